Context: an optimization exercise on an open-source flow, tuned for small area and a short achievable clock period. The choices shown serve that exercise and are no tape-out recipe. Where RTL was checked, it was by simulation tests only, not by an equivalence proof against the original. The runs stand in the order in which they began. Some may have run side by side, so a run need not build on the results above it, and the first need not be the original design. Not every run is shown, and edits may drop behaviour that the tests do not exercise. The RTL of runs 2 to 10, 15, 19, 22, 23, 28, 29, 31, 34 and 35 was laid out without a check of its function. No activity file was given, so power comes from the tool's default toggle rates.

`flow/config.mk`:
```
export PLATFORM = sky130hd
export DESIGN_NAME = DSP48A1_simplified
export DESIGN_NICKNAME = DSP48A1_simplified
export VERILOG_FILES = /design/flow/design.v
export SDC_FILE = /design/flow/constraint.sdc
export NUM_CORES = 4
export LEC_CHECK = 0
export CAP_MARGIN = 20
export CORE_MARGIN = 2
export CORE_UTILIZATION = 40
export SLEW_MARGIN = 20
```
`flow/constraint.sdc`:
```
create_clock -name core_clock -period 6.5 [get_ports {clk}]
set_input_delay 1.3000 -clock core_clock [delete_from_list [all_inputs] [get_ports {clk}]]
set_output_delay 1.3000 -clock core_clock [all_outputs]
set_load 0.01 [all_outputs]
```
`flow/design.v`:
```
module DSP48A1_simplified (P, A, B, D, C, clk, rst_n);
    parameter OPERATION = "ADD";
    input [17:0] A, B, D;
    input [47:0] C;
    input clk, rst_n;
    output reg [47:0] P;
    reg [17:0] A_reg, B_reg, D_reg;
    reg [47:0] C_reg;
    reg [18:0] DB;
    reg [47:0] DBA;
    always @(posedge clk) begin
        A_reg <= A; B_reg <= B; D_reg <= D; C_reg <= C;
    end
    always @(posedge clk) begin
        if(!rst_n)begin
            DB <= 0;
            DBA <= 0;
            P <= 0;
        end
        else begin
            if(OPERATION == "ADD")begin
                DB <= D_reg + B_reg;
                DBA <= DB * A_reg;
                P <= DBA + C_reg;
            end
            else begin
                DB <= D_reg - B_reg;
                DBA <= DB * A_reg;
                P <= DBA - C_reg;
            end
        end
    end
endmodule
```
`flow/run.sh`:
```
#!/bin/bash
# synth_recipe.tcl (not shown) runs the flow's synth.tcl, then flattens the netlist and writes it again
# the make line also repeats each setting of config.mk as NAME=value (left out here)
make -C /OpenROAD-flow-scripts/flow DESIGN_CONFIG=/design/flow/config.mk WORK_HOME=/design/flow/orfs CLKGATE_MAP_FILE= SYNTH_SCRIPT=/design/flow/synth_recipe.tcl finish
```
==> results of run 1 <==
cells in the final DEF, fill, tap and decap left out, types with 13 or more instances in the layout:
| cell | count |
|---|---|
| o21ai_0 | 48 |
| clkdlybuf4s50_1 | 151 |
| nand2_1 | 255 |
| xor2_1 | 35 |
| inv_1 | 321 |
| clkbuf_16 | 25 |
| nand3_1 | 17 |
| dfxtp_2 | 13 |
| fa_1 | 274 |
| nor2_1 | 110 |
| a21o_1 | 28 |
| ha_1 | 166 |
| and2_1 | 158 |
| nand4_1 | 14 |
| a21oi_1 | 87 |
| dfxtp_1 | 193 |
| buf_4 | 70 |
| xnor2_1 | 39 |
power groups by stage:
stage               sequential, mW  clock (mW)  combinational [mW]
floorplan                     1.69           0                5.90
global placement              1.73           0                8.47
detailed placement            1.73           0                8.55
CTS                           1.71        1.41                8.61
global route                  1.73        1.47                9.68
finish                        1.70        1.37                8.58
routing by layer:
layer  wire (microns)  vias up  part of all wire (%)
met5                0        -                     0
met4             1950        0                   4.1
met3             2020       76                   4.3
met2            23300      327                    49
met1            19800     6969                    42
li1                 -     6610                     -
final cells by class:
cell class	count	area, sq um	area share (%)
clock buffer	32	682	3.13
multi-input combinational	1397	12800	58.9
timing repair buffer	222	2060	9.43
sequential	206	4140	19.0
inverter	322	1210	5.54
clock inverter	10	125	0.574
tap	600	751	3.44
per-stage QoR:
stage	util (%)	cell area (sq um)
2_1_floorplan	-	18500
3_3_place_gp	46.1	21000
3_5_place_dp	46.1	21000
4_1_cts	47.8	21800
5_1_grt	47.9	21800
6_report	47.9	21800
worst paths after layout:
path | start | end | slack (ns) | cells past startpoint
setup / recovery | DB[14] | DBA[33] | 0.27 | 21
hold / removal | C_reg[47] | P[47] | 0.48 | 2
setup reg to reg | DB[14] | DBA[33] | 0.27 | 21
hold reg to reg | C_reg[47] | P[47] | 0.48 | 2
timing repair:
action / 4_1_cts / 5_1_grt
resized for setup: 0 / 13
setup endpoints to repair: 0 / 9
hold endpoints to repair: 0 / 0
hold buffers: 0 / 0
cell families (layout without fill, tap and decap cells):
kind of cell | count (synthesis) | in the layout
AOI/OAI and AO/OA | 259 | 259
muxes | 2 | 2
DFF | 206 | 206
buffers and inverters | 405 | 586
and+or+nand+nor | 622 | 622
xor gates and xnor gates | 74 | 74
adders and majority gates | 440 | 440
critical path: stages (launching register included):
cell	delay (ns)
dfxtp_1	0.63
buf_4	0.29
nand2_1	0.10
fa_1	0.51
inv_1	0.05
fa_1	0.48
fa_1	0.61
fa_1	0.45
fa_1	0.49
inv_1	0.05
fa_1	0.49
inv_1	0.05
ha_1	0.37
a211o_1	0.33
o31a_1	0.27
nand4_1	0.09
a21oi_1	0.06
o41ai_1	0.30
buf_4	0.18
a31oi_1	0.10
xnor2_1	0.17
nor2_1	0.06
==> flow_metrics.env, run 1 <==
export IMPL_status="timing/DRC/antenna clean"
export IMPL_cts_buffers=24
export IMPL_drc_errors=0
export IMPL_synth_xor_area_share_pct=3.50
export IMPL_fp_dieW_microns=219
export IMPL_startpoint_type="register"
export IMPL_hpwl_mm=38.6
export IMPL_nets=2717
export IMPL_grt_busiest_layer="met2"
export IMPL_post_cts_buffers=0
export IMPL_max_cap_viol_count=0
export IMPL_drive_gt1_share_pct=6.17
export IMPL_slew_headroom_pct=38.8
export IMPL_grt_usage_pct=20.2
export IMPL_synthArstFlopShare_pct=0
export IMPL_pin_count=152
export IMPL_placedCellCount=2747
export IMPL_yosysSeqAreaShare_pct=22.3
export IMPL_synth_fa_ha_area_share_pct=40.9
export IMPL_clkPwrFrac_pct=11.7
export IMPL_synth_top_family_by_area="adder cells"
export IMPL_sequentialPowerShare_pct=14.6
export IMPL_synth_avg_cell_area_sq_um=9.22
export IMPL_n_antenna_cell=0
export IMPL_p_total_mw=11.7
export IMPL_antenna_found_initial=0
export IMPL_final_cell_count_no_fill=2789
export IMPL_worst_pin_slew_ns=0.918
export IMPL_core_sq_um=45600
export IMPL_grt_util_met3_pct=2.69
export IMPL_ant_nets=0
export IMPL_synth_mux_area_share_pct=0.108
export IMPL_use_met2_pct=35.3
export IMPL_viasPerCell=5.01
export IMPL_cts_num_sinks=206
export IMPL_die_height_microns=219
export IMPL_crit_type="register to register"
export IMPL_synth_compound_area_share_pct=8.89
export IMPL_synth_area_top_cells="fa_1, dfxtp_1, ha_1, inv_1, and2_1"
export IMPL_syn_inst=2008
export IMPL_setup_viol=0
export IMPL_fin_skew_ns=0.0404
export IMPL_comb_power_share_pct=73.7
export IMPL_grt_max_degree=50
export IMPL_yosysMostFrequentCell="inv_1"
export IMPL_syn_area_sq_um=18500
export IMPL_period_needed_ns=6.23
export IMPL_grt_pass1_vias=14700
export IMPL_powerDensity_nw_per_um2=534
export IMPL_finalCritPeriodShare_pct=95.9
export IMPL_numPortBuffers=151
export IMPL_clk_pin_slew_ns=0.06
export IMPL_ys_seq_elements=206
export IMPL_p_switching_mw=5.44
export IMPL_hold_violations=0
export IMPL_synth_distinct_cells=64
export IMPL_cp_required_ns=6.94
export IMPL_fmax_ghz=0.160
export IMPL_clockBufferDepth=3
export IMPL_hold_ws_ns=0.481
export IMPL_tns_ns=0
export IMPL_cp_max_fo=10
export IMPL_hp_class="register to register"
export IMPL_grt_setup_unrepaired="false"
export IMPL_grt_pass1_wl_mm=75.9
export IMPL_cp_arrival_ns=6.67
export IMPL_finalWorstSetupSlack_ns=0.265
export IMPL_vias=14000
export IMPL_fp_row_count=78
export IMPL_fillers=4257
export IMPL_place_worst_setup_slack_ns=0.126
export IMPL_synth_largest_area_cell="fa_1"
export IMPL_grt_ovfl_total=0
export IMPL_initial_core_util_pct=40.6
export IMPL_dr_pass1_iters=6
export IMPL_dieArea_sq_um=48000
export IMPL_cts_tree="built"
export IMPL_synth_edf_count=0
export IMPL_drtIter0Drc=730
export IMPL_synth_warnings=1
export IMPL_yosys_top_cells_count="inv_1, fa_1, nand2_1, dfxtp_1, ha_1"
export IMPL_p_int_mw=6.21
export IMPL_p_leak_nw=10.4
export IMPL_clock_latency_ns=0.55
export IMPL_cts_root_buffer="clkbuf_16"
export IMPL_totalWireLength_mm=47.1
export IMPL_yosys_area_share_simple_pct=16.1
export IMPL_areaGrowthSynthToFinish_pct=17.8
export IMPL_ir_drop_uv=751
export IMPL_synth_top_flop_cell="dfxtp_1"
export IMPL_wl_per_cell_microns=16.9
export IMPL_end_kind="register"
export IMPL_use_met1_pct=25.3
export IMPL_netSwitchingFraction_pct=46.7
export IMPL_h_tree_depth=1
export IMPL_synth_top_cell_area_share_pct=29.6
export IMPL_slew_viol_final=0
export IMPL_gp_congestion=0.869
==> run 2: changes to the inputs <==
==> flow/design.v (replaced) <==
module DSP48A1_simplified (P, A, B, D, C, clk, rst_n);
  parameter OPERATION = "ADD";
  input [17:0] A, B, D;
  input [47:0] C;
  input clk, rst_n;
  output reg [47:0] P;
  reg [18:0] S;       
  reg [18:0] DB;      
  reg [17:0] A_r;
  reg [47:0] C_r;
  reg R0_0;
  reg R0_1;
  reg R1_1;
  reg R0_2;
  reg R1_2;
  reg R0_3;
  reg R1_3;
  reg R0_4;
  reg R1_4;
  reg R0_5;
  reg R1_5;
  reg R0_6;
  reg R1_6;
  reg R0_7;
  reg R1_7;
  reg R0_8;
  reg R1_8;
  reg R0_9;
  reg R1_9;
  reg R0_10;
  reg R1_10;
  reg R0_11;
  reg R1_11;
  reg R0_12;
  reg R1_12;
  reg R0_13;
  reg R1_13;
  reg R0_14;
  reg R1_14;
  reg R0_15;
  reg R1_15;
  reg R0_16;
  reg R1_16;
  reg R0_17;
  reg R1_17;
  reg R0_18;
  reg R1_18;
  reg R0_19;
  reg R1_19;
  reg R0_20;
  reg R1_20;
  reg R0_21;
  reg R1_21;
  reg R0_22;
  reg R1_22;
  reg R0_23;
  reg R1_23;
  reg R0_24;
  reg R1_24;
  reg R0_25;
  reg R1_25;
  reg R0_26;
  reg R1_26;
  reg R0_27;
  reg R1_27;
  reg R0_28;
  reg R1_28;
  reg R0_29;
  reg R1_29;
  reg R0_30;
  reg R1_30;
  reg R0_31;
  reg R1_31;
  reg R0_32;
  reg R1_32;
  reg R0_33;
  reg R1_33;
  reg R0_34;
  reg R1_34;
  reg R0_35;
  reg R1_35;
  always @(posedge clk) begin
    S <= D + B;
    A_r <= A;
    C_r <= C;
    DB <= rst_n ? S : 19'd0;
  end
  wire pp_0_0 = A_r[0] & DB[0];
  wire pp_0_1 = A_r[0] & DB[1];
  wire pp_0_2 = A_r[0] & DB[2];
  wire pp_0_3 = A_r[0] & DB[3];
  wire pp_0_4 = A_r[0] & DB[4];
  wire pp_0_5 = A_r[0] & DB[5];
  wire pp_0_6 = A_r[0] & DB[6];
  wire pp_0_7 = A_r[0] & DB[7];
  wire pp_0_8 = A_r[0] & DB[8];
  wire pp_0_9 = A_r[0] & DB[9];
  wire pp_0_10 = A_r[0] & DB[10];
  wire pp_0_11 = A_r[0] & DB[11];
  wire pp_0_12 = A_r[0] & DB[12];
  wire pp_0_13 = A_r[0] & DB[13];
  wire pp_0_14 = A_r[0] & DB[14];
  wire pp_0_15 = A_r[0] & DB[15];
  wire pp_0_16 = A_r[0] & DB[16];
  wire pp_0_17 = A_r[0] & DB[17];
  wire pp_0_18 = A_r[0] & DB[18];
  wire pp_1_0 = A_r[1] & DB[0];
  wire pp_1_1 = A_r[1] & DB[1];
  wire pp_1_2 = A_r[1] & DB[2];
  wire pp_1_3 = A_r[1] & DB[3];
  wire pp_1_4 = A_r[1] & DB[4];
  wire pp_1_5 = A_r[1] & DB[5];
  wire pp_1_6 = A_r[1] & DB[6];
  wire pp_1_7 = A_r[1] & DB[7];
  wire pp_1_8 = A_r[1] & DB[8];
  wire pp_1_9 = A_r[1] & DB[9];
  wire pp_1_10 = A_r[1] & DB[10];
  wire pp_1_11 = A_r[1] & DB[11];
  wire pp_1_12 = A_r[1] & DB[12];
  wire pp_1_13 = A_r[1] & DB[13];
  wire pp_1_14 = A_r[1] & DB[14];
  wire pp_1_15 = A_r[1] & DB[15];
  wire pp_1_16 = A_r[1] & DB[16];
  wire pp_1_17 = A_r[1] & DB[17];
  wire pp_1_18 = A_r[1] & DB[18];
  wire pp_2_0 = A_r[2] & DB[0];
  wire pp_2_1 = A_r[2] & DB[1];
  wire pp_2_2 = A_r[2] & DB[2];
  wire pp_2_3 = A_r[2] & DB[3];
  wire pp_2_4 = A_r[2] & DB[4];
  wire pp_2_5 = A_r[2] & DB[5];
  wire pp_2_6 = A_r[2] & DB[6];
  wire pp_2_7 = A_r[2] & DB[7];
  wire pp_2_8 = A_r[2] & DB[8];
  wire pp_2_9 = A_r[2] & DB[9];
  wire pp_2_10 = A_r[2] & DB[10];
  wire pp_2_11 = A_r[2] & DB[11];
  wire pp_2_12 = A_r[2] & DB[12];
  wire pp_2_13 = A_r[2] & DB[13];
  wire pp_2_14 = A_r[2] & DB[14];
  wire pp_2_15 = A_r[2] & DB[15];
  wire pp_2_16 = A_r[2] & DB[16];
  wire pp_2_17 = A_r[2] & DB[17];
  wire pp_2_18 = A_r[2] & DB[18];
  wire pp_3_0 = A_r[3] & DB[0];
  wire pp_3_1 = A_r[3] & DB[1];
  wire pp_3_2 = A_r[3] & DB[2];
  wire pp_3_3 = A_r[3] & DB[3];
  wire pp_3_4 = A_r[3] & DB[4];
  wire pp_3_5 = A_r[3] & DB[5];
  wire pp_3_6 = A_r[3] & DB[6];
  wire pp_3_7 = A_r[3] & DB[7];
  wire pp_3_8 = A_r[3] & DB[8];
  wire pp_3_9 = A_r[3] & DB[9];
  wire pp_3_10 = A_r[3] & DB[10];
  wire pp_3_11 = A_r[3] & DB[11];
  wire pp_3_12 = A_r[3] & DB[12];
  wire pp_3_13 = A_r[3] & DB[13];
  wire pp_3_14 = A_r[3] & DB[14];
  wire pp_3_15 = A_r[3] & DB[15];
  wire pp_3_16 = A_r[3] & DB[16];
  wire pp_3_17 = A_r[3] & DB[17];
  wire pp_3_18 = A_r[3] & DB[18];
  wire pp_4_0 = A_r[4] & DB[0];
  wire pp_4_1 = A_r[4] & DB[1];
  wire pp_4_2 = A_r[4] & DB[2];
  wire pp_4_3 = A_r[4] & DB[3];
  wire pp_4_4 = A_r[4] & DB[4];
  wire pp_4_5 = A_r[4] & DB[5];
  wire pp_4_6 = A_r[4] & DB[6];
  wire pp_4_7 = A_r[4] & DB[7];
  wire pp_4_8 = A_r[4] & DB[8];
  wire pp_4_9 = A_r[4] & DB[9];
  wire pp_4_10 = A_r[4] & DB[10];
  wire pp_4_11 = A_r[4] & DB[11];
  wire pp_4_12 = A_r[4] & DB[12];
  wire pp_4_13 = A_r[4] & DB[13];
  wire pp_4_14 = A_r[4] & DB[14];
  wire pp_4_15 = A_r[4] & DB[15];
  wire pp_4_16 = A_r[4] & DB[16];
  wire pp_4_17 = A_r[4] & DB[17];
  wire pp_4_18 = A_r[4] & DB[18];
  wire pp_5_0 = A_r[5] & DB[0];
  wire pp_5_1 = A_r[5] & DB[1];
  wire pp_5_2 = A_r[5] & DB[2];
  wire pp_5_3 = A_r[5] & DB[3];
  wire pp_5_4 = A_r[5] & DB[4];
  wire pp_5_5 = A_r[5] & DB[5];
  wire pp_5_6 = A_r[5] & DB[6];
  wire pp_5_7 = A_r[5] & DB[7];
  wire pp_5_8 = A_r[5] & DB[8];
  wire pp_5_9 = A_r[5] & DB[9];
  wire pp_5_10 = A_r[5] & DB[10];
  wire pp_5_11 = A_r[5] & DB[11];
  wire pp_5_12 = A_r[5] & DB[12];
  wire pp_5_13 = A_r[5] & DB[13];
  wire pp_5_14 = A_r[5] & DB[14];
  wire pp_5_15 = A_r[5] & DB[15];
  wire pp_5_16 = A_r[5] & DB[16];
  wire pp_5_17 = A_r[5] & DB[17];
  wire pp_5_18 = A_r[5] & DB[18];
  wire pp_6_0 = A_r[6] & DB[0];
  wire pp_6_1 = A_r[6] & DB[1];
  wire pp_6_2 = A_r[6] & DB[2];
  wire pp_6_3 = A_r[6] & DB[3];
  wire pp_6_4 = A_r[6] & DB[4];
  wire pp_6_5 = A_r[6] & DB[5];
  wire pp_6_6 = A_r[6] & DB[6];
  wire pp_6_7 = A_r[6] & DB[7];
  wire pp_6_8 = A_r[6] & DB[8];
  wire pp_6_9 = A_r[6] & DB[9];
  wire pp_6_10 = A_r[6] & DB[10];
  wire pp_6_11 = A_r[6] & DB[11];
  wire pp_6_12 = A_r[6] & DB[12];
  wire pp_6_13 = A_r[6] & DB[13];
  wire pp_6_14 = A_r[6] & DB[14];
  wire pp_6_15 = A_r[6] & DB[15];
  wire pp_6_16 = A_r[6] & DB[16];
  wire pp_6_17 = A_r[6] & DB[17];
  wire pp_6_18 = A_r[6] & DB[18];
  wire pp_7_0 = A_r[7] & DB[0];
  wire pp_7_1 = A_r[7] & DB[1];
  wire pp_7_2 = A_r[7] & DB[2];
  wire pp_7_3 = A_r[7] & DB[3];
  wire pp_7_4 = A_r[7] & DB[4];
  wire pp_7_5 = A_r[7] & DB[5];
  wire pp_7_6 = A_r[7] & DB[6];
  wire pp_7_7 = A_r[7] & DB[7];
  wire pp_7_8 = A_r[7] & DB[8];
  wire pp_7_9 = A_r[7] & DB[9];
  wire pp_7_10 = A_r[7] & DB[10];
  wire pp_7_11 = A_r[7] & DB[11];
  wire pp_7_12 = A_r[7] & DB[12];
  wire pp_7_13 = A_r[7] & DB[13];
  wire pp_7_14 = A_r[7] & DB[14];
  wire pp_7_15 = A_r[7] & DB[15];
  wire pp_7_16 = A_r[7] & DB[16];
  wire pp_7_17 = A_r[7] & DB[17];
  wire pp_7_18 = A_r[7] & DB[18];
  wire pp_8_0 = A_r[8] & DB[0];
  wire pp_8_1 = A_r[8] & DB[1];
  wire pp_8_2 = A_r[8] & DB[2];
  wire pp_8_3 = A_r[8] & DB[3];
  wire pp_8_4 = A_r[8] & DB[4];
  wire pp_8_5 = A_r[8] & DB[5];
  wire pp_8_6 = A_r[8] & DB[6];
  wire pp_8_7 = A_r[8] & DB[7];
  wire pp_8_8 = A_r[8] & DB[8];
  wire pp_8_9 = A_r[8] & DB[9];
  wire pp_8_10 = A_r[8] & DB[10];
  wire pp_8_11 = A_r[8] & DB[11];
  wire pp_8_12 = A_r[8] & DB[12];
  wire pp_8_13 = A_r[8] & DB[13];
  wire pp_8_14 = A_r[8] & DB[14];
  wire pp_8_15 = A_r[8] & DB[15];
  wire pp_8_16 = A_r[8] & DB[16];
  wire pp_8_17 = A_r[8] & DB[17];
  wire pp_8_18 = A_r[8] & DB[18];
  wire pp_9_0 = A_r[9] & DB[0];
  wire pp_9_1 = A_r[9] & DB[1];
  wire pp_9_2 = A_r[9] & DB[2];
  wire pp_9_3 = A_r[9] & DB[3];
  wire pp_9_4 = A_r[9] & DB[4];
  wire pp_9_5 = A_r[9] & DB[5];
  wire pp_9_6 = A_r[9] & DB[6];
  wire pp_9_7 = A_r[9] & DB[7];
  wire pp_9_8 = A_r[9] & DB[8];
  wire pp_9_9 = A_r[9] & DB[9];
  wire pp_9_10 = A_r[9] & DB[10];
  wire pp_9_11 = A_r[9] & DB[11];
  wire pp_9_12 = A_r[9] & DB[12];
  wire pp_9_13 = A_r[9] & DB[13];
  wire pp_9_14 = A_r[9] & DB[14];
  wire pp_9_15 = A_r[9] & DB[15];
  wire pp_9_16 = A_r[9] & DB[16];
  wire pp_9_17 = A_r[9] & DB[17];
  wire pp_9_18 = A_r[9] & DB[18];
  wire pp_10_0 = A_r[10] & DB[0];
  wire pp_10_1 = A_r[10] & DB[1];
  wire pp_10_2 = A_r[10] & DB[2];
  wire pp_10_3 = A_r[10] & DB[3];
  wire pp_10_4 = A_r[10] & DB[4];
  wire pp_10_5 = A_r[10] & DB[5];
  wire pp_10_6 = A_r[10] & DB[6];
  wire pp_10_7 = A_r[10] & DB[7];
  wire pp_10_8 = A_r[10] & DB[8];
  wire pp_10_9 = A_r[10] & DB[9];
  wire pp_10_10 = A_r[10] & DB[10];
  wire pp_10_11 = A_r[10] & DB[11];
  wire pp_10_12 = A_r[10] & DB[12];
  wire pp_10_13 = A_r[10] & DB[13];
  wire pp_10_14 = A_r[10] & DB[14];
  wire pp_10_15 = A_r[10] & DB[15];
  wire pp_10_16 = A_r[10] & DB[16];
  wire pp_10_17 = A_r[10] & DB[17];
  wire pp_10_18 = A_r[10] & DB[18];
  wire pp_11_0 = A_r[11] & DB[0];
  wire pp_11_1 = A_r[11] & DB[1];
  wire pp_11_2 = A_r[11] & DB[2];
  wire pp_11_3 = A_r[11] & DB[3];
  wire pp_11_4 = A_r[11] & DB[4];
  wire pp_11_5 = A_r[11] & DB[5];
  wire pp_11_6 = A_r[11] & DB[6];
  wire pp_11_7 = A_r[11] & DB[7];
  wire pp_11_8 = A_r[11] & DB[8];
  wire pp_11_9 = A_r[11] & DB[9];
  wire pp_11_10 = A_r[11] & DB[10];
  wire pp_11_11 = A_r[11] & DB[11];
  wire pp_11_12 = A_r[11] & DB[12];
  wire pp_11_13 = A_r[11] & DB[13];
  wire pp_11_14 = A_r[11] & DB[14];
  wire pp_11_15 = A_r[11] & DB[15];
  wire pp_11_16 = A_r[11] & DB[16];
  wire pp_11_17 = A_r[11] & DB[17];
  wire pp_11_18 = A_r[11] & DB[18];
  wire pp_12_0 = A_r[12] & DB[0];
  wire pp_12_1 = A_r[12] & DB[1];
  wire pp_12_2 = A_r[12] & DB[2];
  wire pp_12_3 = A_r[12] & DB[3];
  wire pp_12_4 = A_r[12] & DB[4];
  wire pp_12_5 = A_r[12] & DB[5];
  wire pp_12_6 = A_r[12] & DB[6];
  wire pp_12_7 = A_r[12] & DB[7];
  wire pp_12_8 = A_r[12] & DB[8];
  wire pp_12_9 = A_r[12] & DB[9];
  wire pp_12_10 = A_r[12] & DB[10];
  wire pp_12_11 = A_r[12] & DB[11];
  wire pp_12_12 = A_r[12] & DB[12];
  wire pp_12_13 = A_r[12] & DB[13];
  wire pp_12_14 = A_r[12] & DB[14];
  wire pp_12_15 = A_r[12] & DB[15];
  wire pp_12_16 = A_r[12] & DB[16];
  wire pp_12_17 = A_r[12] & DB[17];
  wire pp_12_18 = A_r[12] & DB[18];
  wire pp_13_0 = A_r[13] & DB[0];
  wire pp_13_1 = A_r[13] & DB[1];
  wire pp_13_2 = A_r[13] & DB[2];
  wire pp_13_3 = A_r[13] & DB[3];
  wire pp_13_4 = A_r[13] & DB[4];
  wire pp_13_5 = A_r[13] & DB[5];
  wire pp_13_6 = A_r[13] & DB[6];
  wire pp_13_7 = A_r[13] & DB[7];
  wire pp_13_8 = A_r[13] & DB[8];
  wire pp_13_9 = A_r[13] & DB[9];
  wire pp_13_10 = A_r[13] & DB[10];
  wire pp_13_11 = A_r[13] & DB[11];
  wire pp_13_12 = A_r[13] & DB[12];
  wire pp_13_13 = A_r[13] & DB[13];
  wire pp_13_14 = A_r[13] & DB[14];
  wire pp_13_15 = A_r[13] & DB[15];
  wire pp_13_16 = A_r[13] & DB[16];
  wire pp_13_17 = A_r[13] & DB[17];
  wire pp_13_18 = A_r[13] & DB[18];
  wire pp_14_0 = A_r[14] & DB[0];
  wire pp_14_1 = A_r[14] & DB[1];
  wire pp_14_2 = A_r[14] & DB[2];
  wire pp_14_3 = A_r[14] & DB[3];
  wire pp_14_4 = A_r[14] & DB[4];
  wire pp_14_5 = A_r[14] & DB[5];
  wire pp_14_6 = A_r[14] & DB[6];
  wire pp_14_7 = A_r[14] & DB[7];
  wire pp_14_8 = A_r[14] & DB[8];
  wire pp_14_9 = A_r[14] & DB[9];
  wire pp_14_10 = A_r[14] & DB[10];
  wire pp_14_11 = A_r[14] & DB[11];
  wire pp_14_12 = A_r[14] & DB[12];
  wire pp_14_13 = A_r[14] & DB[13];
  wire pp_14_14 = A_r[14] & DB[14];
  wire pp_14_15 = A_r[14] & DB[15];
  wire pp_14_16 = A_r[14] & DB[16];
  wire pp_14_17 = A_r[14] & DB[17];
  wire pp_14_18 = A_r[14] & DB[18];
  wire pp_15_0 = A_r[15] & DB[0];
  wire pp_15_1 = A_r[15] & DB[1];
  wire pp_15_2 = A_r[15] & DB[2];
  wire pp_15_3 = A_r[15] & DB[3];
  wire pp_15_4 = A_r[15] & DB[4];
  wire pp_15_5 = A_r[15] & DB[5];
  wire pp_15_6 = A_r[15] & DB[6];
  wire pp_15_7 = A_r[15] & DB[7];
  wire pp_15_8 = A_r[15] & DB[8];
  wire pp_15_9 = A_r[15] & DB[9];
  wire pp_15_10 = A_r[15] & DB[10];
  wire pp_15_11 = A_r[15] & DB[11];
  wire pp_15_12 = A_r[15] & DB[12];
  wire pp_15_13 = A_r[15] & DB[13];
  wire pp_15_14 = A_r[15] & DB[14];
  wire pp_15_15 = A_r[15] & DB[15];
  wire pp_15_16 = A_r[15] & DB[16];
  wire pp_15_17 = A_r[15] & DB[17];
  wire pp_15_18 = A_r[15] & DB[18];
  wire pp_16_0 = A_r[16] & DB[0];
  wire pp_16_1 = A_r[16] & DB[1];
  wire pp_16_2 = A_r[16] & DB[2];
  wire pp_16_3 = A_r[16] & DB[3];
  wire pp_16_4 = A_r[16] & DB[4];
  wire pp_16_5 = A_r[16] & DB[5];
  wire pp_16_6 = A_r[16] & DB[6];
  wire pp_16_7 = A_r[16] & DB[7];
  wire pp_16_8 = A_r[16] & DB[8];
  wire pp_16_9 = A_r[16] & DB[9];
  wire pp_16_10 = A_r[16] & DB[10];
  wire pp_16_11 = A_r[16] & DB[11];
  wire pp_16_12 = A_r[16] & DB[12];
  wire pp_16_13 = A_r[16] & DB[13];
  wire pp_16_14 = A_r[16] & DB[14];
  wire pp_16_15 = A_r[16] & DB[15];
  wire pp_16_16 = A_r[16] & DB[16];
  wire pp_16_17 = A_r[16] & DB[17];
  wire pp_16_18 = A_r[16] & DB[18];
  wire pp_17_0 = A_r[17] & DB[0];
  wire pp_17_1 = A_r[17] & DB[1];
  wire pp_17_2 = A_r[17] & DB[2];
  wire pp_17_3 = A_r[17] & DB[3];
  wire pp_17_4 = A_r[17] & DB[4];
  wire pp_17_5 = A_r[17] & DB[5];
  wire pp_17_6 = A_r[17] & DB[6];
  wire pp_17_7 = A_r[17] & DB[7];
  wire pp_17_8 = A_r[17] & DB[8];
  wire pp_17_9 = A_r[17] & DB[9];
  wire pp_17_10 = A_r[17] & DB[10];
  wire pp_17_11 = A_r[17] & DB[11];
  wire pp_17_12 = A_r[17] & DB[12];
  wire pp_17_13 = A_r[17] & DB[13];
  wire pp_17_14 = A_r[17] & DB[14];
  wire pp_17_15 = A_r[17] & DB[15];
  wire pp_17_16 = A_r[17] & DB[16];
  wire pp_17_17 = A_r[17] & DB[17];
  wire pp_17_18 = A_r[17] & DB[18];
  wire mc10;
  wire mc100;
  wire mc102;
  wire mc104;
  wire mc106;
  wire mc108;
  wire mc110;
  wire mc112;
  wire mc114;
  wire mc116;
  wire mc118;
  wire mc12;
  wire mc120;
  wire mc122;
  wire mc124;
  wire mc126;
  wire mc128;
  wire mc130;
  wire mc132;
  wire mc134;
  wire mc136;
  wire mc138;
  wire mc14;
  wire mc140;
  wire mc142;
  wire mc144;
  wire mc146;
  wire mc148;
  wire mc150;
  wire mc152;
  wire mc154;
  wire mc156;
  wire mc158;
  wire mc16;
  wire mc160;
  wire mc162;
  wire mc164;
  wire mc166;
  wire mc168;
  wire mc170;
  wire mc172;
  wire mc174;
  wire mc176;
  wire mc178;
  wire mc18;
  wire mc180;
  wire mc182;
  wire mc184;
  wire mc186;
  wire mc188;
  wire mc190;
  wire mc192;
  wire mc194;
  wire mc196;
  wire mc198;
  wire mc2;
  wire mc20;
  wire mc200;
  wire mc202;
  wire mc204;
  wire mc206;
  wire mc208;
  wire mc210;
  wire mc212;
  wire mc214;
  wire mc216;
  wire mc218;
  wire mc22;
  wire mc220;
  wire mc222;
  wire mc224;
  wire mc226;
  wire mc228;
  wire mc230;
  wire mc232;
  wire mc234;
  wire mc236;
  wire mc238;
  wire mc24;
  wire mc240;
  wire mc242;
  wire mc244;
  wire mc246;
  wire mc248;
  wire mc250;
  wire mc252;
  wire mc254;
  wire mc256;
  wire mc258;
  wire mc26;
  wire mc260;
  wire mc262;
  wire mc264;
  wire mc266;
  wire mc268;
  wire mc270;
  wire mc272;
  wire mc274;
  wire mc276;
  wire mc278;
  wire mc28;
  wire mc280;
  wire mc282;
  wire mc284;
  wire mc286;
  wire mc288;
  wire mc290;
  wire mc292;
  wire mc294;
  wire mc296;
  wire mc298;
  wire mc30;
  wire mc300;
  wire mc302;
  wire mc304;
  wire mc306;
  wire mc308;
  wire mc310;
  wire mc312;
  wire mc314;
  wire mc316;
  wire mc318;
  wire mc32;
  wire mc320;
  wire mc322;
  wire mc324;
  wire mc326;
  wire mc328;
  wire mc330;
  wire mc332;
  wire mc334;
  wire mc336;
  wire mc338;
  wire mc34;
  wire mc340;
  wire mc342;
  wire mc344;
  wire mc346;
  wire mc348;
  wire mc350;
  wire mc352;
  wire mc354;
  wire mc356;
  wire mc358;
  wire mc36;
  wire mc360;
  wire mc362;
  wire mc364;
  wire mc366;
  wire mc368;
  wire mc370;
  wire mc372;
  wire mc374;
  wire mc376;
  wire mc378;
  wire mc38;
  wire mc380;
  wire mc382;
  wire mc384;
  wire mc386;
  wire mc388;
  wire mc390;
  wire mc392;
  wire mc394;
  wire mc396;
  wire mc398;
  wire mc4;
  wire mc40;
  wire mc400;
  wire mc402;
  wire mc404;
  wire mc406;
  wire mc408;
  wire mc410;
  wire mc412;
  wire mc414;
  wire mc416;
  wire mc418;
  wire mc42;
  wire mc420;
  wire mc422;
  wire mc424;
  wire mc426;
  wire mc428;
  wire mc430;
  wire mc432;
  wire mc434;
  wire mc436;
  wire mc438;
  wire mc44;
  wire mc440;
  wire mc442;
  wire mc444;
  wire mc446;
  wire mc448;
  wire mc450;
  wire mc452;
  wire mc454;
  wire mc456;
  wire mc458;
  wire mc46;
  wire mc460;
  wire mc462;
  wire mc464;
  wire mc466;
  wire mc468;
  wire mc470;
  wire mc472;
  wire mc474;
  wire mc476;
  wire mc478;
  wire mc48;
  wire mc480;
  wire mc482;
  wire mc484;
  wire mc486;
  wire mc488;
  wire mc490;
  wire mc492;
  wire mc494;
  wire mc496;
  wire mc498;
  wire mc50;
  wire mc500;
  wire mc502;
  wire mc504;
  wire mc506;
  wire mc508;
  wire mc510;
  wire mc512;
  wire mc514;
  wire mc516;
  wire mc518;
  wire mc52;
  wire mc520;
  wire mc522;
  wire mc524;
  wire mc526;
  wire mc528;
  wire mc530;
  wire mc532;
  wire mc534;
  wire mc536;
  wire mc538;
  wire mc54;
  wire mc540;
  wire mc542;
  wire mc544;
  wire mc546;
  wire mc548;
  wire mc550;
  wire mc552;
  wire mc554;
  wire mc556;
  wire mc558;
  wire mc56;
  wire mc560;
  wire mc562;
  wire mc564;
  wire mc566;
  wire mc568;
  wire mc570;
  wire mc572;
  wire mc574;
  wire mc576;
  wire mc58;
  wire mc6;
  wire mc60;
  wire mc62;
  wire mc64;
  wire mc66;
  wire mc68;
  wire mc70;
  wire mc72;
  wire mc74;
  wire mc76;
  wire mc78;
  wire mc8;
  wire mc80;
  wire mc82;
  wire mc84;
  wire mc86;
  wire mc88;
  wire mc90;
  wire mc92;
  wire mc94;
  wire mc96;
  wire mc98;
  wire ms1;
  wire ms101;
  wire ms103;
  wire ms105;
  wire ms107;
  wire ms109;
  wire ms11;
  wire ms111;
  wire ms113;
  wire ms115;
  wire ms117;
  wire ms119;
  wire ms121;
  wire ms123;
  wire ms125;
  wire ms127;
  wire ms129;
  wire ms13;
  wire ms131;
  wire ms133;
  wire ms135;
  wire ms137;
  wire ms139;
  wire ms141;
  wire ms143;
  wire ms145;
  wire ms147;
  wire ms149;
  wire ms15;
  wire ms151;
  wire ms153;
  wire ms155;
  wire ms157;
  wire ms159;
  wire ms161;
  wire ms163;
  wire ms165;
  wire ms167;
  wire ms169;
  wire ms17;
  wire ms171;
  wire ms173;
  wire ms175;
  wire ms177;
  wire ms179;
  wire ms181;
  wire ms183;
  wire ms185;
  wire ms187;
  wire ms189;
  wire ms19;
  wire ms191;
  wire ms193;
  wire ms195;
  wire ms197;
  wire ms199;
  wire ms201;
  wire ms203;
  wire ms205;
  wire ms207;
  wire ms209;
  wire ms21;
  wire ms211;
  wire ms213;
  wire ms215;
  wire ms217;
  wire ms219;
  wire ms221;
  wire ms223;
  wire ms225;
  wire ms227;
  wire ms229;
  wire ms23;
  wire ms231;
  wire ms233;
  wire ms235;
  wire ms237;
  wire ms239;
  wire ms241;
  wire ms243;
  wire ms245;
  wire ms247;
  wire ms249;
  wire ms25;
  wire ms251;
  wire ms253;
  wire ms255;
  wire ms257;
  wire ms259;
  wire ms261;
  wire ms263;
  wire ms265;
  wire ms267;
  wire ms269;
  wire ms27;
  wire ms271;
  wire ms273;
  wire ms275;
  wire ms277;
  wire ms279;
  wire ms281;
  wire ms283;
  wire ms285;
  wire ms287;
  wire ms289;
  wire ms29;
  wire ms291;
  wire ms293;
  wire ms295;
  wire ms297;
  wire ms299;
  wire ms3;
  wire ms301;
  wire ms303;
  wire ms305;
  wire ms307;
  wire ms309;
  wire ms31;
  wire ms311;
  wire ms313;
  wire ms315;
  wire ms317;
  wire ms319;
  wire ms321;
  wire ms323;
  wire ms325;
  wire ms327;
  wire ms329;
  wire ms33;
  wire ms331;
  wire ms333;
  wire ms335;
  wire ms337;
  wire ms339;
  wire ms341;
  wire ms343;
  wire ms345;
  wire ms347;
  wire ms349;
  wire ms35;
  wire ms351;
  wire ms353;
  wire ms355;
  wire ms357;
  wire ms359;
  wire ms361;
  wire ms363;
  wire ms365;
  wire ms367;
  wire ms369;
  wire ms37;
  wire ms371;
  wire ms373;
  wire ms375;
  wire ms377;
  wire ms379;
  wire ms381;
  wire ms383;
  wire ms385;
  wire ms387;
  wire ms389;
  wire ms39;
  wire ms391;
  wire ms393;
  wire ms395;
  wire ms397;
  wire ms399;
  wire ms401;
  wire ms403;
  wire ms405;
  wire ms407;
  wire ms409;
  wire ms41;
  wire ms411;
  wire ms413;
  wire ms415;
  wire ms417;
  wire ms419;
  wire ms421;
  wire ms423;
  wire ms425;
  wire ms427;
  wire ms429;
  wire ms43;
  wire ms431;
  wire ms433;
  wire ms435;
  wire ms437;
  wire ms439;
  wire ms441;
  wire ms443;
  wire ms445;
  wire ms447;
  wire ms449;
  wire ms45;
  wire ms451;
  wire ms453;
  wire ms455;
  wire ms457;
  wire ms459;
  wire ms461;
  wire ms463;
  wire ms465;
  wire ms467;
  wire ms469;
  wire ms47;
  wire ms471;
  wire ms473;
  wire ms475;
  wire ms477;
  wire ms479;
  wire ms481;
  wire ms483;
  wire ms485;
  wire ms487;
  wire ms489;
  wire ms49;
  wire ms491;
  wire ms493;
  wire ms495;
  wire ms497;
  wire ms499;
  wire ms5;
  wire ms501;
  wire ms503;
  wire ms505;
  wire ms507;
  wire ms509;
  wire ms51;
  wire ms511;
  wire ms513;
  wire ms515;
  wire ms517;
  wire ms519;
  wire ms521;
  wire ms523;
  wire ms525;
  wire ms527;
  wire ms529;
  wire ms53;
  wire ms531;
  wire ms533;
  wire ms535;
  wire ms537;
  wire ms539;
  wire ms541;
  wire ms543;
  wire ms545;
  wire ms547;
  wire ms549;
  wire ms55;
  wire ms551;
  wire ms553;
  wire ms555;
  wire ms557;
  wire ms559;
  wire ms561;
  wire ms563;
  wire ms565;
  wire ms567;
  wire ms569;
  wire ms57;
  wire ms571;
  wire ms573;
  wire ms575;
  wire ms59;
  wire ms61;
  wire ms63;
  wire ms65;
  wire ms67;
  wire ms69;
  wire ms7;
  wire ms71;
  wire ms73;
  wire ms75;
  wire ms77;
  wire ms79;
  wire ms81;
  wire ms83;
  wire ms85;
  wire ms87;
  wire ms89;
  wire ms9;
  wire ms91;
  wire ms93;
  wire ms95;
  wire ms97;
  wire ms99;
  assign ms1 = pp_0_13 ^ pp_1_12;
  assign mc2 = pp_0_13 & pp_1_12;
  assign ms3 = pp_0_14 ^ pp_1_13 ^ pp_2_12;
  assign mc4 = (pp_0_14 & pp_1_13) | (pp_0_14 & pp_2_12) | (pp_1_13 & pp_2_12);
  assign ms5 = pp_3_11 ^ pp_4_10;
  assign mc6 = pp_3_11 & pp_4_10;
  assign ms7 = pp_0_15 ^ pp_1_14 ^ pp_2_13;
  assign mc8 = (pp_0_15 & pp_1_14) | (pp_0_15 & pp_2_13) | (pp_1_14 & pp_2_13);
  assign ms9 = pp_3_12 ^ pp_4_11 ^ pp_5_10;
  assign mc10 = (pp_3_12 & pp_4_11) | (pp_3_12 & pp_5_10) | (pp_4_11 & pp_5_10);
  assign ms11 = pp_6_9 ^ pp_7_8;
  assign mc12 = pp_6_9 & pp_7_8;
  assign ms13 = pp_0_16 ^ pp_1_15 ^ pp_2_14;
  assign mc14 = (pp_0_16 & pp_1_15) | (pp_0_16 & pp_2_14) | (pp_1_15 & pp_2_14);
  assign ms15 = pp_3_13 ^ pp_4_12 ^ pp_5_11;
  assign mc16 = (pp_3_13 & pp_4_12) | (pp_3_13 & pp_5_11) | (pp_4_12 & pp_5_11);
  assign ms17 = pp_6_10 ^ pp_7_9 ^ pp_8_8;
  assign mc18 = (pp_6_10 & pp_7_9) | (pp_6_10 & pp_8_8) | (pp_7_9 & pp_8_8);
  assign ms19 = pp_9_7 ^ pp_10_6;
  assign mc20 = pp_9_7 & pp_10_6;
  assign ms21 = pp_0_17 ^ pp_1_16 ^ pp_2_15;
  assign mc22 = (pp_0_17 & pp_1_16) | (pp_0_17 & pp_2_15) | (pp_1_16 & pp_2_15);
  assign ms23 = pp_3_14 ^ pp_4_13 ^ pp_5_12;
  assign mc24 = (pp_3_14 & pp_4_13) | (pp_3_14 & pp_5_12) | (pp_4_13 & pp_5_12);
  assign ms25 = pp_6_11 ^ pp_7_10 ^ pp_8_9;
  assign mc26 = (pp_6_11 & pp_7_10) | (pp_6_11 & pp_8_9) | (pp_7_10 & pp_8_9);
  assign ms27 = pp_9_8 ^ pp_10_7 ^ pp_11_6;
  assign mc28 = (pp_9_8 & pp_10_7) | (pp_9_8 & pp_11_6) | (pp_10_7 & pp_11_6);
  assign ms29 = pp_12_5 ^ pp_13_4;
  assign mc30 = pp_12_5 & pp_13_4;
  assign ms31 = pp_0_18 ^ pp_1_17 ^ pp_2_16;
  assign mc32 = (pp_0_18 & pp_1_17) | (pp_0_18 & pp_2_16) | (pp_1_17 & pp_2_16);
  assign ms33 = pp_3_15 ^ pp_4_14 ^ pp_5_13;
  assign mc34 = (pp_3_15 & pp_4_14) | (pp_3_15 & pp_5_13) | (pp_4_14 & pp_5_13);
  assign ms35 = pp_6_12 ^ pp_7_11 ^ pp_8_10;
  assign mc36 = (pp_6_12 & pp_7_11) | (pp_6_12 & pp_8_10) | (pp_7_11 & pp_8_10);
  assign ms37 = pp_9_9 ^ pp_10_8 ^ pp_11_7;
  assign mc38 = (pp_9_9 & pp_10_8) | (pp_9_9 & pp_11_7) | (pp_10_8 & pp_11_7);
  assign ms39 = pp_12_6 ^ pp_13_5 ^ pp_14_4;
  assign mc40 = (pp_12_6 & pp_13_5) | (pp_12_6 & pp_14_4) | (pp_13_5 & pp_14_4);
  assign ms41 = pp_1_18 ^ pp_2_17 ^ pp_3_16;
  assign mc42 = (pp_1_18 & pp_2_17) | (pp_1_18 & pp_3_16) | (pp_2_17 & pp_3_16);
  assign ms43 = pp_4_15 ^ pp_5_14 ^ pp_6_13;
  assign mc44 = (pp_4_15 & pp_5_14) | (pp_4_15 & pp_6_13) | (pp_5_14 & pp_6_13);
  assign ms45 = pp_7_12 ^ pp_8_11 ^ pp_9_10;
  assign mc46 = (pp_7_12 & pp_8_11) | (pp_7_12 & pp_9_10) | (pp_8_11 & pp_9_10);
  assign ms47 = pp_10_9 ^ pp_11_8 ^ pp_12_7;
  assign mc48 = (pp_10_9 & pp_11_8) | (pp_10_9 & pp_12_7) | (pp_11_8 & pp_12_7);
  assign ms49 = pp_13_6 ^ pp_14_5;
  assign mc50 = pp_13_6 & pp_14_5;
  assign ms51 = pp_2_18 ^ pp_3_17 ^ pp_4_16;
  assign mc52 = (pp_2_18 & pp_3_17) | (pp_2_18 & pp_4_16) | (pp_3_17 & pp_4_16);
  assign ms53 = pp_5_15 ^ pp_6_14 ^ pp_7_13;
  assign mc54 = (pp_5_15 & pp_6_14) | (pp_5_15 & pp_7_13) | (pp_6_14 & pp_7_13);
  assign ms55 = pp_8_12 ^ pp_9_11 ^ pp_10_10;
  assign mc56 = (pp_8_12 & pp_9_11) | (pp_8_12 & pp_10_10) | (pp_9_11 & pp_10_10);
  assign ms57 = pp_11_9 ^ pp_12_8 ^ pp_13_7;
  assign mc58 = (pp_11_9 & pp_12_8) | (pp_11_9 & pp_13_7) | (pp_12_8 & pp_13_7);
  assign ms59 = pp_3_18 ^ pp_4_17 ^ pp_5_16;
  assign mc60 = (pp_3_18 & pp_4_17) | (pp_3_18 & pp_5_16) | (pp_4_17 & pp_5_16);
  assign ms61 = pp_6_15 ^ pp_7_14 ^ pp_8_13;
  assign mc62 = (pp_6_15 & pp_7_14) | (pp_6_15 & pp_8_13) | (pp_7_14 & pp_8_13);
  assign ms63 = pp_9_12 ^ pp_10_11 ^ pp_11_10;
  assign mc64 = (pp_9_12 & pp_10_11) | (pp_9_12 & pp_11_10) | (pp_10_11 & pp_11_10);
  assign ms65 = pp_4_18 ^ pp_5_17 ^ pp_6_16;
  assign mc66 = (pp_4_18 & pp_5_17) | (pp_4_18 & pp_6_16) | (pp_5_17 & pp_6_16);
  assign ms67 = pp_7_15 ^ pp_8_14 ^ pp_9_13;
  assign mc68 = (pp_7_15 & pp_8_14) | (pp_7_15 & pp_9_13) | (pp_8_14 & pp_9_13);
  assign ms69 = pp_5_18 ^ pp_6_17 ^ pp_7_16;
  assign mc70 = (pp_5_18 & pp_6_17) | (pp_5_18 & pp_7_16) | (pp_6_17 & pp_7_16);
  assign ms71 = pp_0_9 ^ pp_1_8;
  assign mc72 = pp_0_9 & pp_1_8;
  assign ms73 = pp_0_10 ^ pp_1_9 ^ pp_2_8;
  assign mc74 = (pp_0_10 & pp_1_9) | (pp_0_10 & pp_2_8) | (pp_1_9 & pp_2_8);
  assign ms75 = pp_3_7 ^ pp_4_6;
  assign mc76 = pp_3_7 & pp_4_6;
  assign ms77 = pp_0_11 ^ pp_1_10 ^ pp_2_9;
  assign mc78 = (pp_0_11 & pp_1_10) | (pp_0_11 & pp_2_9) | (pp_1_10 & pp_2_9);
  assign ms79 = pp_3_8 ^ pp_4_7 ^ pp_5_6;
  assign mc80 = (pp_3_8 & pp_4_7) | (pp_3_8 & pp_5_6) | (pp_4_7 & pp_5_6);
  assign ms81 = pp_6_5 ^ pp_7_4;
  assign mc82 = pp_6_5 & pp_7_4;
  assign ms83 = pp_0_12 ^ pp_1_11 ^ pp_2_10;
  assign mc84 = (pp_0_12 & pp_1_11) | (pp_0_12 & pp_2_10) | (pp_1_11 & pp_2_10);
  assign ms85 = pp_3_9 ^ pp_4_8 ^ pp_5_7;
  assign mc86 = (pp_3_9 & pp_4_8) | (pp_3_9 & pp_5_7) | (pp_4_8 & pp_5_7);
  assign ms87 = pp_6_6 ^ pp_7_5 ^ pp_8_4;
  assign mc88 = (pp_6_6 & pp_7_5) | (pp_6_6 & pp_8_4) | (pp_7_5 & pp_8_4);
  assign ms89 = pp_9_3 ^ pp_10_2;
  assign mc90 = pp_9_3 & pp_10_2;
  assign ms91 = pp_2_11 ^ pp_3_10 ^ pp_4_9;
  assign mc92 = (pp_2_11 & pp_3_10) | (pp_2_11 & pp_4_9) | (pp_3_10 & pp_4_9);
  assign ms93 = pp_5_8 ^ pp_6_7 ^ pp_7_6;
  assign mc94 = (pp_5_8 & pp_6_7) | (pp_5_8 & pp_7_6) | (pp_6_7 & pp_7_6);
  assign ms95 = pp_8_5 ^ pp_9_4 ^ pp_10_3;
  assign mc96 = (pp_8_5 & pp_9_4) | (pp_8_5 & pp_10_3) | (pp_9_4 & pp_10_3);
  assign ms97 = pp_11_2 ^ pp_12_1 ^ pp_13_0;
  assign mc98 = (pp_11_2 & pp_12_1) | (pp_11_2 & pp_13_0) | (pp_12_1 & pp_13_0);
  assign ms99 = pp_5_9 ^ pp_6_8 ^ pp_7_7;
  assign mc100 = (pp_5_9 & pp_6_8) | (pp_5_9 & pp_7_7) | (pp_6_8 & pp_7_7);
  assign ms101 = pp_8_6 ^ pp_9_5 ^ pp_10_4;
  assign mc102 = (pp_8_6 & pp_9_5) | (pp_8_6 & pp_10_4) | (pp_9_5 & pp_10_4);
  assign ms103 = pp_11_3 ^ pp_12_2 ^ pp_13_1;
  assign mc104 = (pp_11_3 & pp_12_2) | (pp_11_3 & pp_13_1) | (pp_12_2 & pp_13_1);
  assign ms105 = pp_14_0 ^ ms3 ^ ms5;
  assign mc106 = (pp_14_0 & ms3) | (pp_14_0 & ms5) | (ms3 & ms5);
  assign ms107 = pp_8_7 ^ pp_9_6 ^ pp_10_5;
  assign mc108 = (pp_8_7 & pp_9_6) | (pp_8_7 & pp_10_5) | (pp_9_6 & pp_10_5);
  assign ms109 = pp_11_4 ^ pp_12_3 ^ pp_13_2;
  assign mc110 = (pp_11_4 & pp_12_3) | (pp_11_4 & pp_13_2) | (pp_12_3 & pp_13_2);
  assign ms111 = pp_14_1 ^ pp_15_0 ^ ms7;
  assign mc112 = (pp_14_1 & pp_15_0) | (pp_14_1 & ms7) | (pp_15_0 & ms7);
  assign ms113 = ms9 ^ ms11 ^ mc4;
  assign mc114 = (ms9 & ms11) | (ms9 & mc4) | (ms11 & mc4);
  assign ms115 = pp_11_5 ^ pp_12_4 ^ pp_13_3;
  assign mc116 = (pp_11_5 & pp_12_4) | (pp_11_5 & pp_13_3) | (pp_12_4 & pp_13_3);
  assign ms117 = pp_14_2 ^ pp_15_1 ^ pp_16_0;
  assign mc118 = (pp_14_2 & pp_15_1) | (pp_14_2 & pp_16_0) | (pp_15_1 & pp_16_0);
  assign ms119 = ms13 ^ ms15 ^ ms17;
  assign mc120 = (ms13 & ms15) | (ms13 & ms17) | (ms15 & ms17);
  assign ms121 = ms19 ^ mc8 ^ mc10;
  assign mc122 = (ms19 & mc8) | (ms19 & mc10) | (mc8 & mc10);
  assign ms123 = pp_14_3 ^ pp_15_2 ^ pp_16_1;
  assign mc124 = (pp_14_3 & pp_15_2) | (pp_14_3 & pp_16_1) | (pp_15_2 & pp_16_1);
  assign ms125 = pp_17_0 ^ ms21 ^ ms23;
  assign mc126 = (pp_17_0 & ms21) | (pp_17_0 & ms23) | (ms21 & ms23);
  assign ms127 = ms25 ^ ms27 ^ ms29;
  assign mc128 = (ms25 & ms27) | (ms25 & ms29) | (ms27 & ms29);
  assign ms129 = mc14 ^ mc16 ^ mc18;
  assign mc130 = (mc14 & mc16) | (mc14 & mc18) | (mc16 & mc18);
  assign ms131 = pp_15_3 ^ pp_16_2 ^ pp_17_1;
  assign mc132 = (pp_15_3 & pp_16_2) | (pp_15_3 & pp_17_1) | (pp_16_2 & pp_17_1);
  assign ms133 = ms31 ^ ms33 ^ ms35;
  assign mc134 = (ms31 & ms33) | (ms31 & ms35) | (ms33 & ms35);
  assign ms135 = ms37 ^ ms39 ^ mc22;
  assign mc136 = (ms37 & ms39) | (ms37 & mc22) | (ms39 & mc22);
  assign ms137 = mc24 ^ mc26 ^ mc28;
  assign mc138 = (mc24 & mc26) | (mc24 & mc28) | (mc26 & mc28);
  assign ms139 = pp_15_4 ^ pp_16_3 ^ pp_17_2;
  assign mc140 = (pp_15_4 & pp_16_3) | (pp_15_4 & pp_17_2) | (pp_16_3 & pp_17_2);
  assign ms141 = ms41 ^ ms43 ^ ms45;
  assign mc142 = (ms41 & ms43) | (ms41 & ms45) | (ms43 & ms45);
  assign ms143 = ms47 ^ ms49 ^ mc32;
  assign mc144 = (ms47 & ms49) | (ms47 & mc32) | (ms49 & mc32);
  assign ms145 = mc34 ^ mc36 ^ mc38;
  assign mc146 = (mc34 & mc36) | (mc34 & mc38) | (mc36 & mc38);
  assign ms147 = pp_14_6 ^ pp_15_5 ^ pp_16_4;
  assign mc148 = (pp_14_6 & pp_15_5) | (pp_14_6 & pp_16_4) | (pp_15_5 & pp_16_4);
  assign ms149 = pp_17_3 ^ ms51 ^ ms53;
  assign mc150 = (pp_17_3 & ms51) | (pp_17_3 & ms53) | (ms51 & ms53);
  assign ms151 = ms55 ^ ms57 ^ mc42;
  assign mc152 = (ms55 & ms57) | (ms55 & mc42) | (ms57 & mc42);
  assign ms153 = mc44 ^ mc46 ^ mc48;
  assign mc154 = (mc44 & mc46) | (mc44 & mc48) | (mc46 & mc48);
  assign ms155 = pp_12_9 ^ pp_13_8 ^ pp_14_7;
  assign mc156 = (pp_12_9 & pp_13_8) | (pp_12_9 & pp_14_7) | (pp_13_8 & pp_14_7);
  assign ms157 = pp_15_6 ^ pp_16_5 ^ pp_17_4;
  assign mc158 = (pp_15_6 & pp_16_5) | (pp_15_6 & pp_17_4) | (pp_16_5 & pp_17_4);
  assign ms159 = ms59 ^ ms61 ^ ms63;
  assign mc160 = (ms59 & ms61) | (ms59 & ms63) | (ms61 & ms63);
  assign ms161 = mc52 ^ mc54 ^ mc56;
  assign mc162 = (mc52 & mc54) | (mc52 & mc56) | (mc54 & mc56);
  assign ms163 = pp_10_12 ^ pp_11_11 ^ pp_12_10;
  assign mc164 = (pp_10_12 & pp_11_11) | (pp_10_12 & pp_12_10) | (pp_11_11 & pp_12_10);
  assign ms165 = pp_13_9 ^ pp_14_8 ^ pp_15_7;
  assign mc166 = (pp_13_9 & pp_14_8) | (pp_13_9 & pp_15_7) | (pp_14_8 & pp_15_7);
  assign ms167 = pp_16_6 ^ pp_17_5 ^ ms65;
  assign mc168 = (pp_16_6 & pp_17_5) | (pp_16_6 & ms65) | (pp_17_5 & ms65);
  assign ms169 = ms67 ^ mc60 ^ mc62;
  assign mc170 = (ms67 & mc60) | (ms67 & mc62) | (mc60 & mc62);
  assign ms171 = pp_8_15 ^ pp_9_14 ^ pp_10_13;
  assign mc172 = (pp_8_15 & pp_9_14) | (pp_8_15 & pp_10_13) | (pp_9_14 & pp_10_13);
  assign ms173 = pp_11_12 ^ pp_12_11 ^ pp_13_10;
  assign mc174 = (pp_11_12 & pp_12_11) | (pp_11_12 & pp_13_10) | (pp_12_11 & pp_13_10);
  assign ms175 = pp_14_9 ^ pp_15_8 ^ pp_16_7;
  assign mc176 = (pp_14_9 & pp_15_8) | (pp_14_9 & pp_16_7) | (pp_15_8 & pp_16_7);
  assign ms177 = pp_17_6 ^ ms69 ^ mc66;
  assign mc178 = (pp_17_6 & ms69) | (pp_17_6 & mc66) | (ms69 & mc66);
  assign ms179 = pp_6_18 ^ pp_7_17 ^ pp_8_16;
  assign mc180 = (pp_6_18 & pp_7_17) | (pp_6_18 & pp_8_16) | (pp_7_17 & pp_8_16);
  assign ms181 = pp_9_15 ^ pp_10_14 ^ pp_11_13;
  assign mc182 = (pp_9_15 & pp_10_14) | (pp_9_15 & pp_11_13) | (pp_10_14 & pp_11_13);
  assign ms183 = pp_12_12 ^ pp_13_11 ^ pp_14_10;
  assign mc184 = (pp_12_12 & pp_13_11) | (pp_12_12 & pp_14_10) | (pp_13_11 & pp_14_10);
  assign ms185 = pp_15_9 ^ pp_16_8 ^ pp_17_7;
  assign mc186 = (pp_15_9 & pp_16_8) | (pp_15_9 & pp_17_7) | (pp_16_8 & pp_17_7);
  assign ms187 = pp_7_18 ^ pp_8_17 ^ pp_9_16;
  assign mc188 = (pp_7_18 & pp_8_17) | (pp_7_18 & pp_9_16) | (pp_8_17 & pp_9_16);
  assign ms189 = pp_10_15 ^ pp_11_14 ^ pp_12_13;
  assign mc190 = (pp_10_15 & pp_11_14) | (pp_10_15 & pp_12_13) | (pp_11_14 & pp_12_13);
  assign ms191 = pp_13_12 ^ pp_14_11 ^ pp_15_10;
  assign mc192 = (pp_13_12 & pp_14_11) | (pp_13_12 & pp_15_10) | (pp_14_11 & pp_15_10);
  assign ms193 = pp_8_18 ^ pp_9_17 ^ pp_10_16;
  assign mc194 = (pp_8_18 & pp_9_17) | (pp_8_18 & pp_10_16) | (pp_9_17 & pp_10_16);
  assign ms195 = pp_11_15 ^ pp_12_14 ^ pp_13_13;
  assign mc196 = (pp_11_15 & pp_12_14) | (pp_11_15 & pp_13_13) | (pp_12_14 & pp_13_13);
  assign ms197 = pp_9_18 ^ pp_10_17 ^ pp_11_16;
  assign mc198 = (pp_9_18 & pp_10_17) | (pp_9_18 & pp_11_16) | (pp_10_17 & pp_11_16);
  assign ms199 = pp_0_6 ^ pp_1_5;
  assign mc200 = pp_0_6 & pp_1_5;
  assign ms201 = pp_0_7 ^ pp_1_6 ^ pp_2_5;
  assign mc202 = (pp_0_7 & pp_1_6) | (pp_0_7 & pp_2_5) | (pp_1_6 & pp_2_5);
  assign ms203 = pp_3_4 ^ pp_4_3;
  assign mc204 = pp_3_4 & pp_4_3;
  assign ms205 = pp_0_8 ^ pp_1_7 ^ pp_2_6;
  assign mc206 = (pp_0_8 & pp_1_7) | (pp_0_8 & pp_2_6) | (pp_1_7 & pp_2_6);
  assign ms207 = pp_3_5 ^ pp_4_4 ^ pp_5_3;
  assign mc208 = (pp_3_5 & pp_4_4) | (pp_3_5 & pp_5_3) | (pp_4_4 & pp_5_3);
  assign ms209 = pp_6_2 ^ pp_7_1;
  assign mc210 = pp_6_2 & pp_7_1;
  assign ms211 = pp_2_7 ^ pp_3_6 ^ pp_4_5;
  assign mc212 = (pp_2_7 & pp_3_6) | (pp_2_7 & pp_4_5) | (pp_3_6 & pp_4_5);
  assign ms213 = pp_5_4 ^ pp_6_3 ^ pp_7_2;
  assign mc214 = (pp_5_4 & pp_6_3) | (pp_5_4 & pp_7_2) | (pp_6_3 & pp_7_2);
  assign ms215 = pp_8_1 ^ pp_9_0 ^ ms71;
  assign mc216 = (pp_8_1 & pp_9_0) | (pp_8_1 & ms71) | (pp_9_0 & ms71);
  assign ms217 = pp_5_5 ^ pp_6_4 ^ pp_7_3;
  assign mc218 = (pp_5_5 & pp_6_4) | (pp_5_5 & pp_7_3) | (pp_6_4 & pp_7_3);
  assign ms219 = pp_8_2 ^ pp_9_1 ^ pp_10_0;
  assign mc220 = (pp_8_2 & pp_9_1) | (pp_8_2 & pp_10_0) | (pp_9_1 & pp_10_0);
  assign ms221 = ms73 ^ ms75 ^ mc72;
  assign mc222 = (ms73 & ms75) | (ms73 & mc72) | (ms75 & mc72);
  assign ms223 = pp_8_3 ^ pp_9_2 ^ pp_10_1;
  assign mc224 = (pp_8_3 & pp_9_2) | (pp_8_3 & pp_10_1) | (pp_9_2 & pp_10_1);
  assign ms225 = pp_11_0 ^ ms77 ^ ms79;
  assign mc226 = (pp_11_0 & ms77) | (pp_11_0 & ms79) | (ms77 & ms79);
  assign ms227 = ms81 ^ mc74 ^ mc76;
  assign mc228 = (ms81 & mc74) | (ms81 & mc76) | (mc74 & mc76);
  assign ms229 = pp_11_1 ^ pp_12_0 ^ ms83;
  assign mc230 = (pp_11_1 & pp_12_0) | (pp_11_1 & ms83) | (pp_12_0 & ms83);
  assign ms231 = ms85 ^ ms87 ^ ms89;
  assign mc232 = (ms85 & ms87) | (ms85 & ms89) | (ms87 & ms89);
  assign ms233 = mc78 ^ mc80 ^ mc82;
  assign mc234 = (mc78 & mc80) | (mc78 & mc82) | (mc80 & mc82);
  assign ms235 = ms1 ^ ms91 ^ ms93;
  assign mc236 = (ms1 & ms91) | (ms1 & ms93) | (ms91 & ms93);
  assign ms237 = ms95 ^ ms97 ^ mc84;
  assign mc238 = (ms95 & ms97) | (ms95 & mc84) | (ms97 & mc84);
  assign ms239 = mc86 ^ mc88 ^ mc90;
  assign mc240 = (mc86 & mc88) | (mc86 & mc90) | (mc88 & mc90);
  assign ms241 = mc2 ^ ms99 ^ ms101;
  assign mc242 = (mc2 & ms99) | (mc2 & ms101) | (ms99 & ms101);
  assign ms243 = ms103 ^ ms105 ^ mc92;
  assign mc244 = (ms103 & ms105) | (ms103 & mc92) | (ms105 & mc92);
  assign ms245 = mc94 ^ mc96 ^ mc98;
  assign mc246 = (mc94 & mc96) | (mc94 & mc98) | (mc96 & mc98);
  assign ms247 = mc6 ^ ms107 ^ ms109;
  assign mc248 = (mc6 & ms107) | (mc6 & ms109) | (ms107 & ms109);
  assign ms249 = ms111 ^ ms113 ^ mc100;
  assign mc250 = (ms111 & ms113) | (ms111 & mc100) | (ms113 & mc100);
  assign ms251 = mc102 ^ mc104 ^ mc106;
  assign mc252 = (mc102 & mc104) | (mc102 & mc106) | (mc104 & mc106);
  assign ms253 = mc12 ^ ms115 ^ ms117;
  assign mc254 = (mc12 & ms115) | (mc12 & ms117) | (ms115 & ms117);
  assign ms255 = ms119 ^ ms121 ^ mc108;
  assign mc256 = (ms119 & ms121) | (ms119 & mc108) | (ms121 & mc108);
  assign ms257 = mc110 ^ mc112 ^ mc114;
  assign mc258 = (mc110 & mc112) | (mc110 & mc114) | (mc112 & mc114);
  assign ms259 = mc20 ^ ms123 ^ ms125;
  assign mc260 = (mc20 & ms123) | (mc20 & ms125) | (ms123 & ms125);
  assign ms261 = ms127 ^ ms129 ^ mc116;
  assign mc262 = (ms127 & ms129) | (ms127 & mc116) | (ms129 & mc116);
  assign ms263 = mc118 ^ mc120 ^ mc122;
  assign mc264 = (mc118 & mc120) | (mc118 & mc122) | (mc120 & mc122);
  assign ms265 = mc30 ^ ms131 ^ ms133;
  assign mc266 = (mc30 & ms131) | (mc30 & ms133) | (ms131 & ms133);
  assign ms267 = ms135 ^ ms137 ^ mc124;
  assign mc268 = (ms135 & ms137) | (ms135 & mc124) | (ms137 & mc124);
  assign ms269 = mc126 ^ mc128 ^ mc130;
  assign mc270 = (mc126 & mc128) | (mc126 & mc130) | (mc128 & mc130);
  assign ms271 = mc40 ^ ms139 ^ ms141;
  assign mc272 = (mc40 & ms139) | (mc40 & ms141) | (ms139 & ms141);
  assign ms273 = ms143 ^ ms145 ^ mc132;
  assign mc274 = (ms143 & ms145) | (ms143 & mc132) | (ms145 & mc132);
  assign ms275 = mc134 ^ mc136 ^ mc138;
  assign mc276 = (mc134 & mc136) | (mc134 & mc138) | (mc136 & mc138);
  assign ms277 = mc50 ^ ms147 ^ ms149;
  assign mc278 = (mc50 & ms147) | (mc50 & ms149) | (ms147 & ms149);
  assign ms279 = ms151 ^ ms153 ^ mc140;
  assign mc280 = (ms151 & ms153) | (ms151 & mc140) | (ms153 & mc140);
  assign ms281 = mc142 ^ mc144 ^ mc146;
  assign mc282 = (mc142 & mc144) | (mc142 & mc146) | (mc144 & mc146);
  assign ms283 = mc58 ^ ms155 ^ ms157;
  assign mc284 = (mc58 & ms155) | (mc58 & ms157) | (ms155 & ms157);
  assign ms285 = ms159 ^ ms161 ^ mc148;
  assign mc286 = (ms159 & ms161) | (ms159 & mc148) | (ms161 & mc148);
  assign ms287 = mc150 ^ mc152 ^ mc154;
  assign mc288 = (mc150 & mc152) | (mc150 & mc154) | (mc152 & mc154);
  assign ms289 = mc64 ^ ms163 ^ ms165;
  assign mc290 = (mc64 & ms163) | (mc64 & ms165) | (ms163 & ms165);
  assign ms291 = ms167 ^ ms169 ^ mc156;
  assign mc292 = (ms167 & ms169) | (ms167 & mc156) | (ms169 & mc156);
  assign ms293 = mc158 ^ mc160 ^ mc162;
  assign mc294 = (mc158 & mc160) | (mc158 & mc162) | (mc160 & mc162);
  assign ms295 = mc68 ^ ms171 ^ ms173;
  assign mc296 = (mc68 & ms171) | (mc68 & ms173) | (ms171 & ms173);
  assign ms297 = ms175 ^ ms177 ^ mc164;
  assign mc298 = (ms175 & ms177) | (ms175 & mc164) | (ms177 & mc164);
  assign ms299 = mc166 ^ mc168 ^ mc170;
  assign mc300 = (mc166 & mc168) | (mc166 & mc170) | (mc168 & mc170);
  assign ms301 = mc70 ^ ms179 ^ ms181;
  assign mc302 = (mc70 & ms179) | (mc70 & ms181) | (ms179 & ms181);
  assign ms303 = ms183 ^ ms185 ^ mc172;
  assign mc304 = (ms183 & ms185) | (ms183 & mc172) | (ms185 & mc172);
  assign ms305 = mc174 ^ mc176 ^ mc178;
  assign mc306 = (mc174 & mc176) | (mc174 & mc178) | (mc176 & mc178);
  assign ms307 = pp_16_9 ^ pp_17_8 ^ ms187;
  assign mc308 = (pp_16_9 & pp_17_8) | (pp_16_9 & ms187) | (pp_17_8 & ms187);
  assign ms309 = ms189 ^ ms191 ^ mc180;
  assign mc310 = (ms189 & ms191) | (ms189 & mc180) | (ms191 & mc180);
  assign ms311 = mc182 ^ mc184 ^ mc186;
  assign mc312 = (mc182 & mc184) | (mc182 & mc186) | (mc184 & mc186);
  assign ms313 = pp_14_12 ^ pp_15_11 ^ pp_16_10;
  assign mc314 = (pp_14_12 & pp_15_11) | (pp_14_12 & pp_16_10) | (pp_15_11 & pp_16_10);
  assign ms315 = pp_17_9 ^ ms193 ^ ms195;
  assign mc316 = (pp_17_9 & ms193) | (pp_17_9 & ms195) | (ms193 & ms195);
  assign ms317 = mc188 ^ mc190 ^ mc192;
  assign mc318 = (mc188 & mc190) | (mc188 & mc192) | (mc190 & mc192);
  assign ms319 = pp_12_15 ^ pp_13_14 ^ pp_14_13;
  assign mc320 = (pp_12_15 & pp_13_14) | (pp_12_15 & pp_14_13) | (pp_13_14 & pp_14_13);
  assign ms321 = pp_15_12 ^ pp_16_11 ^ pp_17_10;
  assign mc322 = (pp_15_12 & pp_16_11) | (pp_15_12 & pp_17_10) | (pp_16_11 & pp_17_10);
  assign ms323 = ms197 ^ mc194 ^ mc196;
  assign mc324 = (ms197 & mc194) | (ms197 & mc196) | (mc194 & mc196);
  assign ms325 = pp_10_18 ^ pp_11_17 ^ pp_12_16;
  assign mc326 = (pp_10_18 & pp_11_17) | (pp_10_18 & pp_12_16) | (pp_11_17 & pp_12_16);
  assign ms327 = pp_13_15 ^ pp_14_14 ^ pp_15_13;
  assign mc328 = (pp_13_15 & pp_14_14) | (pp_13_15 & pp_15_13) | (pp_14_14 & pp_15_13);
  assign ms329 = pp_16_12 ^ pp_17_11 ^ mc198;
  assign mc330 = (pp_16_12 & pp_17_11) | (pp_16_12 & mc198) | (pp_17_11 & mc198);
  assign ms331 = pp_11_18 ^ pp_12_17 ^ pp_13_16;
  assign mc332 = (pp_11_18 & pp_12_17) | (pp_11_18 & pp_13_16) | (pp_12_17 & pp_13_16);
  assign ms333 = pp_14_15 ^ pp_15_14 ^ pp_16_13;
  assign mc334 = (pp_14_15 & pp_15_14) | (pp_14_15 & pp_16_13) | (pp_15_14 & pp_16_13);
  assign ms335 = pp_12_18 ^ pp_13_17 ^ pp_14_16;
  assign mc336 = (pp_12_18 & pp_13_17) | (pp_12_18 & pp_14_16) | (pp_13_17 & pp_14_16);
  assign ms337 = pp_0_4 ^ pp_1_3;
  assign mc338 = pp_0_4 & pp_1_3;
  assign ms339 = pp_0_5 ^ pp_1_4 ^ pp_2_3;
  assign mc340 = (pp_0_5 & pp_1_4) | (pp_0_5 & pp_2_3) | (pp_1_4 & pp_2_3);
  assign ms341 = pp_3_2 ^ pp_4_1;
  assign mc342 = pp_3_2 & pp_4_1;
  assign ms343 = pp_2_4 ^ pp_3_3 ^ pp_4_2;
  assign mc344 = (pp_2_4 & pp_3_3) | (pp_2_4 & pp_4_2) | (pp_3_3 & pp_4_2);
  assign ms345 = pp_5_1 ^ pp_6_0 ^ ms199;
  assign mc346 = (pp_5_1 & pp_6_0) | (pp_5_1 & ms199) | (pp_6_0 & ms199);
  assign ms347 = pp_5_2 ^ pp_6_1 ^ pp_7_0;
  assign mc348 = (pp_5_2 & pp_6_1) | (pp_5_2 & pp_7_0) | (pp_6_1 & pp_7_0);
  assign ms349 = ms201 ^ ms203 ^ mc200;
  assign mc350 = (ms201 & ms203) | (ms201 & mc200) | (ms203 & mc200);
  assign ms351 = pp_8_0 ^ ms205 ^ ms207;
  assign mc352 = (pp_8_0 & ms205) | (pp_8_0 & ms207) | (ms205 & ms207);
  assign ms353 = ms209 ^ mc202 ^ mc204;
  assign mc354 = (ms209 & mc202) | (ms209 & mc204) | (mc202 & mc204);
  assign ms355 = ms211 ^ ms213 ^ ms215;
  assign mc356 = (ms211 & ms213) | (ms211 & ms215) | (ms213 & ms215);
  assign ms357 = mc206 ^ mc208 ^ mc210;
  assign mc358 = (mc206 & mc208) | (mc206 & mc210) | (mc208 & mc210);
  assign ms359 = ms217 ^ ms219 ^ ms221;
  assign mc360 = (ms217 & ms219) | (ms217 & ms221) | (ms219 & ms221);
  assign ms361 = mc212 ^ mc214 ^ mc216;
  assign mc362 = (mc212 & mc214) | (mc212 & mc216) | (mc214 & mc216);
  assign ms363 = ms223 ^ ms225 ^ ms227;
  assign mc364 = (ms223 & ms225) | (ms223 & ms227) | (ms225 & ms227);
  assign ms365 = mc218 ^ mc220 ^ mc222;
  assign mc366 = (mc218 & mc220) | (mc218 & mc222) | (mc220 & mc222);
  assign ms367 = ms229 ^ ms231 ^ ms233;
  assign mc368 = (ms229 & ms231) | (ms229 & ms233) | (ms231 & ms233);
  assign ms369 = mc224 ^ mc226 ^ mc228;
  assign mc370 = (mc224 & mc226) | (mc224 & mc228) | (mc226 & mc228);
  assign ms371 = ms235 ^ ms237 ^ ms239;
  assign mc372 = (ms235 & ms237) | (ms235 & ms239) | (ms237 & ms239);
  assign ms373 = mc230 ^ mc232 ^ mc234;
  assign mc374 = (mc230 & mc232) | (mc230 & mc234) | (mc232 & mc234);
  assign ms375 = ms241 ^ ms243 ^ ms245;
  assign mc376 = (ms241 & ms243) | (ms241 & ms245) | (ms243 & ms245);
  assign ms377 = mc236 ^ mc238 ^ mc240;
  assign mc378 = (mc236 & mc238) | (mc236 & mc240) | (mc238 & mc240);
  assign ms379 = ms247 ^ ms249 ^ ms251;
  assign mc380 = (ms247 & ms249) | (ms247 & ms251) | (ms249 & ms251);
  assign ms381 = mc242 ^ mc244 ^ mc246;
  assign mc382 = (mc242 & mc244) | (mc242 & mc246) | (mc244 & mc246);
  assign ms383 = ms253 ^ ms255 ^ ms257;
  assign mc384 = (ms253 & ms255) | (ms253 & ms257) | (ms255 & ms257);
  assign ms385 = mc248 ^ mc250 ^ mc252;
  assign mc386 = (mc248 & mc250) | (mc248 & mc252) | (mc250 & mc252);
  assign ms387 = ms259 ^ ms261 ^ ms263;
  assign mc388 = (ms259 & ms261) | (ms259 & ms263) | (ms261 & ms263);
  assign ms389 = mc254 ^ mc256 ^ mc258;
  assign mc390 = (mc254 & mc256) | (mc254 & mc258) | (mc256 & mc258);
  assign ms391 = ms265 ^ ms267 ^ ms269;
  assign mc392 = (ms265 & ms267) | (ms265 & ms269) | (ms267 & ms269);
  assign ms393 = mc260 ^ mc262 ^ mc264;
  assign mc394 = (mc260 & mc262) | (mc260 & mc264) | (mc262 & mc264);
  assign ms395 = ms271 ^ ms273 ^ ms275;
  assign mc396 = (ms271 & ms273) | (ms271 & ms275) | (ms273 & ms275);
  assign ms397 = mc266 ^ mc268 ^ mc270;
  assign mc398 = (mc266 & mc268) | (mc266 & mc270) | (mc268 & mc270);
  assign ms399 = ms277 ^ ms279 ^ ms281;
  assign mc400 = (ms277 & ms279) | (ms277 & ms281) | (ms279 & ms281);
  assign ms401 = mc272 ^ mc274 ^ mc276;
  assign mc402 = (mc272 & mc274) | (mc272 & mc276) | (mc274 & mc276);
  assign ms403 = ms283 ^ ms285 ^ ms287;
  assign mc404 = (ms283 & ms285) | (ms283 & ms287) | (ms285 & ms287);
  assign ms405 = mc278 ^ mc280 ^ mc282;
  assign mc406 = (mc278 & mc280) | (mc278 & mc282) | (mc280 & mc282);
  assign ms407 = ms289 ^ ms291 ^ ms293;
  assign mc408 = (ms289 & ms291) | (ms289 & ms293) | (ms291 & ms293);
  assign ms409 = mc284 ^ mc286 ^ mc288;
  assign mc410 = (mc284 & mc286) | (mc284 & mc288) | (mc286 & mc288);
  assign ms411 = ms295 ^ ms297 ^ ms299;
  assign mc412 = (ms295 & ms297) | (ms295 & ms299) | (ms297 & ms299);
  assign ms413 = mc290 ^ mc292 ^ mc294;
  assign mc414 = (mc290 & mc292) | (mc290 & mc294) | (mc292 & mc294);
  assign ms415 = ms301 ^ ms303 ^ ms305;
  assign mc416 = (ms301 & ms303) | (ms301 & ms305) | (ms303 & ms305);
  assign ms417 = mc296 ^ mc298 ^ mc300;
  assign mc418 = (mc296 & mc298) | (mc296 & mc300) | (mc298 & mc300);
  assign ms419 = ms307 ^ ms309 ^ ms311;
  assign mc420 = (ms307 & ms309) | (ms307 & ms311) | (ms309 & ms311);
  assign ms421 = mc302 ^ mc304 ^ mc306;
  assign mc422 = (mc302 & mc304) | (mc302 & mc306) | (mc304 & mc306);
  assign ms423 = ms313 ^ ms315 ^ ms317;
  assign mc424 = (ms313 & ms315) | (ms313 & ms317) | (ms315 & ms317);
  assign ms425 = mc308 ^ mc310 ^ mc312;
  assign mc426 = (mc308 & mc310) | (mc308 & mc312) | (mc310 & mc312);
  assign ms427 = ms319 ^ ms321 ^ ms323;
  assign mc428 = (ms319 & ms321) | (ms319 & ms323) | (ms321 & ms323);
  assign ms429 = mc314 ^ mc316 ^ mc318;
  assign mc430 = (mc314 & mc316) | (mc314 & mc318) | (mc316 & mc318);
  assign ms431 = ms325 ^ ms327 ^ ms329;
  assign mc432 = (ms325 & ms327) | (ms325 & ms329) | (ms327 & ms329);
  assign ms433 = mc320 ^ mc322 ^ mc324;
  assign mc434 = (mc320 & mc322) | (mc320 & mc324) | (mc322 & mc324);
  assign ms435 = pp_17_12 ^ ms331 ^ ms333;
  assign mc436 = (pp_17_12 & ms331) | (pp_17_12 & ms333) | (ms331 & ms333);
  assign ms437 = mc326 ^ mc328 ^ mc330;
  assign mc438 = (mc326 & mc328) | (mc326 & mc330) | (mc328 & mc330);
  assign ms439 = pp_15_15 ^ pp_16_14 ^ pp_17_13;
  assign mc440 = (pp_15_15 & pp_16_14) | (pp_15_15 & pp_17_13) | (pp_16_14 & pp_17_13);
  assign ms441 = ms335 ^ mc332 ^ mc334;
  assign mc442 = (ms335 & mc332) | (ms335 & mc334) | (mc332 & mc334);
  assign ms443 = pp_13_18 ^ pp_14_17 ^ pp_15_16;
  assign mc444 = (pp_13_18 & pp_14_17) | (pp_13_18 & pp_15_16) | (pp_14_17 & pp_15_16);
  assign ms445 = pp_16_15 ^ pp_17_14 ^ mc336;
  assign mc446 = (pp_16_15 & pp_17_14) | (pp_16_15 & mc336) | (pp_17_14 & mc336);
  assign ms447 = pp_14_18 ^ pp_15_17 ^ pp_16_16;
  assign mc448 = (pp_14_18 & pp_15_17) | (pp_14_18 & pp_16_16) | (pp_15_17 & pp_16_16);
  assign ms449 = pp_0_3 ^ pp_1_2;
  assign mc450 = pp_0_3 & pp_1_2;
  assign ms451 = pp_2_2 ^ pp_3_1 ^ pp_4_0;
  assign mc452 = (pp_2_2 & pp_3_1) | (pp_2_2 & pp_4_0) | (pp_3_1 & pp_4_0);
  assign ms453 = pp_5_0 ^ ms339 ^ ms341;
  assign mc454 = (pp_5_0 & ms339) | (pp_5_0 & ms341) | (ms339 & ms341);
  assign ms455 = ms343 ^ ms345 ^ mc340;
  assign mc456 = (ms343 & ms345) | (ms343 & mc340) | (ms345 & mc340);
  assign ms457 = ms347 ^ ms349 ^ mc344;
  assign mc458 = (ms347 & ms349) | (ms347 & mc344) | (ms349 & mc344);
  assign ms459 = ms351 ^ ms353 ^ mc348;
  assign mc460 = (ms351 & ms353) | (ms351 & mc348) | (ms353 & mc348);
  assign ms461 = ms355 ^ ms357 ^ mc352;
  assign mc462 = (ms355 & ms357) | (ms355 & mc352) | (ms357 & mc352);
  assign ms463 = ms359 ^ ms361 ^ mc356;
  assign mc464 = (ms359 & ms361) | (ms359 & mc356) | (ms361 & mc356);
  assign ms465 = ms363 ^ ms365 ^ mc360;
  assign mc466 = (ms363 & ms365) | (ms363 & mc360) | (ms365 & mc360);
  assign ms467 = ms367 ^ ms369 ^ mc364;
  assign mc468 = (ms367 & ms369) | (ms367 & mc364) | (ms369 & mc364);
  assign ms469 = ms371 ^ ms373 ^ mc368;
  assign mc470 = (ms371 & ms373) | (ms371 & mc368) | (ms373 & mc368);
  assign ms471 = ms375 ^ ms377 ^ mc372;
  assign mc472 = (ms375 & ms377) | (ms375 & mc372) | (ms377 & mc372);
  assign ms473 = ms379 ^ ms381 ^ mc376;
  assign mc474 = (ms379 & ms381) | (ms379 & mc376) | (ms381 & mc376);
  assign ms475 = ms383 ^ ms385 ^ mc380;
  assign mc476 = (ms383 & ms385) | (ms383 & mc380) | (ms385 & mc380);
  assign ms477 = ms387 ^ ms389 ^ mc384;
  assign mc478 = (ms387 & ms389) | (ms387 & mc384) | (ms389 & mc384);
  assign ms479 = ms391 ^ ms393 ^ mc388;
  assign mc480 = (ms391 & ms393) | (ms391 & mc388) | (ms393 & mc388);
  assign ms481 = ms395 ^ ms397 ^ mc392;
  assign mc482 = (ms395 & ms397) | (ms395 & mc392) | (ms397 & mc392);
  assign ms483 = ms399 ^ ms401 ^ mc396;
  assign mc484 = (ms399 & ms401) | (ms399 & mc396) | (ms401 & mc396);
  assign ms485 = ms403 ^ ms405 ^ mc400;
  assign mc486 = (ms403 & ms405) | (ms403 & mc400) | (ms405 & mc400);
  assign ms487 = ms407 ^ ms409 ^ mc404;
  assign mc488 = (ms407 & ms409) | (ms407 & mc404) | (ms409 & mc404);
  assign ms489 = ms411 ^ ms413 ^ mc408;
  assign mc490 = (ms411 & ms413) | (ms411 & mc408) | (ms413 & mc408);
  assign ms491 = ms415 ^ ms417 ^ mc412;
  assign mc492 = (ms415 & ms417) | (ms415 & mc412) | (ms417 & mc412);
  assign ms493 = ms419 ^ ms421 ^ mc416;
  assign mc494 = (ms419 & ms421) | (ms419 & mc416) | (ms421 & mc416);
  assign ms495 = ms423 ^ ms425 ^ mc420;
  assign mc496 = (ms423 & ms425) | (ms423 & mc420) | (ms425 & mc420);
  assign ms497 = ms427 ^ ms429 ^ mc424;
  assign mc498 = (ms427 & ms429) | (ms427 & mc424) | (ms429 & mc424);
  assign ms499 = ms431 ^ ms433 ^ mc428;
  assign mc500 = (ms431 & ms433) | (ms431 & mc428) | (ms433 & mc428);
  assign ms501 = ms435 ^ ms437 ^ mc432;
  assign mc502 = (ms435 & ms437) | (ms435 & mc432) | (ms437 & mc432);
  assign ms503 = ms439 ^ ms441 ^ mc436;
  assign mc504 = (ms439 & ms441) | (ms439 & mc436) | (ms441 & mc436);
  assign ms505 = ms443 ^ ms445 ^ mc440;
  assign mc506 = (ms443 & ms445) | (ms443 & mc440) | (ms445 & mc440);
  assign ms507 = pp_17_15 ^ ms447 ^ mc444;
  assign mc508 = (pp_17_15 & ms447) | (pp_17_15 & mc444) | (ms447 & mc444);
  assign ms509 = pp_15_18 ^ pp_16_17 ^ pp_17_16;
  assign mc510 = (pp_15_18 & pp_16_17) | (pp_15_18 & pp_17_16) | (pp_16_17 & pp_17_16);
  assign ms511 = pp_0_2 ^ pp_1_1;
  assign mc512 = pp_0_2 & pp_1_1;
  assign ms513 = pp_2_1 ^ pp_3_0 ^ ms449;
  assign mc514 = (pp_2_1 & pp_3_0) | (pp_2_1 & ms449) | (pp_3_0 & ms449);
  assign ms515 = ms337 ^ ms451 ^ mc450;
  assign mc516 = (ms337 & ms451) | (ms337 & mc450) | (ms451 & mc450);
  assign ms517 = mc338 ^ ms453 ^ mc452;
  assign mc518 = (mc338 & ms453) | (mc338 & mc452) | (ms453 & mc452);
  assign ms519 = mc342 ^ ms455 ^ mc454;
  assign mc520 = (mc342 & ms455) | (mc342 & mc454) | (ms455 & mc454);
  assign ms521 = mc346 ^ ms457 ^ mc456;
  assign mc522 = (mc346 & ms457) | (mc346 & mc456) | (ms457 & mc456);
  assign ms523 = mc350 ^ ms459 ^ mc458;
  assign mc524 = (mc350 & ms459) | (mc350 & mc458) | (ms459 & mc458);
  assign ms525 = mc354 ^ ms461 ^ mc460;
  assign mc526 = (mc354 & ms461) | (mc354 & mc460) | (ms461 & mc460);
  assign ms527 = mc358 ^ ms463 ^ mc462;
  assign mc528 = (mc358 & ms463) | (mc358 & mc462) | (ms463 & mc462);
  assign ms529 = mc362 ^ ms465 ^ mc464;
  assign mc530 = (mc362 & ms465) | (mc362 & mc464) | (ms465 & mc464);
  assign ms531 = mc366 ^ ms467 ^ mc466;
  assign mc532 = (mc366 & ms467) | (mc366 & mc466) | (ms467 & mc466);
  assign ms533 = mc370 ^ ms469 ^ mc468;
  assign mc534 = (mc370 & ms469) | (mc370 & mc468) | (ms469 & mc468);
  assign ms535 = mc374 ^ ms471 ^ mc470;
  assign mc536 = (mc374 & ms471) | (mc374 & mc470) | (ms471 & mc470);
  assign ms537 = mc378 ^ ms473 ^ mc472;
  assign mc538 = (mc378 & ms473) | (mc378 & mc472) | (ms473 & mc472);
  assign ms539 = mc382 ^ ms475 ^ mc474;
  assign mc540 = (mc382 & ms475) | (mc382 & mc474) | (ms475 & mc474);
  assign ms541 = mc386 ^ ms477 ^ mc476;
  assign mc542 = (mc386 & ms477) | (mc386 & mc476) | (ms477 & mc476);
  assign ms543 = mc390 ^ ms479 ^ mc478;
  assign mc544 = (mc390 & ms479) | (mc390 & mc478) | (ms479 & mc478);
  assign ms545 = mc394 ^ ms481 ^ mc480;
  assign mc546 = (mc394 & ms481) | (mc394 & mc480) | (ms481 & mc480);
  assign ms547 = mc398 ^ ms483 ^ mc482;
  assign mc548 = (mc398 & ms483) | (mc398 & mc482) | (ms483 & mc482);
  assign ms549 = mc402 ^ ms485 ^ mc484;
  assign mc550 = (mc402 & ms485) | (mc402 & mc484) | (ms485 & mc484);
  assign ms551 = mc406 ^ ms487 ^ mc486;
  assign mc552 = (mc406 & ms487) | (mc406 & mc486) | (ms487 & mc486);
  assign ms553 = mc410 ^ ms489 ^ mc488;
  assign mc554 = (mc410 & ms489) | (mc410 & mc488) | (ms489 & mc488);
  assign ms555 = mc414 ^ ms491 ^ mc490;
  assign mc556 = (mc414 & ms491) | (mc414 & mc490) | (ms491 & mc490);
  assign ms557 = mc418 ^ ms493 ^ mc492;
  assign mc558 = (mc418 & ms493) | (mc418 & mc492) | (ms493 & mc492);
  assign ms559 = mc422 ^ ms495 ^ mc494;
  assign mc560 = (mc422 & ms495) | (mc422 & mc494) | (ms495 & mc494);
  assign ms561 = mc426 ^ ms497 ^ mc496;
  assign mc562 = (mc426 & ms497) | (mc426 & mc496) | (ms497 & mc496);
  assign ms563 = mc430 ^ ms499 ^ mc498;
  assign mc564 = (mc430 & ms499) | (mc430 & mc498) | (ms499 & mc498);
  assign ms565 = mc434 ^ ms501 ^ mc500;
  assign mc566 = (mc434 & ms501) | (mc434 & mc500) | (ms501 & mc500);
  assign ms567 = mc438 ^ ms503 ^ mc502;
  assign mc568 = (mc438 & ms503) | (mc438 & mc502) | (ms503 & mc502);
  assign ms569 = mc442 ^ ms505 ^ mc504;
  assign mc570 = (mc442 & ms505) | (mc442 & mc504) | (ms505 & mc504);
  assign ms571 = mc446 ^ ms507 ^ mc506;
  assign mc572 = (mc446 & ms507) | (mc446 & mc506) | (ms507 & mc506);
  assign ms573 = mc448 ^ ms509 ^ mc508;
  assign mc574 = (mc448 & ms509) | (mc448 & mc508) | (ms509 & mc508);
  assign ms575 = pp_16_18 ^ pp_17_17 ^ mc510;
  assign mc576 = (pp_16_18 & pp_17_17) | (pp_16_18 & mc510) | (pp_17_17 & mc510);
  always @(posedge clk) begin
    R0_0 <= rst_n & pp_0_0;
    R0_1 <= rst_n & pp_0_1;
    R1_1 <= rst_n & pp_1_0;
    R0_2 <= rst_n & pp_2_0;
    R1_2 <= rst_n & ms511;
    R0_3 <= rst_n & ms513;
    R1_3 <= rst_n & mc512;
    R0_4 <= rst_n & ms515;
    R1_4 <= rst_n & mc514;
    R0_5 <= rst_n & ms517;
    R1_5 <= rst_n & mc516;
    R0_6 <= rst_n & ms519;
    R1_6 <= rst_n & mc518;
    R0_7 <= rst_n & ms521;
    R1_7 <= rst_n & mc520;
    R0_8 <= rst_n & ms523;
    R1_8 <= rst_n & mc522;
    R0_9 <= rst_n & ms525;
    R1_9 <= rst_n & mc524;
    R0_10 <= rst_n & ms527;
    R1_10 <= rst_n & mc526;
    R0_11 <= rst_n & ms529;
    R1_11 <= rst_n & mc528;
    R0_12 <= rst_n & ms531;
    R1_12 <= rst_n & mc530;
    R0_13 <= rst_n & ms533;
    R1_13 <= rst_n & mc532;
    R0_14 <= rst_n & ms535;
    R1_14 <= rst_n & mc534;
    R0_15 <= rst_n & ms537;
    R1_15 <= rst_n & mc536;
    R0_16 <= rst_n & ms539;
    R1_16 <= rst_n & mc538;
    R0_17 <= rst_n & ms541;
    R1_17 <= rst_n & mc540;
    R0_18 <= rst_n & ms543;
    R1_18 <= rst_n & mc542;
    R0_19 <= rst_n & ms545;
    R1_19 <= rst_n & mc544;
    R0_20 <= rst_n & ms547;
    R1_20 <= rst_n & mc546;
    R0_21 <= rst_n & ms549;
    R1_21 <= rst_n & mc548;
    R0_22 <= rst_n & ms551;
    R1_22 <= rst_n & mc550;
    R0_23 <= rst_n & ms553;
    R1_23 <= rst_n & mc552;
    R0_24 <= rst_n & ms555;
    R1_24 <= rst_n & mc554;
    R0_25 <= rst_n & ms557;
    R1_25 <= rst_n & mc556;
    R0_26 <= rst_n & ms559;
    R1_26 <= rst_n & mc558;
    R0_27 <= rst_n & ms561;
    R1_27 <= rst_n & mc560;
    R0_28 <= rst_n & ms563;
    R1_28 <= rst_n & mc562;
    R0_29 <= rst_n & ms565;
    R1_29 <= rst_n & mc564;
    R0_30 <= rst_n & ms567;
    R1_30 <= rst_n & mc566;
    R0_31 <= rst_n & ms569;
    R1_31 <= rst_n & mc568;
    R0_32 <= rst_n & ms571;
    R1_32 <= rst_n & mc570;
    R0_33 <= rst_n & ms573;
    R1_33 <= rst_n & mc572;
    R0_34 <= rst_n & ms575;
    R1_34 <= rst_n & mc574;
    R0_35 <= rst_n & pp_17_18;
    R1_35 <= rst_n & mc576;
  end
  wire fc578;
  wire fc580;
  wire fc582;
  wire fc584;
  wire fc586;
  wire fc588;
  wire fc590;
  wire fc592;
  wire fc594;
  wire fc596;
  wire fc598;
  wire fc600;
  wire fc602;
  wire fc604;
  wire fc606;
  wire fc608;
  wire fc610;
  wire fc612;
  wire fc614;
  wire fc616;
  wire fc618;
  wire fc620;
  wire fc622;
  wire fc624;
  wire fc626;
  wire fc628;
  wire fc630;
  wire fc632;
  wire fc634;
  wire fc636;
  wire fc638;
  wire fc640;
  wire fc642;
  wire fc644;
  wire fc646;
  wire fs577;
  wire fs579;
  wire fs581;
  wire fs583;
  wire fs585;
  wire fs587;
  wire fs589;
  wire fs591;
  wire fs593;
  wire fs595;
  wire fs597;
  wire fs599;
  wire fs601;
  wire fs603;
  wire fs605;
  wire fs607;
  wire fs609;
  wire fs611;
  wire fs613;
  wire fs615;
  wire fs617;
  wire fs619;
  wire fs621;
  wire fs623;
  wire fs625;
  wire fs627;
  wire fs629;
  wire fs631;
  wire fs633;
  wire fs635;
  wire fs637;
  wire fs639;
  wire fs641;
  wire fs643;
  wire fs645;
  assign fs577 = R0_1 ^ R1_1;
  assign fc578 = R0_1 & R1_1;
  assign fs579 = R0_2 ^ R1_2 ^ C_r[2];
  assign fc580 = (R0_2 & R1_2) | (R0_2 & C_r[2]) | (R1_2 & C_r[2]);
  assign fs581 = R0_3 ^ R1_3 ^ C_r[3];
  assign fc582 = (R0_3 & R1_3) | (R0_3 & C_r[3]) | (R1_3 & C_r[3]);
  assign fs583 = R0_4 ^ R1_4 ^ C_r[4];
  assign fc584 = (R0_4 & R1_4) | (R0_4 & C_r[4]) | (R1_4 & C_r[4]);
  assign fs585 = R0_5 ^ R1_5 ^ C_r[5];
  assign fc586 = (R0_5 & R1_5) | (R0_5 & C_r[5]) | (R1_5 & C_r[5]);
  assign fs587 = R0_6 ^ R1_6 ^ C_r[6];
  assign fc588 = (R0_6 & R1_6) | (R0_6 & C_r[6]) | (R1_6 & C_r[6]);
  assign fs589 = R0_7 ^ R1_7 ^ C_r[7];
  assign fc590 = (R0_7 & R1_7) | (R0_7 & C_r[7]) | (R1_7 & C_r[7]);
  assign fs591 = R0_8 ^ R1_8 ^ C_r[8];
  assign fc592 = (R0_8 & R1_8) | (R0_8 & C_r[8]) | (R1_8 & C_r[8]);
  assign fs593 = R0_9 ^ R1_9 ^ C_r[9];
  assign fc594 = (R0_9 & R1_9) | (R0_9 & C_r[9]) | (R1_9 & C_r[9]);
  assign fs595 = R0_10 ^ R1_10 ^ C_r[10];
  assign fc596 = (R0_10 & R1_10) | (R0_10 & C_r[10]) | (R1_10 & C_r[10]);
  assign fs597 = R0_11 ^ R1_11 ^ C_r[11];
  assign fc598 = (R0_11 & R1_11) | (R0_11 & C_r[11]) | (R1_11 & C_r[11]);
  assign fs599 = R0_12 ^ R1_12 ^ C_r[12];
  assign fc600 = (R0_12 & R1_12) | (R0_12 & C_r[12]) | (R1_12 & C_r[12]);
  assign fs601 = R0_13 ^ R1_13 ^ C_r[13];
  assign fc602 = (R0_13 & R1_13) | (R0_13 & C_r[13]) | (R1_13 & C_r[13]);
  assign fs603 = R0_14 ^ R1_14 ^ C_r[14];
  assign fc604 = (R0_14 & R1_14) | (R0_14 & C_r[14]) | (R1_14 & C_r[14]);
  assign fs605 = R0_15 ^ R1_15 ^ C_r[15];
  assign fc606 = (R0_15 & R1_15) | (R0_15 & C_r[15]) | (R1_15 & C_r[15]);
  assign fs607 = R0_16 ^ R1_16 ^ C_r[16];
  assign fc608 = (R0_16 & R1_16) | (R0_16 & C_r[16]) | (R1_16 & C_r[16]);
  assign fs609 = R0_17 ^ R1_17 ^ C_r[17];
  assign fc610 = (R0_17 & R1_17) | (R0_17 & C_r[17]) | (R1_17 & C_r[17]);
  assign fs611 = R0_18 ^ R1_18 ^ C_r[18];
  assign fc612 = (R0_18 & R1_18) | (R0_18 & C_r[18]) | (R1_18 & C_r[18]);
  assign fs613 = R0_19 ^ R1_19 ^ C_r[19];
  assign fc614 = (R0_19 & R1_19) | (R0_19 & C_r[19]) | (R1_19 & C_r[19]);
  assign fs615 = R0_20 ^ R1_20 ^ C_r[20];
  assign fc616 = (R0_20 & R1_20) | (R0_20 & C_r[20]) | (R1_20 & C_r[20]);
  assign fs617 = R0_21 ^ R1_21 ^ C_r[21];
  assign fc618 = (R0_21 & R1_21) | (R0_21 & C_r[21]) | (R1_21 & C_r[21]);
  assign fs619 = R0_22 ^ R1_22 ^ C_r[22];
  assign fc620 = (R0_22 & R1_22) | (R0_22 & C_r[22]) | (R1_22 & C_r[22]);
  assign fs621 = R0_23 ^ R1_23 ^ C_r[23];
  assign fc622 = (R0_23 & R1_23) | (R0_23 & C_r[23]) | (R1_23 & C_r[23]);
  assign fs623 = R0_24 ^ R1_24 ^ C_r[24];
  assign fc624 = (R0_24 & R1_24) | (R0_24 & C_r[24]) | (R1_24 & C_r[24]);
  assign fs625 = R0_25 ^ R1_25 ^ C_r[25];
  assign fc626 = (R0_25 & R1_25) | (R0_25 & C_r[25]) | (R1_25 & C_r[25]);
  assign fs627 = R0_26 ^ R1_26 ^ C_r[26];
  assign fc628 = (R0_26 & R1_26) | (R0_26 & C_r[26]) | (R1_26 & C_r[26]);
  assign fs629 = R0_27 ^ R1_27 ^ C_r[27];
  assign fc630 = (R0_27 & R1_27) | (R0_27 & C_r[27]) | (R1_27 & C_r[27]);
  assign fs631 = R0_28 ^ R1_28 ^ C_r[28];
  assign fc632 = (R0_28 & R1_28) | (R0_28 & C_r[28]) | (R1_28 & C_r[28]);
  assign fs633 = R0_29 ^ R1_29 ^ C_r[29];
  assign fc634 = (R0_29 & R1_29) | (R0_29 & C_r[29]) | (R1_29 & C_r[29]);
  assign fs635 = R0_30 ^ R1_30 ^ C_r[30];
  assign fc636 = (R0_30 & R1_30) | (R0_30 & C_r[30]) | (R1_30 & C_r[30]);
  assign fs637 = R0_31 ^ R1_31 ^ C_r[31];
  assign fc638 = (R0_31 & R1_31) | (R0_31 & C_r[31]) | (R1_31 & C_r[31]);
  assign fs639 = R0_32 ^ R1_32 ^ C_r[32];
  assign fc640 = (R0_32 & R1_32) | (R0_32 & C_r[32]) | (R1_32 & C_r[32]);
  assign fs641 = R0_33 ^ R1_33 ^ C_r[33];
  assign fc642 = (R0_33 & R1_33) | (R0_33 & C_r[33]) | (R1_33 & C_r[33]);
  assign fs643 = R0_34 ^ R1_34 ^ C_r[34];
  assign fc644 = (R0_34 & R1_34) | (R0_34 & C_r[34]) | (R1_34 & C_r[34]);
  assign fs645 = R0_35 ^ R1_35 ^ C_r[35];
  assign fc646 = (R0_35 & R1_35) | (R0_35 & C_r[35]) | (R1_35 & C_r[35]);
  wire [47:0] xa = {C_r[47], C_r[46], C_r[45], C_r[44], C_r[43], C_r[42], C_r[41], C_r[40], C_r[39], C_r[38], C_r[37], C_r[36], fs645, fs643, fs641, fs639, fs637, fs635, fs633, fs631, fs629, fs627, fs625, fs623, fs621, fs619, fs617, fs615, fs613, fs611, fs609, fs607, fs605, fs603, fs601, fs599, fs597, fs595, fs593, fs591, fs589, fs587, fs585, fs583, fs581, fs579, C_r[1], R0_0};
  wire [47:0] xb = {1'b0, 1'b0, 1'b0, 1'b0, 1'b0, 1'b0, 1'b0, 1'b0, 1'b0, 1'b0, 1'b0, fc646, fc644, fc642, fc640, fc638, fc636, fc634, fc632, fc630, fc628, fc626, fc624, fc622, fc620, fc618, fc616, fc614, fc612, fc610, fc608, fc606, fc604, fc602, fc600, fc598, fc596, fc594, fc592, fc590, fc588, fc586, fc584, fc582, fc580, fc578, fs577, C_r[0]};
  always @(posedge clk) P <= rst_n ? xa + xb : 48'd0;
endmodule
==> flow_metrics.env, run 2 <==
export IMPL_status="timing/DRC/antenna clean"
export IMPL_r2r_setup_slack_ns=1.98
export IMPL_yosysSeqAreaShare_pct=25.5
export IMPL_ff_latch_area_sq_um=4460
export IMPL_synth_warnings=1
export IMPL_drc_errors=0
export IMPL_holdPathStages=1
export IMPL_startpoint_type="register"
export IMPL_cts_root_buffer="clkbuf_16"
export IMPL_fp_dieW_microns=213
export IMPL_worstHoldEndpoint="DB[7]"
export IMPL_cts_buffers=26
export IMPL_tns_ns=0
export IMPL_drtIter0Drc=549
export IMPL_cp_max_fo=19
export IMPL_hp_class="register to register"
export IMPL_nets=2369
export IMPL_synth_distinct_cells=53
export IMPL_final_cell_count_no_fill=2489
export IMPL_worst_pin_slew_ns=1.03
export IMPL_grt_ovfl_total=0
export IMPL_p_leak_nw=8.68
export IMPL_slowest_stage="dfxtp_1"
export IMPL_final_util_pct=47.4
export IMPL_setup_viol=0
export IMPL_totalWireLength_mm=44.2
export IMPL_h_tree_depth=1
export IMPL_wl_per_cell_microns=17.8
export IMPL_drive_gt1_share_pct=3.05
export IMPL_worstPathCellList="nand2_1 -> fa_1 -> fa_1 -> fa_1 -> fa_1 -> fa_1 -> fa_1 -> nor2_1"
export IMPL_finalCritPeriodShare_pct=69.5
export IMPL_areaGrowthSynthToFinish_pct=16.8
export IMPL_syn_inst=1768
export IMPL_cp_required_ns=6.90
export IMPL_grt_pass1_vias=13300
export IMPL_slew_headroom_pct=31.4
export IMPL_placed_cell_area_sq_um=19500
export IMPL_final_cell_mix="fa_1, inv_1, and2_1"
export IMPL_grt_max_degree=89
export IMPL_synth_top_flop_cell="dfxtp_1"
export IMPL_end_kind="register"
export IMPL_critPathTopFamily="adder cells"
export IMPL_placedCellCount=2442
export IMPL_synth_area_top_cells="fa_1, dfxtp_1, and2_1, inv_1, ha_1"
export IMPL_path_buf_inv=0
export IMPL_fp_row_count=76
export IMPL_period_needed_ns=4.52
export IMPL_path_depth=8
export IMPL_post_cts_buffers=0
export IMPL_numPortBuffers=151
export IMPL_synth_edf_count=0
export IMPL_grt_usage_pct=20.1
export IMPL_slew_viol_final=0
export IMPL_max_cap_viol_count=0
export IMPL_use_met2_pct=34.0
export IMPL_n_antenna_cell=0
export IMPL_final_common_cell="fa_1"
export IMPL_grt_pass1_wl_mm=70.3
export IMPL_r2r_end="R0_18"
export IMPL_synth_avg_cell_area_sq_um=9.90
export IMPL_clock_latency_ns=0.55
export IMPL_grt_util_met3_pct=2.56
export IMPL_ys_seq_elements=223
export IMPL_startpoint="A_r[12]"
export IMPL_yosysMostFrequentCell="fa_1"
export IMPL_synth_largest_area_cell="fa_1"
export IMPL_fmax_ghz=0.221
export IMPL_grt_busiest_layer="met2"
export IMPL_powerDensity_nw_per_um2=378
export IMPL_crit_type="register to register"
export IMPL_grt_setup_unrepaired="false"
export IMPL_fin_skew_ns=0.0128
export IMPL_antenna_found_initial=1
export IMPL_cts_num_sinks=223
export IMPL_viasPerCell=4.89
export IMPL_hold_start="S[7]"
export IMPL_cts_tree="built"
export IMPL_clockBufferDepth=3
export IMPL_hold_violations=0
export IMPL_dr_pass1_iters=7
export IMPL_dieArea_sq_um=45500
export IMPL_finalInstanceArea_sq_um=20400
export IMPL_gp_congestion=0.949
export IMPL_use_met1_pct=27.0
export IMPL_rr_worst_depth=8
export IMPL_clk_pin_slew_ns=0.06
export IMPL_multiInputGateArea_sq_um=11800
export IMPL_cp_slowest_stage_delay_ns=1.00
export IMPL_cp_arrival_ns=4.92
export IMPL_r2r_start="A_r[12]"
export IMPL_die_height_microns=213
export IMPL_hpwl_mm=32.8
export IMPL_synth_top_cell_area_share_pct=35.1
export IMPL_pin_count=152
export IMPL_core_sq_um=43200
export IMPL_ctsHoldBuffers=0
export IMPL_cp_common_cell="fa_1"
export IMPL_ctsResizeCount=0
export IMPL_ir_drop_uv=267
export IMPL_fillers=4127
export IMPL_vias=12200
export IMPL_initial_core_util_pct=40.5
export IMPL_synthArstFlopShare_pct=0
export IMPL_syn_area_sq_um=17500
export IMPL_yosys_top_cells_count="fa_1, inv_1, and2_1, dfxtp_1, nand2_1"
export IMPL_ant_nets=0
## run 2: kinds of logic after synthesis
family / after synthesis / share of synthesized area (%)
AO/OA/AOI/OAI: 172 / 6.33
XOR/XNOR: 43 / 2.15
adder cells (fa/ha/maj): 380 / 40.3
buffers and inverters: 329 / 7.14
flip-flops: 223 / 25.5
multiplexers: 9 / 0.515
AND/OR/NAND/NOR: 612 / 18.0
## run 2: final cells by class
type                    count  area share, %
multi-input cells        1216           57.7
inverters                 263           4.83
flip-flops and latches    223           21.8
clock buffers              31           3.48
repair buffers            155           7.52
well taps                 585           3.58
clock inverters            16           1.08
## run 2: worst max path at each step
stage / endpoint / slack, ns
2_1_floorplan: R0_20 / 2.51
4_1_cts: R0_18 / 1.98
3_3_place_gp: R0_18 / 2.08
6_report: R0_18 / 1.98
5_1_grt: R0_20 / 1.84
3_5_place_dp: R0_18 / 1.98
## run 2: per-stage QoR
stage / setup slack (ns) / power (mW) / hold slack (ns)
2_1_floorplan: 2.51 / 4.85 / 0.412
3_3_place_gp: 2.08 / 6.09 / 0.421
3_5_place_dp: 1.98 / 6.21 / 0.419
4_1_cts: 1.98 / 7.80 / 0.432
5_1_grt: 1.84 / 8.45 / 0.452
6_report: 1.98 / 7.74 / 0.426
## run 2: metal layers
metal  part of all wire (%)  up-vias
met1                     45     6089
li1                       -     5646
met2                     47      355
met5                      0        -
met4                    2.5        0
met3                    5.6       76
## run 2: worst reg2reg max path: stages (launching register included)
cell and delay [ns]:
dfxtp_1 1.00, nand2_1 0.19, fa_1 0.60, fa_1 0.46, fa_1 0.58, fa_1 0.45
fa_1 0.52, fa_1 0.53, nor2_1 0.04
## run 2: report_power, final
| part | switching, mW | total (mW) | internal [mW] | leakage, nW |
|---|---|---|---|---|
| clock network | 0.612 | 1.56 | 0.953 | 0.457 |
| registers | 0.237 | 1.90 | 1.66 | 1.86 |
| logic | 2.36 | 4.27 | 1.91 | 6.37 |
| total | 3.21 | 7.74 | 4.52 | 8.68 |
## Run 3: large edit since run 2, in outline
flow/design.v: 1798 -> 1862 lines; modules unchanged: 0
  DSP48A1_simplified: edited, 1798 -> 1862 lines, not shown
==> flow_metrics.env, run 3 <==
export IMPL_cp_required_ns=6.95
export IMPL_cts_tree="built"
export IMPL_multiInputGateArea_sq_um=12200
export IMPL_yosysSeqAreaShare_pct=26.9
export IMPL_grt_usage_pct=18.5
export IMPL_post_cts_buffers=0
export IMPL_drc_errors=0
export IMPL_startpoint="A_r[9]"
export IMPL_hp_class="register to register"
export IMPL_setup_viol=0
export IMPL_wl_per_cell_microns=16.6
export IMPL_final_cell_count_no_fill=2702
export IMPL_p_leak_nw=9.36
export IMPL_slew_viol_final=0
export IMPL_cts_root_buffer="clkbuf_16"
export IMPL_cts_buffers=29
export IMPL_final_cell_mix="inv_1, and2_1, fa_1"
export IMPL_ir_drop_uv=206
export IMPL_hpwl_mm=33.3
export IMPL_tns_ns=0
export IMPL_ctsResizeCount=0
export IMPL_period_needed_ns=4.08
export IMPL_synthArstFlopShare_pct=0
export IMPL_synth_avg_cell_area_sq_um=9.71
export IMPL_ctsHoldBuffers=0
export IMPL_fp_row_count=79
export IMPL_cp_arrival_ns=4.53
export IMPL_hold_start="S[9]"
export IMPL_initial_core_util_pct=40.6
export IMPL_clockBufferDepth=3
export IMPL_max_cap_viol_count=0
export IMPL_clock_latency_ns=0.57
export IMPL_cts_num_sinks=255
export IMPL_cp_max_fo=19
export IMPL_placedCellCount=2647
export IMPL_yosys_top_cells_count="inv_1, and2_1, fa_1, dfxtp_1, nor2_1"
export IMPL_synth_edf_count=0
export IMPL_ant_nets=0
export IMPL_hold_ws_ns=0.430
export IMPL_h_tree_depth=1
export IMPL_antenna_found_initial=1
export IMPL_powerDensity_nw_per_um2=361
export IMPL_nets=2556
export IMPL_slew_headroom_pct=34.6
export IMPL_numPortBuffers=151
export IMPL_ys_seq_elements=255
export IMPL_n_antenna_cell=0
export IMPL_areaGrowthSynthToFinish_pct=16.4
export IMPL_final_common_cell="inv_1"
export IMPL_clk_pin_slew_ns=0.06
export IMPL_dr_pass1_iters=16
export IMPL_core_sq_um=46700
export IMPL_finalCritPeriodShare_pct=62.8
export IMPL_viasPerCell=4.69
export IMPL_gp_congestion=0.861
export IMPL_r2r_start="A_r[9]"
export IMPL_synth_area_top_cells="fa_1, dfxtp_1, and2_1, inv_1, ha_1"
export IMPL_drive_gt1_share_pct=4.20
export IMPL_status="timing/DRC/antenna clean"
export IMPL_die_height_microns=222
export IMPL_syn_area_sq_um=19000
export IMPL_grt_ovfl_total=0
export IMPL_synth_top_flop_cell="dfxtp_1"
export IMPL_drtIter0Drc=669
export IMPL_fp_dieW_microns=222
export IMPL_startpoint_type="register"
export IMPL_grt_pass1_vias=13600
export IMPL_synth_top_cell_area_share_pct=32.4
export IMPL_grt_max_degree=101
export IMPL_vias=12700
export IMPL_crit_type="register to register"
export IMPL_ff_latch_area_sq_um=5100
export IMPL_finalInstanceArea_sq_um=22100
export IMPL_finalWorstSetupSlack_ns=2.42
export IMPL_dieArea_sq_um=49100
export IMPL_grt_pass1_wl_mm=72.4
export IMPL_synth_largest_area_cell="fa_1"
export IMPL_syn_inst=1952
export IMPL_grt_setup_unrepaired="false"
export IMPL_fin_skew_ns=0.0119
export IMPL_worst_pin_slew_ns=0.980
export IMPL_place_worst_setup_slack_ns=2.43
export IMPL_pin_count=152
export IMPL_fillers=4427
export IMPL_fmax_ghz=0.245
export IMPL_synth_distinct_cells=64
export IMPL_yosysMostFrequentCell="inv_1"
export IMPL_end_kind="register"
export IMPL_synth_warnings=1
export IMPL_placed_cell_area_sq_um=21000
export IMPL_totalWireLength_mm=44.8
export IMPL_hold_violations=0
## run 3: cell types whose count changed after synthesis, moves of 6 or more
| cell | previous run | this run |
|---|---|---|
| inv_1 | 263 | 371 |
| and3_1 | 11 | 19 |
| nand2_1 | 153 | 112 |
| a21o_1 | 28 | 21 |
| xnor2_1 | 31 | 25 |
| nor2_1 | 113 | 125 |
| nand2b_1 | 12 | 19 |
| dfxtp_1 | 223 | 255 |
| and2_1 | 259 | 308 |
## run 3: critical path, cell delays in order (launching register included)
cell and delay [ns]:
dfxtp_1 0.96, nand2_1 0.18, fa_1 0.58, inv_1 0.05, fa_1 0.53, inv_1 0.06
fa_1 0.56, fa_1 0.45, fa_1 0.55, nor2_1 0.04
## run 3: cells by family (layout without fill, tap and decap cells)
logic type	count (synthesis)	after routing	synth area share (%)
and+or+nand+nor	650	650	18.3
buffers and inverters	443	586	8.82
adders and majority gates	380	380	37.2
DFF	255	255	26.9
AOI/OAI and AO/OA	171	171	6.17
xor gates and xnor gates	39	39	1.80
muxes	14	14	0.752
## run 3: final cells by class
cell class / instances / area share, %
clock inverters: 18 / 1.07
flip-flops and latches: 255 / 23.1
repair buffers: 160 / 7.22
clock buffers: 36 / 3.63
multi-input cells: 1254 / 55.2
inverters: 372 / 6.33
well taps: 607 / 3.44
## run 3: worst paths after layout
kind | depth (start not counted) | slack, ns | end
setup / recovery | 9 | 2.42 | R1_18
hold / removal | 1 | 0.43 | DB[9]
setup reg to reg | 9 | 2.42 | R1_18
hold reg to reg | 1 | 0.43 | DB[9]
## run 3: where the power goes
part           internal (mW)  switching [mW]  total, mW
Clock                   1.07           0.675       1.75
Combinational           1.83            2.35       4.19
Sequential              1.86           0.183       2.04
Total                   4.77            3.21       7.98
## run 3: routing by layer
metal	vias to the layer above	track usage, %	wire (microns)
met4	0	4.97	948
met3	62	3.92	3130
met1	6161	25.1	20300
li1	6107	-	-
met5	-	0	0
met2	355	30.0	20400
## run 3: metrics by stage
stage                     util, %  total power [mW]
final                        47.3              7.98
after global placement       45.0              6.17
after detailed placement     45.0              6.28
after CTS                    47.2              8.06
after global routing         47.3              8.72
after floorplan                 -              5.07
--- run 4: outline of the changes from run 3 ---
flow/design.v: 1862 -> 1547 lines; modules unchanged: 0
  DSP48A1_simplified: edited, 1862 -> 1539 lines, not shown
  dsp_fa: new, 4 lines
  dsp_ha: new, 4 lines
==> module dsp_fa as of run 4 <==
module dsp_fa (input a, input b, input c, output s, output co);
  assign s = a ^ b ^ c;
  assign co = (a & b) | (a & c) | (b & c);
endmodule
==> module dsp_ha as of run 4 <==
module dsp_ha (input a, input b, output s, output co);
  assign s = a ^ b;
  assign co = a & b;
endmodule
--- a/flow/config.mk
+++ b/flow/config.mk
@@ -10,2 +10,3 @@
 export CORE_UTILIZATION = 40
 export SLEW_MARGIN = 20
+export SYNTH_HIERARCHICAL = 1
==> flow_metrics.env, run 4 <==
export IMPL_hp_class="register to register"
export IMPL_cts_root_buffer="clkbuf_16"
export IMPL_startpoint_type="register"
export IMPL_max_cap_viol_count=0
export IMPL_yosys_top_cells_count="and2_1, fa_1, dfxtp_1, ha_1, clkbuf_1"
export IMPL_ctsResizeCount=0
export IMPL_p_total_mw=8.00
export IMPL_final_cell_count_no_fill=2326
export IMPL_crit_type="register to register"
export IMPL_synth_distinct_cells=67
export IMPL_finalInstanceArea_sq_um=21000
export IMPL_gp_congestion=0.901
export IMPL_yosysMostFrequentCell="and2_1"
export IMPL_wl_per_cell_microns=19.4
export IMPL_clockBufferDepth=3
export IMPL_synthArstFlopShare_pct=0
export IMPL_slew_headroom_pct=36.5
export IMPL_end_kind="register"
export IMPL_syn_inst=1591
export IMPL_clk_pin_slew_ns=0.06
export IMPL_yosysSeqAreaShare_pct=28.5
export IMPL_hpwl_mm=32.3
export IMPL_synth_top_cell_area_share_pct=34.3
export IMPL_ir_drop_uv=270
export IMPL_synth_largest_area_cell="fa_1"
export IMPL_grt_setup_unrepaired="false"
export IMPL_synth_warnings=7
export IMPL_cp_arrival_ns=4.41
export IMPL_areaGrowthSynthToFinish_pct=17.3
export IMPL_placedCellCount=2271
export IMPL_syn_area_sq_um=17900
export IMPL_hold_violations=0
export IMPL_antenna_found_initial=0
export IMPL_synth_area_top_cells="fa_1, dfxtp_1, and2_1, ha_1, a21oi_1"
export IMPL_nets=2194
export IMPL_vias=11800
export IMPL_cts_tree="built"
export IMPL_final_cell_mix="and2_1, fa_1, dfxtp_1"
export IMPL_fmax_ghz=0.252
export IMPL_cp_required_ns=6.94
export IMPL_status="timing/DRC/antenna clean"
export IMPL_synth_edf_count=0
export IMPL_final_common_cell="and2_1"
export IMPL_drive_gt1_share_pct=4.04
export IMPL_placed_cell_area_sq_um=20000
export IMPL_drtIter0Drc=740
export IMPL_grt_pass1_vias=13100
export IMPL_ctsHoldBuffers=0
export IMPL_grt_ovfl_total=0
export IMPL_numPortBuffers=151
export IMPL_fp_row_count=77
export IMPL_synth_top_flop_cell="dfxtp_1"
export IMPL_pin_count=152
export IMPL_worst_pin_slew_ns=0.951
export IMPL_clock_latency_ns=0.56
export IMPL_post_cts_buffers=0
export IMPL_grt_pass1_wl_mm=72.3
export IMPL_grt_max_degree=99
export IMPL_die_height_microns=216
export IMPL_ys_seq_elements=255
export IMPL_slew_viol_final=0
export IMPL_cts_buffers=29
export IMPL_drc_errors=0
export IMPL_finalCritPeriodShare_pct=61.0
export IMPL_viasPerCell=5.07
export IMPL_setup_viol=0
export IMPL_final_util_pct=47.6
export IMPL_powerDensity_nw_per_um2=380
export IMPL_ant_nets=0
export IMPL_cp_max_fo=18
export IMPL_synth_avg_cell_area_sq_um=11.3
export IMPL_grt_usage_pct=19.9
export IMPL_totalWireLength_mm=45.1
export IMPL_fp_dieW_microns=216
export IMPL_initial_core_util_pct=40.5
export IMPL_period_needed_ns=3.96
export IMPL_h_tree_depth=1
export IMPL_core_sq_um=44200
export IMPL_fin_skew_ns=0.0178
export IMPL_dieArea_sq_um=46500
export IMPL_cts_num_sinks=255
export IMPL_tns_ns=0
export IMPL_p_leak_nw=9.36
export IMPL_dr_pass1_iters=7
-- run 4: changes by cell type after synthesis, moves of 9 or more --
cell,before,now
and2_1,308,452
nand3_1,23,14
o21ai_0,26,17
inv_1,371,13
nand2_1,112,38
nor2_1,125,54
nand2b_1,19,7
nand4_1,8,17
o21ai_1,3,12
nor3_1,6,15
-- run 4: routing by layer --
layer  GRT usage, %  share of wire [%]  up-vias
li1               -                  -     5432
met1           27.5                 46     5891
met2           32.5                 46      381
met3           2.64                5.1       87
met4           6.46                2.9        0
met5              0                  0        -
-- run 4: Yosys stat by module, one instance, submodules excluded --
module / area [sq um] / flops+latches
DSP48A1_simplified: 11600 / 255
dsp_fa: 20.0 / 0
dsp_ha: 12.5 / 0
-- run 4: where the power goes --
group	leakage, nW	switching [mW]	internal, mW
clock	0.516	0.677	1.15
sequential	2.12	0.241	1.86
combinational	6.73	2.18	1.89
-- run 4: path summary, 6_finish.rpt --
path,start,end,slack (ns),cells past startpoint
worst max register to register,DB[10],R1_20,2.54,7
worst max-delay path,DB[10],R1_20,2.54,7
worst min-delay path,S[1],DB[1],0.43,1
worst min register to register,S[1],DB[1],0.43,1
-- run 4: cell type report --
cell class                 instances  area, sq um
timing repair buffer             158         1560
multi-input combinational       1253        12500
clock inverter                    17          292
tap                              592          741
antenna                            2         5.00
sequential                       255         5100
fill                            4051        23200
inverter                          13         48.8
clock buffer                      36          792
-- run 4: cells by family (layout without fill, tap and decap cells) --
logic type / Yosys count / in the layout / share of synthesized area (%)
other: 0 / 2 / 0
adder cells (fa/ha/maj): 380 / 380 / 39.4
flip-flops: 255 / 255 / 28.5
buffers and inverters: 83 / 224 / 1.84
XOR/XNOR: 39 / 39 / 1.90
multiplexers: 8 / 8 / 0.454
AO/OA/AOI/OAI: 174 / 174 / 6.50
AND/OR/NAND/NOR: 652 / 652 / 21.5
-- run 4: metrics by stage --
step / hold slack, ns / worst slack, ns
2_1_floorplan: 0.412 / 2.92
3_3_place_gp: 0.418 / 2.19
3_5_place_dp: 0.418 / 2.17
4_1_cts: 0.426 / 2.50
5_1_grt: 0.432 / 2.12
6_report: 0.428 / 2.54
-- run 4: worst max-delay path, cell delays in order, from the launching register on --
cell	delay, ns
dfxtp_1	0.94
and2_1	0.25
fa_1	0.44
fa_1	0.53
fa_1	0.58
fa_1	0.46
fa_1	0.48
and2_1	0.16
==> run 5: too many edits to list; what changed since run 4 <==
flow/design.v: 1547 -> 1096 lines; modules unchanged: 2
  DSP48A1_simplified: edited, 1539 -> 1088 lines, not shown
--- a/flow/config.mk
+++ b/flow/config.mk
@@ -9,4 +9,5 @@
 export CORE_MARGIN = 2
 export CORE_UTILIZATION = 40
+export SETUP_SLACK_MARGIN = 3.5
 export SLEW_MARGIN = 20
 export SYNTH_HIERARCHICAL = 1
==> flow_metrics.env, run 5 <==
export IMPL_final_common_cell="dfxtp_1"
export IMPL_grt_busiest_layer="met2"
export IMPL_fillers=3770
export IMPL_h_tree_depth=1
export IMPL_final_cell_mix="dfxtp_1, xnor2_1, fa_1"
export IMPL_ir_drop_uv=243
export IMPL_viasPerCell=5.25
export IMPL_wl_per_cell_microns=18.8
export IMPL_areaGrowthSynthToFinish_pct=25.0
export IMPL_grt_max_degree=141
export IMPL_grt_ovfl_total=0
export IMPL_cp_arrival_ns=4.04
export IMPL_startpoint="R0_4"
export IMPL_grt_usage_pct=19.4
export IMPL_nets=2164
export IMPL_synth_largest_area_cell="dfxtp_1"
export IMPL_p_leak_nw=8.64
export IMPL_cts_tree="built"
export IMPL_cp_endpoint="P[35]"
export IMPL_end_kind="register"
export IMPL_cp_max_fo=3
export IMPL_clk_pin_slew_ns=0.06
export IMPL_worst_pin_slew_ns=1.02
export IMPL_grt_util_met3_pct=4.04
export IMPL_fmax_ghz=0.279
export IMPL_synthArstFlopShare_pct=0
export IMPL_hold_violations=0
export IMPL_grt_setup_unrepaired="true"
export IMPL_r2r_start="R0_4"
export IMPL_antenna_found_initial=0
export IMPL_use_met2_pct=30.8
export IMPL_use_met1_pct=26.9
export IMPL_grt_pass1_vias=12500
export IMPL_slew_headroom_pct=32.0
export IMPL_synth_area_top_cells="dfxtp_1, fa_1, xnor2_1, ha_1, a22oi_1"
export IMPL_drtIter0Drc=815
export IMPL_cts_buffers=29
export IMPL_yosysMostFrequentCell="dfxtp_1"
export IMPL_synth_distinct_cells=57
export IMPL_gp_congestion=0.861
export IMPL_core_sq_um=42100
export IMPL_synth_edf_count=0
export IMPL_crit_type="register to register"
export IMPL_yosysSeqAreaShare_pct=31.0
export IMPL_r2r_setup_slack_ns=2.91
export IMPL_cts_num_sinks=266
export IMPL_synth_top_flop_cell="dfxtp_1"
export IMPL_fp_dieW_microns=211
export IMPL_finalCritPeriodShare_pct=55.2
export IMPL_clock_latency_ns=0.56
export IMPL_vias=12300
export IMPL_cp_required_ns=6.95
export IMPL_hold_ws_ns=0.409
export IMPL_fp_row_count=75
export IMPL_synth_avg_cell_area_sq_um=10.4
export IMPL_totalWireLength_mm=44.1
export IMPL_fin_skew_ns=0.0111
export IMPL_setup_viol=0
export IMPL_startpoint_type="register"
export IMPL_rr_worst_depth=12
export IMPL_powerDensity_nw_per_um2=572
export IMPL_final_cell_count_no_fill=2346
export IMPL_dieArea_sq_um=44600
export IMPL_drc_errors=0
export IMPL_drive_gt1_share_pct=15.7
export IMPL_p_total_mw=12.3
export IMPL_cts_root_buffer="clkbuf_16"
export IMPL_tns_ns=0
export IMPL_syn_inst=1648
export IMPL_pin_count=152
export IMPL_ant_nets=0
export IMPL_dr_pass1_iters=6
export IMPL_grt_pass1_wl_mm=68.5
export IMPL_initial_core_util_pct=40.7
export IMPL_numPortBuffers=151
export IMPL_slew_viol_final=0
export IMPL_yosys_top_cells_count="dfxtp_1, xnor2_1, fa_1, and2_1, a22oi_1"
export IMPL_clockBufferDepth=3
export IMPL_hpwl_mm=30.2
export IMPL_r2r_end="P[35]"
export IMPL_period_needed_ns=3.59
export IMPL_n_antenna_cell=0
export IMPL_hp_class="register to register"
export IMPL_synth_warnings=7
export IMPL_synth_top_cell_area_share_pct=31.0
export IMPL_ys_seq_elements=266
export IMPL_placedCellCount=2228
export IMPL_max_cap_viol_count=0
export IMPL_syn_area_sq_um=17200
export IMPL_die_height_microns=211
export IMPL_status="timing/DRC/antenna clean"
[run 5: what timing repair did]
action / CTS / global route
setup buffers: 27 / 35
endpoints found under the setup margin: 72 / 59
resized for setup: 116 / 65
hold buffers: 0 / 0
pin swaps: 40 / 64
cloned: 4 / 2
[run 5: cell type report]
| cell class | count | area, sq um | area share, % |
|---|---|---|---|
| multi-input combinational | 1218 | 11900 | 55.4 |
| sequential | 266 | 5420 | 25.3 |
| timing repair buffer | 237 | 2380 | 11.1 |
| clock buffer | 38 | 800 | 3.73 |
| tap | 539 | 674 | 3.15 |
| clock inverter | 12 | 166 | 0.776 |
| inverter | 36 | 135 | 0.630 |
[run 5: how the worst min path moves through the flow]
stage | endpoint | startpoint | cells past startpoint
after floorplan | B2[0] | S[0] | 1
after global placement | B2[0] | S[0] | 1
after detailed placement | B2[0] | S[0] | 1
after CTS | B2[0] | S[0] | 1
after global routing | B2[0] | S[0] | 1
final | B2[0] | S[0] | 1
[run 5: per-module statistics from Yosys (local to each module, per instance)]
| module | flip-flops and latches | cells | area [sq um] | copies in the design |
|---|---|---|---|---|
| DSP48A1_simplified | 266 | 1449 | 13400 | 1 |
| dsp_fa | 0 | 1 | 20.0 | 174 |
| dsp_ha | 0 | 1 | 12.5 | 25 |
[run 5: report_power, final]
| part | internal (mW) | switching [mW] | total (mW) | leakage [nW] |
|---|---|---|---|---|
| clock network | 1.02 | 0.638 | 1.65 | 0.477 |
| registers | 2.07 | 0.326 | 2.40 | 2.23 |
| logic | 3.99 | 4.22 | 8.22 | 5.94 |
| total | 7.08 | 5.19 | 12.3 | 8.64 |
[run 5: logic make-up (layout without fill, tap and decap cells)]
kind of cell | Yosys count | after routing | share of synthesized area, %
XOR/XNOR | 227 | 227 | 11.6
AO/OA/AOI/OAI | 337 | 337 | 14.1
AND/OR/NAND/NOR | 371 | 371 | 11.5
flip-flops | 266 | 266 | 31.0
adder cells (fa/ha/maj) | 272 | 272 | 27.5
buffers and inverters | 164 | 323 | 3.60
multiplexers | 11 | 11 | 0.642
[run 5: critical path: stages, from the launching register on]
cell,delay (ns)
dfxtp_2,0.32
fa_1,0.55
fa_1,0.46
ha_4,0.31
o211ai_1,0.12
o211a_4,0.28
and4bb_4,0.33
o211ai_4,0.11
a2111oi_4,0.45
buf_4,0.20
o31ai_2,0.07
xnor2_1,0.14
and2_1,0.13
[run 5: through the flow]
| step | setup WS (ns) | area [sq um] | utilization (%) |
|---|---|---|---|
| floorplan | 3.23 | 17500 | - |
| global placement | 2.69 | 19300 | 45.7 |
| detailed placement | 2.67 | 19300 | 45.7 |
| CTS | 2.82 | 20900 | 49.6 |
| global route | 2.75 | 21400 | 50.9 |
| finish | 2.91 | 21400 | 50.9 |
[run 5: per-layer routing]
metal  wire [microns]  part of all wire [%]
met2            20100                    46
met5                0                     0
met1            19800                    45
met4             1000                   2.3
met3             3200                   7.2
==> run 6: changes to the inputs <==
--- a/flow/config.mk
+++ b/flow/config.mk
@@ -9,5 +9,4 @@
 export CORE_MARGIN = 2
 export CORE_UTILIZATION = 40
-export SETUP_SLACK_MARGIN = 3.5
 export SLEW_MARGIN = 20
 export SYNTH_HIERARCHICAL = 1
==> flow_metrics.env, run 6 <==
export IMPL_clk_pin_slew_ns=0.06
export IMPL_hold_violations=0
export IMPL_totalWireLength_mm=42.1
export IMPL_cts_tree="built"
export IMPL_synth_top_family_by_area="adder cells"
export IMPL_powerDensity_nw_per_um2=565
export IMPL_post_cts_buffers=0
export IMPL_cp_required_ns=6.94
export IMPL_critPathTopFamily="compound AO/OA/AOI/OAI gates"
export IMPL_synth_xor_area_share_pct=11.6
export IMPL_h_tree_depth=1
export IMPL_setup_viol=0
export IMPL_grt_pass1_wl_mm=66.0
export IMPL_synth_distinct_cells=57
export IMPL_grt_max_degree=140
export IMPL_synth_area_top_cells="dfxtp_1, fa_1, xnor2_1, ha_1, a22oi_1"
export IMPL_fp_row_count=75
export IMPL_synth_warnings=7
export IMPL_crit_type="register to register"
export IMPL_n_antenna_cell=0
export IMPL_tns_ns=0
export IMPL_p_leak_nw=8.13
export IMPL_ir_drop_uv=257
export IMPL_hp_class="register to register"
export IMPL_path_buf_inv=0
export IMPL_wl_per_cell_microns=18.4
export IMPL_startpoint_type="register"
export IMPL_synth_fa_ha_area_share_pct=27.5
export IMPL_synthArstFlopShare_pct=0
export IMPL_cp_common_cell="fa_1"
export IMPL_final_cell_mix="dfxtp_1, xnor2_1, fa_1"
export IMPL_fin_skew_ns=0.0125
export IMPL_core_sq_um=42100
export IMPL_pin_count=152
export IMPL_cp_slowest_stage_delay_ns=0.56
export IMPL_cp_arrival_ns=4.36
export IMPL_synth_top_cell_area_share_pct=31.0
export IMPL_viasPerCell=5.28
export IMPL_grt_ovfl_total=0
export IMPL_ctsHoldBuffers=0
export IMPL_finalWorstSetupSlack_ns=2.58
export IMPL_place_worst_setup_slack_ns=2.41
export IMPL_ant_nets=0
export IMPL_finalCritPeriodShare_pct=60.3
export IMPL_yosys_top_cells_count="dfxtp_1, xnor2_1, fa_1, and2_1, a22oi_1"
export IMPL_syn_area_sq_um=17200
export IMPL_drc_errors=0
export IMPL_dr_pass1_iters=5
export IMPL_initial_core_util_pct=40.7
export IMPL_vias=12000
export IMPL_worst_pin_slew_ns=1.03
export IMPL_grt_pass1_vias=12400
export IMPL_slowest_stage="fa_1"
export IMPL_numPortBuffers=151
export IMPL_clock_latency_ns=0.55
export IMPL_areaGrowthSynthToFinish_pct=16.8
export IMPL_cts_buffers=29
export IMPL_synth_top_flop_cell="dfxtp_1"
export IMPL_max_cap_viol_count=0
export IMPL_slew_headroom_pct=31.2
export IMPL_drive_gt1_share_pct=4.71
export IMPL_yosys_area_share_simple_pct=11.5
export IMPL_clockBufferDepth=3
export IMPL_cts_root_buffer="clkbuf_16"
export IMPL_dieArea_sq_um=44600
export IMPL_period_needed_ns=3.92
export IMPL_synth_compound_area_share_pct=14.1
export IMPL_ctsResizeCount=0
export IMPL_antenna_found_initial=0
export IMPL_fp_dieW_microns=211
export IMPL_hpwl_mm=30.0
export IMPL_synth_edf_count=0
export IMPL_die_height_microns=211
export IMPL_synth_avg_cell_area_sq_um=10.4
export IMPL_worstPathCellList="fa_1 -> fa_1 -> ha_1 -> a21o_1 -> a221o_1 -> o211ai_1 -> nand3_1 -> a21oi_2 -> o211ai_2 -> xor2_1 -> and2_1"
export IMPL_slew_viol_final=0
export IMPL_yosysMostFrequentCell="dfxtp_1"
export IMPL_end_kind="register"
export IMPL_synth_mux_area_share_pct=0.642
export IMPL_grt_usage_pct=18.7
export IMPL_cts_num_sinks=266
export IMPL_drtIter0Drc=871
export IMPL_yosysSeqAreaShare_pct=31.0
export IMPL_syn_inst=1648
export IMPL_status="timing/DRC/antenna clean"
export IMPL_ys_seq_elements=266
export IMPL_synth_largest_area_cell="dfxtp_1"
export IMPL_fmax_ghz=0.255
export IMPL_cp_max_fo=5
export IMPL_nets=2096
export IMPL_gp_congestion=0.867
export IMPL_final_common_cell="dfxtp_1"
export IMPL_grt_setup_unrepaired="false"
run 6: cell counts after synthesis:
Identical to the previous run, type by type.
run 6: worst paths after layout:
path	slack (ns)	to	cells after the start	start
max	2.58	P[38]	11	R0_5
min	0.42	B2[0]	1	S[0]
max reg2reg	2.58	P[38]	11	R0_5
min reg2reg	0.42	B2[0]	1	S[0]
run 6: area by class of cell:
| type | count | area [sq um] |
|---|---|---|
| Multi-Input combinational cell | 1218 | 11200 |
| Fill cell | 3883 | 22100 |
| Clock buffer | 35 | 768 |
| Clock inverter | 18 | 282 |
| Inverter | 36 | 135 |
| Timing Repair Buffer | 169 | 1640 |
| Sequential cell | 266 | 5330 |
| Tap cell | 539 | 674 |
run 6: cell families after synthesis:
group                      count (synthesis)
and+or+nand+nor                          371
AOI/OAI and AO/OA                        337
adders and majority gates                272
DFF                                      266
xor gates and xnor gates                 227
buffers and inverters                    164
muxes                                     11
run 6: metal layers:
| layer | part of all wire (%) | global-route usage (%) | vias up |
|---|---|---|---|
| li1 | - | - | 5713 |
| met1 | 46 | 25.9 | 5786 |
| met2 | 44 | 29.5 | 434 |
| met3 | 6.9 | 3.24 | 101 |
| met4 | 3.1 | 6.58 | 0 |
| met5 | 0 | 0 | - |
run 6: report_power, final:
part / switching, mW / total (mW) / internal, mW
sequential: 0.354 / 2.42 / 2.06
combinational: 3.78 / 7.13 / 3.35
clock: 0.657 / 1.78 / 1.12
run 6: modules after synthesis, one instance, submodules excluded:
module,cells inside,copies in the design,area [sq um]
DSP48A1_simplified,1449,1,13400
dsp_fa,1,174,20.0
dsp_ha,1,25,12.5
run 6: metrics by stage:
stage          utilization, %  std cells  hold WS, ns  total power [mW]  instance area [sq um]
2_1_floorplan               -       1648        0.384              7.59                  17200
5_1_grt                  47.6       2281        0.452              12.4                  20000
3_5_place_dp             45.1       2228        0.425              9.54                  19000
3_3_place_gp             45.1       2228        0.401              9.44                  19000
6_report                 47.6       2281        0.423              11.3                  20000
4_1_cts                  47.6       2281        0.433              11.4                  20000
==> run 7: changes to the inputs <==
--- a/flow/design.v
+++ b/flow/design.v
@@ -514,4 +514,72 @@
   wire ms269;
   wire mc270;
+  wire ms271;
+  wire mc272;
+  wire ms273;
+  wire mc274;
+  wire ms275;
+  wire mc276;
+  wire ms277;
+  wire mc278;
+  wire ms279;
+  wire mc280;
+  wire ms281;
+  wire mc282;
+  wire ms283;
+  wire mc284;
+  wire ms285;
+  wire mc286;
+  wire ms287;
+  wire mc288;
+  wire ms289;
+  wire mc290;
+  wire ms291;
+  wire mc292;
+  wire ms293;
+  wire mc294;
+  wire ms295;
+  wire mc296;
+  wire ms297;
+  wire mc298;
+  wire ms299;
+  wire mc300;
+  wire ms301;
+  wire mc302;
+  wire ms303;
+  wire mc304;
+  wire ms305;
+  wire mc306;
+  wire ms307;
+  wire mc308;
+  wire ms309;
+  wire mc310;
+  wire ms311;
+  wire mc312;
+  wire ms313;
+  wire mc314;
+  wire ms315;
+  wire mc316;
+  wire ms317;
+  wire mc318;
+  wire ms319;
+  wire mc320;
+  wire ms321;
+  wire mc322;
+  wire ms323;
+  wire mc324;
+  wire ms325;
+  wire mc326;
+  wire ms327;
+  wire mc328;
+  wire ms329;
+  wire mc330;
+  wire ms331;
+  wire mc332;
+  wire ms333;
+  wire mc334;
+  wire ms335;
+  wire mc336;
+  wire ms337;
+  wire mc338;
   dsp_ha u_ms1 (.a(pp_0_16), .b(pp_1_14), .s(ms1), .co(mc2));
   dsp_ha u_ms3 (.a(pp_0_17), .b(pp_1_15), .s(ms3), .co(mc4));
@@ -656,4 +724,40 @@
   dsp_fa u_ms267 (.a(~BN[7]), .b(pp_8_17), .c(pp_9_15), .s(ms267), .co(mc268));
   dsp_ha u_ms269 (.a(pp_8_18), .b(pp_9_16), .s(ms269), .co(mc270));
+  dsp_ha u_ms271 (.a(pp_0_2), .b(pp_1_0), .s(ms271), .co(mc272));
+  dsp_ha u_ms273 (.a(pp_0_3), .b(pp_1_1), .s(ms273), .co(mc274));
+  dsp_fa u_ms275 (.a(pp_2_0), .b(BN[2]), .c(ms209), .s(ms275), .co(mc276));
+  dsp_fa u_ms277 (.a(pp_2_1), .b(ms211), .c(mc210), .s(ms277), .co(mc278));
+  dsp_fa u_ms279 (.a(ms109), .b(ms213), .c(mc212), .s(ms279), .co(mc280));
+  dsp_fa u_ms281 (.a(mc110), .b(ms215), .c(mc214), .s(ms281), .co(mc282));
+  dsp_fa u_ms283 (.a(mc112), .b(ms217), .c(mc216), .s(ms283), .co(mc284));
+  dsp_fa u_ms285 (.a(mc116), .b(ms219), .c(mc218), .s(ms285), .co(mc286));
+  dsp_fa u_ms287 (.a(mc120), .b(ms221), .c(mc220), .s(ms287), .co(mc288));
+  dsp_fa u_ms289 (.a(mc124), .b(ms223), .c(mc222), .s(ms289), .co(mc290));
+  dsp_fa u_ms291 (.a(mc128), .b(ms225), .c(mc224), .s(ms291), .co(mc292));
+  dsp_fa u_ms293 (.a(mc132), .b(ms227), .c(mc226), .s(ms293), .co(mc294));
+  dsp_fa u_ms295 (.a(mc136), .b(ms229), .c(mc228), .s(ms295), .co(mc296));
+  dsp_fa u_ms297 (.a(mc140), .b(ms231), .c(mc230), .s(ms297), .co(mc298));
+  dsp_fa u_ms299 (.a(mc144), .b(ms233), .c(mc232), .s(ms299), .co(mc300));
+  dsp_fa u_ms301 (.a(mc148), .b(ms235), .c(mc234), .s(ms301), .co(mc302));
+  dsp_fa u_ms303 (.a(mc152), .b(ms237), .c(mc236), .s(ms303), .co(mc304));
+  dsp_fa u_ms305 (.a(mc156), .b(ms239), .c(mc238), .s(ms305), .co(mc306));
+  dsp_fa u_ms307 (.a(mc160), .b(ms241), .c(mc240), .s(ms307), .co(mc308));
+  dsp_fa u_ms309 (.a(mc164), .b(ms243), .c(mc242), .s(ms309), .co(mc310));
+  dsp_fa u_ms311 (.a(mc168), .b(ms245), .c(mc244), .s(ms311), .co(mc312));
+  dsp_fa u_ms313 (.a(mc172), .b(ms247), .c(mc246), .s(ms313), .co(mc314));
+  dsp_fa u_ms315 (.a(mc176), .b(ms249), .c(mc248), .s(ms315), .co(mc316));
+  dsp_fa u_ms317 (.a(mc180), .b(ms251), .c(mc250), .s(ms317), .co(mc318));
+  dsp_fa u_ms319 (.a(mc184), .b(ms253), .c(mc252), .s(ms319), .co(mc320));
+  dsp_fa u_ms321 (.a(mc188), .b(ms255), .c(mc254), .s(ms321), .co(mc322));
+  dsp_fa u_ms323 (.a(mc192), .b(ms257), .c(mc256), .s(ms323), .co(mc324));
+  dsp_fa u_ms325 (.a(mc196), .b(ms259), .c(mc258), .s(ms325), .co(mc326));
+  dsp_fa u_ms327 (.a(mc200), .b(ms261), .c(mc260), .s(ms327), .co(mc328));
+  dsp_fa u_ms329 (.a(mc204), .b(ms263), .c(mc262), .s(ms329), .co(mc330));
+  assign ms331 = ~(ms265 ^ mc264);
+  assign mc332 = ms265 | mc264;
+  dsp_fa u_ms333 (.a(mc208), .b(ms267), .c(mc266), .s(ms333), .co(mc334));
+  assign ms335 = ~(ms269 ^ mc268);
+  assign mc336 = ms269 | mc268;
+  dsp_fa u_ms337 (.a(~BN[8]), .b(pp_9_17), .c(mc270), .s(ms337), .co(mc338));
   reg [47:0] C_r;
   always @(posedge clk) C_r <= C - (48'd1 << 36);   
@@ -663,279 +767,147 @@
   reg R0_2;
   reg R1_2;
-  reg R2_2;
   reg R0_3;
   reg R1_3;
   reg R0_4;
   reg R1_4;
-  reg R2_4;
   reg R0_5;
   reg R1_5;
-  reg R2_5;
   reg R0_6;
   reg R1_6;
-  reg R2_6;
   reg R0_7;
   reg R1_7;
-  reg R2_7;
   reg R0_8;
   reg R1_8;
-  reg R2_8;
   reg R0_9;
   reg R1_9;
-  reg R2_9;
   reg R0_10;
   reg R1_10;
-  reg R2_10;
   reg R0_11;
   reg R1_11;
-  reg R2_11;
   reg R0_12;
   reg R1_12;
-  reg R2_12;
   reg R0_13;
   reg R1_13;
-  reg R2_13;
   reg R0_14;
   reg R1_14;
-  reg R2_14;
   reg R0_15;
   reg R1_15;
-  reg R2_15;
   reg R0_16;
   reg R1_16;
-  reg R2_16;
   reg R0_17;
   reg R1_17;
-  reg R2_17;
   reg R0_18;
   reg R1_18;
-  reg R2_18;
   reg R0_19;
   reg R1_19;
-  reg R2_19;
   reg R0_20;
   reg R1_20;
-  reg R2_20;
   reg R0_21;
   reg R1_21;
-  reg R2_21;
   reg R0_22;
   reg R1_22;
-  reg R2_22;
   reg R0_23;
   reg R1_23;
-  reg R2_23;
   reg R0_24;
   reg R1_24;
-  reg R2_24;
   reg R0_25;
   reg R1_25;
-  reg R2_25;
   reg R0_26;
   reg R1_26;
-  reg R2_26;
   reg R0_27;
   reg R1_27;
-  reg R2_27;
   reg R0_28;
   reg R1_28;
-  reg R2_28;
   reg R0_29;
   reg R1_29;
-  reg R2_29;
   reg R0_30;
   reg R1_30;
-  reg R2_30;
   reg R0_31;
   reg R1_31;
-  reg R2_31;
   reg R0_32;
   reg R1_32;
-  reg R2_32;
   reg R0_33;
   reg R1_33;
-  reg R2_33;
   reg R0_34;
   reg R1_34;
-  reg R2_34;
   reg R0_35;
   reg R1_35;
-  reg R2_35;
   reg R0_36;
+  reg R1_36;
   always @(posedge clk) begin
     R0_0 <= rst_n & pp_0_0;
     R1_0 <= rst_n & BN[0];
     R0_1 <= rst_n & pp_0_1;
-    R0_2 <= rst_n & pp_0_2;
-    R1_2 <= rst_n & pp_1_0;
-    R2_2 <= rst_n & BN[1];
-    R0_3 <= rst_n & pp_0_3;
-    R1_3 <= rst_n & pp_1_1;
-    R0_4 <= rst_n & pp_2_0;
-    R1_4 <= rst_n & BN[2];
-    R2_4 <= rst_n & ms209;
-    R0_5 <= rst_n & pp_2_1;
-    R1_5 <= rst_n & ms211;
-    R2_5 <= rst_n & mc210;
-    R0_6 <= rst_n & ms109;
-    R1_6 <= rst_n & ms213;
-    R2_6 <= rst_n & mc212;
-    R0_7 <= rst_n & mc110;
-    R1_7 <= rst_n & ms215;
-    R2_7 <= rst_n & mc214;
-    R0_8 <= rst_n & mc112;
-    R1_8 <= rst_n & ms217;
-    R2_8 <= rst_n & mc216;
-    R0_9 <= rst_n & mc116;
-    R1_9 <= rst_n & ms219;
-    R2_9 <= rst_n & mc218;
-    R0_10 <= rst_n & mc120;
-    R1_10 <= rst_n & ms221;
-    R2_10 <= rst_n & mc220;
-    R0_11 <= rst_n & mc124;
-    R1_11 <= rst_n & ms223;
-    R2_11 <= rst_n & mc222;
-    R0_12 <= rst_n & mc128;
-    R1_12 <= rst_n & ms225;
-    R2_12 <= rst_n & mc224;
-    R0_13 <= rst_n & mc132;
-    R1_13 <= rst_n & ms227;
-    R2_13 <= rst_n & mc226;
-    R0_14 <= rst_n & mc136;
-    R1_14 <= rst_n & ms229;
-    R2_14 <= rst_n & mc228;
-    R0_15 <= rst_n & mc140;
-    R1_15 <= rst_n & ms231;
-    R2_15 <= rst_n & mc230;
-    R0_16 <= rst_n & mc144;
-    R1_16 <= rst_n & ms233;
-    R2_16 <= rst_n & mc232;
-    R0_17 <= rst_n & mc148;
-    R1_17 <= rst_n & ms235;
-    R2_17 <= rst_n & mc234;
-    R0_18 <= rst_n & mc152;
-    R1_18 <= rst_n & ms237;
-    R2_18 <= rst_n & mc236;
-    R0_19 <= rst_n & mc156;
-    R1_19 <= rst_n & ms239;
-    R2_19 <= rst_n & mc238;
-    R0_20 <= rst_n & mc160;
-    R1_20 <= rst_n & ms241;
-    R2_20 <= rst_n & mc240;
-    R0_21 <= rst_n & mc164;
-    R1_21 <= rst_n & ms243;
-    R2_21 <= rst_n & mc242;
-    R0_22 <= rst_n & mc168;
-    R1_22 <= rst_n & ms245;
-    R2_22 <= rst_n & mc244;
-    R0_23 <= rst_n & mc172;
-    R1_23 <= rst_n & ms247;
-    R2_23 <= rst_n & mc246;
-    R0_24 <= rst_n & mc176;
-    R1_24 <= rst_n & ms249;
-    R2_24 <= rst_n & mc248;
-    R0_25 <= rst_n & mc180;
-    R1_25 <= rst_n & ms251;
-    R2_25 <= rst_n & mc250;
-    R0_26 <= rst_n & mc184;
-    R1_26 <= rst_n & ms253;
-    R2_26 <= rst_n & mc252;
-    R0_27 <= rst_n & mc188;
-    R1_27 <= rst_n & ms255;
-    R2_27 <= rst_n & mc254;
-    R0_28 <= rst_n & mc192;
-    R1_28 <= rst_n & ms257;
-    R2_28 <= rst_n & mc256;
-    R0_29 <= rst_n & mc196;
-    R1_29 <= rst_n & ms259;
-    R2_29 <= rst_n & mc258;
-    R0_30 <= rst_n & mc200;
-    R1_30 <= rst_n & ms261;
-    R2_30 <= rst_n & mc260;
-    R0_31 <= rst_n & mc204;
-    R1_31 <= rst_n & ms263;
-    R2_31 <= rst_n & mc262;
-    R0_32 <= rst_n & 1'b1;
-    R1_32 <= rst_n & ms265;
-    R2_32 <= rst_n & mc264;
-    R0_33 <= rst_n & mc208;
-    R1_33 <= rst_n & ms267;
-    R2_33 <= rst_n & mc266;
-    R0_34 <= rst_n & 1'b1;
-    R1_34 <= rst_n & ms269;
-    R2_34 <= rst_n & mc268;
-    R0_35 <= rst_n & ~BN[8];
-    R1_35 <= rst_n & pp_9_17;
-    R2_35 <= rst_n & mc270;
+    R0_2 <= rst_n & BN[1];
+    R1_2 <= rst_n & ms271;
+    R0_3 <= rst_n & ms273;
+    R1_3 <= rst_n & mc272;
+    R0_4 <= rst_n & ms275;
+    R1_4 <= rst_n & mc274;
+    R0_5 <= rst_n & ms277;
+    R1_5 <= rst_n & mc276;
+    R0_6 <= rst_n & ms279;
+    R1_6 <= rst_n & mc278;
+    R0_7 <= rst_n & ms281;
+    R1_7 <= rst_n & mc280;
+    R0_8 <= rst_n & ms283;
+    R1_8 <= rst_n & mc282;
+    R0_9 <= rst_n & ms285;
+    R1_9 <= rst_n & mc284;
+    R0_10 <= rst_n & ms287;
+    R1_10 <= rst_n & mc286;
+    R0_11 <= rst_n & ms289;
+    R1_11 <= rst_n & mc288;
+    R0_12 <= rst_n & ms291;
+    R1_12 <= rst_n & mc290;
+    R0_13 <= rst_n & ms293;
+    R1_13 <= rst_n & mc292;
+    R0_14 <= rst_n & ms295;
+    R1_14 <= rst_n & mc294;
+    R0_15 <= rst_n & ms297;
+    R1_15 <= rst_n & mc296;
+    R0_16 <= rst_n & ms299;
+    R1_16 <= rst_n & mc298;
+    R0_17 <= rst_n & ms301;
+    R1_17 <= rst_n & mc300;
+    R0_18 <= rst_n & ms303;
+    R1_18 <= rst_n & mc302;
+    R0_19 <= rst_n & ms305;
+    R1_19 <= rst_n & mc304;
+    R0_20 <= rst_n & ms307;
+    R1_20 <= rst_n & mc306;
+    R0_21 <= rst_n & ms309;
+    R1_21 <= rst_n & mc308;
+    R0_22 <= rst_n & ms311;
+    R1_22 <= rst_n & mc310;
+    R0_23 <= rst_n & ms313;
+    R1_23 <= rst_n & mc312;
+    R0_24 <= rst_n & ms315;
+    R1_24 <= rst_n & mc314;
+    R0_25 <= rst_n & ms317;
+    R1_25 <= rst_n & mc316;
+    R0_26 <= rst_n & ms319;
+    R1_26 <= rst_n & mc318;
+    R0_27 <= rst_n & ms321;
+    R1_27 <= rst_n & mc320;
+    R0_28 <= rst_n & ms323;
+    R1_28 <= rst_n & mc322;
+    R0_29 <= rst_n & ms325;
+    R1_29 <= rst_n & mc324;
+    R0_30 <= rst_n & ms327;
+    R1_30 <= rst_n & mc326;
+    R0_31 <= rst_n & ms329;
+    R1_31 <= rst_n & mc328;
+    R0_32 <= rst_n & ms331;
+    R1_32 <= rst_n & mc330;
+    R0_33 <= rst_n & ms333;
+    R1_33 <= rst_n & mc332;
+    R0_34 <= rst_n & ms335;
+    R1_34 <= rst_n & mc334;
+    R0_35 <= rst_n & ms337;
+    R1_35 <= rst_n & mc336;
     R0_36 <= ~rst_n | pp_9_18;   
+    R1_36 <= rst_n & mc338;
   end
-  wire fs271;
-  wire fc272;
-  wire fs273;
-  wire fc274;
-  wire fs275;
-  wire fc276;
-  wire fs277;
-  wire fc278;
-  wire fs279;
-  wire fc280;
-  wire fs281;
-  wire fc282;
-  wire fs283;
-  wire fc284;
-  wire fs285;
-  wire fc286;
-  wire fs287;
-  wire fc288;
-  wire fs289;
-  wire fc290;
-  wire fs291;
-  wire fc292;
-  wire fs293;
-  wire fc294;
-  wire fs295;
-  wire fc296;
-  wire fs297;
-  wire fc298;
-  wire fs299;
-  wire fc300;
-  wire fs301;
-  wire fc302;
-  wire fs303;
-  wire fc304;
-  wire fs305;
-  wire fc306;
-  wire fs307;
-  wire fc308;
-  wire fs309;
-  wire fc310;
-  wire fs311;
-  wire fc312;
-  wire fs313;
-  wire fc314;
-  wire fs315;
-  wire fc316;
-  wire fs317;
-  wire fc318;
-  wire fs319;
-  wire fc320;
-  wire fs321;
-  wire fc322;
-  wire fs323;
-  wire fc324;
-  wire fs325;
-  wire fc326;
-  wire fs327;
-  wire fc328;
-  wire fs329;
-  wire fc330;
-  wire fs331;
-  wire fc332;
-  wire fs333;
-  wire fc334;
-  wire fs335;
-  wire fc336;
-  wire fs337;
-  wire fc338;
   wire fs339;
   wire fc340;
@@ -1012,75 +984,41 @@
   wire fs411;
   wire fc412;
-  dsp_ha u_fs271 (.a(R0_2), .b(R1_2), .s(fs271), .co(fc272));
-  dsp_ha u_fs273 (.a(R0_3), .b(R1_3), .s(fs273), .co(fc274));
-  dsp_fa u_fs275 (.a(R0_4), .b(R1_4), .c(R2_4), .s(fs275), .co(fc276));
-  dsp_fa u_fs277 (.a(R0_5), .b(R1_5), .c(R2_5), .s(fs277), .co(fc278));
-  dsp_fa u_fs279 (.a(R0_6), .b(R1_6), .c(R2_6), .s(fs279), .co(fc280));
-  dsp_fa u_fs281 (.a(R0_7), .b(R1_7), .c(R2_7), .s(fs281), .co(fc282));
-  dsp_fa u_fs283 (.a(R0_8), .b(R1_8), .c(R2_8), .s(fs283), .co(fc284));
-  dsp_fa u_fs285 (.a(R0_9), .b(R1_9), .c(R2_9), .s(fs285), .co(fc286));
-  dsp_fa u_fs287 (.a(R0_10), .b(R1_10), .c(R2_10), .s(fs287), .co(fc288));
-  dsp_fa u_fs289 (.a(R0_11), .b(R1_11), .c(R2_11), .s(fs289), .co(fc290));
-  dsp_fa u_fs291 (.a(R0_12), .b(R1_12), .c(R2_12), .s(fs291), .co(fc292));
-  dsp_fa u_fs293 (.a(R0_13), .b(R1_13), .c(R2_13), .s(fs293), .co(fc294));
-  dsp_fa u_fs295 (.a(R0_14), .b(R1_14), .c(R2_14), .s(fs295), .co(fc296));
-  dsp_fa u_fs297 (.a(R0_15), .b(R1_15), .c(R2_15), .s(fs297), .co(fc298));
-  dsp_fa u_fs299 (.a(R0_16), .b(R1_16), .c(R2_16), .s(fs299), .co(fc300));
-  dsp_fa u_fs301 (.a(R0_17), .b(R1_17), .c(R2_17), .s(fs301), .co(fc302));
-  dsp_fa u_fs303 (.a(R0_18), .b(R1_18), .c(R2_18), .s(fs303), .co(fc304));
-  dsp_fa u_fs305 (.a(R0_19), .b(R1_19), .c(R2_19), .s(fs305), .co(fc306));
-  dsp_fa u_fs307 (.a(R0_20), .b(R1_20), .c(R2_20), .s(fs307), .co(fc308));
-  dsp_fa u_fs309 (.a(R0_21), .b(R1_21), .c(R2_21), .s(fs309), .co(fc310));
-  dsp_fa u_fs311 (.a(R0_22), .b(R1_22), .c(R2_22), .s(fs311), .co(fc312));
-  dsp_fa u_fs313 (.a(R0_23), .b(R1_23), .c(R2_23), .s(fs313), .co(fc314));
-  dsp_fa u_fs315 (.a(R0_24), .b(R1_24), .c(R2_24), .s(fs315), .co(fc316));
-  dsp_fa u_fs317 (.a(R0_25), .b(R1_25), .c(R2_25), .s(fs317), .co(fc318));
-  dsp_fa u_fs319 (.a(R0_26), .b(R1_26), .c(R2_26), .s(fs319), .co(fc320));
-  dsp_fa u_fs321 (.a(R0_27), .b(R1_27), .c(R2_27), .s(fs321), .co(fc322));
-  dsp_fa u_fs323 (.a(R0_28), .b(R1_28), .c(R2_28), .s(fs323), .co(fc324));
-  dsp_fa u_fs325 (.a(R0_29), .b(R1_29), .c(R2_29), .s(fs325), .co(fc326));
-  dsp_fa u_fs327 (.a(R0_30), .b(R1_30), .c(R2_30), .s(fs327), .co(fc328));
-  dsp_fa u_fs329 (.a(R0_31), .b(R1_31), .c(R2_31), .s(fs329), .co(fc330));
-  dsp_fa u_fs331 (.a(R0_32), .b(R1_32), .c(R2_32), .s(fs331), .co(fc332));
-  dsp_fa u_fs333 (.a(R0_33), .b(R1_33), .c(R2_33), .s(fs333), .co(fc334));
-  dsp_fa u_fs335 (.a(R0_34), .b(R1_34), .c(R2_34), .s(fs335), .co(fc336));
-  dsp_fa u_fs337 (.a(R0_35), .b(R1_35), .c(R2_35), .s(fs337), .co(fc338));
   dsp_ha u_fs339 (.a(R0_0), .b(R1_0), .s(fs339), .co(fc340));
   dsp_ha u_fs341 (.a(R0_1), .b(C_r[1]), .s(fs341), .co(fc342));
-  dsp_fa u_fs343 (.a(R2_2), .b(C_r[2]), .c(fs271), .s(fs343), .co(fc344));
-  dsp_fa u_fs345 (.a(C_r[3]), .b(fs273), .c(fc272), .s(fs345), .co(fc346));
-  dsp_fa u_fs347 (.a(C_r[4]), .b(fs275), .c(fc274), .s(fs347), .co(fc348));
-  dsp_fa u_fs349 (.a(C_r[5]), .b(fs277), .c(fc276), .s(fs349), .co(fc350));
-  dsp_fa u_fs351 (.a(C_r[6]), .b(fs279), .c(fc278), .s(fs351), .co(fc352));
-  dsp_fa u_fs353 (.a(C_r[7]), .b(fs281), .c(fc280), .s(fs353), .co(fc354));
-  dsp_fa u_fs355 (.a(C_r[8]), .b(fs283), .c(fc282), .s(fs355), .co(fc356));
-  dsp_fa u_fs357 (.a(C_r[9]), .b(fs285), .c(fc284), .s(fs357), .co(fc358));
-  dsp_fa u_fs359 (.a(C_r[10]), .b(fs287), .c(fc286), .s(fs359), .co(fc360));
-  dsp_fa u_fs361 (.a(C_r[11]), .b(fs289), .c(fc288), .s(fs361), .co(fc362));
-  dsp_fa u_fs363 (.a(C_r[12]), .b(fs291), .c(fc290), .s(fs363), .co(fc364));
-  dsp_fa u_fs365 (.a(C_r[13]), .b(fs293), .c(fc292), .s(fs365), .co(fc366));
-  dsp_fa u_fs367 (.a(C_r[14]), .b(fs295), .c(fc294), .s(fs367), .co(fc368));
-  dsp_fa u_fs369 (.a(C_r[15]), .b(fs297), .c(fc296), .s(fs369), .co(fc370));
-  dsp_fa u_fs371 (.a(C_r[16]), .b(fs299), .c(fc298), .s(fs371), .co(fc372));
-  dsp_fa u_fs373 (.a(C_r[17]), .b(fs301), .c(fc300), .s(fs373), .co(fc374));
-  dsp_fa u_fs375 (.a(C_r[18]), .b(fs303), .c(fc302), .s(fs375), .co(fc376));
-  dsp_fa u_fs377 (.a(C_r[19]), .b(fs305), .c(fc304), .s(fs377), .co(fc378));
-  dsp_fa u_fs379 (.a(C_r[20]), .b(fs307), .c(fc306), .s(fs379), .co(fc380));
-  dsp_fa u_fs381 (.a(C_r[21]), .b(fs309), .c(fc308), .s(fs381), .co(fc382));
-  dsp_fa u_fs383 (.a(C_r[22]), .b(fs311), .c(fc310), .s(fs383), .co(fc384));
-  dsp_fa u_fs385 (.a(C_r[23]), .b(fs313), .c(fc312), .s(fs385), .co(fc386));
-  dsp_fa u_fs387 (.a(C_r[24]), .b(fs315), .c(fc314), .s(fs387), .co(fc388));
-  dsp_fa u_fs389 (.a(C_r[25]), .b(fs317), .c(fc316), .s(fs389), .co(fc390));
-  dsp_fa u_fs391 (.a(C_r[26]), .b(fs319), .c(fc318), .s(fs391), .co(fc392));
-  dsp_fa u_fs393 (.a(C_r[27]), .b(fs321), .c(fc320), .s(fs393), .co(fc394));
-  dsp_fa u_fs395 (.a(C_r[28]), .b(fs323), .c(fc322), .s(fs395), .co(fc396));
-  dsp_fa u_fs397 (.a(C_r[29]), .b(fs325), .c(fc324), .s(fs397), .co(fc398));
-  dsp_fa u_fs399 (.a(C_r[30]), .b(fs327), .c(fc326), .s(fs399), .co(fc400));
-  dsp_fa u_fs401 (.a(C_r[31]), .b(fs329), .c(fc328), .s(fs401), .co(fc402));
-  dsp_fa u_fs403 (.a(C_r[32]), .b(fs331), .c(fc330), .s(fs403), .co(fc404));
-  dsp_fa u_fs405 (.a(C_r[33]), .b(fs333), .c(fc332), .s(fs405), .co(fc406));
-  dsp_fa u_fs407 (.a(C_r[34]), .b(fs335), .c(fc334), .s(fs407), .co(fc408));
-  dsp_fa u_fs409 (.a(C_r[35]), .b(fs337), .c(fc336), .s(fs409), .co(fc410));
-  dsp_fa u_fs411 (.a(R0_36), .b(C_r[36]), .c(fc338), .s(fs411), .co(fc412));
+  dsp_fa u_fs343 (.a(R0_2), .b(R1_2), .c(C_r[2]), .s(fs343), .co(fc344));
+  dsp_fa u_fs345 (.a(R0_3), .b(R1_3), .c(C_r[3]), .s(fs345), .co(fc346));
+  dsp_fa u_fs347 (.a(R0_4), .b(R1_4), .c(C_r[4]), .s(fs347), .co(fc348));
+  dsp_fa u_fs349 (.a(R0_5), .b(R1_5), .c(C_r[5]), .s(fs349), .co(fc350));
+  dsp_fa u_fs351 (.a(R0_6), .b(R1_6), .c(C_r[6]), .s(fs351), .co(fc352));
+  dsp_fa u_fs353 (.a(R0_7), .b(R1_7), .c(C_r[7]), .s(fs353), .co(fc354));
+  dsp_fa u_fs355 (.a(R0_8), .b(R1_8), .c(C_r[8]), .s(fs355), .co(fc356));
+  dsp_fa u_fs357 (.a(R0_9), .b(R1_9), .c(C_r[9]), .s(fs357), .co(fc358));
+  dsp_fa u_fs359 (.a(R0_10), .b(R1_10), .c(C_r[10]), .s(fs359), .co(fc360));
+  dsp_fa u_fs361 (.a(R0_11), .b(R1_11), .c(C_r[11]), .s(fs361), .co(fc362));
+  dsp_fa u_fs363 (.a(R0_12), .b(R1_12), .c(C_r[12]), .s(fs363), .co(fc364));
+  dsp_fa u_fs365 (.a(R0_13), .b(R1_13), .c(C_r[13]), .s(fs365), .co(fc366));
+  dsp_fa u_fs367 (.a(R0_14), .b(R1_14), .c(C_r[14]), .s(fs367), .co(fc368));
+  dsp_fa u_fs369 (.a(R0_15), .b(R1_15), .c(C_r[15]), .s(fs369), .co(fc370));
+  dsp_fa u_fs371 (.a(R0_16), .b(R1_16), .c(C_r[16]), .s(fs371), .co(fc372));
+  dsp_fa u_fs373 (.a(R0_17), .b(R1_17), .c(C_r[17]), .s(fs373), .co(fc374));
+  dsp_fa u_fs375 (.a(R0_18), .b(R1_18), .c(C_r[18]), .s(fs375), .co(fc376));
+  dsp_fa u_fs377 (.a(R0_19), .b(R1_19), .c(C_r[19]), .s(fs377), .co(fc378));
+  dsp_fa u_fs379 (.a(R0_20), .b(R1_20), .c(C_r[20]), .s(fs379), .co(fc380));
+  dsp_fa u_fs381 (.a(R0_21), .b(R1_21), .c(C_r[21]), .s(fs381), .co(fc382));
+  dsp_fa u_fs383 (.a(R0_22), .b(R1_22), .c(C_r[22]), .s(fs383), .co(fc384));
+  dsp_fa u_fs385 (.a(R0_23), .b(R1_23), .c(C_r[23]), .s(fs385), .co(fc386));
+  dsp_fa u_fs387 (.a(R0_24), .b(R1_24), .c(C_r[24]), .s(fs387), .co(fc388));
+  dsp_fa u_fs389 (.a(R0_25), .b(R1_25), .c(C_r[25]), .s(fs389), .co(fc390));
+  dsp_fa u_fs391 (.a(R0_26), .b(R1_26), .c(C_r[26]), .s(fs391), .co(fc392));
+  dsp_fa u_fs393 (.a(R0_27), .b(R1_27), .c(C_r[27]), .s(fs393), .co(fc394));
+  dsp_fa u_fs395 (.a(R0_28), .b(R1_28), .c(C_r[28]), .s(fs395), .co(fc396));
+  dsp_fa u_fs397 (.a(R0_29), .b(R1_29), .c(C_r[29]), .s(fs397), .co(fc398));
+  dsp_fa u_fs399 (.a(R0_30), .b(R1_30), .c(C_r[30]), .s(fs399), .co(fc400));
+  dsp_fa u_fs401 (.a(R0_31), .b(R1_31), .c(C_r[31]), .s(fs401), .co(fc402));
+  dsp_fa u_fs403 (.a(R0_32), .b(R1_32), .c(C_r[32]), .s(fs403), .co(fc404));
+  dsp_fa u_fs405 (.a(R0_33), .b(R1_33), .c(C_r[33]), .s(fs405), .co(fc406));
+  dsp_fa u_fs407 (.a(R0_34), .b(R1_34), .c(C_r[34]), .s(fs407), .co(fc408));
+  dsp_fa u_fs409 (.a(R0_35), .b(R1_35), .c(C_r[35]), .s(fs409), .co(fc410));
+  dsp_fa u_fs411 (.a(R0_36), .b(R1_36), .c(C_r[36]), .s(fs411), .co(fc412));
   wire [47:0] xa = {C_r[47], C_r[46], C_r[45], C_r[44], C_r[43], C_r[42], C_r[41], C_r[40], C_r[39], C_r[38], C_r[37], fs411, fs409, fs407, fs405, fs403, fs401, fs399, fs397, fs395, fs393, fs391, fs389, fs387, fs385, fs383, fs381, fs379, fs377, fs375, fs373, fs371, fs369, fs367, fs365, fs363, fs361, fs359, fs357, fs355, fs353, fs351, fs349, fs347, fs345, fs343, fs341, C_r[0]};
   wire [47:0] xb = {1'b0, 1'b0, 1'b0, 1'b0, 1'b0, 1'b0, 1'b0, 1'b0, 1'b0, 1'b0, fc412, fc410, fc408, fc406, fc404, fc402, fc400, fc398, fc396, fc394, fc392, fc390, fc388, fc386, fc384, fc382, fc380, fc378, fc376, fc374, fc372, fc370, fc368, fc366, fc364, fc362, fc360, fc358, fc356, fc354, fc352, fc350, fc348, fc346, fc344, fc342, fc340, fs339};
--- a/flow/config.mk
+++ b/flow/config.mk
@@ -9,4 +9,5 @@
 export CORE_MARGIN = 2
 export CORE_UTILIZATION = 40
+export SETUP_SLACK_MARGIN = 3.5
 export SLEW_MARGIN = 20
 export SYNTH_HIERARCHICAL = 1
==> flow_metrics.env, run 7 <==
export IMPL_status="timing/DRC/antenna clean"
export IMPL_placed_cell_area_sq_um=18600
export IMPL_wl_per_cell_microns=19.7
export IMPL_viasPerCell=5.37
export IMPL_dr_pass1_iters=5
export IMPL_drive_gt1_share_pct=24.0
export IMPL_n_antenna_cell=0
export IMPL_end_kind="register"
export IMPL_cts_root_buffer="clkbuf_16"
export IMPL_slew_headroom_pct=50.4
export IMPL_finalInstanceArea_sq_um=22100
export IMPL_synth_area_top_cells="dfxtp_1, fa_1, xnor2_1, ha_1, a22oi_1"
export IMPL_synth_avg_cell_area_sq_um=9.91
export IMPL_fin_skew_ns=0.0229
export IMPL_drtIter0Drc=856
export IMPL_hold_ws_ns=0.414
export IMPL_yosysMostFrequentCell="dfxtp_1"
export IMPL_ir_drop_uv=302
export IMPL_max_cap_viol_count=0
export IMPL_syn_inst=1681
export IMPL_cp_slowest_stage_delay_ns=0.56
export IMPL_yosysSeqAreaShare_pct=28.2
export IMPL_clockBufferDepth=3
export IMPL_gp_congestion=0.862
export IMPL_finalCritPeriodShare_pct=53.5
export IMPL_yosys_top_cells_count="dfxtp_1, xnor2_1, fa_1, a22oi_1, clkbuf_1"
export IMPL_slowest_stage="fa_2"
export IMPL_synthArstFlopShare_pct=0
export IMPL_cp_arrival_ns=3.93
export IMPL_synth_largest_area_cell="dfxtp_1"
export IMPL_grt_pass1_wl_mm=73.7
export IMPL_totalWireLength_mm=47.6
export IMPL_fp_dieW_microns=208
export IMPL_grt_ovfl_total=0
export IMPL_cts_buffers=27
export IMPL_hp_class="register to register"
export IMPL_grt_usage_pct=21.3
export IMPL_areaGrowthSynthToFinish_pct=32.5
export IMPL_clock_latency_ns=0.56
export IMPL_dieArea_sq_um=43300
export IMPL_startpoint_type="register"
export IMPL_powerDensity_nw_per_um2=553
export IMPL_tns_ns=0
export IMPL_pin_count=152
export IMPL_period_needed_ns=3.48
export IMPL_grt_pass1_vias=13300
export IMPL_cts_num_sinks=235
export IMPL_numPortBuffers=151
export IMPL_syn_area_sq_um=16700
export IMPL_die_height_microns=208
export IMPL_slew_viol_final=0
export IMPL_ys_seq_elements=235
export IMPL_final_common_cell="dfxtp_1"
export IMPL_h_tree_depth=1
export IMPL_cp_max_fo=7
export IMPL_fp_row_count=74
export IMPL_core_sq_um=40900
export IMPL_final_cell_mix="dfxtp_1, xnor2_1, clkdlybuf4s50_1"
export IMPL_clk_pin_slew_ns=0.06
export IMPL_antenna_found_initial=0
export IMPL_setup_viol=0
export IMPL_nets=2238
export IMPL_synth_edf_count=0
export IMPL_p_leak_nw=8.69
export IMPL_ant_nets=0
export IMPL_hpwl_mm=31.5
export IMPL_synth_warnings=7
export IMPL_cp_required_ns=6.95
export IMPL_grt_setup_unrepaired="true"
export IMPL_synth_top_cell_area_share_pct=28.2
export IMPL_worstPathCellList="buf_12 -> a22oi_2 -> xnor2_2 -> fa_1 -> fa_2 -> fa_2 -> fa_2 -> fa_2 -> and2_1"
export IMPL_cts_tree="built"
export IMPL_initial_core_util_pct=40.7
export IMPL_synth_distinct_cells=59
export IMPL_grt_max_degree=94
export IMPL_synth_top_flop_cell="dfxtp_1"
export IMPL_drc_errors=0
export IMPL_cp_common_cell="fa_2"
export IMPL_hold_violations=0
export IMPL_worst_pin_slew_ns=0.744
export IMPL_vias=13000
export IMPL_crit_type="register to register"
export IMPL_fmax_ghz=0.288
-- run 7: cell types whose count changed after synthesis, moves of 9 or more --
cell	delta
inv_1	+19
buf_2	+9
nor2_1	+65
dfxtp_1	-31
a31oi_1	+10
nand4b_1	+11
and2_1	-70
-- run 7: per-stage QoR --
| stage | setup slack (ns) | instances | power (mW) | utilization, % |
|---|---|---|---|---|
| after floorplan | 3.02 | 1681 | 7.37 | - |
| after global placement | 2.38 | 2240 | 9.20 | 45.5 |
| after detailed placement | 2.35 | 2240 | 9.42 | 45.5 |
| after CTS | 2.99 | 2391 | 11.9 | 52.5 |
| after global routing | 2.96 | 2414 | 13.4 | 53.9 |
| final | 3.02 | 2414 | 12.2 | 53.9 |
-- run 7: path summary, 6_finish.rpt --
| path | endpoint | start | cells after the start | slack [ns] |
|---|---|---|---|---|
| worst max-delay path | R0_19 | A_r[16] | 9 | 3.02 |
| worst min-delay path | B2[0] | S[0] | 1 | 0.41 |
| worst max register to register | R0_19 | A_r[16] | 9 | 3.02 |
| worst min register to register | B2[0] | S[0] | 1 | 0.41 |
-- run 7: where the power goes --
part	leakage [nW]	total, mW	internal [mW]	switching (mW)
clock	0.448	1.55	0.950	0.599
sequential	1.98	2.15	1.86	0.298
combinational	6.26	8.50	4.22	4.28
-- run 7: repair_timing --
item,in CTS,in global routing
hold buffers,0,0
pin swaps,126,92
buffers inserted,99,23
gates cloned,3,0
resized for setup,301,90
setup endpoints to repair,81,75
-- run 7: layout make-up --
| type | instances | area, sq um |
|---|---|---|
| fill | 3657 | 18900 |
| multi-input combinational | 1255 | 12500 |
| sequential | 235 | 4850 |
| timing repair buffer | 288 | 2890 |
| clock buffer | 34 | 722 |
| tap | 532 | 666 |
| inverter | 55 | 210 |
| clock inverter | 15 | 199 |
-- run 7: cells by family (layout without fill, tap and decap cells) --
group | Yosys count | count (layout) | share of synthesized area, %
flip-flops | 235 | 235 | 28.2
buffers and inverters | 192 | 392 | 4.42
XOR/XNOR | 224 | 224 | 11.8
AO/OA/AOI/OAI | 358 | 359 | 15.1
AND/OR/NAND/NOR | 390 | 390 | 11.6
adder cells (fa/ha/maj) | 272 | 272 | 28.3
multiplexers | 10 | 10 | 0.601
-- run 7: worst max-delay path: cells and delay by family (launching register included) --
family	cells	cell delay, ns
compound gates	1	0.18
xor+xnor	1	0.10
fa+ha+maj	5	2.47
buf+inv	1	0.14
flops	1	0.35
simple gates	1	0.14
-- run 7: layer usage --
layer | wire length [microns] | GRT usage (%)
met1 | 20700 | 28.5
met2 | 21900 | 34.3
met3 | 3260 | 3.79
met4 | 1730 | 8.29
met5 | 0 | 0
-- run 7: per-module statistics from Yosys, one instance, submodules excluded --
module              times used  cells inside  area (sq um)
dsp_ha                      25             1          12.5
dsp_fa                     172             1          20.0
DSP48A1_simplified           1          1484         12900
--- run 8: outline of the changes from run 7 ---
flow/design.v: 1034 -> 1128 lines; modules unchanged: 2
  DSP48A1_simplified: edited, 1026 -> 1120 lines, not shown
==> flow_metrics.env, run 8 <==
export IMPL_status="timing/DRC/antenna clean"
export IMPL_clockBufferDepth=3
export IMPL_n_antenna_cell=0
export IMPL_synth_top_flop_cell="dfxtp_1"
export IMPL_hp_class="register to register"
export IMPL_rr_worst_depth=10
export IMPL_yosysMostFrequentCell="dfxtp_1"
export IMPL_powerDensity_nw_per_um2=514
export IMPL_yosys_top_cells_count="dfxtp_1, xnor2_1, fa_1, a22oi_1, clkbuf_1"
export IMPL_holdPathStages=1
export IMPL_regMostFlops="P"
export IMPL_grt_max_degree=106
export IMPL_finalInstanceArea_sq_um=21400
export IMPL_ctsHoldBuffers=0
export IMPL_wl_per_cell_microns=20.1
export IMPL_synth_area_top_cells="dfxtp_1, fa_1, xnor2_1, ha_1, a22oi_1"
export IMPL_ys_seq_elements=235
export IMPL_synth_edf_count=0
export IMPL_h_tree_depth=1
export IMPL_tns_ns=0
export IMPL_drtIter0Drc=956
export IMPL_synth_largest_area_cell="dfxtp_1"
export IMPL_hold_violations=0
export IMPL_grt_pass1_wl_mm=75.1
export IMPL_yosys_area_share_simple_pct=11.4
export IMPL_hpwl_mm=33.0
export IMPL_slew_viol_final=0
export IMPL_dr_pass1_iters=5
export IMPL_drc_errors=0
export IMPL_fin_skew_ns=0.0177
export IMPL_synth_warnings=7
export IMPL_cp_required_ns=6.99
export IMPL_startpoint_type="register"
export IMPL_cp_max_fo=3
export IMPL_top_layer="met4"
export IMPL_largest_reg_flops=48
export IMPL_core_sq_um=42000
export IMPL_cp_arrival_ns=3.68
export IMPL_max_cap_viol_count=0
export IMPL_wl_met2_mm=21.7
export IMPL_syn_inst=1710
export IMPL_wl_met3_mm=3.45
export IMPL_cts_num_sinks=235
export IMPL_antenna_found_initial=0
export IMPL_nets=2228
export IMPL_synth_top_family_by_area="adder cells"
export IMPL_numPortBuffers=151
export IMPL_grt_ovfl_total=0
export IMPL_synth_avg_cell_area_sq_um=9.97
export IMPL_clk_pin_slew_ns=0.06
export IMPL_fmax_ghz=0.313
export IMPL_slew_headroom_pct=28.7
export IMPL_final_common_cell="dfxtp_1"
export IMPL_synth_mux_area_share_pct=2.56
export IMPL_cts_buffers=27
export IMPL_fp_dieW_microns=210
export IMPL_viasPerCell=5.50
export IMPL_synth_compound_area_share_pct=15.2
export IMPL_dieArea_sq_um=44300
export IMPL_wl_met1_mm=21.4
export IMPL_synth_top_cell_area_share_pct=27.6
export IMPL_end_kind="register"
export IMPL_synth_xor_area_share_pct=11.4
export IMPL_areaGrowthSynthToFinish_pct=25.4
export IMPL_worst_pin_slew_ns=1.07
export IMPL_grt_pass1_vias=13400
export IMPL_p_total_mw=11.0
export IMPL_yosysSeqAreaShare_pct=27.6
export IMPL_synth_fa_ha_area_share_pct=27.7
export IMPL_fp_row_count=75
export IMPL_crit_type="register to register"
export IMPL_pin_count=152
export IMPL_synth_distinct_cells=60
export IMPL_setup_viol=0
export IMPL_vias=13300
export IMPL_finalCritPeriodShare_pct=49.2
export IMPL_drive_gt1_share_pct=18.6
export IMPL_ir_drop_uv=322
export IMPL_syn_area_sq_um=17000
export IMPL_cts_root_buffer="clkbuf_16"
export IMPL_synthArstFlopShare_pct=0
export IMPL_final_cell_mix="dfxtp_1, xnor2_1, fa_1"
export IMPL_placed_cell_area_sq_um=19000
export IMPL_totalWireLength_mm=48.4
export IMPL_cts_tree="built"
export IMPL_gp_congestion=0.874
export IMPL_initial_core_util_pct=40.5
export IMPL_period_needed_ns=3.19
export IMPL_p_leak_nw=8.56
export IMPL_clock_latency_ns=0.56
export IMPL_grt_setup_unrepaired="true"
export IMPL_ant_nets=0
export IMPL_die_height_microns=210
export IMPL_grt_usage_pct=21.6
[run 8: changes by cell type in the layout (fill, tap and decap cells not counted), sizes merged, moves of 6 or more]
cell / before / now
a31oi: 18 / 9
clkdlybuf4s50: 138 / 124
mux2: 0 / 29
a21oi: 56 / 62
and3: 14 / 8
xor2: 26 / 20
and2: 88 / 95
buf: 139 / 101
[run 8: repair_timing]
action,CTS,global route
pin swaps,73,68
gates cloned,3,0
buffers inserted,39,33
endpoints found under the setup margin,81,52
resized for setup,203,68
hold endpoints to repair,0,0
[run 8: metrics by stage]
stage               utilization [%]  hold WS [ns]  worst slack (ns)  instances
finish                         50.8         0.425              3.31       2410
CTS                            49.6         0.430              3.31       2377
detailed placement             45.2         0.430              2.15       2287
floorplan                         -         0.384              2.96       1710
global placement               45.2         0.426              2.17       2287
global route                   50.8         0.463              3.23       2410
[run 8: modules after synthesis, one instance, submodules excluded]
module / cells inside / cell area (sq um)
dsp_fa: 1 / 20.0
DSP48A1_simplified: 1512 / 13300
dsp_ha: 1 / 12.5
[run 8: logic make-up (layout without fill, tap and decap cells)]
group                    count (synthesis)  in the layout
flip-flops                             235            235
XOR/XNOR                               222            222
AND/OR/NAND/NOR                        390            390
AO/OA/AOI/OAI                          363            363
buffers and inverters                  188            349
adder cells (fa/ha/maj)                272            272
multiplexers                            40             40
[run 8: routing by layer]
layer / vias up / GRT usage [%]
li1: 6148 / -
met3: 99 / 3.81
met2: 555 / 34.2
met5: - / 0
met1: 6454 / 29.2
met4: 0 / 9.23
[run 8: critical path: stages, from the launching register on]
cell and delay, ns:
dfxtp_2 0.32, fa_1 0.53, ha_4 0.31, a21o_1 0.17
nand3_4 0.08, a2111o_1 0.53, a2111oi_4 0.38, a211oi_4 0.09
o21a_2 0.26, or4_1 0.40, nand3_1 0.09
[run 8: layout make-up]
cell class | instances | area [sq um]
clock buffers | 31 | 701
flip-flops and latches | 235 | 4810
inverters | 57 | 218
multi-input cells | 1287 | 12300
fillers | 3772 | 20700
clock inverters | 17 | 215
well taps | 539 | 674
repair buffers | 244 | 2420
[run 8: power breakdown]
group | internal, mW | total, mW | switching (mW)
logic | 3.48 | 7.23 | 3.75
clock network | 0.937 | 1.56 | 0.626
registers | 1.89 | 2.20 | 0.304
total | 6.31 | 11.0 | 4.68
[run 8: worst paths after layout]
kind	startpoint	endpoint	slack, ns
max reg2reg	R0_2	P[32]	3.31
min	S[0]	B2[0]	0.43
max	R0_2	P[32]	3.31
min reg2reg	S[0]	B2[0]	0.43
==> run 9: too many edits to list; what changed since run 8 <==
flow/design.v: 1128 -> 2096 lines; modules unchanged: 2
  DSP48A1_simplified: edited, 1120 -> 2088 lines, not shown
--- a/flow/config.mk
+++ b/flow/config.mk
@@ -9,5 +9,5 @@
 export CORE_MARGIN = 2
 export CORE_UTILIZATION = 40
-export SETUP_SLACK_MARGIN = 3.5
+export SETUP_SLACK_MARGIN = 3.8
 export SLEW_MARGIN = 20
 export SYNTH_HIERARCHICAL = 1
==> flow_metrics.env, run 9 <==
export IMPL_grt_setup_unrepaired="true"
export IMPL_wl_met2_mm=20.6
export IMPL_cp_arrival_ns=4.24
export IMPL_drc_errors=0
export IMPL_cp_endpoint="P[45]"
export IMPL_fmax_ghz=0.264
export IMPL_cts_tree="built"
export IMPL_core_sq_um=41700
export IMPL_gp_congestion=0.816
export IMPL_startpoint_type="register"
export IMPL_fin_skew_ns=0.00886
export IMPL_top_layer="met5"
export IMPL_viasPerCell=5.26
export IMPL_grt_max_degree=85
export IMPL_final_cell_mix="dfxtp_1, xnor2_1, fa_1"
export IMPL_regMostFlops="P"
export IMPL_cp_slowest_stage_delay_ns=0.56
export IMPL_end_kind="register"
export IMPL_r2r_setup_slack_ns=2.72
export IMPL_hp_class="register to register"
export IMPL_fp_dieW_microns=209
export IMPL_final_common_cell="dfxtp_1"
export IMPL_dieArea_sq_um=43600
export IMPL_tns_ns=0
export IMPL_grt_ovfl_total=0
export IMPL_synth_largest_area_cell="dfxtp_1"
export IMPL_synth_distinct_cells=56
export IMPL_ys_seq_elements=267
export IMPL_cp_common_cell="fa_1"
export IMPL_cts_num_sinks=267
export IMPL_r2r_start="R0_31"
export IMPL_worstPathCellList="fa_1 -> fa_1 -> ha_1 -> nand4_1 -> or3_1 -> o22a_2 -> a2111oi_4 -> buf_4 -> o211ai_1 -> xnor2_1 -> and2_1"
export IMPL_drtIter0Drc=999
export IMPL_clk_pin_slew_ns=0.06
export IMPL_finalCritPeriodShare_pct=58.2
export IMPL_synthArstFlopShare_pct=0
export IMPL_h_tree_depth=1
export IMPL_yosysSeqAreaShare_pct=31.9
export IMPL_yosys_top_cells_count="dfxtp_1, xnor2_1, fa_1, a22oi_1, and2_1"
export IMPL_ant_nets=0
export IMPL_synth_avg_cell_area_sq_um=10.7
export IMPL_vias=12100
export IMPL_numPortBuffers=151
export IMPL_yosysMostFrequentCell="dfxtp_1"
export IMPL_syn_area_sq_um=16800
export IMPL_clockBufferDepth=3
export IMPL_nets=2131
export IMPL_p_leak_nw=8.85
export IMPL_slew_viol_final=0
export IMPL_dr_pass1_iters=5
export IMPL_cts_buffers=30
export IMPL_areaGrowthSynthToFinish_pct=29.3
export IMPL_wl_met1_mm=20.1
export IMPL_die_height_microns=209
export IMPL_cp_max_fo=4
export IMPL_wl_per_cell_microns=20.1
export IMPL_period_needed_ns=3.78
export IMPL_wl_met3_mm=4.32
export IMPL_slowest_stage="fa_1"
export IMPL_powerDensity_nw_per_um2=554
export IMPL_synth_warnings=7
export IMPL_hpwl_mm=30.5
export IMPL_slew_headroom_pct=46.5
export IMPL_finalWorstSetupSlack_ns=2.72
export IMPL_synth_edf_count=0
export IMPL_setup_viol=0
export IMPL_grt_pass1_vias=12700
export IMPL_place_worst_setup_slack_ns=2.16
export IMPL_largest_reg_flops=48
export IMPL_r2r_end="P[45]"
export IMPL_pin_count=152
export IMPL_ir_drop_uv=268
export IMPL_fp_row_count=75
export IMPL_rr_worst_depth=11
export IMPL_status="timing/DRC/antenna clean"
export IMPL_max_cap_viol_count=0
export IMPL_cp_required_ns=6.96
export IMPL_worst_pin_slew_ns=0.802
export IMPL_cts_root_buffer="clkbuf_16"
export IMPL_clock_latency_ns=0.56
export IMPL_grt_pass1_wl_mm=71.7
export IMPL_synth_area_top_cells="dfxtp_1, fa_1, xnor2_1, ha_1, a22oi_1"
export IMPL_crit_type="register to register"
export IMPL_initial_core_util_pct=40.2
export IMPL_synth_top_flop_cell="dfxtp_1"
export IMPL_synth_top_cell_area_share_pct=31.9
export IMPL_syn_inst=1561
export IMPL_grt_usage_pct=21.0
export IMPL_totalWireLength_mm=46.3
export IMPL_hold_violations=0
export IMPL_drive_gt1_share_pct=22.7
export IMPL_antenna_found_initial=1
export IMPL_hold_start="S[0]"
export IMPL_startpoint="R0_31"
run 9: kinds of logic (layout without fill, tap and decap cells):
group	count (synthesis)	count (layout)	share of synthesized area [%]
fa+ha+maj	279	279	29.1
simple gates	313	313	9.45
xor+xnor	223	223	11.6
mux	31	31	2.07
compound gates	278	278	12.1
buf+inv	170	379	3.81
other cells	0	1	0
flops	267	267	31.9
run 9: power by group:
part	switching [mW]	internal, mW
Combinational	3.85	3.95
Clock	0.658	1.11
Sequential	0.302	2.13
run 9: worst max-delay path, delay by kind of cell, from the launching register on:
family | cells | cell delay [ns]
flops | 1 | 0.31
compound gates | 3 | 0.87
fa+ha+maj | 3 | 1.39
buf+inv | 1 | 0.20
simple gates | 3 | 0.75
xor+xnor | 1 | 0.15
run 9: repair_timing:
item,in CTS,in global routing
gates resized for setup,240,74
hold endpoints to repair,0,0
endpoints found under the setup margin,151,68
cloned,2,0
hold buffers,0,0
pin swaps,73,63
setup buffers,68,30
run 9: layout make-up:
class / count / area, sq um
fill: 3768 / 20000
multi-input combinational: 1124 / 11700
sequential: 267 / 5440
timing repair buffer: 272 / 2570
clock buffer: 45 / 908
tap: 539 / 674
inverter: 53 / 208
clock inverter: 9 / 150
antenna: 1 / 2.50
run 9: per-module statistics from Yosys (local to each module, per instance):
module,times used,cells
DSP48A1_simplified,1,1363
dsp_fa,173,1
dsp_ha,25,1
run 9: layer usage:
metal	track usage, %	up-vias
met5	0	-
met2	32.7	538
met3	4.82	86
met4	7.22	2
met1	28.9	5910
li1	-	5605
run 9: stage by stage:
step,hold slack (ns),std cells,instance area (sq um),util (%),power (mW)
6_report,0.401,2310,21700,52.0,12.0
5_1_grt,0.431,2309,21700,52.0,13.0
4_1_cts,0.408,2279,21100,50.6,11.5
3_5_place_dp,0.414,2155,19000,45.7,8.95
3_3_place_gp,0.399,2155,19000,45.7,8.84
2_1_floorplan,0.384,1561,17100,-,7.15
run 9: worst min path at each step:
stage,depth (start not counted),end,slack [ns]
3_3_place_gp,1,B2[0],0.40
2_1_floorplan,1,B2[0],0.38
3_5_place_dp,1,B2[0],0.41
4_1_cts,1,B2[0],0.41
6_report,1,B2[0],0.40
5_1_grt,1,B2[0],0.43
--- run 10: outline of the changes from run 9 ---
flow/design.v: 2096 -> 2032 lines; modules unchanged: 2
  DSP48A1_simplified: edited, 2088 -> 2024 lines, shown in part
==> module DSP48A1_simplified, changes in run 10, first 79 of 680 lines <==
@@ -745,4 +745,72 @@
   wire ms269;
   wire mc270;
+  wire ms271;
+  wire mc272;
+  wire ms273;
+  wire mc274;
+  wire ms275;
+  wire mc276;
+  wire ms277;
+  wire mc278;
+  wire ms279;
+  wire mc280;
+  wire ms281;
+  wire mc282;
+  wire ms283;
+  wire mc284;
+  wire ms285;
+  wire mc286;
+  wire ms287;
+  wire mc288;
+  wire ms289;
+  wire mc290;
+  wire ms291;
+  wire mc292;
+  wire ms293;
+  wire mc294;
+  wire ms295;
+  wire mc296;
+  wire ms297;
+  wire mc298;
+  wire ms299;
+  wire mc300;
+  wire ms301;
+  wire mc302;
+  wire ms303;
+  wire mc304;
+  wire ms305;
+  wire mc306;
+  wire ms307;
+  wire mc308;
+  wire ms309;
+  wire mc310;
+  wire ms311;
+  wire mc312;
+  wire ms313;
+  wire mc314;
+  wire ms315;
+  wire mc316;
+  wire ms317;
+  wire mc318;
+  wire ms319;
+  wire mc320;
+  wire ms321;
+  wire mc322;
+  wire ms323;
+  wire mc324;
+  wire ms325;
+  wire mc326;
+  wire ms327;
+  wire mc328;
+  wire ms329;
+  wire mc330;
+  wire ms331;
+  wire mc332;
+  wire ms333;
+  wire mc334;
+  wire ms335;
+  wire mc336;
+  wire ms337;
+  wire mc338;
   dsp_ha u_ms1 (.a(Cx[14]), .b(pp_0_14), .s(ms1), .co(mc2));
   dsp_ha u_ms3 (.a(Cx[15]), .b(pp_0_15), .s(ms3), .co(mc4));
@@ -888,4 +956,38 @@
   dsp_fa u_ms267 (.a(Cx[33]), .b(~BN[7]), .c(pp_8_17), .s(ms267), .co(mc268));
   dsp_ha u_ms269 (.a(Cx[34]), .b(pp_8_18), .s(ms269), .co(mc270));
+  dsp_ha u_ms271 (.a(Cx[2]), .b(pp_0_2), .s(ms271), .co(mc272));
+  dsp_ha u_ms273 (.a(Cx[3]), .b(pp_0_3), .s(ms273), .co(mc274));
+  dsp_fa u_ms275 (.a(pp_1_2), .b(pp_2_0), .c(BN[2]), .s(ms275), .co(mc276));
==> flow_metrics.env, run 10 <==
export IMPL_yosys_top_cells_count="dfxtp_1, xnor2_1, fa_1, a22oi_1, clkbuf_1"
export IMPL_regMostFlops="P"
export IMPL_clk_pin_slew_ns=0.06
export IMPL_synth_area_top_cells="dfxtp_1, fa_1, xnor2_1, ha_1, a22oi_1"
export IMPL_hp_class="register to register"
export IMPL_grt_pass1_wl_mm=69.1
export IMPL_grt_max_degree=92
export IMPL_synth_distinct_cells=61
export IMPL_initial_core_util_pct=40.5
export IMPL_pin_count=152
export IMPL_fillers=3484
export IMPL_synth_top_flop_cell="dfxtp_1"
export IMPL_clock_latency_ns=0.55
export IMPL_synth_top_cell_area_share_pct=29.3
export IMPL_h_tree_depth=1
export IMPL_areaGrowthSynthToFinish_pct=36.0
export IMPL_gp_congestion=0.874
export IMPL_syn_inst=1513
export IMPL_wl_per_cell_microns=19.6
export IMPL_synth_edf_count=0
export IMPL_cts_num_sinks=235
export IMPL_grt_pass1_vias=12500
export IMPL_fmax_ghz=0.291
export IMPL_end_kind="register"
export IMPL_synth_avg_cell_area_sq_um=10.6
export IMPL_cp_max_fo=2
export IMPL_drive_gt1_share_pct=31.3
export IMPL_n_antenna_cell=0
export IMPL_fin_skew_ns=0.0134
export IMPL_cts_tree="built"
export IMPL_synth_largest_area_cell="dfxtp_1"
export IMPL_antenna_found_initial=0
export IMPL_cts_buffers=27
export IMPL_drc_errors=0
export IMPL_die_height_microns=204
export IMPL_clockBufferDepth=3
export IMPL_setup_viol=0
export IMPL_cp_required_ns=6.94
export IMPL_slew_viol_final=0
export IMPL_ff_latch_area_sq_um=4820
export IMPL_synthArstFlopShare_pct=0
export IMPL_grt_ovfl_total=0
export IMPL_hold_ws_ns=0.402
export IMPL_vias=12000
export IMPL_worst_pin_slew_ns=0.879
export IMPL_max_cap_viol_count=0
export IMPL_drtIter0Drc=709
export IMPL_hpwl_mm=28.8
export IMPL_totalWireLength_mm=44.7
export IMPL_slew_headroom_pct=41.4
export IMPL_powerDensity_nw_per_um2=485
export IMPL_tns_ns=0
export IMPL_fp_row_count=73
export IMPL_viasPerCell=5.25
export IMPL_numPortBuffers=151
export IMPL_dr_pass1_iters=5
export IMPL_dieArea_sq_um=41700
export IMPL_ys_seq_elements=235
export IMPL_finalWorstSetupSlack_ns=3.06
export IMPL_grt_usage_pct=21.2
export IMPL_crit_type="input port to register"
export IMPL_status="timing/DRC/antenna clean"
export IMPL_final_common_cell="dfxtp_1"
export IMPL_grt_setup_unrepaired="true"
export IMPL_ir_drop_uv=214
export IMPL_placed_cell_area_sq_um=18200
export IMPL_synth_warnings=7
export IMPL_finalCritPeriodShare_pct=52.9
export IMPL_cts_root_buffer="clkbuf_16"
export IMPL_yosysSeqAreaShare_pct=29.3
export IMPL_hold_violations=0
export IMPL_final_cell_mix="dfxtp_1, xnor2_1, fa_1"
export IMPL_multiInputGateArea_sq_um=12100
export IMPL_place_worst_setup_slack_ns=2.00
export IMPL_syn_area_sq_um=16000
export IMPL_fp_dieW_microns=204
export IMPL_period_needed_ns=3.44
export IMPL_yosysMostFrequentCell="dfxtp_1"
export IMPL_ant_nets=0
export IMPL_p_leak_nw=8.92
export IMPL_finalInstanceArea_sq_um=21800
export IMPL_cp_arrival_ns=3.88
export IMPL_core_sq_um=39600
export IMPL_nets=2120
export IMPL_ctsHoldBuffers=0
export IMPL_startpoint_type="input port"
export IMPL_largest_reg_flops=48
run 10: metal layers:
layer | wire, microns | global-route usage, % | vias to the layer above
li1 | - | - | 5532
met1 | 19300 | 28.8 | 5891
met2 | 21200 | 34.9 | 447
met3 | 2950 | 3.30 | 80
met4 | 1150 | 6.34 | 0
met5 | 0 | 0 | -
run 10: power by group:
group          switching [mW]  total [mW]  internal, mW
clock                   0.597        1.39         0.794
sequential              0.285        2.17          1.88
combinational            3.34        7.02          3.68
total                    4.23        10.6          6.36
run 10: repair_timing:
| action | CTS | global route |
|---|---|---|
| cloned | 4 | 2 |
| endpoints found under the hold margin | 0 | 0 |
| gates resized for setup | 366 | 164 |
| pin swaps | 148 | 156 |
| setup endpoints to repair | 137 | 103 |
| setup buffers | 83 | 48 |
run 10: metrics by stage:
stage / power (mW) / cells / util, %
detailed placement: 7.80 / 2096 / 45.9
global route: 11.6 / 2277 / 55.0
CTS: 10.0 / 2227 / 52.3
global placement: 7.63 / 2096 / 45.9
finish: 10.6 / 2277 / 55.0
floorplan: 6.25 / 1513 / -
run 10: final cells by class:
type / count / area share, %
clock inverters: 8 / 0.270
flip-flops and latches: 235 / 22.1
clock buffers: 36 / 3.39
multi-input cells: 1104 / 55.4
inverters: 58 / 1.03
repair buffers: 311 / 14.9
well taps: 525 / 3.01
run 10: kinds of logic after synthesis:
| kind of cell | synth area share [%] |
|---|---|
| and+or+nand+nor | 9.02 |
| AOI/OAI and AO/OA | 12.9 |
| adders and majority gates | 30.4 |
| DFF | 29.3 |
| xor gates and xnor gates | 12.2 |
| buffers and inverters | 4.07 |
| muxes | 2.16 |
run 10: path summary, 6_finish.rpt:
path / from / end / slack, ns / depth (start not counted)
worst max register to register: A_r[15] / R1_19 / 3.43 / 8
worst min register to register: S[0] / B2[0] / 0.40 / 1
worst max-delay path: B[0] / S[17] / 3.06 / 13
worst min-delay path: S[0] / B2[0] / 0.40 / 1
run 10: critical path: stages:
cell      delay [ns]
buf_6           0.10
ha_4            0.14
fa_2            0.34
a21o_1          0.16
a21o_1          0.18
a2111o_1        0.41
a31oi_4         0.20
o21ai_2         0.09
a211oi_2        0.25
nand2b_4        0.18
nand2b_4        0.05
fa_2            0.33
xor2_1          0.14
run 10: modules after synthesis, one instance, submodules excluded:
module              cells inside  copies in the design  cell area (sq um)  flip-flops and latches
dsp_ha                         1                    25               12.5                       0
dsp_fa                         1                   173               20.0                       0
DSP48A1_simplified          1315                     1              12300                     235
==> run 11: changes to the inputs <==
--- a/flow/design.v
+++ b/flow/design.v
@@ -6,236 +6,5 @@
   output reg [47:0] P;
   reg [18:0] S;
-  wire [18:0] dx = {1'b0, D};
-  wire [18:0] bx = {1'b0, B};
-  wire qg0_0 = dx[0] & bx[0];
-  wire qp0_0 = dx[0] ^ bx[0];
-  wire qg0_1 = dx[1] & bx[1];
-  wire qp0_1 = dx[1] ^ bx[1];
-  wire qg0_2 = dx[2] & bx[2];
-  wire qp0_2 = dx[2] ^ bx[2];
-  wire qg0_3 = dx[3] & bx[3];
-  wire qp0_3 = dx[3] ^ bx[3];
-  wire qg0_4 = dx[4] & bx[4];
-  wire qp0_4 = dx[4] ^ bx[4];
-  wire qg0_5 = dx[5] & bx[5];
-  wire qp0_5 = dx[5] ^ bx[5];
-  wire qg0_6 = dx[6] & bx[6];
-  wire qp0_6 = dx[6] ^ bx[6];
-  wire qg0_7 = dx[7] & bx[7];
-  wire qp0_7 = dx[7] ^ bx[7];
-  wire qg0_8 = dx[8] & bx[8];
-  wire qp0_8 = dx[8] ^ bx[8];
-  wire qg0_9 = dx[9] & bx[9];
-  wire qp0_9 = dx[9] ^ bx[9];
-  wire qg0_10 = dx[10] & bx[10];
-  wire qp0_10 = dx[10] ^ bx[10];
-  wire qg0_11 = dx[11] & bx[11];
-  wire qp0_11 = dx[11] ^ bx[11];
-  wire qg0_12 = dx[12] & bx[12];
-  wire qp0_12 = dx[12] ^ bx[12];
-  wire qg0_13 = dx[13] & bx[13];
-  wire qp0_13 = dx[13] ^ bx[13];
-  wire qg0_14 = dx[14] & bx[14];
-  wire qp0_14 = dx[14] ^ bx[14];
-  wire qg0_15 = dx[15] & bx[15];
-  wire qp0_15 = dx[15] ^ bx[15];
-  wire qg0_16 = dx[16] & bx[16];
-  wire qp0_16 = dx[16] ^ bx[16];
-  wire qg0_17 = dx[17] & bx[17];
-  wire qp0_17 = dx[17] ^ bx[17];
-  wire qg0_18 = dx[18] & bx[18];
-  wire qp0_18 = dx[18] ^ bx[18];
-  wire qg1_0 = qg0_0;
-  wire qp1_0 = qp0_0;
-  wire qg1_1 = qg0_1 | (qp0_1 & qg0_0);
-  wire qp1_1 = qp0_1 & qp0_0;
-  wire qg1_2 = qg0_2;
-  wire qp1_2 = qp0_2;
-  wire qg1_3 = qg0_3 | (qp0_3 & qg0_2);
-  wire qp1_3 = qp0_3 & qp0_2;
-  wire qg1_4 = qg0_4;
-  wire qp1_4 = qp0_4;
-  wire qg1_5 = qg0_5 | (qp0_5 & qg0_4);
-  wire qp1_5 = qp0_5 & qp0_4;
-  wire qg1_6 = qg0_6;
-  wire qp1_6 = qp0_6;
-  wire qg1_7 = qg0_7 | (qp0_7 & qg0_6);
-  wire qp1_7 = qp0_7 & qp0_6;
-  wire qg1_8 = qg0_8;
-  wire qp1_8 = qp0_8;
-  wire qg1_9 = qg0_9 | (qp0_9 & qg0_8);
-  wire qp1_9 = qp0_9 & qp0_8;
-  wire qg1_10 = qg0_10;
-  wire qp1_10 = qp0_10;
-  wire qg1_11 = qg0_11 | (qp0_11 & qg0_10);
-  wire qp1_11 = qp0_11 & qp0_10;
-  wire qg1_12 = qg0_12;
-  wire qp1_12 = qp0_12;
-  wire qg1_13 = qg0_13 | (qp0_13 & qg0_12);
-  wire qp1_13 = qp0_13 & qp0_12;
-  wire qg1_14 = qg0_14;
-  wire qp1_14 = qp0_14;
-  wire qg1_15 = qg0_15 | (qp0_15 & qg0_14);
-  wire qp1_15 = qp0_15 & qp0_14;
-  wire qg1_16 = qg0_16;
-  wire qp1_16 = qp0_16;
-  wire qg1_17 = qg0_17 | (qp0_17 & qg0_16);
-  wire qp1_17 = qp0_17 & qp0_16;
-  wire qg1_18 = qg0_18;
-  wire qp1_18 = qp0_18;
-  wire qg2_0 = qg1_0;
-  wire qp2_0 = qp1_0;
-  wire qg2_1 = qg1_1;
-  wire qp2_1 = qp1_1;
-  wire qg2_2 = qg1_2 | (qp1_2 & qg1_1);
-  wire qp2_2 = qp1_2 & qp1_1;
-  wire qg2_3 = qg1_3 | (qp1_3 & qg1_1);
-  wire qp2_3 = qp1_3 & qp1_1;
-  wire qg2_4 = qg1_4;
-  wire qp2_4 = qp1_4;
-  wire qg2_5 = qg1_5;
-  wire qp2_5 = qp1_5;
-  wire qg2_6 = qg1_6 | (qp1_6 & qg1_5);
-  wire qp2_6 = qp1_6 & qp1_5;
-  wire qg2_7 = qg1_7 | (qp1_7 & qg1_5);
-  wire qp2_7 = qp1_7 & qp1_5;
-  wire qg2_8 = qg1_8;
-  wire qp2_8 = qp1_8;
-  wire qg2_9 = qg1_9;
-  wire qp2_9 = qp1_9;
-  wire qg2_10 = qg1_10 | (qp1_10 & qg1_9);
-  wire qp2_10 = qp1_10 & qp1_9;
-  wire qg2_11 = qg1_11 | (qp1_11 & qg1_9);
-  wire qp2_11 = qp1_11 & qp1_9;
-  wire qg2_12 = qg1_12;
-  wire qp2_12 = qp1_12;
-  wire qg2_13 = qg1_13;
-  wire qp2_13 = qp1_13;
-  wire qg2_14 = qg1_14 | (qp1_14 & qg1_13);
-  wire qp2_14 = qp1_14 & qp1_13;
-  wire qg2_15 = qg1_15 | (qp1_15 & qg1_13);
-  wire qp2_15 = qp1_15 & qp1_13;
-  wire qg2_16 = qg1_16;
-  wire qp2_16 = qp1_16;
-  wire qg2_17 = qg1_17;
-  wire qp2_17 = qp1_17;
-  wire qg2_18 = qg1_18 | (qp1_18 & qg1_17);
-  wire qp2_18 = qp1_18 & qp1_17;
-  wire qg3_0 = qg2_0;
-  wire qp3_0 = qp2_0;
-  wire qg3_1 = qg2_1;
-  wire qp3_1 = qp2_1;
-  wire qg3_2 = qg2_2;
-  wire qp3_2 = qp2_2;
-  wire qg3_3 = qg2_3;
-  wire qp3_3 = qp2_3;
-  wire qg3_4 = qg2_4 | (qp2_4 & qg2_3);
-  wire qp3_4 = qp2_4 & qp2_3;
-  wire qg3_5 = qg2_5 | (qp2_5 & qg2_3);
-  wire qp3_5 = qp2_5 & qp2_3;
-  wire qg3_6 = qg2_6 | (qp2_6 & qg2_3);
-  wire qp3_6 = qp2_6 & qp2_3;
-  wire qg3_7 = qg2_7 | (qp2_7 & qg2_3);
-  wire qp3_7 = qp2_7 & qp2_3;
-  wire qg3_8 = qg2_8;
-  wire qp3_8 = qp2_8;
-  wire qg3_9 = qg2_9;
-  wire qp3_9 = qp2_9;
-  wire qg3_10 = qg2_10;
-  wire qp3_10 = qp2_10;
-  wire qg3_11 = qg2_11;
-  wire qp3_11 = qp2_11;
-  wire qg3_12 = qg2_12 | (qp2_12 & qg2_11);
-  wire qp3_12 = qp2_12 & qp2_11;
-  wire qg3_13 = qg2_13 | (qp2_13 & qg2_11);
-  wire qp3_13 = qp2_13 & qp2_11;
-  wire qg3_14 = qg2_14 | (qp2_14 & qg2_11);
-  wire qp3_14 = qp2_14 & qp2_11;
-  wire qg3_15 = qg2_15 | (qp2_15 & qg2_11);
-  wire qp3_15 = qp2_15 & qp2_11;
-  wire qg3_16 = qg2_16;
-  wire qp3_16 = qp2_16;
-  wire qg3_17 = qg2_17;
-  wire qp3_17 = qp2_17;
-  wire qg3_18 = qg2_18;
-  wire qp3_18 = qp2_18;
-  wire qg4_0 = qg3_0;
-  wire qp4_0 = qp3_0;
-  wire qg4_1 = qg3_1;
-  wire qp4_1 = qp3_1;
-  wire qg4_2 = qg3_2;
-  wire qp4_2 = qp3_2;
-  wire qg4_3 = qg3_3;
-  wire qp4_3 = qp3_3;
-  wire qg4_4 = qg3_4;
-  wire qp4_4 = qp3_4;
-  wire qg4_5 = qg3_5;
-  wire qp4_5 = qp3_5;
-  wire qg4_6 = qg3_6;
-  wire qp4_6 = qp3_6;
-  wire qg4_7 = qg3_7;
-  wire qp4_7 = qp3_7;
-  wire qg4_8 = qg3_8 | (qp3_8 & qg3_7);
-  wire qp4_8 = qp3_8 & qp3_7;
-  wire qg4_9 = qg3_9 | (qp3_9 & qg3_7);
-  wire qp4_9 = qp3_9 & qp3_7;
-  wire qg4_10 = qg3_10 | (qp3_10 & qg3_7);
-  wire qp4_10 = qp3_10 & qp3_7;
-  wire qg4_11 = qg3_11 | (qp3_11 & qg3_7);
-  wire qp4_11 = qp3_11 & qp3_7;
-  wire qg4_12 = qg3_12 | (qp3_12 & qg3_7);
-  wire qp4_12 = qp3_12 & qp3_7;
-  wire qg4_13 = qg3_13 | (qp3_13 & qg3_7);
-  wire qp4_13 = qp3_13 & qp3_7;
-  wire qg4_14 = qg3_14 | (qp3_14 & qg3_7);
-  wire qp4_14 = qp3_14 & qp3_7;
-  wire qg4_15 = qg3_15 | (qp3_15 & qg3_7);
-  wire qp4_15 = qp3_15 & qp3_7;
-  wire qg4_16 = qg3_16;
-  wire qp4_16 = qp3_16;
-  wire qg4_17 = qg3_17;
-  wire qp4_17 = qp3_17;
-  wire qg4_18 = qg3_18;
-  wire qp4_18 = qp3_18;
-  wire qg5_0 = qg4_0;
-  wire qp5_0 = qp4_0;
-  wire qg5_1 = qg4_1;
-  wire qp5_1 = qp4_1;
-  wire qg5_2 = qg4_2;
-  wire qp5_2 = qp4_2;
-  wire qg5_3 = qg4_3;
-  wire qp5_3 = qp4_3;
-  wire qg5_4 = qg4_4;
-  wire qp5_4 = qp4_4;
-  wire qg5_5 = qg4_5;
-  wire qp5_5 = qp4_5;
-  wire qg5_6 = qg4_6;
-  wire qp5_6 = qp4_6;
-  wire qg5_7 = qg4_7;
-  wire qp5_7 = qp4_7;
-  wire qg5_8 = qg4_8;
-  wire qp5_8 = qp4_8;
-  wire qg5_9 = qg4_9;
-  wire qp5_9 = qp4_9;
-  wire qg5_10 = qg4_10;
-  wire qp5_10 = qp4_10;
-  wire qg5_11 = qg4_11;
-  wire qp5_11 = qp4_11;
-  wire qg5_12 = qg4_12;
-  wire qp5_12 = qp4_12;
-  wire qg5_13 = qg4_13;
-  wire qp5_13 = qp4_13;
-  wire qg5_14 = qg4_14;
-  wire qp5_14 = qp4_14;
-  wire qg5_15 = qg4_15;
-  wire qp5_15 = qp4_15;
-  wire qg5_16 = qg4_16 | (qp4_16 & qg4_15);
-  wire qp5_16 = qp4_16 & qp4_15;
-  wire qg5_17 = qg4_17 | (qp4_17 & qg4_15);
-  wire qp5_17 = qp4_17 & qp4_15;
-  wire qg5_18 = qg4_18 | (qp4_18 & qg4_15);
-  wire qp5_18 = qp4_18 & qp4_15;
-  wire [18:0] dbsum = {qp0_18, qp0_17, qp0_16, qp0_15, qp0_14, qp0_13, qp0_12, qp0_11, qp0_10, qp0_9, qp0_8, qp0_7, qp0_6, qp0_5, qp0_4, qp0_3, qp0_2, qp0_1, qp0_0} ^ {qg5_17, qg5_16, qg5_15, qg5_14, qg5_13, qg5_12, qg5_11, qg5_10, qg5_9, qg5_8, qg5_7, qg5_6, qg5_5, qg5_4, qg5_3, qg5_2, qg5_1, qg5_0, 1'b0};
-  always @(posedge clk) S <= dbsum;
+  always @(posedge clk) S <= D + B;
   reg [9:0] BN, B1, B2;   
   reg [17:0] A_r;
--- a/flow/config.mk
+++ b/flow/config.mk
@@ -9,5 +9,6 @@
 export CORE_MARGIN = 2
 export CORE_UTILIZATION = 40
-export SETUP_SLACK_MARGIN = 3.8
+export CTS_BUF_LIST = sky130_fd_sc_hd__clkbuf_4 sky130_fd_sc_hd__clkbuf_8
+export SETUP_SLACK_MARGIN = 3.5
 export SLEW_MARGIN = 20
 export SYNTH_HIERARCHICAL = 1
==> flow_metrics.env, run 11 <==
export IMPL_areaGrowthSynthToFinish_pct=26.9
export IMPL_synth_top_flop_cell="dfxtp_1"
export IMPL_startpoint_type="register"
export IMPL_cp_arrival_ns=3.70
export IMPL_p_leak_nw=8.20
export IMPL_clk_pin_slew_ns=0.06
export IMPL_finalCritPeriodShare_pct=49.5
export IMPL_regMostFlops="P"
export IMPL_grt_ovfl_total=0
export IMPL_crit_type="register to register"
export IMPL_clock_latency_ns=0.57
export IMPL_gp_congestion=0.881
export IMPL_ir_drop_uv=190
export IMPL_wl_per_cell_microns=19.3
export IMPL_cts_root_buffer="clkbuf_8"
export IMPL_p_total_mw=9.90
export IMPL_max_cap_viol_count=0
export IMPL_tns_ns=0
export IMPL_grt_pass1_vias=12400
export IMPL_syn_inst=1532
export IMPL_totalWireLength_mm=43.8
export IMPL_period_needed_ns=3.21
export IMPL_core_sq_um=39700
export IMPL_fp_row_count=73
export IMPL_synth_area_top_cells="dfxtp_1, fa_1, xnor2_1, ha_1, a22oi_1"
export IMPL_fin_skew_ns=0.0220
export IMPL_hp_class="register to register"
export IMPL_synth_top_cell_area_share_pct=29.2
export IMPL_slowest_stage="fa_1"
export IMPL_powerDensity_nw_per_um2=484
export IMPL_pin_count=152
export IMPL_ctsHoldBuffers=0
export IMPL_cts_tree="built"
export IMPL_yosysMostFrequentCell="dfxtp_1"
export IMPL_n_antenna_cell=0
export IMPL_grt_pass1_wl_mm=68.7
export IMPL_setup_viol=0
export IMPL_end_kind="register"
export IMPL_slew_headroom_pct=39.3
export IMPL_hpwl_mm=29.4
export IMPL_hold_violations=0
export IMPL_synth_edf_count=0
export IMPL_grt_setup_unrepaired="true"
export IMPL_clockBufferDepth=3
export IMPL_syn_area_sq_um=16100
export IMPL_critPathTopFamily="compound AO/OA/AOI/OAI gates"
export IMPL_yosysSeqAreaShare_pct=29.2
export IMPL_grt_usage_pct=21.1
export IMPL_numPortBuffers=151
export IMPL_synth_distinct_cells=60
export IMPL_cts_buffers=42
export IMPL_drive_gt1_share_pct=20.9
export IMPL_ant_nets=0
export IMPL_viasPerCell=5.28
export IMPL_ff_latch_area_sq_um=4800
export IMPL_worstPathCellList="fa_1 -> ha_4 -> nand2_2 -> a2111oi_4 -> a21oi_4 -> a211oi_4 -> o211ai_1 -> a21bo_2 -> buf_6 -> or3_1 -> a21oi_1"
export IMPL_cp_slowest_stage_delay_ns=0.52
export IMPL_drc_errors=0
export IMPL_status="timing/DRC/antenna clean"
export IMPL_final_common_cell="dfxtp_1"
export IMPL_nets=2089
export IMPL_synthArstFlopShare_pct=0
export IMPL_grt_max_degree=75
export IMPL_path_buf_inv=1
export IMPL_vias=12000
export IMPL_drtIter0Drc=702
export IMPL_largest_reg_flops=48
export IMPL_synth_warnings=7
export IMPL_final_cell_mix="dfxtp_1, xnor2_1, fa_1"
export IMPL_fmax_ghz=0.311
export IMPL_multiInputGateArea_sq_um=11400
export IMPL_fillers=3579
export IMPL_cp_max_fo=9
export IMPL_slew_viol_final=0
export IMPL_fp_dieW_microns=205
export IMPL_cts_num_sinks=235
export IMPL_h_tree_depth=2
export IMPL_antenna_found_initial=1
export IMPL_synth_avg_cell_area_sq_um=10.5
export IMPL_synth_largest_area_cell="dfxtp_1"
export IMPL_initial_core_util_pct=40.5
export IMPL_die_height_microns=205
export IMPL_cp_required_ns=6.99
export IMPL_yosys_top_cells_count="dfxtp_1, xnor2_1, fa_1, a22oi_1, clkbuf_1"
export IMPL_dieArea_sq_um=41900
export IMPL_dr_pass1_iters=5
export IMPL_worst_pin_slew_ns=0.910
export IMPL_hold_ws_ns=0.401
export IMPL_ys_seq_elements=235
run 11: changes by cell type after synthesis, sizes merged, moves of 5 or more:
cell	change
nand2	+9
nor3b	+5
nand3	+6
o21ai	+5
o21a	-5
xor2	-6
xnor2	+6
o211ai	+5
nor2	-10
a21oi	+11
run 11: cell families after synthesis:
| logic type | count (synthesis) | share of synthesized area [%] |
|---|---|---|
| AO/OA/AOI/OAI | 298 | 13.4 |
| AND/OR/NAND/NOR | 296 | 9.21 |
| adder cells (fa/ha/maj) | 276 | 29.8 |
| flip-flops | 235 | 29.2 |
| XOR/XNOR | 223 | 12.1 |
| buffers and inverters | 171 | 3.99 |
| multiplexers | 33 | 2.28 |
run 11: worst paths after layout:
path | start | end | slack, ns | depth (start not counted)
hold reg to reg | S[0] | B2[0] | 0.40 | 1
hold / removal | S[0] | B2[0] | 0.40 | 1
setup reg to reg | R0_11 | P[43] | 3.29 | 11
setup / recovery | R0_11 | P[43] | 3.29 | 11
run 11: final cells by class:
cell class / instances / share of cell area, %
inverters: 55 / 1.01
repair buffers: 249 / 12.0
flip-flops and latches: 235 / 23.5
multi-input cells: 1126 / 55.9
clock inverters: 12 / 0.588
clock buffers: 60 / 3.76
well taps: 525 / 3.21
run 11: timing repair:
item,in CTS,in global routing
pin swaps,88,52
gates cloned,4,0
setup endpoints to repair,85,59
setup buffers,50,22
gates resized for setup,196,60
run 11: modules after synthesis (local to each module, per instance):
| module | copies in the design | cells inside |
|---|---|---|
| DSP48A1_simplified | 1 | 1334 |
| dsp_fa | 173 | 1 |
| dsp_ha | 25 | 1 |
run 11: through the flow:
stage                     cells  setup slack [ns]  instance area [sq um]  utilization [%]
after global routing       2262              3.18                  20400             51.4
after CTS                  2240              3.26                  20000             50.3
after floorplan            1532              3.10                  16200                -
after global placement     2114              2.48                  18100             45.5
after detailed placement   2114              2.48                  18100             45.5
final                      2262              3.29                  20400             51.4
run 11: report_power, final:
group / internal, mW / switching [mW] / leakage, nW
Clock: 0.843 / 0.615 / 0.473
Sequential: 1.89 / 0.290 / 1.98
Combinational: 3.14 / 3.13 / 5.75
Total: 5.87 / 4.03 / 8.20
run 11: per-layer routing:
metal | up-vias | GRT usage, % | part of all wire, %
li1 | 5522 | - | -
met1 | 5826 | 27.7 | 43
met2 | 496 | 33.9 | 46
met4 | 2 | 7.79 | 3.3
met5 | - | 0 | 0.027
met3 | 106 | 4.85 | 8.0
--- run 12: outline of the changes from run 11 ---
flow/design.v: 1801 -> 1819 lines; modules unchanged: 2
  DSP48A1_simplified: edited, 1793 -> 1811 lines, not shown
--- a/flow/config.mk
+++ b/flow/config.mk
@@ -9,5 +9,4 @@
 export CORE_MARGIN = 2
 export CORE_UTILIZATION = 40
-export CTS_BUF_LIST = sky130_fd_sc_hd__clkbuf_4 sky130_fd_sc_hd__clkbuf_8
 export SETUP_SLACK_MARGIN = 3.5
 export SLEW_MARGIN = 20
==> flow_metrics.env, run 12 <==
export IMPL_slew_viol_final=0
export IMPL_synth_distinct_cells=53
export IMPL_p_int_mw=6.24
export IMPL_final_util_pct=53.2
export IMPL_place_worst_setup_slack_ns=2.77
export IMPL_end_kind="register"
export IMPL_pin_count=152
export IMPL_cts_tree="built"
export IMPL_p_switching_mw=4.24
export IMPL_regMostFlops="P"
export IMPL_slew_headroom_pct=45.9
export IMPL_fp_row_count=73
export IMPL_viasPerCell=5.39
export IMPL_netSwitchingFraction_pct=40.5
export IMPL_wl_per_cell_microns=19.8
export IMPL_dieArea_sq_um=41500
export IMPL_yosysMostFrequentCell="dfxtp_1"
export IMPL_grt_pass1_wl_mm=69.8
export IMPL_grt_max_degree=85
export IMPL_areaGrowthSynthToFinish_pct=32.0
export IMPL_p_leak_nw=8.47
export IMPL_setup_viol=0
export IMPL_grt_pass1_vias=12600
export IMPL_antenna_found_initial=1
export IMPL_synth_top_flop_cell="dfxtp_1"
export IMPL_startpoint_type="register"
export IMPL_fin_skew_ns=0.0261
export IMPL_period_needed_ns=3.16
export IMPL_clockBufferDepth=3
export IMPL_worst_pin_slew_ns=0.811
export IMPL_finalInstanceArea_sq_um=21000
export IMPL_cts_buffers=26
export IMPL_tns_ns=0
export IMPL_drtIter0Drc=994
export IMPL_drc_errors=0
export IMPL_placed_cell_area_sq_um=17800
export IMPL_nets=2145
export IMPL_synth_warnings=7
export IMPL_syn_inst=1524
export IMPL_numPortBuffers=151
export IMPL_hp_class="register to register"
export IMPL_ant_nets=0
export IMPL_drive_gt1_share_pct=26.3
export IMPL_synth_top_cell_area_share_pct=27.4
export IMPL_multiInputGateArea_sq_um=12000
export IMPL_final_cell_mix="xnor2_1, dfxtp_1, clkdlybuf4s50_1"
export IMPL_ctsHoldBuffers=0
export IMPL_core_sq_um=39500
export IMPL_yosys_top_cells_count="dfxtp_1, xnor2_1, fa_1, a22oi_1, ha_1"
export IMPL_totalWireLength_mm=45.2
export IMPL_ff_latch_area_sq_um=4510
export IMPL_synth_area_top_cells="dfxtp_1, fa_1, xnor2_1, ha_1, a22oi_1"
export IMPL_cts_root_buffer="clkbuf_16"
export IMPL_synth_avg_cell_area_sq_um=10.5
export IMPL_fillers=3398
export IMPL_syn_area_sq_um=15900
export IMPL_cts_num_sinks=218
export IMPL_clock_latency_ns=0.56
export IMPL_ir_drop_uv=205
export IMPL_crit_type="register to register"
export IMPL_grt_ovfl_total=0
export IMPL_h_tree_depth=1
export IMPL_sequentialPowerShare_pct=20.1
export IMPL_cp_required_ns=6.90
export IMPL_largest_reg_flops=48
export IMPL_hold_violations=0
export IMPL_finalCritPeriodShare_pct=48.6
export IMPL_max_cap_viol_count=0
export IMPL_initial_core_util_pct=40.3
export IMPL_grt_setup_unrepaired="true"
export IMPL_r2r_setup_slack_ns=3.34
export IMPL_vias=12300
export IMPL_fp_dieW_microns=204
export IMPL_comb_power_share_pct=66.8
export IMPL_dr_pass1_iters=6
export IMPL_final_common_cell="xnor2_1"
export IMPL_gp_congestion=0.839
export IMPL_status="timing/DRC/antenna clean"
export IMPL_yosysSeqAreaShare_pct=27.4
export IMPL_powerDensity_nw_per_um2=498
export IMPL_finalWorstSetupSlack_ns=3.34
export IMPL_hpwl_mm=28.4
export IMPL_synthArstFlopShare_pct=0
export IMPL_cp_arrival_ns=3.56
export IMPL_clkPwrFrac_pct=13.1
export IMPL_clk_pin_slew_ns=0.06
export IMPL_grt_usage_pct=21.4
export IMPL_synth_edf_count=0
export IMPL_cp_max_fo=5
export IMPL_p_total_mw=10.5
export IMPL_ys_seq_elements=218
export IMPL_fmax_ghz=0.317
export IMPL_synth_largest_area_cell="dfxtp_1"
export IMPL_die_height_microns=204
==> run 12: path summary, 6_finish.rpt <==
check	start	to	cells after the start
max	R0_15	P[46]	11
min	S[0]	B2[0]	1
max reg2reg	R0_15	P[46]	11
min reg2reg	S[0]	B2[0]	1
==> run 12: repair_timing <==
item | CTS | global route
setup endpoints to repair | 104 | 59
resized for setup | 167 | 162
pin swaps | 59 | 89
setup buffers | 90 | 54
cloned | 1 | 0
==> run 12: metal layers <==
metal	GRT usage, %	vias up	routed length [microns]	share of wire [%]
li1	-	5660	-	-
met1	29.8	5987	19500	43
met2	34.1	547	20300	45
met3	3.24	123	3710	8.2
met4	6.52	0	1620	3.6
met5	0	-	0	0
==> run 12: metrics by stage <==
step,hold slack (ns),std cells
6_report,0.413,2284
5_1_grt,0.458,2283
4_1_cts,0.418,2229
3_5_place_dp,0.419,2096
3_3_place_gp,0.416,2096
2_1_floorplan,0.384,1524
==> run 12: kinds of logic after synthesis <==
kind of cell | after synthesis | share of synthesized area [%]
xor+xnor | 214 | 11.8
fa+ha+maj | 297 | 31.6
flops | 218 | 27.4
compound gates | 296 | 13.2
mux | 39 | 2.72
buf+inv | 165 | 3.93
simple gates | 295 | 9.47
==> run 12: modules after synthesis (local to each module, per instance) <==
| module | flip-flops and latches | cell area, sq um | times used |
|---|---|---|---|
| dsp_ha | 0 | 12.5 | 46 |
| dsp_fa | 0 | 20.0 | 168 |
| DSP48A1_simplified | 218 | 12000 | 1 |
==> run 12: cell type report <==
cell class,instances,area share (%)
antenna,1,0.0119
clock buffer,37,3.62
multi-input combinational,1142,56.9
sequential,218,21.4
tap,525,3.12
clock inverter,5,0.220
timing repair buffer,305,13.8
inverter,51,0.910
==> run 12: critical path, cell delays in order, from the launching register on <==
cell and delay (ns):
dfxtp_2 0.32, fa_1 0.52, ha_4 0.32, and4_4 0.25, nand2_4 0.06, nand4b_4 0.21
a21o_4 0.29, a21o_4 0.23, buf_4 0.14, a41o_4 0.23, o31ai_1 0.32, a21oi_2 0.10
==> run 12: power by group through the flow <==
stage | Clock, mW | Sequential [mW] | Combinational [mW]
global placement | 0 | 2.17 | 5.80
finish | 1.37 | 2.11 | 7.00
CTS | 1.42 | 2.12 | 6.45
floorplan | 0 | 2.01 | 4.42
global route | 1.48 | 2.15 | 7.91
detailed placement | 0 | 2.19 | 5.88
==> run 13: changes to the inputs <==
--- a/flow/config.mk
+++ b/flow/config.mk
@@ -6,4 +6,5 @@
 export NUM_CORES = 4
 export LEC_CHECK = 0
+export ABC_AREA = 1
 export CAP_MARGIN = 20
 export CORE_MARGIN = 2
==> flow_metrics.env, run 13 <==
export IMPL_largest_reg_flops=48
export IMPL_ant_nets=0
export IMPL_hold_start="S[0]"
export IMPL_multiInputGateArea_sq_um=11400
export IMPL_fp_row_count=74
export IMPL_hold_ws_ns=0.417
export IMPL_ys_seq_elements=218
export IMPL_grt_ovfl_total=0
export IMPL_cp_common_cell="fa_1"
export IMPL_syn_area_sq_um=16500
export IMPL_cp_arrival_ns=3.76
export IMPL_period_needed_ns=3.28
export IMPL_status="timing/DRC/antenna clean"
export IMPL_drc_errors=0
export IMPL_tns_ns=0
export IMPL_finalCritPeriodShare_pct=50.4
export IMPL_die_height_microns=207
export IMPL_hold_violations=0
export IMPL_placed_cell_area_sq_um=18300
export IMPL_cts_root_buffer="clkbuf_16"
export IMPL_grt_max_degree=71
export IMPL_worstHoldEndpoint="B2[0]"
export IMPL_clock_latency_ns=0.54
export IMPL_core_sq_um=40700
export IMPL_drive_gt1_share_pct=18.1
export IMPL_finalInstanceArea_sq_um=21200
export IMPL_synth_top_flop_cell="dfxtp_1"
export IMPL_synth_top_cell_area_share_pct=26.5
export IMPL_dr_pass1_iters=6
export IMPL_clockBufferDepth=3
export IMPL_p_total_mw=10.2
export IMPL_initial_core_util_pct=40.4
export IMPL_syn_inst=1890
export IMPL_n_antenna_cell=0
export IMPL_cts_buffers=25
export IMPL_yosysMostFrequentCell="nand2_1"
export IMPL_areaGrowthSynthToFinish_pct=28.9
export IMPL_crit_type="register to register"
export IMPL_fmax_ghz=0.305
export IMPL_powerDensity_nw_per_um2=483
export IMPL_path_buf_inv=3
export IMPL_grt_pass1_vias=13400
export IMPL_r2r_end="R2_18"
export IMPL_nets=2506
export IMPL_end_kind="register"
export IMPL_slew_headroom_pct=51.7
export IMPL_p_leak_nw=10.2
export IMPL_gp_congestion=0.912
export IMPL_max_cap_viol_count=0
export IMPL_yosys_top_cells_count="nand2_1, inv_1, dfxtp_1, xor2_1, fa_1"
export IMPL_worstPathCellList="buf_12 -> clkinvlp_4 -> o22ai_1 -> xor2_1 -> fa_1 -> fa_1 -> fa_1 -> fa_1 -> nand2_1 -> inv_1"
export IMPL_fillers=3712
export IMPL_viasPerCell=5.15
export IMPL_wl_per_cell_microns=16.9
export IMPL_final_cell_mix="nand2_1, inv_1, dfxtp_1"
export IMPL_grt_pass1_wl_mm=69.9
export IMPL_synth_edf_count=0
export IMPL_slowest_stage="fa_1"
export IMPL_regMostFlops="P"
export IMPL_synth_area_top_cells="dfxtp_1, fa_1, xor2_1, ha_1, nand2_1"
export IMPL_synth_avg_cell_area_sq_um=8.71
export IMPL_holdPathStages=1
export IMPL_r2r_start="A_r[14]"
export IMPL_h_tree_depth=1
export IMPL_cp_required_ns=6.98
export IMPL_clk_pin_slew_ns=0.06
export IMPL_r2r_setup_slack_ns=3.22
export IMPL_pin_count=152
export IMPL_rr_worst_depth=10
export IMPL_numPortBuffers=151
export IMPL_setup_viol=0
export IMPL_hp_class="register to register"
export IMPL_vias=13700
export IMPL_fp_dieW_microns=207
export IMPL_worst_pin_slew_ns=0.724
export IMPL_synth_largest_area_cell="dfxtp_1"
export IMPL_slew_viol_final=0
export IMPL_drtIter0Drc=1253
export IMPL_grt_usage_pct=20.7
export IMPL_totalWireLength_mm=44.9
export IMPL_final_common_cell="nand2_1"
export IMPL_hpwl_mm=30.4
export IMPL_synth_warnings=7
export IMPL_dieArea_sq_um=42800
export IMPL_antenna_found_initial=0
export IMPL_fin_skew_ns=0.0221
export IMPL_ff_latch_area_sq_um=4450
export IMPL_cp_max_fo=5
export IMPL_synth_distinct_cells=43
export IMPL_cts_tree="built"
export IMPL_ir_drop_uv=249
export IMPL_cts_num_sinks=218
export IMPL_startpoint_type="register"
export IMPL_critPathTopFamily="adder cells"
export IMPL_synthArstFlopShare_pct=0
export IMPL_yosysSeqAreaShare_pct=26.5
export IMPL_grt_setup_unrepaired="true"
export IMPL_cp_slowest_stage_delay_ns=0.55
-- run 13: cells by family after synthesis --
| family | count (synthesis) | synth area share (%) |
|---|---|---|
| xor gates and xnor gates | 200 | 10.6 |
| adders and majority gates | 297 | 30.6 |
| AOI/OAI and AO/OA | 279 | 10.2 |
| and+or+nand+nor | 555 | 14.0 |
| buffers and inverters | 341 | 8.00 |
| DFF | 218 | 26.5 |
-- run 13: how the worst max path moves through the flow --
stage,startpoint,end,slack [ns],cells past startpoint
3_3_place_gp,C[19],R2_21,2.86,7
5_1_grt,A_r[14],R2_18,3.19,10
6_report,A_r[14],R2_18,3.22,10
2_1_floorplan,C[19],R2_21,3.41,6
3_5_place_dp,A_r[17],R2_21,2.86,9
4_1_cts,A_r[16],R2_18,3.32,9
-- run 13: layout make-up --
cell class | instances | area share [%]
Inverter | 246 | 5.08
Clock inverter | 6 | 0.519
Sequential cell | 218 | 21.0
Tap cell | 532 | 3.14
Multi-Input combinational cell | 1331 | 53.8
Clock buffer | 37 | 3.59
Timing Repair inverter | 20 | 0.696
Timing Repair Buffer | 263 | 12.2
-- run 13: worst reg2reg max path, cell delays in order (launching register included) --
cell and delay [ns]:
dfxtp_4 0.37, buf_12 0.12, clkinvlp_4 0.17, o22ai_1 0.26, xor2_1 0.27, fa_1 0.49, fa_1 0.47, fa_1 0.43
fa_1 0.55, nand2_1 0.05, inv_1 0.07
-- run 13: report_power, final --
part / total, mW / internal (mW) / switching, mW
sequential: 2.01 / 1.79 / 0.219
combinational: 6.76 / 3.03 / 3.73
clock: 1.47 / 0.920 / 0.547
total: 10.2 / 5.74 / 4.49
-- run 13: per-layer routing --
metal  vias to the layer above  global-route usage [%]  share of wire (%)
met2                       637                    33.2                 45
li1                       6464                       -                  -
met3                       128                    4.29                9.1
met5                         -                       0                  0
met1                      6441                    27.8                 42
met4                         0                    7.32                3.7
-- run 13: timing repair --
item                       CTS  global route
gates resized for setup    174            95
cloned                      19             1
setup endpoints to repair   78            51
hold buffers                 0             0
setup buffers               63            41
pin swaps                   24            30
-- run 13: modules after synthesis (local to each module, per instance) --
module,times used,flops+latches,cells
dsp_ha,46,0,1
dsp_fa,168,0,1
DSP48A1_simplified,1,218,1676
-- run 13: metrics by stage --
stage	instances	setup slack, ns	utilization (%)
after global placement	2486	2.86	44.9
final	2653	3.22	52.1
after global routing	2653	3.19	52.1
after detailed placement	2486	2.86	45.0
after CTS	2611	3.32	50.1
after floorplan	1890	3.41	-
==> run 14: changes to the inputs <==
==> flow/design.v: back to that of run 11 <==
--- a/flow/config.mk
+++ b/flow/config.mk
@@ -6,5 +6,4 @@
 export NUM_CORES = 4
 export LEC_CHECK = 0
-export ABC_AREA = 1
 export CAP_MARGIN = 20
 export CORE_MARGIN = 2
==> flow_metrics.env, run 14 <==
export IMPL_netSwitchingFraction_pct=40.3
export IMPL_cp_required_ns=6.98
export IMPL_vias=11800
export IMPL_end_kind="register"
export IMPL_cts_num_sinks=235
export IMPL_tns_ns=0
export IMPL_fillers=3577
export IMPL_status="timing/DRC/antenna clean"
export IMPL_setup_viol=0
export IMPL_dieArea_sq_um=41900
export IMPL_grt_max_degree=75
export IMPL_fp_dieW_microns=205
export IMPL_slew_headroom_pct=40.0
export IMPL_cts_tree="built"
export IMPL_areaGrowthSynthToFinish_pct=27.2
export IMPL_grt_setup_unrepaired="true"
export IMPL_synth_distinct_cells=60
export IMPL_grt_pass1_wl_mm=68.3
export IMPL_fin_skew_ns=0.0103
export IMPL_synth_area_top_cells="dfxtp_1, fa_1, xnor2_1, ha_1, a22oi_1"
export IMPL_totalWireLength_mm=43.7
export IMPL_h_tree_depth=1
export IMPL_drive_gt1_share_pct=19.9
export IMPL_clkPwrFrac_pct=15.4
export IMPL_multiInputGateArea_sq_um=11400
export IMPL_ff_latch_area_sq_um=4810
export IMPL_synth_fa_ha_area_share_pct=29.8
export IMPL_placedCellCount=2114
export IMPL_numPortBuffers=151
export IMPL_synthArstFlopShare_pct=0
export IMPL_pin_count=152
export IMPL_yosysSeqAreaShare_pct=29.2
export IMPL_antenna_found_initial=1
export IMPL_grt_pass1_vias=12200
export IMPL_clock_latency_ns=0.54
export IMPL_finalCritPeriodShare_pct=49.3
export IMPL_initial_core_util_pct=40.5
export IMPL_wl_per_cell_microns=19.5
export IMPL_n_antenna_cell=0
export IMPL_drc_errors=0
export IMPL_synth_xor_area_share_pct=12.1
export IMPL_synth_edf_count=0
export IMPL_p_leak_nw=8.18
export IMPL_synth_mux_area_share_pct=2.28
export IMPL_hp_class="register to register"
export IMPL_cp_arrival_ns=3.68
export IMPL_syn_inst=1532
export IMPL_gp_congestion=0.881
export IMPL_synth_largest_area_cell="dfxtp_1"
export IMPL_sequentialPowerShare_pct=21.9
export IMPL_nets=2075
export IMPL_final_cell_count_no_fill=2238
export IMPL_cp_max_fo=9
export IMPL_synth_top_family_by_area="adder cells"
export IMPL_powerDensity_nw_per_um2=488
export IMPL_crit_type="register to register"
export IMPL_startpoint_type="register"
export IMPL_synth_avg_cell_area_sq_um=10.5
export IMPL_period_needed_ns=3.21
export IMPL_hpwl_mm=29.4
export IMPL_fp_row_count=73
export IMPL_grt_ovfl_total=0
export IMPL_core_sq_um=39700
export IMPL_worst_pin_slew_ns=0.898
export IMPL_synth_top_cell_area_share_pct=29.2
export IMPL_ys_seq_elements=235
export IMPL_p_int_mw=5.97
export IMPL_dr_pass1_iters=6
export IMPL_cts_root_buffer="clkbuf_16"
export IMPL_cts_buffers=27
export IMPL_comb_power_share_pct=62.7
export IMPL_die_height_microns=205
export IMPL_regMostFlops="P"
export IMPL_yosys_top_cells_count="dfxtp_1, xnor2_1, fa_1, a22oi_1, clkbuf_1"
export IMPL_clk_pin_slew_ns=0.06
export IMPL_grt_usage_pct=20.9
export IMPL_drtIter0Drc=675
export IMPL_ant_nets=0
export IMPL_ir_drop_uv=257
export IMPL_synth_warnings=7
export IMPL_syn_area_sq_um=16100
export IMPL_synth_compound_area_share_pct=13.4
export IMPL_p_switching_mw=4.03
export IMPL_synth_top_flop_cell="dfxtp_1"
export IMPL_ctsHoldBuffers=0
export IMPL_clockBufferDepth=3
export IMPL_max_cap_viol_count=0
export IMPL_yosys_area_share_simple_pct=9.21
export IMPL_final_common_cell="dfxtp_1"
export IMPL_final_cell_mix="dfxtp_1, xnor2_1, fa_1"
export IMPL_hold_violations=0
export IMPL_hold_ws_ns=0.401
export IMPL_fmax_ghz=0.312
export IMPL_largest_reg_flops=48
export IMPL_yosysMostFrequentCell="dfxtp_1"
export IMPL_viasPerCell=5.29
export IMPL_slew_viol_final=0
-- run 14: cell count changes after synthesis, moves of 41 or more --
cell,previous run,this run
clkbuf_1,60,101
a22oi_1,0,154
o22ai_1,170,0
xor2_1,194,19
xnor2_1,6,204
inv_1,224,54
and2_1,1,88
nand2_1,356,67
-- run 14: repair_timing --
item,4_1_cts,5_1_grt
setup endpoints to repair,86,61
gates resized for setup,204,62
cloned,4,1
pin swaps,90,66
setup buffers,48,24
-- run 14: modules after synthesis (local to each module, per instance) --
module,cells inside,times used
DSP48A1_simplified,1334,1
dsp_fa,1,173
dsp_ha,1,25
-- run 14: logic make-up after synthesis --
family,after synthesis
fa+ha+maj,276
buf+inv,171
compound gates,298
flops,235
xor+xnor,223
mux,33
simple gates,296
-- run 14: worst paths after layout --
check / from / end / slack (ns) / cells past startpoint
setup reg to reg: R0_14 / P[41] / 3.29 / 12
hold reg to reg: S[0] / B2[0] / 0.40 / 1
setup / recovery: R0_14 / P[41] / 3.29 / 12
hold / removal: S[0] / B2[0] / 0.40 / 1
-- run 14: worst max-delay path: stages (launching register included) --
cell and delay [ns]:
dfxtp_1 0.32, fa_1 0.55, ha_4 0.35, nand3_1 0.12, a21boi_4 0.25, nor4_4 0.08, buf_4 0.17, a211oi_4 0.31
o211ai_1 0.16, a21bo_2 0.25, buf_6 0.13, or3_4 0.33, a21oi_2 0.13
-- run 14: per-stage QoR --
step	power (mW)	setup slack [ns]	area [sq um]	utilization, %
2_1_floorplan	6.27	3.10	16200	-
3_3_place_gp	7.67	2.48	18100	45.5
3_5_place_dp	7.84	2.48	18100	45.5
4_1_cts	9.87	3.26	20000	50.4
5_1_grt	10.9	3.19	20500	51.6
6_report	10.0	3.29	20500	51.6
-- run 14: layout make-up --
class,count,share of cell area (%)
Inverter,55,1.01
Clock inverter,11,0.720
Multi-Input combinational cell,1126,55.8
Tap cell,525,3.21
Clock buffer,36,3.71
Timing Repair Buffer,250,12.1
Sequential cell,235,23.5
-- run 14: metal layers --
| layer | wire length [microns] | GRT usage, % | vias up |
|---|---|---|---|
| met5 | 12 | 0 | - |
| met4 | 1240 | 6.70 | 2 |
| met3 | 3380 | 3.75 | 86 |
| met2 | 19800 | 33.9 | 496 |
| met1 | 19300 | 28.2 | 5762 |
| li1 | - | - | 5494 |
-- run 14: power by group through the flow --
stage	Combinational (mW)	Sequential [mW]	Clock (mW)
final	6.27	2.19	1.54
after floorplan	4.16	2.11	0
after global routing	7.06	2.23	1.65
after detailed placement	5.59	2.26	0
after global placement	5.42	2.24	0
after CTS	6.10	2.19	1.58
==> run 15: too many edits to list; what changed since run 14 <==
flow/design.v: 1801 -> 1890 lines; modules unchanged: 2
  DSP48A1_simplified: edited, 1793 -> 1874 lines, not shown
  dsp_gpn: new, 4 lines
  dsp_gpp: new, 4 lines
==> module dsp_gpn as of run 15 <==
module dsp_gpn (input gh, input ph, input gl, input pl, output g, output p);
  assign g = ~(gh | (ph & gl));
  assign p = ~(ph & pl);
endmodule
==> module dsp_gpp as of run 15 <==
module dsp_gpp (input gh, input ph, input gl, input pl, output g, output p);
  assign g = ~(gh & (ph | gl));
  assign p = ~(ph | pl);
endmodule
==> flow_metrics.env, run 15 <==
export IMPL_status="timing/DRC/antenna clean"
export IMPL_gp_congestion=0.920
export IMPL_worstPathCellList="buf_4 -> buf_4 -> a22oi_2 -> xnor2_1 -> fa_2 -> fa_1 -> fa_1 -> fa_1 -> mux2_2"
export IMPL_hp_class="register to register"
export IMPL_cp_common_cell="fa_1"
export IMPL_cp_required_ns=6.92
export IMPL_cts_buffers=25
export IMPL_slew_headroom_pct=49.6
export IMPL_n_antenna_cell=0
export IMPL_core_sq_um=44100
export IMPL_worstHoldEndpoint="B2[0]"
export IMPL_hold_violations=0
export IMPL_pin_count=152
export IMPL_largest_reg_flops=48
export IMPL_ant_nets=0
export IMPL_tns_ns=0
export IMPL_h_tree_depth=1
export IMPL_synth_warnings=7
export IMPL_regMostFlops="P"
export IMPL_cp_max_fo=8
export IMPL_crit_type="register to register"
export IMPL_grt_ovfl_total=0
export IMPL_totalWireLength_mm=51.7
export IMPL_fp_dieW_microns=215
export IMPL_fillers=4160
export IMPL_r2r_setup_slack_ns=3.43
export IMPL_cts_tree="built"
export IMPL_place_worst_setup_slack_ns=2.70
export IMPL_numPortBuffers=151
export IMPL_vias=13500
export IMPL_syn_area_sq_um=17800
export IMPL_powerDensity_nw_per_um2=527
export IMPL_antenna_found_initial=0
export IMPL_areaGrowthSynthToFinish_pct=23.3
export IMPL_max_cap_viol_count=0
export IMPL_grt_setup_unrepaired="true"
export IMPL_period_needed_ns=3.07
export IMPL_rr_worst_depth=9
export IMPL_synth_avg_cell_area_sq_um=9.95
export IMPL_fin_skew_ns=0.00839
export IMPL_slew_viol_final=0
export IMPL_holdPathStages=1
export IMPL_r2r_end="R0_29"
export IMPL_drtIter0Drc=712
export IMPL_p_total_mw=11.6
export IMPL_final_common_cell="xnor2_1"
export IMPL_fmax_ghz=0.326
export IMPL_cts_num_sinks=218
export IMPL_cp_slowest_stage_delay_ns=0.47
export IMPL_setup_viol=0
export IMPL_drc_errors=0
export IMPL_clockBufferDepth=3
export IMPL_dr_pass1_iters=5
export IMPL_final_cell_mix="xnor2_1, dfxtp_1, nand2_1"
export IMPL_drive_gt1_share_pct=26.3
export IMPL_initial_core_util_pct=40.4
export IMPL_hold_start="S[0]"
export IMPL_die_height_microns=215
export IMPL_p_leak_nw=8.50
export IMPL_nets=2358
export IMPL_clock_latency_ns=0.54
export IMPL_fp_row_count=77
export IMPL_dieArea_sq_um=46300
export IMPL_hpwl_mm=38.0
export IMPL_cp_arrival_ns=3.49
export IMPL_syn_inst=1791
export IMPL_finalCritPeriodShare_pct=47.2
export IMPL_grt_max_degree=89
export IMPL_grt_pass1_wl_mm=79.4
export IMPL_r2r_start="B1[7]"
export IMPL_end_kind="register"
export IMPL_worst_pin_slew_ns=0.756
export IMPL_placed_cell_area_sq_um=19800
export IMPL_grt_pass1_vias=14100
export IMPL_wl_per_cell_microns=20.1
export IMPL_clk_pin_slew_ns=0.06
export IMPL_viasPerCell=5.24
export IMPL_grt_usage_pct=21.8
export IMPL_ir_drop_uv=267
export IMPL_startpoint_type="register"
export IMPL_ctsHoldBuffers=0
export IMPL_cts_root_buffer="clkbuf_16"
export IMPL_finalInstanceArea_sq_um=22000
export IMPL_slowest_stage="fa_1"
export IMPL_finalWorstSetupSlack_ns=3.43
[run 15: cell count changes in the layout (fill, tap and decap cells not counted), moves of 14 or more]
cell and change:
a21oi_2 +111, o21ai_2 +97, nand2_1 +96, ha_1 +46
and2_1 +40, fa_1 -25, a21oi_1 -24, buf_4 -20
dfxtp_1 -20, ha_4 -18, xor2_1 +17, clkdlybuf4s50_1 +16
fa_2 +14
[run 15: per-stage QoR]
step	cells	util [%]	hold slack (ns)
finish	2571	49.8	0.408
floorplan	1803	-	0.384
global placement	2443	44.8	0.408
CTS	2536	48.4	0.414
global route	2571	49.8	0.438
detailed placement	2443	44.8	0.414
[run 15: critical path: cells and delay by family (launching register included)]
kind            cells  cell delay [ns]
xor+xnor            1             0.12
buf+inv             2             0.35
mux                 1             0.29
flops               1             0.40
fa+ha+maj           4             1.63
compound gates      1             0.16
[run 15: layout make-up]
| class | instances | area [sq um] | share of cell area [%] |
|---|---|---|---|
| timing repair buffer | 245 | 2480 | 11.3 |
| multi-input combinational | 1426 | 13300 | 60.3 |
| inverter | 46 | 173 | 0.786 |
| tap | 592 | 741 | 3.37 |
| clock buffer | 28 | 647 | 2.94 |
| sequential | 218 | 4500 | 20.5 |
| clock inverter | 16 | 185 | 0.843 |
[run 15: routing by layer]
layer	share of wire (%)	GRT usage [%]
met1	41	27.1
met2	48	37.5
met3	6.2	3.77
met4	4.7	8.94
met5	0	0
[run 15: how the worst max path moves through the flow]
stage	from	endpoint	depth (start not counted)	slack [ns]
floorplan	C[19]	R2_21	5	3.36
global placement	C[19]	R2_21	6	2.71
detailed placement	C[19]	R2_21	6	2.70
CTS	A_r[12]	R2_21	8	3.44
global route	A_r[7]	R2_18	8	3.37
finish	B1[7]	R0_29	9	3.43
[run 15: where the power goes]
group | internal (mW) | total (mW) | switching, mW | leakage, nW
combinational | 3.65 | 8.06 | 4.41 | 6.26
clock | 0.839 | 1.41 | 0.567 | 0.404
sequential | 1.81 | 2.11 | 0.301 | 1.84
total | 6.30 | 11.6 | 5.28 | 8.50
[run 15: timing repair]
item	CTS	global route
setup endpoints to repair	80	46
buffers inserted	49	35
pin swaps	13	29
gates resized for setup	118	87
==> run 16: changes to the inputs <==
==> flow/design.v: back to that of run 11 <==
--- a/flow/config.mk
+++ b/flow/config.mk
@@ -8,5 +8,6 @@
 export CAP_MARGIN = 20
 export CORE_MARGIN = 2
-export CORE_UTILIZATION = 40
+export CORE_UTILIZATION = 70
+export PLACE_DENSITY = 0.8
 export SETUP_SLACK_MARGIN = 3.5
 export SLEW_MARGIN = 20
==> flow_metrics.env, run 16 <==
export IMPL_yosys_top_cells_count="dfxtp_1, xnor2_1, fa_1, a22oi_1, clkbuf_1"
export IMPL_finalCritPeriodShare_pct=52.2
export IMPL_numPortBuffers=151
export IMPL_comb_power_share_pct=64.6
export IMPL_grt_max_degree=75
export IMPL_final_cell_mix="dfxtp_1, xnor2_1, fa_1"
export IMPL_critPathTopFamily="compound AO/OA/AOI/OAI gates"
export IMPL_grt_pass1_vias=13400
export IMPL_place_worst_setup_slack_ns=2.48
export IMPL_slew_viol_final=0
export IMPL_cts_num_sinks=235
export IMPL_startpoint_type="register"
export IMPL_p_leak_nw=8.26
export IMPL_slowest_stage="fa_1"
export IMPL_dieArea_sq_um=24200
export IMPL_yosysSeqAreaShare_pct=29.2
export IMPL_clkPwrFrac_pct=14.6
export IMPL_fillers=913
export IMPL_grt_util_met3_pct=9.03
export IMPL_final_common_cell="dfxtp_1"
export IMPL_crit_type="register to register"
export IMPL_use_met2_pct=63.5
export IMPL_hp_class="register to register"
export IMPL_ir_drop_uv=322
export IMPL_grt_ovfl_total=0
export IMPL_clk_pin_slew_ns=0.06
export IMPL_drive_gt1_share_pct=22.4
export IMPL_ys_seq_elements=235
export IMPL_synth_top_cell_area_share_pct=29.2
export IMPL_n_antenna_cell=0
export IMPL_netSwitchingFraction_pct=41.7
export IMPL_p_switching_mw=4.45
export IMPL_clockBufferDepth=3
export IMPL_cts_buffers=26
export IMPL_totalWireLength_mm=50.4
export IMPL_cts_root_buffer="clkbuf_16"
export IMPL_grt_usage_pct=37.6
export IMPL_worstPathCellList="fa_1 -> ha_1 -> a21oi_1 -> a21oi_1 -> o21ai_1 -> a211oi_2 -> o211ai_1 -> a21bo_2 -> buf_6 -> or3_4 -> a21oi_4"
export IMPL_gp_congestion=0.924
export IMPL_cp_slowest_stage_delay_ns=0.47
export IMPL_synth_edf_count=0
export IMPL_largest_reg_flops=48
export IMPL_synth_area_top_cells="dfxtp_1, fa_1, xnor2_1, ha_1, a22oi_1"
export IMPL_use_met1_pct=46.8
export IMPL_worst_pin_slew_ns=0.872
export IMPL_h_tree_depth=1
export IMPL_synth_avg_cell_area_sq_um=10.5
export IMPL_sequentialPowerShare_pct=20.8
export IMPL_dr_pass1_iters=6
export IMPL_end_kind="register"
export IMPL_finalWorstSetupSlack_ns=3.10
export IMPL_initial_core_util_pct=71.2
export IMPL_regMostFlops="P"
export IMPL_grt_setup_unrepaired="true"
export IMPL_final_util_pct=90.2
export IMPL_yosysMostFrequentCell="dfxtp_1"
export IMPL_grt_busiest_layer="met2"
export IMPL_ant_nets=0
export IMPL_areaGrowthSynthToFinish_pct=26.8
export IMPL_synth_distinct_cells=60
export IMPL_drc_errors=0
export IMPL_ff_latch_area_sq_um=4820
export IMPL_multiInputGateArea_sq_um=11600
export IMPL_path_buf_inv=1
export IMPL_synth_largest_area_cell="dfxtp_1"
export IMPL_pin_count=152
export IMPL_ctsHoldBuffers=0
export IMPL_core_sq_um=22600
export IMPL_cp_common_cell="a21oi_1"
export IMPL_fp_row_count=55
export IMPL_powerDensity_nw_per_um2=522
export IMPL_synthArstFlopShare_pct=0
export IMPL_syn_area_sq_um=16100
export IMPL_synth_top_flop_cell="dfxtp_1"
export IMPL_tns_ns=0
export IMPL_status="timing/DRC/antenna clean"
export IMPL_period_needed_ns=3.40
export IMPL_viasPerCell=6.62
export IMPL_fp_dieW_microns=156
export IMPL_fmax_ghz=0.294
export IMPL_cts_tree="built"
export IMPL_hold_ws_ns=0.411
export IMPL_wl_per_cell_microns=25.1
export IMPL_fin_skew_ns=0.0191
export IMPL_cp_max_fo=8
export IMPL_cp_arrival_ns=3.85
export IMPL_antenna_found_initial=0
export IMPL_nets=2084
export IMPL_die_height_microns=156
export IMPL_synth_warnings=7
export IMPL_hold_violations=0
export IMPL_setup_viol=0
export IMPL_hpwl_mm=27.0
export IMPL_p_int_mw=6.21
export IMPL_syn_inst=1532
export IMPL_clock_latency_ns=0.54
export IMPL_cp_required_ns=6.95
export IMPL_max_cap_viol_count=0
export IMPL_slew_headroom_pct=41.8
export IMPL_vias=13300
export IMPL_drtIter0Drc=1652
export IMPL_grt_pass1_wl_mm=71.0
## run 16: cell count changes in the layout (fill, tap and decap cells not counted), sizes merged, moves of 17 or more
cell           previous run  this run
nand2                   161        67
o21ai                   116        21
and2                    126        88
xor2                     36        19
clkdlybuf4s50           139       121
ha                      123        96
a21oi                   135        51
nor2                    101        83
dfxtp                   218       235
buf                      92       118
## run 16: modules after synthesis, one instance, submodules excluded
module / area (sq um) / times used
dsp_fa: 20.0 / 173
DSP48A1_simplified: 12300 / 1
dsp_ha: 12.5 / 25
## run 16: routing by layer
| metal | wire (microns) | share of wire, % |
|---|---|---|
| met2 | 24200 | 48 |
| met1 | 17800 | 35 |
| met3 | 5710 | 11 |
| met4 | 2650 | 5.3 |
| met5 | 0 | 0 |
## run 16: final timing paths
path	endpoint	from	cells past startpoint	slack [ns]
setup / recovery	P[41]	R1_17	11	3.10
hold / removal	B2[0]	S[0]	1	0.41
setup reg to reg	P[41]	R1_17	11	3.10
hold reg to reg	B2[0]	S[0]	1	0.41
## run 16: stage by stage
stage	power, mW	instance area [sq um]	std cells
after floorplan	6.27	16200	1532
after global placement	7.43	17700	1866
after detailed placement	7.76	17700	1866
after CTS	9.93	19600	1964
after global routing	11.4	20400	2008
final	10.7	20400	2008
## run 16: power groups by stage
| stage | logic (mW) | registers, mW | clock network (mW) |
|---|---|---|---|
| final | 6.88 | 2.22 | 1.56 |
| after global routing | 7.53 | 2.25 | 1.62 |
| after CTS | 6.20 | 2.20 | 1.53 |
| after detailed placement | 5.51 | 2.25 | 0 |
| after global placement | 5.19 | 2.24 | 0 |
| after floorplan | 4.16 | 2.11 | 0 |
## run 16: cell type report
cell class              instances  share of cell area [%]
clock inverters                13                   0.754
clock buffers                  34                    3.68
multi-input cells            1126                    56.8
repair buffers                260                    12.5
well taps                     285                    1.75
flip-flops and latches        235                    23.6
inverters                      55                    1.03
## run 16: logic make-up after synthesis
logic type      after synthesis  synth area share, %
buf+inv                     171                 3.99
compound gates              298                 13.4
fa+ha+maj                   276                 29.8
mux                          33                 2.28
xor+xnor                    223                 12.1
simple gates                296                 9.21
flops                       235                 29.2
## run 16: repair_timing
| item | in CTS | in global routing |
|---|---|---|
| gates resized for setup | 222 | 110 |
| gates cloned | 0 | 1 |
| hold endpoints to repair | 0 | 0 |
| setup endpoints to repair | 86 | 70 |
| pin swaps | 99 | 94 |
| buffers inserted | 51 | 43 |
==> run 17: changes to the inputs <==
--- a/flow/config.mk
+++ b/flow/config.mk
@@ -8,6 +8,6 @@
 export CAP_MARGIN = 20
 export CORE_MARGIN = 2
-export CORE_UTILIZATION = 70
-export PLACE_DENSITY = 0.8
+export CORE_UTILIZATION = 60
+export PLACE_DENSITY = 0.7
 export SETUP_SLACK_MARGIN = 3.5
 export SLEW_MARGIN = 20
==> flow_metrics.env, run 17 <==
export IMPL_dr_pass1_iters=6
export IMPL_yosysMostFrequentCell="dfxtp_1"
export IMPL_hold_violations=0
export IMPL_die_height_microns=168
export IMPL_synth_fa_ha_area_share_pct=29.8
export IMPL_setup_viol=0
export IMPL_totalWireLength_mm=43.6
export IMPL_n_antenna_cell=0
export IMPL_cp_required_ns=6.97
export IMPL_yosysSeqAreaShare_pct=29.2
export IMPL_ctsHoldBuffers=0
export IMPL_largest_reg_flops=48
export IMPL_grt_pass1_wl_mm=67.5
export IMPL_nets=2105
export IMPL_critPathTopFamily="compound AO/OA/AOI/OAI gates"
export IMPL_p_int_mw=6.28
export IMPL_fin_skew_ns=0.0219
export IMPL_slew_viol_final=0
export IMPL_synth_avg_cell_area_sq_um=10.5
export IMPL_powerDensity_nw_per_um2=497
export IMPL_status="timing/DRC/antenna clean"
export IMPL_fmax_ghz=0.318
export IMPL_synth_top_flop_cell="dfxtp_1"
export IMPL_synth_top_family_by_area="adder cells"
export IMPL_final_common_cell="dfxtp_1"
export IMPL_cts_buffers=27
export IMPL_cts_num_sinks=235
export IMPL_hp_class="register to register"
export IMPL_worst_pin_slew_ns=1.02
export IMPL_cts_root_buffer="clkbuf_16"
export IMPL_synth_compound_area_share_pct=13.4
export IMPL_areaGrowthSynthToFinish_pct=30.2
export IMPL_yosys_area_share_simple_pct=9.21
export IMPL_cts_tree="built"
export IMPL_gp_congestion=0.865
export IMPL_wl_per_cell_microns=21.0
export IMPL_initial_core_util_pct=61.5
export IMPL_ys_seq_elements=235
export IMPL_grt_setup_unrepaired="true"
export IMPL_final_cell_mix="dfxtp_1, xnor2_1, fa_1"
export IMPL_hpwl_mm=27.6
export IMPL_grt_ovfl_total=0
export IMPL_drtIter0Drc=1121
export IMPL_end_kind="register"
export IMPL_numPortBuffers=151
export IMPL_fillers=1660
export IMPL_yosys_top_cells_count="dfxtp_1, xnor2_1, fa_1, a22oi_1, clkbuf_1"
export IMPL_drc_errors=0
export IMPL_pin_count=152
export IMPL_period_needed_ns=3.15
export IMPL_synth_area_top_cells="dfxtp_1, fa_1, xnor2_1, ha_1, a22oi_1"
export IMPL_crit_type="register to register"
export IMPL_synthArstFlopShare_pct=0
export IMPL_core_sq_um=26200
export IMPL_sequentialPowerShare_pct=21.1
export IMPL_clk_pin_slew_ns=0.06
export IMPL_netSwitchingFraction_pct=39.8
export IMPL_syn_area_sq_um=16100
export IMPL_syn_inst=1532
export IMPL_cp_slowest_stage_delay_ns=0.51
export IMPL_ir_drop_uv=273
export IMPL_startpoint_type="register"
export IMPL_vias=12300
export IMPL_dieArea_sq_um=28200
export IMPL_viasPerCell=5.92
export IMPL_cp_max_fo=5
export IMPL_synth_warnings=7
export IMPL_clock_latency_ns=0.54
export IMPL_grt_pass1_vias=12600
export IMPL_synth_mux_area_share_pct=2.28
export IMPL_cp_arrival_ns=3.62
export IMPL_synth_edf_count=0
export IMPL_antenna_found_initial=0
export IMPL_synth_distinct_cells=60
export IMPL_hold_ws_ns=0.402
export IMPL_slowest_stage="fa_1"
export IMPL_synth_largest_area_cell="dfxtp_1"
export IMPL_drive_gt1_share_pct=24.3
export IMPL_synth_top_cell_area_share_pct=29.2
export IMPL_clockBufferDepth=3
export IMPL_worstPathCellList="fa_1 -> ha_4 -> nand3_1 -> a21boi_2 -> nor4_4 -> buf_4 -> a211oi_4 -> o211ai_1 -> a21bo_2 -> buf_6 -> or3_1 -> a21oi_1"
export IMPL_fp_row_count=59
export IMPL_max_cap_viol_count=0
export IMPL_fp_dieW_microns=168
export IMPL_finalCritPeriodShare_pct=48.4
export IMPL_h_tree_depth=1
export IMPL_clkPwrFrac_pct=14.7
export IMPL_synth_xor_area_share_pct=12.1
export IMPL_p_switching_mw=4.14
export IMPL_comb_power_share_pct=64.2
export IMPL_path_buf_inv=2
export IMPL_grt_max_degree=104
export IMPL_slew_headroom_pct=32.1
export IMPL_p_leak_nw=8.50
export IMPL_grt_usage_pct=30.3
export IMPL_tns_ns=0
export IMPL_regMostFlops="P"
export IMPL_ant_nets=0
[run 17: kinds of logic after synthesis]
logic type,Yosys count
DFF,235
xor gates and xnor gates,223
buffers and inverters,171
muxes,33
adders and majority gates,276
and+or+nand+nor,296
AOI/OAI and AO/OA,298
[run 17: timing repair]
| item | CTS | global route |
|---|---|---|
| endpoints found under the setup margin | 83 | 60 |
| resized for setup | 213 | 134 |
| buffers inserted | 42 | 50 |
| cloned | 7 | 3 |
| pin swaps | 96 | 101 |
[run 17: worst paths after layout]
kind              slack [ns]     to  cells past startpoint   from
setup reg to reg        3.35  P[42]                     12  R0_14
hold reg to reg         0.40  B2[0]                      1   S[0]
setup / recovery        3.35  P[42]                     12  R0_14
hold / removal          0.40  B2[0]                      1   S[0]
[run 17: power by group through the flow]
stage          sequential [mW]  clock [mW]  combinational [mW]
2_1_floorplan             2.11           0                4.16
3_3_place_gp              2.22           0                5.33
3_5_place_dp              2.23           0                5.49
4_1_cts                   2.19        1.56                6.12
5_1_grt                   2.24        1.63                7.49
6_report                  2.19        1.54                6.69
[run 17: stage by stage]
step	setup WS, ns	instances	power [mW]	utilization, %	instance area, sq um
2_1_floorplan	3.10	1532	6.27	-	16200
3_3_place_gp	2.51	1929	7.55	68.3	17900
3_5_place_dp	2.46	1929	7.72	68.3	17900
4_1_cts	3.35	2026	9.87	76.1	19900
5_1_grt	3.28	2079	11.3	80.0	21000
6_report	3.35	2079	10.4	80.0	21000
[run 17: Yosys stat by module, one instance, submodules excluded]
module | area, sq um | cells inside | flip-flops and latches
dsp_ha | 12.5 | 1 | 0
DSP48A1_simplified | 12300 | 1334 | 235
dsp_fa | 20.0 | 1 | 0
[run 17: layer usage]
metal	track usage, %	share of wire [%]	vias to the layer above
li1	-	-	5553
met3	6.68	9.6	112
met5	0	0	-
met1	41.2	41	5968
met2	49.3	46	678
met4	8.39	2.7	0
[run 17: layout make-up]
class	count	area (sq um)	share of cell area (%)
clock buffers	33	748	3.57
flip-flops and latches	235	4800	22.9
inverters	55	206	0.984
clock inverters	15	158	0.752
repair buffers	280	2940	14.0
multi-input cells	1126	11700	55.8
well taps	335	419	2.00
==> run 18: changes to the inputs <==
--- a/flow/design.v
+++ b/flow/design.v
@@ -584,179 +584,179 @@
   dsp_ha u_ms1 (.a(Cx[14]), .b(pp_0_14), .s(ms1), .co(mc2));
   dsp_ha u_ms3 (.a(Cx[15]), .b(pp_0_15), .s(ms3), .co(mc4));
-  dsp_fa u_ms5 (.a(Cx[16]), .b(pp_0_16), .c(pp_1_14), .s(ms5), .co(mc6));
+  dsp_fa u_ms5 (.a(pp_0_16), .b(pp_1_14), .c(Cx[16]), .s(ms5), .co(mc6));
   dsp_ha u_ms7 (.a(pp_2_12), .b(pp_3_10), .s(ms7), .co(mc8));
-  dsp_fa u_ms9 (.a(Cx[17]), .b(pp_0_17), .c(pp_1_15), .s(ms9), .co(mc10));
+  dsp_fa u_ms9 (.a(pp_0_17), .b(pp_1_15), .c(Cx[17]), .s(ms9), .co(mc10));
   dsp_ha u_ms11 (.a(pp_2_13), .b(pp_3_11), .s(ms11), .co(mc12));
-  dsp_fa u_ms13 (.a(Cx[18]), .b(pp_0_18), .c(pp_1_16), .s(ms13), .co(mc14));
+  dsp_fa u_ms13 (.a(pp_0_18), .b(pp_1_16), .c(Cx[18]), .s(ms13), .co(mc14));
   dsp_fa u_ms15 (.a(pp_2_14), .b(pp_3_12), .c(pp_4_10), .s(ms15), .co(mc16));
-  dsp_fa u_ms17 (.a(Cx[19]), .b(~BN[0]), .c(pp_1_17), .s(ms17), .co(mc18));
+  dsp_fa u_ms17 (.a(~BN[0]), .b(pp_1_17), .c(Cx[19]), .s(ms17), .co(mc18));
   dsp_fa u_ms19 (.a(pp_2_15), .b(pp_3_13), .c(pp_4_11), .s(ms19), .co(mc20));
   dsp_ha u_ms21 (.a(pp_5_9), .b(pp_6_7), .s(ms21), .co(mc22));
-  dsp_fa u_ms23 (.a(Cx[20]), .b(pp_1_18), .c(pp_2_16), .s(ms23), .co(mc24));
+  dsp_fa u_ms23 (.a(pp_1_18), .b(pp_2_16), .c(Cx[20]), .s(ms23), .co(mc24));
   dsp_fa u_ms25 (.a(pp_3_14), .b(pp_4_12), .c(pp_5_10), .s(ms25), .co(mc26));
   dsp_ha u_ms27 (.a(pp_6_8), .b(pp_7_6), .s(ms27), .co(mc28));
-  dsp_fa u_ms29 (.a(Cx[21]), .b(~BN[1]), .c(pp_2_17), .s(ms29), .co(mc30));
+  dsp_fa u_ms29 (.a(~BN[1]), .b(pp_2_17), .c(Cx[21]), .s(ms29), .co(mc30));
   dsp_fa u_ms31 (.a(pp_3_15), .b(pp_4_13), .c(pp_5_11), .s(ms31), .co(mc32));
-  dsp_fa u_ms33 (.a(Cx[22]), .b(pp_2_18), .c(pp_3_16), .s(ms33), .co(mc34));
+  dsp_fa u_ms33 (.a(pp_2_18), .b(pp_3_16), .c(Cx[22]), .s(ms33), .co(mc34));
   dsp_ha u_ms35 (.a(pp_4_14), .b(pp_5_12), .s(ms35), .co(mc36));
-  dsp_fa u_ms37 (.a(Cx[23]), .b(~BN[2]), .c(pp_3_17), .s(ms37), .co(mc38));
+  dsp_fa u_ms37 (.a(~BN[2]), .b(pp_3_17), .c(Cx[23]), .s(ms37), .co(mc38));
   dsp_ha u_ms39 (.a(Cx[24]), .b(pp_3_18), .s(ms39), .co(mc40));
   dsp_ha u_ms41 (.a(Cx[8]), .b(pp_0_8), .s(ms41), .co(mc42));
   dsp_ha u_ms43 (.a(Cx[9]), .b(pp_0_9), .s(ms43), .co(mc44));
-  dsp_fa u_ms45 (.a(Cx[10]), .b(pp_0_10), .c(pp_1_8), .s(ms45), .co(mc46));
+  dsp_fa u_ms45 (.a(pp_0_10), .b(pp_1_8), .c(Cx[10]), .s(ms45), .co(mc46));
   dsp_ha u_ms47 (.a(pp_2_6), .b(pp_3_4), .s(ms47), .co(mc48));
-  dsp_fa u_ms49 (.a(Cx[11]), .b(pp_0_11), .c(pp_1_9), .s(ms49), .co(mc50));
+  dsp_fa u_ms49 (.a(pp_0_11), .b(pp_1_9), .c(Cx[11]), .s(ms49), .co(mc50));
   dsp_ha u_ms51 (.a(pp_2_7), .b(pp_3_5), .s(ms51), .co(mc52));
-  dsp_fa u_ms53 (.a(Cx[12]), .b(pp_0_12), .c(pp_1_10), .s(ms53), .co(mc54));
+  dsp_fa u_ms53 (.a(pp_0_12), .b(pp_1_10), .c(Cx[12]), .s(ms53), .co(mc54));
   dsp_fa u_ms55 (.a(pp_2_8), .b(pp_3_6), .c(pp_4_4), .s(ms55), .co(mc56));
   dsp_ha u_ms57 (.a(pp_5_2), .b(pp_6_0), .s(ms57), .co(mc58));
-  dsp_fa u_ms59 (.a(Cx[13]), .b(pp_0_13), .c(pp_1_11), .s(ms59), .co(mc60));
+  dsp_fa u_ms59 (.a(pp_0_13), .b(pp_1_11), .c(Cx[13]), .s(ms59), .co(mc60));
   dsp_fa u_ms61 (.a(pp_2_9), .b(pp_3_7), .c(pp_4_5), .s(ms61), .co(mc62));
   dsp_ha u_ms63 (.a(pp_5_3), .b(pp_6_1), .s(ms63), .co(mc64));
   dsp_fa u_ms65 (.a(pp_1_12), .b(pp_2_10), .c(pp_3_8), .s(ms65), .co(mc66));
   dsp_fa u_ms67 (.a(pp_4_6), .b(pp_5_4), .c(pp_6_2), .s(ms67), .co(mc68));
-  dsp_fa u_ms69 (.a(pp_7_0), .b(BN[7]), .c(ms1), .s(ms69), .co(mc70));
+  dsp_fa u_ms69 (.a(BN[7]), .b(pp_7_0), .c(ms1), .s(ms69), .co(mc70));
   dsp_fa u_ms71 (.a(pp_1_13), .b(pp_2_11), .c(pp_3_9), .s(ms71), .co(mc72));
   dsp_fa u_ms73 (.a(pp_4_7), .b(pp_5_5), .c(pp_6_3), .s(ms73), .co(mc74));
-  dsp_fa u_ms75 (.a(pp_7_1), .b(ms3), .c(mc2), .s(ms75), .co(mc76));
+  dsp_fa u_ms75 (.a(pp_7_1), .b(mc2), .c(ms3), .s(ms75), .co(mc76));
   dsp_fa u_ms77 (.a(pp_4_8), .b(pp_5_6), .c(pp_6_4), .s(ms77), .co(mc78));
-  dsp_fa u_ms79 (.a(pp_7_2), .b(pp_8_0), .c(BN[8]), .s(ms79), .co(mc80));
-  dsp_fa u_ms81 (.a(ms5), .b(ms7), .c(mc4), .s(ms81), .co(mc82));
+  dsp_fa u_ms79 (.a(BN[8]), .b(pp_7_2), .c(pp_8_0), .s(ms79), .co(mc80));
+  dsp_fa u_ms81 (.a(ms7), .b(mc4), .c(ms5), .s(ms81), .co(mc82));
   dsp_fa u_ms83 (.a(pp_4_9), .b(pp_5_7), .c(pp_6_5), .s(ms83), .co(mc84));
   dsp_fa u_ms85 (.a(pp_7_3), .b(pp_8_1), .c(ms9), .s(ms85), .co(mc86));
-  dsp_fa u_ms87 (.a(ms11), .b(mc6), .c(mc8), .s(ms87), .co(mc88));
+  dsp_fa u_ms87 (.a(mc8), .b(ms11), .c(mc6), .s(ms87), .co(mc88));
   dsp_fa u_ms89 (.a(pp_5_8), .b(pp_6_6), .c(pp_7_4), .s(ms89), .co(mc90));
   dsp_fa u_ms91 (.a(pp_8_2), .b(pp_9_0), .c(ms13), .s(ms91), .co(mc92));
-  dsp_fa u_ms93 (.a(ms15), .b(mc10), .c(mc12), .s(ms93), .co(mc94));
+  dsp_fa u_ms93 (.a(mc12), .b(ms15), .c(mc10), .s(ms93), .co(mc94));
   dsp_fa u_ms95 (.a(pp_7_5), .b(pp_8_3), .c(pp_9_1), .s(ms95), .co(mc96));
-  dsp_fa u_ms97 (.a(ms17), .b(ms19), .c(ms21), .s(ms97), .co(mc98));
+  dsp_fa u_ms97 (.a(ms21), .b(ms19), .c(ms17), .s(ms97), .co(mc98));
   assign ms99 = ~(mc14 ^ mc16);
   assign mc100 = mc14 | mc16;
   dsp_fa u_ms101 (.a(pp_8_4), .b(pp_9_2), .c(ms23), .s(ms101), .co(mc102));
-  dsp_fa u_ms103 (.a(ms25), .b(ms27), .c(mc18), .s(ms103), .co(mc104));
+  dsp_fa u_ms103 (.a(ms27), .b(ms25), .c(mc18), .s(ms103), .co(mc104));
   assign ms105 = ~(mc20 ^ mc22);
   assign mc106 = mc20 | mc22;
   dsp_fa u_ms107 (.a(pp_6_9), .b(pp_7_7), .c(pp_8_5), .s(ms107), .co(mc108));
-  dsp_fa u_ms109 (.a(pp_9_3), .b(ms29), .c(ms31), .s(ms109), .co(mc110));
-  dsp_fa u_ms111 (.a(mc24), .b(mc26), .c(mc28), .s(ms111), .co(mc112));
+  dsp_fa u_ms109 (.a(pp_9_3), .b(ms31), .c(ms29), .s(ms109), .co(mc110));
+  dsp_fa u_ms111 (.a(mc28), .b(mc26), .c(mc24), .s(ms111), .co(mc112));
   dsp_fa u_ms113 (.a(pp_6_10), .b(pp_7_8), .c(pp_8_6), .s(ms113), .co(mc114));
-  dsp_fa u_ms115 (.a(pp_9_4), .b(ms33), .c(ms35), .s(ms115), .co(mc116));
+  dsp_fa u_ms115 (.a(pp_9_4), .b(ms35), .c(ms33), .s(ms115), .co(mc116));
   assign ms117 = ~(mc30 ^ mc32);
   assign mc118 = mc30 | mc32;
   dsp_fa u_ms119 (.a(pp_4_15), .b(pp_5_13), .c(pp_6_11), .s(ms119), .co(mc120));
   dsp_fa u_ms121 (.a(pp_7_9), .b(pp_8_7), .c(pp_9_5), .s(ms121), .co(mc122));
-  dsp_fa u_ms123 (.a(ms37), .b(mc34), .c(mc36), .s(ms123), .co(mc124));
+  dsp_fa u_ms123 (.a(mc36), .b(mc34), .c(ms37), .s(ms123), .co(mc124));
   dsp_fa u_ms125 (.a(pp_4_16), .b(pp_5_14), .c(pp_6_12), .s(ms125), .co(mc126));
   dsp_fa u_ms127 (.a(pp_7_10), .b(pp_8_8), .c(pp_9_6), .s(ms127), .co(mc128));
   assign ms129 = ~(ms39 ^ mc38);
   assign mc130 = ms39 | mc38;
-  dsp_fa u_ms131 (.a(Cx[25]), .b(~BN[3]), .c(pp_4_17), .s(ms131), .co(mc132));
+  dsp_fa u_ms131 (.a(~BN[3]), .b(pp_4_17), .c(Cx[25]), .s(ms131), .co(mc132));
   dsp_fa u_ms133 (.a(pp_5_15), .b(pp_6_13), .c(pp_7_11), .s(ms133), .co(mc134));
   dsp_fa u_ms135 (.a(pp_8_9), .b(pp_9_7), .c(mc40), .s(ms135), .co(mc136));
-  dsp_fa u_ms137 (.a(Cx[26]), .b(pp_4_18), .c(pp_5_16), .s(ms137), .co(mc138));
+  dsp_fa u_ms137 (.a(pp_4_18), .b(pp_5_16), .c(Cx[26]), .s(ms137), .co(mc138));
   dsp_fa u_ms139 (.a(pp_6_14), .b(pp_7_12), .c(pp_8_10), .s(ms139), .co(mc140));
   assign ms141 = ~pp_9_8;
   assign mc142 = pp_9_8;
-  dsp_fa u_ms143 (.a(Cx[27]), .b(~BN[4]), .c(pp_5_17), .s(ms143), .co(mc144));
+  dsp_fa u_ms143 (.a(~BN[4]), .b(pp_5_17), .c(Cx[27]), .s(ms143), .co(mc144));
   dsp_fa u_ms145 (.a(pp_6_15), .b(pp_7_13), .c(pp_8_11), .s(ms145), .co(mc146));
-  dsp_fa u_ms147 (.a(Cx[28]), .b(pp_5_18), .c(pp_6_16), .s(ms147), .co(mc148));
+  dsp_fa u_ms147 (.a(pp_5_18), .b(pp_6_16), .c(Cx[28]), .s(ms147), .co(mc148));
   dsp_ha u_ms149 (.a(pp_7_14), .b(pp_8_12), .s(ms149), .co(mc150));
-  dsp_fa u_ms151 (.a(Cx[29]), .b(~BN[5]), .c(pp_6_17), .s(ms151), .co(mc152));
+  dsp_fa u_ms151 (.a(~BN[5]), .b(pp_6_17), .c(Cx[29]), .s(ms151), .co(mc152));
   dsp_ha u_ms153 (.a(Cx[30]), .b(pp_6_18), .s(ms153), .co(mc154));
   dsp_ha u_ms155 (.a(Cx[4]), .b(pp_0_4), .s(ms155), .co(mc156));
   dsp_ha u_ms157 (.a(Cx[5]), .b(pp_0_5), .s(ms157), .co(mc158));
-  dsp_fa u_ms159 (.a(Cx[6]), .b(pp_0_6), .c(pp_1_4), .s(ms159), .co(mc160));
+  dsp_fa u_ms159 (.a(pp_0_6), .b(pp_1_4), .c(Cx[6]), .s(ms159), .co(mc160));
   dsp_ha u_ms161 (.a(pp_2_2), .b(pp_3_0), .s(ms161), .co(mc162));
-  dsp_fa u_ms163 (.a(Cx[7]), .b(pp_0_7), .c(pp_1_5), .s(ms163), .co(mc164));
+  dsp_fa u_ms163 (.a(pp_0_7), .b(pp_1_5), .c(Cx[7]), .s(ms163), .co(mc164));
   dsp_ha u_ms165 (.a(pp_2_3), .b(pp_3_1), .s(ms165), .co(mc166));
   dsp_fa u_ms167 (.a(pp_1_6), .b(pp_2_4), .c(pp_3_2), .s(ms167), .co(mc168));
-  dsp_fa u_ms169 (.a(pp_4_0), .b(BN[4]), .c(ms41), .s(ms169), .co(mc170));
+  dsp_fa u_ms169 (.a(BN[4]), .b(pp_4_0), .c(ms41), .s(ms169), .co(mc170));
   dsp_fa u_ms171 (.a(pp_1_7), .b(pp_2_5), .c(pp_3_3), .s(ms171), .co(mc172));
-  dsp_fa u_ms173 (.a(pp_4_1), .b(ms43), .c(mc42), .s(ms173), .co(mc174));
-  dsp_fa u_ms175 (.a(pp_4_2), .b(pp_5_0), .c(BN[5]), .s(ms175), .co(mc176));
-  dsp_fa u_ms177 (.a(ms45), .b(ms47), .c(mc44), .s(ms177), .co(mc178));
+  dsp_fa u_ms173 (.a(pp_4_1), .b(mc42), .c(ms43), .s(ms173), .co(mc174));
+  dsp_fa u_ms175 (.a(BN[5]), .b(pp_4_2), .c(pp_5_0), .s(ms175), .co(mc176));
+  dsp_fa u_ms177 (.a(ms47), .b(mc44), .c(ms45), .s(ms177), .co(mc178));
   dsp_fa u_ms179 (.a(pp_4_3), .b(pp_5_1), .c(ms49), .s(ms179), .co(mc180));
-  dsp_fa u_ms181 (.a(ms51), .b(mc46), .c(mc48), .s(ms181), .co(mc182));
-  dsp_fa u_ms183 (.a(BN[6]), .b(ms53), .c(ms55), .s(ms183), .co(mc184));
-  dsp_fa u_ms185 (.a(ms57), .b(mc50), .c(mc52), .s(ms185), .co(mc186));
-  dsp_fa u_ms187 (.a(ms59), .b(ms61), .c(ms63), .s(ms187), .co(mc188));
-  dsp_fa u_ms189 (.a(mc54), .b(mc56), .c(mc58), .s(ms189), .co(mc190));
+  dsp_fa u_ms181 (.a(mc48), .b(ms51), .c(mc46), .s(ms181), .co(mc182));
+  dsp_fa u_ms183 (.a(BN[6]), .b(ms55), .c(ms53), .s(ms183), .co(mc184));
+  dsp_fa u_ms185 (.a(mc52), .b(ms57), .c(mc50), .s(ms185), .co(mc186));
+  dsp_fa u_ms187 (.a(ms63), .b(ms61), .c(ms59), .s(ms187), .co(mc188));
+  dsp_fa u_ms189 (.a(mc58), .b(mc56), .c(mc54), .s(ms189), .co(mc190));
   dsp_fa u_ms191 (.a(ms65), .b(ms67), .c(ms69), .s(ms191), .co(mc192));
-  dsp_fa u_ms193 (.a(mc60), .b(mc62), .c(mc64), .s(ms193), .co(mc194));
+  dsp_fa u_ms193 (.a(mc64), .b(mc62), .c(mc60), .s(ms193), .co(mc194));
   dsp_fa u_ms195 (.a(ms71), .b(ms73), .c(ms75), .s(ms195), .co(mc196));
   dsp_fa u_ms197 (.a(mc66), .b(mc68), .c(mc70), .s(ms197), .co(mc198));
   dsp_fa u_ms199 (.a(ms77), .b(ms79), .c(ms81), .s(ms199), .co(mc200));
   dsp_fa u_ms201 (.a(mc72), .b(mc74), .c(mc76), .s(ms201), .co(mc202));
-  dsp_fa u_ms203 (.a(ms83), .b(ms85), .c(ms87), .s(ms203), .co(mc204));
+  dsp_fa u_ms203 (.a(ms83), .b(ms87), .c(ms85), .s(ms203), .co(mc204));
   dsp_fa u_ms205 (.a(mc78), .b(mc80), .c(mc82), .s(ms205), .co(mc206));
-  dsp_fa u_ms207 (.a(ms89), .b(ms91), .c(ms93), .s(ms207), .co(mc208));
-  dsp_fa u_ms209 (.a(mc84), .b(mc86), .c(mc88), .s(ms209), .co(mc210));
-  dsp_fa u_ms211 (.a(ms95), .b(ms97), .c(ms99), .s(ms211), .co(mc212));
-  dsp_fa u_ms213 (.a(mc90), .b(mc92), .c(mc94), .s(ms213), .co(mc214));
-  dsp_fa u_ms215 (.a(ms101), .b(ms103), .c(ms105), .s(ms215), .co(mc216));
-  dsp_fa u_ms217 (.a(mc96), .b(mc98), .c(mc100), .s(ms217), .co(mc218));
-  dsp_fa u_ms219 (.a(ms107), .b(ms109), .c(ms111), .s(ms219), .co(mc220));
-  dsp_fa u_ms221 (.a(mc102), .b(mc104), .c(mc106), .s(ms221), .co(mc222));
-  dsp_fa u_ms223 (.a(ms113), .b(ms115), .c(ms117), .s(ms223), .co(mc224));
-  dsp_fa u_ms225 (.a(mc108), .b(mc110), .c(mc112), .s(ms225), .co(mc226));
+  dsp_fa u_ms207 (.a(ms89), .b(ms93), .c(ms91), .s(ms207), .co(mc208));
+  dsp_fa u_ms209 (.a(mc84), .b(mc88), .c(mc86), .s(ms209), .co(mc210));
+  dsp_fa u_ms211 (.a(ms95), .b(ms99), .c(ms97), .s(ms211), .co(mc212));
+  dsp_fa u_ms213 (.a(mc90), .b(mc94), .c(mc92), .s(ms213), .co(mc214));
+  dsp_fa u_ms215 (.a(ms105), .b(ms103), .c(ms101), .s(ms215), .co(mc216));
+  dsp_fa u_ms217 (.a(mc96), .b(mc100), .c(mc98), .s(ms217), .co(mc218));
+  dsp_fa u_ms219 (.a(ms107), .b(ms111), .c(ms109), .s(ms219), .co(mc220));
+  dsp_fa u_ms221 (.a(mc106), .b(mc104), .c(mc102), .s(ms221), .co(mc222));
+  dsp_fa u_ms223 (.a(ms113), .b(ms117), .c(ms115), .s(ms223), .co(mc224));
+  dsp_fa u_ms225 (.a(mc108), .b(mc112), .c(mc110), .s(ms225), .co(mc226));
   dsp_fa u_ms227 (.a(ms119), .b(ms121), .c(ms123), .s(ms227), .co(mc228));
-  dsp_fa u_ms229 (.a(mc114), .b(mc116), .c(mc118), .s(ms229), .co(mc230));
+  dsp_fa u_ms229 (.a(mc114), .b(mc118), .c(mc116), .s(ms229), .co(mc230));
   dsp_fa u_ms231 (.a(ms125), .b(ms127), .c(ms129), .s(ms231), .co(mc232));
   dsp_fa u_ms233 (.a(mc120), .b(mc122), .c(mc124), .s(ms233), .co(mc234));
-  dsp_fa u_ms235 (.a(ms131), .b(ms133), .c(ms135), .s(ms235), .co(mc236));
+  dsp_fa u_ms235 (.a(ms133), .b(ms131), .c(ms135), .s(ms235), .co(mc236));
   dsp_fa u_ms237 (.a(mc126), .b(mc128), .c(mc130), .s(ms237), .co(mc238));
-  dsp_fa u_ms239 (.a(ms137), .b(ms139), .c(ms141), .s(ms239), .co(mc240));
-  dsp_fa u_ms241 (.a(mc132), .b(mc134), .c(mc136), .s(ms241), .co(mc242));
-  dsp_fa u_ms243 (.a(pp_9_9), .b(ms143), .c(ms145), .s(ms243), .co(mc244));
-  dsp_fa u_ms245 (.a(mc138), .b(mc140), .c(mc142), .s(ms245), .co(mc246));
-  dsp_fa u_ms247 (.a(pp_9_10), .b(ms147), .c(ms149), .s(ms247), .co(mc248));
+  dsp_fa u_ms239 (.a(ms141), .b(ms139), .c(ms137), .s(ms239), .co(mc240));
+  dsp_fa u_ms241 (.a(mc134), .b(mc132), .c(mc136), .s(ms241), .co(mc242));
+  dsp_fa u_ms243 (.a(pp_9_9), .b(ms145), .c(ms143), .s(ms243), .co(mc244));
+  dsp_fa u_ms245 (.a(mc142), .b(mc140), .c(mc138), .s(ms245), .co(mc246));
+  dsp_fa u_ms247 (.a(pp_9_10), .b(ms149), .c(ms147), .s(ms247), .co(mc248));
   assign ms249 = ~(mc144 ^ mc146);
   assign mc250 = mc144 | mc146;
   dsp_fa u_ms251 (.a(pp_7_15), .b(pp_8_13), .c(pp_9_11), .s(ms251), .co(mc252));
-  dsp_fa u_ms253 (.a(ms151), .b(mc148), .c(mc150), .s(ms253), .co(mc254));
+  dsp_fa u_ms253 (.a(mc150), .b(mc148), .c(ms151), .s(ms253), .co(mc254));
   dsp_fa u_ms255 (.a(pp_7_16), .b(pp_8_14), .c(pp_9_12), .s(ms255), .co(mc256));
   assign ms257 = ~(ms153 ^ mc152);
   assign mc258 = ms153 | mc152;
-  dsp_fa u_ms259 (.a(Cx[31]), .b(~BN[6]), .c(pp_7_17), .s(ms259), .co(mc260));
+  dsp_fa u_ms259 (.a(~BN[6]), .b(pp_7_17), .c(Cx[31]), .s(ms259), .co(mc260));
   dsp_fa u_ms261 (.a(pp_8_15), .b(pp_9_13), .c(mc154), .s(ms261), .co(mc262));
-  dsp_fa u_ms263 (.a(Cx[32]), .b(pp_7_18), .c(pp_8_16), .s(ms263), .co(mc264));
+  dsp_fa u_ms263 (.a(pp_7_18), .b(pp_8_16), .c(Cx[32]), .s(ms263), .co(mc264));
   assign ms265 = ~pp_9_14;
   assign mc266 = pp_9_14;
-  dsp_fa u_ms267 (.a(Cx[33]), .b(~BN[7]), .c(pp_8_17), .s(ms267), .co(mc268));
+  dsp_fa u_ms267 (.a(~BN[7]), .b(pp_8_17), .c(Cx[33]), .s(ms267), .co(mc268));
   dsp_ha u_ms269 (.a(Cx[34]), .b(pp_8_18), .s(ms269), .co(mc270));
   dsp_ha u_ms271 (.a(Cx[2]), .b(pp_0_2), .s(ms271), .co(mc272));
   dsp_ha u_ms273 (.a(Cx[3]), .b(pp_0_3), .s(ms273), .co(mc274));
-  dsp_fa u_ms275 (.a(pp_1_2), .b(pp_2_0), .c(BN[2]), .s(ms275), .co(mc276));
+  dsp_fa u_ms275 (.a(BN[2]), .b(pp_1_2), .c(pp_2_0), .s(ms275), .co(mc276));
   dsp_fa u_ms277 (.a(pp_1_3), .b(pp_2_1), .c(ms157), .s(ms277), .co(mc278));
-  dsp_fa u_ms279 (.a(BN[3]), .b(ms159), .c(ms161), .s(ms279), .co(mc280));
-  dsp_fa u_ms281 (.a(ms163), .b(ms165), .c(mc160), .s(ms281), .co(mc282));
-  dsp_fa u_ms283 (.a(ms167), .b(ms169), .c(mc164), .s(ms283), .co(mc284));
-  dsp_fa u_ms285 (.a(ms171), .b(ms173), .c(mc168), .s(ms285), .co(mc286));
-  dsp_fa u_ms287 (.a(ms175), .b(ms177), .c(mc172), .s(ms287), .co(mc288));
-  dsp_fa u_ms289 (.a(ms179), .b(ms181), .c(mc176), .s(ms289), .co(mc290));
-  dsp_fa u_ms291 (.a(ms183), .b(ms185), .c(mc180), .s(ms291), .co(mc292));
-  dsp_fa u_ms293 (.a(ms187), .b(ms189), .c(mc184), .s(ms293), .co(mc294));
-  dsp_fa u_ms295 (.a(ms191), .b(ms193), .c(mc188), .s(ms295), .co(mc296));
-  dsp_fa u_ms297 (.a(ms195), .b(ms197), .c(mc192), .s(ms297), .co(mc298));
-  dsp_fa u_ms299 (.a(ms199), .b(ms201), .c(mc196), .s(ms299), .co(mc300));
-  dsp_fa u_ms301 (.a(ms203), .b(ms205), .c(mc200), .s(ms301), .co(mc302));
-  dsp_fa u_ms303 (.a(ms207), .b(ms209), .c(mc204), .s(ms303), .co(mc304));
-  dsp_fa u_ms305 (.a(ms211), .b(ms213), .c(mc208), .s(ms305), .co(mc306));
-  dsp_fa u_ms307 (.a(ms215), .b(ms217), .c(mc212), .s(ms307), .co(mc308));
-  dsp_fa u_ms309 (.a(ms219), .b(ms221), .c(mc216), .s(ms309), .co(mc310));
-  dsp_fa u_ms311 (.a(ms223), .b(ms225), .c(mc220), .s(ms311), .co(mc312));
-  dsp_fa u_ms313 (.a(ms227), .b(ms229), .c(mc224), .s(ms313), .co(mc314));
+  dsp_fa u_ms279 (.a(BN[3]), .b(ms161), .c(ms159), .s(ms279), .co(mc280));
+  dsp_fa u_ms281 (.a(ms165), .b(mc160), .c(ms163), .s(ms281), .co(mc282));
+  dsp_fa u_ms283 (.a(ms167), .b(mc164), .c(ms169), .s(ms283), .co(mc284));
+  dsp_fa u_ms285 (.a(mc168), .b(ms171), .c(ms173), .s(ms285), .co(mc286));
+  dsp_fa u_ms287 (.a(mc172), .b(ms175), .c(ms177), .s(ms287), .co(mc288));
+  dsp_fa u_ms289 (.a(mc176), .b(ms181), .c(ms179), .s(ms289), .co(mc290));
+  dsp_fa u_ms291 (.a(ms185), .b(mc180), .c(ms183), .s(ms291), .co(mc292));
+  dsp_fa u_ms293 (.a(ms189), .b(mc184), .c(ms187), .s(ms293), .co(mc294));
+  dsp_fa u_ms295 (.a(ms193), .b(mc188), .c(ms191), .s(ms295), .co(mc296));
+  dsp_fa u_ms297 (.a(mc192), .b(ms197), .c(ms195), .s(ms297), .co(mc298));
+  dsp_fa u_ms299 (.a(mc196), .b(ms201), .c(ms199), .s(ms299), .co(mc300));
+  dsp_fa u_ms301 (.a(ms205), .b(mc200), .c(ms203), .s(ms301), .co(mc302));
+  dsp_fa u_ms303 (.a(ms209), .b(mc204), .c(ms207), .s(ms303), .co(mc304));
+  dsp_fa u_ms305 (.a(ms213), .b(mc208), .c(ms211), .s(ms305), .co(mc306));
+  dsp_fa u_ms307 (.a(ms217), .b(mc212), .c(ms215), .s(ms307), .co(mc308));
+  dsp_fa u_ms309 (.a(ms221), .b(mc216), .c(ms219), .s(ms309), .co(mc310));
+  dsp_fa u_ms311 (.a(ms225), .b(mc220), .c(ms223), .s(ms311), .co(mc312));
+  dsp_fa u_ms313 (.a(ms229), .b(mc224), .c(ms227), .s(ms313), .co(mc314));
   dsp_fa u_ms315 (.a(ms231), .b(ms233), .c(mc228), .s(ms315), .co(mc316));
   dsp_fa u_ms317 (.a(ms235), .b(ms237), .c(mc232), .s(ms317), .co(mc318));
   dsp_fa u_ms319 (.a(ms239), .b(ms241), .c(mc236), .s(ms319), .co(mc320));
-  dsp_fa u_ms321 (.a(ms243), .b(ms245), .c(mc240), .s(ms321), .co(mc322));
-  dsp_fa u_ms323 (.a(ms247), .b(ms249), .c(mc244), .s(ms323), .co(mc324));
-  dsp_fa u_ms325 (.a(ms251), .b(ms253), .c(mc248), .s(ms325), .co(mc326));
-  dsp_fa u_ms327 (.a(ms255), .b(ms257), .c(mc252), .s(ms327), .co(mc328));
-  dsp_fa u_ms329 (.a(ms259), .b(ms261), .c(mc256), .s(ms329), .co(mc330));
-  dsp_fa u_ms331 (.a(ms263), .b(ms265), .c(mc260), .s(ms331), .co(mc332));
-  dsp_fa u_ms333 (.a(pp_9_15), .b(ms267), .c(mc264), .s(ms333), .co(mc334));
+  dsp_fa u_ms321 (.a(ms245), .b(mc240), .c(ms243), .s(ms321), .co(mc322));
+  dsp_fa u_ms323 (.a(ms249), .b(mc244), .c(ms247), .s(ms323), .co(mc324));
+  dsp_fa u_ms325 (.a(ms251), .b(mc248), .c(ms253), .s(ms325), .co(mc326));
+  dsp_fa u_ms327 (.a(mc252), .b(ms255), .c(ms257), .s(ms327), .co(mc328));
+  dsp_fa u_ms329 (.a(mc256), .b(ms259), .c(ms261), .s(ms329), .co(mc330));
+  dsp_fa u_ms331 (.a(ms265), .b(mc260), .c(ms263), .s(ms331), .co(mc332));
+  dsp_fa u_ms333 (.a(pp_9_15), .b(mc264), .c(ms267), .s(ms333), .co(mc334));
   dsp_fa u_ms335 (.a(pp_9_16), .b(ms269), .c(mc268), .s(ms335), .co(mc336));
-  dsp_fa u_ms337 (.a(Cx[35]), .b(~BN[8]), .c(pp_9_17), .s(ms337), .co(mc338));
+  dsp_fa u_ms337 (.a(~BN[8]), .b(pp_9_17), .c(Cx[35]), .s(ms337), .co(mc338));
   wire [47:0] Cx = C - (48'd1 << 36);
   reg R0_0;
==> flow/flow/run.sh (new file) <==
#!/bin/bash
# The standard layout (standard.sh: standard synthesis, then ORFS to the
# routed layout), with one change: the port buffers are plain buf_2 cells
# instead of the delay-cell buffers that port buffering picks by default.
# Every port still gets its own buffer. All make/tool output goes to
# standard.log in this folder.
set -uo pipefail
export BUFFER_PORTS_ARGS="-buffer_cell sky130_fd_sc_hd__buf_2"
bash standard.sh > standard.log 2>&1
==> flow/standard.sh (new file) <==
#!/bin/bash
# synth_recipe.tcl (not shown) runs the flow's synth.tcl, then flattens the netlist and writes it again
# the make line also repeats each setting of config.mk as NAME=value (left out here)
make -C /OpenROAD-flow-scripts/flow DESIGN_CONFIG=/design/flow/config.mk WORK_HOME=/design/flow/orfs CLKGATE_MAP_FILE= SYNTH_SCRIPT=/design/flow/synth_recipe.tcl "${@:-finish}"
--- a/flow/config.mk
+++ b/flow/config.mk
@@ -8,7 +8,7 @@
 export CAP_MARGIN = 20
 export CORE_MARGIN = 2
-export CORE_UTILIZATION = 60
-export PLACE_DENSITY = 0.7
+export CORE_UTILIZATION = 40
 export SETUP_SLACK_MARGIN = 3.5
 export SLEW_MARGIN = 20
 export SYNTH_HIERARCHICAL = 1
+export TNS_END_PERCENT = 10
removed: flow/run.sh
==> flow_metrics.env, run 18 <==
export IMPL_comb_power_share_pct=60.4
export IMPL_fp_row_count=73
export IMPL_yosysMostFrequentCell="dfxtp_1"
export IMPL_grt_ovfl_total=0
export IMPL_r2r_end="P[41]"
export IMPL_viasPerCell=5.34
export IMPL_cp_max_fo=11
export IMPL_areaGrowthSynthToFinish_pct=19.9
export IMPL_gp_congestion=0.882
export IMPL_grt_setup_unrepaired="true"
export IMPL_placed_cell_area_sq_um=17300
export IMPL_grt_pass1_wl_mm=68.4
export IMPL_grt_pass1_vias=12500
export IMPL_period_needed_ns=3.16
export IMPL_tns_ns=0
export IMPL_p_leak_nw=7.97
export IMPL_largest_reg_flops=48
export IMPL_multiInputGateArea_sq_um=11200
export IMPL_initial_core_util_pct=40.5
export IMPL_place_worst_setup_slack_ns=2.85
export IMPL_grt_max_degree=104
export IMPL_rr_worst_depth=12
export IMPL_yosysSeqAreaShare_pct=29.2
export IMPL_cts_num_sinks=235
export IMPL_netSwitchingFraction_pct=40.1
export IMPL_final_cell_mix="dfxtp_1, xnor2_1, fa_1"
export IMPL_vias=11800
export IMPL_slowest_stage="fa_1"
export IMPL_status="timing/DRC/antenna clean"
export IMPL_clock_latency_ns=0.55
export IMPL_holdPathStages=1
export IMPL_crit_type="register to register"
export IMPL_die_height_microns=205
export IMPL_cp_arrival_ns=3.64
export IMPL_cts_tree="built"
export IMPL_fp_dieW_microns=205
export IMPL_r2r_setup_slack_ns=3.34
export IMPL_cp_slowest_stage_delay_ns=0.54
export IMPL_dr_pass1_iters=5
export IMPL_finalWorstSetupSlack_ns=3.34
export IMPL_fmax_ghz=0.316
export IMPL_setup_viol=0
export IMPL_end_kind="register"
export IMPL_synth_largest_area_cell="dfxtp_1"
export IMPL_antenna_found_initial=4
export IMPL_cp_required_ns=6.98
export IMPL_finalCritPeriodShare_pct=48.6
export IMPL_grt_usage_pct=21.0
export IMPL_max_cap_viol_count=0
export IMPL_hold_start="S[0]"
export IMPL_dieArea_sq_um=41900
export IMPL_h_tree_depth=1
export IMPL_slew_viol_final=0
export IMPL_finalInstanceArea_sq_um=19300
export IMPL_worstHoldEndpoint="B2[0]"
export IMPL_slew_headroom_pct=33.7
export IMPL_hold_violations=0
export IMPL_drive_gt1_share_pct=23.2
export IMPL_clk_pin_slew_ns=0.06
export IMPL_cts_buffers=28
export IMPL_fin_skew_ns=0.00840
export IMPL_synth_avg_cell_area_sq_um=10.5
export IMPL_yosys_top_cells_count="dfxtp_1, xnor2_1, fa_1, a22oi_1, clkbuf_1"
export IMPL_cts_root_buffer="clkbuf_16"
export IMPL_clkPwrFrac_pct=17.4
export IMPL_p_switching_mw=3.98
export IMPL_synth_edf_count=0
export IMPL_synth_warnings=7
export IMPL_clockBufferDepth=3
export IMPL_synthArstFlopShare_pct=0
export IMPL_synth_distinct_cells=60
export IMPL_ctsHoldBuffers=0
export IMPL_hpwl_mm=29.5
export IMPL_synth_top_flop_cell="dfxtp_1"
export IMPL_totalWireLength_mm=43.8
export IMPL_synth_top_cell_area_share_pct=29.2
export IMPL_ant_nets=0
export IMPL_sequentialPowerShare_pct=22.2
export IMPL_drc_errors=0
export IMPL_ys_seq_elements=235
export IMPL_pin_count=152
export IMPL_p_int_mw=5.94
export IMPL_drtIter0Drc=776
export IMPL_core_sq_um=39700
export IMPL_regMostFlops="P"
export IMPL_ff_latch_area_sq_um=4800
export IMPL_synth_area_top_cells="dfxtp_1, fa_1, xnor2_1, ha_1, a22oi_1"
export IMPL_fillers=3611
export IMPL_powerDensity_nw_per_um2=514
export IMPL_numPortBuffers=151
export IMPL_nets=2034
export IMPL_worst_pin_slew_ns=0.995
export IMPL_hp_class="register to register"
export IMPL_worstPathCellList="fa_1 -> ha_4 -> nand3_1 -> a21boi_4 -> nor4_4 -> buf_4 -> a211oi_4 -> o211ai_1 -> a21bo_2 -> buf_12 -> or3_1 -> a21oi_2"
export IMPL_r2r_start="R2_14"
export IMPL_ir_drop_uv=249
export IMPL_startpoint_type="register"
export IMPL_wl_per_cell_microns=19.9
export IMPL_syn_inst=1532
export IMPL_syn_area_sq_um=16100
## run 18: per-stage QoR
step / cells / hold WS (ns) / power, mW / util [%]
after floorplan: 1532 / 0.384 / 6.24 / -
after global placement: 2114 / 0.394 / 7.60 / 43.5
after detailed placement: 2114 / 0.414 / 7.73 / 43.5
after CTS: 2200 / 0.414 / 9.94 / 48.4
after global routing: 2202 / 0.432 / 10.9 / 48.6
final: 2203 / 0.403 / 9.92 / 48.6
## run 18: worst max-delay path by stage
stage	cells past startpoint	to	slack, ns	startpoint
final	12	P[41]	3.34	R2_14
after global routing	11	P[41]	3.23	R2_14
after CTS	11	P[32]	3.32	R1_0
after detailed placement	10	S[15]	2.85	B[1]
after global placement	10	S[17]	2.92	B[1]
after floorplan	5	R1_17	3.14	C[17]
## run 18: metal layers
layer	track usage [%]	share of wire, %	wire length, microns
met3	4.17	7.8	3410
met5	0	0.062	27
met1	26.9	42	18300
met2	35.0	47	20500
met4	7.92	3.3	1440
## run 18: worst max-delay path: cells and delay by family, from the launching register on
| kind | cells | cell delay, ns |
|---|---|---|
| and+or+nand+nor | 3 | 0.53 |
| DFF | 1 | 0.31 |
| adders and majority gates | 2 | 0.89 |
| buffers and inverters | 2 | 0.31 |
| AOI/OAI and AO/OA | 5 | 1.07 |
## run 18: cell type report
type | instances | share of cell area (%)
Multi-Input combinational cell | 1126 | 57.9
Antenna cell | 2 | 0.0259
Clock inverter | 15 | 1.24
Clock buffer | 37 | 4.17
Inverter | 55 | 1.07
Sequential cell | 235 | 24.9
Timing Repair Buffer | 208 | 7.30
Tap cell | 525 | 3.40
## run 18: kinds of logic after synthesis
family | synth area share, %
DFF | 29.2
xor gates and xnor gates | 12.1
muxes | 2.28
buffers and inverters | 3.99
adders and majority gates | 29.8
and+or+nand+nor | 9.21
AOI/OAI and AO/OA | 13.4
## run 18: modules after synthesis (local to each module, per instance)
| module | copies in the design | flops+latches |
|---|---|---|
| DSP48A1_simplified | 1 | 235 |
| dsp_fa | 173 | 0 |
| dsp_ha | 25 | 0 |
## run 18: power by group through the flow
stage | Sequential (mW) | Clock (mW) | Combinational (mW)
global placement | 2.24 | 0 | 5.36
CTS | 2.20 | 1.77 | 5.97
detailed placement | 2.25 | 0 | 5.47
finish | 2.20 | 1.73 | 6.00
global route | 2.25 | 1.83 | 6.82
floorplan | 2.11 | 0 | 4.13
## run 18: repair_timing
item / 4_1_cts / 5_1_grt
resized for setup: 130 / 11
hold endpoints to repair: 0 / 0
cloned: 5 / 0
setup buffers: 29 / 1
pin swaps: 57 / 19
setup endpoints to repair: 79 / 65
==> run 19: too many edits to list; what changed since run 18 <==
flow/design.v: 1801 -> 1987 lines; modules unchanged: 2
  DSP48A1_simplified: edited, 1793 -> 1971 lines, not shown
  dsp_gpn: new, 4 lines
  dsp_gpp: new, 4 lines
==> module dsp_gpn as of run 19 <==
module dsp_gpn (input gh, input ph, input gl, input pl, output g, output p);
  assign g = ~(gh | (ph & gl));
  assign p = ~(ph & pl);
endmodule
==> module dsp_gpp as of run 19 <==
module dsp_gpp (input gh, input ph, input gl, input pl, output g, output p);
  assign g = ~(gh & (ph | gl));
  assign p = ~(ph | pl);
endmodule
==> flow_metrics.env, run 19 <==
export IMPL_ff_latch_area_sq_um=4510
export IMPL_totalWireLength_mm=42.8
export IMPL_antenna_found_initial=2
export IMPL_cp_slowest_stage_delay_ns=0.58
export IMPL_synth_avg_cell_area_sq_um=10.1
export IMPL_max_cap_viol_count=0
export IMPL_final_cell_mix="xnor2_1, dfxtp_1, buf_2"
export IMPL_hp_class="register to register"
export IMPL_grt_pass1_wl_mm=68.1
export IMPL_pin_count=152
export IMPL_ir_drop_uv=203
export IMPL_multiInputGateArea_sq_um=11900
export IMPL_finalCritPeriodShare_pct=47.4
export IMPL_cp_max_fo=8
export IMPL_grt_max_degree=105
export IMPL_drtIter0Drc=835
export IMPL_largest_reg_flops=48
export IMPL_cts_root_buffer="clkbuf_16"
export IMPL_syn_area_sq_um=16900
export IMPL_r2r_setup_slack_ns=3.42
export IMPL_clk_pin_slew_ns=0.06
export IMPL_vias=12200
export IMPL_areaGrowthSynthToFinish_pct=19.2
export IMPL_hold_start="S[0]"
export IMPL_core_sq_um=41800
export IMPL_hold_violations=0
export IMPL_regMostFlops="P"
export IMPL_fin_skew_ns=0.0117
export IMPL_wl_per_cell_microns=17.9
export IMPL_slew_headroom_pct=41.9
export IMPL_synth_warnings=7
export IMPL_r2r_start="A_r[17]"
export IMPL_period_needed_ns=3.08
export IMPL_initial_core_util_pct=40.4
export IMPL_end_kind="register"
export IMPL_slowest_stage="fa_1"
export IMPL_fillers=3865
export IMPL_worstPathCellList="buf_8 -> a22oi_2 -> xnor2_2 -> fa_1 -> fa_1 -> fa_1 -> fa_1 -> and2_1"
export IMPL_fp_dieW_microns=209
export IMPL_p_total_mw=10.5
export IMPL_cts_buffers=27
export IMPL_ant_nets=0
export IMPL_cp_common_cell="fa_1"
export IMPL_fmax_ghz=0.324
export IMPL_worst_pin_slew_ns=0.871
export IMPL_placed_cell_area_sq_um=18000
export IMPL_crit_type="register to register"
export IMPL_dr_pass1_iters=5
export IMPL_cts_tree="built"
export IMPL_startpoint_type="register"
export IMPL_tns_ns=0
export IMPL_dieArea_sq_um=43900
export IMPL_die_height_microns=209
export IMPL_fp_row_count=75
export IMPL_r2r_end="R2_21"
export IMPL_nets=2223
export IMPL_grt_setup_unrepaired="true"
export IMPL_cp_required_ns=6.95
export IMPL_grt_ovfl_total=0
export IMPL_numPortBuffers=151
export IMPL_p_leak_nw=8.57
export IMPL_cts_num_sinks=218
export IMPL_setup_viol=0
export IMPL_hpwl_mm=29.9
export IMPL_final_common_cell="xnor2_1"
export IMPL_rr_worst_depth=8
export IMPL_h_tree_depth=1
export IMPL_placedCellCount=2262
export IMPL_viasPerCell=5.12
export IMPL_cp_arrival_ns=3.53
export IMPL_clock_latency_ns=0.55
export IMPL_status="timing/DRC/antenna clean"
export IMPL_gp_congestion=0.873
export IMPL_drive_gt1_share_pct=28.5
export IMPL_grt_usage_pct=19.4
export IMPL_syn_inst=1667
export IMPL_grt_pass1_vias=12500
export IMPL_drc_errors=0
export IMPL_worstHoldEndpoint="B2[0]"
export IMPL_holdPathStages=1
export IMPL_powerDensity_nw_per_um2=521
export IMPL_final_cell_count_no_fill=2388
export IMPL_finalInstanceArea_sq_um=20100
export IMPL_slew_viol_final=0
export IMPL_clockBufferDepth=3
## run 19: repair_timing
action                     4_1_cts  5_1_grt
hold buffers                     0        0
setup endpoints to repair       91       55
buffers inserted                27       46
pin swaps                       16       30
gates cloned                     2        0
resized for setup               99       45
## run 19: stage by stage
step	utilization (%)	hold slack [ns]	setup slack [ns]
after global routing	48.2	0.432	3.32
after global placement	43.1	0.395	2.81
final	48.2	0.395	3.42
after CTS	46.7	0.401	3.47
after floorplan	-	0.384	3.36
after detailed placement	43.2	0.401	2.81
## run 19: power breakdown
part / leakage (nW) / total, mW / internal (mW) / switching [mW]
sequential: 1.84 / 2.13 / 1.81 / 0.316
clock: 0.440 / 1.48 / 0.895 / 0.583
combinational: 6.29 / 6.87 / 3.33 / 3.54
total: 8.57 / 10.5 / 6.04 / 4.44
## run 19: how the worst max path moves through the flow
stage / from / end / cells past startpoint
floorplan: C[19] / R2_21 / 5
detailed placement: BN[1] / R2_21 / 6
global route: A_r[16] / R2_18 / 8
finish: A_r[17] / R2_21 / 8
global placement: BN[1] / R2_21 / 6
CTS: B1[4] / R2_21 / 7
## run 19: layout make-up
class                   count  area share, %
multi-input cells        1230           59.1
flip-flops and latches    218           22.4
repair buffers            239           8.60
clock buffers              41           4.02
well taps                 539           3.35
inverters                 111           2.07
clock inverters             9          0.417
diodes                      1         0.0124
## run 19: worst max-delay path, delay by kind of cell (launching register included)
| family | cells | cell delay (ns) |
|---|---|---|
| simple gates | 1 | 0.16 |
| fa+ha+maj | 4 | 1.98 |
| flops | 1 | 0.34 |
| xor+xnor | 1 | 0.14 |
| compound gates | 1 | 0.22 |
| buf+inv | 1 | 0.14 |
## run 19: metal layers
metal	global-route usage (%)	routed length, microns	vias up	share of wire, %
met5	0	13	-	0.030
met4	4.98	916	2	2.1
met3	3.65	2990	77	7.0
met2	31.7	19500	402	46
met1	26.5	19300	5874	45
li1	-	-	5862	-
==> run 20: changes to the inputs <==
==> flow/design.v: back to that of run 18 <==
==> flow/flow/run.sh (replaced) <==
#!/bin/bash
set -uo pipefail
export BUFFER_PORTS_ARGS="-buffer_cell sky130_fd_sc_hd__buf_1"
export CTS_ARGS="-sink_clustering_enable -repair_clock_nets -dont_use_dummy_load -buf_list sky130_fd_sc_hd__clkbuf_8 -sink_clustering_size 14 -sink_clustering_max_diameter 80"
bash standard.sh > standard.log 2>&1
==> flow_metrics.env, run 20 <==
export IMPL_end_kind="register"
export IMPL_dieArea_sq_um=41900
export IMPL_fp_dieW_microns=205
export IMPL_areaGrowthSynthToFinish_pct=14.4
export IMPL_grt_ovfl_total=0
export IMPL_grt_setup_unrepaired="true"
export IMPL_rr_worst_depth=9
export IMPL_grt_pass1_vias=12200
export IMPL_wl_per_cell_microns=19.7
export IMPL_path_depth=9
export IMPL_core_sq_um=39700
export IMPL_startpoint_type="register"
export IMPL_dr_pass1_iters=8
export IMPL_period_needed_ns=3.15
export IMPL_cts_tree="built"
export IMPL_yosysMostFrequentCell="dfxtp_1"
export IMPL_r2r_setup_slack_ns=3.35
export IMPL_cp_required_ns=7.02
export IMPL_worstPathCellList="fa_1 -> ha_2 -> and4_1 -> and3_2 -> a221oi_2 -> o211ai_1 -> or2_4 -> fa_2 -> and2_1"
export IMPL_cp_slowest_stage_delay_ns=0.54
export IMPL_final_cell_mix="xnor2_1, dfxtp_1, fa_1"
export IMPL_place_worst_setup_slack_ns=2.88
export IMPL_hp_class="register to register"
export IMPL_worst_pin_slew_ns=0.898
export IMPL_fin_skew_ns=0.0317
export IMPL_gp_congestion=0.871
export IMPL_path_buf_inv=0
export IMPL_drtIter0Drc=790
export IMPL_critPathTopFamily="adder cells"
export IMPL_largest_reg_flops=48
export IMPL_final_common_cell="xnor2_1"
export IMPL_slew_viol_final=0
export IMPL_yosys_top_cells_count="dfxtp_1, xnor2_1, fa_1, a22oi_1, clkbuf_1"
export IMPL_numPortBuffers=151
export IMPL_synth_area_top_cells="dfxtp_1, fa_1, xnor2_1, ha_1, a22oi_1"
export IMPL_ys_seq_elements=235
export IMPL_synth_top_flop_cell="dfxtp_1"
export IMPL_h_tree_depth=1
export IMPL_fmax_ghz=0.317
export IMPL_finalInstanceArea_sq_um=18400
export IMPL_cts_root_buffer="clkbuf_8"
export IMPL_die_height_microns=205
export IMPL_viasPerCell=5.33
export IMPL_powerDensity_nw_per_um2=482
export IMPL_clockBufferDepth=3
export IMPL_startpoint="R0_28"
export IMPL_r2r_end="P[32]"
export IMPL_hold_violations=0
export IMPL_cp_arrival_ns=3.67
export IMPL_r2r_start="R0_28"
export IMPL_synth_distinct_cells=60
export IMPL_slew_headroom_pct=40.2
export IMPL_cp_max_fo=6
export IMPL_synth_edf_count=0
export IMPL_drive_gt1_share_pct=13.5
export IMPL_syn_area_sq_um=16100
export IMPL_hpwl_mm=29.4
export IMPL_cts_buffers=21
export IMPL_synth_top_cell_area_share_pct=29.2
export IMPL_cp_endpoint="P[32]"
export IMPL_finalCritPeriodShare_pct=48.5
export IMPL_ant_nets=0
export IMPL_fp_row_count=73
export IMPL_antenna_found_initial=3
export IMPL_synth_avg_cell_area_sq_um=10.5
export IMPL_regMostFlops="P"
export IMPL_drc_errors=0
export IMPL_max_cap_viol_count=0
export IMPL_crit_type="register to register"
export IMPL_status="timing/DRC/antenna clean"
export IMPL_synth_warnings=7
export IMPL_ir_drop_uv=175
export IMPL_clk_pin_slew_ns=0.09
export IMPL_clock_latency_ns=0.57
export IMPL_cts_num_sinks=235
export IMPL_grt_usage_pct=20.7
export IMPL_p_total_mw=8.88
export IMPL_nets=2032
export IMPL_finalWorstSetupSlack_ns=3.35
export IMPL_synth_largest_area_cell="dfxtp_1"
export IMPL_grt_max_degree=96
export IMPL_pin_count=152
export IMPL_placed_cell_area_sq_um=17100
export IMPL_setup_viol=0
export IMPL_vias=11600
export IMPL_p_leak_nw=7.20
export IMPL_ctsHoldBuffers=0
export IMPL_syn_inst=1532
export IMPL_grt_pass1_wl_mm=67.2
export IMPL_totalWireLength_mm=42.9
export IMPL_synthArstFlopShare_pct=0
export IMPL_slowest_stage="fa_1"
export IMPL_yosysSeqAreaShare_pct=29.2
export IMPL_initial_core_util_pct=40.5
export IMPL_tns_ns=0
[run 20: repair_timing]
item	CTS	global route
pin swaps	56	30
setup buffers	30	5
gates resized for setup	132	16
endpoints found under the hold margin	0	0
gates cloned	5	0
endpoints found under the setup margin	75	64
[run 20: worst min-delay path by stage]
stage / depth (start not counted) / from / endpoint / slack [ns]
2_1_floorplan: 1 / S[0] / B2[0] / 0.38
3_3_place_gp: 1 / S[0] / B2[0] / 0.39
3_5_place_dp: 1 / S[0] / B2[0] / 0.41
4_1_cts: 1 / S[0] / B2[0] / 0.41
5_1_grt: 1 / S[0] / B2[0] / 0.43
6_report: 1 / S[0] / B2[0] / 0.40
[run 20: metal layers]
layer,part of all wire (%),GRT usage [%],vias up
li1,-,-,5384
met1,43,27.3,5671
met4,3.0,7.92,0
met5,0,0,-
met2,46,34.0,469
met3,8.0,3.26,86
[run 20: through the flow]
step	hold slack [ns]	utilization, %	std cells
floorplan	0.384	-	1532
global placement	0.393	43.0	2114
detailed placement	0.413	43.0	2114
CTS	0.413	46.1	2170
global route	0.435	46.4	2177
finish	0.402	46.4	2178
[run 20: modules after synthesis (local to each module, per instance)]
| module | times used | flip-flops and latches | cells inside | area (sq um) |
|---|---|---|---|---|
| dsp_fa | 173 | 0 | 1 | 20.0 |
| DSP48A1_simplified | 1 | 235 | 1334 | 12300 |
| dsp_ha | 25 | 0 | 1 | 12.5 |
[run 20: area by class of cell]
| class | instances | area [sq um] |
|---|---|---|
| timing repair buffer | 213 | 1270 |
| clock buffer | 21 | 289 |
| sequential | 235 | 4800 |
| antenna | 3 | 7.51 |
| fill | 3746 | 21300 |
| multi-input combinational | 1126 | 11200 |
| tap | 525 | 657 |
| inverter | 55 | 206 |
[run 20: logic make-up after synthesis]
logic type / synth area share (%)
flops: 29.2
buf+inv: 3.99
fa+ha+maj: 29.8
compound gates: 13.4
mux: 2.28
xor+xnor: 12.1
simple gates: 9.21
[run 20: report_power, final]
group | internal (mW) | switching (mW) | leakage (nW)
logic | 2.89 | 3.03 | 5.07
clock network | 0.289 | 0.472 | 0.151
registers | 1.88 | 0.317 | 1.98
==> run 21: changes to the inputs <==
--- a/flow/config.mk
+++ b/flow/config.mk
@@ -9,5 +9,5 @@
 export CORE_MARGIN = 2
 export CORE_UTILIZATION = 40
-export SETUP_SLACK_MARGIN = 3.5
+export SETUP_SLACK_MARGIN = 3.3
 export SLEW_MARGIN = 20
 export SYNTH_HIERARCHICAL = 1
==> flow_metrics.env, run 21 <==
export IMPL_nets=2012
export IMPL_setup_viol=0
export IMPL_initial_core_util_pct=40.5
export IMPL_synth_distinct_cells=60
export IMPL_yosysSeqAreaShare_pct=29.2
export IMPL_cp_arrival_ns=3.73
export IMPL_ctsHoldBuffers=0
export IMPL_h_tree_depth=1
export IMPL_grt_pass1_wl_mm=65.9
export IMPL_crit_type="register to register"
export IMPL_hp_class="register to register"
export IMPL_yosys_top_cells_count="dfxtp_1, xnor2_1, fa_1, a22oi_1, clkbuf_1"
export IMPL_cts_root_buffer="clkbuf_8"
export IMPL_slew_viol_final=0
export IMPL_cts_num_sinks=235
export IMPL_final_util_pct=45.1
export IMPL_fin_skew_ns=0.0405
export IMPL_n_antenna_cell=0
export IMPL_grt_pass1_vias=12200
export IMPL_drtIter0Drc=764
export IMPL_grt_ovfl_total=0
export IMPL_dieArea_sq_um=41900
export IMPL_antenna_found_initial=1
export IMPL_max_cap_viol_count=0
export IMPL_drive_gt1_share_pct=10.4
export IMPL_grt_setup_unrepaired="true"
export IMPL_worst_pin_slew_ns=0.968
export IMPL_wl_per_cell_microns=19.3
export IMPL_synthArstFlopShare_pct=0
export IMPL_regMostFlops="P"
export IMPL_areaGrowthSynthToFinish_pct=11.2
export IMPL_synth_top_flop_cell="dfxtp_1"
export IMPL_vias=11600
export IMPL_powerDensity_nw_per_um2=495
export IMPL_core_sq_um=39700
export IMPL_syn_inst=1532
export IMPL_period_needed_ns=3.21
export IMPL_drc_errors=0
export IMPL_end_kind="register"
export IMPL_synth_avg_cell_area_sq_um=10.5
export IMPL_fmax_ghz=0.312
export IMPL_p_leak_nw=6.98
export IMPL_synth_top_cell_area_share_pct=29.2
export IMPL_fp_row_count=73
export IMPL_p_total_mw=8.87
export IMPL_fillers=3785
export IMPL_yosysMostFrequentCell="dfxtp_1"
export IMPL_ys_seq_elements=235
export IMPL_synth_edf_count=0
export IMPL_final_common_cell="dfxtp_1"
export IMPL_numPortBuffers=151
export IMPL_fp_dieW_microns=205
export IMPL_gp_congestion=0.896
export IMPL_cts_buffers=21
export IMPL_finalWorstSetupSlack_ns=3.29
export IMPL_pin_count=152
export IMPL_syn_area_sq_um=16100
export IMPL_viasPerCell=5.37
export IMPL_hold_violations=0
export IMPL_largest_reg_flops=48
export IMPL_cts_tree="built"
export IMPL_clockBufferDepth=3
export IMPL_dr_pass1_iters=7
export IMPL_tns_ns=0
export IMPL_clock_latency_ns=0.57
export IMPL_grt_usage_pct=20.0
export IMPL_synth_warnings=7
export IMPL_startpoint_type="register"
export IMPL_synth_area_top_cells="dfxtp_1, fa_1, xnor2_1, ha_1, a22oi_1"
export IMPL_cp_max_fo=5
export IMPL_place_worst_setup_slack_ns=2.83
export IMPL_final_cell_mix="dfxtp_1, xnor2_1, fa_1"
export IMPL_placed_cell_area_sq_um=17100
export IMPL_totalWireLength_mm=41.6
export IMPL_ir_drop_uv=174
export IMPL_grt_max_degree=104
export IMPL_synth_largest_area_cell="dfxtp_1"
export IMPL_die_height_microns=205
export IMPL_ant_nets=0
export IMPL_hpwl_mm=29.0
export IMPL_cp_required_ns=7.02
export IMPL_finalCritPeriodShare_pct=49.4
export IMPL_clk_pin_slew_ns=0.09
export IMPL_status="timing/DRC/antenna clean"
export IMPL_finalInstanceArea_sq_um=17900
export IMPL_slew_headroom_pct=35.5
==> run 21: cell counts after synthesis <==
Identical to the previous run, type by type.
==> run 21: per-module statistics from Yosys, one instance, submodules excluded <==
module | flops+latches | cell area [sq um] | copies in the design | cells
dsp_ha | 0 | 12.5 | 25 | 1
DSP48A1_simplified | 235 | 12300 | 1 | 1334
dsp_fa | 0 | 20.0 | 173 | 1
==> run 21: area by class of cell <==
cell class	count	area (sq um)	area share, %
Timing Repair Buffer	193	917	5.12
Multi-Input combinational cell	1126	11100	61.9
Tap cell	525	657	3.67
Clock buffer	21	289	1.61
Sequential cell	235	4750	26.5
Inverter	55	206	1.15
==> run 21: worst max-delay path: stages, from the launching register on <==
cell	delay, ns
dfxtp_1	0.33
fa_1	0.61
ha_4	0.25
a21oi_1	0.24
a21boi_4	0.13
nor4_4	0.26
buf_4	0.19
a211oi_4	0.08
buf_4	0.15
or2_2	0.30
fa_2	0.52
and2_1	0.12
==> run 21: final timing paths <==
| check | slack, ns | cells past startpoint | from | end |
|---|---|---|---|---|
| max | 3.29 | 11 | R2_14 | P[32] |
| min reg2reg | 0.42 | 1 | S[0] | B2[0] |
| max reg2reg | 3.29 | 11 | R2_14 | P[32] |
| min | 0.42 | 1 | S[0] | B2[0] |
==> run 21: timing repair <==
action	CTS	global route
buffers inserted	13	4
setup endpoints to repair	38	40
pin swaps	26	25
hold endpoints to repair	0	0
gates resized for setup	59	28
==> run 21: routing by layer <==
metal / share of wire [%] / GRT usage, %
met1: 44 / 26.6
met2: 45 / 32.6
met3: 8.2 / 3.95
met4: 2.5 / 6.37
met5: 0.031 / 0
==> run 21: kinds of logic (layout without fill, tap and decap cells) <==
| logic type | count (synthesis) | after routing | synth area share (%) |
|---|---|---|---|
| muxes | 33 | 33 | 2.28 |
| adders and majority gates | 276 | 276 | 29.8 |
| DFF | 235 | 235 | 29.2 |
| xor gates and xnor gates | 223 | 223 | 12.1 |
| and+or+nand+nor | 296 | 296 | 9.21 |
| buffers and inverters | 171 | 269 | 3.99 |
| AOI/OAI and AO/OA | 298 | 298 | 13.4 |
==> run 21: stage by stage <==
stage | instances | hold slack, ns
finish | 2155 | 0.419
global route | 2155 | 0.443
CTS | 2151 | 0.422
detailed placement | 2117 | 0.407
global placement | 2117 | 0.397
floorplan | 1532 | 0.384
==> run 21: power breakdown <==
part	internal [mW]	switching [mW]	leakage, nW
clock network	0.289	0.474	0.151
registers	1.88	0.341	1.97
logic	2.86	3.02	4.86
==> run 22: too many edits to list; what changed since run 21 <==
flow/design.v: 1801 -> 2501 lines; modules unchanged: 2
  DSP48A1_simplified: edited, 1793 -> 2479 lines, not shown
  dsp_gpn: new, 4 lines
  dsp_gpp: new, 4 lines
  dsp_x2: new, 3 lines
  dsp_mj: new, 3 lines
==> module dsp_gpn as of run 22 <==
module dsp_gpn (input gh, input ph, input gl, input pl, output g, output p);
  assign g = ~(gh | (ph & gl));
  assign p = ~(ph & pl);
endmodule
==> module dsp_gpp as of run 22 <==
module dsp_gpp (input gh, input ph, input gl, input pl, output g, output p);
  assign g = ~(gh & (ph | gl));
  assign p = ~(ph | pl);
endmodule
==> module dsp_x2 as of run 22 <==
module dsp_x2 (input a, input b, output y);
  assign y = a ^ b;
endmodule
==> module dsp_mj as of run 22 <==
module dsp_mj (input a, input b, input c, output y);
  assign y = (a & b) | (a & c) | (b & c);
endmodule
--- a/flow/config.mk
+++ b/flow/config.mk
@@ -9,5 +9,5 @@
 export CORE_MARGIN = 2
 export CORE_UTILIZATION = 40
-export SETUP_SLACK_MARGIN = 3.3
+export SETUP_SLACK_MARGIN = 3.7
 export SLEW_MARGIN = 20
 export SYNTH_HIERARCHICAL = 1
==> flow_metrics.env, run 22 <==
export IMPL_viasPerCell=5.17
export IMPL_grt_setup_unrepaired="true"
export IMPL_hold_violations=0
export IMPL_die_height_microns=220
export IMPL_hpwl_mm=32.4
export IMPL_cts_tree="built"
export IMPL_finalWorstSetupSlack_ns=3.54
export IMPL_cp_required_ns=6.96
export IMPL_slew_headroom_pct=57.7
export IMPL_powerDensity_nw_per_um2=573
export IMPL_worst_pin_slew_ns=0.634
export IMPL_finalCritPeriodShare_pct=45.6
export IMPL_h_tree_depth=1
export IMPL_core_sq_um=46300
export IMPL_final_cell_count_no_fill=2864
export IMPL_clock_latency_ns=0.61
export IMPL_r2r_setup_slack_ns=3.54
export IMPL_clockBufferDepth=3
export IMPL_startpoint_type="register"
export IMPL_initial_core_util_pct=40.3
export IMPL_hold_ws_ns=0.502
export IMPL_rr_worst_depth=12
export IMPL_cts_root_buffer="clkbuf_8"
export IMPL_largest_reg_flops=48
export IMPL_numPortBuffers=151
export IMPL_synth_warnings=7
export IMPL_gp_congestion=0.869
export IMPL_grt_pass1_vias=14300
export IMPL_nets=2485
export IMPL_placedCellCount=2684
export IMPL_drtIter0Drc=805
export IMPL_tns_ns=0
export IMPL_vias=14800
export IMPL_pin_count=152
export IMPL_cts_buffers=23
export IMPL_grt_ovfl_total=0
export IMPL_fin_skew_ns=0.0878
export IMPL_areaGrowthSynthToFinish_pct=18.4
export IMPL_max_cap_viol_count=0
export IMPL_grt_max_degree=108
export IMPL_drive_gt1_share_pct=28.0
export IMPL_grt_pass1_wl_mm=74.2
export IMPL_ff_latch_area_sq_um=4850
export IMPL_final_cell_mix="xor2_1, dfxtp_1, xnor2_1"
export IMPL_period_needed_ns=2.96
export IMPL_wl_per_cell_microns=17.0
export IMPL_syn_area_sq_um=18600
export IMPL_grt_usage_pct=19.2
export IMPL_cts_num_sinks=235
export IMPL_r2r_start="B2[4]"
export IMPL_startpoint="B2[4]"
export IMPL_cp_arrival_ns=3.43
export IMPL_dr_pass1_iters=5
export IMPL_fmax_ghz=0.338
export IMPL_place_worst_setup_slack_ns=2.90
export IMPL_status="timing/DRC/antenna clean"
export IMPL_hp_class="register to register"
export IMPL_ir_drop_uv=232
export IMPL_final_common_cell="xor2_1"
export IMPL_antenna_found_initial=1
export IMPL_setup_viol=0
export IMPL_cp_endpoint="R2_20"
export IMPL_multiInputGateArea_sq_um=13500
export IMPL_clk_pin_slew_ns=0.09
export IMPL_crit_type="register to register"
export IMPL_synth_avg_cell_area_sq_um=9.23
export IMPL_syn_inst=2019
export IMPL_dieArea_sq_um=48300
export IMPL_fillers=4404
export IMPL_totalWireLength_mm=48.7
export IMPL_p_leak_nw=9.42
export IMPL_end_kind="register"
export IMPL_drc_errors=0
export IMPL_final_util_pct=47.7
export IMPL_slew_viol_final=0
export IMPL_cp_max_fo=7
export IMPL_fp_row_count=79
export IMPL_fp_dieW_microns=220
export IMPL_r2r_end="R2_20"
export IMPL_regMostFlops="P"
export IMPL_ant_nets=0
-- run 22: worst min-delay path by stage --
| stage | start | to | slack [ns] | depth (start not counted) |
|---|---|---|---|---|
| 2_1_floorplan | R0_47 | P[47] | 0.45 | 2 |
| 3_3_place_gp | R0_47 | P[47] | 0.48 | 2 |
| 3_5_place_dp | R0_47 | P[47] | 0.48 | 2 |
| 4_1_cts | R0_47 | P[47] | 0.52 | 2 |
| 5_1_grt | R0_47 | P[47] | 0.55 | 2 |
| 6_report | R0_47 | P[47] | 0.50 | 2 |
-- run 22: power breakdown --
group	switching [mW]	internal (mW)
clock	0.492	0.314
sequential	0.275	1.90
combinational	4.91	4.76
total	5.68	6.97
-- run 22: cell type report --
type | count | area share [%]
Antenna cell | 1 | 0.0113
Clock buffer | 23 | 1.43
Inverter | 124 | 2.13
Multi-Input combinational cell | 1553 | 61.0
Sequential cell | 235 | 22.0
Tap cell | 607 | 3.44
Timing Repair Buffer | 321 | 10.0
-- run 22: metal layers --
layer | track usage [%] | vias to the layer above | routed length [microns]
li1 | - | 7255 | -
met1 | 24.6 | 7012 | 21400
met2 | 33.1 | 451 | 22800
met3 | 3.23 | 97 | 2880
met4 | 5.26 | 0 | 1550
met5 | 0 | - | 0
-- run 22: metrics by stage --
step,total power [mW],area (sq um)
finish,12.7,22100
global route,13.9,22100
CTS,12.2,21200
detailed placement,10.8,19700
global placement,10.6,19700
floorplan,9.36,18800
-- run 22: worst max-delay path, stage by stage, from the launching register on --
cell and delay [ns]:
dfxtp_4 0.39, buf_2 0.19, buf_4 0.15, a22oi_1 0.19, xnor2_1 0.19, xor2_1 0.19
xor2_1 0.23, xor2_1 0.28, xor2_1 0.20, xor2_1 0.25, xor2_1 0.17, ha_1 0.24
and2_1 0.15
-- run 22: timing repair --
item                                    CTS  global route
setup buffers                            98            54
cloned                                    0             3
gates resized for setup                 122            49
endpoints found under the setup margin   95            74
pin swaps                                46            63
hold buffers                              0             0
==> run 23: changes to the inputs <==
--- a/flow/design.v
+++ b/flow/design.v
@@ -5,10 +5,6 @@
   input clk, rst_n;
   output reg [47:0] P;
-  reg [17:0] D_r, B_r;
-  always @(posedge clk) begin
-    D_r <= D;
-    B_r <= B;
-  end
-  wire [18:0] S = D_r + B_r;   
+  reg [18:0] S;
+  always @(posedge clk) S <= D + B;
   reg [9:0] BN, B1, B2;   
   reg [17:0] A_r;
==> flow_metrics.env, run 23 <==
export IMPL_grt_setup_unrepaired="true"
export IMPL_max_cap_viol_count=0
export IMPL_p_leak_nw=9.18
export IMPL_slew_viol_final=0
export IMPL_syn_area_sq_um=18400
export IMPL_period_needed_ns=2.91
export IMPL_cts_num_sinks=218
export IMPL_finalInstanceArea_sq_um=21400
export IMPL_worst_pin_slew_ns=0.902
export IMPL_clockBufferDepth=3
export IMPL_hp_class="register to register"
export IMPL_p_switching_mw=5.46
export IMPL_crit_type="register to register"
export IMPL_cp_max_fo=10
export IMPL_h_tree_depth=1
export IMPL_largest_reg_flops=48
export IMPL_hold_violations=0
export IMPL_p_int_mw=6.75
export IMPL_vias=14300
export IMPL_cts_tree="built"
export IMPL_grt_ovfl_total=0
export IMPL_areaGrowthSynthToFinish_pct=16.4
export IMPL_startpoint_type="register"
export IMPL_rr_worst_depth=13
export IMPL_gp_congestion=0.850
export IMPL_grt_pass1_wl_mm=71.1
export IMPL_numPortBuffers=151
export IMPL_r2r_start="A_r[16]"
export IMPL_tns_ns=0
export IMPL_r2r_end="R0_18"
export IMPL_sequentialPowerShare_pct=17.4
export IMPL_end_kind="register"
export IMPL_startpoint="A_r[16]"
export IMPL_viasPerCell=5.10
export IMPL_grt_max_degree=92
export IMPL_fmax_ghz=0.343
export IMPL_cts_buffers=21
export IMPL_drive_gt1_share_pct=26.4
export IMPL_finalCritPeriodShare_pct=44.8
export IMPL_ant_nets=0
export IMPL_initial_core_util_pct=40.5
export IMPL_die_height_microns=218
export IMPL_wl_per_cell_microns=16.4
export IMPL_cts_root_buffer="clkbuf_8"
export IMPL_drc_errors=0
export IMPL_fin_skew_ns=0.0458
export IMPL_synth_avg_cell_area_sq_um=9.18
export IMPL_syn_inst=2003
export IMPL_grt_pass1_vias=13800
export IMPL_status="timing/DRC/antenna clean"
export IMPL_placed_cell_area_sq_um=19400
export IMPL_ir_drop_uv=215
export IMPL_r2r_setup_slack_ns=3.59
export IMPL_setup_viol=0
export IMPL_cp_arrival_ns=3.37
export IMPL_hpwl_mm=31.2
export IMPL_regMostFlops="P"
export IMPL_final_common_cell="xor2_1"
export IMPL_antenna_found_initial=1
export IMPL_totalWireLength_mm=46.2
export IMPL_pin_count=152
export IMPL_grt_usage_pct=18.1
export IMPL_cp_endpoint="R0_18"
export IMPL_dr_pass1_iters=6
export IMPL_clock_latency_ns=0.57
export IMPL_nets=2440
export IMPL_hold_ws_ns=0.415
export IMPL_cp_required_ns=6.96
export IMPL_clkPwrFrac_pct=6.1
export IMPL_core_sq_um=45400
export IMPL_powerDensity_nw_per_um2=570
export IMPL_fp_dieW_microns=218
export IMPL_slew_headroom_pct=39.8
export IMPL_final_cell_mix="xor2_1, xnor2_1, dfxtp_1"
export IMPL_clk_pin_slew_ns=0.09
export IMPL_fp_row_count=78
export IMPL_netSwitchingFraction_pct=44.7
export IMPL_synth_warnings=7
export IMPL_comb_power_share_pct=76.5
export IMPL_dieArea_sq_um=47700
export IMPL_drtIter0Drc=822
run 23: layout make-up:
| type | count | area, sq um |
|---|---|---|
| fill | 4409 | 24000 |
| multi-input combinational | 1566 | 13500 |
| sequential | 218 | 4500 |
| timing repair buffer | 293 | 1910 |
| tap | 600 | 751 |
| inverter | 112 | 420 |
| clock buffer | 21 | 289 |
| antenna | 1 | 2.50 |
run 23: critical path, stage by stage, from the launching register on:
cell and delay [ns]:
dfxtp_2 0.36, buf_12 0.15, a22oi_2 0.20, xnor2_2 0.15, xor2_1 0.18, xor2_1 0.16
buf_4 0.15, xor2_1 0.17, xor2_1 0.28, xor2_1 0.12, xor2_1 0.20, buf_4 0.14
maj3_2 0.29, mux2_2 0.25
run 23: worst min path at each step:
| stage | startpoint | to | slack, ns | cells after the start |
|---|---|---|---|---|
| floorplan | S[0] | B2[0] | 0.38 | 1 |
| global placement | S[0] | B2[0] | 0.40 | 1 |
| detailed placement | S[0] | B2[0] | 0.41 | 1 |
| CTS | S[0] | B2[0] | 0.42 | 1 |
| global route | S[0] | B2[0] | 0.44 | 1 |
| finish | S[0] | B2[0] | 0.42 | 1 |
run 23: stage by stage:
| stage | instances | power, mW | util, % | setup slack [ns] |
|---|---|---|---|---|
| floorplan | 2011 | 9.33 | - | 3.68 |
| global placement | 2660 | 10.5 | 42.9 | 2.90 |
| detailed placement | 2660 | 10.7 | 42.9 | 2.90 |
| CTS | 2737 | 11.8 | 45.2 | 3.59 |
| global route | 2810 | 13.5 | 47.1 | 3.36 |
| finish | 2811 | 12.2 | 47.2 | 3.59 |
run 23: per-layer routing:
| layer | wire, microns | track usage (%) | vias up |
|---|---|---|---|
| li1 | - | - | 7118 |
| met1 | 20800 | 24.4 | 6665 |
| met2 | 20900 | 29.9 | 448 |
| met3 | 3170 | 2.67 | 94 |
| met4 | 1310 | 5.56 | 4 |
| met5 | 23 | 0 | - |
run 23: power groups by stage:
stage | logic (mW) | registers [mW] | clock network, mW
after floorplan | 7.29 | 2.03 | 0
after global placement | 8.34 | 2.18 | 0
after detailed placement | 8.50 | 2.20 | 0
after CTS | 8.91 | 2.14 | 0.798
after global routing | 10.5 | 2.17 | 0.847
final | 9.34 | 2.12 | 0.747
run 23: what timing repair did:
action,CTS,global route
endpoints found under the hold margin,0,0
endpoints found under the setup margin,95,92
setup buffers,54,71
pin swaps,22,59
gates resized for setup,93,50
gates cloned,2,2
hold buffers,0,0
==> run 24: changes to the inputs <==
==> flow/design.v: back to that of run 12 <==
--- a/flow/config.mk
+++ b/flow/config.mk
@@ -9,5 +9,5 @@
 export CORE_MARGIN = 2
 export CORE_UTILIZATION = 40
-export SETUP_SLACK_MARGIN = 3.7
+export SETUP_SLACK_MARGIN = 3.5
 export SLEW_MARGIN = 20
 export SYNTH_HIERARCHICAL = 1
==> flow_metrics.env, run 24 <==
export IMPL_fin_skew_ns=0.0266
export IMPL_cp_max_fo=6
export IMPL_clkPwrFrac_pct=7.9
export IMPL_ant_nets=0
export IMPL_ctsHoldBuffers=0
export IMPL_fp_row_count=73
export IMPL_clk_pin_slew_ns=0.10
export IMPL_fp_dieW_microns=204
export IMPL_finalWorstSetupSlack_ns=3.39
export IMPL_placedCellCount=2095
export IMPL_drive_gt1_share_pct=13.6
export IMPL_grt_setup_unrepaired="true"
export IMPL_place_worst_setup_slack_ns=2.56
export IMPL_synth_warnings=7
export IMPL_synth_largest_area_cell="dfxtp_1"
export IMPL_crit_type="register to register"
export IMPL_max_cap_viol_count=0
export IMPL_multiInputGateArea_sq_um=11300
export IMPL_dr_pass1_iters=6
export IMPL_totalWireLength_mm=41.1
export IMPL_hold_violations=0
export IMPL_powerDensity_nw_per_um2=502
export IMPL_fillers=3679
export IMPL_initial_core_util_pct=40.3
export IMPL_tns_ns=0
export IMPL_cp_required_ns=6.99
export IMPL_setup_viol=0
export IMPL_synth_distinct_cells=53
export IMPL_drc_errors=0
export IMPL_regMostFlops="P"
export IMPL_p_leak_nw=7.19
export IMPL_cp_arrival_ns=3.60
export IMPL_sequentialPowerShare_pct=23.6
export IMPL_placed_cell_area_sq_um=16800
export IMPL_synth_mux_area_share_pct=2.72
export IMPL_hp_class="register to register"
export IMPL_gp_congestion=0.837
export IMPL_ir_drop_uv=151
export IMPL_synth_fa_ha_area_share_pct=31.6
export IMPL_ys_seq_elements=218
export IMPL_vias=11400
export IMPL_die_height_microns=204
export IMPL_finalCritPeriodShare_pct=47.8
export IMPL_pin_count=152
export IMPL_cts_tree="built"
export IMPL_synth_top_flop_cell="dfxtp_1"
export IMPL_end_kind="register"
export IMPL_status="timing/DRC/antenna clean"
export IMPL_wl_per_cell_microns=18.9
export IMPL_clockBufferDepth=3
export IMPL_cts_root_buffer="clkbuf_8"
export IMPL_grt_max_degree=85
export IMPL_nets=2048
export IMPL_cts_buffers=20
export IMPL_clock_latency_ns=0.56
export IMPL_hpwl_mm=28.0
export IMPL_n_antenna_cell=0
export IMPL_synth_top_family_by_area="adder cells"
export IMPL_ff_latch_area_sq_um=4510
export IMPL_grt_pass1_vias=12200
export IMPL_synth_area_top_cells="dfxtp_1, fa_1, xnor2_1, ha_1, a22oi_1"
export IMPL_areaGrowthSynthToFinish_pct=13.5
export IMPL_numPortBuffers=151
export IMPL_largest_reg_flops=48
export IMPL_yosysSeqAreaShare_pct=27.4
export IMPL_startpoint_type="register"
export IMPL_drtIter0Drc=752
export IMPL_synth_compound_area_share_pct=13.2
export IMPL_grt_usage_pct=20.3
export IMPL_synth_xor_area_share_pct=11.8
export IMPL_yosys_top_cells_count="dfxtp_1, xnor2_1, fa_1, a22oi_1, ha_1"
export IMPL_p_int_mw=5.19
export IMPL_synth_top_cell_area_share_pct=27.4
export IMPL_final_cell_count_no_fill=2170
export IMPL_comb_power_share_pct=68.5
export IMPL_final_common_cell="xnor2_1"
export IMPL_netSwitchingFraction_pct=42.9
export IMPL_final_cell_mix="xnor2_1, dfxtp_1, fa_1"
export IMPL_yosysMostFrequentCell="dfxtp_1"
export IMPL_finalInstanceArea_sq_um=18100
export IMPL_p_switching_mw=3.89
export IMPL_h_tree_depth=1
export IMPL_syn_inst=1524
export IMPL_grt_ovfl_total=0
export IMPL_synth_avg_cell_area_sq_um=10.5
export IMPL_cts_num_sinks=218
export IMPL_antenna_found_initial=0
export IMPL_synthArstFlopShare_pct=0
export IMPL_syn_area_sq_um=15900
export IMPL_fmax_ghz=0.322
export IMPL_slew_headroom_pct=46.6
export IMPL_final_util_pct=45.7
export IMPL_synth_edf_count=0
export IMPL_grt_pass1_wl_mm=66.5
export IMPL_dieArea_sq_um=41500
export IMPL_viasPerCell=5.27
export IMPL_worst_pin_slew_ns=0.800
export IMPL_slew_viol_final=0
export IMPL_period_needed_ns=3.11
export IMPL_yosys_area_share_simple_pct=9.47
export IMPL_core_sq_um=39500
[run 24: changes by cell type in the layout (fill, tap and decap cells not counted), sizes merged, moves of 58 or more]
| cell | change |
|---|---|
| buf | -72 |
| xor2 | -359 |
| o21ai | -58 |
| maj3 | -168 |
| inv | -61 |
| fa | +174 |
[run 24: kinds of logic (layout without fill, tap and decap cells)]
family,Yosys count,after routing
AND/OR/NAND/NOR,295,295
multiplexers,39,39
AO/OA/AOI/OAI,296,297
XOR/XNOR,214,214
adder cells (fa/ha/maj),297,297
buffers and inverters,165,285
flip-flops,218,218
[run 24: per-stage QoR]
step / hold slack, ns / power, mW
after floorplan: 0.384 / 6.40
after global placement: 0.416 / 7.78
after CTS: 0.433 / 9.04
final: 0.423 / 9.08
after global routing: 0.448 / 10.2
after detailed placement: 0.427 / 7.88
[run 24: repair_timing]
item,4_1_cts,5_1_grt
setup endpoints to repair,101,63
gates resized for setup,134,16
gates cloned,1,0
setup buffers,50,4
pin swaps,30,10
[run 24: area by class of cell]
| type | count | area share [%] |
|---|---|---|
| multi-input cells | 1142 | 62.3 |
| inverters | 51 | 1.07 |
| flip-flops and latches | 218 | 24.9 |
| well taps | 525 | 3.63 |
| clock buffers | 20 | 1.52 |
| repair buffers | 214 | 6.50 |
[run 24: modules after synthesis (local to each module, per instance)]
module | cell area (sq um) | flops+latches
DSP48A1_simplified | 12000 | 218
dsp_fa | 20.0 | 0
dsp_ha | 12.5 | 0
[run 24: worst max-delay path, cell delays in order, from the launching register on]
cell     delay (ns)
dfxtp_1        0.33
fa_1           0.47
ha_1           0.40
nand4_2        0.16
or3_1          0.38
a21o_4         0.22
a21o_4         0.21
a41o_4         0.24
or4_1          0.49
a21oi_2        0.14
[run 24: power groups by stage]
stage	registers, mW	logic (mW)	clock network, mW
after floorplan	2.01	4.39	0
after global placement	2.18	5.60	0
after detailed placement	2.19	5.69	0
after CTS	2.14	6.14	0.760
after global routing	2.19	7.20	0.806
final	2.14	6.22	0.720
[run 24: metal layers]
metal | wire, microns | global-route usage (%) | vias to the layer above
li1 | - | - | 5424
met1 | 18300 | 27.3 | 5553
met2 | 18800 | 32.6 | 394
met3 | 2740 | 3.74 | 75
met4 | 1140 | 7.33 | 0
met5 | 0 | 0 | -
[run 24: worst paths after layout]
| check | cells after the start | slack [ns] | from | endpoint |
|---|---|---|---|---|
| setup / recovery | 9 | 3.39 | R1_26 | P[45] |
| hold / removal | 1 | 0.42 | S[0] | B2[0] |
| setup reg to reg | 9 | 3.39 | R1_26 | P[45] |
| hold reg to reg | 1 | 0.42 | S[0] | B2[0] |
==> run 25: changes to the inputs <==
--- a/flow/config.mk
+++ b/flow/config.mk
@@ -9,5 +9,5 @@
 export CORE_MARGIN = 2
 export CORE_UTILIZATION = 40
-export SETUP_SLACK_MARGIN = 3.5
+export SETUP_SLACK_MARGIN = 3.3
 export SLEW_MARGIN = 20
 export SYNTH_HIERARCHICAL = 1
==> flow_metrics.env, run 25 <==
export IMPL_totalWireLength_mm=39.0
export IMPL_drive_gt1_share_pct=9.39
export IMPL_drtIter0Drc=716
export IMPL_final_common_cell="xnor2_1"
export IMPL_slowest_stage="fa_1"
export IMPL_p_leak_nw=6.91
export IMPL_startpoint_type="register"
export IMPL_areaGrowthSynthToFinish_pct=9.77
export IMPL_clock_latency_ns=0.57
export IMPL_synth_top_cell_area_share_pct=27.4
export IMPL_syn_area_sq_um=15900
export IMPL_gp_congestion=0.831
export IMPL_cts_root_buffer="clkbuf_8"
export IMPL_slew_viol_final=0
export IMPL_tns_ns=0
export IMPL_n_antenna_cell=0
export IMPL_regMostFlops="P"
export IMPL_cts_buffers=21
export IMPL_setup_viol=0
export IMPL_yosys_top_cells_count="dfxtp_1, xnor2_1, fa_1, a22oi_1, ha_1"
export IMPL_pin_count=152
export IMPL_finalCritPeriodShare_pct=48.9
export IMPL_die_height_microns=204
export IMPL_cp_slowest_stage_delay_ns=0.53
export IMPL_critPathTopFamily="compound AO/OA/AOI/OAI gates"
export IMPL_syn_inst=1524
export IMPL_synth_top_flop_cell="dfxtp_1"
export IMPL_cp_max_fo=5
export IMPL_multiInputGateArea_sq_um=11200
export IMPL_fmax_ghz=0.314
export IMPL_p_total_mw=8.84
export IMPL_period_needed_ns=3.18
export IMPL_cp_arrival_ns=3.66
export IMPL_synth_area_top_cells="dfxtp_1, fa_1, xnor2_1, ha_1, a22oi_1"
export IMPL_grt_pass1_wl_mm=63.3
export IMPL_dieArea_sq_um=41500
export IMPL_antenna_found_initial=0
export IMPL_ant_nets=0
export IMPL_crit_type="register to register"
export IMPL_synth_warnings=7
export IMPL_h_tree_depth=1
export IMPL_grt_pass1_vias=11800
export IMPL_nets=2001
export IMPL_core_sq_um=39500
export IMPL_ctsHoldBuffers=0
export IMPL_viasPerCell=5.25
export IMPL_clk_pin_slew_ns=0.09
export IMPL_place_worst_setup_slack_ns=2.63
export IMPL_synthArstFlopShare_pct=0
export IMPL_grt_usage_pct=19.1
export IMPL_powerDensity_nw_per_um2=505
export IMPL_end_kind="register"
export IMPL_ys_seq_elements=218
export IMPL_synth_largest_area_cell="dfxtp_1"
export IMPL_worstPathCellList="fa_1 -> ha_4 -> and4_4 -> nand2_2 -> nand4b_4 -> a21o_4 -> a21o_4 -> a41o_4 -> buf_4 -> or3_1 -> a21oi_1"
export IMPL_hpwl_mm=28.0
export IMPL_vias=11200
export IMPL_synth_distinct_cells=53
export IMPL_numPortBuffers=151
export IMPL_slew_headroom_pct=46.0
export IMPL_fp_row_count=73
export IMPL_ff_latch_area_sq_um=4480
export IMPL_yosysMostFrequentCell="dfxtp_1"
export IMPL_drc_errors=0
export IMPL_finalWorstSetupSlack_ns=3.32
export IMPL_dr_pass1_iters=5
export IMPL_cp_common_cell="a21o_4"
export IMPL_fp_dieW_microns=204
export IMPL_ir_drop_uv=164
export IMPL_grt_ovfl_total=0
export IMPL_grt_setup_unrepaired="true"
export IMPL_clockBufferDepth=3
export IMPL_hp_class="register to register"
export IMPL_initial_core_util_pct=40.3
export IMPL_fin_skew_ns=0.0507
export IMPL_fillers=3778
export IMPL_max_cap_viol_count=0
export IMPL_path_buf_inv=1
export IMPL_largest_reg_flops=48
export IMPL_grt_max_degree=85
export IMPL_cts_num_sinks=218
export IMPL_wl_per_cell_microns=18.4
export IMPL_yosysSeqAreaShare_pct=27.4
export IMPL_cts_tree="built"
export IMPL_synth_avg_cell_area_sq_um=10.5
export IMPL_cp_required_ns=6.98
export IMPL_status="timing/DRC/antenna clean"
export IMPL_final_cell_mix="xnor2_1, dfxtp_1, fa_1"
export IMPL_synth_edf_count=0
export IMPL_hold_violations=0
export IMPL_worst_pin_slew_ns=0.810
[run 25: cell type report]
type                       instances  share of cell area [%]
inverter                          51                    1.11
multi-input combinational       1142                    64.0
sequential                       218                    25.6
tap                              525                    3.75
clock buffer                      21                    1.65
timing repair buffer             166                    3.91
[run 25: worst register-to-register path: stages, from the launching register on]
cell	delay (ns)
dfxtp_2	0.33
fa_1	0.53
ha_4	0.32
and4_4	0.24
nand2_2	0.07
nand4b_4	0.22
a21o_4	0.29
a21o_4	0.25
a41o_4	0.24
buf_4	0.14
or3_1	0.33
a21oi_1	0.14
[run 25: repair_timing]
action	in CTS	in global routing
endpoints found under the setup margin	79	30
resized for setup	62	37
pin swaps	4	10
setup buffers	2	4
cloned	0	1
[run 25: logic make-up (layout without fill, tap and decap cells)]
logic type      after synthesis  in the layout  share of synthesized area [%]
buf+inv                     165            238                           3.93
flops                       218            218                           27.4
xor+xnor                    214            214                           11.8
simple gates                295            295                           9.47
mux                          39             39                           2.72
compound gates              296            297                           13.2
fa+ha+maj                   297            297                           31.6
[run 25: stage by stage]
stage	hold slack [ns]	cell area, sq um	utilization, %	cells
2_1_floorplan	0.384	16000	-	1524
3_3_place_gp	0.412	16800	42.5	2095
3_5_place_dp	0.409	16800	42.5	2095
4_1_cts	0.426	17300	43.7	2118
5_1_grt	0.451	17500	44.2	2123
6_report	0.422	17500	44.2	2123
[run 25: per-layer routing]
layer / global-route usage [%] / wire length, microns / up-vias
li1: - / - / 5338
met1: 26.5 / 17800 / 5455
met2: 31.3 / 18100 / 317
met3: 2.80 / 2460 / 43
met4: 4.90 / 654 / 0
met5: 0 / 0 / -
[run 25: per-module statistics from Yosys (local to each module, per instance)]
| module | cell area [sq um] | cells inside | flops+latches | copies in the design |
|---|---|---|---|---|
| dsp_fa | 20.0 | 1 | 0 | 168 |
| dsp_ha | 12.5 | 1 | 0 | 46 |
| DSP48A1_simplified | 12000 | 1310 | 218 | 1 |
[run 25: worst paths after layout]
kind / start / endpoint / slack [ns] / depth (start not counted)
max: R2_14 / P[44] / 3.32 / 11
min: S[0] / B2[0] / 0.42 / 1
max reg2reg: R2_14 / P[44] / 3.32 / 11
min reg2reg: S[0] / B2[0] / 0.42 / 1
[run 25: power by group]
group	total, mW	leakage, nW	internal [mW]	switching, mW
combinational	5.95	4.92	2.95	3.00
sequential	2.16	1.84	1.80	0.361
clock	0.732	0.151	0.288	0.444
==> run 26: changes to the inputs <==
--- a/flow/flow/run.sh
+++ b/flow/flow/run.sh
@@ -1,3 +1,10 @@
 #!/bin/bash
+# The standard layout (standard.sh: the standard synthesis, then ORFS to the
+# routed layout), with two changes made through ORFS's own variables:
+#  - the port buffers are plain buf_1 cells instead of the delay-cell buffers
+#    that port buffering picks by default (every port still gets its own buffer);
+#  - clock tree synthesis uses clkbuf_8 buffers with sink clusters of at most
+#    14 flip-flops (80 um across) and no dummy loads, instead of clkbuf_16 leaves.
+# All make/tool output goes to standard.log in this folder.
 set -uo pipefail
 export BUFFER_PORTS_ARGS="-buffer_cell sky130_fd_sc_hd__buf_1"
==> flow_metrics.env, run 26 <==
export IMPL_numPortBuffers=151
export IMPL_synth_warnings=7
export IMPL_grt_pass1_vias=11800
export IMPL_cp_common_cell="a21o_4"
export IMPL_dieArea_sq_um=41500
export IMPL_slew_viol_final=0
export IMPL_synth_area_top_cells="dfxtp_1, fa_1, xnor2_1, ha_1, a22oi_1"
export IMPL_synth_avg_cell_area_sq_um=10.5
export IMPL_ant_nets=0
export IMPL_wl_per_cell_microns=18.4
export IMPL_die_height_microns=204
export IMPL_h_tree_depth=1
export IMPL_setup_viol=0
export IMPL_syn_inst=1524
export IMPL_core_sq_um=39500
export IMPL_placed_cell_area_sq_um=16800
export IMPL_clockBufferDepth=3
export IMPL_hpwl_mm=28.0
export IMPL_powerDensity_nw_per_um2=505
export IMPL_fillers=3778
export IMPL_p_total_mw=8.84
export IMPL_viasPerCell=5.25
export IMPL_cp_required_ns=6.98
export IMPL_synthArstFlopShare_pct=0
export IMPL_max_cap_viol_count=0
export IMPL_period_needed_ns=3.18
export IMPL_fp_row_count=73
export IMPL_final_common_cell="xnor2_1"
export IMPL_place_worst_setup_slack_ns=2.63
export IMPL_grt_usage_pct=19.1
export IMPL_worst_pin_slew_ns=0.810
export IMPL_hp_class="register to register"
export IMPL_slowest_stage="fa_1"
export IMPL_wl_met2_mm=18.1
export IMPL_drc_errors=0
export IMPL_cts_buffers=21
export IMPL_synth_edf_count=0
export IMPL_crit_type="register to register"
export IMPL_cts_root_buffer="clkbuf_8"
export IMPL_cp_arrival_ns=3.66
export IMPL_initial_core_util_pct=40.3
export IMPL_yosysSeqAreaShare_pct=27.4
export IMPL_fmax_ghz=0.314
export IMPL_end_kind="register"
export IMPL_vias=11200
export IMPL_finalInstanceArea_sq_um=17500
export IMPL_cp_max_fo=5
export IMPL_grt_pass1_wl_mm=63.3
export IMPL_p_leak_nw=6.91
export IMPL_fin_skew_ns=0.0507
export IMPL_grt_setup_unrepaired="true"
export IMPL_largest_reg_flops=48
export IMPL_worstPathCellList="fa_1 -> ha_4 -> and4_4 -> nand2_2 -> nand4b_4 -> a21o_4 -> a21o_4 -> a41o_4 -> buf_4 -> or3_1 -> a21oi_1"
export IMPL_cts_num_sinks=218
export IMPL_grt_ovfl_total=0
export IMPL_wl_met1_mm=17.8
export IMPL_ys_seq_elements=218
export IMPL_nets=2001
export IMPL_clk_pin_slew_ns=0.09
export IMPL_yosysMostFrequentCell="dfxtp_1"
export IMPL_top_layer="met4"
export IMPL_fp_dieW_microns=204
export IMPL_synth_largest_area_cell="dfxtp_1"
export IMPL_drive_gt1_share_pct=9.39
export IMPL_ir_drop_uv=164
export IMPL_totalWireLength_mm=39.0
export IMPL_gp_congestion=0.831
export IMPL_syn_area_sq_um=15900
export IMPL_yosys_top_cells_count="dfxtp_1, xnor2_1, fa_1, a22oi_1, ha_1"
export IMPL_synth_top_flop_cell="dfxtp_1"
export IMPL_wl_met3_mm=2.46
export IMPL_dr_pass1_iters=5
export IMPL_slew_headroom_pct=46.0
export IMPL_holdPathStages=1
export IMPL_n_antenna_cell=0
export IMPL_hold_violations=0
export IMPL_synth_distinct_cells=53
export IMPL_startpoint_type="register"
export IMPL_synth_top_cell_area_share_pct=27.4
export IMPL_pin_count=152
export IMPL_finalWorstSetupSlack_ns=3.32
export IMPL_cp_slowest_stage_delay_ns=0.53
export IMPL_status="timing/DRC/antenna clean"
export IMPL_areaGrowthSynthToFinish_pct=9.77
export IMPL_grt_max_degree=85
export IMPL_final_cell_mix="xnor2_1, dfxtp_1, fa_1"
export IMPL_clock_latency_ns=0.57
export IMPL_rr_worst_depth=11
export IMPL_cts_tree="built"
export IMPL_antenna_found_initial=0
export IMPL_finalCritPeriodShare_pct=48.9
export IMPL_tns_ns=0
export IMPL_regMostFlops="P"
export IMPL_drtIter0Drc=716
run 26: cell counts after synthesis:
Identical to the previous run, type by type.
run 26: Yosys stat by module, one instance, submodules excluded:
module              cells  flops+latches  copies in the design  area, sq um
dsp_ha                  1              0                    46         12.5
DSP48A1_simplified   1310            218                     1        12000
dsp_fa                  1              0                   168         20.0
run 26: metal layers:
| layer | up-vias | track usage (%) |
|---|---|---|
| li1 | 5338 | - |
| met1 | 5455 | 26.5 |
| met2 | 317 | 31.3 |
| met3 | 43 | 2.80 |
| met4 | 0 | 4.90 |
| met5 | - | 0 |
run 26: kinds of logic after synthesis:
| logic type | count (synthesis) | synth area share, % |
|---|---|---|
| XOR/XNOR | 214 | 11.8 |
| multiplexers | 39 | 2.72 |
| buffers and inverters | 165 | 3.93 |
| AO/OA/AOI/OAI | 296 | 13.2 |
| adder cells (fa/ha/maj) | 297 | 31.6 |
| AND/OR/NAND/NOR | 295 | 9.47 |
| flip-flops | 218 | 27.4 |
run 26: repair_timing:
| item | in CTS | in global routing |
|---|---|---|
| gates cloned | 0 | 1 |
| gates resized for setup | 62 | 37 |
| setup endpoints to repair | 79 | 30 |
| buffers inserted | 2 | 4 |
| hold buffers | 0 | 0 |
| pin swaps | 4 | 10 |
run 26: critical path, delay by kind of cell (launching register included):
kind / cells / cell delay, ns
AOI/OAI and AO/OA: 4 / 0.91
adders and majority gates: 2 / 0.85
buffers and inverters: 1 / 0.14
and+or+nand+nor: 4 / 0.86
DFF: 1 / 0.33
run 26: power breakdown:
group | switching, mW | internal (mW) | total [mW] | leakage [nW]
combinational | 3.00 | 2.95 | 5.95 | 4.92
sequential | 0.361 | 1.80 | 2.16 | 1.84
clock | 0.444 | 0.288 | 0.732 | 0.151
total | 3.80 | 5.04 | 8.84 | 6.91
run 26: cell type report:
cell class                      instances  area, sq um  area share (%)
Clock buffer                           21          289            1.65
Inverter                               51          194            1.11
Multi-Input combinational cell       1142        11200            64.0
Sequential cell                       218         4480            25.6
Tap cell                              525          657            3.75
Timing Repair Buffer                  166          683            3.91
run 26: worst paths after layout:
| path | start | slack [ns] | end |
|---|---|---|---|
| hold reg to reg | S[0] | 0.42 | B2[0] |
| hold / removal | S[0] | 0.42 | B2[0] |
| setup reg to reg | R2_14 | 3.32 | P[44] |
| setup / recovery | R2_14 | 3.32 | P[44] |
run 26: stage by stage:
| stage | utilization [%] | std cells | hold slack (ns) |
|---|---|---|---|
| 6_report | 44.2 | 2123 | 0.422 |
| 5_1_grt | 44.2 | 2123 | 0.451 |
| 4_1_cts | 43.7 | 2118 | 0.426 |
| 3_5_place_dp | 42.5 | 2095 | 0.409 |
| 3_3_place_gp | 42.5 | 2095 | 0.412 |
| 2_1_floorplan | - | 1524 | 0.384 |
==> run 27: changes to the inputs <==
--- a/flow/config.mk
+++ b/flow/config.mk
@@ -9,6 +9,6 @@
 export CORE_MARGIN = 2
 export CORE_UTILIZATION = 40
-export SETUP_SLACK_MARGIN = 3.3
+export SETUP_SLACK_MARGIN = 3.6
 export SLEW_MARGIN = 20
 export SYNTH_HIERARCHICAL = 1
-export TNS_END_PERCENT = 10
+export TNS_END_PERCENT = 0
==> flow_metrics.env, run 27 <==
export IMPL_core_sq_um=39500
export IMPL_startpoint="R0_16"
export IMPL_grt_setup_unrepaired="true"
export IMPL_cp_arrival_ns=3.65
export IMPL_grt_pass1_vias=11400
export IMPL_syn_area_sq_um=15900
export IMPL_syn_inst=1524
export IMPL_antenna_found_initial=1
export IMPL_dr_pass1_iters=5
export IMPL_grt_ovfl_total=0
export IMPL_slew_viol_final=0
export IMPL_finalInstanceArea_sq_um=17500
export IMPL_multiInputGateArea_sq_um=11200
export IMPL_worst_pin_slew_ns=0.786
export IMPL_cp_max_fo=3
export IMPL_yosys_top_cells_count="dfxtp_1, xnor2_1, fa_1, a22oi_1, ha_1"
export IMPL_grt_usage_pct=18.7
export IMPL_initial_core_util_pct=40.3
export IMPL_place_worst_setup_slack_ns=2.59
export IMPL_powerDensity_nw_per_um2=502
export IMPL_synth_avg_cell_area_sq_um=10.5
export IMPL_cp_slowest_stage_delay_ns=0.56
export IMPL_placedCellCount=2094
export IMPL_finalCritPeriodShare_pct=48.6
export IMPL_synth_distinct_cells=53
export IMPL_rr_worst_depth=12
export IMPL_pin_count=152
export IMPL_clockBufferDepth=3
export IMPL_drc_errors=0
export IMPL_tns_ns=0
export IMPL_totalWireLength_mm=38.4
export IMPL_grt_max_degree=86
export IMPL_ff_latch_area_sq_um=4500
export IMPL_synth_area_top_cells="dfxtp_1, fa_1, xnor2_1, ha_1, a22oi_1"
export IMPL_largest_reg_flops=48
export IMPL_clk_pin_slew_ns=0.10
export IMPL_hp_class="register to register"
export IMPL_fmax_ghz=0.317
export IMPL_yosysMostFrequentCell="dfxtp_1"
export IMPL_p_leak_nw=6.94
export IMPL_nets=2003
export IMPL_gp_congestion=0.852
export IMPL_hold_ws_ns=0.426
export IMPL_cp_required_ns=6.99
export IMPL_fin_skew_ns=0.0369
export IMPL_synth_top_flop_cell="dfxtp_1"
export IMPL_cts_num_sinks=218
export IMPL_crit_type="register to register"
export IMPL_slew_headroom_pct=47.6
export IMPL_r2r_end="P[32]"
export IMPL_synth_largest_area_cell="dfxtp_1"
export IMPL_dieArea_sq_um=41500
export IMPL_max_cap_viol_count=0
export IMPL_ant_nets=0
export IMPL_setup_viol=0
export IMPL_synth_warnings=7
export IMPL_vias=11100
export IMPL_h_tree_depth=1
export IMPL_slowest_stage="fa_1"
export IMPL_final_cell_count_no_fill=2125
export IMPL_viasPerCell=5.21
export IMPL_synthArstFlopShare_pct=0
export IMPL_fp_dieW_microns=204
export IMPL_period_needed_ns=3.16
export IMPL_finalWorstSetupSlack_ns=3.34
export IMPL_cts_buffers=20
export IMPL_grt_pass1_wl_mm=61.7
export IMPL_synth_edf_count=0
export IMPL_placed_cell_area_sq_um=16800
export IMPL_status="timing/DRC/antenna clean"
export IMPL_hold_violations=0
export IMPL_clock_latency_ns=0.55
export IMPL_cts_root_buffer="clkbuf_8"
export IMPL_cts_tree="built"
export IMPL_end_kind="register"
export IMPL_final_common_cell="xnor2_1"
export IMPL_r2r_start="R0_16"
export IMPL_startpoint_type="register"
export IMPL_areaGrowthSynthToFinish_pct=10.1
export IMPL_cp_common_cell="buf_4"
export IMPL_n_antenna_cell=0
export IMPL_hpwl_mm=27.9
export IMPL_ir_drop_uv=146
export IMPL_wl_per_cell_microns=18.1
export IMPL_ys_seq_elements=218
export IMPL_yosysSeqAreaShare_pct=27.4
export IMPL_fillers=3736
export IMPL_numPortBuffers=151
export IMPL_fp_row_count=73
export IMPL_synth_top_cell_area_share_pct=27.4
export IMPL_die_height_microns=204
export IMPL_drive_gt1_share_pct=10.1
export IMPL_drtIter0Drc=649
export IMPL_final_cell_mix="xnor2_1, dfxtp_1, fa_1"
export IMPL_regMostFlops="P"
export IMPL_cp_endpoint="P[32]"
export IMPL_r2r_setup_slack_ns=3.34
export IMPL_worstPathCellList="fa_1 -> ha_1 -> and4_4 -> buf_4 -> buf_4 -> a2bb2oi_4 -> a21o_4 -> buf_4 -> a31oi_4 -> or2_4 -> fa_2 -> and2_1"
run 27: cell counts after synthesis:
No cell type changed its count.
run 27: timing repair:
item / CTS / global route
setup endpoints to repair: 109 / 87
pin swaps: 20 / 12
setup buffers: 7 / 4
gates resized for setup: 91 / 21
hold buffers: 0 / 0
run 27: how the worst min path moves through the flow:
stage                  to  startpoint  depth (start not counted)
floorplan           B2[0]        S[0]                          1
global placement    B2[0]        S[0]                          1
detailed placement  B2[0]        S[0]                          1
CTS                 B2[0]        S[0]                          1
global route        B2[0]        S[0]                          1
finish              B2[0]        S[0]                          1
run 27: stage by stage:
| stage | total power, mW | utilization, % |
|---|---|---|
| 5_1_grt | 9.91 | 44.4 |
| 4_1_cts | 8.84 | 44.1 |
| 6_report | 8.81 | 44.4 |
| 3_3_place_gp | 7.76 | 42.5 |
| 2_1_floorplan | 6.38 | - |
| 3_5_place_dp | 7.84 | 42.5 |
run 27: final cells by class:
| cell class | instances | area share, % |
|---|---|---|
| Multi-Input combinational cell | 1141 | 63.9 |
| Sequential cell | 218 | 25.7 |
| Inverter | 51 | 1.11 |
| Tap cell | 525 | 3.74 |
| Clock buffer | 20 | 1.57 |
| Timing Repair Buffer | 170 | 4.06 |
run 27: metal layers:
metal	share of wire, %	global-route usage (%)	up-vias
li1	-	-	5326
met1	46	25.5	5396
met2	48	31.2	294
met3	4.9	2.56	51
met4	1.5	4.93	2
met5	0.034	0	-
run 27: kinds of logic (layout without fill, tap and decap cells):
| logic type | after synthesis | in the layout | synth area share, % |
|---|---|---|---|
| adder cells (fa/ha/maj) | 297 | 297 | 31.6 |
| XOR/XNOR | 214 | 214 | 11.8 |
| buffers and inverters | 165 | 241 | 3.93 |
| AO/OA/AOI/OAI | 296 | 296 | 13.2 |
| AND/OR/NAND/NOR | 295 | 295 | 9.47 |
| flip-flops | 218 | 218 | 27.4 |
| multiplexers | 39 | 39 | 2.72 |
run 27: per-module statistics from Yosys, one instance, submodules excluded:
| module | cell area (sq um) | times used | flops+latches | cells inside |
|---|---|---|---|---|
| dsp_ha | 12.5 | 46 | 0 | 1 |
| DSP48A1_simplified | 12000 | 1 | 218 | 1310 |
| dsp_fa | 20.0 | 168 | 0 | 1 |
run 27: power breakdown:
| group | internal (mW) | switching, mW | total, mW |
|---|---|---|---|
| logic | 2.95 | 2.97 | 5.92 |
| clock network | 0.276 | 0.441 | 0.718 |
| registers | 1.80 | 0.372 | 2.17 |
| total | 5.03 | 3.78 | 8.81 |
run 27: critical path: cells and delay by family, from the launching register on:
kind | cells | cell delay [ns]
buf+inv | 3 | 0.38
compound gates | 3 | 0.47
simple gates | 3 | 0.58
flops | 1 | 0.33
fa+ha+maj | 3 | 1.34
==> run 28: changes to the inputs <==
--- a/flow/design.v
+++ b/flow/design.v
@@ -1217,18 +1217,4 @@
   wire kg0_40 = xa[40] & xb[40];
   wire kp0_40 = xa[40] ^ xb[40];
-  wire kg0_41 = xa[41] & xb[41];
-  wire kp0_41 = xa[41] ^ xb[41];
-  wire kg0_42 = xa[42] & xb[42];
-  wire kp0_42 = xa[42] ^ xb[42];
-  wire kg0_43 = xa[43] & xb[43];
-  wire kp0_43 = xa[43] ^ xb[43];
-  wire kg0_44 = xa[44] & xb[44];
-  wire kp0_44 = xa[44] ^ xb[44];
-  wire kg0_45 = xa[45] & xb[45];
-  wire kp0_45 = xa[45] ^ xb[45];
-  wire kg0_46 = xa[46] & xb[46];
-  wire kp0_46 = xa[46] ^ xb[46];
-  wire kg0_47 = xa[47] & xb[47];
-  wire kp0_47 = xa[47] ^ xb[47];
   wire kg1_0 = kg0_0;
   wire kp1_0 = kp0_0;
@@ -1313,18 +1299,4 @@
   wire kg1_40 = kg0_40;
   wire kp1_40 = kp0_40;
-  wire kg1_41 = kg0_41 | (kp0_41 & kg0_40);
-  wire kp1_41 = kp0_41 & kp0_40;
-  wire kg1_42 = kg0_42;
-  wire kp1_42 = kp0_42;
-  wire kg1_43 = kg0_43 | (kp0_43 & kg0_42);
-  wire kp1_43 = kp0_43 & kp0_42;
-  wire kg1_44 = kg0_44;
-  wire kp1_44 = kp0_44;
-  wire kg1_45 = kg0_45 | (kp0_45 & kg0_44);
-  wire kp1_45 = kp0_45 & kp0_44;
-  wire kg1_46 = kg0_46;
-  wire kp1_46 = kp0_46;
-  wire kg1_47 = kg0_47 | (kp0_47 & kg0_46);
-  wire kp1_47 = kp0_47 & kp0_46;
   wire kg2_0 = kg1_0;
   wire kp2_0 = kp1_0;
@@ -1409,18 +1381,4 @@
   wire kg2_40 = kg1_40;
   wire kp2_40 = kp1_40;
-  wire kg2_41 = kg1_41;
-  wire kp2_41 = kp1_41;
-  wire kg2_42 = kg1_42 | (kp1_42 & kg1_41);
-  wire kp2_42 = kp1_42 & kp1_41;
-  wire kg2_43 = kg1_43 | (kp1_43 & kg1_41);
-  wire kp2_43 = kp1_43 & kp1_41;
-  wire kg2_44 = kg1_44;
-  wire kp2_44 = kp1_44;
-  wire kg2_45 = kg1_45;
-  wire kp2_45 = kp1_45;
-  wire kg2_46 = kg1_46 | (kp1_46 & kg1_45);
-  wire kp2_46 = kp1_46 & kp1_45;
-  wire kg2_47 = kg1_47 | (kp1_47 & kg1_45);
-  wire kp2_47 = kp1_47 & kp1_45;
   wire kg3_0 = kg2_0;
   wire kp3_0 = kp2_0;
@@ -1505,18 +1463,4 @@
   wire kg3_40 = kg2_40;
   wire kp3_40 = kp2_40;
-  wire kg3_41 = kg2_41;
-  wire kp3_41 = kp2_41;
-  wire kg3_42 = kg2_42;
-  wire kp3_42 = kp2_42;
-  wire kg3_43 = kg2_43;
-  wire kp3_43 = kp2_43;
-  wire kg3_44 = kg2_44 | (kp2_44 & kg2_43);
-  wire kp3_44 = kp2_44 & kp2_43;
-  wire kg3_45 = kg2_45 | (kp2_45 & kg2_43);
-  wire kp3_45 = kp2_45 & kp2_43;
-  wire kg3_46 = kg2_46 | (kp2_46 & kg2_43);
-  wire kp3_46 = kp2_46 & kp2_43;
-  wire kg3_47 = kg2_47 | (kp2_47 & kg2_43);
-  wire kp3_47 = kp2_47 & kp2_43;
   wire kg4_0 = kg3_0;
   wire kp4_0 = kp3_0;
@@ -1601,18 +1545,4 @@
   wire kg4_40 = kg3_40 | (kp3_40 & kg3_39);
   wire kp4_40 = kp3_40 & kp3_39;
-  wire kg4_41 = kg3_41 | (kp3_41 & kg3_39);
-  wire kp4_41 = kp3_41 & kp3_39;
-  wire kg4_42 = kg3_42 | (kp3_42 & kg3_39);
-  wire kp4_42 = kp3_42 & kp3_39;
-  wire kg4_43 = kg3_43 | (kp3_43 & kg3_39);
-  wire kp4_43 = kp3_43 & kp3_39;
-  wire kg4_44 = kg3_44 | (kp3_44 & kg3_39);
-  wire kp4_44 = kp3_44 & kp3_39;
-  wire kg4_45 = kg3_45 | (kp3_45 & kg3_39);
-  wire kp4_45 = kp3_45 & kp3_39;
-  wire kg4_46 = kg3_46 | (kp3_46 & kg3_39);
-  wire kp4_46 = kp3_46 & kp3_39;
-  wire kg4_47 = kg3_47 | (kp3_47 & kg3_39);
-  wire kp4_47 = kp3_47 & kp3_39;
   wire kg5_0 = kg4_0;
   wire kp5_0 = kp4_0;
@@ -1697,18 +1627,4 @@
   wire kg5_40 = kg4_40;
   wire kp5_40 = kp4_40;
-  wire kg5_41 = kg4_41;
-  wire kp5_41 = kp4_41;
-  wire kg5_42 = kg4_42;
-  wire kp5_42 = kp4_42;
-  wire kg5_43 = kg4_43;
-  wire kp5_43 = kp4_43;
-  wire kg5_44 = kg4_44;
-  wire kp5_44 = kp4_44;
-  wire kg5_45 = kg4_45;
-  wire kp5_45 = kp4_45;
-  wire kg5_46 = kg4_46;
-  wire kp5_46 = kp4_46;
-  wire kg5_47 = kg4_47;
-  wire kp5_47 = kp4_47;
   wire kg6_0 = kg5_0;
   wire kp6_0 = kp5_0;
@@ -1793,19 +1709,10 @@
   wire kg6_40 = kg5_40 | (kp5_40 & kg5_31);
   wire kp6_40 = kp5_40 & kp5_31;
-  wire kg6_41 = kg5_41 | (kp5_41 & kg5_31);
-  wire kp6_41 = kp5_41 & kp5_31;
-  wire kg6_42 = kg5_42 | (kp5_42 & kg5_31);
-  wire kp6_42 = kp5_42 & kp5_31;
-  wire kg6_43 = kg5_43 | (kp5_43 & kg5_31);
-  wire kp6_43 = kp5_43 & kp5_31;
-  wire kg6_44 = kg5_44 | (kp5_44 & kg5_31);
-  wire kp6_44 = kp5_44 & kp5_31;
-  wire kg6_45 = kg5_45 | (kp5_45 & kg5_31);
-  wire kp6_45 = kp5_45 & kp5_31;
-  wire kg6_46 = kg5_46 | (kp5_46 & kg5_31);
-  wire kp6_46 = kp5_46 & kp5_31;
-  wire kg6_47 = kg5_47 | (kp5_47 & kg5_31);
-  wire kp6_47 = kp5_47 & kp5_31;
-  wire [47:0] sum = {kp0_47, kp0_46, kp0_45, kp0_44, kp0_43, kp0_42, kp0_41, kp0_40, kp0_39, kp0_38, kp0_37, kp0_36, kp0_35, kp0_34, kp0_33, kp0_32, kp0_31, kp0_30, kp0_29, kp0_28, kp0_27, kp0_26, kp0_25, kp0_24, kp0_23, kp0_22, kp0_21, kp0_20, kp0_19, kp0_18, kp0_17, kp0_16, kp0_15, kp0_14, kp0_13, kp0_12, kp0_11, kp0_10, kp0_9, kp0_8, kp0_7, kp0_6, kp0_5, kp0_4, kp0_3, kp0_2, kp0_1, kp0_0} ^ {kg6_46, kg6_45, kg6_44, kg6_43, kg6_42, kg6_41, kg6_40, kg6_39, kg6_38, kg6_37, kg6_36, kg6_35, kg6_34, kg6_33, kg6_32, kg6_31, kg6_30, kg6_29, kg6_28, kg6_27, kg6_26, kg6_25, kg6_24, kg6_23, kg6_22, kg6_21, kg6_20, kg6_19, kg6_18, kg6_17, kg6_16, kg6_15, kg6_14, kg6_13, kg6_12, kg6_11, kg6_10, kg6_9, kg6_8, kg6_7, kg6_6, kg6_5, kg6_4, kg6_3, kg6_2, kg6_1, kg6_0, 1'b0};
+  wire [40:0] sumlo = {kp0_40, kp0_39, kp0_38, kp0_37, kp0_36, kp0_35, kp0_34, kp0_33, kp0_32, kp0_31, kp0_30, kp0_29, kp0_28, kp0_27, kp0_26, kp0_25, kp0_24, kp0_23, kp0_22, kp0_21, kp0_20, kp0_19, kp0_18, kp0_17, kp0_16, kp0_15, kp0_14, kp0_13, kp0_12, kp0_11, kp0_10, kp0_9, kp0_8, kp0_7, kp0_6, kp0_5, kp0_4, kp0_3, kp0_2, kp0_1, kp0_0} ^ {kg6_39, kg6_38, kg6_37, kg6_36, kg6_35, kg6_34, kg6_33, kg6_32, kg6_31, kg6_30, kg6_29, kg6_28, kg6_27, kg6_26, kg6_25, kg6_24, kg6_23, kg6_22, kg6_21, kg6_20, kg6_19, kg6_18, kg6_17, kg6_16, kg6_15, kg6_14, kg6_13, kg6_12, kg6_11, kg6_10, kg6_9, kg6_8, kg6_7, kg6_6, kg6_5, kg6_4, kg6_3, kg6_2, kg6_1, kg6_0, 1'b0};
+  wire sumlo_co = kg6_40;   
+  wire kco = sumlo_co;
+  wire [6:0] xhi = xa[47:41];
+  wire [6:0] xhi1 = xhi + 1'b1;
+  wire [47:0] sum = {kco ? xhi1 : xhi, sumlo};
   always @(posedge clk) P <= rst_n ? sum : 48'd0;
 endmodule
--- a/flow/config.mk
+++ b/flow/config.mk
@@ -9,5 +9,5 @@
 export CORE_MARGIN = 2
 export CORE_UTILIZATION = 40
-export SETUP_SLACK_MARGIN = 3.6
+export SETUP_SLACK_MARGIN = 3.4
 export SLEW_MARGIN = 20
 export SYNTH_HIERARCHICAL = 1
==> flow_metrics.env, run 28 <==
export IMPL_final_cell_mix="xnor2_1, dfxtp_1, fa_1"
export IMPL_clock_latency_ns=0.56
export IMPL_end_kind="register"
export IMPL_core_sq_um=39700
export IMPL_grt_ovfl_total=0
export IMPL_multiInputGateArea_sq_um=11200
export IMPL_hold_violations=0
export IMPL_drtIter0Drc=721
export IMPL_largest_reg_flops=48
export IMPL_path_depth=12
export IMPL_syn_area_sq_um=16100
export IMPL_die_height_microns=205
export IMPL_pin_count=152
export IMPL_cts_root_buffer="clkbuf_8"
export IMPL_slowest_stage="o41a_1"
export IMPL_nets=1999
export IMPL_r2r_start="A_r[6]"
export IMPL_dr_pass1_iters=5
export IMPL_yosysMostFrequentCell="dfxtp_1"
export IMPL_yosysSeqAreaShare_pct=27.1
export IMPL_syn_inst=1515
export IMPL_areaGrowthSynthToFinish_pct=8.86
export IMPL_final_util_pct=44.2
export IMPL_wl_per_cell_microns=18.2
export IMPL_r2r_setup_slack_ns=3.28
export IMPL_fin_skew_ns=0.0555
export IMPL_dieArea_sq_um=41900
export IMPL_worstPathCellList="buf_1 -> ha_2 -> fa_2 -> a21o_1 -> a21oi_2 -> o21ai_2 -> a221o_1 -> o41a_1 -> buf_4 -> a31oi_1 -> o21ai_0 -> xor2_1"
export IMPL_n_antenna_cell=0
export IMPL_fillers=3809
export IMPL_critPathTopFamily="compound AO/OA/AOI/OAI gates"
export IMPL_powerDensity_nw_per_um2=502
export IMPL_p_leak_nw=6.99
export IMPL_cp_arrival_ns=3.70
export IMPL_grt_pass1_wl_mm=63.1
export IMPL_synth_edf_count=0
export IMPL_placed_cell_area_sq_um=17000
export IMPL_totalWireLength_mm=38.6
export IMPL_numPortBuffers=151
export IMPL_synth_largest_area_cell="dfxtp_1"
export IMPL_vias=11300
export IMPL_tns_ns=0
export IMPL_initial_core_util_pct=40.6
export IMPL_cts_buffers=23
export IMPL_ys_seq_elements=218
export IMPL_rr_worst_depth=7
export IMPL_max_cap_viol_count=0
export IMPL_status="timing/DRC/antenna clean"
export IMPL_cp_max_fo=2
export IMPL_gp_congestion=0.834
export IMPL_cts_num_sinks=218
export IMPL_finalInstanceArea_sq_um=17500
export IMPL_synth_avg_cell_area_sq_um=10.6
export IMPL_startpoint="B[0]"
export IMPL_final_common_cell="xnor2_1"
export IMPL_finalCritPeriodShare_pct=50.3
export IMPL_ant_nets=0
export IMPL_clockBufferDepth=3
export IMPL_ff_latch_area_sq_um=4440
export IMPL_h_tree_depth=1
export IMPL_slew_viol_final=0
export IMPL_slew_headroom_pct=46.0
export IMPL_crit_type="input port to register"
export IMPL_worst_pin_slew_ns=0.810
export IMPL_period_needed_ns=3.27
export IMPL_p_total_mw=8.81
export IMPL_setup_viol=0
export IMPL_hpwl_mm=28.0
export IMPL_grt_max_degree=94
export IMPL_hp_class="register to register"
export IMPL_grt_setup_unrepaired="true"
export IMPL_yosys_top_cells_count="dfxtp_1, xnor2_1, fa_1, a22oi_1, ha_1"
export IMPL_cp_endpoint="S[16]"
export IMPL_fp_dieW_microns=205
export IMPL_drc_errors=0
export IMPL_grt_pass1_vias=11700
export IMPL_fp_row_count=73
export IMPL_grt_usage_pct=18.9
export IMPL_antenna_found_initial=2
export IMPL_cp_slowest_stage_delay_ns=0.46
export IMPL_startpoint_type="input port"
export IMPL_viasPerCell=5.34
export IMPL_r2r_end="R2_14"
export IMPL_synthArstFlopShare_pct=0
export IMPL_cts_tree="built"
export IMPL_fmax_ghz=0.306
export IMPL_synth_distinct_cells=72
export IMPL_regMostFlops="P"
export IMPL_cp_required_ns=6.93
export IMPL_ir_drop_uv=228
export IMPL_synth_top_flop_cell="dfxtp_1"
export IMPL_path_buf_inv=2
export IMPL_synth_top_cell_area_share_pct=27.1
export IMPL_clk_pin_slew_ns=0.08
export IMPL_drive_gt1_share_pct=8.59
export IMPL_synth_area_top_cells="dfxtp_1, fa_1, xnor2_1, ha_1, a22oi_1"
export IMPL_synth_warnings=7
## run 28: repair_timing
action                                  in CTS  in global routing
setup buffers                                4                  3
hold buffers                                 0                  0
pin swaps                                    7                  5
endpoints found under the setup margin      91                 64
resized for setup                           59                  2
gates cloned                                 0                  0
## run 28: metal layers
metal,routed length (microns),GRT usage (%)
met1,17400,26.0
met4,635,4.43
met2,18200,31.3
met5,26,0
met3,2390,2.74
## run 28: per-stage QoR
step	setup slack (ns)	hold WS [ns]	instances
detailed placement	2.66	0.432	2090
global route	3.12	0.459	2120
floorplan	2.95	0.384	1515
global placement	2.68	0.421	2090
finish	3.23	0.444	2120
CTS	3.31	0.438	2117
## run 28: final cells by class
type	count	share of cell area (%)
timing repair buffer	173	4.26
inverter	48	1.03
multi-input combinational	1133	63.8
clock buffer	23	1.80
sequential	218	25.3
tap	525	3.74
## run 28: modules after synthesis (local to each module, per instance)
module	cells	flip-flops and latches	cell area [sq um]
DSP48A1_simplified	1301	218	12200
dsp_ha	1	0	12.5
dsp_fa	1	0	20.0
## run 28: power breakdown
| group | internal (mW) | switching, mW | total [mW] |
|---|---|---|---|
| clock | 0.314 | 0.449 | 0.763 |
| sequential | 1.80 | 0.345 | 2.14 |
| combinational | 2.91 | 2.99 | 5.90 |
| total | 5.02 | 3.79 | 8.81 |
## run 28: worst reg2reg max path: stages, from the launching register on
cell,delay [ns]
dfxtp_2,0.64
a22oi_1,0.20
xnor2_1,0.18
fa_1,0.54
fa_1,0.44
fa_1,0.54
fa_1,0.40
and2_1,0.16
## run 28: worst min-delay path by stage
stage | from | slack [ns] | cells after the start | end
after detailed placement | S[0] | 0.43 | 1 | B2[0]
after floorplan | S[0] | 0.38 | 1 | B2[0]
after CTS | S[0] | 0.44 | 1 | B2[0]
after global placement | S[0] | 0.42 | 1 | B2[0]
after global routing | S[0] | 0.46 | 1 | B2[0]
final | S[0] | 0.44 | 1 | B2[0]
## run 28: cells by family after synthesis
| family | count (synthesis) | share of synthesized area [%] |
|---|---|---|
| mux | 39 | 2.69 |
| fa+ha+maj | 298 | 31.3 |
| compound gates | 299 | 13.8 |
| simple gates | 273 | 9.11 |
| flops | 218 | 27.1 |
| buf+inv | 164 | 3.90 |
| xor+xnor | 224 | 12.2 |
## Run 29: large edit since run 28, in outline
flow/design.v: 1726 -> 1824 lines; modules unchanged: 2
  DSP48A1_simplified: edited, 1718 -> 1816 lines, not shown
==> flow_metrics.env, run 29 <==
export IMPL_fillers=3786
export IMPL_cts_tree="built"
export IMPL_synth_avg_cell_area_sq_um=10.4
export IMPL_wl_per_cell_microns=18.9
export IMPL_rr_worst_depth=12
export IMPL_areaGrowthSynthToFinish_pct=9.02
export IMPL_fp_row_count=73
export IMPL_slew_viol_final=0
export IMPL_cp_slowest_stage_delay_ns=0.58
export IMPL_cp_arrival_ns=3.68
export IMPL_synth_top_flop_cell="dfxtp_1"
export IMPL_vias=11400
export IMPL_startpoint_type="register"
export IMPL_synth_area_top_cells="dfxtp_1, fa_1, xnor2_1, ha_1, a22oi_1"
export IMPL_setup_viol=0
export IMPL_numPortBuffers=151
export IMPL_nets=2019
export IMPL_viasPerCell=5.33
export IMPL_path_buf_inv=2
export IMPL_grt_max_degree=96
export IMPL_synth_fa_ha_area_share_pct=31.7
export IMPL_largest_reg_flops=48
export IMPL_clockBufferDepth=3
export IMPL_initial_core_util_pct=40.3
export IMPL_grt_ovfl_total=0
export IMPL_crit_type="register to register"
export IMPL_totalWireLength_mm=40.5
export IMPL_clk_pin_slew_ns=0.09
export IMPL_drtIter0Drc=801
export IMPL_antenna_found_initial=0
export IMPL_status="timing/DRC/antenna clean"
export IMPL_hp_class="register to register"
export IMPL_yosys_area_share_simple_pct=9.33
export IMPL_synth_largest_area_cell="dfxtp_1"
export IMPL_n_antenna_cell=0
export IMPL_hold_violations=0
export IMPL_fmax_ghz=0.314
export IMPL_path_depth=12
export IMPL_ys_seq_elements=217
export IMPL_gp_congestion=0.853
export IMPL_syn_inst=1537
export IMPL_yosysMostFrequentCell="dfxtp_1"
export IMPL_worst_pin_slew_ns=0.937
export IMPL_regMostFlops="P"
export IMPL_drc_errors=0
export IMPL_ant_nets=0
export IMPL_tns_ns=0
export IMPL_slowest_stage="fa_1"
export IMPL_final_common_cell="xnor2_1"
export IMPL_core_sq_um=39500
export IMPL_synth_mux_area_share_pct=2.15
export IMPL_period_needed_ns=3.19
export IMPL_cts_num_sinks=217
export IMPL_cp_max_fo=5
export IMPL_placed_cell_area_sq_um=16800
export IMPL_final_cell_mix="xnor2_1, dfxtp_1, fa_1"
export IMPL_grt_pass1_wl_mm=64.1
export IMPL_critPathTopFamily="compound AO/OA/AOI/OAI gates"
export IMPL_cp_common_cell="buf_4"
export IMPL_grt_pass1_vias=11500
export IMPL_synth_edf_count=0
export IMPL_p_leak_nw=6.98
export IMPL_slew_headroom_pct=37.5
export IMPL_synth_top_cell_area_share_pct=27.2
export IMPL_synth_distinct_cells=60
export IMPL_syn_area_sq_um=16000
export IMPL_dieArea_sq_um=41500
export IMPL_h_tree_depth=1
export IMPL_max_cap_viol_count=0
export IMPL_cts_buffers=20
export IMPL_drive_gt1_share_pct=8.30
export IMPL_synth_xor_area_share_pct=11.7
export IMPL_pin_count=152
export IMPL_grt_usage_pct=19.5
export IMPL_fin_skew_ns=0.0551
export IMPL_cp_required_ns=7.00
export IMPL_worstPathCellList="fa_1 -> ha_4 -> a21oi_4 -> o21ai_2 -> a311o_1 -> a22o_4 -> o21ai_4 -> buf_4 -> buf_4 -> a21oi_2 -> a311oi_2 -> mux2i_1"
export IMPL_powerDensity_nw_per_um2=493
export IMPL_ir_drop_uv=182
export IMPL_synth_top_family_by_area="adder cells"
export IMPL_yosys_top_cells_count="dfxtp_1, xnor2_1, fa_1, a22oi_1, ha_1"
export IMPL_synthArstFlopShare_pct=0
export IMPL_die_height_microns=204
export IMPL_yosysSeqAreaShare_pct=27.2
export IMPL_synth_warnings=7
export IMPL_fp_dieW_microns=204
export IMPL_finalCritPeriodShare_pct=49.0
export IMPL_holdPathStages=1
export IMPL_synth_compound_area_share_pct=13.9
export IMPL_end_kind="register"
export IMPL_grt_setup_unrepaired="true"
export IMPL_clock_latency_ns=0.56
export IMPL_dr_pass1_iters=5
export IMPL_finalInstanceArea_sq_um=17400
export IMPL_cts_root_buffer="clkbuf_8"
export IMPL_hpwl_mm=29.0
[run 29: cell types whose count changed in the layout (fill, tap and decap cells not counted), sizes merged, moves of 5 or more]
cell / change
nor3: +17
and2: -33
o21a: +8
nor2b: -8
xnor2: -7
o21ai: -5
a21oi: +11
nand2: +9
nor2: +37
mux2: -9
inv: +7
[run 29: metal layers]
layer / up-vias / GRT usage [%] / wire [microns]
met5: - / 0 / 0
met4: 0 / 6.20 / 1140
met3: 88 / 3.72 / 3300
met2: 465 / 29.3 / 17500
met1: 5475 / 28.1 / 18500
li1: 5367 / - / -
[run 29: kinds of logic (layout without fill, tap and decap cells)]
logic type,count (synthesis),after routing
mux,31,31
fa+ha+maj,299,299
compound gates,307,307
buf+inv,170,247
simple gates,300,300
flops,217,217
xor+xnor,213,213
[run 29: layout make-up]
cell class	count	area [sq um]	share of cell area, %
clock buffers	20	275	1.58
repair buffers	172	728	4.19
inverters	55	206	1.19
well taps	525	657	3.78
flip-flops and latches	217	4450	25.6
multi-input cells	1150	11100	63.7
[run 29: worst paths after layout]
kind / to / from / slack (ns)
max: P[37] / R2_17 / 3.31
min: B2[0] / S[0] / 0.43
max reg2reg: P[37] / R2_17 / 3.31
min reg2reg: B2[0] / S[0] / 0.43
[run 29: Yosys stat by module (local to each module, per instance)]
module              cells  cell area [sq um]  flip-flops and latches
DSP48A1_simplified   1321              12000                     217
dsp_fa                  1               20.0                       0
dsp_ha                  1               12.5                       0
[run 29: through the flow]
step | cells | util, % | power [mW] | hold slack, ns | worst slack [ns]
finish | 2139 | 44.0 | 8.57 | 0.428 | 3.31
global route | 2139 | 44.0 | 9.54 | 0.461 | 3.22
CTS | 2135 | 43.7 | 8.57 | 0.440 | 3.28
detailed placement | 2110 | 42.6 | 7.70 | 0.428 | 2.69
global placement | 2110 | 42.6 | 7.57 | 0.405 | 2.76
floorplan | 1537 | - | 6.16 | 0.384 | 3.09
[run 29: timing repair]
action,in CTS,in global routing
cloned,0,0
setup endpoints to repair,90,71
gates resized for setup,51,24
hold buffers,0,0
setup buffers,5,4
pin swaps,7,9
[run 29: where the power goes]
part	switching (mW)	total (mW)	internal, mW
clock network	0.438	0.713	0.275
logic	2.96	5.72	2.77
registers	0.354	2.13	1.78
[run 29: worst register-to-register path, cell delays in order (launching register included)]
cell and delay (ns):
dfxtp_2 0.33, fa_1 0.58, ha_4 0.23, a21oi_4 0.13, o21ai_2 0.09, a311o_1 0.42
a22o_4 0.27, o21ai_4 0.21, buf_4 0.14, buf_4 0.12, a21oi_2 0.09, a311oi_2 0.31
mux2i_1 0.20
==> run 30: changes to the inputs <==
==> flow/design.v: back to that of run 12 <==
==> flow_metrics.env, run 30 <==
export IMPL_end_kind="register"
export IMPL_dr_pass1_iters=5
export IMPL_ys_seq_elements=218
export IMPL_cp_slowest_stage_delay_ns=0.62
export IMPL_ant_nets=0
export IMPL_cts_tree="built"
export IMPL_synth_area_top_cells="dfxtp_1, fa_1, xnor2_1, ha_1, a22oi_1"
export IMPL_yosysSeqAreaShare_pct=27.4
export IMPL_tns_ns=0
export IMPL_hold_violations=0
export IMPL_fp_row_count=73
export IMPL_die_height_microns=204
export IMPL_hold_ws_ns=0.398
export IMPL_crit_type="register to register"
export IMPL_multiInputGateArea_sq_um=11200
export IMPL_largest_reg_flops=48
export IMPL_core_sq_um=39500
export IMPL_slowest_stage="dfxtp_2"
export IMPL_numPortBuffers=151
export IMPL_hpwl_mm=28.1
export IMPL_hp_class="register to register"
export IMPL_clk_pin_slew_ns=0.09
export IMPL_cp_arrival_ns=3.57
export IMPL_regMostFlops="P"
export IMPL_cp_max_fo=20
export IMPL_period_needed_ns=3.12
export IMPL_drtIter0Drc=614
export IMPL_grt_ovfl_total=0
export IMPL_slew_headroom_pct=30.5
export IMPL_cp_required_ns=6.94
export IMPL_drc_errors=0
export IMPL_powerDensity_nw_per_um2=503
export IMPL_grt_pass1_vias=11600
export IMPL_viasPerCell=5.25
export IMPL_status="timing/DRC/antenna clean"
export IMPL_synth_distinct_cells=53
export IMPL_grt_pass1_wl_mm=62.4
export IMPL_areaGrowthSynthToFinish_pct=9.79
export IMPL_worstPathCellList="a22oi_1 -> xnor2_1 -> fa_1 -> fa_1 -> fa_1 -> fa_1 -> and2_1"
export IMPL_nets=2003
export IMPL_clock_latency_ns=0.55
export IMPL_cts_root_buffer="clkbuf_8"
export IMPL_synth_top_cell_area_share_pct=27.4
export IMPL_syn_inst=1524
export IMPL_cp_common_cell="fa_1"
export IMPL_fillers=3739
export IMPL_cts_num_sinks=218
export IMPL_final_common_cell="xnor2_1"
export IMPL_initial_core_util_pct=40.3
export IMPL_fp_dieW_microns=204
export IMPL_grt_setup_unrepaired="true"
export IMPL_wl_per_cell_microns=18.2
export IMPL_slew_viol_final=0
export IMPL_cts_buffers=20
export IMPL_ff_latch_area_sq_um=4490
export IMPL_finalWorstSetupSlack_ns=3.38
export IMPL_worst_pin_slew_ns=1.04
export IMPL_yosysMostFrequentCell="dfxtp_1"
export IMPL_fin_skew_ns=0.0449
export IMPL_gp_congestion=0.851
export IMPL_totalWireLength_mm=38.7
export IMPL_synth_warnings=7
export IMPL_final_cell_mix="xnor2_1, dfxtp_1, fa_1"
export IMPL_place_worst_setup_slack_ns=2.93
export IMPL_ir_drop_uv=153
export IMPL_p_leak_nw=6.91
export IMPL_setup_viol=0
export IMPL_h_tree_depth=1
export IMPL_grt_usage_pct=18.9
export IMPL_pin_count=152
export IMPL_startpoint_type="register"
export IMPL_r2r_setup_slack_ns=3.38
export IMPL_synth_avg_cell_area_sq_um=10.5
export IMPL_antenna_found_initial=1
export IMPL_synth_edf_count=0
export IMPL_fmax_ghz=0.320
export IMPL_drive_gt1_share_pct=9.38
export IMPL_finalCritPeriodShare_pct=48.1
export IMPL_yosys_top_cells_count="dfxtp_1, xnor2_1, fa_1, a22oi_1, ha_1"
export IMPL_synthArstFlopShare_pct=0
export IMPL_grt_max_degree=116
export IMPL_synth_top_flop_cell="dfxtp_1"
export IMPL_clockBufferDepth=3
export IMPL_dieArea_sq_um=41500
export IMPL_syn_area_sq_um=15900
export IMPL_max_cap_viol_count=0
export IMPL_p_total_mw=8.81
export IMPL_vias=11200
export IMPL_synth_largest_area_cell="dfxtp_1"
-- run 30: cell families (layout without fill, tap and decap cells) --
| logic type | count (synthesis) | in the layout | share of synthesized area (%) |
|---|---|---|---|
| xor+xnor | 214 | 214 | 11.8 |
| simple gates | 295 | 295 | 9.47 |
| buf+inv | 165 | 240 | 3.93 |
| other cells | 0 | 1 | 0 |
| mux | 39 | 39 | 2.72 |
| flops | 218 | 218 | 27.4 |
| fa+ha+maj | 297 | 297 | 31.6 |
| compound gates | 296 | 297 | 13.2 |
-- run 30: power breakdown --
group,internal [mW],total [mW],switching [mW]
logic,2.94,5.95,3.00
clock network,0.276,0.713,0.437
registers,1.80,2.15,0.353
total,5.02,8.81,3.79
-- run 30: final cells by class --
type	instances	area share, %
Inverter	51	1.09
Timing Repair Buffer	169	4.05
Sequential cell	218	25.6
Clock buffer	20	1.57
Multi-Input combinational cell	1142	63.9
Tap cell	525	3.75
Antenna cell	1	0.0143
-- run 30: modules after synthesis, one instance, submodules excluded --
| module | area, sq um | flip-flops and latches | cells inside |
|---|---|---|---|
| DSP48A1_simplified | 12000 | 218 | 1310 |
| dsp_fa | 20.0 | 0 | 1 |
| dsp_ha | 12.5 | 0 | 1 |
-- run 30: per-stage QoR --
step / cell area, sq um / instances / util (%)
CTS: 17500 / 2125 / 44.2
finish: 17500 / 2126 / 44.2
global placement: 16800 / 2097 / 42.6
floorplan: 16000 / 1524 / -
detailed placement: 16800 / 2097 / 42.6
global route: 17500 / 2125 / 44.2
-- run 30: critical path: cells and delay by family, from the launching register on --
family | cells | cell delay, ns
adders and majority gates | 4 | 1.86
DFF | 1 | 0.62
AOI/OAI and AO/OA | 1 | 0.19
xor gates and xnor gates | 1 | 0.18
and+or+nand+nor | 1 | 0.16
-- run 30: path summary, 6_finish.rpt --
path	start	end	cells past startpoint
max	A_r[1]	R2_18	7
min	S[0]	B2[0]	1
min reg2reg	S[0]	B2[0]	1
max reg2reg	A_r[1]	R2_18	7
-- run 30: layer usage --
| layer | up-vias | wire length (microns) | part of all wire, % | global-route usage, % |
|---|---|---|---|---|
| li1 | 5345 | - | - | - |
| met1 | 5448 | 17500 | 45 | 25.7 |
| met2 | 322 | 18000 | 46 | 31.1 |
| met3 | 47 | 2470 | 6.4 | 3.39 |
| met4 | 0 | 791 | 2.0 | 5.11 |
| met5 | - | 0 | 0 | 0 |
-- run 30: timing repair --
action,4_1_cts,5_1_grt
hold buffers,0,0
resized for setup,89,7
pin swaps,10,1
setup endpoints to repair,84,43
buffers inserted,7,0
cloned,1,0
==> run 31: changes to the inputs <==
==> flow/design.v: back to that of run 29 <==
--- a/flow/config.mk
+++ b/flow/config.mk
@@ -9,6 +9,6 @@
 export CORE_MARGIN = 2
 export CORE_UTILIZATION = 40
-export SETUP_SLACK_MARGIN = 3.4
+export SETUP_SLACK_MARGIN = 3.3
 export SLEW_MARGIN = 20
 export SYNTH_HIERARCHICAL = 1
-export TNS_END_PERCENT = 0
+export TNS_END_PERCENT = 10
==> flow_metrics.env, run 31 <==
export IMPL_viasPerCell=5.30
export IMPL_clockBufferDepth=3
export IMPL_dr_pass1_iters=6
export IMPL_cts_tree="built"
export IMPL_synth_fa_ha_area_share_pct=31.7
export IMPL_antenna_found_initial=0
export IMPL_yosysSeqAreaShare_pct=27.2
export IMPL_vias=11300
export IMPL_drtIter0Drc=928
export IMPL_place_worst_setup_slack_ns=2.74
export IMPL_hold_start="S[0]"
export IMPL_synth_edf_count=0
export IMPL_final_util_pct=44.1
export IMPL_final_cell_mix="xnor2_1, dfxtp_1, fa_1"
export IMPL_cp_required_ns=6.96
export IMPL_ctsHoldBuffers=0
export IMPL_max_cap_viol_count=0
export IMPL_gp_congestion=0.868
export IMPL_synth_distinct_cells=60
export IMPL_synth_top_cell_area_share_pct=27.2
export IMPL_powerDensity_nw_per_um2=499
export IMPL_grt_usage_pct=19.4
export IMPL_r2r_start="B1[0]"
export IMPL_fin_skew_ns=0.0299
export IMPL_syn_area_sq_um=16000
export IMPL_end_kind="register"
export IMPL_nets=2017
export IMPL_cp_arrival_ns=3.63
export IMPL_drc_errors=0
export IMPL_synth_mux_area_share_pct=2.15
export IMPL_grt_ovfl_total=0
export IMPL_syn_inst=1537
export IMPL_synth_top_flop_cell="dfxtp_1"
export IMPL_grt_pass1_wl_mm=63.7
export IMPL_hold_violations=0
export IMPL_cp_max_fo=18
export IMPL_rr_worst_depth=7
export IMPL_slew_headroom_pct=36.5
export IMPL_final_cell_count_no_fill=2138
export IMPL_tns_ns=0
export IMPL_placedCellCount=2109
export IMPL_synthArstFlopShare_pct=0
export IMPL_startpoint="B1[0]"
export IMPL_worstHoldEndpoint="B2[0]"
export IMPL_hpwl_mm=29.4
export IMPL_clock_latency_ns=0.56
export IMPL_pin_count=152
export IMPL_worst_pin_slew_ns=0.951
export IMPL_cts_buffers=20
export IMPL_synth_largest_area_cell="dfxtp_1"
export IMPL_grt_setup_unrepaired="true"
export IMPL_grt_pass1_vias=11500
export IMPL_placed_cell_area_sq_um=16800
export IMPL_fmax_ghz=0.315
export IMPL_clk_pin_slew_ns=0.09
export IMPL_fp_dieW_microns=204
export IMPL_largest_reg_flops=48
export IMPL_initial_core_util_pct=40.3
export IMPL_synth_area_top_cells="dfxtp_1, fa_1, xnor2_1, ha_1, a22oi_1"
export IMPL_totalWireLength_mm=40.8
export IMPL_status="timing/DRC/antenna clean"
export IMPL_finalInstanceArea_sq_um=17500
export IMPL_synth_compound_area_share_pct=13.9
export IMPL_r2r_setup_slack_ns=3.33
export IMPL_areaGrowthSynthToFinish_pct=9.40
export IMPL_finalWorstSetupSlack_ns=3.33
export IMPL_wl_per_cell_microns=19.1
export IMPL_hp_class="register to register"
export IMPL_synth_top_family_by_area="adder cells"
export IMPL_final_common_cell="xnor2_1"
export IMPL_slew_viol_final=0
export IMPL_crit_type="register to register"
export IMPL_numPortBuffers=151
export IMPL_h_tree_depth=1
export IMPL_grt_max_degree=82
export IMPL_finalCritPeriodShare_pct=48.8
export IMPL_cts_num_sinks=217
export IMPL_drive_gt1_share_pct=8.81
export IMPL_dieArea_sq_um=41500
export IMPL_hold_ws_ns=0.429
export IMPL_startpoint_type="register"
export IMPL_p_total_mw=8.70
export IMPL_p_leak_nw=6.95
export IMPL_core_sq_um=39500
export IMPL_yosys_area_share_simple_pct=9.33
export IMPL_ys_seq_elements=217
export IMPL_regMostFlops="P"
export IMPL_fillers=3740
export IMPL_holdPathStages=1
export IMPL_cts_root_buffer="clkbuf_8"
export IMPL_ir_drop_uv=165
export IMPL_die_height_microns=204
export IMPL_yosysMostFrequentCell="dfxtp_1"
export IMPL_r2r_end="R2_16"
export IMPL_synth_avg_cell_area_sq_um=10.4
export IMPL_setup_viol=0
export IMPL_yosys_top_cells_count="dfxtp_1, xnor2_1, fa_1, a22oi_1, ha_1"
export IMPL_synth_xor_area_share_pct=11.7
export IMPL_fp_row_count=73
export IMPL_period_needed_ns=3.17
export IMPL_ant_nets=0
export IMPL_synth_warnings=7
==> run 31: logic make-up (layout without fill, tap and decap cells) <==
family,Yosys count,count (layout)
AOI/OAI and AO/OA,307,307
xor gates and xnor gates,213,213
adders and majority gates,299,299
buffers and inverters,170,245
DFF,217,217
muxes,31,31
other,0,1
and+or+nand+nor,300,300
==> run 31: what timing repair did <==
action | CTS | global route
pin swaps | 4 | 15
buffers inserted | 0 | 8
gates resized for setup | 46 | 40
setup endpoints to repair | 73 | 32
cloned | 0 | 0
==> run 31: Yosys stat by module (local to each module, per instance) <==
module,copies in the design,cells
DSP48A1_simplified,1,1321
dsp_fa,168,1
dsp_ha,48,1
==> run 31: power breakdown <==
group / internal (mW) / leakage (nW) / total [mW] / switching [mW]
Combinational: 2.86 / 4.98 / 5.85 / 3.00
Sequential: 1.78 / 1.83 / 2.14 / 0.356
Clock: 0.275 / 0.144 / 0.712 / 0.436
==> run 31: per-layer routing <==
layer	GRT usage, %	wire, microns
met5	0	0
met2	29.2	18100
met4	6.23	839
met3	4.84	3470
met1	27.1	18400
==> run 31: cell type report <==
class / count / area, sq um / area share [%]
Multi-Input combinational cell: 1150 / 11100 / 63.8
Antenna cell: 1 / 2.50 / 0.0143
Inverter: 55 / 206 / 1.18
Timing Repair Buffer: 170 / 713 / 4.09
Clock buffer: 20 / 275 / 1.58
Tap cell: 525 / 657 / 3.76
Sequential cell: 217 / 4460 / 25.6
==> run 31: worst max path at each step <==
stage | end | slack (ns) | depth (start not counted)
2_1_floorplan | R2_18 | 3.09 | 5
3_3_place_gp | S[18] | 2.74 | 11
3_5_place_dp | S[18] | 2.74 | 11
4_1_cts | P[33] | 3.23 | 11
5_1_grt | P[33] | 3.22 | 11
6_report | R2_16 | 3.33 | 7
==> run 31: worst max-delay path, cell delays in order (launching register included) <==
cell and delay [ns]:
dfxtp_2 0.59, a22oi_1 0.18, xnor2_1 0.27, fa_1 0.49
fa_2 0.42, fa_1 0.56, fa_1 0.41, and2_1 0.16
==> run 32: changes to the inputs <==
==> flow/design.v: back to that of run 12 <==
--- a/flow/config.mk
+++ b/flow/config.mk
@@ -12,3 +12,3 @@
 export SLEW_MARGIN = 20
 export SYNTH_HIERARCHICAL = 1
-export TNS_END_PERCENT = 10
+export TNS_END_PERCENT = 0
==> flow_metrics.env, run 32 <==
export IMPL_drc_errors=0
export IMPL_synthArstFlopShare_pct=0
export IMPL_grt_pass1_wl_mm=63.2
export IMPL_antenna_found_initial=1
export IMPL_fillers=3769
export IMPL_numPortBuffers=151
export IMPL_nets=2003
export IMPL_slowest_stage="fa_1"
export IMPL_wl_per_cell_microns=18.5
export IMPL_synth_top_family_by_area="adder cells"
export IMPL_cp_required_ns=6.97
export IMPL_grt_max_degree=116
export IMPL_cts_root_buffer="clkbuf_8"
export IMPL_hold_violations=0
export IMPL_end_kind="register"
export IMPL_synth_warnings=7
export IMPL_synth_mux_area_share_pct=2.72
export IMPL_gp_congestion=0.848
export IMPL_initial_core_util_pct=40.3
export IMPL_drive_gt1_share_pct=9.88
export IMPL_path_buf_inv=0
export IMPL_hp_class="register to register"
export IMPL_powerDensity_nw_per_um2=511
export IMPL_grt_usage_pct=19.1
export IMPL_clockBufferDepth=3
export IMPL_grt_pass1_vias=11700
export IMPL_ctsHoldBuffers=0
export IMPL_cp_arrival_ns=3.63
export IMPL_status="timing/DRC/antenna clean"
export IMPL_synth_fa_ha_area_share_pct=31.6
export IMPL_slew_headroom_pct=31.2
export IMPL_fmax_ghz=0.317
export IMPL_synth_top_cell_area_share_pct=27.4
export IMPL_yosys_area_share_simple_pct=9.47
export IMPL_yosysMostFrequentCell="dfxtp_1"
export IMPL_cts_tree="built"
export IMPL_vias=11300
export IMPL_areaGrowthSynthToFinish_pct=10.4
export IMPL_critPathTopFamily="simple AND/OR/NAND/NOR gates"
export IMPL_cts_buffers=21
export IMPL_ys_seq_elements=218
export IMPL_synth_top_flop_cell="dfxtp_1"
export IMPL_dr_pass1_iters=5
export IMPL_finalCritPeriodShare_pct=48.6
export IMPL_worst_pin_slew_ns=1.03
export IMPL_worstPathCellList="fa_1 -> ha_4 -> and4_4 -> nand2_2 -> nand4b_4 -> a21o_4 -> a21o_4 -> a41o_4 -> or4_1 -> a21oi_1"
export IMPL_placed_cell_area_sq_um=16800
export IMPL_final_common_cell="xnor2_1"
export IMPL_tns_ns=0
export IMPL_fp_dieW_microns=204
export IMPL_final_cell_mix="xnor2_1, dfxtp_1, fa_1"
export IMPL_final_util_pct=44.5
export IMPL_period_needed_ns=3.16
export IMPL_syn_area_sq_um=15900
export IMPL_grt_ovfl_total=0
export IMPL_slew_viol_final=0
export IMPL_max_cap_viol_count=0
export IMPL_setup_viol=0
export IMPL_p_leak_nw=6.93
export IMPL_synth_area_top_cells="dfxtp_1, fa_1, xnor2_1, ha_1, a22oi_1"
export IMPL_n_antenna_cell=0
export IMPL_synth_edf_count=0
export IMPL_dieArea_sq_um=41500
export IMPL_top_layer="met5"
export IMPL_wl_met3_mm=2.47
export IMPL_startpoint_type="register"
export IMPL_synth_xor_area_share_pct=11.8
export IMPL_pin_count=152
export IMPL_finalWorstSetupSlack_ns=3.34
export IMPL_hpwl_mm=28.0
export IMPL_ir_drop_uv=182
export IMPL_totalWireLength_mm=39.2
export IMPL_yosys_top_cells_count="dfxtp_1, xnor2_1, fa_1, a22oi_1, ha_1"
export IMPL_cp_max_fo=7
export IMPL_synth_distinct_cells=53
export IMPL_finalInstanceArea_sq_um=17600
export IMPL_fp_row_count=73
export IMPL_die_height_microns=204
export IMPL_grt_setup_unrepaired="true"
export IMPL_syn_inst=1524
export IMPL_core_sq_um=39500
export IMPL_largest_reg_flops=48
export IMPL_synth_largest_area_cell="dfxtp_1"
export IMPL_synth_compound_area_share_pct=13.2
export IMPL_cts_num_sinks=218
export IMPL_viasPerCell=5.31
export IMPL_wl_met2_mm=18.2
export IMPL_wl_met1_mm=17.9
export IMPL_regMostFlops="P"
export IMPL_fin_skew_ns=0.0611
export IMPL_cp_slowest_stage_delay_ns=0.52
export IMPL_clock_latency_ns=0.57
export IMPL_crit_type="register to register"
export IMPL_h_tree_depth=1
export IMPL_synth_avg_cell_area_sq_um=10.5
export IMPL_yosysSeqAreaShare_pct=27.4
export IMPL_clk_pin_slew_ns=0.09
export IMPL_drtIter0Drc=650
export IMPL_ant_nets=0
export IMPL_cp_common_cell="a21o_4"
export IMPL_place_worst_setup_slack_ns=2.89
[run 32: cell types whose count changed after synthesis, sizes merged, moves of 5 or more]
| cell | before | now |
|---|---|---|
| nand2 | 74 | 58 |
| mux2 | 26 | 35 |
| a21oi | 48 | 40 |
| nor2 | 69 | 77 |
| a21o | 14 | 19 |
| a31oi | 2 | 7 |
[run 32: stage by stage]
stage / power (mW) / instances / hold WS [ns]
2_1_floorplan: 6.37 / 1524 / 0.384
3_3_place_gp: 7.79 / 2096 / 0.406
3_5_place_dp: 7.86 / 2096 / 0.409
4_1_cts: 8.77 / 2118 / 0.414
5_1_grt: 10.1 / 2125 / 0.445
6_report: 8.98 / 2125 / 0.406
[run 32: cell families (layout without fill, tap and decap cells)]
logic type	Yosys count	after routing
fa+ha+maj	297	297
compound gates	296	297
simple gates	295	295
flops	218	218
xor+xnor	214	214
buf+inv	165	240
mux	39	39
[run 32: metal layers]
metal,global-route usage [%],vias up
met5,0,-
met4,4.90,2
met3,2.94,42
met2,30.8,346
met1,26.7,5548
li1,-,5343
[run 32: timing repair]
item | in CTS | in global routing
cloned | 0 | 1
pin swaps | 3 | 22
resized for setup | 53 | 60
setup buffers | 1 | 6
setup endpoints to repair | 74 | 34
[run 32: cell type report]
cell class	instances	area (sq um)	share of cell area [%]
Multi-Input combinational cell	1142	11300	64.0
Sequential cell	218	4500	25.6
Timing Repair Buffer	168	698	3.97
Tap cell	525	657	3.73
Clock buffer	21	289	1.64
Inverter	51	191	1.09
[run 32: where the power goes]
| part | internal [mW] | switching [mW] |
|---|---|---|
| logic | 3.03 | 3.07 |
| registers | 1.80 | 0.353 |
| clock network | 0.288 | 0.447 |
[run 32: path summary, 6_finish.rpt]
path | from | to | slack [ns] | cells past startpoint
worst max-delay path | R1_15 | P[45] | 3.34 | 10
worst min-delay path | S[0] | B2[0] | 0.41 | 1
worst max register to register | R1_15 | P[45] | 3.34 | 10
worst min register to register | S[0] | B2[0] | 0.41 | 1
[run 32: modules after synthesis, one instance, submodules excluded]
module              times used  cells  flops+latches
DSP48A1_simplified           1   1310            218
dsp_fa                     168      1              0
dsp_ha                      46      1              0
==> run 33: changes to the inputs <==
--- a/flow/config.mk
+++ b/flow/config.mk
@@ -9,5 +9,5 @@
 export CORE_MARGIN = 2
 export CORE_UTILIZATION = 40
-export SETUP_SLACK_MARGIN = 3.3
+export SETUP_SLACK_MARGIN = 3.5
 export SLEW_MARGIN = 20
 export SYNTH_HIERARCHICAL = 1
==> flow_metrics.env, run 33 <==
export IMPL_status="timing/DRC/antenna clean"
export IMPL_wl_met2_mm=18.2
export IMPL_ant_nets=0
export IMPL_synth_top_family_by_area="adder cells"
export IMPL_fp_row_count=73
export IMPL_p_switching_mw=3.78
export IMPL_top_layer="met5"
export IMPL_core_sq_um=39500
export IMPL_clk_pin_slew_ns=0.10
export IMPL_cts_num_sinks=218
export IMPL_slew_headroom_pct=47.6
export IMPL_totalWireLength_mm=38.4
export IMPL_sequentialPowerShare_pct=24.7
export IMPL_worst_pin_slew_ns=0.786
export IMPL_drtIter0Drc=649
export IMPL_r2r_start="R0_16"
export IMPL_n_antenna_cell=0
export IMPL_largest_reg_flops=48
export IMPL_setup_viol=0
export IMPL_synth_edf_count=0
export IMPL_cp_arrival_ns=3.65
export IMPL_tns_ns=0
export IMPL_synth_xor_area_share_pct=11.8
export IMPL_hp_class="register to register"
export IMPL_final_cell_mix="xnor2_1, dfxtp_1, fa_1"
export IMPL_synth_distinct_cells=53
export IMPL_fp_dieW_microns=204
export IMPL_period_needed_ns=3.16
export IMPL_pin_count=152
export IMPL_netSwitchingFraction_pct=42.9
export IMPL_finalCritPeriodShare_pct=48.6
export IMPL_cts_buffers=20
export IMPL_drc_errors=0
export IMPL_wl_met3_mm=1.88
export IMPL_ys_seq_elements=218
export IMPL_grt_usage_pct=18.7
export IMPL_fmax_ghz=0.317
export IMPL_final_util_pct=44.4
export IMPL_antenna_found_initial=1
export IMPL_synth_top_flop_cell="dfxtp_1"
export IMPL_hpwl_mm=27.9
export IMPL_cp_required_ns=6.99
export IMPL_syn_area_sq_um=15900
export IMPL_hold_ws_ns=0.426
export IMPL_grt_max_degree=86
export IMPL_cts_root_buffer="clkbuf_8"
export IMPL_vias=11100
export IMPL_numPortBuffers=151
export IMPL_nets=2003
export IMPL_slew_viol_final=0
export IMPL_cp_max_fo=3
export IMPL_wl_met1_mm=17.7
export IMPL_wl_per_cell_microns=18.1
export IMPL_hold_start="S[0]"
export IMPL_final_common_cell="xnor2_1"
export IMPL_yosys_area_share_simple_pct=9.47
export IMPL_comb_power_share_pct=67.2
export IMPL_synth_compound_area_share_pct=13.2
export IMPL_clkPwrFrac_pct=8.1
export IMPL_regMostFlops="P"
export IMPL_startpoint="R0_16"
export IMPL_synth_largest_area_cell="dfxtp_1"
export IMPL_die_height_microns=204
export IMPL_synth_fa_ha_area_share_pct=31.6
export IMPL_crit_type="register to register"
export IMPL_drive_gt1_share_pct=10.1
export IMPL_viasPerCell=5.21
export IMPL_grt_pass1_wl_mm=61.7
export IMPL_grt_pass1_vias=11400
export IMPL_cts_tree="built"
export IMPL_gp_congestion=0.852
export IMPL_synth_top_cell_area_share_pct=27.4
export IMPL_fin_skew_ns=0.0369
export IMPL_yosysMostFrequentCell="dfxtp_1"
export IMPL_initial_core_util_pct=40.3
export IMPL_synth_avg_cell_area_sq_um=10.5
export IMPL_startpoint_type="register"
export IMPL_dr_pass1_iters=5
export IMPL_synthArstFlopShare_pct=0
export IMPL_p_leak_nw=6.94
export IMPL_synth_warnings=7
export IMPL_synth_area_top_cells="dfxtp_1, fa_1, xnor2_1, ha_1, a22oi_1"
export IMPL_hold_violations=0
export IMPL_powerDensity_nw_per_um2=502
export IMPL_clock_latency_ns=0.55
export IMPL_ir_drop_uv=146
export IMPL_h_tree_depth=1
export IMPL_clockBufferDepth=3
export IMPL_yosys_top_cells_count="dfxtp_1, xnor2_1, fa_1, a22oi_1, ha_1"
export IMPL_synth_mux_area_share_pct=2.72
export IMPL_grt_ovfl_total=0
export IMPL_max_cap_viol_count=0
export IMPL_grt_setup_unrepaired="true"
export IMPL_ctsHoldBuffers=0
export IMPL_dieArea_sq_um=41500
export IMPL_yosysSeqAreaShare_pct=27.4
export IMPL_end_kind="register"
export IMPL_p_int_mw=5.03
export IMPL_syn_inst=1524
export IMPL_areaGrowthSynthToFinish_pct=10.1
-- run 33: cell count changes in the layout (fill, tap and decap cells not counted), moves of 2 or more --
cell	delta
ha_1	+4
dfxtp_2	+3
fa_1	-3
buf_4	+2
ha_4	-5
dfxtp_1	-4
fa_2	+3
-- run 33: logic make-up (layout without fill, tap and decap cells) --
logic type | count (synthesis) | in the layout
flops | 218 | 218
buf+inv | 165 | 241
simple gates | 295 | 295
mux | 39 | 39
fa+ha+maj | 297 | 297
compound gates | 296 | 296
xor+xnor | 214 | 214
-- run 33: stage by stage --
stage               instance area (sq um)  cells  power [mW]  setup slack (ns)
floorplan                           16000   1524        6.38              3.36
global route                        17500   2125        9.91              3.25
finish                              17500   2125        8.81              3.34
CTS                                 17400   2121        8.84              3.35
global placement                    16800   2094        7.76              2.66
detailed placement                  16800   2094        7.84              2.59
-- run 33: power groups by stage --
stage | logic [mW] | clock network (mW) | registers [mW]
after floorplan | 4.37 | 0 | 2.01
after global placement | 5.57 | 0 | 2.19
after detailed placement | 5.64 | 0 | 2.20
after CTS | 5.91 | 0.756 | 2.17
after global routing | 6.89 | 0.802 | 2.22
final | 5.92 | 0.718 | 2.17
-- run 33: metal layers --
metal | vias to the layer above | global-route usage, %
met3 | 51 | 2.56
met4 | 2 | 4.93
met5 | - | 0
li1 | 5326 | -
met2 | 294 | 31.2
met1 | 5396 | 25.5
-- run 33: repair_timing --
item,in CTS,in global routing
setup buffers,7,4
cloned,0,0
pin swaps,20,12
resized for setup,91,21
endpoints found under the setup margin,100,69
-- run 33: path summary, 6_finish.rpt --
path                              end  slack (ns)  depth (start not counted)
worst min-delay path            B2[0]        0.43                          1
worst max register to register  P[32]        3.34                         12
worst max-delay path            P[32]        3.34                         12
worst min register to register  B2[0]        0.43                          1
-- run 33: cell type report --
| class | instances | area [sq um] |
|---|---|---|
| multi-input cells | 1141 | 11200 |
| well taps | 525 | 657 |
| fillers | 3736 | 22000 |
| inverters | 51 | 194 |
| flip-flops and latches | 218 | 4500 |
| clock buffers | 20 | 275 |
| repair buffers | 170 | 713 |
-- run 33: modules after synthesis (local to each module, per instance) --
module              area, sq um  times used  cells inside
dsp_fa                     20.0         168             1
DSP48A1_simplified        12000           1          1310
dsp_ha                     12.5          46             1
-- run 33: worst max-delay path: stages (launching register included) --
cell	delay, ns
dfxtp_1	0.33
fa_1	0.56
ha_1	0.25
and4_4	0.21
buf_4	0.13
buf_4	0.13
a2bb2oi_4	0.20
a21o_4	0.19
buf_4	0.12
a31oi_4	0.08
or2_4	0.26
fa_2	0.53
and2_1	0.11
## Run 34: large edit since run 33, in outline
flow/design.v: 1819 -> 1631 lines; modules unchanged: 2
  DSP48A1_simplified: edited, 1811 -> 1623 lines, not shown
--- a/flow/config.mk
+++ b/flow/config.mk
@@ -9,5 +9,5 @@
 export CORE_MARGIN = 2
 export CORE_UTILIZATION = 40
-export SETUP_SLACK_MARGIN = 3.5
+export SETUP_SLACK_MARGIN = 3.4
 export SLEW_MARGIN = 20
 export SYNTH_HIERARCHICAL = 1
==> flow_metrics.env, run 34 <==
export IMPL_period_needed_ns=3.29
export IMPL_yosys_area_share_simple_pct=9.80
export IMPL_die_height_microns=208
export IMPL_r2r_setup_slack_ns=3.21
export IMPL_nets=2076
export IMPL_grt_usage_pct=19.4
export IMPL_end_kind="register"
export IMPL_slew_viol_final=0
export IMPL_grt_max_degree=110
export IMPL_fin_skew_ns=0.0528
export IMPL_powerDensity_nw_per_um2=497
export IMPL_grt_pass1_vias=12500
export IMPL_tns_ns=0
export IMPL_synth_edf_count=0
export IMPL_regMostFlops="P"
export IMPL_hp_class="register to register"
export IMPL_drive_gt1_share_pct=11.2
export IMPL_hpwl_mm=31.2
export IMPL_wl_per_cell_microns=19.1
export IMPL_fp_dieW_microns=208
export IMPL_ant_nets=0
export IMPL_synth_area_top_cells="dfxtp_1, fa_1, ha_1, xnor2_1, a221oi_1"
export IMPL_synth_xor_area_share_pct=10.3
export IMPL_synth_warnings=7
export IMPL_synth_mux_area_share_pct=2.73
export IMPL_grt_setup_unrepaired="true"
export IMPL_pin_count=152
export IMPL_cp_arrival_ns=3.72
export IMPL_worst_pin_slew_ns=0.947
export IMPL_largest_reg_flops=48
export IMPL_ys_seq_elements=234
export IMPL_final_util_pct=44.8
export IMPL_clock_latency_ns=0.57
export IMPL_fp_row_count=74
export IMPL_antenna_found_initial=1
export IMPL_synthArstFlopShare_pct=0
export IMPL_vias=12500
export IMPL_cts_root_buffer="clkbuf_8"
export IMPL_cp_required_ns=6.93
export IMPL_numPortBuffers=151
export IMPL_cts_tree="built"
export IMPL_rr_worst_depth=8
export IMPL_drc_errors=0
export IMPL_synth_compound_area_share_pct=18.6
export IMPL_grt_ovfl_total=0
export IMPL_synth_top_family_by_area="adder cells"
export IMPL_slew_headroom_pct=36.9
export IMPL_yosys_top_cells_count="dfxtp_1, xnor2_1, ha_1, fa_1, clkbuf_1"
export IMPL_cp_endpoint="R0_21"
export IMPL_p_leak_nw=7.41
export IMPL_ir_drop_uv=167
export IMPL_status="timing/DRC/antenna clean"
export IMPL_clockBufferDepth=3
export IMPL_max_cap_viol_count=0
export IMPL_finalInstanceArea_sq_um=18300
export IMPL_synth_fa_ha_area_share_pct=25.9
export IMPL_synth_distinct_cells=67
export IMPL_grt_pass1_wl_mm=68.5
export IMPL_cts_buffers=24
export IMPL_setup_viol=0
export IMPL_clk_pin_slew_ns=0.09
export IMPL_totalWireLength_mm=42.7
export IMPL_dr_pass1_iters=6
export IMPL_synth_avg_cell_area_sq_um=10.2
export IMPL_fmax_ghz=0.304
export IMPL_ctsHoldBuffers=0
export IMPL_cts_num_sinks=234
export IMPL_finalCritPeriodShare_pct=50.7
export IMPL_drtIter0Drc=870
export IMPL_h_tree_depth=1
export IMPL_areaGrowthSynthToFinish_pct=10.2
export IMPL_initial_core_util_pct=40.6
export IMPL_gp_congestion=0.881
export IMPL_final_cell_mix="dfxtp_1, xnor2_1, buf_1"
export IMPL_synth_top_flop_cell="dfxtp_1"
export IMPL_cp_max_fo=20
export IMPL_dieArea_sq_um=43200
export IMPL_core_sq_um=40900
export IMPL_hold_violations=0
export IMPL_placed_cell_area_sq_um=17600
export IMPL_r2r_start="A_r[9]"
export IMPL_synth_top_cell_area_share_pct=28.2
export IMPL_yosysMostFrequentCell="dfxtp_1"
export IMPL_viasPerCell=5.62
export IMPL_startpoint_type="register"
export IMPL_yosysSeqAreaShare_pct=28.2
export IMPL_startpoint="A_r[9]"
export IMPL_syn_inst=1626
export IMPL_crit_type="register to register"
export IMPL_synth_largest_area_cell="dfxtp_1"
export IMPL_r2r_end="R0_21"
export IMPL_final_common_cell="dfxtp_1"
export IMPL_syn_area_sq_um=16600
export IMPL_p_total_mw=9.10
-- run 34: cell types whose count changed in the layout (fill, tap and decap cells not counted), sizes merged, moves of 11 or more --
cell / delta
a221oi: +96
ha: +32
a22oi: -147
nor2: -28
o21ai: +19
inv: +21
a22o: +81
dfxtp: +16
and3: +11
a222oi: +29
fa: -56
a21oi: +14
xnor2: -37
xor2: +18
-- run 34: timing repair --
action,CTS,global route
setup endpoints to repair,69,61
gates resized for setup,86,23
setup buffers,10,0
pin swaps,13,7
hold endpoints to repair,0,0
-- run 34: worst min-delay path by stage --
stage,startpoint,to,slack (ns),depth (start not counted)
2_1_floorplan,S[0],M4[0],0.41,1
3_3_place_gp,S[0],M4[0],0.45,1
3_5_place_dp,S[0],M4[0],0.45,1
4_1_cts,S[0],M4[0],0.44,1
5_1_grt,S[0],M4[0],0.46,1
6_report,S[0],M4[0],0.45,1
-- run 34: critical path, stage by stage (launching register included) --
cell	delay (ns)
dfxtp_4	0.43
a22o_1	0.25
a221oi_1	0.39
xnor2_1	0.17
fa_1	0.42
fa_1	0.42
fa_1	0.45
fa_1	0.36
mux2_2	0.26
-- run 34: layer usage --
| layer | wire length [microns] | global-route usage [%] | share of wire [%] | vias to the layer above |
|---|---|---|---|---|
| li1 | - | - | - | 5970 |
| met1 | 19800 | 27.2 | 46 | 6004 |
| met2 | 18600 | 30.1 | 44 | 462 |
| met3 | 2880 | 3.22 | 6.8 | 89 |
| met4 | 1390 | 7.17 | 3.2 | 0 |
| met5 | 0 | 0 | 0 | - |
-- run 34: Yosys stat by module, one instance, submodules excluded --
module,flops+latches,copies in the design,cells inside,cell area (sq um)
dsp_fa,0,111,1,20.0
dsp_ha,0,55,1,12.5
DSP48A1_simplified,234,1,1460,13700
-- run 34: layout make-up --
cell class                      instances  area [sq um]
Tap cell                              532           666
Multi-Input combinational cell       1195         11500
Clock buffer                           24           330
Timing Repair Buffer                  168           698
Antenna cell                            1          2.50
Inverter                               76           285
Fill cell                            3910         22600
Sequential cell                       234          4800
-- run 34: metrics by stage --
stage	worst slack (ns)	hold slack, ns	std cells
floorplan	3.17	0.414	1626
global placement	2.43	0.448	2195
detailed placement	2.67	0.446	2195
CTS	3.23	0.438	2229
global route	3.11	0.456	2230
finish	3.21	0.446	2230
-- run 34: kinds of logic after synthesis --
family | Yosys count
xor gates and xnor gates | 195
and+or+nand+nor | 295
AOI/OAI and AO/OA | 391
adders and majority gates | 273
muxes | 41
DFF | 234
buffers and inverters | 197
-- run 34: where the power goes --
part	switching [mW]	internal [mW]	total (mW)	leakage, nW
Clock	0.474	0.327	0.801	0.173
Combinational	2.97	2.97	5.94	5.26
Sequential	0.447	1.91	2.35	1.97
--- run 35: outline of the changes from run 34 ---
flow/design.v: 1631 -> 1831 lines; modules unchanged: 2
  DSP48A1_simplified: edited, 1623 -> 1823 lines, not shown
==> flow_metrics.env, run 35 <==
export IMPL_status="timing/DRC/antenna clean"
export IMPL_p_int_mw=5.10
export IMPL_slew_headroom_pct=42.5
export IMPL_slew_viol_final=0
export IMPL_dr_pass1_iters=5
export IMPL_areaGrowthSynthToFinish_pct=11.5
export IMPL_nets=2033
export IMPL_hp_class="register to register"
export IMPL_hpwl_mm=28.3
export IMPL_grt_setup_unrepaired="true"
export IMPL_largest_reg_flops=48
export IMPL_synth_avg_cell_area_sq_um=10.5
export IMPL_synth_top_cell_area_share_pct=26.9
export IMPL_startpoint="B2[8]"
export IMPL_totalWireLength_mm=40.8
export IMPL_r2r_end="R0_29"
export IMPL_fp_dieW_microns=203
export IMPL_drtIter0Drc=748
export IMPL_clockBufferDepth=3
export IMPL_ir_drop_uv=198
export IMPL_yosysSeqAreaShare_pct=26.9
export IMPL_final_cell_count_no_fill=2140
export IMPL_dieArea_sq_um=41100
export IMPL_grt_usage_pct=19.2
export IMPL_yosys_top_cells_count="dfxtp_1, xnor2_1, fa_1, a22oi_1, ha_1"
export IMPL_setup_viol=0
export IMPL_clkPwrFrac_pct=7.8
export IMPL_yosysMostFrequentCell="dfxtp_1"
export IMPL_netSwitchingFraction_pct=43.5
export IMPL_r2r_start="B2[8]"
export IMPL_regMostFlops="P"
export IMPL_hold_ws_ns=0.441
export IMPL_cts_buffers=19
export IMPL_n_antenna_cell=0
export IMPL_fmax_ghz=0.303
export IMPL_finalCritPeriodShare_pct=50.7
export IMPL_synth_edf_count=0
export IMPL_startpoint_type="register"
export IMPL_synthArstFlopShare_pct=0
export IMPL_placed_cell_area_sq_um=16700
export IMPL_cp_endpoint="R0_29"
export IMPL_cts_num_sinks=212
export IMPL_synth_largest_area_cell="dfxtp_1"
export IMPL_period_needed_ns=3.30
export IMPL_drc_errors=0
export IMPL_final_common_cell="xnor2_1"
export IMPL_grt_ovfl_total=0
export IMPL_synth_distinct_cells=50
export IMPL_powerDensity_nw_per_um2=512
export IMPL_initial_core_util_pct=40.6
export IMPL_hold_violations=0
export IMPL_comb_power_share_pct=69.0
export IMPL_syn_inst=1508
export IMPL_ctsHoldBuffers=0
export IMPL_rr_worst_depth=8
export IMPL_grt_max_degree=77
export IMPL_die_height_microns=203
export IMPL_cp_required_ns=6.95
export IMPL_synth_top_flop_cell="dfxtp_1"
export IMPL_clk_pin_slew_ns=0.10
export IMPL_drive_gt1_share_pct=11.1
export IMPL_ff_latch_area_sq_um=4380
export IMPL_synth_area_top_cells="dfxtp_1, fa_1, xnor2_1, ha_1, a22oi_1"
export IMPL_wl_per_cell_microns=19.1
export IMPL_cts_tree="built"
export IMPL_p_total_mw=9.01
export IMPL_final_cell_mix="xnor2_1, dfxtp_1, fa_1"
export IMPL_h_tree_depth=1
export IMPL_cp_arrival_ns=3.75
export IMPL_vias=11200
export IMPL_fp_row_count=72
export IMPL_finalInstanceArea_sq_um=17600
export IMPL_sequentialPowerShare_pct=23.2
export IMPL_crit_type="register to register"
export IMPL_fillers=3685
export IMPL_syn_area_sq_um=15800
export IMPL_clock_latency_ns=0.57
export IMPL_ys_seq_elements=212
export IMPL_viasPerCell=5.23
export IMPL_grt_pass1_vias=11400
export IMPL_ant_nets=0
export IMPL_synth_warnings=7
export IMPL_grt_pass1_wl_mm=62.9
export IMPL_gp_congestion=0.859
export IMPL_worst_pin_slew_ns=0.862
export IMPL_multiInputGateArea_sq_um=11100
export IMPL_max_cap_viol_count=0
export IMPL_p_switching_mw=3.92
export IMPL_tns_ns=0
export IMPL_hold_start="S[0]"
export IMPL_cp_max_fo=18
export IMPL_fin_skew_ns=0.0359
export IMPL_core_sq_um=38800
export IMPL_r2r_setup_slack_ns=3.20
export IMPL_placedCellCount=2074
export IMPL_antenna_found_initial=0
export IMPL_cts_root_buffer="clkbuf_8"
export IMPL_numPortBuffers=151
export IMPL_p_leak_nw=7.01
export IMPL_end_kind="register"
export IMPL_pin_count=152
-- run 35: cell types whose count changed in the layout (fill, tap and decap cells not counted), moves of 24 or more --
cell and delta:
a222oi_1 -29, fa_1 +52, buf_4 +26, inv_1 -28, a22oi_1 +143, xnor2_1 +33
a22o_1 -81, a221oi_1 -87, nor2_1 +24
-- run 35: cell type report --
class	count	share of cell area [%]
multi-input combinational	1138	62.8
sequential	212	24.9
timing repair buffer	209	6.18
tap	518	3.68
clock buffer	19	1.49
inverter	44	0.939
-- run 35: modules after synthesis (local to each module, per instance) --
module	flip-flops and latches	times used	cell area, sq um	cells inside
dsp_ha	0	54	12.5	1
dsp_fa	0	168	20.0	1
DSP48A1_simplified	212	1	11700	1286
-- run 35: per-layer routing --
metal | part of all wire [%] | track usage, % | wire (microns)
met4 | 1.8 | 4.12 | 731
met2 | 44 | 30.3 | 18100
met3 | 7.3 | 3.69 | 2990
met1 | 46 | 27.3 | 19000
met5 | 0.086 | 0 | 35
-- run 35: worst min path at each step --
| stage | end | slack (ns) | cells past startpoint |
|---|---|---|---|
| 4_1_cts | B2[0] | 0.45 | 1 |
| 5_1_grt | B2[0] | 0.47 | 1 |
| 3_3_place_gp | B2[0] | 0.43 | 1 |
| 6_report | B2[0] | 0.44 | 1 |
| 3_5_place_dp | B2[0] | 0.44 | 1 |
| 2_1_floorplan | B2[0] | 0.38 | 1 |
-- run 35: power by group through the flow --
stage | Sequential, mW | Clock [mW] | Combinational, mW
floorplan | 1.96 | 0 | 4.59
global placement | 2.12 | 0 | 5.91
detailed placement | 2.13 | 0 | 6.02
CTS | 2.11 | 0.745 | 6.15
global route | 2.14 | 0.790 | 7.19
finish | 2.09 | 0.700 | 6.22
-- run 35: per-stage QoR --
stage               utilization [%]  setup WS, ns
floorplan                         -          3.32
global placement               42.9          2.65
detailed placement             42.9          2.67
CTS                            44.2          3.18
global route                   45.3          3.16
finish                         45.3          3.20
-- run 35: cells by family after synthesis --
group                    share of synthesized area (%)
AO/OA/AOI/OAI                                     13.4
XOR/XNOR                                          11.8
adder cells (fa/ha/maj)                           32.5
buffers and inverters                             3.77
flip-flops                                        26.9
multiplexers                                      2.75
AND/OR/NAND/NOR                                   8.88
-- run 35: worst max-delay path, stage by stage (launching register included) --
cell and delay [ns]:
dfxtp_2 0.63, a22oi_1 0.21, xnor2_1 0.21, fa_1 0.47
fa_1 0.41, fa_1 0.41, fa_1 0.38, ha_1 0.20
mux2_2 0.25
-- run 35: repair_timing --
item | in CTS | in global routing
setup buffers | 8 | 39
endpoints found under the hold margin | 0 | 0
gates resized for setup | 75 | 25
endpoints found under the setup margin | 86 | 79
pin swaps | 13 | 10

## re-timing with driven ports
The results above use ideal ports. As a check the final layouts listed here were re-extracted and re-timed, cells and wires unchanged. Step 1: set_driving_cell puts a clkbuf_16 on clk and a buf_2 on each other input, an assumption about the parent block. Step 2, shift: input delay + t, output delay - t, t = (earliest + latest rising clock arrival at the registers) / 2. This alone moves slack from input paths to output paths. Slacks: ideal / step 1 / step 2; pairs: ideal / step 1.
run | t (ns) | setup WS [ns] | worst slew at a driven data input, ns | cell pins on the clock port's net
run 1 | 0.584 | 0.265 / 0.265 / 0.265 | 0.06 | 1
run 2 | 0.591 | 1.982 / 1.982 / 1.982 | 0.07 | 1
run 3 | 0.618 | 2.418 / 2.418 / 2.418 | 0.05 | 1
run 4 | 0.601 | 2.536 / 2.536 / 2.156 | 0.08 | 1
run 5 | 0.605 | 2.914 / 2.914 / 2.914 | 0.06 | 1
run 6 | 0.599 | 2.581 / 2.581 / 2.337 | 0.05 | 1
run 7 | 0.593 | 3.025 / 3.025 / 2.782 | 0.06 | 1
run 8 | 0.598 | 3.305 / 3.305 / 2.754 | 0.12 | 1
run 9 | 0.614 | 2.715 / 2.715 / 2.559 | 0.06 | 1
run 10 | 0.595 | 3.061 / 3.085 / 2.490 | 0.08 | 1
run 11 | 0.609 | 3.285 / 3.285 / 2.773 | 0.07 | 1
run 12 | 0.603 | 3.344 / 3.344 / 2.910 | 0.06 | 1
run 13 | 0.583 | 3.225 / 3.225 / 2.816 | 0.06 | 1
run 14 | 0.589 | 3.294 / 3.294 / 2.795 | 0.08 | 1
run 15 | 0.594 | 3.434 / 3.434 / 2.923 | 0.04 | 1
run 16 | 0.583 | 3.104 / 3.104 / 2.748 | 0.12 | 1
run 17 | 0.580 | 3.351 / 3.351 / 2.798 | 0.07 | 1
run 18 | 0.596 | 3.339 / 3.339 / 2.803 | 0.08 | 1
run 19 | 0.603 | 3.418 / 3.418 / 3.072 | 0.06 | 1
run 20 | 0.607 | 3.349 / 3.349 / 2.839 | 0.07 | 1
run 21 | 0.598 | 3.291 / 3.291 / 2.847 | 0.08 | 1
run 22 | 0.617 | 3.538 / 3.538 / 3.494 | 0.09 | 1
run 23 | 0.603 | 3.586 / 3.586 / 3.270 | 0.07 | 1
run 24 | 0.595 | 3.390 / 3.390 / 3.050 | 0.07 | 1
run 25 | 0.589 | 3.320 / 3.320 / 2.911 | 0.06 | 1
run 26 | 0.589 | 3.320 / 3.320 / 2.911 | 0.06 | 1
run 27 | 0.576 | 3.341 / 3.341 / 2.844 | 0.06 | 1
run 28 | 0.582 | 3.229 / 3.254 / 2.672 | 0.07 | 1
run 29 | 0.578 | 3.314 / 3.314 / 2.821 | 0.08 | 1
run 30 | 0.578 | 3.375 / 3.375 / 3.044 | 0.06 | 1
run 31 | 0.594 | 3.327 / 3.327 / 2.850 | 0.06 | 1
run 32 | 0.593 | 3.342 / 3.342 / 2.938 | 0.06 | 1
run 33 | 0.576 | 3.341 / 3.341 / 2.844 | 0.06 | 1
run 34 | 0.595 | 3.206 / 3.206 / 2.674 | 0.07 | 1
run 35 | 0.596 | 3.204 / 3.204 / 2.932 | 0.05 | 1
After both steps setup and hold are still met in every run listed. For run 10, which loses most, drivers alone change the setup slack by +0.024 ns; drivers and shift together by -0.571 ns.
